Background: an optimization exercise with open tools, aiming at a short achievable clock period and few clock cycles. Do not read the settings as production practice.
Where RTL was checked, it was by simulation tests only, not by an equivalence proof against the original.
Runs are listed by start time; runs that overlapped did not see each other's results, and the first one shown may already differ from the original design.
Not every run is shown, and edits may drop behaviour that the tests do not exercise.
The RTL of runs 2 to 8, 10 to 19, 22, 23, 25, 26, 28 and 30 was laid out without a check of its function.
Power and IR drop assume default switching activity.

## design/flow/run.sh

```bash
#!/bin/bash
# synth_recipe.tcl (not shown) runs the flow's synth.tcl, then flattens the netlist and writes it again
# the make line also repeats each setting of config.mk as NAME=value (left out here)
make -C /OpenROAD-flow-scripts/flow DESIGN_CONFIG=/design/flow/config.mk WORK_HOME=/design/flow/orfs CLKGATE_MAP_FILE= SYNTH_SCRIPT=/design/flow/synth_recipe.tcl finish
```

## design/flow/config.mk

```make
export PLATFORM = sky130hd
export DESIGN_NAME = cpu4
export DESIGN_NICKNAME = cpu4
export VERILOG_FILES = /design/flow/design.v
export SDC_FILE = /design/flow/constraint.sdc
export NUM_CORES = 4
export LEC_CHECK = 0
export CAP_MARGIN = 20
export CORE_MARGIN = 2
export CORE_UTILIZATION = 40
export SLEW_MARGIN = 20
```

## design/flow/constraint.sdc

```tcl
create_clock -name core_clock -period 8.0 [get_ports {clk}]
set_input_delay 1.6000 -clock core_clock [delete_from_list [all_inputs] [get_ports {clk}]]
set_output_delay 1.6000 -clock core_clock [all_outputs]
set_load 0.01 [all_outputs]
```

## design/flow/design.v

```verilog
module ALU(input [15:0] in_A,
		   input [15:0] in_B,
		   input add_sub,
		   output reg [15:0] adder_out);
	always@(*)
	begin
		if(add_sub == 0)  
		begin
			adder_out <= in_A + in_B;
		end
		else
		begin
			adder_out <= in_A - in_B;
		end
	end
endmodule
module HALT(input halt,
            output reg LE);
always @ ( * )
begin            
    if ( halt ) 
        LE=0;
    else 
        LE=1;
end
endmodule
module IR(input [15:0] mem_data,
          input clk,
          input rst,
		  input IRin,  
		  input hazard,
		  input branch,
		  output reg [3:0] opcode,
          output reg [3:0] dest_reg,
          output reg [3:0] src_reg1,
          output reg [3:0] src_reg2);
	always@(posedge clk)
    begin
        if(rst)
            opcode <= 4'b1100;
        else if(IRin)
        begin
            if ( hazard || branch ) begin
                src_reg2 <= mem_data[3:0];
                src_reg1 <= mem_data[7:4];
                dest_reg <= mem_data[11:8];
                opcode <= 4'b1100; end
            else begin
                src_reg2 <= mem_data[3:0];
                src_reg1 <= mem_data[7:4];
                dest_reg <= mem_data[11:8];
                opcode <= mem_data[15:12]; end
        end
    end
endmodule
module Lab6_DECODE(input [3:0] opcode,
			  output reg D,       
			  output reg WrX,
			  output reg MemWr,   
			  output reg MemRd,
			  output reg imm,     
			  output reg bz,      
			  output reg bnz,
			  output reg beq,
			  output reg bneq,
			  output reg bgt,
			  output reg blt,     
			  output reg jmp,     
			  output reg sub,     
			  output reg spc,
			  output reg halt);
always @ ( * )
begin
    D=0;
    WrX=0;
    MemWr=0;
    MemRd=0;
    imm=0;
    sub=0;
    halt=0;
    bz=0;
    bnz=0;
    beq=0;
    bneq=0;
    bgt=0;
    blt=0;
    jmp=0;
    spc=0;
    if ( opcode == 0 ) begin
        D=0;
        WrX=1;
        MemWr=0;
        MemRd=1;
        imm=0;
        sub=0;
        halt=0;
        bz=0;
        bnz=0;
        beq=0;
        bneq=0;
        bgt=0;
        blt=0; end
    if ( opcode == 1 ) begin
        D=0;
        WrX=0;
        MemWr=1;
        MemRd=1;
        imm=0;
        sub=0;
        halt=0;
        bz=0;
        bnz=0;
        beq=0;
        bneq=0;
        bgt=0;
        blt=0; end
    if ( opcode == 2 ) begin
        D=0;
        WrX=1;
        MemWr=0;
        MemRd=0;
        imm=0;
        sub=0;
        halt=0;
        bz=0;
        bnz=0; end
    if ( opcode == 3 ) begin
        D=0;
        WrX=1;
        MemWr=0;
        MemRd=0;
        imm=0;
        sub=1;
        halt=0;
        bz=0;
        bnz=0;
        beq=0;
        bneq=0;
        bgt=0;
        blt=0; end
    if ( opcode == 4 ) begin
        D=0;
        WrX=1;
        MemWr=0;
        MemRd=0;
        imm=1;
        sub=0;
        halt=0;
        bz=0;
        bnz=0;
        beq=0;
        bneq=0;
        bgt=0;
        blt=0; end
    if ( opcode == 5 ) begin
        D=0;
        WrX=1;
        MemWr=0;
        MemRd=0;
        imm=1;
        sub=1;
        halt=0;
        bz=0;
        bnz=0;
        beq=0;
        bneq=0;
        bgt=0;
        blt=0; end
    if ( opcode == 6 ) begin
        D=0;
        WrX=0;
        MemWr=0;
        MemRd=0;
        imm=0;
        sub=0;
        halt=0;
        bz=0;
        bnz=0;
        beq=0;
        bneq=0;
        bgt=0;
        blt=1; end
    if ( opcode == 7 ) begin
        D=0;
        WrX=0;
        MemWr=0;
        MemRd=0;
        imm=0;
        sub=0;
        halt=1;
        bz=0;
        bnz=0;
        beq=0;
        bneq=0;
        bgt=0;
        blt=1; end
    if ( opcode == 8 ) begin
        D=0;
        WrX=0;
        MemWr=0;
        MemRd=0;
        imm=0;
        sub=0;
        halt=0;
        bz=1;
        bnz=0;
        beq=0;
        bneq=0;
        bgt=0;
        blt=0; end
    if ( opcode == 9 ) begin
        D=0;
        WrX=0;
        MemWr=0;
        MemRd=0;
        imm=0;
        sub=0;
        halt=0;
        bz=0;
        bnz=1;
        beq=0;
        bneq=0;
        bgt=0;
        blt=0; end
    if ( opcode == 12 ) begin
        D=0;
        WrX=0;
        MemWr=0;
        MemRd=0;
        imm=0;
        sub=0;
        halt=0;
        bz=0;
        bnz=0;
        beq=0;
        bneq=0;
        bgt=0;
        blt=0; end
    if ( opcode == 13 ) begin
        D=0;
        WrX=0;
        MemWr=0;
        MemRd=0;
        imm=0;
        sub=0;
        halt=0;
        bz=0;
        bnz=0;
        beq=1;
        bneq=0;
        bgt=0;
        blt=0; end
    if ( opcode == 14 ) begin
        D=0;
        WrX=0;
        MemWr=0;
        MemRd=0;
        imm=0;
        sub=0;
        halt=0;
        bz=0;
        bnz=0;
        beq=0;
        bneq=1;
        bgt=0;
        blt=0; end
    if ( opcode == 15 ) begin
        D=0;
        WrX=0;
        MemWr=0;
        MemRd=0;
        imm=0;
        sub=0;
        halt=0;
        bz=0;
        bnz=0;
        beq=0;
        bneq=0;
        bgt=1;
        blt=0; end
end      
endmodule
module Lab6_PC(input clk,
               input rst,
               input hazard,
               input load_new_pc,
               input [7:0] new_pc,
               output reg [7:0] PC_out);
    reg [7:0] counter;
    always@(posedge clk)
    begin
    if ( rst ) begin
        PC_out <= 0;
        counter <= 1; end
    else if ( hazard ) begin
        PC_out <= counter - 2;
        counter <= counter - 1; end
    else if ( load_new_pc) begin
        PC_out <= new_pc;
        counter <= new_pc + 1; end
    else begin
        PC_out <= counter;
        counter <= counter + 1; end
    end
endmodule
module MDR(input [15:0] MD_in,
           input load_en,
           input clk,
           output reg [15:0] MD_out);
    always@(posedge clk)
    begin
        if(load_en)
			MD_out <= MD_in;
    end
endmodule
module RF(input clk,
          input [15:0] DataIn,
          input [3:0] raddr_0,
          input [3:0] raddr_1,
          input [3:0] waddr,
          input WrX,
          output [15:0] out_data_0,
          output [15:0] out_data_1);
   reg [15:0] datastorage [15:0]; 
    always@(posedge clk)
    begin
        if(WrX)  
            datastorage[waddr] <= DataIn;
    end
    assign out_data_0 = datastorage[raddr_0];
    assign out_data_1 = datastorage[raddr_1];
endmodule
module STAGING (input clk,
           input rst,
           input LD_EN,
           input WrX_in,
           output reg Wrx_out,
           input sub_in,
           output reg sub_out,
           input [3:0] op_in,
           output reg [3:0] op_out,
           input MemRd_in,
           output reg MemRd_out,
           input MemWr_in,
           output reg MemWr_out,
           input [3:0] dst_in,  
           output reg [3:0] dst_out,
           input hazard,
           input branch);
always @ (posedge clk)
  begin
    if (rst)
      begin
          op_out <= 4'b1100;
          MemRd_out <= 0;
          MemWr_out <= 0;
          Wrx_out <= 0;
      end
    else if (LD_EN)
      begin
      if ( hazard || branch ) begin
          op_out <= 4'b1100;
          MemRd_out <= 0;
          MemWr_out <= 0;
          Wrx_out <= 0; end
      else begin
          sub_out <= sub_in;
          op_out <= op_in;
          MemRd_out <= MemRd_in;
          MemWr_out <= MemWr_in;
          dst_out <= dst_in;
          Wrx_out <= WrX_in; end
      end
  end
endmodule
module SimpleReg1(input Ain,
                  input load_en,
                  input clk,
                  output reg Aout);
    always@(posedge clk)
    begin
        if(load_en)
			Aout <= Ain;
    end
endmodule
module WBMux(input [15:0] MDR_data,
			 input [15:0] G_data,
			 input load,
			 output reg [15:0] mux_output);
always @ ( * )
begin
    if ( load )
        mux_output <= MDR_data;
    else
        mux_output <= G_data;
end
endmodule
module WB_staging(input WrX_in,
                  input [3:0] dst_in,
                  input LD_EN,
                  input clk,
                  input rst,
                  output reg WrX_out,
                  output reg [3:0] dst_out );
    always@(posedge clk)
    begin
        if(rst)
            WrX_out <= 0;
        else if(LD_EN)
          begin
      			WrX_out <= WrX_in;
            dst_out <= dst_in;
          end
    end
endmodule
module branch_ct(input bz,
                 input bnz,
                 input beq,
                 input bneq,
                 input bgt,
                 input blt,
                 input jmp,
                 input [15:0] rf_0,
                 input [15:0] rf_1,
                 output reg load_new_pc);
always@( * ) 
begin
if ( bz && $signed(rf_0) == 0 )
    load_new_pc=1;
else if ( bnz && $signed(rf_0) != 0 )
    load_new_pc=1;
else if ( beq && $signed(rf_0) == $signed(rf_1) )
    load_new_pc=1;
else if ( bneq && $signed(rf_0) != $signed(rf_1) )
    load_new_pc=1;
else if ( bgt && $signed(rf_0) > $signed(rf_1) )
    load_new_pc=1;
else if ( blt && $signed(rf_0) < $signed(rf_1) )
    load_new_pc=1;
else
    load_new_pc=0;
end
endmodule
module branch_mux(input [1:0] forward_a,
                  input [1:0] forward_b,
                  input [15:0] rf_0,
                  input [15:0] rf_1,
                  input [15:0] adder_data,
                  input [15:0] wbmux_data,
                  output reg [15:0] mux_output_a,
                  output reg [15:0] mux_output_b);
always@( * )
begin
mux_output_a = rf_0;
mux_output_b = rf_1;
if ( forward_a == 1 )
    mux_output_a = adder_data;
if ( forward_a == 2 )
    mux_output_a = wbmux_data;
if (forward_b == 1 )
    mux_output_b = adder_data;
if ( forward_b == 2 )
    mux_output_b = wbmux_data;
end
endmodule
module branch_pc(input [7:0] pc_address,
                 input [3:0] offset,
                 output reg [7:0] adjusted_pc);
always@( * )
begin
    adjusted_pc = (pc_address-1) + { {4{offset[3]}}, offset};
end
endmodule
module forward_ct(input WrX_s,
                  input WrX_s2,
                  input imm,
                  input [3:0] dest_s,
                  input [3:0] src1_reg,
                  input [3:0] src2_reg,
                  input [3:0] dest_s2,
                  output reg [1:0] forward_a,
                  output reg [1:0] forward_b);
always@( * )
begin
forward_a=0;
forward_b=0;              
if ( WrX_s && (dest_s == src1_reg) )
    forward_a=1;
if ( WrX_s && (dest_s == src2_reg) && !imm )
    forward_b=1;
if ( WrX_s2 && (dest_s2 == src1_reg) && !(WrX_s && (dest_s == src1_reg)) )
    forward_a=2;
if ( WrX_s2 && (dest_s2 == src2_reg) && !(WrX_s && (dest_s == src2_reg)) && !imm )
    forward_b=2;
end
endmodule
module fwd_mux(input [15:0] rf_out,
               input [15:0] adder_data,
               input [15:0] wbmux_data,
               input [1:0] fwd,
               output reg [15:0] fwd_mux_out);
always@( * )
begin
fwd_mux_out <= rf_out;
if ( fwd == 1 )
    fwd_mux_out <= adder_data;
if ( fwd == 2 )
    fwd_mux_out <= wbmux_data;
end
endmodule
module hazard_ct(input MemRd_s,
                 input [3:0] dest_s,
                 input [3:0] src1_reg,
                 input [3:0] src2_reg,
                 output reg hazard);
always@( * )
begin
if ( MemRd_s && ((dest_s == src1_reg) || (dest_s == src2_reg)) )
    hazard=1;
else
    hazard=0;
end
endmodule
module immediate_mux(input [15:0] RF,
                    input [3:0] imm,
                    input RF_imm,
                    output [15:0] B);
    assign B = RF_imm ? { {12{imm[3]}}, imm} : RF;              
endmodule
module rf_mux(input beq,
              input bneq,
              input bgt,
              input blt,
              input [3:0] src2_reg,
              input [3:0] dst_reg,
              output reg [3:0] mux_out);
always@( * )
begin
    if ( beq || bneq || bgt || blt )
        mux_out = dst_reg;
    else
        mux_out  = src2_reg;
end
endmodule
module simple_reg(input [15:0] Ain,
                  input load_en,
                  input clk,
                  output reg [15:0] Aout);
    always@(posedge clk)
    begin
        if(load_en)
			Aout <= Ain;
    end
endmodule
module cpu4(input clk,
            input rst,
            output [7:0] imem_addr,
            input [15:0] imem_data,
            output [7:0] dmem_addr,
            output [15:0] dmem_wdata,
            output dmem_we,
            output dmem_re,
            input [15:0] dmem_rdata,
            output rf_we,
            output [3:0] rf_waddr,
            output [15:0] rf_wdata,
            output halted);
	wire const1 = 1'b1;
	wire [7:0] pc;	
	wire [3:0] opcode, dst, src1, offset;
	wire D, WrX, MemWr, MemRd, imm, bz, bnz, beq, bneq, bgt, blt, jmp, sub, spc, halt;
	wire [15:0] rf_0, rf_1;
	wire branch;
	wire WrX_s2;
	wire [3:0] dst_s2;
	wire [15:0] wbdata;
	wire hzd;
	wire [7:0] new_pc;
    Lab6_PC pcm(.clk(clk),
                .rst(rst),
                .hazard(hzd),
                .load_new_pc(branch),
                .new_pc(new_pc),
		        .PC_out(pc));
    branch_pc BPC(.pc_address(pc),
                  .offset(offset),
                  .adjusted_pc(new_pc));
	wire [15:0] instruction = imem_data;
	assign imem_addr = pc;
    wire ir_le;
    HALT h(.halt(halt),
           .LE(ir_le));
	IR ir(.mem_data(instruction),
		  .clk(clk),
		  .rst(rst),
		  .IRin(ir_le),
		  .hazard(hzd),
		  .branch(branch),
		  .opcode(opcode),
          .dest_reg(dst),
          .src_reg1(src1),
          .src_reg2(offset));
	Lab6_DECODE decoder(.opcode(opcode),
						.D(D),       
						.WrX(WrX),
						.MemWr(MemWr),   
						.MemRd(MemRd),
						.imm(imm),     
						.bz(bz),      
						.bnz(bnz),
						.beq(beq),
						.bneq(bneq),
						.bgt(bgt),
						.blt(blt),     
						.jmp(jmp),     
						.sub(sub),     
						.spc(spc),
						.halt(halt));
    wire [3:0] rf_1_in;                     
    rf_mux rfMUX(.beq(beq),
                 .bneq(bneq),
                 .bgt(bgt),
                 .blt(blt),
                 .src2_reg(offset),
                 .dst_reg(dst),
                 .mux_out(rf_1_in));	
	wire WrX_s, MemRd_s;
	wire [1:0] fwd_a, fwd_b;
	wire [3:0] dst_s;				
    forward_ct FWD(.WrX_s(WrX_s),
                   .WrX_s2(WrX_s2),
                   .imm(imm),
                   .dest_s(dst_s),
                   .dest_s2(dst_s2),
                   .src1_reg(src1),
                   .src2_reg(rf_1_in),
                   .forward_a(fwd_a),
                   .forward_b(fwd_b));
    hazard_ct HZD(.MemRd_s(MemRd_s),
                  .dest_s(dst_s),
                  .src1_reg(src1),
                  .src2_reg(rf_1_in),
                  .hazard(hzd));
    wire [15:0] rf_0_branch, rf_1_branch;              
    branch_ct BRANCH(.bz(bz),
                     .bnz(bnz),
                     .beq(beq),
                     .bneq(bneq),
                     .bgt(bgt),
                     .blt(blt),
                     .jmp(jmp),
                     .rf_0(rf_0_branch),
                     .rf_1(rf_1_branch),
                     .load_new_pc(branch));
    wire [15:0] aluResult;                 
    branch_mux BRNCH_MUX(.forward_a(fwd_a),
                         .forward_b(fwd_b),
                         .rf_0(rf_0),
                         .rf_1(rf_1),
                         .adder_data(aluResult),
                         .wbmux_data(wbdata),
                         .mux_output_a(rf_0_branch),
                         .mux_output_b(rf_1_branch));
	RF rf(.clk(clk),
          .DataIn(wbdata),
          .raddr_0(src1),
          .raddr_1(rf_1_in),
          .waddr(dst_s2),
          .WrX(WrX_s2),
          .out_data_0(rf_0),
          .out_data_1(rf_1));
	wire [15:0] B_in;
	immediate_mux im(.RF(rf_1),
                     .imm(offset),
                     .RF_imm(imm),
                     .B(B_in));
    wire [15:0] fwd_a_data, fwd_b_data;                
    fwd_mux fwd_A(.rf_out(rf_0),
                  .adder_data(aluResult),
                  .wbmux_data(wbdata),
                  .fwd(fwd_a),
                  .fwd_mux_out(fwd_a_data));
    fwd_mux fwd_B(.rf_out(B_in),
                  .adder_data(aluResult),
                  .wbmux_data(wbdata),
                  .fwd(fwd_b),
                  .fwd_mux_out(fwd_b_data));
	wire [15:0] A_out;
	simple_reg A(.Ain(fwd_a_data),
                 .load_en(const1),
                 .clk(clk),
                 .Aout(A_out));
	wire [15:0] B_out;	
	simple_reg B(.Ain(fwd_b_data),
                 .load_en(const1),
                 .clk(clk),
                 .Aout(B_out));
	wire sub_s, MemWr_s;
	wire [3:0] opcode_s;
	STAGING stg(.clk(clk),
				.rst(rst),
				.LD_EN(const1),
				.WrX_in(WrX),
				.Wrx_out(WrX_s),
				.sub_in(sub),
				.sub_out(sub_s),
				.op_in(opcode),
				.op_out(opcode_s),
				.MemRd_in(MemRd),
				.MemRd_out(MemRd_s),
				.MemWr_in(MemWr),
				.MemWr_out(MemWr_s),
				.dst_in(dst),
				.dst_out(dst_s),
				.hazard(hzd),
				.branch(branch));
	ALU alu(.in_A(A_out),
		    .in_B(B_out),
		    .add_sub(sub_s),
		    .adder_out(aluResult));
	wire [15:0] G;
	simple_reg Gr(.Ain(aluResult),
                 .load_en(const1),
                 .clk(clk),
                 .Aout(G));
	assign dmem_addr = A_out[7:0];
	assign dmem_wdata = B_out;
	assign dmem_we = MemWr_s;
	assign dmem_re = MemRd_s;
	wire MemRd_s2;					
	SimpleReg1 memrdstage(.Ain(MemRd_s),
						 .load_en(const1),
						 .clk(clk),
						 .Aout(MemRd_s2));
	wire [15:0] memdata;
	MDR mdr(.MD_in(dmem_rdata),
            .load_en(const1),
            .clk(clk),
            .MD_out(memdata));
	WB_staging wbs(.clk(clk),
				   .rst(rst),
				   .LD_EN(const1),
				   .WrX_in(WrX_s),
				   .WrX_out(WrX_s2),
				   .dst_in(dst_s),
				   .dst_out(dst_s2));
	WBMux wbm(.MDR_data(memdata),
			  .G_data(G),
			  .load(MemRd_s2),
			  .mux_output(wbdata));
	assign rf_we = WrX_s2;
	assign rf_waddr = dst_s2;
	assign rf_wdata = wbdata;
	assign halted = halt && !WrX_s && !MemWr_s && !WrX_s2;
endmodule
```

==> results.toml, run 1 <==
[clocking]
htree_levels = 2
holdBufCountCts = 0
cts_tree = "yes"
cts_resized = 0
clock_sinks = 370
cts_root_buf = "clkbuf_16"
post-cts-setup-buffer-count = 0
clockBufferDepth = 3
clk_pin_slew_ps = 60
numCtsBuffers = 42
clkLatencyLatePin_ps = 590

[logic_synthesis]
syn_avg_cell_area_sq_um = 13.28
synthFlopType = "edfxtp_1"
ys_types = 64
yosysWarnings = 19
netlist_instances = 1422
syn_nets = 1507
async_flop_share_pct = 0
synth_seq_area_share_pct = 53.90
synthesis.area_sq_um = 18890
synth_edf_count = 277
ys_ff_latch = 370

[route]
drt-wirelength-per-cell_um = 25.37
drc = 0
first_iter_violations = 1486
routed_wl_um = 54400
drt-pass1-iter-count = 7
ant_nets = 0
viasPerCell = 5.940
vias = 12736

[floorplan]
ioPinCount = 90
die_h_um = 221.3
rows = 79
die-area_sq_um = 48970
core_sq_um = 46560
start_util_pct = 40.57
die_w_um = 221.3

[timing]
min_period_ps = 7073
drv_slew = 0
setup_viol = 0
period_share_pct = 88.42
hold_viol = 0
setup_slack_ps = 926.6
rsz0062_at_grt = "false"
max_freq_mhz = 141.4
finClkSkew_ps = 20.37
fin_tns_setup_ps = 0
slew_headroom_pct = 22.42
tightest_slew_ps = 1159

[grt]
grt_use_met3_pct = 4.276
grt-busiest-layer = "met2"
antenna_found_initial = 0
grt.met1_usage_pct = 30.16
grt.total_usage_pct = 22.09
overflow = 0
gr-usage-met2_pct = 35.75
grt_max_degree = 66
grt_pass1_vias = 12816
grt_first_pass_wirelength_um = 81610

[setup_path]
critPathLaunchType = "register"
worstPathRequired_ps = 8480
cp_max_fo = 18
worstSetupPathType = "register to register"
critical_path_arrival_ps = 7550
cp-end-kind = "register"

[final_layout]
fill_cells = 4132
layout_commonest_cell = "edfxtp_1"
largest_reg_flops = 256
layout_common_cells = "277 x edfxtp_1, 130 x mux4_2, 102 x nand2_1"
diodes = 0
layout.nets = 1591
top_register = "rf.datastorage"
drive_above_1_share_pct = 19.06
area_growth_pct = 16.14

[place]
numPortBuffers = 89
pre_cts_ws_ps = 994.1
dpl.hpwl_um = 36010
gp_congestion = 0.8966

[hold_path]
hp-class = "register to register"

[status]
status = "complete, no violations"

[power]
ir_drop_uv = 234.8
p_total_mw = 6.753
leakagePower_nw = 7.753
power.density_nw_per_um2 = 307.9

[job]
cap_violations = 0
-- final cells by class --
class	count	area (sq um)	share of cell area [%]
inverters	67	251.5	1.146
clock inverters	25	260.3	1.186
repair buffers	131	1231	5.613
flip-flops and latches	370	10180	46.43
clock buffers	50	1091	4.974
well taps	607	759.5	3.462
multi-input cells	894	8158	37.19
-- synth_stat cells, types with 9 or more instances --
cell	number	share of area, %
a21o_1	21	0.83
inv_1	66	1.3
and2_1	21	0.70
mux2_2	21	1.3
dfxtp_1	93	9.9
buf_2	9	0.24
clkbuf_1	59	1.2
and3_1	13	0.43
mux4_2	130	16
ha_1	49	3.2
a22oi_1	19	0.76
xnor2_1	48	2.2
nand2_1	102	2.0
edfxtp_1	277	44
buf_4	11	0.44
a21oi_1	92	2.4
nor4_1	11	0.36
o21ai_0	30	0.79
nor2_1	74	1.5
a31oi_1	22	0.73
mux2i_1	31	1.6
nand3_1	32	0.85
a211oi_1	24	0.95
nor3_1	21	0.56
buf_1	10	0.20
o211ai_1	11	0.44
xor2_1	20	0.93
nand4_1	11	0.36
-- per-stage QoR --
stage,area [sq um],util (%),hold WS (ps),instances
after global placement,20580,44.22,421.3,2069
after floorplan,18890,-,402.1,1422
final,21940,47.12,417.6,2144
after CTS,21940,47.12,425.7,2144
after global routing,21940,47.12,428.0,2144
after detailed placement,20580,44.22,417.7,2069
-- power breakdown --
group          total [mW]  internal, mW  switching [mW]
clock                1.90          1.08           0.818
sequential           2.56          2.41           0.140
combinational        2.30         0.891            1.40
total                6.75          4.39            2.36
-- per-layer routing --
| layer | vias up | wire length, um |
|---|---|---|
| li1 | 5680 | - |
| met1 | 6455 | 22860 |
| met2 | 527 | 26060 |
| met3 | 74 | 4150 |
| met4 | 0 | 1332 |
| met5 | - | 0 |
-- path summary, 6_finish.rpt --
kind | startpoint | endpoint | slack, ps | depth (start not counted)
worst max-delay path | ir.opcode[1]$_SDFFE_PP0N_ | pcm.counter[6]$_SDFF_PP0_ | 930 | 25
worst min-delay path | stg.MemRd_out$_SDFF_PP0_ | memrdstage.Aout$_DFF_P_ | 420 | 0
worst max register to register | ir.opcode[1]$_SDFFE_PP0N_ | pcm.counter[6]$_SDFF_PP0_ | 930 | 25
worst min register to register | stg.MemRd_out$_SDFF_PP0_ | memrdstage.Aout$_DFF_P_ | 420 | 0
-- critical path, cell delays in order, from the launching register on --
cell and delay [ps]:
dfxtp_1 400, a21o_1 190, nand2_1 370, mux2i_4 540
xnor2_1 110, nor4_1 310, buf_4 190, nand3_1 600
mux2_2 520, a21oi_1 180, ha_1 270, a2111oi_0 430
a2111oi_0 140, a21oi_1 190, mux2i_1 370, nor2_1 120
or2_2 300, o21a_1 340, o21ai_1 250, o21ai_0 130
ha_1 270, and3_1 210, nand3_1 90, xor2_1 150
o211ai_1 110, o311a_1 150
-- cells by family after synthesis --
group,Yosys count,synth area share (%)
AOI/OAI and AO/OA,277,9.678
and+or+nand+nor,316,7.923
xor gates and xnor gates,68,3.153
DFF,370,53.90
muxes,182,18.40
adders and majority gates,51,3.458
buffers and inverters,158,3.498
Testbench counts, summed over its fixed seeds: cycles 19,177.
==> inputs of run 2 (changes only) <==
==> design/flow/design.v (replaced) <==
module cpu4(input clk,
            input rst,
            output [7:0] imem_addr,
            input [15:0] imem_data,
            output [7:0] dmem_addr,
            output [15:0] dmem_wdata,
            output dmem_we,
            output dmem_re,
            input [15:0] dmem_rdata,
            output rf_we,
            output [3:0] rf_waddr,
            output [15:0] rf_wdata,
            output halted);
    reg [7:0]  pc;
    reg        halted_r;
    reg        e_valid;       
    reg        e_wr;          
    reg        e_ld;          
    reg        e_st;          
    reg        e_sub;         
    reg        e_br;          
    reg        e_pred;        
    reg [5:0]  e_bt;          
    reg [3:0]  e_dst;
    reg [15:0] e_a, e_b;
    reg [7:0]  e_redir;       
    reg        e_re_r, e_we_r;
    reg        w_we;
    reg [3:0]  w_addr;
    reg [15:0] w_data;
    reg [15:0] rf [0:15];
    wire [15:0] sum  = e_a + e_b;
    wire [15:0] diff = e_a - e_b;
    wire [15:0] alu  = e_sub ? diff : sum;
    wire [15:0] e_res = e_ld ? dmem_rdata : alu;
    wire eq   = (e_a == e_b);
    wire zero = (e_a == 16'd0);
    wire lt   = $signed(e_a) < $signed(e_b);
    wire gt   = $signed(e_a) > $signed(e_b);
    wire taken = (e_bt[0] & zero) | (e_bt[1] & ~zero) | (e_bt[2] & eq) |
                 (e_bt[3] & ~eq) | (e_bt[4] & lt) | (e_bt[5] & gt);
    wire mispredict = e_valid & e_br & (taken ^ e_pred);
    wire e_fwd = e_valid & e_wr;
    wire [3:0] op = imem_data[15:12];
    wire [3:0] rd = imem_data[11:8];
    wire [3:0] ra = imem_data[7:4];
    wire [3:0] rb = imem_data[3:0];
    wire f_ld   = (op == 4'd0);
    wire f_st   = (op == 4'd1);
    wire f_rr   = (op == 4'd2) | (op == 4'd3);
    wire f_ri   = (op == 4'd4) | (op == 4'd5);
    wire f_sub  = (op == 4'd3) | (op == 4'd5);
    wire f_halt = (op == 4'd7);
    wire f_bz   = (op == 4'd8);
    wire f_bnz  = (op == 4'd9);
    wire f_beq  = (op == 4'd13);
    wire f_bneq = (op == 4'd14);
    wire f_blt  = (op == 4'd6);
    wire f_bgt  = (op == 4'd15);
    wire f_cmp  = f_beq | f_bneq | f_blt | f_bgt;    
    wire f_br   = f_bz | f_bnz | f_cmp;
    wire f_wr   = f_ld | f_rr | f_ri;
    wire same = (ra == rd);
    wire back = rb[3];
    wire f_pred = f_bnz | (f_beq & (same | back)) | (f_bneq & ~same) |
                  ((f_blt | f_bgt) & ~same & back);
    wire [15:0] rf_a = rf[ra];
    wire [15:0] rf_b = rf[rb];
    wire [15:0] rf_d = rf[rd];
    wire fa = e_fwd & (e_dst == ra);
    wire fb = e_fwd & (e_dst == rb);
    wire fd = e_fwd & (e_dst == rd);
    wire [15:0] opa = fa ? e_res : rf_a;
    wire [15:0] opb = f_ri ? {{12{rb[3]}}, rb} :
                      f_cmp ? (fd ? e_res : rf_d) :
                      (fb ? e_res : rf_b);
    wire [7:0] pc_inc = pc + 8'd1;
    wire [7:0] pc_tgt = pc + {{4{rb[3]}}, rb};
    wire [7:0] pc_pred = f_pred ? pc_tgt : pc_inc;
    wire [7:0] f_redir = f_pred ? pc_inc : pc_tgt;
    wire f_go = ~mispredict & ~f_halt & ~halted_r;
    always @(posedge clk) begin
        if (rst) begin
            pc <= 8'd0;
            halted_r <= 1'b0;
            e_valid <= 1'b0;
            e_re_r <= 1'b0;
            e_we_r <= 1'b0;
            w_we <= 1'b0;
        end else begin
            if (mispredict)
                pc <= e_redir;
            else if (!f_halt && !halted_r)
                pc <= pc_pred;
            if (f_halt && !mispredict && !e_fwd)
                halted_r <= 1'b1;
            e_valid <= f_go;
            e_re_r <= f_go & f_ld;
            e_we_r <= f_go & f_st;
            w_we <= e_fwd;
        end
        e_wr <= f_wr;
        e_ld <= f_ld;
        e_st <= f_st;
        e_sub <= f_sub;
        e_br <= f_br;
        e_pred <= f_pred;
        e_bt <= {f_bgt, f_blt, f_bneq, f_beq, f_bnz, f_bz};
        e_dst <= rd;
        e_a <= opa;
        e_b <= opb;
        e_redir <= f_redir;
        w_addr <= e_dst;
        w_data <= e_res;
        if (e_fwd)
            rf[e_dst] <= e_res;
    end
    assign imem_addr = pc;
    assign dmem_addr = e_a[7:0];
    assign dmem_wdata = e_b;
    assign dmem_we = e_we_r;
    assign dmem_re = e_re_r;
    assign rf_we = w_we;
    assign rf_waddr = w_addr;
    assign rf_wdata = w_data;
    assign halted = halted_r;
endmodule
--- a/design/flow/config.mk
+++ b/design/flow/config.mk
@@ -5,7 +5,9 @@
 export SDC_FILE = /design/flow/constraint.sdc
 export NUM_CORES = 4
 export LEC_CHECK = 0
+export ABC_CLOCK_PERIOD_IN_PS = 2000
 export CAP_MARGIN = 20
 export CORE_MARGIN = 2
 export CORE_UTILIZATION = 40
+export SETUP_SLACK_MARGIN = 5
 export SLEW_MARGIN = 20
==> run 2 against run 1 <==
Still clean on timing, DRC and antenna. Global-route usage rose by 5.1 points. Combinational power decreased by 16%. Final cell count is 2.3% higher. Clock-buffer cell count is 2 higher. Final area is 15% higher. Synthesized area down 0.58%. Critical endpoint is now rf[13][12]$_DFFE_PP_. Largest cell class is now multi-input combinational cells.
==> results.toml, run 2 <==
[setup_path]
worstPathRequired_ps = 8320
critPathLaunchType = "register"
critical_path_arrival_ps = 4740
cp-end-kind = "register"
cp_max_fo = 9
rrSetupSlack_ps = 3580
worstSetupPathType = "register to register"

[route]
first_iter_violations = 1888
viasPerCell = 6.502
routed_wl_um = 66630
vias = 14258
drt-wirelength-per-cell_um = 30.38
ant_nets = 0
drt-pass1-iter-count = 6
drc = 0

[floorplan]
start_util_pct = 40.42
die_h_um = 220.7
die_w_um = 220.7
ioPinCount = 90
core_sq_um = 46460
rows = 79
die-area_sq_um = 48700

[timing]
finClkSkew_ps = 19.86
hold_viol = 0
period_share_pct = 55.24
max_freq_mhz = 226.3
slew_headroom_pct = 25.07
tightest_slew_ps = 1118
setup_viol = 0
rsz0062_at_grt = "true"
min_period_ps = 4419
fin_tns_setup_ps = 0
drv_slew = 0

[clocking]
clockBufferDepth = 3
clock_sinks = 332
numCtsBuffers = 38
holdBufCountCts = 0
cts_tree = "yes"
clk_pin_slew_ps = 60
cts_root_buf = "clkbuf_16"
clkLatencyLatePin_ps = 570
htree_levels = 2

[final_layout]
layout_common_cells = "256 x edfxtp_1, 220 x mux4_2, 102 x buf_4"
area_growth_pct = 33.82
layout.nets = 1631
fill_cells = 3669
drive_above_1_share_pct = 44.48
final_util_pct = 54.09
largest_reg_flops = 256
layout_commonest_cell = "edfxtp_1"
fin_cells = 2193
largestRegisters = "rf x256, e_b x16, w_data x16"
top_register = "rf"

[logic_synthesis]
synth_top_area_share_pct = 40.94
synthTopCellsByCount = "256 x edfxtp_1, 220 x mux4_2, 81 x nor2_1, 80 x nand2_1, 76 x dfxtp_1"
synthesis.area_sq_um = 18780
synth_top_family_by_area = "multiplexers"
synth_edf_count = 256
synthFlopType = "edfxtp_1"
synth_fa_ha_area_share_pct = 2.918
synth_compound_area_share_pct = 8.002
async_flop_share_pct = 0
synthSimpleGateAreaFrac_pct = 6.796
synth_xor_area_share_pct = 1.446
yosysMostFrequentCell = "edfxtp_1"
yosysWarnings = 1
syn_avg_cell_area_sq_um = 14.23
ys_types = 75
ys_ff_latch = 332
yosys-mux-area-fraction_pct = 28.60
synth_seq_area_share_pct = 49.04
synth_area_leaders = "edfxtp_1 41%, mux4_2 26%, dfxtp_1 8.1%"
synth_top_area_cell = "edfxtp_1"
netlist_instances = 1320
syn_nets = 1396

[grt]
grt.total_usage_pct = 27.20
overflow = 0
antenna_found_initial = 0
grt_first_pass_wirelength_um = 94500
grt_max_degree = 67
grt_pass1_vias = 14120

[status]
status = "complete, no violations"

[power]
ir_drop_uv = 205.8
p_int_mw = 4.304
leakagePower_nw = 8.908
p_seq_share_pct = 36.2
netSwitchingPower_mw = 1.836
power.density_nw_per_um2 = 244.3
clockPowerShare_pct = 32.2
power_frac_comb_pct = 31.6
swShare_pct = 29.91

[place]
gp_congestion = 0.9478
dpl.hpwl_um = 37000
dp_cells = 1948
numPortBuffers = 89

[hold_path]
hp-class = "register to register"

[job]
cap_violations = 0
[run 2: cell types whose count changed in the layout (fill, tap and decap cells not counted), sizes merged, moves of 15 or more]
cell	change
buf	+150
mux4	+90
clkdlybuf4s50	-71
dlygate4sd2	+48
a21oi	-38
o21ai	+34
xnor2	-29
edfxtp	-21
nand2	-19
a211oi	-18
dfxtp	-17
mux2	-17
nand3	-16
a21o	-15
[run 2: worst paths after layout]
path / from / end / depth (start not counted)
worst max-delay path: register / rf[13][12]$_DFFE_PP_ / 23
worst min-delay path: e_redir[4]$_DFF_P_ / pc[4]$_SDFFE_PP0P_ / 2
worst max register to register: register / rf[13][12]$_DFFE_PP_ / 23
worst min register to register: e_redir[4]$_DFF_P_ / pc[4]$_SDFFE_PP0P_ / 2
[run 2: per-stage QoR]
step / worst slack, ps / hold slack (ps) / area (sq um) / power, mW
finish: 3581 / 434.9 / 25130 / 6.140
detailed placement: 2367 / 438.7 / 20500 / 3.485
CTS: 3670 / 438.7 / 24410 / 5.961
global placement: 2491 / 428.4 / 20500 / 3.473
global route: 3511 / 464.1 / 25130 / 6.332
floorplan: 3781 / 329.0 / 19300 / 3.035
[run 2: layer usage]
metal	routed length, um	vias to the layer above	track usage (%)
li1	-	5831	-
met1	24250	7288	35.23
met2	30350	915	42.51
met3	8012	224	6.887
met4	4017	0	13.91
met5	0	-	0
[run 2: power by group through the flow]
stage               logic (mW)  clock network, mW  registers (mW)
floorplan                0.782                  0            2.25
CTS                       1.74               2.00            2.22
global route              2.04               2.06            2.23
detailed placement        1.22                  0            2.27
global placement          1.21                  0            2.27
finish                    1.94               1.98            2.22
[run 2: repair_timing]
action                                 4_1_cts  5_1_grt
cloned                                      27        5
pin swaps                                   46       51
gates resized for setup                    385       78
endpoints found under the hold margin        0        0
setup endpoints to repair                  365      316
setup buffers                              108       34
[run 2: cell type report]
cell class | instances | area (sq um) | area share, %
Antenna cell | 1 | 2.502 | 0.009958
Clock buffer | 52 | 1127 | 4.486
Clock inverter | 18 | 292.8 | 1.165
Inverter | 62 | 296.5 | 1.180
Multi-Input combinational cell | 846 | 10330 | 41.12
Sequential cell | 332 | 9249 | 36.81
Tap cell | 607 | 759.5 | 3.022
Timing Repair Buffer | 270 | 3029 | 12.05
Timing Repair inverter | 5 | 38.79 | 0.1544
[run 2: cells by family after synthesis]
group / count (synthesis)
mux: 261
flops: 332
simple gates: 270
buf+inv: 155
fa+ha+maj: 42
xor+xnor: 31
compound gates: 229
[run 2: critical path: stages (launching register included)]
cell	delay [ps]
dfxtp_4	380
buf_12	140
buf_12	130
buf_16	140
buf_6	120
mux2i_2	140
a221o_1	340
a21oi_4	190
buf_6	130
buf_6	90
buf_6	100
ha_4	140
inv_2	40
fa_2	350
o21ba_4	220
o21ai_4	160
a21oi_2	100
o21ai_2	190
a311oi_2	150
nor3_1	220
o21ai_1	120
xnor2_2	290
o21ai_4	150
buf_12	160
==> inputs of run 3 (changes only) <==
==> design/flow/config.mk (replaced) <==
export PLATFORM = sky130hd
export DESIGN_NAME = cpu4
export DESIGN_NICKNAME = cpu4
export VERILOG_FILES = /design/flow/design.v
export SDC_FILE = /design/flow/constraint.sdc
export NUM_CORES = 4
export LEC_CHECK = 0
export CAP_MARGIN = 20
export CORE_MARGIN = 2
export CORE_UTILIZATION = 40
export SLEW_MARGIN = 20
==> run 3 against run 2 <==
Critical endpoint is now pc[7]$_SDFFE_PP0P_. Total power down 15%. Routed wire length decreased by 13%. Still clean. Clock skew increased by 0.59 ps. Highest routed layer unchanged. Sequential power barely moved. Sequential cell count did not move. Largest power group unchanged. Worst hold slack gained 13 ps. Synthesized area did not move. First-iteration DRC count fell by 8.4%. Largest cell class is now sequential cells.
==> results.toml, run 3 <==
[clocking]
htree_levels = 2
clock_sinks = 332
cts_root_buf = "clkbuf_16"
holdBufCountCts = 0
cts_resized = 0
clk_pin_slew_ps = 60
cts_tree = "yes"
clockBufferDepth = 3
numCtsBuffers = 38
post-cts-setup-buffer-count = 0
clkLatencyLatePin_ps = 570

[route]
drt-pass1-iter-count = 5
vias = 12845
first_iter_violations = 1729
viasPerCell = 6.365
drt-wirelength-per-cell_um = 28.73
ant_nets = 0
drc = 0
routed_wl_um = 57980

[grt]
antenna_found_initial = 0
overflow = 0
grt_max_degree = 69
grt_first_pass_wirelength_um = 84260
grt_pass1_vias = 12460
grt.total_usage_pct = 24.13

[timing]
rsz0062_at_grt = "false"
slew_headroom_pct = 23.48
period_share_pct = 76.59
hold_viol = 0
drv_slew = 0
max_freq_mhz = 163.2
min_period_ps = 6127
finClkSkew_ps = 20.45
fin_tns_setup_ps = 0
setup_viol = 0
tightest_slew_ps = 1148

[setup_path]
cpMaxStageDelayCell = "nor3_2"
cp-end-kind = "register"
worstSetupPathType = "register to register"
cp_max_fo = 27
cp_cell_sequence = "buf_4 -> nor2b_1 -> a22oi_1 -> a32oi_1 -> o21ai_0 -> ha_1 -> a21oi_1 -> o21ai_0 -> a211oi_1 -> o311a_1 -> a21oi_1 -> nor2b_1 -> o41a_1 -> nor3_2 -> mux2_2"
critPathMaxStageDelay_ps = 820
worstPathRequired_ps = 8450
critPathLaunchType = "register"
critical_path_arrival_ps = 6570

[final_layout]
drive_above_1_share_pct = 24.52
layout_common_cells = "256 x edfxtp_1, 220 x mux4_2, 83 x clkdlybuf4s50_1"
area_growth_pct = 15.18
layout_commonest_cell = "edfxtp_1"
diodes = 0
largest_reg_flops = 256
layout.nets = 1457
largestRegisters = "rf x256, e_b x16, w_data x16"
top_register = "rf"
final_util_pct = 46.56

[hold_path]
hp-class = "register to register"

[logic_synthesis]
synth_edf_count = 256
synth_compound_area_share_pct = 8.002
synthTopCellsByCount = "256 x edfxtp_1, 220 x mux4_2, 81 x nor2_1, 80 x nand2_1, 76 x dfxtp_1"
ys_ff_latch = 332
synth_top_area_share_pct = 40.94
syn_nets = 1396
synth_area_leaders = "edfxtp_1 41%, mux4_2 26%, dfxtp_1 8.1%"
synth_top_family_by_area = "multiplexers"
synth_xor_area_share_pct = 1.446
yosysWarnings = 1
synthFlopType = "edfxtp_1"
netlist_instances = 1320
synth_fa_ha_area_share_pct = 2.918
synthesis.area_sq_um = 18780
syn_avg_cell_area_sq_um = 14.23
ys_types = 75
synthSimpleGateAreaFrac_pct = 6.796
async_flop_share_pct = 0
yosys-mux-area-fraction_pct = 28.60
synth_seq_area_share_pct = 49.04
yosysMostFrequentCell = "edfxtp_1"
synth_top_area_cell = "edfxtp_1"

[floorplan]
rows = 79
die_h_um = 220.7
ioPinCount = 90
core_sq_um = 46460
start_util_pct = 40.42
die_w_um = 220.7
die-area_sq_um = 48700

[power]
ir_drop_uv = 164.3
power.density_nw_per_um2 = 241.8
leakagePower_nw = 7.358

[place]
gp_congestion = 0.8991
numPortBuffers = 89
dpl.hpwl_um = 36540

[job]
cap_violations = 0

[status]
status = "complete, no violations"
-- run 3: through the flow --
step	area, sq um	power (mW)	hold slack (ps)	setup slack, ps	cells
detailed placement	20350	3.464	438.7	1981	1948
CTS	21620	5.255	448.7	1912	2018
global placement	20340	3.446	431.0	1995	1948
global route	21630	5.434	461.5	1577	2018
floorplan	18780	2.972	329.0	2917	1320
finish	21630	5.230	448.3	1873	2018
-- run 3: critical path: cells and delay by family, from the launching register on --
family / cells / cell delay (ps)
adders and majority gates: 1 / 610
DFF: 1 / 530
muxes: 1 / 420
AOI/OAI and AO/OA: 9 / 2360
and+or+nand+nor: 3 / 1600
buffers and inverters: 1 / 470
-- run 3: logic make-up after synthesis --
family                     Yosys count
xor gates and xnor gates            31
DFF                                332
buffers and inverters              155
and+or+nand+nor                    270
muxes                              261
adders and majority gates           42
AOI/OAI and AO/OA                  229
-- run 3: final timing paths --
kind,from,end,slack [ps],cells after the start
max reg2reg,register,pc[7]$_SDFFE_PP0P_,1870,15
min reg2reg,e_redir[4]$_DFF_P_,pc[4]$_SDFFE_PP0P_,450,2
max,register,pc[7]$_SDFFE_PP0P_,1870,15
min,e_redir[4]$_DFF_P_,pc[4]$_SDFFE_PP0P_,450,2
-- run 3: cell type report --
type / instances / area [sq um]
multi-input cells: 833 / 9092
repair buffers: 114 / 1054
fillers: 4031 / 24830
clock buffers: 58 / 1140
flip-flops and latches: 332 / 9215
well taps: 607 / 759.5
inverters: 62 / 232.7
clock inverters: 12 / 135.1
-- run 3: metal layers --
| layer | wire length (um) | global-route usage (%) | vias to the layer above |
|---|---|---|---|
| met5 | 0 | 0 | - |
| met4 | 1895 | 9.044 | 0 |
| met3 | 5420 | 4.976 | 121 |
| met2 | 27580 | 38.70 | 692 |
| met1 | 23090 | 32.49 | 6592 |
| li1 | - | - | 5440 |
-- run 3: report_power, final --
| group | leakage, nW | internal (mW) | switching (mW) |
|---|---|---|---|
| clock network | 0.627 | 1.08 | 0.711 |
| logic | 3.79 | 0.480 | 0.730 |
| registers | 2.94 | 2.15 | 0.0786 |
| total | 7.36 | 3.71 | 1.52 |
==> inputs of run 4 (changes only) <==
--- a/design/flow/design.v
+++ b/design/flow/design.v
@@ -11,27 +11,30 @@
             output [3:0] rf_waddr,
             output [15:0] rf_wdata,
             output halted);
-    reg [7:0]  pc;
+    reg [7:0]  pc;            
+    reg [7:0]  pc1;           
     reg        halted_r;
     reg        e_valid;       
     reg        e_wr;          
     reg        e_ld;          
-    reg        e_st;          
-    reg        e_sub;         
     reg        e_br;          
     reg        e_pred;        
     reg [5:0]  e_bt;          
     reg [3:0]  e_dst;
-    reg [15:0] e_a, e_b;
+    reg [15:0] e_a;           
+    reg [15:0] e_b;           
+    reg        e_cin;         
     reg [7:0]  e_redir;       
+    reg [7:0]  e_redir1;      
     reg        e_re_r, e_we_r;
+    reg [7:0]  e_daddr;       
+    reg [15:0] e_wdata;       
     reg        w_we;
     reg [3:0]  w_addr;
     reg [15:0] w_data;
-    reg [15:0] rf [0:15];
-    wire [15:0] sum  = e_a + e_b;
-    wire [15:0] diff = e_a - e_b;
-    wire [15:0] alu  = e_sub ? diff : sum;
+    wire [255:0] rfv;
+    wire [16:0] sum17 = {e_a, 1'b1} + {e_b, e_cin};
+    wire [15:0] alu   = sum17[16:1];
     wire [15:0] e_res = e_ld ? dmem_rdata : alu;
     wire eq   = (e_a == e_b);
     wire zero = (e_a == 16'd0);
@@ -41,6 +44,16 @@
                  (e_bt[3] & ~eq) | (e_bt[4] & lt) | (e_bt[5] & gt);
     wire mispredict = e_valid & e_br & (taken ^ e_pred);
     wire e_fwd = e_valid & e_wr;
+    genvar gi;
+    generate
+        for (gi = 0; gi < 16; gi = gi + 1) begin : R
+            reg [15:0] q;
+            always @(posedge clk)
+                if (e_fwd && e_dst == gi)
+                    q <= e_res;
+            assign rfv[gi*16 +: 16] = q;
+        end
+    endgenerate
     wire [3:0] op = imem_data[15:12];
     wire [3:0] rd = imem_data[11:8];
     wire [3:0] ra = imem_data[7:4];
@@ -64,34 +77,50 @@
     wire back = rb[3];
     wire f_pred = f_bnz | (f_beq & (same | back)) | (f_bneq & ~same) |
                   ((f_blt | f_bgt) & ~same & back);
-    wire [15:0] rf_a = rf[ra];
-    wire [15:0] rf_b = rf[rb];
-    wire [15:0] rf_d = rf[rd];
+    wire [15:0] rf_a = rfv[ra*16 +: 16];
+    wire [15:0] rf_b = rfv[rb*16 +: 16];
+    wire [15:0] rf_d = rfv[rd*16 +: 16];
     wire fa = e_fwd & (e_dst == ra);
     wire fb = e_fwd & (e_dst == rb);
     wire fd = e_fwd & (e_dst == rd);
     wire [15:0] opa = fa ? e_res : rf_a;
+    wire [15:0] opr = fb ? e_res : rf_b;
     wire [15:0] opb = f_ri ? {{12{rb[3]}}, rb} :
-                      f_cmp ? (fd ? e_res : rf_d) :
-                      (fb ? e_res : rf_b);
-    wire [7:0] pc_inc = pc + 8'd1;
-    wire [7:0] pc_tgt = pc + {{4{rb[3]}}, rb};
-    wire [7:0] pc_pred = f_pred ? pc_tgt : pc_inc;
-    wire [7:0] f_redir = f_pred ? pc_inc : pc_tgt;
+                      f_cmp ? (fd ? e_res : rf_d) : opr;
+    wire [127:0] tgv, tgv1;
+    generate
+        for (gi = 0; gi < 16; gi = gi + 1) begin : T
+            wire [7:0] k = gi;
+            wire [7:0] sk = {{4{k[3]}}, k[3:0]};
+            assign tgv[gi*8 +: 8]  = pc1 + sk - 8'd1;
+            assign tgv1[gi*8 +: 8] = pc1 + sk;
+        end
+    endgenerate
+    wire [7:0] pc_tgt  = tgv[rb*8 +: 8];
+    wire [7:0] pc_tgt1 = tgv1[rb*8 +: 8];
+    wire [7:0] pc2 = pc1 + 8'd1;
+    wire [7:0] pc_pred  = f_pred ? pc_tgt  : pc1;
+    wire [7:0] pc_pred1 = f_pred ? pc_tgt1 : pc2;
+    wire [7:0] f_redir  = f_pred ? pc1 : pc_tgt;
+    wire [7:0] f_redir1 = f_pred ? pc2 : pc_tgt1;
     wire f_go = ~mispredict & ~f_halt & ~halted_r;
     always @(posedge clk) begin
         if (rst) begin
             pc <= 8'd0;
+            pc1 <= 8'd1;
             halted_r <= 1'b0;
             e_valid <= 1'b0;
             e_re_r <= 1'b0;
             e_we_r <= 1'b0;
             w_we <= 1'b0;
         end else begin
-            if (mispredict)
+            if (mispredict) begin
                 pc <= e_redir;
-            else if (!f_halt && !halted_r)
+                pc1 <= e_redir1;
+            end else if (!f_halt && !halted_r) begin
                 pc <= pc_pred;
+                pc1 <= pc_pred1;
+            end
             if (f_halt && !mispredict && !e_fwd)
                 halted_r <= 1'b1;
             e_valid <= f_go;
@@ -101,23 +130,25 @@
         end
         e_wr <= f_wr;
         e_ld <= f_ld;
-        e_st <= f_st;
-        e_sub <= f_sub;
         e_br <= f_br;
         e_pred <= f_pred;
         e_bt <= {f_bgt, f_blt, f_bneq, f_beq, f_bnz, f_bz};
         e_dst <= rd;
         e_a <= opa;
-        e_b <= opb;
+        e_b <= f_sub ? ~opb : opb;
+        e_cin <= f_sub;
         e_redir <= f_redir;
+        e_redir1 <= f_redir1;
+        if (f_ld | f_st)
+            e_daddr <= opa[7:0];
+        if (f_st)
+            e_wdata <= opr;
         w_addr <= e_dst;
         w_data <= e_res;
-        if (e_fwd)
-            rf[e_dst] <= e_res;
     end
     assign imem_addr = pc;
-    assign dmem_addr = e_a[7:0];
-    assign dmem_wdata = e_b;
+    assign dmem_addr = e_daddr;
+    assign dmem_wdata = e_wdata;
     assign dmem_we = e_we_r;
     assign dmem_re = e_re_r;
     assign rf_we = w_we;
==> design/flow/flow/run.sh (new file) <==
#!/bin/bash
# Standard ORFS layout; timing repair aims for a tighter setup margin.
set -o pipefail
bash standard.sh finish SETUP_SLACK_MARGIN=5.2 > standard.log 2>&1
==> design/flow/standard.sh (new file) <==
#!/bin/bash
# synth_recipe.tcl (not shown) runs the flow's synth.tcl, then flattens the netlist and writes it again
# the make line also repeats each setting of config.mk as NAME=value (left out here)
make -C /OpenROAD-flow-scripts/flow DESIGN_CONFIG=/design/flow/config.mk WORK_HOME=/design/flow/orfs CLKGATE_MAP_FILE= SYNTH_SCRIPT=/design/flow/synth_recipe.tcl "${@:-finish}"
--- a/design/flow/config.mk
+++ b/design/flow/config.mk
@@ -8,4 +8,5 @@
 export CAP_MARGIN = 20
 export CORE_MARGIN = 2
 export CORE_UTILIZATION = 40
+export SETUP_SLACK_MARGIN = 5
 export SLEW_MARGIN = 20
removed: design/flow/run.sh
==> run 4 against run 3 <==
Still clean. Synthesized cell count grew 47%. Via count is 57% higher. Sequential power grew 17%. Critical path type unchanged. Largest cell class is now multi-input combinational cells.
==> results.toml, run 4 <==
[setup_path]
critical_path_arrival_ps = 3830
cpMaxStageDelayCell = "or3b_2"
timing.critical_path.to = "pc[6]$_SDFFE_PP0P_"
rr_worst_depth = 16
cpLargestDelayFamily = "compound AO/OA/AOI/OAI gates"
cp_max_fo = 9
rrSetupSlack_ps = 4620
worst-path-stages = 16
critPathLaunchType = "register"
r2r-start = "pc1[3]$_SDFFE_PP0P_"
worstSetupPathType = "register to register"
crit_start = "pc1[3]$_SDFFE_PP0P_"
cp-end-kind = "register"
timing.rr.end = "pc[6]$_SDFFE_PP0P_"
cp_cell_sequence = "buf_12 -> clkinvlp_4 -> buf_8 -> buf_12 -> buf_4 -> ha_4 -> nand2_1 -> xnor2_1 -> o21a_1 -> or3b_2 -> xnor2_1 -> o22ai_1 -> o21ai_1 -> a21oi_2 -> a221o_1 -> a21oi_1"
critPathMaxStageDelay_ps = 510
worstPathRequired_ps = 8450
critPathBufInv = 5

[timing]
fin_tns_setup_ps = 0
slew_headroom_pct = 41.66
setup_slack_ps = 4618
hold_viol = 0
setup_viol = 0
drv_slew = 0
min_period_ps = 3382
tightest_slew_ps = 870.3
rsz0062_at_grt = "true"
period_share_pct = 42.27
max_freq_mhz = 295.7
finClkSkew_ps = 87.58

[final_layout]
drive_above_1_share_pct = 43.24
layout_common_cells = "280 x edfxtp_1, 246 x mux4_2, 166 x buf_4"
final_area_sq_um = 32900
area_growth_pct = 34.93
layout.nets = 2319
regArea_sq_um = 10530
top_register = "R.q"
fill_cells = 4691
layout_commonest_cell = "edfxtp_1"
multi_input_area_sq_um = 14630
largest_reg_flops = 256
final_util_pct = 54.50
diodes = 0

[logic_synthesis]
async_flop_share_pct = 0
yosysMostFrequentCell = "edfxtp_1"
yosysWarnings = 1
ys_ff_latch = 384
synth_top_area_share_pct = 34.49
synthesis.area_sq_um = 24380
synth_edf_count = 280
syn_nets = 2028
ys_types = 93
synthFlopType = "edfxtp_1"
synthTopCellsByCount = "280 x edfxtp_1, 246 x mux4_2, 148 x nand2_1, 128 x xnor2_1, 127 x nor2_1"
synth_seq_area_share_pct = 43.03
netlist_instances = 1938
syn_avg_cell_area_sq_um = 12.58
synth_top_area_cell = "edfxtp_1"
synth_area_leaders = "edfxtp_1 34%, mux4_2 23%, dfxtp_1 8.5%"

[route]
viasPerCell = 6.627
drt-wirelength-per-cell_um = 30.91
vias = 20172
drc = 0
first_iter_violations = 2689
routed_wl_um = 94090
drt-pass1-iter-count = 6
ant_nets = 0

[grt]
antenna_found_initial = 3
grt_pass1_vias = 19454
grt_first_pass_wirelength_um = 133400
overflow = 0
grt_max_degree = 47
grt.total_usage_pct = 28.84

[power]
power.density_nw_per_um2 = 248.7
leakagePower_nw = 11.90
ir_drop_uv = 179.6
p_total_mw = 8.182

[hold_path]
hp-class = "register to register"
hold_path_depth = 2
hp-start = "e_redir[6]$_DFF_P_"

[floorplan]
die-area_sq_um = 62940
die_w_um = 250.9
die_h_um = 250.9
core_sq_um = 60360
start_util_pct = 40.39
ioPinCount = 90
rows = 90

[place]
pre_cts_ws_ps = 2249
gp_congestion = 0.9183
dpl_cell_area_sq_um = 26180
numPortBuffers = 89
dpl.hpwl_um = 49560

[job]
cap_violations = 0

[clocking]
htree_levels = 2
clockBufferDepth = 3
clkLatencyLatePin_ps = 620
clk_pin_slew_ps = 60
cts_tree = "yes"
clock_sinks = 384
numCtsBuffers = 42
holdBufCountCts = 0
cts_root_buf = "clkbuf_16"

[status]
status = "complete, no violations"
==> run 4: cell families (layout without fill, tap and decap cells) <==
family	after synthesis	after routing	share of synthesized area (%)
compound gates	314	317	8.914
xor+xnor	180	180	6.466
fa+ha+maj	57	57	2.946
buf+inv	214	529	3.741
flops	384	384	43.03
mux	300	305	25.13
simple gates	489	490	9.776
==> run 4: layout make-up <==
class / instances / share of cell area (%)
Multi-Input combinational cell: 1349 / 44.47
Sequential cell: 384 / 32.01
Timing Repair Buffer: 398 / 15.03
Clock buffer: 45 / 3.290
Tap cell: 782 / 2.974
Clock inverter: 32 / 1.400
Inverter: 53 / 0.7721
Timing Repair inverter: 1 / 0.04944
==> run 4: layer usage <==
metal / share of wire, % / track usage, %
met1: 37 / 39.19
met2: 44 / 43.88
met3: 14 / 8.035
met4: 5.0 / 11.48
met5: 0.030 / 0
==> run 4: report_power, final <==
part           total (mW)  switching (mW)  leakage [nW]  internal, mW
sequential           2.60          0.0858          3.40          2.52
clock                2.17           0.882         0.742          1.29
combinational        3.41            1.91          7.76          1.50
total                8.18            2.88          11.9          5.30
==> run 4: stage by stage <==
stage	hold slack (ps)	cells
2_1_floorplan	329.0	1938
3_3_place_gp	425.0	2704
3_5_place_dp	438.2	2704
4_1_cts	446.2	2991
5_1_grt	461.3	3044
6_report	448.2	3044
==> run 4: how the worst min path moves through the flow <==
| stage | endpoint | slack [ps] |
|---|---|---|
| final | pc[6]$_SDFFE_PP0P_ | 450 |
| after global routing | pc[6]$_SDFFE_PP0P_ | 460 |
| after CTS | pc[6]$_SDFFE_PP0P_ | 450 |
| after detailed placement | pc[6]$_SDFFE_PP0P_ | 440 |
| after global placement | pc1[0]$_SDFFE_PP1P_ | 430 |
| after floorplan | w_addr[0]$_DFF_P_ | 330 |
==> run 4: worst min-delay path: stages (launching register included) <==
cell	delay, ps
dfxtp_1	300
nand2_1	50
a21oi_1	50
==> run 4: what timing repair did <==
action                                 4_1_cts  5_1_grt
cloned                                      48        9
setup buffers                              162       44
pin swaps                                   94       40
endpoints found under the hold margin        0        0
resized for setup                          560      122
setup endpoints to repair                  274      195
==> inputs of run 5 (changes only) <==
==> design/flow/flow/run.sh (replaced) <==
#!/bin/bash
# Standard ORFS layout; timing repair aims for a tighter setup margin.
set -o pipefail
bash standard.sh finish SETUP_SLACK_MARGIN=5.5 > standard.log 2>&1
==> run 5 against run 4 <==
Setup slack better by 66 ps. Final cell count rose by 0.53%. Core utilization increased by 1.1 points. Clock power is 11% lower. Die area stayed put. Non-clock buffer count is 3 higher. Critical path type unchanged.
==> results.toml, run 5 <==
[logic_synthesis]
synth_edf_count = 280
synth_area_leaders = "edfxtp_1 34%, mux4_2 23%, dfxtp_1 8.5%"
netlist_instances = 1938
synth_seq_area_share_pct = 43.03
synth_top_area_cell = "edfxtp_1"
synthesis.area_sq_um = 24380
syn_avg_cell_area_sq_um = 12.58
syn_nets = 2028
async_flop_share_pct = 0
yosysMostFrequentCell = "edfxtp_1"
ys_ff_latch = 384
synthTopCellsByCount = "280 x edfxtp_1, 246 x mux4_2, 148 x nand2_1, 128 x xnor2_1, 127 x nor2_1"
synthFlopType = "edfxtp_1"
yosysWarnings = 1
synth_top_area_share_pct = 34.49
ys_types = 93

[setup_path]
cp-end-kind = "register"
rrSetupSlack_ps = 4680
worstSetupPathType = "register to register"
critical_path_arrival_ps = 3770
critPathLaunchType = "register"
cp_max_fo = 11
worstPathRequired_ps = 8450

[route]
drt-wirelength-per-cell_um = 31.47
vias = 20265
drt-pass1-iter-count = 6
first_iter_violations = 2956
ant_nets = 0
drc = 0
routed_wl_um = 96280
viasPerCell = 6.623

[grt]
overflow = 0
grt_max_degree = 66
antenna_found_initial = 2
grt_pass1_vias = 19689
grt_first_pass_wirelength_um = 135300
grt.total_usage_pct = 29.32

[timing]
rsz0062_at_grt = "true"
hold_viol = 0
period_share_pct = 41.45
hold-worst-slack_ps = 464.8
tightest_slew_ps = 1088
setup_viol = 0
drv_slew = 0
min_period_ps = 3316
slew_headroom_pct = 27.38
max_freq_mhz = 301.5
fin_tns_setup_ps = 0
finClkSkew_ps = 37.45

[clocking]
numCtsBuffers = 43
clockBufferDepth = 3
clk_pin_slew_ps = 60
cts_root_buf = "clkbuf_16"
cts_tree = "yes"
holdBufCountCts = 0
clkLatencyLatePin_ps = 620
htree_levels = 2
clock_sinks = 384

[final_layout]
layout_commonest_cell = "edfxtp_1"
multi_input_area_sq_um = 15120
drive_above_1_share_pct = 48.09
layout.nets = 2332
layout_common_cells = "280 x edfxtp_1, 246 x mux4_2, 158 x buf_4"
area_growth_pct = 37.65
fill_cells = 4630
regArea_sq_um = 10560
largest_reg_flops = 256
top_register = "R.q"

[place]
dpl.hpwl_um = 50140
gp_congestion = 0.9304
numPortBuffers = 89

[floorplan]
die_h_um = 250.9
core_sq_um = 60360
die_w_um = 250.9
rows = 90
ioPinCount = 90
die-area_sq_um = 62940
start_util_pct = 40.39

[power]
power.density_nw_per_um2 = 246.2
ir_drop_uv = 189.8
leakagePower_nw = 12.07

[job]
cap_violations = 0

[status]
status = "complete, no violations"

[hold_path]
hp-class = "register to register"
[run 5: changes by cell type in the layout (fill, tap and decap cells not counted), moves of 10 or more]
cell	delta
buf_2	+17
nand2_1	-10
clkdlybuf4s15_2	-11
dfxtp_2	+24
buf_6	+23
dfxtp_1	-25
clkdlybuf4s15_1	-14
[run 5: logic make-up after synthesis]
group	after synthesis	share of synthesized area, %
simple gates	489	9.776
mux	300	25.13
buf+inv	214	3.741
fa+ha+maj	57	2.946
xor+xnor	180	6.466
compound gates	314	8.914
flops	384	43.03
[run 5: timing repair]
item,in CTS,in global routing
resized for setup,719,190
buffers inserted,157,52
gates cloned,60,11
pin swaps,105,85
setup endpoints to repair,360,300
[run 5: worst max-delay path, cell delays in order, from the launching register on]
cell,delay (ps)
dfxtp_2,350
buf_12,150
inv_8,140
ha_4,220
inv_2,60
or3_4,330
o21a_1,200
or4_4,550
nor2_2,140
nor3_2,60
o211ai_1,300
a32oi_2,250
a221oi_2,300
a211oi_1,100
[run 5: area by class of cell]
type | instances | share of cell area [%]
repair buffers | 401 | 15.36
inverters | 53 | 0.8687
clock buffers | 57 | 3.516
well taps | 782 | 2.916
flip-flops and latches | 384 | 31.48
repair inverters | 5 | 0.2684
clock inverters | 23 | 0.5294
diodes | 1 | 0.007457
multi-input cells | 1354 | 45.06
[run 5: layer usage]
metal | GRT usage [%] | part of all wire (%) | up-vias
met1 | 39.18 | 37 | 10137
met3 | 9.609 | 14 | 308
met2 | 43.66 | 44 | 1631
met4 | 12.99 | 4.9 | 2
met5 | 0 | 0.13 | -
li1 | - | - | 8187
[run 5: worst paths after layout]
kind | start | end | cells after the start
worst min register to register | e_redir[6]$_DFF_P_ | pc[6]$_SDFFE_PP0P_ | 2
worst min-delay path | e_redir[6]$_DFF_P_ | pc[6]$_SDFFE_PP0P_ | 2
worst max-delay path | pc1[2]$_SDFFE_PP0P_ | pc[7]$_SDFFE_PP0P_ | 13
worst max register to register | pc1[2]$_SDFFE_PP0P_ | pc[7]$_SDFFE_PP0P_ | 13
[run 5: stage by stage]
step / instance area [sq um] / setup WS (ps) / instances / power (mW) / utilization [%]
6_report: 33560 / 4684 / 3060 / 8.264 / 55.60
4_1_cts: 32100 / 4773 / 2996 / 7.833 / 53.18
2_1_floorplan: 25290 / 4426 / 1938 / 4.251 / -
3_5_place_dp: 26290 / 2448 / 2699 / 4.986 / 43.55
3_3_place_gp: 26290 / 2472 / 2699 / 4.961 / 43.55
5_1_grt: 33560 / 4608 / 3059 / 8.503 / 55.60
[run 5: power breakdown]
group	leakage (nW)	switching, mW	internal, mW
logic	8.00	2.04	1.67
registers	3.40	0.0941	2.53
clock network	0.668	0.851	1.08
==> inputs of run 6 (changes only) <==
--- a/design/flow/design.v
+++ b/design/flow/design.v
@@ -11,6 +11,7 @@
             output [3:0] rf_waddr,
             output [15:0] rf_wdata,
             output halted);
+    genvar gi;
     reg [7:0]  pc;            
     reg [7:0]  pc1;           
     reg        halted_r;
@@ -21,8 +22,12 @@
     reg        e_pred;        
     reg [5:0]  e_bt;          
     reg [3:0]  e_dst;
-    reg [15:0] e_a;           
-    reg [15:0] e_b;           
+    reg [15:0] e_ra;          
+    reg [15:0] e_rb;          
+    reg [15:0] e_rd;          
+    reg [15:0] e_imm;         
+    reg        e_fa;          
+    reg [5:0]  e_sb;          
     reg        e_cin;         
     reg [7:0]  e_redir;       
     reg [7:0]  e_redir1;      
@@ -32,7 +37,13 @@
     reg        w_we;
     reg [3:0]  w_addr;
     reg [15:0] w_data;
+    reg [15:0] w_fwd;         
     wire [255:0] rfv;
+    wire [15:0] zf;
+    wire [15:0] e_a = e_fa ? w_fwd : e_ra;
+    wire [15:0] e_b = ({16{e_sb[0]}} & e_rb) | ({16{e_sb[1]}} & ~e_rb) |
+                      ({16{e_sb[2]}} & e_rd) | ({16{e_sb[3]}} & e_imm) |
+                      ({16{e_sb[4]}} & w_fwd) | ({16{e_sb[5]}} & ~w_fwd);
     wire [16:0] sum17 = {e_a, 1'b1} + {e_b, e_cin};
     wire [15:0] alu   = sum17[16:1];
     wire [15:0] e_res = e_ld ? dmem_rdata : alu;
@@ -44,14 +55,19 @@
                  (e_bt[3] & ~eq) | (e_bt[4] & lt) | (e_bt[5] & gt);
     wire mispredict = e_valid & e_br & (taken ^ e_pred);
     wire e_fwd = e_valid & e_wr;
-    genvar gi;
+    wire alu_zero = ((e_a ^ e_b) == {e_a[14:0] | e_b[14:0], e_cin});
+    wire e_zero = e_ld ? (dmem_rdata == 16'd0) : alu_zero;
     generate
         for (gi = 0; gi < 16; gi = gi + 1) begin : R
             reg [15:0] q;
+            reg z;
             always @(posedge clk)
-                if (e_fwd && e_dst == gi)
+                if (e_fwd && e_dst == gi) begin
                     q <= e_res;
+                    z <= e_zero;
+                end
             assign rfv[gi*16 +: 16] = q;
+            assign zf[gi] = z;
         end
     endgenerate
     wire [3:0] op = imem_data[15:12];
@@ -73,32 +89,45 @@
     wire f_cmp  = f_beq | f_bneq | f_blt | f_bgt;    
     wire f_br   = f_bz | f_bnz | f_cmp;
     wire f_wr   = f_ld | f_rr | f_ri;
+    wire fa = e_fwd & (e_dst == ra);
+    wire fb = e_fwd & (e_dst == rb);
+    wire fd = e_fwd & (e_dst == rd);
     wire same = (ra == rd);
     wire back = rb[3];
-    wire f_pred = f_bnz | (f_beq & (same | back)) | (f_bneq & ~same) |
-                  ((f_blt | f_bgt) & ~same & back);
+    wire z_ra = fa ? e_zero : zf[ra];
+    wire f_pred = (f_bz & z_ra) | (f_bnz & ~z_ra) | (f_beq & (same | back)) |
+                  (f_bneq & ~same) | ((f_blt | f_bgt) & ~same & back);
     wire [15:0] rf_a = rfv[ra*16 +: 16];
     wire [15:0] rf_b = rfv[rb*16 +: 16];
     wire [15:0] rf_d = rfv[rd*16 +: 16];
-    wire fa = e_fwd & (e_dst == ra);
-    wire fb = e_fwd & (e_dst == rb);
-    wire fd = e_fwd & (e_dst == rd);
-    wire [15:0] opa = fa ? e_res : rf_a;
-    wire [15:0] opr = fb ? e_res : rf_b;
-    wire [15:0] opb = f_ri ? {{12{rb[3]}}, rb} :
-                      f_cmp ? (fd ? e_res : rf_d) : opr;
+    wire [15:0] sx16 = {{12{rb[3]}}, rb};
+    wire b_imm = f_ri;
+    wire b_rd  = f_cmp & ~fd;
+    wire b_w   = (f_cmp & fd) | (~f_ri & ~f_cmp & fb & ~f_sub);
+    wire b_wn  = ~f_ri & ~f_cmp & fb & f_sub;
+    wire b_rb  = ~f_ri & ~f_cmp & ~fb & ~f_sub;
+    wire b_rbn = ~f_ri & ~f_cmp & ~fb & f_sub;
+    wire [3:0] hi   = pc1[7:4];
+    wire [3:0] hi_p = hi + 4'd1;
+    wire [3:0] hi_m = hi - 4'd1;
     wire [127:0] tgv, tgv1;
     generate
         for (gi = 0; gi < 16; gi = gi + 1) begin : T
-            wire [7:0] k = gi;
-            wire [7:0] sk = {{4{k[3]}}, k[3:0]};
-            assign tgv[gi*8 +: 8]  = pc1 + sk - 8'd1;
-            assign tgv1[gi*8 +: 8] = pc1 + sk;
+            localparam integer SK = (gi >= 8) ? gi - 16 : gi;
+            localparam [4:0] C1 = SK - 1;
+            localparam [4:0] C2 = SK;
+            wire [4:0] l1 = {1'b0, pc1[3:0]} + C1;
+            wire [4:0] l2 = {1'b0, pc1[3:0]} + C2;
+            wire [3:0] h1 = l1[4] ? ((SK - 1 < 0) ? hi_m : hi_p) : hi;
+            wire [3:0] h2 = l2[4] ? ((SK < 0) ? hi_m : hi_p) : hi;
+            assign tgv[gi*8 +: 8]  = {h1, l1[3:0]};    
+            assign tgv1[gi*8 +: 8] = {h2, l2[3:0]};    
         end
     endgenerate
+    wire [4:0] l3 = {1'b0, pc1[3:0]} + 5'd1;
+    wire [7:0] pc2 = {l3[4] ? hi_p : hi, l3[3:0]};
     wire [7:0] pc_tgt  = tgv[rb*8 +: 8];
     wire [7:0] pc_tgt1 = tgv1[rb*8 +: 8];
-    wire [7:0] pc2 = pc1 + 8'd1;
     wire [7:0] pc_pred  = f_pred ? pc_tgt  : pc1;
     wire [7:0] pc_pred1 = f_pred ? pc_tgt1 : pc2;
     wire [7:0] f_redir  = f_pred ? pc1 : pc_tgt;
@@ -134,17 +163,23 @@
         e_pred <= f_pred;
         e_bt <= {f_bgt, f_blt, f_bneq, f_beq, f_bnz, f_bz};
         e_dst <= rd;
-        e_a <= opa;
-        e_b <= f_sub ? ~opb : opb;
+        e_ra <= rf_a;
+        e_rb <= rf_b;
+        e_rd <= rf_d;
+        e_imm <= f_sub ? ~sx16 : sx16;
+        e_fa <= fa;
+        e_sb <= {b_wn, b_w, b_imm, b_rd, b_rbn, b_rb};
         e_cin <= f_sub;
         e_redir <= f_redir;
         e_redir1 <= f_redir1;
         if (f_ld | f_st)
-            e_daddr <= opa[7:0];
+            e_daddr <= fa ? e_res[7:0] : rf_a[7:0];
         if (f_st)
-            e_wdata <= opr;
+            e_wdata <= fb ? e_res : rf_b;
         w_addr <= e_dst;
         w_data <= e_res;
+        if (e_fwd)
+            w_fwd <= e_res;
     end
     assign imem_addr = pc;
     assign dmem_addr = e_daddr;
==> run 6 against run 5 <==
Synthesized area fell by 4.3%. Worst hold slack got worse by 35 ps. Still clean. Critical endpoint is now pc[4]$_SDFFE_PP0P_. Largest cell class unchanged. Global-route usage down 2.8 points. Synthesized cell count down 17%. Register-to-register slack got worse by 520 ps. Sequential share of layout area grew 5.9 points.
==> results.toml, run 6 <==
[setup_path]
cpMaxStageDelayCell = "edfxtp_1"
timing.rr.end = "pc[4]$_SDFFE_PP0P_"
rr_worst_depth = 17
critPathMaxStageDelay_ps = 400
cp_cell_sequence = "mux2_4 -> a2111oi_4 -> ha_4 -> buf_6 -> xor2_4 -> nor4_2 -> nand4_1 -> buf_6 -> buf_4 -> a311oi_4 -> a211oi_4 -> buf_12 -> buf_4 -> or2_4 -> xnor2_2 -> o21ai_1 -> a22o_1"
cp_max_fo = 6
timing.critical_path.to = "pc[4]$_SDFFE_PP0P_"
cp-end-kind = "register"
r2r-start = "w_fwd[15]$_DFFE_PP_"
rrSetupSlack_ps = 4170
worstPathRequired_ps = 8500
worstSetupPathType = "register to register"
critical_path_arrival_ps = 4330
critPathLaunchType = "register"
crit_start = "w_fwd[15]$_DFFE_PP_"

[floorplan]
die_h_um = 245.5
start_util_pct = 40.44
rows = 88
core_sq_um = 57700
die-area_sq_um = 60280
die_w_um = 245.5
ioPinCount = 90

[clocking]
cts_root_buf = "clkbuf_16"
cts_tree = "yes"
clkLatencyLatePin_ps = 610
clock_sinks = 443
clockBufferDepth = 3
clk_pin_slew_ps = 60
numCtsBuffers = 50
htree_levels = 2
holdBufCountCts = 0

[timing]
drv_slew = 0
max_freq_mhz = 261.0
hold-worst-slack_ps = 430.0
fin_tns_setup_ps = 0
min_period_ps = 3832
setup_viol = 0
period_share_pct = 47.90
hold_viol = 0
finClkSkew_ps = 38.60
tightest_slew_ps = 924.5
rsz0062_at_grt = "true"
slew_headroom_pct = 38.22

[route]
drt-wirelength-per-cell_um = 30.89
vias = 17231
routed_wl_um = 84630
ant_nets = 0
drc = 0
first_iter_violations = 2029
viasPerCell = 6.289
drt-pass1-iter-count = 5

[grt]
grt.total_usage_pct = 26.56
overflow = 0
grt_first_pass_wirelength_um = 115100
antenna_found_initial = 3
grt_max_degree = 27
grt_pass1_vias = 16654

[final_layout]
fin_cells = 2740
fill_cells = 4356
layout_commonest_cell = "edfxtp_1"
largest_reg_flops = 256
layout.nets = 2025
top_register = "R.q"
area_growth_pct = 38.26
layout_common_cells = "312 x edfxtp_1, 245 x mux4_2, 102 x dfxtp_1, 102 x buf_4, 84 x buf_6"
drive_above_1_share_pct = 48.56

[logic_synthesis]
synth_top_area_share_pct = 40.15
ys_ff_latch = 443
yosysWarnings = 1
syn_avg_cell_area_sq_um = 14.42
netlist_instances = 1618
syn_nets = 1712
synthFlopType = "edfxtp_1"
synthesis.area_sq_um = 23330
synth_edf_count = 312
ys_types = 69
synth_seq_area_share_pct = 51.39
synth_top_area_cell = "edfxtp_1"
yosysMostFrequentCell = "edfxtp_1"
async_flop_share_pct = 0
synthTopCellsByCount = "312 x edfxtp_1, 245 x mux4_2, 131 x dfxtp_1, 98 x nor2_1, 86 x nand2_1"
synth_area_leaders = "edfxtp_1 40%, mux4_2 24%, dfxtp_1 11%"

[power]
leakagePower_nw = 11.64
ir_drop_uv = 204.7
p_total_mw = 7.957
power.density_nw_per_um2 = 246.6

[status]
status = "complete, no violations"

[job]
cap_violations = 0

[hold_path]
hp-start = "e_redir1[3]$_DFF_P_"
hp-class = "register to register"

[place]
dp_cells = 2377
gp_congestion = 0.8759
dpl.hpwl_um = 42610
numPortBuffers = 89
## run 6: cell types whose count changed in the layout (fill, tap and decap cells not counted), moves of 21 or more
cell,before,now
mux2i_1,18,44
xnor2_1,110,44
edfxtp_1,280,312
nor2_1,89,68
nand2_1,123,75
dfxtp_2,44,21
buf_4,158,102
xor2_1,43,14
dfxtp_1,55,102
## run 6: cell families (layout without fill, tap and decap cells)
family                     after synthesis  count (layout)  share of synthesized area (%)
AOI/OAI and AO/OA                      218             223                          5.936
xor gates and xnor gates                73              73                          2.740
adders and majority gates               60              60                          3.250
buffers and inverters                  178             522                          2.912
DFF                                    443             443                          51.39
muxes                                  328             330                          27.34
other                                    0               2                              0
and+or+nand+nor                        318             322                          6.435
## run 6: worst max-delay path: cells and delay by family (launching register included)
family	cells	cell delay, ps
fa+ha+maj	1	270
flops	1	400
simple gates	3	680
mux	1	340
compound gates	5	940
xor+xnor	2	300
buf+inv	5	770
## run 6: report_power, final
group          internal, mW  switching (mW)  total (mW)
clock network          1.33           0.971        2.30
logic                  1.30            1.39        2.69
registers              2.84           0.118        2.96
total                  5.48            2.48        7.96
## run 6: worst min path at each step
stage                                     end  depth (start not counted)
after global routing       pc[4]$_SDFFE_PP0P_                          1
final                     pc1[3]$_SDFFE_PP0P_                          2
after detailed placement  pc1[3]$_SDFFE_PP0P_                          2
after CTS                 pc1[3]$_SDFFE_PP0P_                          2
after global placement    pc1[3]$_SDFFE_PP0P_                          2
after floorplan             w_addr[0]$_DFF_P_                          0
## run 6: final cells by class
class	instances	area [sq um]	share of cell area (%)
Antenna cell	2	5.005	0.01551
Clock buffer	71	1453	4.503
Clock inverter	23	186.4	0.5779
Inverter	59	261.5	0.8105
Multi-Input combinational cell	1008	12400	38.43
Sequential cell	443	12050	37.34
Tap cell	765	957.2	2.967
Timing Repair Buffer	364	4907	15.21
Timing Repair inverter	5	46.29	0.1435
## run 6: routing by layer
| layer | GRT usage [%] | vias to the layer above | routed length (um) |
|---|---|---|---|
| met3 | 5.861 | 273 | 9555 |
| met1 | 35.02 | 8770 | 31380 |
| met5 | 0 | - | 13 |
| met2 | 42.41 | 1129 | 39460 |
| met4 | 11.32 | 2 | 4212 |
| li1 | - | 7057 | - |
## run 6: timing repair
action,in CTS,in global routing
pin swaps,82,92
gates resized for setup,638,173
buffers inserted,128,74
cloned,46,19
setup endpoints to repair,644,538
## run 6: per-stage QoR
step	util [%]	setup slack [ps]	instance area, sq um
final	55.92	4168	32260
after CTS	52.72	4256	30420
after global routing	55.91	4007	32260
after global placement	43.72	2717	25230
after detailed placement	43.72	2688	25230
after floorplan	-	4058	24170
==> inputs of run 7 (changes only) <==
==> design/flow/run.sh (new file) <==
#!/bin/bash
# synth_recipe.tcl (not shown) runs the flow's synth.tcl, then flattens the netlist and writes it again
# the make line also repeats each setting of config.mk as NAME=value (left out here)
make -C /OpenROAD-flow-scripts/flow DESIGN_CONFIG=/design/flow/config.mk WORK_HOME=/design/flow/orfs CLKGATE_MAP_FILE= SYNTH_SCRIPT=/design/flow/synth_recipe.tcl finish
removed: design/flow/flow/run.sh
removed: design/flow/standard.sh
==> run 7 against run 6 <==
Core utilization is 4.2 points lower. Clock power hardly changed. Critical path depth is 2 lower. Worst hold slack improved by 0.84 ps. Via count shrank 6.7%. Total power shrank 3.6%. Synthesized area did not move. Global-route usage decreased by 2.3 points. Die area is the same. Final cell count decreased by 4.2%.
==> results.toml, run 7 <==
[status]
status = "complete, no violations"

[timing]
rsz0062_at_grt = "true"
hold_viol = 0
slew_headroom_pct = 31.83
max_freq_mhz = 260.9
tightest_slew_ps = 1020
finClkSkew_ps = 29.90
setup_viol = 0
period_share_pct = 47.91
min_period_ps = 3833
drv_slew = 0
setup_slack_ps = 4167
fin_tns_setup_ps = 0

[floorplan]
die-area_sq_um = 60280
rows = 88
start_util_pct = 40.44
ioPinCount = 90
die_h_um = 245.5
core_sq_um = 57700
die_w_um = 245.5

[final_layout]
area_growth_pct = 27.92
final_util_pct = 51.73
largest_reg_flops = 256
final_area_sq_um = 29850
layout_commonest_cell = "edfxtp_1"
layout.nets = 1913
top_register = "R.q"
layout_common_cells = "312 x edfxtp_1, 245 x mux4_2, 123 x dfxtp_1"
drive_above_1_share_pct = 37.80

[place]
numPortBuffers = 89
pre_cts_ws_ps = 2744
gp_congestion = 0.8592
dpl.hpwl_um = 42270
dpl_cell_area_sq_um = 25100

[logic_synthesis]
synthFlopType = "edfxtp_1"
syn_nets = 1712
synth_edf_count = 312
synth_area_leaders = "edfxtp_1 40%, mux4_2 24%, dfxtp_1 11%"
yosysMostFrequentCell = "edfxtp_1"
synth_top_area_share_pct = 40.15
ys_ff_latch = 443
yosysWarnings = 1
synthTopCellsByCount = "312 x edfxtp_1, 245 x mux4_2, 131 x dfxtp_1, 98 x nor2_1, 86 x nand2_1"
synth_seq_area_share_pct = 51.39
netlist_instances = 1618
syn_avg_cell_area_sq_um = 14.42
synth_top_area_cell = "edfxtp_1"
synthesis.area_sq_um = 23330
async_flop_share_pct = 0
ys_types = 69

[clocking]
cts_root_buf = "clkbuf_16"
clkLatencyLatePin_ps = 610
htree_levels = 2
cts_tree = "yes"
clockBufferDepth = 3
clk_pin_slew_ps = 60
clock_sinks = 443
numCtsBuffers = 49

[grt]
antenna_found_initial = 3
grt.total_usage_pct = 24.28
overflow = 0
grt_pass1_vias = 15687
grt_first_pass_wirelength_um = 106100
grt_max_degree = 59

[setup_path]
cp_max_fo = 8
r2r-start = "e_fa$_DFF_P_"
critPathLaunchType = "register"
rrSetupSlack_ps = 4170
rr_worst_depth = 15
timing.rr.end = "pc[1]$_SDFFE_PP0P_"
worstPathRequired_ps = 8500
critical_path_arrival_ps = 4330
worstSetupPathType = "register to register"
cp-end-kind = "register"

[hold_path]
hp-class = "register to register"
holdPathEnd = "pc1[5]$_SDFFE_PP0P_"
hp-start = "e_redir1[5]$_DFF_P_"
hold_path_depth = 2

[route]
drt-pass1-iter-count = 5
ant_nets = 0
routed_wl_um = 75160
vias = 16069
first_iter_violations = 1966
viasPerCell = 6.119
drt-wirelength-per-cell_um = 28.62
drc = 0

[power]
ir_drop_uv = 158.5
p_total_mw = 7.668
leakagePower_nw = 10.54
power.density_nw_per_um2 = 256.9

[job]
cap_violations = 0
[run 7: cell counts after synthesis]
Identical to the previous run, type by type.
[run 7: worst max-delay path by stage]
stage / from / slack (ps) / cells past startpoint / to
6_report: e_fa$_DFF_P_ / 4170 / 15 / pc[1]$_SDFFE_PP0P_
5_1_grt: e_fa$_DFF_P_ / 4080 / 16 / pc[1]$_SDFFE_PP0P_
4_1_cts: e_sb[0]$_DFF_P_ / 4250 / 14 / pc[5]$_SDFFE_PP0P_
3_3_place_gp: imem_data[7] / 2770 / 12 / pc1[4]$_SDFFE_PP0P_
2_1_floorplan: imem_data[4] / 4060 / 11 / pc1[4]$_SDFFE_PP0P_
3_5_place_dp: imem_data[7] / 2740 / 12 / pc1[4]$_SDFFE_PP0P_
[run 7: cells by family after synthesis]
group,count (synthesis),synth area share (%)
flip-flops,443,51.39
multiplexers,328,27.34
AND/OR/NAND/NOR,318,6.435
AO/OA/AOI/OAI,218,5.936
buffers and inverters,178,2.912
XOR/XNOR,73,2.740
adder cells (fa/ha/maj),60,3.250
[run 7: layer usage]
layer / vias to the layer above / global-route usage (%) / share of wire, %
li1: 6804 / - / -
met1: 8257 / 32.56 / 39
met2: 842 / 39.73 / 47
met3: 166 / 4.747 / 9.6
met4: 0 / 7.879 / 3.8
met5: - / 0 / 0
[run 7: critical path: stages (launching register included)]
cell and delay, ps:
dfxtp_4 430, mux2i_1 430, inv_1 170, ha_4 290, xnor2_1 180, nor4_2 280
nand4_1 250, buf_4 220, a31o_4 240, a211oi_4 290, buf_12 180, buf_8 130
nor2_1 50, o21ai_1 130, o2111ai_1 150, a311oi_1 280
[run 7: layout make-up]
class	count	area [sq um]
fill	4679	27850
clock inverter	21	201.4
inverter	59	247.7
clock buffer	71	1429
antenna	1	2.502
timing repair inverter	2	18.77
sequential	443	12020
tap	765	957.2
multi-input combinational	1000	11830
timing repair buffer	264	3138
[run 7: power breakdown]
part	internal [mW]	switching, mW	total, mW
logic	1.16	1.28	2.44
registers	2.84	0.101	2.94
clock network	1.34	0.948	2.28
total	5.34	2.33	7.67
[run 7: per-stage QoR]
step	cells	hold slack, ps
6_report	2626	430.8
5_1_grt	2626	458.2
4_1_cts	2587	428.8
3_5_place_dp	2378	420.4
3_3_place_gp	2378	415.0
2_1_floorplan	1618	329.0
[run 7: what timing repair did]
item                       4_1_cts  5_1_grt
gates resized for setup        340       80
cloned                          20        9
pin swaps                       68       42
setup endpoints to repair      556      268
hold buffers                     0        0
setup buffers                   97       29
==> inputs of run 8 (changes only) <==
--- a/design/flow/design.v
+++ b/design/flow/design.v
@@ -29,8 +29,12 @@
     reg        e_fa;          
     reg [5:0]  e_sb;          
     reg        e_cin;         
-    reg [7:0]  e_redir;       
-    reg [7:0]  e_redir1;      
+    reg [7:0]  e_tgt;         
+    reg [7:0]  e_tgt1;        
+    reg [7:0]  e_fall;        
+    reg [7:0]  e_fall1;       
+    reg        e_zok;         
+    reg        e_zpre;        
     reg        e_re_r, e_we_r;
     reg [7:0]  e_daddr;       
     reg [15:0] e_wdata;       
@@ -94,13 +98,17 @@
     wire fd = e_fwd & (e_dst == rd);
     wire same = (ra == rd);
     wire back = rb[3];
-    wire z_ra = fa ? e_zero : zf[ra];
-    wire f_pred = (f_bz & z_ra) | (f_bnz & ~z_ra) | (f_beq & (same | back)) |
+    wire z_ok = ~fa | e_zok;
+    wire z_ra = fa ? e_zpre : zf[ra];
+    wire f_pred = (f_bz & z_ok & z_ra) | (f_bnz & ~(z_ok & z_ra)) |
+                  (f_beq & (same | back)) |
                   (f_bneq & ~same) | ((f_blt | f_bgt) & ~same & back);
     wire [15:0] rf_a = rfv[ra*16 +: 16];
     wire [15:0] rf_b = rfv[rb*16 +: 16];
     wire [15:0] rf_d = rfv[rd*16 +: 16];
     wire [15:0] sx16 = {{12{rb[3]}}, rb};
+    wire [15:0] zk = f_sub ? sx16 : (16'd0 - sx16);
+    wire f_zpre = (rf_a == zk);
     wire b_imm = f_ri;
     wire b_rd  = f_cmp & ~fd;
     wire b_w   = (f_cmp & fd) | (~f_ri & ~f_cmp & fb & ~f_sub);
@@ -130,8 +138,8 @@
     wire [7:0] pc_tgt1 = tgv1[rb*8 +: 8];
     wire [7:0] pc_pred  = f_pred ? pc_tgt  : pc1;
     wire [7:0] pc_pred1 = f_pred ? pc_tgt1 : pc2;
-    wire [7:0] f_redir  = f_pred ? pc1 : pc_tgt;
-    wire [7:0] f_redir1 = f_pred ? pc2 : pc_tgt1;
+    wire [7:0] e_redir  = e_pred ? e_fall : e_tgt;
+    wire [7:0] e_redir1 = e_pred ? e_fall1 : e_tgt1;
     wire f_go = ~mispredict & ~f_halt & ~halted_r;
     always @(posedge clk) begin
         if (rst) begin
@@ -170,8 +178,12 @@
         e_fa <= fa;
         e_sb <= {b_wn, b_w, b_imm, b_rd, b_rbn, b_rb};
         e_cin <= f_sub;
-        e_redir <= f_redir;
-        e_redir1 <= f_redir1;
+        e_tgt <= pc_tgt;
+        e_tgt1 <= pc_tgt1;
+        e_fall <= pc1;
+        e_fall1 <= pc2;
+        e_zok <= f_ri & ~fa;
+        e_zpre <= f_zpre;
         if (f_ld | f_st)
             e_daddr <= fa ? e_res[7:0] : rf_a[7:0];
         if (f_st)
==> run 8 against run 7 <==
Clock-buffer cell count rose by 4. Sequential power rose by 4%. Critical path depth fell by 4. Synthesized cell count rose by 4.1%. Final area rose by 6.8%. Synthesized area rose by 3.9%. Final cell count rose by 5.2%. Non-clock buffer count rose by 59. Worst hold slack improved by 64 ps. Die area rose by 3.8%. Critical endpoint is now pc[6]$_SDFFE_PP0P_. Largest power group unchanged.
==> results.toml, run 8 <==
[status]
status = "complete, no violations"

[floorplan]
core_sq_um = 60130
die_h_um = 250.2
ioPinCount = 90
die-area_sq_um = 62600
start_util_pct = 40.32
rows = 90
die_w_um = 250.2

[final_layout]
fin_cells = 2763
layout_common_cells = "312 x edfxtp_1, 246 x mux4_2, 139 x dfxtp_1"
layout_commonest_cell = "edfxtp_1"
drive_above_1_share_pct = 41.20
fill_cells = 4788
area_growth_pct = 31.46
top_register = "R.q"
final_util_pct = 53.01
largest_reg_flops = 256
layout.nets = 2033

[logic_synthesis]
synthTopCellsByCount = "312 x edfxtp_1, 246 x mux4_2, 149 x dfxtp_1, 82 x clkbuf_1, 70 x nand2_1"
syn_nets = 1780
synth_top_area_share_pct = 38.64
syn_avg_cell_area_sq_um = 14.39
synth_edf_count = 312
netlist_instances = 1685
yosysMostFrequentCell = "edfxtp_1"
synthFlopType = "edfxtp_1"
ys_types = 76
synth_area_leaders = "edfxtp_1 39%, mux4_2 23%, dfxtp_1 12%"
async_flop_share_pct = 0
synthesis.area_sq_um = 24250
synth_seq_area_share_pct = 50.94
ys_ff_latch = 461
synth_top_area_cell = "edfxtp_1"
yosysWarnings = 1

[grt]
grt.total_usage_pct = 24.41
overflow = 0
grt_first_pass_wirelength_um = 112200
grt-busiest-layer = "met2"
grt_use_met3_pct = 5.134
grt.met1_usage_pct = 31.29
antenna_found_initial = 4
grt_pass1_vias = 17096
gr-usage-met2_pct = 40.63
grt_max_degree = 66

[setup_path]
critPathLaunchType = "input port"
cpMaxStageDelayCell = "mux4_2"
worstPathRequired_ps = 8460
critical_path_arrival_ps = 4310
cp_common_cell = "mux4_2"
cp-end-kind = "register"
worstSetupPathType = "input port to register"
critPathMaxStageDelay_ps = 520
cp_cell_sequence = "buf_16 -> mux4_2 -> mux4_2 -> o21a_1 -> or4_4 -> nand3_4 -> buf_4 -> mux2i_1 -> nor2_1 -> o32ai_1 -> a221oi_1"
cp_max_fo = 6

[timing]
slew_headroom_pct = 33.25
rsz0062_at_grt = "true"
min_period_ps = 3846
drv_slew = 0
fin_tns_setup_ps = 0
finClkSkew_ps = 24.37
tightest_slew_ps = 998.9
hold_viol = 0
setup_viol = 0
period_share_pct = 48.08
max_freq_mhz = 260.0

[hold_path]
hp-class = "register to register"

[power]
leakagePower_nw = 11.31
clockPowerShare_pct = 29.7
power_frac_comb_pct = 31.6
swShare_pct = 30.75
p_seq_share_pct = 38.7
p_int_mw = 5.470
netSwitchingPower_mw = 2.429
ir_drop_uv = 152.0
power.density_nw_per_um2 = 247.8

[route]
drt-wirelength-per-cell_um = 28.45
vias = 17024
ant_nets = 0
drc = 0
drt-pass1-iter-count = 5
routed_wl_um = 78600
first_iter_violations = 1850
viasPerCell = 6.161

[clocking]
clockBufferDepth = 3
htree_levels = 2
cts_root_buf = "clkbuf_16"
cts_tree = "yes"
clk_pin_slew_ps = 60
numCtsBuffers = 50
clock_sinks = 461
clkLatencyLatePin_ps = 600

[place]
dpl.hpwl_um = 45290
gp_congestion = 0.8480
numPortBuffers = 89
dp_cells = 2457

[job]
cap_violations = 0
run 8: changes by cell type in the layout (fill, tap and decap cells not counted), sizes merged, moves of 8 or more:
cell	previous run	this run
buf	178	234
nor2	99	66
nand2	89	70
dfxtp	131	149
a211oi	10	24
clkdlybuf4s50	5	16
o21ai	57	46
nor3	23	32
o21a	4	12
run 8: kinds of logic (layout without fill, tap and decap cells):
group,after synthesis,after routing,synth area share [%]
compound gates,246,246,6.827
fa+ha+maj,61,61,3.179
mux,337,337,26.74
other cells,0,3,0
flops,461,461,50.94
buf+inv,188,478,2.978
simple gates,319,322,6.698
xor+xnor,73,73,2.637
run 8: layout make-up:
| cell class | count | area (sq um) | share of cell area (%) |
|---|---|---|---|
| inverters | 63 | 251.5 | 0.7890 |
| repair buffers | 323 | 3897 | 12.23 |
| clock buffers | 75 | 1469 | 4.608 |
| clock inverters | 17 | 183.9 | 0.5770 |
| well taps | 782 | 978.4 | 3.070 |
| multi-input cells | 1039 | 12700 | 39.85 |
| diodes | 3 | 7.507 | 0.02355 |
| flip-flops and latches | 461 | 12380 | 38.85 |
run 8: final timing paths:
check	end	cells past startpoint	from	slack (ps)
min reg2reg	e_fall[2]$_DFF_P_	0	pc1[2]$_SDFFE_PP0P_	490
min	e_fall[2]$_DFF_P_	0	pc1[2]$_SDFFE_PP0P_	490
max	pc[6]$_SDFFE_PP0P_	11	imem_data[4]	4150
max reg2reg	pc[6]$_SDFFE_PP0P_	14	e_sb[0]$_DFF_P_	4350
run 8: layer usage:
layer / part of all wire, % / wire length, um
met5: 0 / 0
met2: 49 / 38150
met3: 8.7 / 6822
met4: 4.4 / 3453
met1: 38 / 30180
run 8: metrics by stage:
step / power, mW / setup WS, ps / cell area [sq um] / hold WS (ps)
2_1_floorplan: 4.159 / 3742 / 25080 / 329.0
3_3_place_gp: 4.721 / 2250 / 26170 / 515.9
3_5_place_dp: 4.754 / 2169 / 26170 / 527.9
4_1_cts: 7.687 / 4223 / 30620 / 535.2
5_1_grt: 8.177 / 4069 / 31870 / 507.0
6_report: 7.899 / 4154 / 31870 / 494.6
run 8: repair_timing:
action / CTS / global route
buffers inserted: 106 / 77
resized for setup: 354 / 112
cloned: 23 / 5
setup endpoints to repair: 521 / 248
hold buffers: 0 / 0
pin swaps: 66 / 54
run 8: worst max-delay path: cells and delay by family:
family | cells | cell delay, ps
AO/OA/AOI/OAI | 3 | 610
buffers and inverters | 2 | 250
multiplexers | 3 | 1180
AND/OR/NAND/NOR | 3 | 670
run 8: power groups by stage:
stage | Combinational [mW] | Clock (mW) | Sequential, mW
after global routing | 2.63 | 2.47 | 3.08
after global placement | 1.62 | 0 | 3.10
final | 2.50 | 2.35 | 3.06
after floorplan | 1.09 | 0 | 3.07
after CTS | 2.26 | 2.38 | 3.06
after detailed placement | 1.64 | 0 | 3.11
==> inputs of run 9 (changes only) <==
==> design/flow/design.v (replaced) <==
module cpu4(input clk,
            input rst,
            output [7:0] imem_addr,
            input [15:0] imem_data,
            output [7:0] dmem_addr,
            output [15:0] dmem_wdata,
            output dmem_we,
            output dmem_re,
            input [15:0] dmem_rdata,
            output rf_we,
            output [3:0] rf_waddr,
            output [15:0] rf_wdata,
            output halted);
    reg [7:0]  pc;            
    reg [7:0]  pc1;           
    reg        halted_r;
    reg        e_valid;       
    reg        e_wr;          
    reg        e_ld;          
    reg        e_br;          
    reg        e_pred;        
    reg [5:0]  e_bt;          
    reg [3:0]  e_dst;
    reg [15:0] e_a;           
    reg [15:0] e_b;           
    reg        e_cin;         
    reg [7:0]  e_redir;       
    reg [7:0]  e_redir1;      
    reg        e_re_r, e_we_r;
    reg [7:0]  e_daddr;       
    reg [15:0] e_wdata;       
    reg        w_we;
    reg [3:0]  w_addr;
    reg [15:0] w_data;
    wire [255:0] rfv;
    wire [16:0] sum17 = {e_a, 1'b1} + {e_b, e_cin};
    wire [15:0] alu   = sum17[16:1];
    wire [15:0] e_res = e_ld ? dmem_rdata : alu;
    wire eq   = (e_a == e_b);
    wire zero = (e_a == 16'd0);
    wire lt   = $signed(e_a) < $signed(e_b);
    wire gt   = $signed(e_a) > $signed(e_b);
    wire taken = (e_bt[0] & zero) | (e_bt[1] & ~zero) | (e_bt[2] & eq) |
                 (e_bt[3] & ~eq) | (e_bt[4] & lt) | (e_bt[5] & gt);
    wire mispredict = e_valid & e_br & (taken ^ e_pred);
    wire e_fwd = e_valid & e_wr;
    genvar gi;
    generate
        for (gi = 0; gi < 16; gi = gi + 1) begin : R
            reg [15:0] q;
            always @(posedge clk)
                if (e_fwd && e_dst == gi)
                    q <= e_res;
            assign rfv[gi*16 +: 16] = q;
        end
    endgenerate
    wire [3:0] op = imem_data[15:12];
    wire [3:0] rd = imem_data[11:8];
    wire [3:0] ra = imem_data[7:4];
    wire [3:0] rb = imem_data[3:0];
    wire f_ld   = (op == 4'd0);
    wire f_st   = (op == 4'd1);
    wire f_rr   = (op == 4'd2) | (op == 4'd3);
    wire f_ri   = (op == 4'd4) | (op == 4'd5);
    wire f_sub  = (op == 4'd3) | (op == 4'd5);
    wire f_halt = (op == 4'd7);
    wire f_bz   = (op == 4'd8);
    wire f_bnz  = (op == 4'd9);
    wire f_beq  = (op == 4'd13);
    wire f_bneq = (op == 4'd14);
    wire f_blt  = (op == 4'd6);
    wire f_bgt  = (op == 4'd15);
    wire f_cmp  = f_beq | f_bneq | f_blt | f_bgt;    
    wire f_br   = f_bz | f_bnz | f_cmp;
    wire f_wr   = f_ld | f_rr | f_ri;
    wire same = (ra == rd);
    wire back = rb[3];
    wire f_pred = f_bnz | (f_beq & (same | back)) | (f_bneq & ~same) |
                  ((f_blt | f_bgt) & ~same & back);
    wire [15:0] rf_a = rfv[ra*16 +: 16];
    wire [15:0] rf_b = rfv[rb*16 +: 16];
    wire [15:0] rf_d = rfv[rd*16 +: 16];
    wire fa = e_fwd & (e_dst == ra);
    wire fb = e_fwd & (e_dst == rb);
    wire fd = e_fwd & (e_dst == rd);
    wire [15:0] opa = fa ? e_res : rf_a;
    wire [15:0] opr = fb ? e_res : rf_b;
    wire [15:0] opb = f_ri ? {{12{rb[3]}}, rb} :
                      f_cmp ? (fd ? e_res : rf_d) : opr;
    wire [7:0] sx = {{4{rb[3]}}, rb};
    wire [7:0] pc_tgt  = pc1 + sx - 8'd1;
    wire [7:0] pc_tgt1 = pc1 + sx;
    wire [7:0] pc2 = pc1 + 8'd1;
    wire [7:0] pc_pred  = f_pred ? pc_tgt  : pc1;
    wire [7:0] pc_pred1 = f_pred ? pc_tgt1 : pc2;
    wire [7:0] f_redir  = f_pred ? pc1 : pc_tgt;
    wire [7:0] f_redir1 = f_pred ? pc2 : pc_tgt1;
    wire f_go = ~mispredict & ~f_halt & ~halted_r;
    always @(posedge clk) begin
        if (rst) begin
            pc <= 8'd0;
            pc1 <= 8'd1;
            halted_r <= 1'b0;
            e_valid <= 1'b0;
            e_re_r <= 1'b0;
            e_we_r <= 1'b0;
            w_we <= 1'b0;
        end else begin
            if (mispredict) begin
                pc <= e_redir;
                pc1 <= e_redir1;
            end else if (!f_halt && !halted_r) begin
                pc <= pc_pred;
                pc1 <= pc_pred1;
            end
            if (f_halt && !mispredict && !e_fwd)
                halted_r <= 1'b1;
            e_valid <= f_go;
            e_re_r <= f_go & f_ld;
            e_we_r <= f_go & f_st;
            w_we <= e_fwd;
        end
        e_wr <= f_wr;
        e_ld <= f_ld;
        e_br <= f_br;
        e_pred <= f_pred;
        e_bt <= {f_bgt, f_blt, f_bneq, f_beq, f_bnz, f_bz};
        e_dst <= rd;
        e_a <= opa;
        e_b <= f_sub ? ~opb : opb;
        e_cin <= f_sub;
        e_redir <= f_redir;
        e_redir1 <= f_redir1;
        if (f_ld | f_st)
            e_daddr <= opa[7:0];
        if (f_st)
            e_wdata <= opr;
        w_addr <= e_dst;
        w_data <= e_res;
    end
    assign imem_addr = pc;
    assign dmem_addr = e_daddr;
    assign dmem_wdata = e_wdata;
    assign dmem_we = e_we_r;
    assign dmem_re = e_re_r;
    assign rf_we = w_we;
    assign rf_waddr = w_addr;
    assign rf_wdata = w_data;
    assign halted = halted_r;
endmodule
==> run 9 against run 8 <==
Final area shrank 18%. Clock power shrank 16%. Core utilization shrank 0.88 points. Sequential power shrank 15%. Fmax grew 17%. Critical endpoint is now pc[7]$_SDFFE_PP0P_.
==> results.toml, run 9 <==
[floorplan]
core_sq_um = 50380
die_w_um = 230.4
die_h_um = 230.4
ioPinCount = 90
rows = 82
start_util_pct = 40.71
die-area_sq_um = 53100

[logic_synthesis]
synthSimpleGateAreaFrac_pct = 6.491
synth_edf_count = 280
syn_avg_cell_area_sq_um = 14.88
yosysMostFrequentCell = "edfxtp_1"
synth_xor_area_share_pct = 2.221
netlist_instances = 1378
yosysWarnings = 1
synthesis.area_sq_um = 20510
syn_nets = 1454
synth_fa_ha_area_share_pct = 2.635
yosys-mux-area-fraction_pct = 28.72
synth_seq_area_share_pct = 51.15
synth_compound_area_share_pct = 5.985
synth_top_family_by_area = "multiplexers"
ys_ff_latch = 384
synth_top_area_share_pct = 41.00
synthFlopType = "edfxtp_1"
synthTopCellsByCount = "280 x edfxtp_1, 237 x mux4_2, 104 x dfxtp_1, 88 x nor2_1, 86 x nand2_1"
ys_types = 65
async_flop_share_pct = 0
synth_area_leaders = "edfxtp_1 41%, mux4_2 26%, dfxtp_1 10%"
synth_top_area_cell = "edfxtp_1"

[setup_path]
critPathLaunchType = "input port"
worstSetupPathType = "input port to register"
cp_cell_sequence = "buf_16 -> ha_4 -> fa_2 -> a211oi_4 -> o21ba_4 -> o221ai_4 -> nor3_2 -> xor2_1 -> mux2i_1 -> o21ai_1 -> mux2i_1 -> nor2_1"
critPathMaxStageDelay_ps = 390
rr_worst_depth = 11
rrSetupSlack_ps = 4780
cp_max_fo = 4
timing.rr.end = "e_we_r$_SDFF_PP0_"
cp_common_cell = "mux2i_1"
worstPathRequired_ps = 8510
cp-end-kind = "register"
critical_path_arrival_ps = 3780
r2r-start = "e_a[6]$_DFF_P_"
cpMaxStageDelayCell = "fa_2"

[hold_path]
hold_path_depth = 2
hp-class = "register to register"
holdPathEnd = "pc[0]$_SDFFE_PP0P_"
hp-start = "e_redir[0]$_DFF_P_"

[route]
routed_wl_um = 66210
drc = 0
ant_nets = 0
vias = 13997
drt-pass1-iter-count = 5
drt-wirelength-per-cell_um = 29.30
first_iter_violations = 1423
viasPerCell = 6.193

[final_layout]
largest_reg_flops = 256
top_register = "R.q"
diodes = 0
drive_above_1_share_pct = 40.68
layout.nets = 1631
layout_commonest_cell = "edfxtp_1"
final_util_pct = 52.13
area_growth_pct = 28.04
layout_common_cells = "280 x edfxtp_1, 237 x mux4_2, 93 x dfxtp_1"

[grt]
grt_use_met3_pct = 4.484
grt_pass1_vias = 13818
grt-busiest-layer = "met2"
grt.total_usage_pct = 24.42
gr-usage-met2_pct = 40.52
grt_max_degree = 33
antenna_found_initial = 0
overflow = 0
grt.met1_usage_pct = 31.51
grt_first_pass_wirelength_um = 94040

[clocking]
clockBufferDepth = 3
cts_tree = "yes"
cts_root_buf = "clkbuf_16"
numCtsBuffers = 42
clock_sinks = 384
clk_pin_slew_ps = 60
htree_levels = 2
clkLatencyLatePin_ps = 590

[power]
ir_drop_uv = 150.0
leakagePower_nw = 9.216
power.density_nw_per_um2 = 240.1
p_total_mw = 6.304

[timing]
tightest_slew_ps = 970.4
fin_tns_setup_ps = 0
slew_headroom_pct = 35.16
hold_viol = 0
rsz0062_at_grt = "true"
min_period_ps = 3274
drv_slew = 0
max_freq_mhz = 305.4
period_share_pct = 40.92
finClkSkew_ps = 24.91
setup_viol = 0

[place]
gp_congestion = 0.8804
numPortBuffers = 89
dpl.hpwl_um = 36390

[job]
cap_violations = 0

[status]
status = "complete, no violations"
-- run 9: worst max-delay path, delay by kind of cell --
kind                     cells  cell delay [ps]
AO/OA/AOI/OAI                4              820
XOR/XNOR                     1              220
adder cells (fa/ha/maj)      2              550
buffers and inverters        1              120
multiplexers                 2              190
AND/OR/NAND/NOR              2              280
-- run 9: cell type report --
cell class	instances	area, sq um
Sequential cell	384	10510
Inverter	46	205.2
Clock inverter	24	255.2
Tap cell	672	840.8
Timing Repair Buffer	227	2851
Multi-Input combinational cell	853	10450
Timing Repair inverter	1	16.27
Clock buffer	53	1134
Fill cell	4103	24120
-- run 9: where the power goes --
part / internal (mW) / switching [mW] / total, mW
combinational: 0.726 / 1.00 / 1.73
sequential: 2.50 / 0.0944 / 2.60
clock: 1.14 / 0.834 / 1.98
total: 4.37 / 1.93 / 6.30
-- run 9: cells by family after synthesis --
| logic type | Yosys count |
|---|---|
| xor+xnor | 52 |
| mux | 289 |
| compound gates | 183 |
| flops | 384 |
| fa+ha+maj | 42 |
| simple gates | 286 |
| buf+inv | 142 |
-- run 9: how the worst max path moves through the flow --
| stage | cells past startpoint | startpoint | slack (ps) | end |
|---|---|---|---|---|
| 4_1_cts | 12 | imem_data[0] | 4720 | pc[7]$_SDFFE_PP0P_ |
| 3_5_place_dp | 8 | imem_data[0] | 3040 | e_b[5]$_DFF_P_ |
| 2_1_floorplan | 9 | imem_data[8] | 4450 | e_b[10]$_DFF_P_ |
| 6_report | 12 | imem_data[0] | 4730 | pc[7]$_SDFFE_PP0P_ |
| 5_1_grt | 12 | imem_data[0] | 4610 | pc[7]$_SDFFE_PP0P_ |
| 3_3_place_gp | 8 | imem_data[0] | 3050 | e_b[5]$_DFF_P_ |
-- run 9: repair_timing --
| item | in CTS | in global routing |
|---|---|---|
| setup buffers | 49 | 23 |
| endpoints found under the setup margin | 249 | 82 |
| pin swaps | 34 | 37 |
| hold buffers | 0 | 0 |
| gates cloned | 25 | 5 |
| resized for setup | 269 | 82 |
-- run 9: routing by layer --
metal | vias up | wire (um)
met5 | - | 0
met4 | 0 | 3203
met3 | 149 | 5585
met2 | 750 | 32090
met1 | 7223 | 25340
li1 | 5875 | -
-- run 9: stage by stage --
| stage | cell area [sq um] | cells | hold slack, ps | worst slack, ps |
|---|---|---|---|---|
| 2_1_floorplan | 21170 | 1378 | 329.0 | 4451 |
| 3_5_place_dp | 22390 | 2081 | 427.6 | 3044 |
| 3_3_place_gp | 22360 | 2080 | 425.6 | 3047 |
| 5_1_grt | 26260 | 2260 | 471.9 | 4614 |
| 4_1_cts | 25690 | 2232 | 436.3 | 4720 |
| 6_report | 26260 | 2260 | 442.8 | 4726 |
Testbench counts for the RTL of run 9, summed over its fixed seeds: cycles 16,154.
==> inputs of run 10 (changes only) <==
--- a/design/flow/design.v
+++ b/design/flow/design.v
@@ -11,8 +11,8 @@
             output [3:0] rf_waddr,
             output [15:0] rf_wdata,
             output halted);
+    genvar gi;
     reg [7:0]  pc;            
-    reg [7:0]  pc1;           
     reg        halted_r;
     reg        e_valid;       
     reg        e_wr;          
@@ -21,18 +21,30 @@
     reg        e_pred;        
     reg [5:0]  e_bt;          
     reg [3:0]  e_dst;
-    reg [15:0] e_a;           
-    reg [15:0] e_b;           
+    reg [15:0] e_ra;          
+    reg [15:0] e_rb;          
+    reg [15:0] e_rd;          
+    reg [15:0] e_imm;         
+    reg        e_fa;          
+    reg [5:0]  e_sb;          
     reg        e_cin;         
-    reg [7:0]  e_redir;       
-    reg [7:0]  e_redir1;      
+    reg [7:0]  e_tgt;         
+    reg [7:0]  e_fall;        
+    reg        e_zok;         
+    reg        e_zpre;        
     reg        e_re_r, e_we_r;
     reg [7:0]  e_daddr;       
     reg [15:0] e_wdata;       
     reg        w_we;
     reg [3:0]  w_addr;
     reg [15:0] w_data;
+    reg [15:0] w_fwd;         
     wire [255:0] rfv;
+    wire [15:0] zf;
+    wire [15:0] e_a = e_fa ? w_fwd : e_ra;
+    wire [15:0] e_b = ({16{e_sb[0]}} & e_rb) | ({16{e_sb[1]}} & ~e_rb) |
+                      ({16{e_sb[2]}} & e_rd) | ({16{e_sb[3]}} & e_imm) |
+                      ({16{e_sb[4]}} & w_fwd) | ({16{e_sb[5]}} & ~w_fwd);
     wire [16:0] sum17 = {e_a, 1'b1} + {e_b, e_cin};
     wire [15:0] alu   = sum17[16:1];
     wire [15:0] e_res = e_ld ? dmem_rdata : alu;
@@ -44,14 +56,19 @@
                  (e_bt[3] & ~eq) | (e_bt[4] & lt) | (e_bt[5] & gt);
     wire mispredict = e_valid & e_br & (taken ^ e_pred);
     wire e_fwd = e_valid & e_wr;
-    genvar gi;
+    wire alu_zero = ((e_a ^ e_b) == {e_a[14:0] | e_b[14:0], e_cin});
+    wire e_zero = e_ld ? (dmem_rdata == 16'd0) : alu_zero;
     generate
         for (gi = 0; gi < 16; gi = gi + 1) begin : R
             reg [15:0] q;
+            reg z;
             always @(posedge clk)
-                if (e_fwd && e_dst == gi)
+                if (e_fwd && e_dst == gi) begin
                     q <= e_res;
+                    z <= e_zero;
+                end
             assign rfv[gi*16 +: 16] = q;
+            assign zf[gi] = z;
         end
     endgenerate
     wire [3:0] op = imem_data[15:12];
@@ -73,33 +90,50 @@
     wire f_cmp  = f_beq | f_bneq | f_blt | f_bgt;    
     wire f_br   = f_bz | f_bnz | f_cmp;
     wire f_wr   = f_ld | f_rr | f_ri;
+    wire fa = e_fwd & (e_dst == ra);
+    wire fb = e_fwd & (e_dst == rb);
+    wire fd = e_fwd & (e_dst == rd);
     wire same = (ra == rd);
     wire back = rb[3];
-    wire f_pred = f_bnz | (f_beq & (same | back)) | (f_bneq & ~same) |
-                  ((f_blt | f_bgt) & ~same & back);
+    wire z_ok = ~fa | e_zok;
+    wire z_ra = fa ? e_zpre : zf[ra];
+    wire f_pred = (f_bz & z_ok & z_ra) | (f_bnz & ~(z_ok & z_ra)) |
+                  (f_beq & (same | back)) |
+                  (f_bneq & ~same) | ((f_blt | f_bgt) & ~same & back);
     wire [15:0] rf_a = rfv[ra*16 +: 16];
     wire [15:0] rf_b = rfv[rb*16 +: 16];
     wire [15:0] rf_d = rfv[rd*16 +: 16];
-    wire fa = e_fwd & (e_dst == ra);
-    wire fb = e_fwd & (e_dst == rb);
-    wire fd = e_fwd & (e_dst == rd);
-    wire [15:0] opa = fa ? e_res : rf_a;
-    wire [15:0] opr = fb ? e_res : rf_b;
-    wire [15:0] opb = f_ri ? {{12{rb[3]}}, rb} :
-                      f_cmp ? (fd ? e_res : rf_d) : opr;
-    wire [7:0] sx = {{4{rb[3]}}, rb};
-    wire [7:0] pc_tgt  = pc1 + sx - 8'd1;
-    wire [7:0] pc_tgt1 = pc1 + sx;
-    wire [7:0] pc2 = pc1 + 8'd1;
-    wire [7:0] pc_pred  = f_pred ? pc_tgt  : pc1;
-    wire [7:0] pc_pred1 = f_pred ? pc_tgt1 : pc2;
-    wire [7:0] f_redir  = f_pred ? pc1 : pc_tgt;
-    wire [7:0] f_redir1 = f_pred ? pc2 : pc_tgt1;
+    wire [15:0] sx16 = {{12{rb[3]}}, rb};
+    wire [15:0] zk = f_sub ? sx16 : (16'd0 - sx16);
+    wire f_zpre = (rf_a == zk);
+    wire b_imm = f_ri;
+    wire b_rd  = f_cmp & ~fd;
+    wire b_w   = (f_cmp & fd) | (~f_ri & ~f_cmp & fb & ~f_sub);
+    wire b_wn  = ~f_ri & ~f_cmp & fb & f_sub;
+    wire b_rb  = ~f_ri & ~f_cmp & ~fb & ~f_sub;
+    wire b_rbn = ~f_ri & ~f_cmp & ~fb & f_sub;
+    wire [3:0] hi   = pc[7:4];
+    wire [3:0] hi_p = hi + 4'd1;
+    wire [3:0] hi_m = hi - 4'd1;
+    wire [127:0] tgv;
+    generate
+        for (gi = 0; gi < 16; gi = gi + 1) begin : T
+            localparam integer SK = (gi >= 8) ? gi - 16 : gi;
+            localparam [4:0] C1 = SK;
+            wire [4:0] l1 = {1'b0, pc[3:0]} + C1;
+            wire [3:0] h1 = l1[4] ? ((SK < 0) ? hi_m : hi_p) : hi;
+            assign tgv[gi*8 +: 8] = {h1, l1[3:0]};    
+        end
+    endgenerate
+    wire [4:0] l3 = {1'b0, pc[3:0]} + 5'd1;
+    wire [7:0] pc1 = {l3[4] ? hi_p : hi, l3[3:0]};
+    wire [7:0] pc_tgt  = tgv[rb*8 +: 8];
+    wire [7:0] pc_pred = f_pred ? pc_tgt : pc1;
+    wire [7:0] e_redir = e_pred ? e_fall : e_tgt;
     wire f_go = ~mispredict & ~f_halt & ~halted_r;
     always @(posedge clk) begin
         if (rst) begin
             pc <= 8'd0;
-            pc1 <= 8'd1;
             halted_r <= 1'b0;
             e_valid <= 1'b0;
             e_re_r <= 1'b0;
@@ -108,10 +142,8 @@
         end else begin
             if (mispredict) begin
                 pc <= e_redir;
-                pc1 <= e_redir1;
             end else if (!f_halt && !halted_r) begin
                 pc <= pc_pred;
-                pc1 <= pc_pred1;
             end
             if (f_halt && !mispredict && !e_fwd)
                 halted_r <= 1'b1;
@@ -126,17 +158,25 @@
         e_pred <= f_pred;
         e_bt <= {f_bgt, f_blt, f_bneq, f_beq, f_bnz, f_bz};
         e_dst <= rd;
-        e_a <= opa;
-        e_b <= f_sub ? ~opb : opb;
+        e_ra <= rf_a;
+        e_rb <= rf_b;
+        e_rd <= rf_d;
+        e_imm <= f_sub ? ~sx16 : sx16;
+        e_fa <= fa;
+        e_sb <= {b_wn, b_w, b_imm, b_rd, b_rbn, b_rb};
         e_cin <= f_sub;
-        e_redir <= f_redir;
-        e_redir1 <= f_redir1;
+        e_tgt <= pc_tgt;
+        e_fall <= pc1;
+        e_zok <= f_ri & ~fa;
+        e_zpre <= f_zpre;
         if (f_ld | f_st)
-            e_daddr <= opa[7:0];
+            e_daddr <= fa ? e_res[7:0] : rf_a[7:0];
         if (f_st)
-            e_wdata <= opr;
+            e_wdata <= fb ? e_res : rf_b;
         w_addr <= e_dst;
         w_data <= e_res;
+        if (e_fwd)
+            w_fwd <= e_res;
     end
     assign imem_addr = pc;
     assign dmem_addr = e_daddr;
==> run 10 against run 9 <==
Sequential share of layout area up 0.37 points. Clock power up 8%. Synthesized area up 11%. Via count up 15%. Critical endpoint is now pc[4]$_SDFFE_PP0P_. Global-route usage up 2.0 points.
==> results.toml, run 10 <==
[timing]
fin_tns_setup_ps = 0
tightest_slew_ps = 1032
min_period_ps = 3657
finClkSkew_ps = 17.62
rsz0062_at_grt = "true"
hold_viol = 0
max_freq_mhz = 273.4
setup_viol = 0
setup_slack_ps = 4343
slew_headroom_pct = 31.00
drv_slew = 0
period_share_pct = 45.71

[grt]
grt_use_met3_pct = 4.699
grt_pass1_vias = 16282
overflow = 0
grt_max_degree = 65
gr-usage-met2_pct = 42.40
grt_first_pass_wirelength_um = 113300
grt.total_usage_pct = 26.39
antenna_found_initial = 5
grt-busiest-layer = "met2"
grt.met1_usage_pct = 35.57

[setup_path]
critical_path_arrival_ps = 4120
critPathLaunchType = "input port"
worstSetupPathType = "input port to register"
cpMaxStageDelayCell = "mux4_2"
worstPathRequired_ps = 8460
critPathMaxStageDelay_ps = 520
cp-end-kind = "register"
cp_cell_sequence = "buf_16 -> mux4_2 -> mux4_2 -> o21a_1 -> or4_4 -> nand3_4 -> mux2i_1 -> nand2_1 -> xnor2_1 -> a21oi_1"
cp_max_fo = 6
cpLargestDelayFamily = "multiplexers"
critPathBufInv = 1
cp_common_cell = "mux4_2"

[final_layout]
top_register = "R.q"
layout_common_cells = "312 x edfxtp_1, 197 x mux4_2, 113 x mux2i_1"
area_growth_pct = 29.56
layout_commonest_cell = "edfxtp_1"
drive_above_1_share_pct = 37.18
largest_reg_flops = 256
layout.nets = 1922
final_area_sq_um = 29510

[clocking]
clock_sinks = 437
numCtsBuffers = 46
clkLatencyLatePin_ps = 590
cts_tree = "yes"
holdBufCountCts = 0
clockBufferDepth = 3
htree_levels = 2
cts_root_buf = "clkbuf_16"
clk_pin_slew_ps = 60

[floorplan]
die_h_um = 242.6
core_sq_um = 56390
start_util_pct = 40.39
die_w_um = 242.6
ioPinCount = 90
rows = 87
die-area_sq_um = 58860

[logic_synthesis]
synthSimpleGateAreaFrac_pct = 5.966
ys_types = 75
synthTopCellsByCount = "312 x edfxtp_1, 197 x mux4_2, 129 x mux2i_1, 125 x dfxtp_1, 76 x nor2_1"
syn_avg_cell_area_sq_um = 14.37
synth_fa_ha_area_share_pct = 3.439
netlist_instances = 1585
async_flop_share_pct = 0
synth_edf_count = 312
yosys-mux-area-fraction_pct = 26.24
yosysMostFrequentCell = "edfxtp_1"
syn_nets = 1681
synth_top_area_cell = "edfxtp_1"
ys_ff_latch = 437
synth_area_leaders = "edfxtp_1 41%, mux4_2 19%, dfxtp_1 11%"
synth_top_family_by_area = "multiplexers"
synthFlopType = "edfxtp_1"
synth_compound_area_share_pct = 6.823
synthesis.area_sq_um = 22770
synth_top_area_share_pct = 41.14
yosysWarnings = 1
synth_seq_area_share_pct = 52.13
synth_xor_area_share_pct = 2.423

[power]
leakagePower_nw = 10.62
ir_drop_uv = 150.0
power.density_nw_per_um2 = 242.4

[route]
drt-pass1-iter-count = 6
drc = 0
vias = 16152
ant_nets = 0
drt-wirelength-per-cell_um = 29.85
routed_wl_um = 78250
viasPerCell = 6.163
first_iter_violations = 1987

[place]
gp_congestion = 0.8861
dpl.hpwl_um = 45520
dpl_cell_area_sq_um = 24850
numPortBuffers = 89
pre_cts_ws_ps = 2854

[job]
cap_violations = 0

[hold_path]
hp-class = "register to register"

[status]
status = "complete, no violations"
## run 10: cell count changes after synthesis, moves of 17 or more
| cell | delta |
|---|---|
| a221oi_1 | +32 |
| a22oi_1 | +17 |
| dfxtp_1 | +21 |
| edfxtp_1 | +32 |
| ha_1 | +21 |
| mux2i_1 | +100 |
| mux4_2 | -40 |
| nand2_1 | -23 |
| nand3_1 | +19 |
## run 10: power breakdown
group / switching, mW / internal (mW) / total (mW)
registers: 0.103 / 2.77 / 2.87
logic: 1.14 / 0.994 / 2.14
clock network: 0.903 / 1.24 / 2.14
## run 10: timing repair
action / CTS / global route
pin swaps: 41 / 29
setup endpoints to repair: 450 / 235
gates resized for setup: 326 / 47
gates cloned: 26 / 2
setup buffers: 120 / 31
## run 10: kinds of logic after synthesis
group / count (synthesis)
muxes: 348
buffers and inverters: 173
DFF: 437
AOI/OAI and AO/OA: 227
xor gates and xnor gates: 63
and+or+nand+nor: 275
adders and majority gates: 62
## run 10: layout make-up
type                            count  area [sq um]
Fill cell                        4687         26880
Tap cell                          756         945.9
Multi-Input combinational cell    985         11500
Sequential cell                   437         11920
Antenna cell                        1         2.502
Timing Repair Buffer              295          3407
Clock buffer                       63          1309
Clock inverter                     23         185.2
Inverter                           61         237.7
## run 10: worst reg2reg max path, cell delays in order (launching register included)
cell	delay, ps
dfxtp_4	360
buf_8	140
mux2i_1	180
nand3_1	190
inv_2	120
ha_4	230
nor4_4	290
nand4_1	220
nand4bb_4	330
mux2i_1	190
nand3_1	130
a311oi_4	380
buf_6	220
mux2i_1	190
o21ai_0	90
a41oi_1	190
## run 10: through the flow
step	power (mW)	utilization, %	instances	hold slack [ps]
after floorplan	3.766	-	1585	329.0
after global placement	4.284	44.05	2354	525.1
after detailed placement	4.299	44.07	2355	525.3
after CTS	7.010	51.40	2587	511.7
after global routing	7.380	52.33	2621	526.8
final	7.152	52.33	2621	519.7
## run 10: final timing paths
path | start | end | slack [ps] | cells past startpoint
worst max register to register | e_sb[0]$_DFF_P_ | pc[6]$_SDFFE_PP0P_ | 4450 | 15
worst max-delay path | imem_data[4] | pc[4]$_SDFFE_PP0P_ | 4340 | 10
worst min-delay path | pc[0]$_SDFFE_PP0P_ | e_fall[0]$_DFF_P_ | 520 | 1
worst min register to register | pc[0]$_SDFFE_PP0P_ | e_fall[0]$_DFF_P_ | 520 | 1
## run 10: per-layer routing
layer	part of all wire (%)	up-vias
li1	-	6800
met1	39	8236
met2	47	926
met3	9.8	188
met4	4.4	2
met5	0.018	-
==> inputs of run 11 (changes only) <==
--- a/design/flow/design.v
+++ b/design/flow/design.v
@@ -45,8 +45,8 @@
     wire [15:0] e_b = ({16{e_sb[0]}} & e_rb) | ({16{e_sb[1]}} & ~e_rb) |
                       ({16{e_sb[2]}} & e_rd) | ({16{e_sb[3]}} & e_imm) |
                       ({16{e_sb[4]}} & w_fwd) | ({16{e_sb[5]}} & ~w_fwd);
-    wire [16:0] sum17 = {e_a, 1'b1} + {e_b, e_cin};
-    wire [15:0] alu   = sum17[16:1];
+    wire [15:0] alu;
+    cpu4_add16 add(.a(e_a), .b(e_b), .cin(e_cin), .s(alu));
     wire [15:0] e_res = e_ld ? dmem_rdata : alu;
     wire eq   = (e_a == e_b);
     wire zero = (e_a == 16'd0);
@@ -96,13 +96,19 @@
     wire same = (ra == rd);
     wire back = rb[3];
     wire z_ok = ~fa | e_zok;
-    wire z_ra = fa ? e_zpre : zf[ra];
-    wire f_pred = (f_bz & z_ok & z_ra) | (f_bnz & ~(z_ok & z_ra)) |
-                  (f_beq & (same | back)) |
-                  (f_bneq & ~same) | ((f_blt | f_bgt) & ~same & back);
-    wire [15:0] rf_a = rfv[ra*16 +: 16];
-    wire [15:0] rf_b = rfv[rb*16 +: 16];
-    wire [15:0] rf_d = rfv[rd*16 +: 16];
+    wire zf_ra;
+    cpu4_mux16 #(.W(1)) zf_rd(.d(zf), .s(ra), .y(zf_ra));
+    wire st_pred = (f_beq & (same | back)) | (f_bneq & ~same) |
+                   ((f_blt | f_bgt) & ~same & back);
+    wire p_z  = f_bz | st_pred;
+    wire p_nz = f_bnz | st_pred;
+    wire f_pred;
+    cpu4_zsel zs(.z_ok(z_ok), .fa(fa), .zpre(e_zpre), .zf(zf_ra),
+                 .p_z(p_z), .p_nz(p_nz), .pred(f_pred));
+    wire [15:0] rf_a, rf_b, rf_d;
+    cpu4_mux16 #(.W(16)) rd_a(.d(rfv), .s(ra), .y(rf_a));
+    cpu4_mux16 #(.W(16)) rd_b(.d(rfv), .s(rb), .y(rf_b));
+    cpu4_mux16 #(.W(16)) rd_d(.d(rfv), .s(rd), .y(rf_d));
     wire [15:0] sx16 = {{12{rb[3]}}, rb};
     wire [15:0] zk = f_sub ? sx16 : (16'd0 - sx16);
     wire f_zpre = (rf_a == zk);
@@ -127,24 +133,24 @@
     endgenerate
     wire [4:0] l3 = {1'b0, pc[3:0]} + 5'd1;
     wire [7:0] pc1 = {l3[4] ? hi_p : hi, l3[3:0]};
-    wire [7:0] pc_tgt  = tgv[rb*8 +: 8];
-    wire [7:0] pc_pred = f_pred ? pc_tgt : pc1;
+    wire [7:0] pc_tgt;
+    cpu4_mux16 #(.W(8)) tg(.d(tgv), .s(rb), .y(pc_tgt));
     wire [7:0] e_redir = e_pred ? e_fall : e_tgt;
+    wire [7:0] pc_d;
+    cpu4_pcmux pm(.rst(rst), .misp(mispredict), .hold(f_halt | halted_r),
+                  .sel(f_pred), .redir(e_redir), .pc(pc), .tgt(pc_tgt),
+                  .pc1(pc1), .d(pc_d));
+    always @(posedge clk)
+        pc <= pc_d;
     wire f_go = ~mispredict & ~f_halt & ~halted_r;
     always @(posedge clk) begin
         if (rst) begin
-            pc <= 8'd0;
             halted_r <= 1'b0;
             e_valid <= 1'b0;
             e_re_r <= 1'b0;
             e_we_r <= 1'b0;
             w_we <= 1'b0;
         end else begin
-            if (mispredict) begin
-                pc <= e_redir;
-            end else if (!f_halt && !halted_r) begin
-                pc <= pc_pred;
-            end
             if (f_halt && !mispredict && !e_fwd)
                 halted_r <= 1'b1;
             e_valid <= f_go;
@@ -188,3 +194,37 @@
     assign rf_wdata = w_data;
     assign halted = halted_r;
 endmodule
+module cpu4_mux16 #(parameter W = 16)
+                  (input [16*W-1:0] d,
+                   input [3:0] s,
+                   output [W-1:0] y);
+    assign y = d[s*W +: W];
+endmodule
+module cpu4_add16(input [15:0] a,
+                  input [15:0] b,
+                  input cin,
+                  output [15:0] s);
+    wire [16:0] t = {a, 1'b1} + {b, cin};
+    assign s = t[16:1];
+endmodule
+module cpu4_zsel(input z_ok,
+                 input fa,
+                 input zpre,
+                 input zf,
+                 input p_z,
+                 input p_nz,
+                 output pred);
+    wire z = z_ok & (fa ? zpre : zf);
+    assign pred = z ? p_z : p_nz;
+endmodule
+module cpu4_pcmux(input rst,
+                  input misp,
+                  input hold,
+                  input sel,
+                  input [7:0] redir,
+                  input [7:0] pc,
+                  input [7:0] tgt,
+                  input [7:0] pc1,
+                  output [7:0] d);
+    assign d = rst ? 8'd0 : misp ? redir : hold ? pc : sel ? tgt : pc1;
+endmodule
--- a/design/flow/config.mk
+++ b/design/flow/config.mk
@@ -10,3 +10,5 @@
 export CORE_UTILIZATION = 40
 export SETUP_SLACK_MARGIN = 5
 export SLEW_MARGIN = 20
+export SYNTH_HIERARCHICAL = 1
+export SYNTH_MINIMUM_KEEP_SIZE = 0
==> run 11 against run 10 <==
Core utilization is 2.7 points lower. Sequential cell count stayed put. Worst hold slack worse by 54 ps. Routed wire length is 4.1% lower. Sequential share of layout area is 0.61 points lower. Fmax is 3.5% lower. Die area is 6.9% higher. Clock-buffer cell count is 8 higher. Setup slack worse by 130 ps. Final cell count is 3.0% higher. Final area is 1.5% higher.
==> results.toml, run 11 <==
[clocking]
clock_sinks = 437
cts_tree = "yes"
numCtsBuffers = 49
clkLatencyLatePin_ps = 610
htree_levels = 2
clk_pin_slew_ps = 60
cts_root_buf = "clkbuf_16"
clockBufferDepth = 3
holdBufCountCts = 0

[logic_synthesis]
async_flop_share_pct = 0
syn_avg_cell_area_sq_um = 14.29
yosysMostFrequentCell = "edfxtp_1"
ys_types = 74
synth_top_area_cell = "edfxtp_1"
yosysWarnings = 7
synthTopCellsByCount = "312 x edfxtp_1, 180 x mux4_2, 125 x dfxtp_1, 115 x a22oi_1, 115 x nand2_1"
synth_edf_count = 312
ys_ff_latch = 437
netlist_instances = 1706
synthesis.area_sq_um = 24380
synth_area_leaders = "edfxtp_1 38%, mux4_2 17%, dfxtp_1 10%"
synthFlopType = "edfxtp_1"
synth_top_area_share_pct = 38.43
syn_nets = 1801
synth_seq_area_share_pct = 48.70

[final_layout]
drive_above_1_share_pct = 35.56
layout_common_cells = "312 x edfxtp_1, 193 x mux4_2, 110 x dfxtp_1"
layout.nets = 1970
largest_reg_flops = 256
final_util_pct = 49.64
top_register = "R.q"
area_growth_pct = 22.90
final_area_sq_um = 29960
fill_cells = 4977
layout_commonest_cell = "edfxtp_1"
regArea_sq_um = 11920
multi_input_area_sq_um = 12510

[grt]
overflow = 0
grt_max_degree = 68
grt.total_usage_pct = 23.49
grt_pass1_vias = 16628
grt_first_pass_wirelength_um = 108500
antenna_found_initial = 3

[route]
drt-pass1-iter-count = 5
viasPerCell = 6.071
dr_wl_met3_um = 5439
drc = 0
wl_met2_um = 37330
top_layer = "met4"
vias = 16385
ant_nets = 0
first_iter_violations = 1763
drt-wirelength-per-cell_um = 27.79
routed_wl_um = 75010
routedLengthMet1_um = 29590

[power]
ir_drop_uv = 132.8
power.density_nw_per_um2 = 240.0
p_total_mw = 7.190
leakagePower_nw = 10.85

[setup_path]
critPathLaunchType = "register"
cpLargestDelayFamily = "simple AND/OR/NAND/NOR gates"
worstPathRequired_ps = 8510
cp_cell_sequence = "and2_4 -> a21oi_1 -> and3_4 -> ha_1 -> nor3b_1 -> o31ai_1 -> a311oi_1 -> or4_1 -> o22ai_4 -> mux2i_4 -> mux2i_4 -> or3_4 -> o221ai_2"
critPathBufInv = 0
cp_common_cell = "mux2i_4"
critical_path_arrival_ps = 4290
worstSetupPathType = "register to register"
cpMaxStageDelayCell = "or4_1"
critPathMaxStageDelay_ps = 580
cp_max_fo = 8
cp-end-kind = "register"

[floorplan]
die_w_um = 250.9
rows = 90
die_h_um = 250.9
ioPinCount = 90
die-area_sq_um = 62940
core_sq_um = 60360
start_util_pct = 40.39

[timing]
fin_tns_setup_ps = 0
finClkSkew_ps = 29.81
setup_viol = 0
period_share_pct = 47.35
slew_headroom_pct = 38.73
hold_viol = 0
max_freq_mhz = 264.0
drv_slew = 0
min_period_ps = 3788
rsz0062_at_grt = "true"
tightest_slew_ps = 914.0

[hold_path]
hp-class = "register to register"

[job]
cap_violations = 0

[place]
numPortBuffers = 89
dpl_cell_area_sq_um = 25940
dpl.hpwl_um = 45480
gp_congestion = 0.8559

[status]
status = "complete, no violations"
run 11: modules after synthesis (local to each module, per instance), a selection:
module,flip-flops and latches,copies in the design,cells,area (sq um)
cpu4_add16,0,1,95,718.2
cpu4_pcmux,0,1,39,337.8
cpu4,437,1,1081,16320
cpu4_zsel,0,1,3,30.03
run 11: power by group:
| group | switching, mW | leakage, nW | internal, mW | total (mW) |
|---|---|---|---|---|
| Clock | 0.949 | 0.809 | 1.34 | 2.29 |
| Combinational | 1.13 | 6.13 | 0.886 | 2.02 |
| Sequential | 0.0957 | 3.91 | 2.79 | 2.88 |
| Total | 2.18 | 10.8 | 5.01 | 7.19 |
run 11: logic make-up after synthesis:
kind of cell / share of synthesized area (%)
XOR/XNOR: 3.988
flip-flops: 48.70
buffers and inverters: 3.993
adder cells (fa/ha/maj): 3.162
AO/OA/AOI/OAI: 6.965
multiplexers: 26.45
AND/OR/NAND/NOR: 6.744
run 11: repair_timing:
action,in CTS,in global routing
gates cloned,12,2
setup buffers,76,27
gates resized for setup,319,74
pin swaps,40,21
endpoints found under the hold margin,0,0
setup endpoints to repair,497,317
run 11: worst paths after layout:
path | from | end | slack, ps | cells after the start
setup / recovery | e_imm[14]$_DFF_P_ | pc[5]$_DFF_P_ | 4210 | 13
hold / removal | e_dst[0]$_DFF_P_ | w_addr[0]$_DFF_P_ | 470 | 0
setup reg to reg | e_imm[14]$_DFF_P_ | pc[5]$_DFF_P_ | 4210 | 13
hold reg to reg | e_dst[0]$_DFF_P_ | w_addr[0]$_DFF_P_ | 470 | 0
run 11: metrics by stage:
step / worst slack, ps / instances / hold slack [ps]
4_1_cts: 4290 / 2667 / 473.8
5_1_grt: 4136 / 2698 / 506.6
3_3_place_gp: 3092 / 2487 / 467.5
3_5_place_dp: 3011 / 2488 / 465.4
6_report: 4212 / 2699 / 465.4
2_1_floorplan: 4321 / 1706 / 329.0
run 11: area by class of cell:
type	instances	area share [%]
sequential	437	39.79
clock buffer	71	4.878
antenna	2	0.01670
multi-input combinational	1075	41.74
tap	782	3.266
inverter	75	1.011
clock inverter	20	0.6473
timing repair buffer	237	8.653
run 11: layer usage:
layer / vias up / track usage [%]
met4: 0 / 8.095
met1: 8383 / 30.53
li1: 7124 / -
met5: - / 0
met3: 163 / 3.852
met2: 715 / 40.04
==> inputs of run 12 (changes only) <==
--- a/design/flow/design.v
+++ b/design/flow/design.v
@@ -26,6 +26,7 @@
     reg [15:0] e_rd;          
     reg [15:0] e_imm;         
     reg        e_fa;          
+    reg [3:0]  e_cs;          
     reg [5:0]  e_sb;          
     reg        e_cin;         
     reg [7:0]  e_tgt;         
@@ -48,12 +49,11 @@
     wire [15:0] alu;
     cpu4_add16 add(.a(e_a), .b(e_b), .cin(e_cin), .s(alu));
     wire [15:0] e_res = e_ld ? dmem_rdata : alu;
-    wire eq   = (e_a == e_b);
-    wire zero = (e_a == 16'd0);
-    wire lt   = $signed(e_a) < $signed(e_b);
-    wire gt   = $signed(e_a) > $signed(e_b);
-    wire taken = (e_bt[0] & zero) | (e_bt[1] & ~zero) | (e_bt[2] & eq) |
-                 (e_bt[3] & ~eq) | (e_bt[4] & lt) | (e_bt[5] & gt);
+    wire t0, t1, t2;
+    cpu4_brcmp c0(.bt(e_bt), .x(e_ra), .y(e_rd), .taken(t0));
+    cpu4_brcmp c1(.bt(e_bt), .x(w_fwd), .y(e_rd), .taken(t1));
+    cpu4_brcmp c2(.bt(e_bt), .x(e_ra), .y(w_fwd), .taken(t2));
+    wire taken = (e_cs[0] & t0) | (e_cs[1] & t1) | (e_cs[2] & t2) | e_cs[3];
     wire mispredict = e_valid & e_br & (taken ^ e_pred);
     wire e_fwd = e_valid & e_wr;
     wire alu_zero = ((e_a ^ e_b) == {e_a[14:0] | e_b[14:0], e_cin});
@@ -169,6 +169,8 @@
         e_rd <= rf_d;
         e_imm <= f_sub ? ~sx16 : sx16;
         e_fa <= fa;
+        e_cs <= {f_cmp & fa & fd & f_beq, f_cmp & ~fa & fd,
+                 fa & ~(f_cmp & fd), ~fa & ~(f_cmp & fd)};
         e_sb <= {b_wn, b_w, b_imm, b_rd, b_rbn, b_rb};
         e_cin <= f_sub;
         e_tgt <= pc_tgt;
@@ -228,3 +230,14 @@
                   output [7:0] d);
     assign d = rst ? 8'd0 : misp ? redir : hold ? pc : sel ? tgt : pc1;
 endmodule
+module cpu4_brcmp(input [5:0] bt,
+                  input [15:0] x,
+                  input [15:0] y,
+                  output taken);
+    wire eq   = (x == y);
+    wire zero = (x == 16'd0);
+    wire lt   = $signed(x) < $signed(y);
+    wire gt   = $signed(x) > $signed(y);
+    assign taken = (bt[0] & zero) | (bt[1] & ~zero) | (bt[2] & eq) |
+                   (bt[3] & ~eq) | (bt[4] & lt) | (bt[5] & gt);
+endmodule
==> run 12 against run 11 <==
Routed wire length is 9.7% higher. Synthesized area is 4.4% higher. Still clean on timing, DRC and antenna. Critical path depth is 1 lower. Clock power is 2% higher. Critical path type unchanged. Critical endpoint is now pc[0]$_DFF_P_. Register-to-register slack better by 200 ps.
==> results.toml, run 12 <==
[status]
status = "complete, no violations"

[logic_synthesis]
yosysWarnings = 7
syn_nets = 1976
synthFlopType = "edfxtp_1"
synth_top_area_cell = "edfxtp_1"
synth_top_area_share_pct = 36.80
yosysMostFrequentCell = "edfxtp_1"
syn_avg_cell_area_sq_um = 13.78
synth_area_leaders = "edfxtp_1 37%, mux4_2 16%, dfxtp_1 10%"
ys_types = 68
ys_ff_latch = 441
synth_edf_count = 312
synthesis.area_sq_um = 25460
synthTopCellsByCount = "312 x edfxtp_1, 180 x mux4_2, 135 x nand2_1, 129 x dfxtp_1, 117 x a22oi_1"
synth_seq_area_share_pct = 46.94
netlist_instances = 1848
async_flop_share_pct = 0

[clocking]
cts_root_buf = "clkbuf_16"
numCtsBuffers = 49
clock_sinks = 441
cts_tree = "yes"
clk_pin_slew_ps = 60
clockBufferDepth = 3
clkLatencyLatePin_ps = 610
holdBufCountCts = 0
htree_levels = 2

[timing]
max_freq_mhz = 278.4
finClkSkew_ps = 17.66
tightest_slew_ps = 1075
setup_viol = 0
hold_viol = 0
min_period_ps = 3592
slew_headroom_pct = 28.35
rsz0062_at_grt = "true"
drv_slew = 0
period_share_pct = 44.90
fin_tns_setup_ps = 0
setup_slack_ps = 4408

[setup_path]
cpMaxStageDelayCell = "dfxtp_1"
critPathBufInv = 0
critPathMaxStageDelay_ps = 520
worstPathRequired_ps = 8520
worstSetupPathType = "register to register"
critical_path_arrival_ps = 4110
cp_cell_sequence = "ha_1 -> nand4_1 -> nor2_1 -> a221o_1 -> o31a_1 -> o211ai_1 -> or3b_4 -> a21oi_2 -> nand3b_1 -> and4b_4 -> or3_4 -> o221ai_2"
critPathLaunchType = "register"
cp-end-kind = "register"
cp_max_fo = 8
cpLargestDelayFamily = "simple AND/OR/NAND/NOR gates"

[route]
viasPerCell = 6.114
first_iter_violations = 1743
routed_wl_um = 82290
vias = 17927
drt-pass1-iter-count = 8
ant_nets = 0
drc = 0
drt-wirelength-per-cell_um = 28.07

[final_layout]
layout.nets = 2172
layout_common_cells = "312 x edfxtp_1, 196 x mux4_2, 123 x nand2_1"
largest_reg_flops = 256
regArea_sq_um = 12020
drive_above_1_share_pct = 33.33
fill_cells = 5373
area_growth_pct = 24.38
multi_input_area_sq_um = 13280
top_register = "R.q"
fin_cells = 2932
layout_commonest_cell = "edfxtp_1"

[power]
leakagePower_nw = 11.84
p_total_mw = 7.733
power.density_nw_per_um2 = 244.2
ir_drop_uv = 147.3

[grt]
grt_first_pass_wirelength_um = 118300
overflow = 0
grt_max_degree = 68
grt_pass1_vias = 18079
grt.total_usage_pct = 24.36
antenna_found_initial = 3

[floorplan]
die_h_um = 256.3
start_util_pct = 40.44
die-area_sq_um = 65680
core_sq_um = 62970
ioPinCount = 90
die_w_um = 256.3
rows = 92

[hold_path]
hp-class = "register to register"

[place]
gp_congestion = 0.8906
dp_cells = 2692
dpl.hpwl_um = 50300
pre_cts_ws_ps = 3291
numPortBuffers = 89

[job]
cap_violations = 0
run 12: layout make-up:
cell class	count	share of cell area (%)
Tap cell	846	3.343
Multi-Input combinational cell	1174	41.93
Sequential cell	441	37.95
Inverter	113	1.430
Antenna cell	1	0.007902
Clock inverter	31	0.9601
Timing Repair Buffer	265	10.14
Clock buffer	61	4.239
run 12: where the power goes:
group / leakage, nW / switching (mW) / internal (mW)
clock network: 0.815 / 0.968 / 1.36
logic: 7.08 / 1.29 / 1.22
registers: 3.94 / 0.104 / 2.79
total: 11.8 / 2.36 / 5.37
run 12: routing by layer:
metal | global-route usage (%) | share of wire, % | wire length (um)
met3 | 4.132 | 7.4 | 6085
met2 | 42.68 | 50 | 41260
met1 | 30.07 | 38 | 31330
met4 | 9.227 | 4.4 | 3607
met5 | 0 | 0 | 0
run 12: final timing paths:
kind,startpoint,to,slack (ps),depth (start not counted)
max reg2reg,e_ra[11]$_DFF_P_,pc[0]$_DFF_P_,4410,12
min,e_dst[1]$_DFF_P_,w_addr[1]$_DFF_P_,480,0
min reg2reg,e_dst[1]$_DFF_P_,w_addr[1]$_DFF_P_,480,0
max,e_ra[11]$_DFF_P_,pc[0]$_DFF_P_,4410,12
run 12: through the flow:
step	hold slack [ps]	utilization [%]	cell area [sq um]
final	484.3	50.29	31670
after global routing	506.9	50.29	31670
after CTS	480.4	49.07	30900
after detailed placement	471.2	42.93	27030
after global placement	475.7	42.93	27030
after floorplan	325.8	-	25660
run 12: modules after synthesis, one instance, submodules excluded, a selection:
module      cell area (sq um)  times used  cells
cpu4                    15940           1   1018
cpu4_pcmux              337.8           1     39
cpu4_zsel               30.03           1      3
cpu4_brcmp              488.0           3     68
cpu4_add16              724.4           1     96
run 12: what timing repair did:
action / 4_1_cts / 5_1_grt
resized for setup: 325 / 83
cloned: 24 / 7
setup buffers: 89 / 27
endpoints found under the setup margin: 559 / 316
pin swaps: 50 / 25
run 12: cell families (layout without fill, tap and decap cells):
family	after synthesis	in the layout	share of synthesized area [%]
AOI/OAI and AO/OA	264	264	7.229
muxes	340	341	25.46
other	0	1	0
and+or+nand+nor	362	364	7.253
adders and majority gates	94	94	4.649
xor gates and xnor gates	111	111	3.872
DFF	441	441	46.94
buffers and inverters	236	470	4.600
==> inputs of run 13 (changes only) <==
--- a/design/flow/design.v
+++ b/design/flow/design.v
@@ -102,9 +102,9 @@
                    ((f_blt | f_bgt) & ~same & back);
     wire p_z  = f_bz | st_pred;
     wire p_nz = f_bnz | st_pred;
-    wire f_pred;
-    cpu4_zsel zs(.z_ok(z_ok), .fa(fa), .zpre(e_zpre), .zf(zf_ra),
-                 .p_z(p_z), .p_nz(p_nz), .pred(f_pred));
+    wire z_ra;
+    cpu4_zget zs(.z_ok(z_ok), .fa(fa), .zpre(e_zpre), .zf(zf_ra), .z(z_ra));
+    wire f_pred = z_ra ? p_z : p_nz;
     wire [15:0] rf_a, rf_b, rf_d;
     cpu4_mux16 #(.W(16)) rd_a(.d(rfv), .s(ra), .y(rf_a));
     cpu4_mux16 #(.W(16)) rd_b(.d(rfv), .s(rb), .y(rf_b));
@@ -137,9 +137,12 @@
     cpu4_mux16 #(.W(8)) tg(.d(tgv), .s(rb), .y(pc_tgt));
     wire [7:0] e_redir = e_pred ? e_fall : e_tgt;
     wire [7:0] pc_d;
-    cpu4_pcmux pm(.rst(rst), .misp(mispredict), .hold(f_halt | halted_r),
-                  .sel(f_pred), .redir(e_redir), .pc(pc), .tgt(pc_tgt),
-                  .pc1(pc1), .d(pc_d));
+    wire pc_k = rst | mispredict | f_halt | halted_r;
+    wire [7:0] pc_kv = rst ? 8'd0 : mispredict ? e_redir : pc;
+    cpu4_pcnext pm(.z(z_ra), .t1(~pc_k & p_z), .f1(~pc_k & ~p_z),
+                   .t0(~pc_k & p_nz), .f0(~pc_k & ~p_nz),
+                   .kterm(pc_kv & {8{pc_k}}), .tgt(pc_tgt), .pc1(pc1),
+                   .d(pc_d));
     always @(posedge clk)
         pc <= pc_d;
     wire f_go = ~mispredict & ~f_halt & ~halted_r;
@@ -209,26 +212,25 @@
     wire [16:0] t = {a, 1'b1} + {b, cin};
     assign s = t[16:1];
 endmodule
-module cpu4_zsel(input z_ok,
+module cpu4_zget(input z_ok,
                  input fa,
                  input zpre,
                  input zf,
-                 input p_z,
-                 input p_nz,
-                 output pred);
-    wire z = z_ok & (fa ? zpre : zf);
-    assign pred = z ? p_z : p_nz;
-endmodule
-module cpu4_pcmux(input rst,
-                  input misp,
-                  input hold,
-                  input sel,
-                  input [7:0] redir,
-                  input [7:0] pc,
-                  input [7:0] tgt,
-                  input [7:0] pc1,
-                  output [7:0] d);
-    assign d = rst ? 8'd0 : misp ? redir : hold ? pc : sel ? tgt : pc1;
+                 output z);
+    assign z = z_ok & (fa ? zpre : zf);
+endmodule
+module cpu4_pcnext(input z,
+                   input t1,
+                   input f1,
+                   input t0,
+                   input f0,
+                   input [7:0] kterm,
+                   input [7:0] tgt,
+                   input [7:0] pc1,
+                   output [7:0] d);
+    wire [7:0] d1 = ({8{t1}} & tgt) | ({8{f1}} & pc1);
+    wire [7:0] d0 = ({8{t0}} & tgt) | ({8{f0}} & pc1);
+    assign d = (z ? d1 : d0) | kterm;
 endmodule
 module cpu4_brcmp(input [5:0] bt,
                   input [15:0] x,
==> run 13 against run 12 <==
Combinational power fell by 13%. Register-to-register slack got worse by 600 ps. Clock skew fell by 0.96 ps. Die area rose by 0.46%. Final cell count rose by 0.68%. Clock power rose by 3%. Still clean. Clock-buffer cell count rose by 2. Total power fell by 3.1%. Core utilization fell by 0.14 points. Routed wire length rose by 2.0%.
==> results.toml, run 13 <==
[final_layout]
regArea_sq_um = 11990
layout.nets = 2195
layout_commonest_cell = "edfxtp_1"
final_util_pct = 50.16
largest_reg_flops = 256
drive_above_1_share_pct = 32.16
fin_cells = 2952
top_register = "R.q"
area_growth_pct = 23.93
multi_input_area_sq_um = 13560
layout_common_cells = "312 x edfxtp_1, 196 x mux4_2, 118 x nand2_1"
fill_cells = 5266

[logic_synthesis]
netlist_instances = 1891
yosysMostFrequentCell = "edfxtp_1"
synthFlopType = "edfxtp_1"
synth_top_area_cell = "edfxtp_1"
syn_nets = 2019
synthesis.area_sq_um = 25580
async_flop_share_pct = 0
synth_seq_area_share_pct = 46.73
syn_avg_cell_area_sq_um = 13.53
synth_edf_count = 312
ys_types = 69
ys_ff_latch = 441
synth_area_leaders = "edfxtp_1 37%, mux4_2 16%, dfxtp_1 10%"
yosysWarnings = 7
synth_top_area_share_pct = 36.63
synthTopCellsByCount = "312 x edfxtp_1, 180 x mux4_2, 131 x nand2_1, 129 x dfxtp_1, 125 x inv_1"

[route]
routed_wl_um = 83960
drc = 0
drt-pass1-iter-count = 5
first_iter_violations = 1646
viasPerCell = 6.128
drt-wirelength-per-cell_um = 28.44
vias = 18091
ant_nets = 0

[clocking]
clk_pin_slew_ps = 60
clkLatencyLatePin_ps = 600
numCtsBuffers = 47
clockBufferDepth = 3
htree_levels = 2
cts_root_buf = "clkbuf_16"
clock_sinks = 441
cts_tree = "yes"

[place]
pre_cts_ws_ps = 2815
numPortBuffers = 89
dpl.hpwl_um = 51710
dp_cells = 2737
gp_congestion = 0.9263

[grt]
grt_use_met3_pct = 3.723
antenna_found_initial = 1
grt_pass1_vias = 18192
overflow = 0
gr-usage-met2_pct = 42.21
grt-busiest-layer = "met2"
grt_max_degree = 41
grt_first_pass_wirelength_um = 120600
grt.total_usage_pct = 24.84
grt.met1_usage_pct = 31.33

[setup_path]
timing.rr.end = "pc[4]$_DFF_P_"
crit_start = "w_fwd[6]$_DFFE_PP_"
critPathMaxStageDelay_ps = 480
timing.critical_path.to = "pc[4]$_DFF_P_"
cpLargestDelayFamily = "simple AND/OR/NAND/NOR gates"
cp_max_fo = 8
critPathLaunchType = "register"
cp_cell_sequence = "buf_4 -> ha_1 -> nand2_2 -> o21ai_1 -> a221o_1 -> nor4_2 -> nor3b_1 -> or3b_4 -> a22oi_2 -> nand3b_1 -> and4b_4 -> nand2b_4 -> buf_12 -> a21oi_4 -> nand2_1 -> a31oi_1 -> o221a_1"
worst-path-stages = 17
worstSetupPathType = "register to register"
r2r-start = "w_fwd[6]$_DFFE_PP_"
critPathBufInv = 2
cpMaxStageDelayCell = "edfxtp_1"
worstPathRequired_ps = 8520
rrSetupSlack_ps = 3800
rr_worst_depth = 17
cp-end-kind = "register"
critical_path_arrival_ps = 4720

[timing]
rsz0062_at_grt = "true"
fin_tns_setup_ps = 0
slew_headroom_pct = 36.66
tightest_slew_ps = 946.6
period_share_pct = 52.44
hold_viol = 0
hold-worst-slack_ps = 502.3
setup_slack_ps = 3805
finClkSkew_ps = 16.70
setup_viol = 0
min_period_ps = 4195
max_freq_mhz = 238.4
drv_slew = 0

[floorplan]
start_util_pct = 40.47
rows = 92
die_w_um = 256.9
ioPinCount = 90
die_h_um = 256.9
core_sq_um = 63200
die-area_sq_um = 65980

[job]
cap_violations = 0

[status]
status = "complete, no violations"

[power]
power.density_nw_per_um2 = 236.4
ir_drop_uv = 167.6
leakagePower_nw = 11.73

[hold_path]
hp-class = "register to register"
[run 13: how the worst min path moves through the flow]
stage                startpoint  cells past startpoint           endpoint
2_1_floorplan  e_dst[2]$_DFF_P_                      0  w_addr[2]$_DFF_P_
3_3_place_gp   e_dst[0]$_DFF_P_                      0  w_addr[0]$_DFF_P_
3_5_place_dp   e_dst[0]$_DFF_P_                      0  w_addr[0]$_DFF_P_
4_1_cts        e_dst[0]$_DFF_P_                      0  w_addr[0]$_DFF_P_
5_1_grt        e_dst[0]$_DFF_P_                      0  w_addr[0]$_DFF_P_
6_report       e_dst[0]$_DFF_P_                      0  w_addr[0]$_DFF_P_
[run 13: cell families (layout without fill, tap and decap cells)]
kind of cell | count (synthesis) | in the layout | share of synthesized area [%]
xor+xnor | 113 | 113 | 3.952
fa+ha+maj | 95 | 95 | 4.667
other cells | 0 | 1 | 0
mux | 329 | 329 | 24.84
flops | 441 | 441 | 46.73
simple gates | 375 | 379 | 7.284
compound gates | 289 | 289 | 7.822
buf+inv | 249 | 459 | 4.706
[run 13: layout make-up]
type	count	share of cell area [%]
Clock buffer	63	4.295
Tap cell	846	3.339
Timing Repair Buffer	246	9.059
Clock inverter	24	1.082
Inverter	126	1.626
Multi-Input combinational cell	1205	42.76
Sequential cell	441	37.83
Antenna cell	1	0.007895
[run 13: Yosys stat by module, one instance, submodules excluded, excerpt]
| module | flops+latches | times used | cell area [sq um] |
|---|---|---|---|
| cpu4_add16 | 0 | 1 | 724.4 |
| cpu4_brcmp | 0 | 3 | 488.0 |
| cpu4 | 441 | 1 | 16010 |
| cpu4_pcnext | 0 | 1 | 399.1 |
| cpu4_zget | 0 | 1 | 16.27 |
[run 13: metrics by stage]
stage          cell area, sq um  power, mW
2_1_floorplan             25860      3.947
3_3_place_gp              27240      4.517
3_5_place_dp              27240      4.537
4_1_cts                   30750      7.304
5_1_grt                   31700      7.757
6_report                  31700      7.493
[run 13: layer usage]
layer	part of all wire [%]	vias to the layer above
li1	-	7778
met1	39	9222
met2	50	862
met3	7.0	229
met4	4.8	0
met5	0	-
[run 13: where the power goes]
| group | internal (mW) | switching (mW) |
|---|---|---|
| clock network | 1.46 | 0.939 |
| logic | 0.998 | 1.19 |
| registers | 2.79 | 0.120 |
| total | 5.25 | 2.25 |
[run 13: worst register-to-register path, stage by stage, from the launching register on]
cell	delay [ps]
edfxtp_1	480
buf_4	190
ha_1	280
nand2_2	110
o21ai_1	90
a221o_1	350
nor4_2	370
nor3b_1	100
or3b_4	380
a22oi_2	240
nand3b_1	150
and4b_4	240
nand2b_4	170
buf_12	150
a21oi_4	280
nand2_1	130
a31oi_1	200
o221a_1	210
[run 13: timing repair]
item | CTS | global route
hold buffers | 0 | 0
gates resized for setup | 321 | 92
pin swaps | 39 | 50
buffers inserted | 58 | 47
cloned | 14 | 8
setup endpoints to repair | 471 | 315
==> inputs of run 14 (changes only) <==
--- a/design/flow/design.v
+++ b/design/flow/design.v
@@ -39,20 +39,20 @@
     reg        w_we;
     reg [3:0]  w_addr;
     reg [15:0] w_data;
-    reg [15:0] w_fwd;         
+    reg        w_zero;        
     wire [255:0] rfv;
     wire [15:0] zf;
-    wire [15:0] e_a = e_fa ? w_fwd : e_ra;
+    wire [15:0] e_a = e_fa ? w_data : e_ra;
     wire [15:0] e_b = ({16{e_sb[0]}} & e_rb) | ({16{e_sb[1]}} & ~e_rb) |
                       ({16{e_sb[2]}} & e_rd) | ({16{e_sb[3]}} & e_imm) |
-                      ({16{e_sb[4]}} & w_fwd) | ({16{e_sb[5]}} & ~w_fwd);
+                      ({16{e_sb[4]}} & w_data) | ({16{e_sb[5]}} & ~w_data);
     wire [15:0] alu;
     cpu4_add16 add(.a(e_a), .b(e_b), .cin(e_cin), .s(alu));
     wire [15:0] e_res = e_ld ? dmem_rdata : alu;
     wire t0, t1, t2;
     cpu4_brcmp c0(.bt(e_bt), .x(e_ra), .y(e_rd), .taken(t0));
-    cpu4_brcmp c1(.bt(e_bt), .x(w_fwd), .y(e_rd), .taken(t1));
-    cpu4_brcmp c2(.bt(e_bt), .x(e_ra), .y(w_fwd), .taken(t2));
+    cpu4_brcmp c1(.bt(e_bt), .x(w_data), .y(e_rd), .taken(t1));
+    cpu4_brcmp c2(.bt(e_bt), .x(e_ra), .y(w_data), .taken(t2));
     wire taken = (e_cs[0] & t0) | (e_cs[1] & t1) | (e_cs[2] & t2) | e_cs[3];
     wire mispredict = e_valid & e_br & (taken ^ e_pred);
     wire e_fwd = e_valid & e_wr;
@@ -62,13 +62,14 @@
         for (gi = 0; gi < 16; gi = gi + 1) begin : R
             reg [15:0] q;
             reg z;
+            wire wr = w_we && w_addr == gi;
             always @(posedge clk)
-                if (e_fwd && e_dst == gi) begin
-                    q <= e_res;
-                    z <= e_zero;
+                if (wr) begin
+                    q <= w_data;
+                    z <= w_zero;
                 end
-            assign rfv[gi*16 +: 16] = q;
-            assign zf[gi] = z;
+            assign rfv[gi*16 +: 16] = wr ? w_data : q;
+            assign zf[gi] = wr ? w_zero : z;
         end
     endgenerate
     wire [3:0] op = imem_data[15:12];
@@ -180,14 +181,11 @@
         e_fall <= pc1;
         e_zok <= f_ri & ~fa;
         e_zpre <= f_zpre;
-        if (f_ld | f_st)
-            e_daddr <= fa ? e_res[7:0] : rf_a[7:0];
-        if (f_st)
-            e_wdata <= fb ? e_res : rf_b;
+        e_daddr <= fa ? e_res[7:0] : rf_a[7:0];
+        e_wdata <= fb ? e_res : rf_b;
         w_addr <= e_dst;
         w_data <= e_res;
-        if (e_fwd)
-            w_fwd <= e_res;
+        w_zero <= e_zero;
     end
     assign imem_addr = pc;
     assign dmem_addr = e_daddr;
@@ -236,10 +234,36 @@
                   input [15:0] x,
                   input [15:0] y,
                   output taken);
-    wire eq   = (x == y);
+    wire [15:0] xu = {~x[15], x[14:0]};
+    wire [15:0] yu = {~y[15], y[14:0]};
+    wire [15:0] g0 = xu & ~yu;
+    wire [15:0] l0 = ~xu & yu;
+    wire [15:0] e0 = ~(xu ^ yu);
+    wire [7:0] g1, l1, e1;
+    wire [3:0] g2, l2, e2;
+    wire [1:0] g3, l3, e3;
+    genvar i;
+    generate
+        for (i = 0; i < 8; i = i + 1) begin : L1
+            assign g1[i] = g0[2*i+1] | (e0[2*i+1] & g0[2*i]);
+            assign l1[i] = l0[2*i+1] | (e0[2*i+1] & l0[2*i]);
+            assign e1[i] = e0[2*i+1] & e0[2*i];
+        end
+        for (i = 0; i < 4; i = i + 1) begin : L2
+            assign g2[i] = g1[2*i+1] | (e1[2*i+1] & g1[2*i]);
+            assign l2[i] = l1[2*i+1] | (e1[2*i+1] & l1[2*i]);
+            assign e2[i] = e1[2*i+1] & e1[2*i];
+        end
+        for (i = 0; i < 2; i = i + 1) begin : L3
+            assign g3[i] = g2[2*i+1] | (e2[2*i+1] & g2[2*i]);
+            assign l3[i] = l2[2*i+1] | (e2[2*i+1] & l2[2*i]);
+            assign e3[i] = e2[2*i+1] & e2[2*i];
+        end
+    endgenerate
+    wire gt = g3[1] | (e3[1] & g3[0]);
+    wire lt = l3[1] | (e3[1] & l3[0]);
+    wire eq = e3[1] & e3[0];
     wire zero = (x == 16'd0);
-    wire lt   = $signed(x) < $signed(y);
-    wire gt   = $signed(x) > $signed(y);
     assign taken = (bt[0] & zero) | (bt[1] & ~zero) | (bt[2] & eq) |
                    (bt[3] & ~eq) | (bt[4] & lt) | (bt[5] & gt);
 endmodule
==> run 14 against run 13 <==
Core utilization up 0.15 points. Synthesized area is 4.1% higher. Via count is 14% higher. Sequential share of layout area decreased by 12 points. First-iteration DRC count up 1.1%. Clock skew is 0.69 ps higher. Clock-buffer cell count stayed put. Critical path type unchanged. Critical endpoint is now pc[1]$_DFF_P_. Largest cell class unchanged.
==> results.toml, run 14 <==
[status]
status = "complete, no violations"

[logic_synthesis]
synthTopCellsByCount = "426 x dfxtp_1, 288 x mux2_2, 180 x mux4_2, 171 x inv_1, 140 x ha_1"
ys_ff_latch = 426
synth_edf_count = 0
netlist_instances = 2318
synthesis.area_sq_um = 26630
yosysWarnings = 7
syn_avg_cell_area_sq_um = 11.49
synth_top_area_cell = "dfxtp_1"
synth_area_leaders = "dfxtp_1 32%, mux4_2 15%, mux2_2 12%"
yosysMostFrequentCell = "dfxtp_1"
syn_nets = 2493
ys_types = 79
synth_top_area_share_pct = 32.02
synth_seq_area_share_pct = 32.02
async_flop_share_pct = 0
synthFlopType = "dfxtp_1"

[power]
p_total_mw = 6.638
swShare_pct = 31.35
clockPowerShare_pct = 34.9
ir_drop_uv = 159.8
p_seq_share_pct = 36.6
netSwitchingPower_mw = 2.081
power_frac_comb_pct = 28.6
p_int_mw = 4.557
leakagePower_nw = 13.73
power.density_nw_per_um2 = 200.3

[place]
dpl.hpwl_um = 52520
pre_cts_ws_ps = 3044
gp_congestion = 0.8393
dpl_cell_area_sq_um = 28120
numPortBuffers = 89

[clocking]
cts_tree = "yes"
clk_pin_slew_ps = 60
numCtsBuffers = 47
cts_root_buf = "clkbuf_16"
htree_levels = 2
clock_sinks = 426
clkLatencyLatePin_ps = 600
clockBufferDepth = 3

[timing]
setup_viol = 0
slew_headroom_pct = 44.55
hold_viol = 0
tightest_slew_ps = 828.7
drv_slew = 0
setup_slack_ps = 4023
rsz0062_at_grt = "true"
max_freq_mhz = 251.4
hold-worst-slack_ps = 414.6
min_period_ps = 3977
finClkSkew_ps = 17.39
fin_tns_setup_ps = 0
period_share_pct = 49.72

[floorplan]
core_sq_um = 65860
start_util_pct = 40.44
die_h_um = 262.0
die_w_um = 262.0
die-area_sq_um = 68660
rows = 94
ioPinCount = 90

[final_layout]
top_register = "R.q"
largest_reg_flops = 256
layout_common_cells = "366 x dfxtp_1, 284 x mux2_2, 191 x mux4_2"
drive_above_1_share_pct = 42.43
fill_cells = 5691
final_area_sq_um = 33140
layout_commonest_cell = "dfxtp_1"
area_growth_pct = 24.42
layout.nets = 2679

[grt]
overflow = 0
grt_first_pass_wirelength_um = 131700
grt_max_degree = 57
grt.total_usage_pct = 25.79
antenna_found_initial = 5
grt_pass1_vias = 20696

[route]
viasPerCell = 6.024
drc = 0
vias = 20543
ant_nets = 0
drt-wirelength-per-cell_um = 26.12
first_iter_violations = 1664
drt-pass1-iter-count = 5
routed_wl_um = 89080

[setup_path]
worstPathRequired_ps = 8480
critPathLaunchType = "register"
cp_max_fo = 5
rrSetupSlack_ps = 4020
worstSetupPathType = "register to register"
cp-end-kind = "register"
critical_path_arrival_ps = 4460

[job]
cap_violations = 0

[hold_path]
hp-class = "register to register"
## run 14: cell types whose count changed after synthesis, sizes merged, moves of 22 or more
cell | previous run | this run
buf | 73 | 102
clkbuf | 47 | 69
dfxtp | 129 | 426
edfxtp | 312 | 0
ha | 93 | 140
inv | 125 | 172
mux2 | 23 | 301
## run 14: cell families (layout without fill, tap and decap cells)
| group | after synthesis | in the layout | synth area share (%) |
|---|---|---|---|
| AND/OR/NAND/NOR | 363 | 366 | 7.310 |
| AO/OA/AOI/OAI | 327 | 327 | 8.409 |
| multiplexers | 602 | 602 | 35.57 |
| buffers and inverters | 347 | 569 | 6.300 |
| other | 0 | 3 | 0 |
| XOR/XNOR | 111 | 111 | 3.702 |
| adder cells (fa/ha/maj) | 142 | 142 | 6.690 |
| flip-flops | 426 | 426 | 32.02 |
## run 14: power groups by stage
stage                     logic, mW  registers, mW  clock network (mW)
final                          1.90           2.43                2.32
after global placement         1.36           2.57                   0
after detailed placement       1.40           2.58                   0
after floorplan                1.10           2.44                   0
after global routing           2.03           2.44                2.43
after CTS                      1.80           2.42                2.34
## run 14: Yosys stat by module (local to each module, per instance), a selection
module | times used | flip-flops and latches | cell area [sq um] | cells inside
cpu4 | 1 | 426 | 16020 | 1342
cpu4_zget | 1 | 0 | 16.27 | 2
cpu4_add16 | 1 | 0 | 718.2 | 95
cpu4_pcnext | 1 | 0 | 399.1 | 61
cpu4_brcmp | 3 | 0 | 835.8 | 110
## run 14: critical path, stage by stage, from the launching register on
cell	delay [ps]
dfxtp_4	380
inv_1	70
ha_4	280
nand4_1	180
nor4_2	330
mux2_2	370
a311oi_2	200
nand4_1	280
a21oi_2	280
nand3b_1	150
and4b_4	250
o31ai_4	220
buf_6	180
a211oi_2	60
a211oi_2	260
or2b_1	250
o221a_1	110
## run 14: final timing paths
path                         start           endpoint  cells past startpoint
setup / recovery   e_rd[3]$_DFF_P_      pc[1]$_DFF_P_                     16
hold / removal    e_dst[0]$_DFF_P_  w_addr[0]$_DFF_P_                      0
setup reg to reg   e_rd[3]$_DFF_P_      pc[1]$_DFF_P_                     16
hold reg to reg   e_dst[0]$_DFF_P_  w_addr[0]$_DFF_P_                      0
## run 14: through the flow
step                      utilization, %  std cells
after CTS                          49.45       3389
final                              50.31       3410
after detailed placement           42.69       3131
after global placement             42.69       3131
after global routing               50.31       3409
after floorplan                        -       2318
## run 14: repair_timing
item                                    in CTS  in global routing
pin swaps                                   48                 48
hold buffers                                 0                  0
buffers inserted                           160                 17
gates resized for setup                    343                108
gates cloned                                10                  1
endpoints found under the setup margin     169                 55
## run 14: final cells by class
class | instances | area, sq um | share of cell area (%)
multi-input cells | 1548 | 17560 | 52.98
flip-flops and latches | 426 | 8713 | 26.29
repair buffers | 308 | 3468 | 10.47
clock buffers | 63 | 1359 | 4.100
well taps | 864 | 1081 | 3.262
inverters | 173 | 663.1 | 2.001
clock inverters | 25 | 290.3 | 0.8760
diodes | 3 | 7.507 | 0.02265
## run 14: routing by layer
layer / global-route usage, % / vias to the layer above / part of all wire (%)
met3: 4.659 / 202 / 7.5
met5: 0 / - / 0.012
met1: 32.51 / 10406 / 40
li1: - / 9037 / -
met2: 43.71 / 896 / 49
met4: 10.40 / 2 / 4.0
==> inputs of run 15 (changes only) <==
--- a/design/flow/design.v
+++ b/design/flow/design.v
@@ -138,11 +138,11 @@
     cpu4_mux16 #(.W(8)) tg(.d(tgv), .s(rb), .y(pc_tgt));
     wire [7:0] e_redir = e_pred ? e_fall : e_tgt;
     wire [7:0] pc_d;
-    wire pc_k = rst | mispredict | f_halt | halted_r;
-    wire [7:0] pc_kv = rst ? 8'd0 : mispredict ? e_redir : pc;
-    cpu4_pcnext pm(.z(z_ra), .t1(~pc_k & p_z), .f1(~pc_k & ~p_z),
-                   .t0(~pc_k & p_nz), .f0(~pc_k & ~p_nz),
-                   .kterm(pc_kv & {8{pc_k}}), .tgt(pc_tgt), .pc1(pc1),
+    wire hold = f_halt | halted_r;
+    cpu4_pcnext pm(.z(z_ra), .t1(~hold & p_z), .f1(~hold & ~p_z),
+                   .t0(~hold & p_nz), .f0(~hold & ~p_nz), .h(hold),
+                   .pc(pc), .tgt(pc_tgt), .pc1(pc1),
+                   .m(mispredict | rst), .redir(rst ? 8'd0 : e_redir),
                    .d(pc_d));
     always @(posedge clk)
         pc <= pc_d;
@@ -222,13 +222,17 @@
                    input f1,
                    input t0,
                    input f0,
-                   input [7:0] kterm,
+                   input h,
+                   input [7:0] pc,
                    input [7:0] tgt,
                    input [7:0] pc1,
+                   input m,
+                   input [7:0] redir,
                    output [7:0] d);
-    wire [7:0] d1 = ({8{t1}} & tgt) | ({8{f1}} & pc1);
-    wire [7:0] d0 = ({8{t0}} & tgt) | ({8{f0}} & pc1);
-    assign d = (z ? d1 : d0) | kterm;
+    wire [7:0] d1 = ({8{t1}} & tgt) | ({8{f1}} & pc1) | ({8{h}} & pc);
+    wire [7:0] d0 = ({8{t0}} & tgt) | ({8{f0}} & pc1) | ({8{h}} & pc);
+    wire [7:0] df = z ? d1 : d0;
+    assign d = m ? redir : df;
 endmodule
 module cpu4_brcmp(input [5:0] bt,
                   input [15:0] x,
==> run 15 against run 14 <==
Largest cell class unchanged. Clock power shrank 5%. Total power increased by 1.4%. Core utilization down 1.6 points. Critical endpoint is now e_zpre$_DFF_P_. Non-clock buffer count decreased by 45. Sequential power hardly changed. Largest power group unchanged. Synthesized area decreased by 1.0%.
==> results.toml, run 15 <==
[final_layout]
fill_cells = 5745
top_register = "R.q"
largest_reg_flops = 256
drive_above_1_share_pct = 40.36
layout_commonest_cell = "dfxtp_1"
layout.nets = 2611
layout_common_cells = "360 x dfxtp_1, 292 x mux2_2, 198 x mux4_2"
regArea_sq_um = 8713
fin_cells = 3337
area_growth_pct = 21.11
multi_input_area_sq_um = 17180

[floorplan]
ioPinCount = 90
die-area_sq_um = 67950
die_h_um = 260.7
core_sq_um = 65510
rows = 94
start_util_pct = 40.23
die_w_um = 260.7

[setup_path]
critical_path_arrival_ps = 3990
timing.rr.end = "e_zpre$_DFF_P_"
rrSetupSlack_ps = 4510
rr_worst_depth = 12
worstPathRequired_ps = 8500
cp_max_fo = 15
worstSetupPathType = "register to register"
critPathLaunchType = "register"
cp-end-kind = "register"
r2r-start = "w_addr[1]$_DFF_P_"

[power]
clockPowerShare_pct = 32.7
netSwitchingPower_mw = 2.144
p_seq_share_pct = 36.1
swShare_pct = 31.86
power_frac_comb_pct = 31.1
power.density_nw_per_um2 = 210.8
ir_drop_uv = 146.0
p_int_mw = 4.585
leakagePower_nw = 13.20

[logic_synthesis]
synth_edf_count = 0
synth_area_leaders = "dfxtp_1 32%, mux4_2 15%, mux2_2 13%"
yosysMostFrequentCell = "dfxtp_1"
synth_top_area_share_pct = 32.36
synth_seq_area_share_pct = 32.36
yosysWarnings = 7
syn_nets = 2476
synthTopCellsByCount = "426 x dfxtp_1, 298 x mux2_2, 180 x mux4_2, 164 x inv_1, 140 x ha_1"
synthesis.area_sq_um = 26350
syn_avg_cell_area_sq_um = 11.45
synth_top_area_cell = "dfxtp_1"
ys_types = 71
async_flop_share_pct = 0
synthFlopType = "dfxtp_1"
netlist_instances = 2301
ys_ff_latch = 426

[route]
drt-wirelength-per-cell_um = 26.63
routed_wl_um = 88860
ant_nets = 0
first_iter_violations = 1752
viasPerCell = 6.057
drc = 0
vias = 20213
drt-pass1-iter-count = 6

[place]
gp_congestion = 0.8642
numPortBuffers = 89
dp_cells = 3122
pre_cts_ws_ps = 3341
dpl.hpwl_um = 55360

[clocking]
htree_levels = 2
clk_pin_slew_ps = 70
numCtsBuffers = 45
cts_root_buf = "clkbuf_16"
clockBufferDepth = 3
cts_tree = "yes"
clock_sinks = 426
clkLatencyLatePin_ps = 590

[timing]
period_share_pct = 43.61
tightest_slew_ps = 851.6
slew_headroom_pct = 42.82
min_period_ps = 3489
setup_viol = 0
max_freq_mhz = 286.6
drv_slew = 0
fin_tns_setup_ps = 0
setup_slack_ps = 4511
hold_viol = 0
rsz0062_at_grt = "true"
finClkSkew_ps = 16.67
hold-worst-slack_ps = 417.9

[hold_path]
hold_path_depth = 0
hp-class = "register to register"
holdPathEnd = "w_addr[0]$_DFF_P_"
hp-start = "e_dst[0]$_DFF_P_"

[grt]
overflow = 0
grt_max_degree = 71
grt.total_usage_pct = 25.91
antenna_found_initial = 6
grt_pass1_vias = 20393
grt_first_pass_wirelength_um = 131700

[status]
status = "complete, no violations"

[job]
cap_violations = 0
## run 15: critical path, stage by stage, from the launching register on
cell,delay (ps)
dfxtp_2,360
nand3b_1,250
nor2_2,290
buf_8,270
mux2_2,410
mux4_2,460
a22oi_1,250
nand2_1,250
nor4_1,260
nand2_1,140
nor3_4,180
mux2i_1,110
nor3_1,150
## run 15: cell type report
class,count,area share (%)
Clock buffer,59,3.983
Multi-Input combinational cell,1535,53.81
Timing Repair Buffer,263,8.742
Tap cell,864,3.387
Inverter,165,1.944
Antenna cell,3,0.02352
Sequential cell,426,27.30
Clock inverter,22,0.8114
## run 15: worst max path at each step
stage                     slack [ps]              to               from  depth (start not counted)
after global placement          3490  e_zpre$_DFF_P_       imem_data[4]                          9
after global routing            4420  e_zpre$_DFF_P_  w_addr[1]$_DFF_P_                         12
after detailed placement        3340  e_zpre$_DFF_P_       imem_data[4]                          9
after CTS                       4530  e_zpre$_DFF_P_       imem_data[4]                         10
final                           4510  e_zpre$_DFF_P_  w_addr[1]$_DFF_P_                         12
after floorplan                 4490  e_zpre$_DFF_P_       imem_data[4]                          9
## run 15: power by group through the flow
stage	Clock [mW]	Combinational (mW)	Sequential, mW
2_1_floorplan	0	1.24	2.44
3_3_place_gp	0	1.55	2.54
3_5_place_dp	0	1.60	2.56
4_1_cts	2.23	2.01	2.43
5_1_grt	2.31	2.24	2.45
6_report	2.20	2.09	2.43
## run 15: what timing repair did
item / 4_1_cts / 5_1_grt
gates resized for setup: 350 / 102
hold buffers: 0 / 0
pin swaps: 49 / 24
cloned: 9 / 0
endpoints found under the setup margin: 168 / 69
setup buffers: 112 / 10
## run 15: Yosys stat by module, one instance, submodules excluded, a selection
module | cells inside | flip-flops and latches | area, sq um | copies in the design
cpu4_add16 | 95 | 0 | 718.2 | 1
cpu4_brcmp | 110 | 0 | 835.8 | 3
cpu4 | 1328 | 426 | 15770 | 1
cpu4_pcnext | 58 | 0 | 379.1 | 1
cpu4_zget | 2 | 0 | 16.27 | 1
## run 15: kinds of logic after synthesis
group	Yosys count	synth area share (%)
AOI/OAI and AO/OA	327	8.370
xor gates and xnor gates	112	3.774
adders and majority gates	141	6.723
buffers and inverters	341	5.968
DFF	426	32.36
muxes	603	35.84
and+or+nand+nor	351	6.965
## run 15: layer usage
| metal | part of all wire [%] | vias to the layer above | GRT usage, % |
|---|---|---|---|
| met2 | 47 | 933 | 42.23 |
| met3 | 8.0 | 217 | 4.856 |
| li1 | - | 8837 | - |
| met5 | 0.015 | - | 0 |
| met1 | 41 | 10224 | 34.00 |
| met4 | 4.1 | 2 | 10.11 |
## run 15: stage by stage
| step | area (sq um) | utilization, % | power [mW] |
|---|---|---|---|
| floorplan | 26480 | - | 3.676 |
| global placement | 27660 | 42.23 | 4.097 |
| detailed placement | 27660 | 42.23 | 4.157 |
| CTS | 31430 | 47.98 | 6.667 |
| global route | 31920 | 48.72 | 6.993 |
| finish | 31920 | 48.72 | 6.729 |
==> inputs of run 16 (changes only) <==
--- a/design/flow/design.v
+++ b/design/flow/design.v
@@ -31,8 +31,9 @@
     reg        e_cin;         
     reg [7:0]  e_tgt;         
     reg [7:0]  e_fall;        
-    reg        e_zok;         
-    reg        e_zpre;        
+    reg        s_pend;        
+    reg        s_miss;        
+    reg [7:0]  s_redir;       
     reg        e_re_r, e_we_r;
     reg [7:0]  e_daddr;       
     reg [15:0] e_wdata;       
@@ -50,14 +51,20 @@
     cpu4_add16 add(.a(e_a), .b(e_b), .cin(e_cin), .s(alu));
     wire [15:0] e_res = e_ld ? dmem_rdata : alu;
     wire t0, t1, t2;
-    cpu4_brcmp c0(.bt(e_bt), .x(e_ra), .y(e_rd), .taken(t0));
-    cpu4_brcmp c1(.bt(e_bt), .x(w_data), .y(e_rd), .taken(t1));
-    cpu4_brcmp c2(.bt(e_bt), .x(e_ra), .y(w_data), .taken(t2));
+    wire s0, s1, s2;
+    cpu4_brcmp c0(.bt(e_bt), .x(e_ra), .y(e_rd), .taken(t0), .slow(s0));
+    cpu4_brcmp c1(.bt(e_bt), .x(w_data), .y(e_rd), .taken(t1), .slow(s1));
+    cpu4_brcmp c2(.bt(e_bt), .x(e_ra), .y(w_data), .taken(t2), .slow(s2));
     wire taken = (e_cs[0] & t0) | (e_cs[1] & t1) | (e_cs[2] & t2) | e_cs[3];
-    wire mispredict = e_valid & e_br & (taken ^ e_pred);
+    wire taken_s = (e_cs[0] & s0) | (e_cs[1] & s1) | (e_cs[2] & s2);
+    wire e_slow = e_bt[4] | e_bt[5];
+    wire mispredict2 = s_pend & s_miss;
+    wire mispredict = (e_valid & e_br & ~e_slow & (taken ^ e_pred)) | mispredict2;
     wire e_fwd = e_valid & e_wr;
     wire alu_zero = ((e_a ^ e_b) == {e_a[14:0] | e_b[14:0], e_cin});
     wire e_zero = e_ld ? (dmem_rdata == 16'd0) : alu_zero;
+    wire e_zfwd;
+    cpu4_zero16 ez(.a(e_a), .b(e_b), .cin(e_cin), .z(e_zfwd));
     generate
         for (gi = 0; gi < 16; gi = gi + 1) begin : R
             reg [15:0] q;
@@ -96,7 +103,7 @@
     wire fd = e_fwd & (e_dst == rd);
     wire same = (ra == rd);
     wire back = rb[3];
-    wire z_ok = ~fa | e_zok;
+    wire z_ok = ~fa | ~e_ld;
     wire zf_ra;
     cpu4_mux16 #(.W(1)) zf_rd(.d(zf), .s(ra), .y(zf_ra));
     wire st_pred = (f_beq & (same | back)) | (f_bneq & ~same) |
@@ -104,15 +111,13 @@
     wire p_z  = f_bz | st_pred;
     wire p_nz = f_bnz | st_pred;
     wire z_ra;
-    cpu4_zget zs(.z_ok(z_ok), .fa(fa), .zpre(e_zpre), .zf(zf_ra), .z(z_ra));
+    cpu4_zget zs(.z_ok(z_ok), .fa(fa), .zpre(e_zfwd), .zf(zf_ra), .z(z_ra));
     wire f_pred = z_ra ? p_z : p_nz;
     wire [15:0] rf_a, rf_b, rf_d;
     cpu4_mux16 #(.W(16)) rd_a(.d(rfv), .s(ra), .y(rf_a));
     cpu4_mux16 #(.W(16)) rd_b(.d(rfv), .s(rb), .y(rf_b));
     cpu4_mux16 #(.W(16)) rd_d(.d(rfv), .s(rd), .y(rf_d));
     wire [15:0] sx16 = {{12{rb[3]}}, rb};
-    wire [15:0] zk = f_sub ? sx16 : (16'd0 - sx16);
-    wire f_zpre = (rf_a == zk);
     wire b_imm = f_ri;
     wire b_rd  = f_cmp & ~fd;
     wire b_w   = (f_cmp & fd) | (~f_ri & ~f_cmp & fb & ~f_sub);
@@ -138,29 +143,32 @@
     cpu4_mux16 #(.W(8)) tg(.d(tgv), .s(rb), .y(pc_tgt));
     wire [7:0] e_redir = e_pred ? e_fall : e_tgt;
     wire [7:0] pc_d;
-    wire hold = f_halt | halted_r;
+    wire st_wait = f_st & e_valid & e_slow;
+    wire hold = f_halt | halted_r | st_wait;
     cpu4_pcnext pm(.z(z_ra), .t1(~hold & p_z), .f1(~hold & ~p_z),
                    .t0(~hold & p_nz), .f0(~hold & ~p_nz), .h(hold),
                    .pc(pc), .tgt(pc_tgt), .pc1(pc1),
-                   .m(mispredict | rst), .redir(rst ? 8'd0 : e_redir),
+                   .m(mispredict | rst), .redir(rst ? 8'd0 : mispredict2 ? s_redir : e_redir),
                    .d(pc_d));
     always @(posedge clk)
         pc <= pc_d;
-    wire f_go = ~mispredict & ~f_halt & ~halted_r;
+    wire f_go = ~mispredict & ~f_halt & ~halted_r & ~st_wait;
     always @(posedge clk) begin
         if (rst) begin
             halted_r <= 1'b0;
+            s_pend <= 1'b0;
             e_valid <= 1'b0;
             e_re_r <= 1'b0;
             e_we_r <= 1'b0;
             w_we <= 1'b0;
         end else begin
-            if (f_halt && !mispredict && !e_fwd)
+            if (f_halt && !mispredict && !e_fwd && !(e_valid && e_slow))
                 halted_r <= 1'b1;
+            s_pend <= e_valid & e_slow & ~mispredict2;
             e_valid <= f_go;
             e_re_r <= f_go & f_ld;
             e_we_r <= f_go & f_st;
-            w_we <= e_fwd;
+            w_we <= e_fwd & ~mispredict2;
         end
         e_wr <= f_wr;
         e_ld <= f_ld;
@@ -179,8 +187,8 @@
         e_cin <= f_sub;
         e_tgt <= pc_tgt;
         e_fall <= pc1;
-        e_zok <= f_ri & ~fa;
-        e_zpre <= f_zpre;
+        s_miss <= taken_s ^ e_pred;
+        s_redir <= e_redir;
         e_daddr <= fa ? e_res[7:0] : rf_a[7:0];
         e_wdata <= fb ? e_res : rf_b;
         w_addr <= e_dst;
@@ -237,37 +245,19 @@
 module cpu4_brcmp(input [5:0] bt,
                   input [15:0] x,
                   input [15:0] y,
-                  output taken);
-    wire [15:0] xu = {~x[15], x[14:0]};
-    wire [15:0] yu = {~y[15], y[14:0]};
-    wire [15:0] g0 = xu & ~yu;
-    wire [15:0] l0 = ~xu & yu;
-    wire [15:0] e0 = ~(xu ^ yu);
-    wire [7:0] g1, l1, e1;
-    wire [3:0] g2, l2, e2;
-    wire [1:0] g3, l3, e3;
-    genvar i;
-    generate
-        for (i = 0; i < 8; i = i + 1) begin : L1
-            assign g1[i] = g0[2*i+1] | (e0[2*i+1] & g0[2*i]);
-            assign l1[i] = l0[2*i+1] | (e0[2*i+1] & l0[2*i]);
-            assign e1[i] = e0[2*i+1] & e0[2*i];
-        end
-        for (i = 0; i < 4; i = i + 1) begin : L2
-            assign g2[i] = g1[2*i+1] | (e1[2*i+1] & g1[2*i]);
-            assign l2[i] = l1[2*i+1] | (e1[2*i+1] & l1[2*i]);
-            assign e2[i] = e1[2*i+1] & e1[2*i];
-        end
-        for (i = 0; i < 2; i = i + 1) begin : L3
-            assign g3[i] = g2[2*i+1] | (e2[2*i+1] & g2[2*i]);
-            assign l3[i] = l2[2*i+1] | (e2[2*i+1] & l2[2*i]);
-            assign e3[i] = e2[2*i+1] & e2[2*i];
-        end
-    endgenerate
-    wire gt = g3[1] | (e3[1] & g3[0]);
-    wire lt = l3[1] | (e3[1] & l3[0]);
-    wire eq = e3[1] & e3[0];
+                  output taken,
+                  output slow);
+    wire eq   = (x == y);
     wire zero = (x == 16'd0);
+    wire lt   = $signed(x) < $signed(y);
+    wire gt   = $signed(x) > $signed(y);
     assign taken = (bt[0] & zero) | (bt[1] & ~zero) | (bt[2] & eq) |
-                   (bt[3] & ~eq) | (bt[4] & lt) | (bt[5] & gt);
-endmodule
+                   (bt[3] & ~eq);
+    assign slow = (bt[4] & lt) | (bt[5] & gt);
+endmodule
+module cpu4_zero16(input [15:0] a,
+                   input [15:0] b,
+                   input cin,
+                   output z);
+    assign z = ((a ^ b) == {a[14:0] | b[14:0], cin});
+endmodule
==> run 16 against run 15 <==
Critical endpoint is now pc[1]$_DFF_P_. Critical path type unchanged. First-iteration DRC count is 1.6% lower. Synthesized cell count is 2.9% lower. Largest cell class unchanged. Via count is 1.7% lower.
==> results.toml, run 16 <==
[logic_synthesis]
ys_ff_latch = 434
synth_seq_area_share_pct = 33.36
synthFlopType = "dfxtp_1"
synth_top_area_cell = "dfxtp_1"
syn_avg_cell_area_sq_um = 11.66
yosysWarnings = 7
synthesis.area_sq_um = 26040
syn_nets = 2375
netlist_instances = 2234
synth_top_area_share_pct = 33.36
synthTopCellsByCount = "434 x dfxtp_1, 327 x mux2_2, 180 x mux4_2, 136 x inv_1, 130 x a22oi_1"
ys_types = 65
yosysMostFrequentCell = "dfxtp_1"
synth_edf_count = 0
synth_area_leaders = "dfxtp_1 33%, mux4_2 16%, mux2_2 14%"
async_flop_share_pct = 0

[final_layout]
top_register = "R.q"
layout_common_cells = "393 x dfxtp_1, 314 x mux2_2, 195 x mux4_2"
diodes = 0
multi_input_area_sq_um = 16590
layout_commonest_cell = "dfxtp_1"
layout.nets = 2500
regArea_sq_um = 8820
area_growth_pct = 19.71
largest_reg_flops = 256
drive_above_1_share_pct = 39.28
fill_cells = 5681

[floorplan]
die_h_um = 259.2
die-area_sq_um = 67160
core_sq_um = 64460
rows = 93
die_w_um = 259.2
start_util_pct = 40.40
ioPinCount = 90

[route]
first_iter_violations = 1724
vias = 19864
top_layer = "met5"
drt-pass1-iter-count = 5
routedLengthMet1_um = 34950
dr_wl_met3_um = 6652
drt-wirelength-per-cell_um = 26.41
routed_wl_um = 85900
viasPerCell = 6.106
wl_met2_um = 40120
drc = 0
ant_nets = 0

[place]
numPortBuffers = 89
pre_cts_ws_ps = 3133
dpl.hpwl_um = 52390
gp_congestion = 0.8832

[power]
netSwitchingPower_mw = 2.113
clockPowerShare_pct = 34.2
swShare_pct = 31.28
power_frac_comb_pct = 28.9
p_int_mw = 4.644
ir_drop_uv = 151.4
leakagePower_nw = 12.78
power.density_nw_per_um2 = 216.7
p_seq_share_pct = 36.9

[timing]
min_period_ps = 3348
tightest_slew_ps = 636.7
setup_viol = 0
period_share_pct = 41.85
hold_viol = 0
rsz0062_at_grt = "true"
slew_headroom_pct = 57.40
setup_slack_ps = 4652
drv_slew = 0
finClkSkew_ps = 21.90
max_freq_mhz = 298.7
fin_tns_setup_ps = 0

[clocking]
numCtsBuffers = 47
htree_levels = 2
clock_sinks = 434
cts_tree = "yes"
clk_pin_slew_ps = 60
cts_root_buf = "clkbuf_16"
clockBufferDepth = 3
clkLatencyLatePin_ps = 600

[setup_path]
critPathLaunchType = "register"
cp_max_fo = 7
worstPathRequired_ps = 8470
cp-end-kind = "register"
worstSetupPathType = "register to register"
critical_path_arrival_ps = 3820

[grt]
grt.total_usage_pct = 24.97
overflow = 0
grt_max_degree = 62
grt_first_pass_wirelength_um = 125800
grt_pass1_vias = 20052
antenna_found_initial = 2

[job]
cap_violations = 0

[status]
status = "complete, no violations"

[hold_path]
hp-class = "register to register"
run 16: changes by cell type in the layout (fill, tap and decap cells not counted), sizes merged, moves of 11 or more:
cell,change
ha,-34
inv,-31
mux2,+26
buf,-22
a21o,-20
dlygate4sd2,+19
a21oi,-17
o21ai,-15
mux2i,-13
nor2,+12
nor3,+11
xor2,+11
run 16: area by class of cell:
| cell class | count | share of cell area (%) |
|---|---|---|
| Multi-Input combinational cell | 1493 | 53.23 |
| Inverter | 136 | 1.690 |
| Clock inverter | 22 | 0.8749 |
| Sequential cell | 434 | 28.29 |
| Clock buffer | 66 | 4.423 |
| Timing Repair Buffer | 247 | 8.063 |
| Tap cell | 855 | 3.432 |
run 16: per-layer routing:
metal  track usage, %  vias to the layer above
li1                 -                     8608
met1            31.80                    10132
met2            40.99                      909
met3            4.833                      213
met4            11.51                        2
met5                0                        -
run 16: metrics by stage:
step	std cells	instance area [sq um]	utilization (%)	power, mW	hold WS, ps
3_5_place_dp	3036	27290	42.34	4.213	416.8
6_report	3253	31170	48.36	6.757	413.6
2_1_floorplan	2234	26160	-	3.744	396.1
3_3_place_gp	3036	27290	42.34	4.151	420.6
4_1_cts	3240	30770	47.73	6.703	412.3
5_1_grt	3253	31170	48.36	7.017	422.7
run 16: worst paths after layout:
path	cells after the start	endpoint	from	slack (ps)
setup reg to reg	15	pc[1]$_DFF_P_	e_sb[3]$_DFF_P_	4650
hold reg to reg	0	w_addr[2]$_DFF_P_	e_dst[2]$_DFF_P_	410
hold / removal	0	w_addr[2]$_DFF_P_	e_dst[2]$_DFF_P_	410
setup / recovery	15	pc[1]$_DFF_P_	e_sb[3]$_DFF_P_	4650
run 16: cell families after synthesis:
group / Yosys count / share of synthesized area (%)
AND/OR/NAND/NOR: 375 / 7.678
AO/OA/AOI/OAI: 270 / 7.125
buffers and inverters: 308 / 5.549
XOR/XNOR: 124 / 4.223
flip-flops: 434 / 33.36
adder cells (fa/ha/maj): 107 / 5.170
multiplexers: 616 / 36.89
run 16: critical path: stages, from the launching register on:
cell and delay [ps]:
dfxtp_4 390, and2_4 260, buf_6 130, a21oi_1 30
and3_4 210, inv_2 80, inv_1 50, ha_1 270
xor2_1 150, nand4_1 160, nor4_4 560, mux2i_1 180
nor2b_2 240, nor2b_4 270, a22o_1 190, a21oi_2 50
run 16: power groups by stage:
| stage | Combinational (mW) | Sequential (mW) | Clock (mW) |
|---|---|---|---|
| global route | 2.09 | 2.51 | 2.41 |
| detailed placement | 1.58 | 2.63 | 0 |
| CTS | 1.89 | 2.48 | 2.33 |
| floorplan | 1.26 | 2.48 | 0 |
| global placement | 1.53 | 2.62 | 0 |
| finish | 1.96 | 2.49 | 2.31 |
run 16: per-module statistics from Yosys (local to each module, per instance), a selection:
module,cells,copies in the design
cpu4,1307,1
cpu4_add16,96,1
cpu4_brcmp,72,3
cpu4_zero16,67,1
cpu4_pcnext,58,1
cpu4_zget,2,1
run 16: what timing repair did:
item	4_1_cts	5_1_grt
buffers inserted	111	10
cloned	5	3
endpoints found under the setup margin	162	38
pin swaps	47	38
hold buffers	0	0
resized for setup	291	65
==> inputs of run 17 (changes only) <==
==> design/flow/design.v (replaced) <==
module cpu4(input clk,
            input rst,
            output [7:0] imem_addr,
            input [15:0] imem_data,
            output [7:0] dmem_addr,
            output [15:0] dmem_wdata,
            output dmem_we,
            output dmem_re,
            input [15:0] dmem_rdata,
            output rf_we,
            output [3:0] rf_waddr,
            output [15:0] rf_wdata,
            output halted);
    reg [7:0]  pc;            
    reg        halted_r;
    reg        e_valid;       
    reg        e_wr;          
    reg        e_ld;          
    reg        e_br;          
    reg        e_pred;        
    reg [5:0]  e_bt;          
    reg [3:0]  e_dst;
    reg [15:0] e_a;           
    reg [15:0] e_b;           
    reg        e_cin;         
    reg [7:0]  e_redir;       
    reg        e_re_r, e_we_r;
    reg [7:0]  e_daddr;       
    reg [15:0] e_wdata;       
    reg        w_we;
    reg [3:0]  w_addr;
    reg [15:0] w_data;
    wire [255:0] rfv;
    wire [16:0] sum17 = {e_a, 1'b1} + {e_b, e_cin};
    wire [15:0] alu   = sum17[16:1];
    wire [15:0] e_res = e_ld ? dmem_rdata : alu;
    wire eq   = (e_a == e_b);
    wire zero = (e_a == 16'd0);
    wire lt   = $signed(e_a) < $signed(e_b);
    wire gt   = $signed(e_a) > $signed(e_b);
    wire taken = (e_bt[0] & zero) | (e_bt[1] & ~zero) | (e_bt[2] & eq) |
                 (e_bt[3] & ~eq) | (e_bt[4] & lt) | (e_bt[5] & gt);
    wire mispredict = e_valid & e_br & (taken ^ e_pred);
    wire e_fwd = e_valid & e_wr;
    genvar gi;
    generate
        for (gi = 0; gi < 16; gi = gi + 1) begin : R
            reg [15:0] q;
            always @(posedge clk)
                if (e_fwd && e_dst == gi)
                    q <= e_res;
            assign rfv[gi*16 +: 16] = q;
        end
    endgenerate
    wire [3:0] op = imem_data[15:12];
    wire [3:0] rd = imem_data[11:8];
    wire [3:0] ra = imem_data[7:4];
    wire [3:0] rb = imem_data[3:0];
    wire f_ld   = (op == 4'd0);
    wire f_st   = (op == 4'd1);
    wire f_rr   = (op == 4'd2) | (op == 4'd3);
    wire f_ri   = (op == 4'd4) | (op == 4'd5);
    wire f_sub  = (op == 4'd3) | (op == 4'd5);
    wire f_halt = (op == 4'd7);
    wire f_bz   = (op == 4'd8);
    wire f_bnz  = (op == 4'd9);
    wire f_beq  = (op == 4'd13);
    wire f_bneq = (op == 4'd14);
    wire f_blt  = (op == 4'd6);
    wire f_bgt  = (op == 4'd15);
    wire f_cmp  = f_beq | f_bneq | f_blt | f_bgt;    
    wire f_br   = f_bz | f_bnz | f_cmp;
    wire f_wr   = f_ld | f_rr | f_ri;
    wire same = (ra == rd);
    wire back = rb[3];
    wire f_pred = f_bnz | (f_beq & (same | back)) | (f_bneq & ~same) |
                  ((f_blt | f_bgt) & ~same & back);
    wire [15:0] rf_a = rfv[ra*16 +: 16];
    wire [15:0] rf_b = rfv[rb*16 +: 16];
    wire [15:0] rf_d = rfv[rd*16 +: 16];
    wire fa = e_fwd & (e_dst == ra);
    wire fb = e_fwd & (e_dst == rb);
    wire fd = e_fwd & (e_dst == rd);
    wire [15:0] opa = fa ? e_res : rf_a;
    wire [15:0] opr = fb ? e_res : rf_b;
    wire [15:0] opb = f_ri ? {{12{rb[3]}}, rb} :
                      f_cmp ? (fd ? e_res : rf_d) : opr;
    wire [3:0] hi   = pc[7:4];
    wire [3:0] hi_p = hi + 4'd1;
    wire [3:0] hi_m = hi - 4'd1;
    wire [127:0] tgv;
    generate
        for (gi = 0; gi < 16; gi = gi + 1) begin : T
            localparam integer SK = (gi >= 8) ? gi - 16 : gi;
            localparam [4:0] C1 = SK;
            wire [4:0] l1 = {1'b0, pc[3:0]} + C1;
            wire [3:0] h1 = l1[4] ? ((SK < 0) ? hi_m : hi_p) : hi;
            assign tgv[gi*8 +: 8] = {h1, l1[3:0]};    
        end
    endgenerate
    wire [4:0] l3 = {1'b0, pc[3:0]} + 5'd1;
    wire [7:0] pc_inc = {l3[4] ? hi_p : hi, l3[3:0]};
    wire [7:0] pc_tgt = tgv[rb*8 +: 8];
    wire [7:0] pc_pred = f_pred ? pc_tgt : pc_inc;
    wire [7:0] f_redir = f_pred ? pc_inc : pc_tgt;
    wire f_go = ~mispredict & ~f_halt & ~halted_r;
    always @(posedge clk) begin
        if (rst) begin
            pc <= 8'd0;
            halted_r <= 1'b0;
            e_valid <= 1'b0;
            e_re_r <= 1'b0;
            e_we_r <= 1'b0;
            w_we <= 1'b0;
        end else begin
            if (mispredict) begin
                pc <= e_redir;
            end else if (!f_halt && !halted_r) begin
                pc <= pc_pred;
            end
            if (f_halt && !mispredict && !e_fwd)
                halted_r <= 1'b1;
            e_valid <= f_go;
            e_re_r <= f_go & f_ld;
            e_we_r <= f_go & f_st;
            w_we <= e_fwd;
        end
        e_wr <= f_wr;
        e_ld <= f_ld;
        e_br <= f_br;
        e_pred <= f_pred;
        e_bt <= {f_bgt, f_blt, f_bneq, f_beq, f_bnz, f_bz};
        e_dst <= rd;
        e_a <= opa;
        e_b <= f_sub ? ~opb : opb;
        e_cin <= f_sub;
        e_redir <= f_redir;
        if (f_ld | f_st)
            e_daddr <= opa[7:0];
        if (f_st)
            e_wdata <= opr;
        w_addr <= e_dst;
        w_data <= e_res;
    end
    assign imem_addr = pc;
    assign dmem_addr = e_daddr;
    assign dmem_wdata = e_wdata;
    assign dmem_we = e_we_r;
    assign dmem_re = e_re_r;
    assign rf_we = w_we;
    assign rf_waddr = w_addr;
    assign rf_wdata = w_data;
    assign halted = halted_r;
endmodule
--- a/design/flow/config.mk
+++ b/design/flow/config.mk
@@ -10,5 +10,3 @@
 export CORE_UTILIZATION = 40
 export SETUP_SLACK_MARGIN = 5
 export SLEW_MARGIN = 20
-export SYNTH_HIERARCHICAL = 1
-export SYNTH_MINIMUM_KEEP_SIZE = 0
==> run 17 against run 16 <==
Die area is 22% lower. Sequential power about the same. Combinational power decreased by 14%. First-iteration DRC count down 2.9%. Critical path type is now input port to register. Still clean on timing, DRC and antenna. Total power decreased by 9.8%. Global-route usage rose by 1.2 points. Synthesized cell count decreased by 38%. Highest routed layer unchanged. Core utilization is 3.6 points higher. Sequential share of layout area up 11 points. Worst hold slack better by 51 ps. Critical path depth shrank 3. Clock skew grew 6.1 ps.
==> results.toml, run 17 <==
[final_layout]
fin_cells = 2276
layout_commonest_cell = "edfxtp_1"
top_register = "R.q"
drive_above_1_share_pct = 40.26
largest_reg_flops = 256
area_growth_pct = 28.39
layout_common_cells = "280 x edfxtp_1, 236 x mux4_2, 85 x buf_4"
layout.nets = 1648

[grt]
grt_first_pass_wirelength_um = 99330
antenna_found_initial = 3
grt.total_usage_pct = 26.16
grt_pass1_vias = 14244
grt_max_degree = 30
overflow = 0

[job]
cap_violations = 0

[clocking]
clockBufferDepth = 3
cts_tree = "yes"
clk_pin_slew_ps = 60
cts_root_buf = "clkbuf_16"
clkLatencyLatePin_ps = 580
htree_levels = 2
numCtsBuffers = 42
clock_sinks = 368

[logic_synthesis]
synth_edf_count = 280
synthesis.area_sq_um = 20290
ys_types = 73
async_flop_share_pct = 0
synth_top_area_cell = "edfxtp_1"
synth_seq_area_share_pct = 50.11
netlist_instances = 1376
yosysWarnings = 1
synth_area_leaders = "edfxtp_1 41%, mux4_2 26%, dfxtp_1 8.7%"
synth_top_area_share_pct = 41.43
synthTopCellsByCount = "280 x edfxtp_1, 236 x mux4_2, 92 x nand2_1, 88 x dfxtp_1, 73 x nor2_1"
syn_avg_cell_area_sq_um = 14.75
yosysMostFrequentCell = "edfxtp_1"
syn_nets = 1456
ys_ff_latch = 368
synthFlopType = "edfxtp_1"

[place]
dpl.hpwl_um = 38050
numPortBuffers = 89
dp_cells = 2073
gp_congestion = 0.9126

[timing]
fin_tns_setup_ps = 0
tightest_slew_ps = 1085
setup_viol = 0
finClkSkew_ps = 28.01
hold_viol = 0
rsz0062_at_grt = "true"
max_freq_mhz = 302.7
drv_slew = 0
period_share_pct = 41.29
slew_headroom_pct = 27.24
min_period_ps = 3303

[power]
p_total_mw = 6.093
swShare_pct = 30.83
p_seq_share_pct = 40.5
p_int_mw = 4.215
ir_drop_uv = 132.1
power_frac_comb_pct = 27.7
clockPowerShare_pct = 31.7
power.density_nw_per_um2 = 233.9
netSwitchingPower_mw = 1.879
leakagePower_nw = 9.254

[setup_path]
worstSetupPathType = "input port to register"
critical_path_arrival_ps = 3750
cp_max_fo = 4
cp-end-kind = "register"
critPathLaunchType = "input port"
cp_cell_sequence = "buf_6 -> buf_12 -> xor2_4 -> or4_4 -> a22o_4 -> a21o_4 -> clkinv_4 -> buf_12 -> mux2i_1 -> a21oi_1 -> mux2i_1 -> nor2_1"
cpMaxStageDelayCell = "or4_4"
critPathMaxStageDelay_ps = 550
worstPathRequired_ps = 8450

[status]
status = "complete, no violations"

[route]
vias = 14471
first_iter_violations = 1674
ant_nets = 0
drt-pass1-iter-count = 5
routed_wl_um = 69670
drc = 0
viasPerCell = 6.358
drt-wirelength-per-cell_um = 30.61

[floorplan]
die_h_um = 229.2
die-area_sq_um = 52550
rows = 82
start_util_pct = 40.45
die_w_um = 229.2
core_sq_um = 50170
ioPinCount = 90

[hold_path]
hp-class = "register to register"
## run 17: cell type report
cell class                 instances  area [sq um]
clock buffer                      51          1106
antenna                            2         5.005
timing repair buffer             244          3075
fill                            4114         24120
sequential                       368         10200
inverter                          44         183.9
multi-input combinational        868         10370
tap                              672         840.8
clock inverter                    27         265.3
## run 17: power groups by stage
stage                     Combinational [mW]  Clock, mW  Sequential [mW]
after floorplan                        0.789          0             2.50
after global placement                  1.29          0             2.51
after detailed placement                1.31          0             2.51
after CTS                               1.56       1.96             2.47
after global routing                    1.79       2.03             2.48
final                                   1.69       1.93             2.47
## run 17: metrics by stage
| step | instance area (sq um) | util [%] | setup slack, ps | hold WS [ps] |
|---|---|---|---|---|
| 2_1_floorplan | 20730 | - | 4393 | 329.0 |
| 3_3_place_gp | 22040 | 43.93 | 3050 | 444.2 |
| 3_5_place_dp | 22070 | 43.98 | 3064 | 454.6 |
| 4_1_cts | 25380 | 50.59 | 4760 | 470.5 |
| 5_1_grt | 26050 | 51.93 | 4654 | 509.9 |
| 6_report | 26060 | 51.93 | 4697 | 464.2 |
## run 17: timing repair
| item | 4_1_cts | 5_1_grt |
|---|---|---|
| pin swaps | 39 | 51 |
| setup endpoints to repair | 243 | 65 |
| setup buffers | 60 | 26 |
| gates resized for setup | 267 | 95 |
| hold buffers | 0 | 0 |
| cloned | 32 | 5 |
## run 17: worst paths after layout
path / startpoint / end / slack (ps) / cells after the start
max: imem_data[10] / pc[3]$_SDFFE_PP0P_ / 4700 / 12
min: e_redir[5]$_DFF_P_ / pc[5]$_SDFFE_PP0P_ / 460 / 2
max reg2reg: e_b[2]$_DFF_P_ / e_b[8]$_DFF_P_ / 4920 / 12
min reg2reg: e_redir[5]$_DFF_P_ / pc[5]$_SDFFE_PP0P_ / 460 / 2
## run 17: kinds of logic after synthesis
family	after synthesis	synth area share, %
DFF	368	50.11
muxes	284	28.74
and+or+nand+nor	283	6.745
AOI/OAI and AO/OA	196	6.425
buffers and inverters	148	2.867
xor gates and xnor gates	51	2.238
adders and majority gates	46	2.873
## run 17: critical path, delay by kind of cell
kind,cells,cell delay (ps)
buf+inv,4,440
xor+xnor,1,150
compound gates,3,620
simple gates,2,590
mux,2,340
## run 17: per-layer routing
| layer | vias to the layer above | part of all wire, % | global-route usage (%) |
|---|---|---|---|
| met3 | 184 | 11 | 7.072 |
| met2 | 910 | 47 | 41.94 |
| li1 | 5963 | - | - |
| met1 | 7412 | 37 | 33.46 |
| met5 | - | 0.016 | 0 |
| met4 | 2 | 4.7 | 11.40 |
==> inputs of run 18 (changes only) <==
==> design/flow/design.v: back to that of run 16 <==
--- a/design/flow/config.mk
+++ b/design/flow/config.mk
@@ -7,6 +7,9 @@
 export LEC_CHECK = 0
 export CAP_MARGIN = 20
 export CORE_MARGIN = 2
-export CORE_UTILIZATION = 40
+export CORE_UTILIZATION = 60
+export GPL_TIMING_DRIVEN = 1
 export SETUP_SLACK_MARGIN = 5
 export SLEW_MARGIN = 20
+export SYNTH_HIERARCHICAL = 1
+export SYNTH_MINIMUM_KEEP_SIZE = 0
==> run 18 against run 17 <==
Still clean on timing, DRC and antenna. Sequential power about the same. Routed wire length up 25%. Synthesized area up 28%. Synthesized cell count up 62%. Setup slack better by 39 ps. Final cell count up 32%. Clock power up 13%. Non-clock buffer count up 24. Fmax up 1.2%. Critical path type is now register to register. Largest cell class unchanged.
==> results.toml, run 18 <==
[setup_path]
cpLargestDelayFamily = "multiplexers"
critPathBufInv = 3
cp_max_fo = 10
critPathLaunchType = "register"
cp_cell_sequence = "nor3b_4 -> buf_4 -> nand2_4 -> buf_6 -> mux2_2 -> mux4_2 -> mux2i_1 -> mux2i_1 -> mux2i_1 -> nor2b_2 -> buf_4 -> nor2_4 -> a22o_1 -> a21oi_2"
worstPathRequired_ps = 8480
worst-path-stages = 14
cp_common_cell = "mux2i_1"
cp-end-kind = "register"
critPathMaxStageDelay_ps = 470
worstSetupPathType = "register to register"
cpMaxStageDelayCell = "mux4_2"
rr_worst_depth = 14
critical_path_arrival_ps = 3740

[logic_synthesis]
synth_top_area_cell = "dfxtp_1"
netlist_instances = 2234
yosysMostFrequentCell = "dfxtp_1"
async_flop_share_pct = 0
synthTopCellsByCount = "434 x dfxtp_1, 327 x mux2_2, 180 x mux4_2, 136 x inv_1, 130 x a22oi_1"
synth_edf_count = 0
ys_ff_latch = 434
yosysWarnings = 7
synthFlopType = "dfxtp_1"
syn_avg_cell_area_sq_um = 11.66
synth_seq_area_share_pct = 33.36
ys_types = 65
synth_top_area_share_pct = 33.36
synth_area_leaders = "dfxtp_1 33%, mux4_2 16%, mux2_2 14%"
synthesis.area_sq_um = 26040
syn_nets = 2375

[floorplan]
die_h_um = 212.3
die_w_um = 212.3
core_sq_um = 42980
rows = 76
start_util_pct = 60.59
die-area_sq_um = 45090
ioPinCount = 90

[route]
vias = 20163
routed_wl_um = 86830
viasPerCell = 6.717
first_iter_violations = 2076
ant_nets = 0
drt-wirelength-per-cell_um = 28.92
drt-pass1-iter-count = 5
drc = 0

[power]
p_int_mw = 4.595
power.density_nw_per_um2 = 214.4
ir_drop_uv = 201.9
leakagePower_nw = 12.88
power_frac_comb_pct = 30.0
netSwitchingPower_mw = 2.098
swShare_pct = 31.35
clockPowerShare_pct = 32.6
p_seq_share_pct = 37.4

[clocking]
clk_pin_slew_ps = 60
clockBufferDepth = 3
htree_levels = 2
clock_sinks = 434
clkLatencyLatePin_ps = 600
cts_root_buf = "clkbuf_16"
cts_tree = "yes"
numCtsBuffers = 47

[final_layout]
fin_cells = 3002
layout_common_cells = "386 x dfxtp_1, 313 x mux2_2, 196 x mux4_2"
largest_reg_flops = 256
layout_commonest_cell = "dfxtp_1"
layout.nets = 2520
area_growth_pct = 19.86
drive_above_1_share_pct = 41.22
top_register = "R.q"

[grt]
grt-busiest-layer = "met2"
grt.total_usage_pct = 38.66
grt_max_degree = 52
overflow = 0
grt_use_met3_pct = 8.996
grt_first_pass_wirelength_um = 127200
grt_pass1_vias = 19732
grt.met1_usage_pct = 47.87
gr-usage-met2_pct = 61.53
antenna_found_initial = 5

[timing]
max_freq_mhz = 306.4
finClkSkew_ps = 21.80
setup_slack_ps = 4736
tightest_slew_ps = 664.1
drv_slew = 0
min_period_ps = 3264
rsz0062_at_grt = "true"
period_share_pct = 40.80
fin_tns_setup_ps = 0
hold-worst-slack_ps = 412.7
slew_headroom_pct = 55.73
setup_viol = 0
hold_viol = 0

[job]
cap_violations = 0

[hold_path]
hp-class = "register to register"
hold_path_depth = 0

[place]
pre_cts_ws_ps = 3426
dpl.hpwl_um = 54550
numPortBuffers = 89
dp_cells = 2781
gp_congestion = 0.9345

[status]
status = "complete, no violations"
[run 18: per-module statistics from Yosys (local to each module, per instance), a selection]
module / cell area (sq um) / flip-flops and latches / cells inside / times used
cpu4: 15880 / 434 / 1307 / 1
cpu4_add16: 724.4 / 0 / 96 / 1
cpu4_brcmp: 529.3 / 0 / 72 / 3
cpu4_zero16: 486.7 / 0 / 67 / 1
cpu4_pcnext: 379.1 / 0 / 58 / 1
cpu4_zget: 16.27 / 0 / 2 / 1
[run 18: power groups by stage]
stage	clock network, mW	registers [mW]	logic, mW
after floorplan	0	2.48	1.26
after global placement	0	2.58	1.59
after detailed placement	0	2.59	1.64
after CTS	2.19	2.50	1.93
after global routing	2.28	2.51	2.15
final	2.18	2.50	2.01
[run 18: area by class of cell]
class                   count  area, sq um
multi-input cells        1492        16660
fillers                  3082        11770
flip-flops and latches    434         8833
repair buffers            268         2922
clock buffers              72         1370
well taps                 585        732.0
inverters                 136        528.0
clock inverters            12        158.9
diodes                      3        7.507
[run 18: kinds of logic after synthesis]
| kind of cell | Yosys count | synth area share (%) |
|---|---|---|
| muxes | 616 | 36.89 |
| DFF | 434 | 33.36 |
| and+or+nand+nor | 375 | 7.678 |
| buffers and inverters | 308 | 5.549 |
| AOI/OAI and AO/OA | 270 | 7.125 |
| xor gates and xnor gates | 124 | 4.223 |
| adders and majority gates | 107 | 5.170 |
[run 18: final timing paths]
kind	startpoint	end	slack [ps]
max	w_we$_SDFF_PP0_	pc[7]$_DFF_P_	4740
min	e_dst[0]$_DFF_P_	w_addr[0]$_DFF_P_	410
max reg2reg	w_we$_SDFF_PP0_	pc[7]$_DFF_P_	4740
min reg2reg	e_dst[0]$_DFF_P_	w_addr[0]$_DFF_P_	410
[run 18: worst register-to-register path: stages (launching register included)]
cell	delay, ps
dfxtp_2	410
nor3b_4	310
buf_4	180
nand2_4	130
buf_6	230
mux2_2	320
mux4_2	470
mux2i_1	140
mux2i_1	120
mux2i_1	190
nor2b_2	90
buf_4	150
nor2_4	180
a22o_1	180
a21oi_2	60
[run 18: routing by layer]
metal	vias to the layer above	share of wire, %
li1	8666	-
met1	10096	38
met2	1086	46
met3	311	9.1
met4	4	6.4
met5	-	0.030
[run 18: metrics by stage]
step	power (mW)	instance area [sq um]	utilization, %
after floorplan	3.744	26160	-
after global placement	4.174	27030	62.88
after detailed placement	4.229	27050	62.95
after CTS	6.620	30660	71.34
after global routing	6.943	31210	72.60
final	6.693	31210	72.62
[run 18: what timing repair did]
action	CTS	global route
hold buffers	0	0
endpoints found under the setup margin	163	43
resized for setup	354	99
pin swaps	41	42
setup buffers	105	20
cloned	8	1
==> inputs of run 19 (changes only) <==
--- a/design/flow/config.mk
+++ b/design/flow/config.mk
@@ -7,7 +7,7 @@
 export LEC_CHECK = 0
 export CAP_MARGIN = 20
 export CORE_MARGIN = 2
-export CORE_UTILIZATION = 60
+export CORE_UTILIZATION = 25
 export GPL_TIMING_DRIVEN = 1
 export SETUP_SLACK_MARGIN = 5
 export SLEW_MARGIN = 20
==> run 19 against run 18 <==
Still clean. Sequential share of layout area is 0.53 points lower. Clock power is 13% higher. Register-to-register slack worse by 150 ps. Total power is 4.2% higher. Final area is 1.7% higher. Fmax is 4.5% lower. Clock skew is 45 ps higher. Routed wire length is 2.3% higher. Clock-buffer cell count is 5 lower. Core utilization is 42 points lower. Via count is 2.4% lower. Sequential cell count stayed put. Largest power group unchanged. Highest routed layer unchanged.
==> results.toml, run 19 <==
[route]
first_iter_violations = 1904
ant_nets = 0
routed_wl_um = 88840
drc = 0
drt-pass1-iter-count = 5
drt-wirelength-per-cell_um = 23.52
vias = 19677
viasPerCell = 5.208

[final_layout]
multi_input_area_sq_um = 16410
layout.nets = 2499
fin_cells = 3778
area_growth_pct = 21.91
layout_commonest_cell = "dfxtp_1"
regArea_sq_um = 8817
largest_reg_flops = 256
layout_common_cells = "389 x dfxtp_1, 325 x mux2_2, 195 x mux4_2"
top_register = "R.q"
fill_cells = 10445
drive_above_1_share_pct = 39.47

[grt]
grt_max_degree = 68
grt.total_usage_pct = 16.06
grt_pass1_vias = 18907
overflow = 0
antenna_found_initial = 10
grt_first_pass_wirelength_um = 128400

[setup_path]
rr_worst_depth = 14
cp_max_fo = 9
worstSetupPathType = "register to register"
worst-path-stages = 14
cpMaxStageDelayCell = "nor4_4"
cpLargestDelayFamily = "simple AND/OR/NAND/NOR gates"
critPathBufInv = 3
critPathMaxStageDelay_ps = 530
worstPathRequired_ps = 8490
cp-end-kind = "register"
critPathLaunchType = "register"
cp_cell_sequence = "buf_4 -> mux2i_1 -> and3_1 -> inv_1 -> inv_1 -> ha_1 -> xor2_1 -> nand4_1 -> nor4_4 -> mux2i_1 -> nor2b_2 -> nor2b_4 -> a32o_1 -> a21oi_2"
critical_path_arrival_ps = 3910

[timing]
fin_tns_setup_ps = 0
min_period_ps = 3417
period_share_pct = 42.71
rsz0062_at_grt = "true"
setup_viol = 0
tightest_slew_ps = 741.9
max_freq_mhz = 292.7
hold_viol = 0
finClkSkew_ps = 66.42
drv_slew = 0
slew_headroom_pct = 50.44

[hold_path]
hold_path_depth = 0
hp-class = "register to register"

[floorplan]
die_h_um = 326.8
die_w_um = 326.8
start_util_pct = 25.20
ioPinCount = 90
core_sq_um = 103300
rows = 118
die-area_sq_um = 106800

[logic_synthesis]
syn_nets = 2375
syn_avg_cell_area_sq_um = 11.66
async_flop_share_pct = 0
synth_top_area_cell = "dfxtp_1"
synth_top_area_share_pct = 33.36
synth_edf_count = 0
yosysWarnings = 7
synthFlopType = "dfxtp_1"
synth_seq_area_share_pct = 33.36
synthTopCellsByCount = "434 x dfxtp_1, 327 x mux2_2, 180 x mux4_2, 136 x inv_1, 130 x a22oi_1"
ys_types = 65
synth_area_leaders = "dfxtp_1 33%, mux4_2 16%, mux2_2 14%"
yosysMostFrequentCell = "dfxtp_1"
netlist_instances = 2234
ys_ff_latch = 434
synthesis.area_sq_um = 26040

[place]
numPortBuffers = 89
gp_congestion = 0.8485
dp_cells = 3575
dpl.hpwl_um = 54910

[clocking]
clk_pin_slew_ps = 60
cts_root_buf = "clkbuf_16"
clock_sinks = 434
holdBufCountCts = 0
htree_levels = 2
numCtsBuffers = 49
clockBufferDepth = 3
clkLatencyLatePin_ps = 640
cts_tree = "yes"

[power]
power.density_nw_per_um2 = 219.6
ir_drop_uv = 178.2
leakagePower_nw = 12.80

[job]
cap_violations = 0

[status]
status = "complete, no violations"
run 19: modules after synthesis, one instance, submodules excluded, a selection:
module	cell area, sq um	flops+latches	copies in the design	cells
cpu4	15880	434	1	1307
cpu4_add16	724.4	0	1	96
cpu4_brcmp	529.3	0	3	72
cpu4_pcnext	379.1	0	1	58
cpu4_zero16	486.7	0	1	67
cpu4_zget	16.27	0	1	2
run 19: kinds of logic after synthesis:
family                     share of synthesized area, %
AOI/OAI and AO/OA                                 7.125
xor gates and xnor gates                          4.223
adders and majority gates                         5.170
buffers and inverters                             5.549
DFF                                               33.36
muxes                                             36.89
and+or+nand+nor                                   7.678
run 19: metal layers:
layer	global-route usage (%)	part of all wire, %
met3	3.771	9.9
met1	22.83	44
met4	4.607	3.0
met5	0	0.083
met2	24.16	43
run 19: through the flow:
stage	hold WS [ps]	util [%]	power [mW]	setup slack, ps	cell area [sq um]
detailed placement	415.1	27.13	4.250	3324	28030
CTS	424.0	30.36	6.927	4591	31380
floorplan	396.1	-	3.744	4858	26160
global placement	416.1	27.13	4.226	3366	28030
global route	430.9	30.72	7.247	4482	31750
finish	420.6	30.72	6.973	4583	31750
run 19: what timing repair did:
action,in CTS,in global routing
gates resized for setup,280,57
endpoints found under the setup margin,144,43
pin swaps,27,22
setup buffers,83,20
gates cloned,9,0
run 19: path summary, 6_finish.rpt:
| kind | start | to | slack [ps] |
|---|---|---|---|
| setup / recovery | e_sb[4]$_DFF_P_ | pc[6]$_DFF_P_ | 4580 |
| hold / removal | e_dst[3]$_DFF_P_ | w_addr[3]$_DFF_P_ | 420 |
| hold reg to reg | e_dst[3]$_DFF_P_ | w_addr[3]$_DFF_P_ | 420 |
| setup reg to reg | e_sb[4]$_DFF_P_ | pc[6]$_DFF_P_ | 4580 |
run 19: power breakdown:
part,internal [mW],switching [mW],total (mW)
logic,0.951,1.07,2.03
clock network,1.48,0.977,2.46
registers,2.36,0.132,2.49
run 19: layout make-up:
class / instances / area share [%]
Tap cell: 1380 / 5.439
Multi-Input combinational cell: 1493 / 51.70
Clock inverter: 23 / 1.178
Inverter: 136 / 1.628
Sequential cell: 434 / 27.77
Clock buffer: 67 / 4.453
Antenna cell: 1 / 0.007882
Timing Repair Buffer: 244 / 7.819
==> inputs of run 20 (changes only) <==
--- a/design/flow/design.v
+++ b/design/flow/design.v
@@ -17,6 +17,7 @@
     reg        e_valid;       
     reg        e_wr;          
     reg        e_ld;          
+    reg        e_ri;          
     reg        e_br;          
     reg        e_pred;        
     reg [5:0]  e_bt;          
@@ -63,8 +64,10 @@
     wire e_fwd = e_valid & e_wr;
     wire alu_zero = ((e_a ^ e_b) == {e_a[14:0] | e_b[14:0], e_cin});
     wire e_zero = e_ld ? (dmem_rdata == 16'd0) : alu_zero;
-    wire e_zfwd;
-    cpu4_zero16 ez(.a(e_a), .b(e_b), .cin(e_cin), .z(e_zfwd));
+    wire za0, za1;
+    cpu4_zero16 ez0(.a(e_ra), .b(e_imm), .cin(e_cin), .z(za0));
+    cpu4_zero16 ez1(.a(w_data), .b(e_imm), .cin(e_cin), .z(za1));
+    wire e_zfwd = e_fa ? za1 : za0;
     generate
         for (gi = 0; gi < 16; gi = gi + 1) begin : R
             reg [15:0] q;
@@ -103,7 +106,7 @@
     wire fd = e_fwd & (e_dst == rd);
     wire same = (ra == rd);
     wire back = rb[3];
-    wire z_ok = ~fa | ~e_ld;
+    wire z_ok = ~fa | e_ri;
     wire zf_ra;
     cpu4_mux16 #(.W(1)) zf_rd(.d(zf), .s(ra), .y(zf_ra));
     wire st_pred = (f_beq & (same | back)) | (f_bneq & ~same) |
@@ -172,6 +175,7 @@
         end
         e_wr <= f_wr;
         e_ld <= f_ld;
+        e_ri <= f_ri;
         e_br <= f_br;
         e_pred <= f_pred;
         e_bt <= {f_bgt, f_blt, f_bneq, f_beq, f_bnz, f_bz};
--- a/design/flow/config.mk
+++ b/design/flow/config.mk
@@ -7,7 +7,7 @@
 export LEC_CHECK = 0
 export CAP_MARGIN = 20
 export CORE_MARGIN = 2
-export CORE_UTILIZATION = 25
+export CORE_UTILIZATION = 70
 export GPL_TIMING_DRIVEN = 1
 export SETUP_SLACK_MARGIN = 5
 export SLEW_MARGIN = 20
==> run 20 against run 19 <==
Sequential share of layout area hardly changed. Clock-buffer cell count is 3 lower. Via count is 9.2% higher. Critical path depth is 2 lower. Sequential power hardly changed. Fmax is 4.8% higher. Register-to-register slack better by 160 ps. Clock power is 8% lower. Combinational power is 9% higher. Non-clock buffer count is 37 higher. Final area is 0.49% higher. Setup slack better by 160 ps. Largest cell class unchanged.
==> results.toml, run 20 <==
[logic_synthesis]
netlist_instances = 2302
ys_types = 67
ys_ff_latch = 434
syn_avg_cell_area_sq_um = 11.54
syn_nets = 2458
synthesis.area_sq_um = 26560
synth_top_area_cell = "dfxtp_1"
synthFlopType = "dfxtp_1"
synth_top_area_share_pct = 32.71
yosysMostFrequentCell = "dfxtp_1"
synth_seq_area_share_pct = 32.71
yosysWarnings = 7
async_flop_share_pct = 0
synth_area_leaders = "dfxtp_1 33%, mux4_2 15%, mux2_2 14%"
synthTopCellsByCount = "434 x dfxtp_1, 325 x mux2_2, 180 x mux4_2, 166 x inv_1, 130 x a22oi_1"
synth_edf_count = 0

[power]
netSwitchingPower_mw = 2.241
ir_drop_uv = 189.5
p_seq_share_pct = 35.9
p_int_mw = 4.751
leakagePower_nw = 13.35
clockPowerShare_pct = 32.4
swShare_pct = 32.05
power.density_nw_per_um2 = 219.1
power_frac_comb_pct = 31.6

[setup_path]
cp-end-kind = "register"
cp_max_fo = 6
worstPathRequired_ps = 8460
critical_path_arrival_ps = 3720
worstSetupPathType = "register to register"
critPathLaunchType = "register"

[clocking]
cts_root_buf = "clkbuf_16"
numCtsBuffers = 45
clk_pin_slew_ps = 60
clockBufferDepth = 3
clkLatencyLatePin_ps = 610
cts_tree = "yes"
clock_sinks = 434
htree_levels = 2
holdBufCountCts = 0

[route]
first_iter_violations = 2524
routed_wl_um = 88840
drc = 0
viasPerCell = 7.152
vias = 21478
drt-pass1-iter-count = 8
ant_nets = 0
drt-wirelength-per-cell_um = 29.59

[final_layout]
final_area_sq_um = 31900
drive_above_1_share_pct = 41.27
largest_reg_flops = 256
fin_cells = 3003
layout_commonest_cell = "dfxtp_1"
top_register = "R.q"
area_growth_pct = 20.12
layout_common_cells = "376 x dfxtp_1, 322 x mux2_2, 191 x mux4_2"
layout.nets = 2614
fill_cells = 1906

[grt]
grt-busiest-layer = "met2"
grt_max_degree = 68
grt_first_pass_wirelength_um = 125900
grt.met1_usage_pct = 55.61
overflow = 0
grt.total_usage_pct = 43.26
grt_use_met3_pct = 11.39
gr-usage-met2_pct = 66.08
antenna_found_initial = 3
grt_pass1_vias = 20652

[floorplan]
start_util_pct = 70.85
die_h_um = 198.8
ioPinCount = 90
die-area_sq_um = 39520
core_sq_um = 37490
rows = 71
die_w_um = 198.8

[timing]
rsz0062_at_grt = "true"
max_freq_mhz = 306.7
hold_viol = 0
slew_headroom_pct = 12.75
min_period_ps = 3261
setup_slack_ps = 4739
finClkSkew_ps = 31.11
tightest_slew_ps = 1309
drv_slew = 0
setup_viol = 0
fin_tns_setup_ps = 0
period_share_pct = 40.76

[job]
cap_violations = 0

[place]
pre_cts_ws_ps = 3253
dp_cells = 2766
dpl.hpwl_um = 50080
numPortBuffers = 89
gp_congestion = 0.9918
dpl_cell_area_sq_um = 27410

[status]
status = "complete, no violations"

[hold_path]
hp-class = "register to register"
## run 20: Yosys stat by module, one instance, submodules excluded, a selection
| module | copies in the design | cells inside | area, sq um | flip-flops and latches |
|---|---|---|---|---|
| cpu4_add16 | 1 | 96 | 724.4 | 0 |
| cpu4 | 1 | 1308 | 15910 | 434 |
| cpu4_zget | 1 | 2 | 16.27 | 0 |
| cpu4_brcmp | 3 | 72 | 529.3 | 0 |
| cpu4_zero16 | 2 | 67 | 486.7 | 0 |
| cpu4_pcnext | 1 | 58 | 379.1 | 0 |
## run 20: layout make-up
cell class	count	area, sq um	area share (%)
diodes	1	2.502	0.007843
clock buffers	64	1319	4.133
clock inverters	16	266.5	0.8353
inverters	166	649.4	2.035
multi-input cells	1530	17210	53.93
flip-flops and latches	434	8861	27.77
well taps	511	639.4	2.004
repair buffers	281	2962	9.283
## run 20: cells by family (layout without fill, tap and decap cells)
kind of cell,Yosys count,after routing,synth area share (%)
AO/OA/AOI/OAI,270,270,6.986
XOR/XNOR,141,141,4.701
adder cells (fa/ha/maj),122,122,5.775
buffers and inverters,338,527,5.893
flip-flops,434,434,32.71
multiplexers,617,617,36.22
other,0,1,0
AND/OR/NAND/NOR,380,380,7.716
## run 20: path summary, 6_finish.rpt
kind | startpoint | cells past startpoint | slack [ps] | to
setup / recovery | e_ra[5]$_DFF_P_ | 12 | 4740 | pc[7]$_DFF_P_
hold / removal | e_dst[3]$_DFF_P_ | 0 | 430 | w_addr[3]$_DFF_P_
setup reg to reg | e_ra[5]$_DFF_P_ | 12 | 4740 | pc[7]$_DFF_P_
hold reg to reg | e_dst[3]$_DFF_P_ | 0 | 430 | w_addr[3]$_DFF_P_
## run 20: worst max-delay path: stages (launching register included)
cell     delay, ps
dfxtp_1        760
ha_1           250
nand4_1        180
nor4_4         350
mux2i_1        230
nand2_1         70
a22o_1         230
o21a_1         200
o31ai_2        200
buf_6          190
buf_4          160
nor2b_1        230
a21oi_1         80
## run 20: layer usage
metal	up-vias	wire length, um	share of wire, %
met5	-	46	0.052
met4	4	6143	6.9
met3	435	11440	13
met2	1566	39500	44
met1	10600	31710	36
li1	8873	-	-
## run 20: power by group through the flow
stage          clock network [mW]  registers (mW)  logic, mW
3_3_place_gp                    0            2.60       1.57
4_1_cts                      2.25            2.49       1.99
5_1_grt                      2.35            2.52       2.33
2_1_floorplan                   0            2.49       1.30
6_report                     2.27            2.51       2.21
3_5_place_dp                    0            2.62       1.64
## run 20: per-stage QoR
| step | power (mW) | hold WS (ps) | util [%] |
|---|---|---|---|
| global route | 7.200 | 439.4 | 85.10 |
| global placement | 4.177 | 416.1 | 73.11 |
| floorplan | 3.792 | 396.1 | - |
| CTS | 6.728 | 420.4 | 82.62 |
| finish | 6.992 | 428.1 | 85.10 |
| detailed placement | 4.258 | 417.7 | 73.11 |
## run 20: repair_timing
action                     in CTS  in global routing
gates cloned                    9                  0
setup endpoints to repair     160                 40
resized for setup             296                168
pin swaps                      28                 35
buffers inserted              115                 32
Testbench counts for the RTL of run 20, summed over its fixed seeds: cycles 15,983.
==> inputs of run 21 (changes only) <==
--- a/design/flow/config.mk
+++ b/design/flow/config.mk
@@ -7,8 +7,7 @@
 export LEC_CHECK = 0
 export CAP_MARGIN = 20
 export CORE_MARGIN = 2
-export CORE_UTILIZATION = 70
-export GPL_TIMING_DRIVEN = 1
+export CORE_UTILIZATION = 40
 export SETUP_SLACK_MARGIN = 5
 export SLEW_MARGIN = 20
 export SYNTH_HIERARCHICAL = 1
==> run 21 against run 20 <==
Sequential share of layout area shrank 0.46 points. Global-route usage shrank 18 points. Routed wire length shrank 1.9%. First-iteration DRC count shrank 27%. Critical path depth grew 1. Synthesized cell count is the same. Setup slack gained 140 ps. Die area grew 73%. Non-clock buffer count grew 3. Worst hold slack is essentially flat. Via count shrank 5.9%. Sequential cell count is the same. Critical path type unchanged. Largest cell class unchanged.
==> results.toml, run 21 <==
[power]
power.density_nw_per_um2 = 215.0
p_seq_share_pct = 35.6
ir_drop_uv = 151.3
leakagePower_nw = 13.45
p_int_mw = 4.769
netSwitchingPower_mw = 2.196
power_frac_comb_pct = 31.2
clockPowerShare_pct = 33.2
swShare_pct = 31.53
p_total_mw = 6.965

[route]
drc = 0
first_iter_violations = 1843
viasPerCell = 6.005
vias = 20220
drt-pass1-iter-count = 5
routed_wl_um = 87180
drt-wirelength-per-cell_um = 25.89
ant_nets = 0

[setup_path]
cp-end-kind = "register"
rr_worst_depth = 13
cp_max_fo = 7
cpLargestDelayFamily = "multiplexers"
r2r-start = "w_addr[1]$_DFF_P_"
critPathLaunchType = "register"
worstPathRequired_ps = 8510
timing.rr.end = "pc[0]$_DFF_P_"
cpMaxStageDelayCell = "mux4_2"
critical_path_arrival_ps = 3630
worstSetupPathType = "register to register"
cp_cell_sequence = "nand3b_1 -> buf_4 -> nor2_2 -> buf_12 -> mux2_2 -> mux4_2 -> mux2i_2 -> mux2i_2 -> mux2i_2 -> nor2b_4 -> nor2b_4 -> a22o_1 -> a21oi_2"
critPathBufInv = 2
cp_common_cell = "mux2i_2"
rrSetupSlack_ps = 4880
critPathMaxStageDelay_ps = 460

[timing]
finClkSkew_ps = 36.93
period_share_pct = 38.98
max_freq_mhz = 320.7
min_period_ps = 3118
slew_headroom_pct = 24.44
hold-worst-slack_ps = 427.9
setup_viol = 0
tightest_slew_ps = 1133
hold_viol = 0
setup_slack_ps = 4882
drv_slew = 0
rsz0062_at_grt = "true"
fin_tns_setup_ps = 0

[final_layout]
top_register = "R.q"
layout.nets = 2619
layout_commonest_cell = "dfxtp_1"
largest_reg_flops = 256
drive_above_1_share_pct = 40.80
final_util_pct = 49.27
final_area_sq_um = 32390
fin_cells = 3367
layout_common_cells = "378 x dfxtp_1, 324 x mux2_2, 190 x mux4_2"
fill_cells = 5670
area_growth_pct = 21.95

[logic_synthesis]
synth_fa_ha_area_share_pct = 5.775
synthFlopType = "dfxtp_1"
yosys-mux-area-fraction_pct = 36.22
synthTopCellsByCount = "434 x dfxtp_1, 325 x mux2_2, 180 x mux4_2, 166 x inv_1, 130 x a22oi_1"
synth_xor_area_share_pct = 4.701
synth_seq_area_share_pct = 32.71
synth_top_family_by_area = "multiplexers"
synth_compound_area_share_pct = 6.986
yosysMostFrequentCell = "dfxtp_1"
synth_area_leaders = "dfxtp_1 33%, mux4_2 15%, mux2_2 14%"
synth_edf_count = 0
async_flop_share_pct = 0
ys_types = 67
synth_top_area_share_pct = 32.71
synthSimpleGateAreaFrac_pct = 7.716
yosysWarnings = 7
synth_top_area_cell = "dfxtp_1"
ys_ff_latch = 434
netlist_instances = 2302
synthesis.area_sq_um = 26560
syn_avg_cell_area_sq_um = 11.54
syn_nets = 2458

[clocking]
clockBufferDepth = 3
clkLatencyLatePin_ps = 600
clk_pin_slew_ps = 60
cts_tree = "yes"
clock_sinks = 434
holdBufCountCts = 0
numCtsBuffers = 47
cts_root_buf = "clkbuf_16"
htree_levels = 2

[place]
dpl.hpwl_um = 54850
dpl_cell_area_sq_um = 27930
numPortBuffers = 89
pre_cts_ws_ps = 3233
dp_cells = 3128
gp_congestion = 0.8900

[floorplan]
start_util_pct = 40.40
die_w_um = 261.7
core_sq_um = 65750
rows = 94
ioPinCount = 90
die-area_sq_um = 68480
die_h_um = 261.7

[grt]
antenna_found_initial = 6
overflow = 0
grt.total_usage_pct = 25.27
grt_pass1_vias = 20463
grt_first_pass_wirelength_um = 129100
grt_max_degree = 51

[job]
cap_violations = 0

[hold_path]
holdPathEnd = "w_addr[3]$_DFF_P_"
hp-class = "register to register"
hp-start = "e_dst[3]$_DFF_P_"
hold_path_depth = 0

[status]
status = "complete, no violations"
run 21: layer usage:
metal	vias up	global-route usage [%]	part of all wire [%]
met5	-	0	0.083
met4	4	12.12	5.1
met3	267	5.893	8.6
met2	970	41.14	47
met1	10085	31.67	40
li1	8894	-	-
run 21: area by class of cell:
cell class	instances	area, sq um	area share, %
flip-flops and latches	434	8846	27.31
clock inverters	22	275.3	0.8498
multi-input cells	1530	17050	52.63
inverters	166	633.1	1.955
well taps	864	1081	3.337
clock buffers	64	1370	4.230
diodes	3	7.507	0.02318
repair buffers	284	3131	9.665
run 21: worst max path at each step:
stage	start	endpoint	depth (start not counted)
final	w_addr[1]$_DFF_P_	pc[0]$_DFF_P_	13
after global routing	w_addr[1]$_DFF_P_	pc[1]$_DFF_P_	13
after CTS	w_data[2]$_DFF_P_	pc[7]$_DFF_P_	14
after detailed placement	imem_data[7]	pc[7]$_DFF_P_	8
after global placement	imem_data[7]	pc[6]$_DFF_P_	8
after floorplan	imem_data[5]	pc[6]$_DFF_P_	11
run 21: cell families (layout without fill, tap and decap cells):
group	count (synthesis)	count (layout)
compound gates	270	270
buf+inv	338	536
simple gates	380	380
other cells	0	3
fa+ha+maj	122	122
flops	434	434
mux	617	617
xor+xnor	141	141
run 21: power by group through the flow:
stage	clock [mW]	sequential, mW	combinational, mW
after CTS	2.34	2.48	2.06
after detailed placement	0	2.58	1.71
after floorplan	0	2.49	1.30
after global placement	0	2.58	1.66
final	2.31	2.48	2.17
after global routing	2.42	2.50	2.33
run 21: per-module statistics from Yosys (local to each module, per instance), excerpt:
| module | area (sq um) | times used | flip-flops and latches | cells inside |
|---|---|---|---|---|
| cpu4_brcmp | 529.3 | 3 | 0 | 72 |
| cpu4_zget | 16.27 | 1 | 0 | 2 |
| cpu4_pcnext | 379.1 | 1 | 0 | 58 |
| cpu4 | 15910 | 1 | 434 | 1308 |
| cpu4_zero16 | 486.7 | 2 | 0 | 67 |
| cpu4_add16 | 724.4 | 1 | 0 | 96 |
run 21: what timing repair did:
item	CTS	global route
resized for setup	343	106
pin swaps	31	12
gates cloned	12	1
setup endpoints to repair	170	49
buffers inserted	122	15
hold endpoints to repair	0	0
==> inputs of run 22 (changes only) <==
--- a/design/flow/design.v
+++ b/design/flow/design.v
@@ -39,6 +39,7 @@
     reg [7:0]  e_daddr;       
     reg [15:0] e_wdata;       
     reg        w_we;
+    reg [15:0] w_oh;          
     reg [3:0]  w_addr;
     reg [15:0] w_data;
     reg        w_zero;        
@@ -72,7 +73,7 @@
         for (gi = 0; gi < 16; gi = gi + 1) begin : R
             reg [15:0] q;
             reg z;
-            wire wr = w_we && w_addr == gi;
+            wire wr = w_oh[gi];
             always @(posedge clk)
                 if (wr) begin
                     q <= w_data;
@@ -155,6 +156,12 @@
                    .d(pc_d));
     always @(posedge clk)
         pc <= pc_d;
+    wire [7:0] e_daddr_d;
+    wire [15:0] e_wdata_d;
+    cpu4_fwd3 #(.W(8)) fwd_ad(.alu(alu[7:0]), .ld(dmem_rdata[7:0]), .rf(rf_a[7:0]),
+                              .sa(fa & ~e_ld), .sl(fa & e_ld), .y(e_daddr_d));
+    cpu4_fwd3 #(.W(16)) fwd_wd(.alu(alu), .ld(dmem_rdata), .rf(rf_b),
+                               .sa(fb & ~e_ld), .sl(fb & e_ld), .y(e_wdata_d));
     wire f_go = ~mispredict & ~f_halt & ~halted_r & ~st_wait;
     always @(posedge clk) begin
         if (rst) begin
@@ -164,6 +171,7 @@
             e_re_r <= 1'b0;
             e_we_r <= 1'b0;
             w_we <= 1'b0;
+            w_oh <= 16'd0;
         end else begin
             if (f_halt && !mispredict && !e_fwd && !(e_valid && e_slow))
                 halted_r <= 1'b1;
@@ -172,6 +180,7 @@
             e_re_r <= f_go & f_ld;
             e_we_r <= f_go & f_st;
             w_we <= e_fwd & ~mispredict2;
+            w_oh <= {16{e_fwd & ~mispredict2}} & (16'd1 << e_dst);
         end
         e_wr <= f_wr;
         e_ld <= f_ld;
@@ -193,8 +202,8 @@
         e_fall <= pc1;
         s_miss <= taken_s ^ e_pred;
         s_redir <= e_redir;
-        e_daddr <= fa ? e_res[7:0] : rf_a[7:0];
-        e_wdata <= fb ? e_res : rf_b;
+        e_daddr <= e_daddr_d;
+        e_wdata <= e_wdata_d;
         w_addr <= e_dst;
         w_data <= e_res;
         w_zero <= e_zero;
@@ -265,3 +274,12 @@
                    output z);
     assign z = ((a ^ b) == {a[14:0] | b[14:0], cin});
 endmodule
+module cpu4_fwd3 #(parameter W = 16)
+                 (input [W-1:0] alu,
+                  input [W-1:0] ld,
+                  input [W-1:0] rf,
+                  input sa,
+                  input sl,
+                  output [W-1:0] y);
+    assign y = ({W{sa}} & alu) | ({W{sl}} & ld) | ({W{~sa & ~sl}} & rf);
+endmodule
==> run 22 against run 21 <==
Still clean. Die area is 2.2% higher. Routed wire length up 4.2%. Clock-buffer cell count increased by 8. Sequential share of layout area up 0.88 points. Highest routed layer unchanged.
==> results.toml, run 22 <==
[logic_synthesis]
synthSimpleGateAreaFrac_pct = 7.499
syn_avg_cell_area_sq_um = 11.49
syn_nets = 2521
synth_area_leaders = "dfxtp_1 33%, mux4_2 15%, mux2_2 13%"
synth_xor_area_share_pct = 4.597
yosysMostFrequentCell = "dfxtp_1"
synthFlopType = "dfxtp_1"
synth_top_area_cell = "dfxtp_1"
netlist_instances = 2365
synth_fa_ha_area_share_pct = 5.647
ys_ff_latch = 450
yosys-mux-area-fraction_pct = 34.42
synth_seq_area_share_pct = 33.16
synthesis.area_sq_um = 27160
ys_types = 74
async_flop_share_pct = 0
synth_compound_area_share_pct = 8.544
synth_top_family_by_area = "multiplexers"
synth_edf_count = 0
synth_top_area_share_pct = 33.16
synthTopCellsByCount = "450 x dfxtp_1, 304 x mux2_2, 180 x mux4_2, 164 x inv_1, 130 x a22oi_1"
yosysWarnings = 7

[job]
cap_violations = 0

[setup_path]
cp_max_fo = 5
critPathBufInv = 10
timing.rr.end = "s_miss$_DFF_P_"
worstPathRequired_ps = 8460
worstSetupPathType = "register to register"
cpLargestDelayFamily = "buffers and inverters"
cp_common_cell = "buf_6"
cp-end-kind = "register"
r2r-start = "w_data[7]$_DFF_P_"
critPathLaunchType = "register"
critical_path_arrival_ps = 3580
cpMaxStageDelayCell = "a222oi_1"
cp_cell_sequence = "buf_8 -> clkinv_4 -> ha_4 -> nand4_1 -> buf_4 -> buf_6 -> buf_6 -> buf_6 -> buf_6 -> buf_6 -> buf_6 -> buf_6 -> nor3_4 -> o31ai_4 -> o2111ai_2 -> nand2_1 -> a222oi_1 -> xnor2_1"
rr_worst_depth = 18
rrSetupSlack_ps = 4880
critPathMaxStageDelay_ps = 380

[route]
routed_wl_um = 90880
viasPerCell = 6.155
vias = 20950
ant_nets = 0
drc = 0
first_iter_violations = 2227
drt-pass1-iter-count = 5
drt-wirelength-per-cell_um = 26.70

[hold_path]
hp-start = "R[3].z$_DFF_P_"
hold_path_depth = 1
holdPathEnd = "R[3].z$_DFF_P_"
hp-class = "register to register"

[floorplan]
die_w_um = 264.6
start_util_pct = 40.45
die-area_sq_um = 70010
die_h_um = 264.6
ioPinCount = 90
core_sq_um = 67160
rows = 95

[final_layout]
area_growth_pct = 19.54
drive_above_1_share_pct = 36.69
largest_reg_flops = 256
top_register = "R.q"
layout.nets = 2652
layout_commonest_cell = "dfxtp_1"
fin_cells = 3404
layout_common_cells = "397 x dfxtp_1, 302 x mux2_2, 185 x mux4_2"

[power]
ir_drop_uv = 152.3
clockPowerShare_pct = 31.3
power.density_nw_per_um2 = 219.5
leakagePower_nw = 13.57
p_seq_share_pct = 36.1
swShare_pct = 31.80
power_frac_comb_pct = 32.6
netSwitchingPower_mw = 2.266
p_int_mw = 4.860

[clocking]
clkLatencyLatePin_ps = 620
clock_sinks = 450
numCtsBuffers = 47
htree_levels = 2
cts_tree = "yes"
cts_root_buf = "clkbuf_16"
clk_pin_slew_ps = 60
clockBufferDepth = 3
holdBufCountCts = 0

[timing]
finClkSkew_ps = 37.47
rsz0062_at_grt = "true"
hold_viol = 0
tightest_slew_ps = 836.5
slew_headroom_pct = 44.23
setup_viol = 0
max_freq_mhz = 320.9
period_share_pct = 38.96
min_period_ps = 3117
drv_slew = 0
fin_tns_setup_ps = 0

[grt]
antenna_found_initial = 9
grt_max_degree = 67
grt_first_pass_wirelength_um = 132700
overflow = 0
grt_pass1_vias = 20423
grt.total_usage_pct = 25.21

[place]
dp_cells = 3182
dpl.hpwl_um = 55460
gp_congestion = 0.9173
numPortBuffers = 89

[status]
status = "complete, no violations"
-- run 22: repair_timing --
item	CTS	global route
cloned	11	2
endpoints found under the setup margin	145	49
gates resized for setup	289	105
hold endpoints to repair	0	0
setup buffers	98	27
pin swaps	31	38
-- run 22: logic make-up after synthesis --
family,count (synthesis)
fa+ha+maj,122
buf+inv,355
mux,593
xor+xnor,141
simple gates,376
flops,450
compound gates,328
-- run 22: power groups by stage --
stage          Sequential, mW  Clock, mW  Combinational, mW
6_report                 2.58       2.23               2.32
4_1_cts                  2.58       2.26               2.16
2_1_floorplan            2.58          0               1.34
3_3_place_gp             2.67          0               1.71
5_1_grt                  2.59       2.34               2.48
3_5_place_dp             2.68          0               1.76
-- run 22: how the worst max path moves through the flow --
stage,startpoint,end,slack [ps],depth (start not counted)
finish,w_data[7]$_DFF_P_,s_miss$_DFF_P_,4880,18
global route,w_data[7]$_DFF_P_,pc[0]$_DFF_P_,4780,14
CTS,w_data[0]$_DFF_P_,pc[0]$_DFF_P_,4920,14
detailed placement,imem_data[7],pc[7]$_DFF_P_,3360,8
global placement,imem_data[7],pc[7]$_DFF_P_,3320,8
floorplan,imem_data[4],pc[6]$_DFF_P_,4860,9
-- run 22: cell type report --
class	count	area, sq um
antenna	2	5.005
clock buffer	72	1410
clock inverter	10	140.1
fill	5820	34690
inverter	164	636.9
multi-input combinational	1560	17090
sequential	450	9155
tap	873	1092
timing repair buffer	273	2947
-- run 22: routing by layer --
metal / up-vias / GRT usage [%] / wire length [um]
met5: - / 0 / 61
met1: 10577 / 33.20 / 36930
met4: 10 / 11.15 / 4222
met3: 247 / 5.499 / 8370
li1: 9055 / - / -
met2: 1061 / 39.82 / 41290
-- run 22: stage by stage --
| step | setup WS, ps | area (sq um) | utilization, % | power (mW) | hold WS (ps) |
|---|---|---|---|---|---|
| after global routing | 4785 | 32470 | 48.35 | 7.415 | 489.3 |
| final | 4883 | 32470 | 48.35 | 7.126 | 471.2 |
| after detailed placement | 3361 | 28430 | 42.34 | 4.444 | 460.5 |
| after floorplan | 4857 | 27180 | - | 3.921 | 325.8 |
| after CTS | 4916 | 31830 | 47.40 | 6.998 | 475.9 |
| after global placement | 3320 | 28430 | 42.34 | 4.376 | 452.0 |
-- run 22: modules after synthesis (local to each module, per instance), a selection --
module,copies in the design,area (sq um),cells inside,flip-flops and latches
cpu4_zget,1,16.27,2,0
cpu4_add16,1,724.4,96,0
cpu4_zero16,2,486.7,67,0
cpu4_pcnext,1,379.1,58,0
cpu4,1,16030,1314,450
cpu4_brcmp,3,529.3,72,0
==> inputs of run 23 (changes only) <==
==> design/flow/flow/run.sh (new file) <==
#!/bin/bash
# Standard ORFS layout; timing repair aims for a tighter setup margin.
set -o pipefail
bash standard.sh finish SETUP_SLACK_MARGIN=5.4 > standard.log 2>&1
==> design/flow/standard.sh (new file) <==
#!/bin/bash
# synth_recipe.tcl (not shown) runs the flow's synth.tcl, then flattens the netlist and writes it again
# the make line also repeats each setting of config.mk as NAME=value (left out here)
make -C /OpenROAD-flow-scripts/flow DESIGN_CONFIG=/design/flow/config.mk WORK_HOME=/design/flow/orfs CLKGATE_MAP_FILE= SYNTH_SCRIPT=/design/flow/synth_recipe.tcl "${@:-finish}"
removed: design/flow/run.sh
==> run 23 against run 22 <==
Still clean on timing, DRC and antenna. Routed wire length rose by 7.7%. Clock-buffer cell count rose by 7. Synthesized area did not move. Register-to-register slack barely moved. Critical endpoint is now imem_addr[6].
==> results.toml, run 23 <==
[logic_synthesis]
yosysWarnings = 7
netlist_instances = 2365
yosysMostFrequentCell = "dfxtp_1"
syn_nets = 2521
synth_area_leaders = "dfxtp_1 33%, mux4_2 15%, mux2_2 13%"
synthFlopType = "dfxtp_1"
synthTopCellsByCount = "450 x dfxtp_1, 304 x mux2_2, 180 x mux4_2, 164 x inv_1, 130 x a22oi_1"
synth_seq_area_share_pct = 33.16
synth_edf_count = 0
synth_top_area_share_pct = 33.16
syn_avg_cell_area_sq_um = 11.49
ys_ff_latch = 450
synth_top_area_cell = "dfxtp_1"
async_flop_share_pct = 0
synthesis.area_sq_um = 27160
ys_types = 74

[route]
drc = 0
viasPerCell = 6.190
drt-wirelength-per-cell_um = 27.90
ant_nets = 0
routed_wl_um = 97860
drt-pass1-iter-count = 5
first_iter_violations = 2480
vias = 21716

[power]
power.density_nw_per_um2 = 214.2
leakagePower_nw = 14.18
ir_drop_uv = 171.6
p_total_mw = 7.406

[setup_path]
critPathBufInv = 2
critical_path_arrival_ps = 1510
critPathMaxStageDelay_ps = 460
critPathLaunchType = "register"
cp_cell_sequence = "buf_12 -> dlygate4sd2_1"
cp_max_fo = 11
r2r-start = "w_data[9]$_DFF_P_"
worstSetupPathType = "register to output pin"
cpMaxStageDelayCell = "dfxtp_1"
rr_worst_depth = 15
timing.rr.end = "pc[6]$_DFF_P_"
cp-end-kind = "output pin"
worstPathRequired_ps = 6400
cpLargestDelayFamily = "buffers and inverters"
rrSetupSlack_ps = 4890

[place]
dpl.hpwl_um = 56950
dpl_cell_area_sq_um = 28390
dp_cells = 3185
numPortBuffers = 89
gp_congestion = 0.9308

[final_layout]
final_area_sq_um = 34570
diodes = 0
drive_above_1_share_pct = 47.32
fill_cells = 5549
fin_cells = 3508
layout.nets = 2753
layout_commonest_cell = "dfxtp_1"
area_growth_pct = 27.28
layout_common_cells = "362 x dfxtp_1, 303 x mux2_2, 225 x mux4_2"
largest_reg_flops = 256
top_register = "R.q"

[timing]
hold_viol = 0
tightest_slew_ps = 680.7
setup_viol = 0
drv_slew = 0
min_period_ps = 3114
fin_tns_setup_ps = 0
slew_headroom_pct = 54.56
finClkSkew_ps = 23.08
period_share_pct = 38.92
rsz0062_at_grt = "true"
max_freq_mhz = 321.2

[grt]
overflow = 0
grt_pass1_vias = 21519
grt_max_degree = 66
grt_first_pass_wirelength_um = 140400
grt.total_usage_pct = 26.85
antenna_found_initial = 1

[job]
cap_violations = 0

[hold_path]
hp-class = "register to register"
holdPathEnd = "R[8].z$_DFF_P_"
hp-start = "R[8].z$_DFF_P_"
hold_path_depth = 1

[floorplan]
core_sq_um = 67160
ioPinCount = 90
start_util_pct = 40.45
rows = 95
die-area_sq_um = 70010
die_h_um = 264.6
die_w_um = 264.6

[status]
status = "complete, no violations"

[clocking]
cts_root_buf = "clkbuf_16"
numCtsBuffers = 49
clockBufferDepth = 3
htree_levels = 2
clk_pin_slew_ps = 60
cts_tree = "yes"
clock_sinks = 450
clkLatencyLatePin_ps = 610
## run 23: area by class of cell
class	count	area (sq um)	share of cell area, %
Clock buffer	79	1521	4.401
Clock inverter	10	120.1	0.3474
Inverter	164	636.9	1.842
Multi-Input combinational cell	1561	17490	50.60
Sequential cell	450	9254	26.77
Tap cell	873	1092	3.159
Timing Repair Buffer	371	4456	12.89
## run 23: through the flow
stage	worst slack, ps	hold slack, ps	utilization, %
4_1_cts	4931	475.7	49.70
6_report	4886	474.7	51.48
2_1_floorplan	4865	325.8	-
3_3_place_gp	3548	452.5	42.28
3_5_place_dp	3440	461.3	42.28
5_1_grt	4828	486.1	51.48
## run 23: how the worst max path moves through the flow
stage | startpoint | depth (start not counted) | to
floorplan | imem_data[4] | 9 | pc[6]$_DFF_P_
CTS | pc[6]$_DFF_P_ | 2 | imem_addr[6]
global placement | imem_data[7] | 8 | pc[6]$_DFF_P_
global route | w_data[9]$_DFF_P_ | 15 | pc[3]$_DFF_P_
finish | pc[6]$_DFF_P_ | 2 | imem_addr[6]
detailed placement | imem_data[7] | 8 | pc[7]$_DFF_P_
## run 23: per-module statistics from Yosys (local to each module, per instance), excerpt
module	flip-flops and latches	cells
cpu4_pcnext	0	58
cpu4_brcmp	0	72
cpu4_zero16	0	67
cpu4_add16	0	96
cpu4	450	1314
cpu4_zget	0	2
## run 23: power breakdown
part | internal, mW | total [mW] | switching [mW]
Clock | 1.34 | 2.31 | 0.974
Sequential | 2.45 | 2.59 | 0.145
Combinational | 1.25 | 2.50 | 1.25
Total | 5.04 | 7.41 | 2.37
## run 23: cells by family after synthesis
kind of cell               after synthesis  share of synthesized area [%]
muxes                                  593                          34.42
DFF                                    450                          33.16
and+or+nand+nor                        376                          7.499
buffers and inverters                  355                          6.131
AOI/OAI and AO/OA                      328                          8.545
xor gates and xnor gates               141                          4.597
adders and majority gates              122                          5.647
## run 23: timing repair
action / CTS / global route
endpoints found under the setup margin: 189 / 132
pin swaps: 60 / 71
buffers inserted: 161 / 41
hold buffers: 0 / 0
gates cloned: 24 / 8
gates resized for setup: 654 / 156
## run 23: layer usage
| metal | vias up | part of all wire (%) | track usage [%] |
|---|---|---|---|
| li1 | 9240 | - | - |
| met1 | 10957 | 40 | 35.17 |
| met2 | 1229 | 45 | 42.94 |
| met3 | 288 | 9.5 | 4.849 |
| met4 | 2 | 5.2 | 12.91 |
| met5 | - | 0.014 | 0 |
## run 23: worst reg2reg max path, stage by stage (launching register included)
cell	delay [ps]
dfxtp_4	360
buf_12	110
inv_1	60
ha_4	260
nand4_1	190
nor4_4	330
buf_4	190
mux2i_1	180
nand2_1	70
a22o_1	240
o21a_1	230
o31ai_4	220
buf_12	170
nor2b_4	60
a32o_1	260
a21oi_2	110
==> inputs of run 24 (changes only) <==
--- a/design/flow/design.v
+++ b/design/flow/design.v
@@ -33,7 +33,9 @@
     reg [7:0]  e_tgt;         
     reg [7:0]  e_fall;        
     reg        s_pend;        
-    reg        s_miss;        
+    reg [2:0]  s_t;           
+    reg [2:0]  s_cs;          
+    reg        s_pred;        
     reg [7:0]  s_redir;       
     reg        e_re_r, e_we_r;
     reg [7:0]  e_daddr;       
@@ -50,7 +52,8 @@
                       ({16{e_sb[2]}} & e_rd) | ({16{e_sb[3]}} & e_imm) |
                       ({16{e_sb[4]}} & w_data) | ({16{e_sb[5]}} & ~w_data);
     wire [15:0] alu;
-    cpu4_add16 add(.a(e_a), .b(e_b), .cin(e_cin), .s(alu));
+    cpu4_alu add(.ra(e_ra), .rb(e_rb), .rd(e_rd), .imm(e_imm), .w(w_data),
+                 .fa(e_fa), .sb(e_sb), .cin(e_cin), .s(alu));
     wire [15:0] e_res = e_ld ? dmem_rdata : alu;
     wire t0, t1, t2;
     wire s0, s1, s2;
@@ -58,8 +61,9 @@
     cpu4_brcmp c1(.bt(e_bt), .x(w_data), .y(e_rd), .taken(t1), .slow(s1));
     cpu4_brcmp c2(.bt(e_bt), .x(e_ra), .y(w_data), .taken(t2), .slow(s2));
     wire taken = (e_cs[0] & t0) | (e_cs[1] & t1) | (e_cs[2] & t2) | e_cs[3];
-    wire taken_s = (e_cs[0] & s0) | (e_cs[1] & s1) | (e_cs[2] & s2);
     wire e_slow = e_bt[4] | e_bt[5];
+    wire s_miss = ((s_cs[0] & s_t[0]) | (s_cs[1] & s_t[1]) |
+                   (s_cs[2] & s_t[2])) ^ s_pred;
     wire mispredict2 = s_pend & s_miss;
     wire mispredict = (e_valid & e_br & ~e_slow & (taken ^ e_pred)) | mispredict2;
     wire e_fwd = e_valid & e_wr;
@@ -149,7 +153,7 @@
     wire [7:0] pc_d;
     wire st_wait = f_st & e_valid & e_slow;
     wire hold = f_halt | halted_r | st_wait;
-    cpu4_pcnext pm(.z(z_ra), .t1(~hold & p_z), .f1(~hold & ~p_z),
+    cpu4_pcnext pm(.z_ok(z_ok), .fa(fa), .zfwd(e_zfwd), .zf(zf_ra), .t1(~hold & p_z), .f1(~hold & ~p_z),
                    .t0(~hold & p_nz), .f0(~hold & ~p_nz), .h(hold),
                    .pc(pc), .tgt(pc_tgt), .pc1(pc1),
                    .m(mispredict | rst), .redir(rst ? 8'd0 : mispredict2 ? s_redir : e_redir),
@@ -200,7 +204,9 @@
         e_cin <= f_sub;
         e_tgt <= pc_tgt;
         e_fall <= pc1;
-        s_miss <= taken_s ^ e_pred;
+        s_t <= {s2, s1, s0};
+        s_cs <= e_cs[2:0];
+        s_pred <= e_pred;
         s_redir <= e_redir;
         e_daddr <= e_daddr_d;
         e_wdata <= e_wdata_d;
@@ -224,13 +230,6 @@
                    output [W-1:0] y);
     assign y = d[s*W +: W];
 endmodule
-module cpu4_add16(input [15:0] a,
-                  input [15:0] b,
-                  input cin,
-                  output [15:0] s);
-    wire [16:0] t = {a, 1'b1} + {b, cin};
-    assign s = t[16:1];
-endmodule
 module cpu4_zget(input z_ok,
                  input fa,
                  input zpre,
@@ -238,7 +237,10 @@
                  output z);
     assign z = z_ok & (fa ? zpre : zf);
 endmodule
-module cpu4_pcnext(input z,
+module cpu4_pcnext(input z_ok,
+                   input fa,
+                   input zfwd,
+                   input zf,
                    input t1,
                    input f1,
                    input t0,
@@ -252,6 +254,7 @@
                    output [7:0] d);
     wire [7:0] d1 = ({8{t1}} & tgt) | ({8{f1}} & pc1) | ({8{h}} & pc);
     wire [7:0] d0 = ({8{t0}} & tgt) | ({8{f0}} & pc1) | ({8{h}} & pc);
+    wire z = z_ok & (fa ? zfwd : zf);
     wire [7:0] df = z ? d1 : d0;
     assign d = m ? redir : df;
 endmodule
@@ -283,3 +286,19 @@
                   output [W-1:0] y);
     assign y = ({W{sa}} & alu) | ({W{sl}} & ld) | ({W{~sa & ~sl}} & rf);
 endmodule
+module cpu4_alu(input [15:0] ra,
+                input [15:0] rb,
+                input [15:0] rd,
+                input [15:0] imm,
+                input [15:0] w,
+                input fa,
+                input [5:0] sb,
+                input cin,
+                output [15:0] s);
+    wire [15:0] a = fa ? w : ra;
+    wire [15:0] b = ({16{sb[0]}} & rb) | ({16{sb[1]}} & ~rb) |
+                    ({16{sb[2]}} & rd) | ({16{sb[3]}} & imm) |
+                    ({16{sb[4]}} & w) | ({16{sb[5]}} & ~w);
+    wire [16:0] t = {a, 1'b1} + {b, cin};
+    assign s = t[16:1];
+endmodule
==> design/flow/run.sh (new file) <==
#!/bin/bash
# synth_recipe.tcl (not shown) runs the flow's synth.tcl, then flattens the netlist and writes it again
# the make line also repeats each setting of config.mk as NAME=value (left out here)
make -C /OpenROAD-flow-scripts/flow DESIGN_CONFIG=/design/flow/config.mk WORK_HOME=/design/flow/orfs CLKGATE_MAP_FILE= SYNTH_SCRIPT=/design/flow/synth_recipe.tcl finish
removed: design/flow/flow/run.sh
removed: design/flow/standard.sh
==> run 24 against run 23 <==
Sequential cell count increased by 6. Still clean on timing, DRC and antenna. First-iteration DRC count decreased by 14%. Setup slack improved by 100 ps. Critical path depth increased by 7. Combinational power decreased by 14%.
==> results.toml, run 24 <==
[status]
status = "complete, no violations"

[route]
routed_wl_um = 93320
drt-wirelength-per-cell_um = 26.75
ant_nets = 0
vias = 21394
first_iter_violations = 2135
viasPerCell = 6.132
drc = 0
drt-pass1-iter-count = 5

[floorplan]
ioPinCount = 90
die_h_um = 268.1
rows = 96
die-area_sq_um = 71860
die_w_um = 268.1
core_sq_um = 68830
start_util_pct = 40.53

[power]
leakagePower_nw = 13.44
power.density_nw_per_um2 = 212.3
ir_drop_uv = 164.7
p_total_mw = 6.927

[final_layout]
layout.nets = 2677
diodes = 0
fin_cells = 3489
fill_cells = 6225
layout_common_cells = "416 x dfxtp_1, 337 x mux2_2, 197 x mux4_2"
area_growth_pct = 16.97
largest_reg_flops = 256
final_area_sq_um = 32620
layout_commonest_cell = "dfxtp_1"
top_register = "R.q"
drive_above_1_share_pct = 35.89

[grt]
grt_max_degree = 61
grt_pass1_vias = 21128
grt.total_usage_pct = 25.23
antenna_found_initial = 8
grt_first_pass_wirelength_um = 134900
overflow = 0

[hold_path]
hp-class = "register to register"

[logic_synthesis]
yosysMostFrequentCell = "dfxtp_1"
synth_top_area_share_pct = 32.73
synthesis.area_sq_um = 27890
ys_ff_latch = 456
netlist_instances = 2424
synth_edf_count = 0
syn_avg_cell_area_sq_um = 11.51
yosysWarnings = 7
syn_nets = 2580
synth_area_leaders = "dfxtp_1 33%, mux4_2 15%, mux2_2 14%"
synth_top_area_cell = "dfxtp_1"
synthFlopType = "dfxtp_1"
async_flop_share_pct = 0
synth_seq_area_share_pct = 32.73
synthTopCellsByCount = "456 x dfxtp_1, 339 x mux2_2, 180 x mux4_2, 148 x inv_1, 137 x a22oi_1"
ys_types = 71

[place]
dpl_cell_area_sq_um = 29250
pre_cts_ws_ps = 3433
dpl.hpwl_um = 57890
gp_congestion = 0.8981
numPortBuffers = 89
dp_cells = 3300

[timing]
max_freq_mhz = 332.1
fin_tns_setup_ps = 0
min_period_ps = 3011
tightest_slew_ps = 714.0
setup_slack_ps = 4989
period_share_pct = 37.64
rsz0062_at_grt = "true"
drv_slew = 0
slew_headroom_pct = 52.40
setup_viol = 0
hold_viol = 0
finClkSkew_ps = 25.50

[clocking]
numCtsBuffers = 48
holdBufCountCts = 0
cts_root_buf = "clkbuf_16"
htree_levels = 2
clk_pin_slew_ps = 60
clkLatencyLatePin_ps = 600
clockBufferDepth = 3
clock_sinks = 456
cts_tree = "yes"

[setup_path]
critical_path_arrival_ps = 3500
critPathLaunchType = "input port"
cp-end-kind = "register"
worstSetupPathType = "input port to register"
worstPathRequired_ps = 8490
cp_max_fo = 8

[job]
cap_violations = 0
## run 24: cell types whose count changed after synthesis, moves of 16 or more
cell / delta
mux2i_1: +17
inv_1: -16
a21oi_1: -20
mux2_2: +35
buf_2: -34
and3_1: -16
nand3_1: +16
clkbuf_1: +24
## run 24: timing repair
| action | 4_1_cts | 5_1_grt |
|---|---|---|
| gates resized for setup | 241 | 106 |
| pin swaps | 11 | 28 |
| cloned | 7 | 5 |
| endpoints found under the setup margin | 154 | 38 |
| setup buffers | 63 | 27 |
## run 24: power breakdown
group	switching, mW	internal (mW)	total, mW
Clock	0.941	1.21	2.15
Combinational	1.14	1.02	2.16
Sequential	0.142	2.47	2.61
## run 24: through the flow
step | util [%] | hold slack (ps)
6_report | 47.40 | 379.4
3_5_place_dp | 42.50 | 354.6
3_3_place_gp | 42.50 | 346.0
2_1_floorplan | - | 329.0
5_1_grt | 47.40 | 381.4
4_1_cts | 46.40 | 363.0
## run 24: worst max-delay path, cell delays in order
cell and delay, ps:
clkbuf_4 180, xnor2_2 210, nand4_1 230, a32oi_2 310
nand2_2 130, nor2_4 310, a22oi_1 120, a21o_2 210
a32oi_1 190
## run 24: cell type report
class	count	area, sq um	share of cell area (%)
well taps	931	1165	3.571
multi-input cells	1632	17650	54.11
inverters	148	565.5	1.734
clock inverters	16	101.3	0.3107
clock buffers	71	1398	4.284
repair buffers	235	2491	7.636
flip-flops and latches	456	9251	28.36
## run 24: final timing paths
| kind | endpoint | slack [ps] | cells past startpoint | startpoint |
|---|---|---|---|---|
| worst min register to register | s_cs[1]$_DFF_P_ | 380 | 0 | e_cs[1]$_DFF_P_ |
| worst max register to register | e_wdata[15]$_DFF_P_ | 5000 | 10 | e_fa$_DFF_P_ |
| worst min-delay path | s_cs[1]$_DFF_P_ | 380 | 0 | e_cs[1]$_DFF_P_ |
| worst max-delay path | pc[7]$_DFF_P_ | 4990 | 9 | imem_data[6] |
## run 24: per-layer routing
layer,part of all wire [%],vias up,GRT usage (%)
li1,-,9285,-
met3,8.5,246,4.866
met5,0.064,-,0
met4,4.9,10,11.51
met1,41,10841,33.12
met2,46,1012,40.29
## run 24: logic make-up after synthesis
family          Yosys count  share of synthesized area, %
buf+inv                 338                         5.549
xor+xnor                139                         4.365
simple gates            377                         7.070
mux                     651                         35.80
fa+ha+maj               122                         5.500
compound gates          341                         8.990
flops                   456                         32.73
## run 24: per-module statistics from Yosys, one instance, submodules excluded, excerpt
module,area (sq um),flops+latches,times used,cells
cpu4_alu,1493,0,1,191
cpu4_brcmp,529.3,0,3,72
cpu4_zero16,486.7,0,2,67
cpu4,15930,456,1,1269
cpu4_pcnext,439.2,0,1,67
cpu4_zget,16.27,0,1,2
Testbench counts for the RTL of run 24, summed over its fixed seeds: cycles 15,983.
==> inputs of run 25 (changes only) <==
--- a/design/flow/design.v
+++ b/design/flow/design.v
@@ -47,10 +47,6 @@
     reg        w_zero;        
     wire [255:0] rfv;
     wire [15:0] zf;
-    wire [15:0] e_a = e_fa ? w_data : e_ra;
-    wire [15:0] e_b = ({16{e_sb[0]}} & e_rb) | ({16{e_sb[1]}} & ~e_rb) |
-                      ({16{e_sb[2]}} & e_rd) | ({16{e_sb[3]}} & e_imm) |
-                      ({16{e_sb[4]}} & w_data) | ({16{e_sb[5]}} & ~w_data);
     wire [15:0] alu;
     cpu4_alu add(.ra(e_ra), .rb(e_rb), .rd(e_rd), .imm(e_imm), .w(w_data),
                  .fa(e_fa), .sb(e_sb), .cin(e_cin), .s(alu));
@@ -67,8 +63,10 @@
     wire mispredict2 = s_pend & s_miss;
     wire mispredict = (e_valid & e_br & ~e_slow & (taken ^ e_pred)) | mispredict2;
     wire e_fwd = e_valid & e_wr;
-    wire alu_zero = ((e_a ^ e_b) == {e_a[14:0] | e_b[14:0], e_cin});
-    wire e_zero = e_ld ? (dmem_rdata == 16'd0) : alu_zero;
+    wire e_zero;
+    cpu4_zalu zalu(.ra(e_ra), .rb(e_rb), .rd(e_rd), .imm(e_imm), .w(w_data),
+                   .fa(e_fa), .sb(e_sb), .cin(e_cin), .ld(e_ld),
+                   .rdata(dmem_rdata), .z(e_zero));
     wire za0, za1;
     cpu4_zero16 ez0(.a(e_ra), .b(e_imm), .cin(e_cin), .z(za0));
     cpu4_zero16 ez1(.a(w_data), .b(e_imm), .cin(e_cin), .z(za1));
@@ -116,11 +114,8 @@
     cpu4_mux16 #(.W(1)) zf_rd(.d(zf), .s(ra), .y(zf_ra));
     wire st_pred = (f_beq & (same | back)) | (f_bneq & ~same) |
                    ((f_blt | f_bgt) & ~same & back);
-    wire p_z  = f_bz | st_pred;
-    wire p_nz = f_bnz | st_pred;
-    wire z_ra;
-    cpu4_zget zs(.z_ok(z_ok), .fa(fa), .zpre(e_zfwd), .zf(zf_ra), .z(z_ra));
-    wire f_pred = z_ra ? p_z : p_nz;
+    wire z_ra = z_ok & (fa ? e_zfwd : zf_ra);
+    wire f_pred = (f_bz & z_ra) | (f_bnz & ~z_ra) | st_pred;
     wire [15:0] rf_a, rf_b, rf_d;
     cpu4_mux16 #(.W(16)) rd_a(.d(rfv), .s(ra), .y(rf_a));
     cpu4_mux16 #(.W(16)) rd_b(.d(rfv), .s(rb), .y(rf_b));
@@ -153,8 +148,8 @@
     wire [7:0] pc_d;
     wire st_wait = f_st & e_valid & e_slow;
     wire hold = f_halt | halted_r | st_wait;
-    cpu4_pcnext pm(.z_ok(z_ok), .fa(fa), .zfwd(e_zfwd), .zf(zf_ra), .t1(~hold & p_z), .f1(~hold & ~p_z),
-                   .t0(~hold & p_nz), .f0(~hold & ~p_nz), .h(hold),
+    cpu4_pcnext pm(.op(op), .ra(ra), .rd(rd), .back(back), .h(hold),
+                   .z_ok(z_ok), .fa(fa), .zfwd(e_zfwd), .zf(zf_ra),
                    .pc(pc), .tgt(pc_tgt), .pc1(pc1),
                    .m(mispredict | rst), .redir(rst ? 8'd0 : mispredict2 ? s_redir : e_redir),
                    .d(pc_d));
@@ -162,10 +157,15 @@
         pc <= pc_d;
     wire [7:0] e_daddr_d;
     wire [15:0] e_wdata_d;
-    cpu4_fwd3 #(.W(8)) fwd_ad(.alu(alu[7:0]), .ld(dmem_rdata[7:0]), .rf(rf_a[7:0]),
-                              .sa(fa & ~e_ld), .sl(fa & e_ld), .y(e_daddr_d));
-    cpu4_fwd3 #(.W(16)) fwd_wd(.alu(alu), .ld(dmem_rdata), .rf(rf_b),
-                               .sa(fb & ~e_ld), .sl(fb & e_ld), .y(e_wdata_d));
+    cpu4_alufwd #(.W(8)) fwd_ad(.ra(e_ra[7:0]), .rb(e_rb[7:0]), .rd(e_rd[7:0]),
+                                .imm(e_imm[7:0]), .w(w_data[7:0]), .fa(e_fa),
+                                .sb(e_sb), .cin(e_cin), .ld(dmem_rdata[7:0]),
+                                .rf(rf_a[7:0]), .sa(fa & ~e_ld), .sl(fa & e_ld),
+                                .y(e_daddr_d));
+    cpu4_alufwd #(.W(16)) fwd_wd(.ra(e_ra), .rb(e_rb), .rd(e_rd), .imm(e_imm),
+                                 .w(w_data), .fa(e_fa), .sb(e_sb), .cin(e_cin),
+                                 .ld(dmem_rdata), .rf(rf_b), .sa(fb & ~e_ld),
+                                 .sl(fb & e_ld), .y(e_wdata_d));
     wire f_go = ~mispredict & ~f_halt & ~halted_r & ~st_wait;
     always @(posedge clk) begin
         if (rst) begin
@@ -230,32 +230,27 @@
                    output [W-1:0] y);
     assign y = d[s*W +: W];
 endmodule
-module cpu4_zget(input z_ok,
-                 input fa,
-                 input zpre,
-                 input zf,
-                 output z);
-    assign z = z_ok & (fa ? zpre : zf);
-endmodule
-module cpu4_pcnext(input z_ok,
+module cpu4_pcnext(input [3:0] op,
+                   input [3:0] ra,
+                   input [3:0] rd,
+                   input back,
+                   input h,
+                   input z_ok,
                    input fa,
                    input zfwd,
                    input zf,
-                   input t1,
-                   input f1,
-                   input t0,
-                   input f0,
-                   input h,
                    input [7:0] pc,
                    input [7:0] tgt,
                    input [7:0] pc1,
                    input m,
                    input [7:0] redir,
                    output [7:0] d);
-    wire [7:0] d1 = ({8{t1}} & tgt) | ({8{f1}} & pc1) | ({8{h}} & pc);
-    wire [7:0] d0 = ({8{t0}} & tgt) | ({8{f0}} & pc1) | ({8{h}} & pc);
+    wire same = (ra == rd);
+    wire st_pred = ((op == 4'd13) & (same | back)) | ((op == 4'd14) & ~same) |
+                   (((op == 4'd6) | (op == 4'd15)) & ~same & back);
     wire z = z_ok & (fa ? zfwd : zf);
-    wire [7:0] df = z ? d1 : d0;
+    wire pred = ((op == 4'd8) & z) | ((op == 4'd9) & ~z) | st_pred;
+    wire [7:0] df = h ? pc : pred ? tgt : pc1;
     assign d = m ? redir : df;
 endmodule
 module cpu4_brcmp(input [5:0] bt,
@@ -277,14 +272,44 @@
                    output z);
     assign z = ((a ^ b) == {a[14:0] | b[14:0], cin});
 endmodule
-module cpu4_fwd3 #(parameter W = 16)
-                 (input [W-1:0] alu,
-                  input [W-1:0] ld,
-                  input [W-1:0] rf,
-                  input sa,
-                  input sl,
-                  output [W-1:0] y);
-    assign y = ({W{sa}} & alu) | ({W{sl}} & ld) | ({W{~sa & ~sl}} & rf);
+module cpu4_alufwd #(parameter W = 16)
+                   (input [W-1:0] ra,
+                    input [W-1:0] rb,
+                    input [W-1:0] rd,
+                    input [W-1:0] imm,
+                    input [W-1:0] w,
+                    input fa,
+                    input [5:0] sb,
+                    input cin,
+                    input [W-1:0] ld,
+                    input [W-1:0] rf,
+                    input sa,
+                    input sl,
+                    output [W-1:0] y);
+    wire [W-1:0] a = fa ? w : ra;
+    wire [W-1:0] b = ({W{sb[0]}} & rb) | ({W{sb[1]}} & ~rb) |
+                     ({W{sb[2]}} & rd) | ({W{sb[3]}} & imm) |
+                     ({W{sb[4]}} & w) | ({W{sb[5]}} & ~w);
+    wire [W:0] t = {a, 1'b1} + {b, cin};
+    assign y = ({W{sa}} & t[W:1]) | ({W{sl}} & ld) | ({W{~sa & ~sl}} & rf);
+endmodule
+module cpu4_zalu(input [15:0] ra,
+                 input [15:0] rb,
+                 input [15:0] rd,
+                 input [15:0] imm,
+                 input [15:0] w,
+                 input fa,
+                 input [5:0] sb,
+                 input cin,
+                 input ld,
+                 input [15:0] rdata,
+                 output z);
+    wire [15:0] a = fa ? w : ra;
+    wire [15:0] b = ({16{sb[0]}} & rb) | ({16{sb[1]}} & ~rb) |
+                    ({16{sb[2]}} & rd) | ({16{sb[3]}} & imm) |
+                    ({16{sb[4]}} & w) | ({16{sb[5]}} & ~w);
+    wire az = ((a ^ b) == {a[14:0] | b[14:0], cin});
+    assign z = ld ? (rdata == 16'd0) : az;
 endmodule
 module cpu4_alu(input [15:0] ra,
                 input [15:0] rb,
==> run 25 against run 24 <==
Routed wire length up 15%. Core utilization is 1.5 points higher. Highest routed layer unchanged. Synthesized area up 7.5%. Setup slack worse by 150 ps. Combinational power is 41% higher. Critical path type unchanged. Total power increased by 17%. Critical path depth is the same. Clock skew about the same. First-iteration DRC count grew 18%. Sequential cell count unchanged.
==> results.toml, run 25 <==
[clocking]
holdBufCountCts = 0
htree_levels = 2
clkLatencyLatePin_ps = 610
cts_tree = "yes"
clock_sinks = 456
cts_root_buf = "clkbuf_16"
numCtsBuffers = 50
clockBufferDepth = 3
clk_pin_slew_ps = 60

[timing]
max_freq_mhz = 316.0
setup_viol = 0
rsz0062_at_grt = "true"
min_period_ps = 3164
hold_viol = 0
tightest_slew_ps = 708.2
finClkSkew_ps = 25.33
hold-worst-slack_ps = 361.4
period_share_pct = 39.55
fin_tns_setup_ps = 0
drv_slew = 0
slew_headroom_pct = 52.73

[final_layout]
final_util_pct = 48.90
final_area_sq_um = 36340
area_growth_pct = 21.24
multi_input_area_sq_um = 19950
regArea_sq_um = 9315
diodes = 0
layout_common_cells = "391 x dfxtp_1, 332 x mux2_2, 187 x mux4_2"
layout_commonest_cell = "dfxtp_1"
fill_cells = 6545
drive_above_1_share_pct = 34.79
top_register = "R.q"
largest_reg_flops = 256
layout.nets = 3036

[floorplan]
die_w_um = 277.7
rows = 100
start_util_pct = 40.33
ioPinCount = 90
die-area_sq_um = 77140
die_h_um = 277.7
core_sq_um = 74320

[logic_synthesis]
yosysWarnings = 7
syn_avg_cell_area_sq_um = 11.02
synth_edf_count = 0
ys_ff_latch = 456
synthFlopType = "dfxtp_1"
syn_nets = 2900
synth_seq_area_share_pct = 30.46
yosysMostFrequentCell = "dfxtp_1"
async_flop_share_pct = 0
synth_top_area_cell = "dfxtp_1"
synthTopCellsByCount = "456 x dfxtp_1, 334 x mux2_2, 180 x mux4_2, 174 x a22oi_1, 146 x inv_1"
ys_types = 90
netlist_instances = 2719
synth_area_leaders = "dfxtp_1 30%, mux4_2 14%, mux2_2 13%"
synthesis.area_sq_um = 29970
synth_top_area_share_pct = 30.46

[grt]
grt_use_met3_pct = 5.786
antenna_found_initial = 4
grt_max_degree = 66
grt.total_usage_pct = 26.48
overflow = 0
grt_pass1_vias = 23910
grt_first_pass_wirelength_um = 154300
grt-busiest-layer = "met2"
gr-usage-met2_pct = 42.43
grt.met1_usage_pct = 34.29

[power]
leakagePower_nw = 14.67
p_seq_share_pct = 33.2
netSwitchingPower_mw = 2.754
clockPowerShare_pct = 29.0
power.density_nw_per_um2 = 222.1
p_int_mw = 5.318
swShare_pct = 34.12
ir_drop_uv = 162.2
power_frac_comb_pct = 37.8

[hold_path]
hp-class = "register to register"

[place]
dpl_cell_area_sq_um = 31530
numPortBuffers = 89
gp_congestion = 0.9194
dpl.hpwl_um = 63690

[route]
drt-pass1-iter-count = 5
routed_wl_um = 107000
ant_nets = 0
first_iter_violations = 2518
drt-wirelength-per-cell_um = 27.72
viasPerCell = 6.299
drc = 0
vias = 24321

[status]
status = "complete, no violations"

[setup_path]
critical_path_arrival_ps = 3680
cp-end-kind = "register"
worstSetupPathType = "input port to register"
cp_max_fo = 8
critPathLaunchType = "input port"
worstPathRequired_ps = 8520

[job]
cap_violations = 0
[run 25: logic make-up after synthesis]
kind of cell,share of synthesized area [%]
multiplexers,35.31
AND/OR/NAND/NOR,8.148
flip-flops,30.46
AO/OA/AOI/OAI,9.860
buffers and inverters,5.243
XOR/XNOR,4.734
adder cells (fa/ha/maj),6.245
[run 25: layer usage]
layer | routed length, um | vias to the layer above
li1 | - | 10562
met1 | 42550 | 12167
met2 | 48990 | 1283
met3 | 10320 | 307
met4 | 5167 | 2
met5 | 13 | -
[run 25: final timing paths]
path	cells past startpoint	end	start	slack, ps
setup / recovery	9	pc[7]$_DFF_P_	imem_data[4]	4840
hold / removal	0	s_cs[0]$_DFF_P_	e_cs[0]$_DFF_P_	360
setup reg to reg	11	pc[7]$_DFF_P_	e_ra[4]$_DFF_P_	4850
hold reg to reg	0	s_cs[0]$_DFF_P_	e_cs[0]$_DFF_P_	360
[run 25: power groups by stage]
stage / registers [mW] / logic (mW) / clock network (mW)
3_5_place_dp: 2.70 / 2.45 / 0
2_1_floorplan: 2.71 / 1.71 / 0
4_1_cts: 2.67 / 2.85 / 2.38
5_1_grt: 2.69 / 3.24 / 2.47
6_report: 2.68 / 3.05 / 2.34
3_3_place_gp: 2.69 / 2.37 / 0
[run 25: final cells by class]
class,count,area share [%]
well taps,969,3.336
clock inverters,20,0.6886
clock buffers,69,3.860
repair buffers,286,10.03
flip-flops and latches,456,25.63
inverters,147,1.556
repair inverters,1,0.01377
multi-input cells,1913,54.89
[run 25: critical path: stages]
cell,delay [ps]
buf_16,100
mux4_2,490
mux2i_1,190
mux2i_2,150
mux2_4,340
a211oi_4,290
a31o_4,230
o31ai_2,100
a31oi_1,180
[run 25: modules after synthesis, one instance, submodules excluded, a selection]
module,flip-flops and latches,copies in the design
cpu4,456,1
cpu4_brcmp,0,3
cpu4_alu,0,1
cpu4_zero16,0,2
cpu4_pcnext,0,1
cpu4_zalu,0,1
[run 25: timing repair]
action,4_1_cts,5_1_grt
buffers inserted,76,31
endpoints found under the setup margin,145,61
resized for setup,299,150
pin swaps,17,35
endpoints found under the hold margin,0,0
gates cloned,23,7
[run 25: metrics by stage]
stage | setup slack, ps | total power [mW] | instances
4_1_cts | 4866 | 7.896 | 3823
3_5_place_dp | 3482 | 5.144 | 3635
6_report | 4836 | 8.071 | 3861
3_3_place_gp | 3564 | 5.057 | 3635
2_1_floorplan | 4601 | 4.418 | 2719
5_1_grt | 4785 | 8.402 | 3861
==> inputs of run 26 (changes only) <==
--- a/design/flow/design.v
+++ b/design/flow/design.v
@@ -47,26 +47,31 @@
     reg        w_zero;        
     wire [255:0] rfv;
     wire [15:0] zf;
+    wire [15:0] e_a = e_fa ? w_data : e_ra;
+    wire [15:0] e_b = ({16{e_sb[0]}} & e_rb) | ({16{e_sb[1]}} & ~e_rb) |
+                      ({16{e_sb[2]}} & e_rd) | ({16{e_sb[3]}} & e_imm) |
+                      ({16{e_sb[4]}} & w_data) | ({16{e_sb[5]}} & ~w_data);
     wire [15:0] alu;
     cpu4_alu add(.ra(e_ra), .rb(e_rb), .rd(e_rd), .imm(e_imm), .w(w_data),
                  .fa(e_fa), .sb(e_sb), .cin(e_cin), .s(alu));
     wire [15:0] e_res = e_ld ? dmem_rdata : alu;
     wire t0, t1, t2;
     wire s0, s1, s2;
-    cpu4_brcmp c0(.bt(e_bt), .x(e_ra), .y(e_rd), .taken(t0), .slow(s0));
-    cpu4_brcmp c1(.bt(e_bt), .x(w_data), .y(e_rd), .taken(t1), .slow(s1));
-    cpu4_brcmp c2(.bt(e_bt), .x(e_ra), .y(w_data), .taken(t2), .slow(s2));
-    wire taken = (e_cs[0] & t0) | (e_cs[1] & t1) | (e_cs[2] & t2) | e_cs[3];
+    wire f0, f1, f2;
+    cpu4_brcmp c0(.bt(e_bt), .x(e_ra), .y(e_rd), .taken(t0), .fast(f0), .slow(s0));
+    cpu4_brcmp c1(.bt(e_bt), .x(w_data), .y(e_rd), .taken(t1), .fast(f1), .slow(s1));
+    cpu4_brcmp c2(.bt(e_bt), .x(e_ra), .y(w_data), .taken(t2), .fast(f2), .slow(s2));
+    wire taken = (e_cs[0] & t0) | (e_cs[1] & t1) | (e_cs[2] & t2) |
+                 (e_cs[3] & e_bt[2]);
+    wire e_fast = (e_cs[0] & f0) | (e_cs[1] & f1) | (e_cs[2] & f2) | e_cs[3];
     wire e_slow = e_bt[4] | e_bt[5];
     wire s_miss = ((s_cs[0] & s_t[0]) | (s_cs[1] & s_t[1]) |
                    (s_cs[2] & s_t[2])) ^ s_pred;
     wire mispredict2 = s_pend & s_miss;
-    wire mispredict = (e_valid & e_br & ~e_slow & (taken ^ e_pred)) | mispredict2;
+    wire mispredict = (e_valid & e_br & e_fast & (taken ^ e_pred)) | mispredict2;
     wire e_fwd = e_valid & e_wr;
-    wire e_zero;
-    cpu4_zalu zalu(.ra(e_ra), .rb(e_rb), .rd(e_rd), .imm(e_imm), .w(w_data),
-                   .fa(e_fa), .sb(e_sb), .cin(e_cin), .ld(e_ld),
-                   .rdata(dmem_rdata), .z(e_zero));
+    wire alu_zero = ((e_a ^ e_b) == {e_a[14:0] | e_b[14:0], e_cin});
+    wire e_zero = e_ld ? (dmem_rdata == 16'd0) : alu_zero;
     wire za0, za1;
     cpu4_zero16 ez0(.a(e_ra), .b(e_imm), .cin(e_cin), .z(za0));
     cpu4_zero16 ez1(.a(w_data), .b(e_imm), .cin(e_cin), .z(za1));
@@ -114,8 +119,11 @@
     cpu4_mux16 #(.W(1)) zf_rd(.d(zf), .s(ra), .y(zf_ra));
     wire st_pred = (f_beq & (same | back)) | (f_bneq & ~same) |
                    ((f_blt | f_bgt) & ~same & back);
-    wire z_ra = z_ok & (fa ? e_zfwd : zf_ra);
-    wire f_pred = (f_bz & z_ra) | (f_bnz & ~z_ra) | st_pred;
+    wire p_z  = f_bz | st_pred;
+    wire p_nz = f_bnz | st_pred;
+    wire z_ra;
+    cpu4_zget zs(.z_ok(z_ok), .fa(fa), .zpre(e_zfwd), .zf(zf_ra), .z(z_ra));
+    wire f_pred = z_ra ? p_z : p_nz;
     wire [15:0] rf_a, rf_b, rf_d;
     cpu4_mux16 #(.W(16)) rd_a(.d(rfv), .s(ra), .y(rf_a));
     cpu4_mux16 #(.W(16)) rd_b(.d(rfv), .s(rb), .y(rf_b));
@@ -148,8 +156,8 @@
     wire [7:0] pc_d;
     wire st_wait = f_st & e_valid & e_slow;
     wire hold = f_halt | halted_r | st_wait;
-    cpu4_pcnext pm(.op(op), .ra(ra), .rd(rd), .back(back), .h(hold),
-                   .z_ok(z_ok), .fa(fa), .zfwd(e_zfwd), .zf(zf_ra),
+    cpu4_pcnext pm(.z_ok(z_ok), .fa(fa), .zfwd(e_zfwd), .zf(zf_ra), .t1(~hold & p_z), .f1(~hold & ~p_z),
+                   .t0(~hold & p_nz), .f0(~hold & ~p_nz), .h(hold),
                    .pc(pc), .tgt(pc_tgt), .pc1(pc1),
                    .m(mispredict | rst), .redir(rst ? 8'd0 : mispredict2 ? s_redir : e_redir),
                    .d(pc_d));
@@ -157,15 +165,10 @@
         pc <= pc_d;
     wire [7:0] e_daddr_d;
     wire [15:0] e_wdata_d;
-    cpu4_alufwd #(.W(8)) fwd_ad(.ra(e_ra[7:0]), .rb(e_rb[7:0]), .rd(e_rd[7:0]),
-                                .imm(e_imm[7:0]), .w(w_data[7:0]), .fa(e_fa),
-                                .sb(e_sb), .cin(e_cin), .ld(dmem_rdata[7:0]),
-                                .rf(rf_a[7:0]), .sa(fa & ~e_ld), .sl(fa & e_ld),
-                                .y(e_daddr_d));
-    cpu4_alufwd #(.W(16)) fwd_wd(.ra(e_ra), .rb(e_rb), .rd(e_rd), .imm(e_imm),
-                                 .w(w_data), .fa(e_fa), .sb(e_sb), .cin(e_cin),
-                                 .ld(dmem_rdata), .rf(rf_b), .sa(fb & ~e_ld),
-                                 .sl(fb & e_ld), .y(e_wdata_d));
+    cpu4_fwd3 #(.W(8)) fwd_ad(.alu(alu[7:0]), .ld(dmem_rdata[7:0]), .rf(rf_a[7:0]),
+                              .sa(fa & ~e_ld), .sl(fa & e_ld), .y(e_daddr_d));
+    cpu4_fwd3 #(.W(16)) fwd_wd(.alu(alu), .ld(dmem_rdata), .rf(rf_b),
+                               .sa(fb & ~e_ld), .sl(fb & e_ld), .y(e_wdata_d));
     wire f_go = ~mispredict & ~f_halt & ~halted_r & ~st_wait;
     always @(posedge clk) begin
         if (rst) begin
@@ -179,7 +182,7 @@
         end else begin
             if (f_halt && !mispredict && !e_fwd && !(e_valid && e_slow))
                 halted_r <= 1'b1;
-            s_pend <= e_valid & e_slow & ~mispredict2;
+            s_pend <= e_valid & e_slow & ~e_fast & ~mispredict2;
             e_valid <= f_go;
             e_re_r <= f_go & f_ld;
             e_we_r <= f_go & f_st;
@@ -198,7 +201,7 @@
         e_rd <= rf_d;
         e_imm <= f_sub ? ~sx16 : sx16;
         e_fa <= fa;
-        e_cs <= {f_cmp & fa & fd & f_beq, f_cmp & ~fa & fd,
+        e_cs <= {f_cmp & fa & fd, f_cmp & ~fa & fd,
                  fa & ~(f_cmp & fd), ~fa & ~(f_cmp & fd)};
         e_sb <= {b_wn, b_w, b_imm, b_rd, b_rbn, b_rb};
         e_cin <= f_sub;
@@ -230,40 +233,48 @@
                    output [W-1:0] y);
     assign y = d[s*W +: W];
 endmodule
-module cpu4_pcnext(input [3:0] op,
-                   input [3:0] ra,
-                   input [3:0] rd,
-                   input back,
-                   input h,
-                   input z_ok,
+module cpu4_zget(input z_ok,
+                 input fa,
+                 input zpre,
+                 input zf,
+                 output z);
+    assign z = z_ok & (fa ? zpre : zf);
+endmodule
+module cpu4_pcnext(input z_ok,
                    input fa,
                    input zfwd,
                    input zf,
+                   input t1,
+                   input f1,
+                   input t0,
+                   input f0,
+                   input h,
                    input [7:0] pc,
                    input [7:0] tgt,
                    input [7:0] pc1,
                    input m,
                    input [7:0] redir,
                    output [7:0] d);
-    wire same = (ra == rd);
-    wire st_pred = ((op == 4'd13) & (same | back)) | ((op == 4'd14) & ~same) |
-                   (((op == 4'd6) | (op == 4'd15)) & ~same & back);
+    wire [7:0] d1 = ({8{t1}} & tgt) | ({8{f1}} & pc1) | ({8{h}} & pc);
+    wire [7:0] d0 = ({8{t0}} & tgt) | ({8{f0}} & pc1) | ({8{h}} & pc);
     wire z = z_ok & (fa ? zfwd : zf);
-    wire pred = ((op == 4'd8) & z) | ((op == 4'd9) & ~z) | st_pred;
-    wire [7:0] df = h ? pc : pred ? tgt : pc1;
+    wire [7:0] df = z ? d1 : d0;
     assign d = m ? redir : df;
 endmodule
 module cpu4_brcmp(input [5:0] bt,
                   input [15:0] x,
                   input [15:0] y,
                   output taken,
+                  output fast,
                   output slow);
     wire eq   = (x == y);
     wire zero = (x == 16'd0);
+    wire sd   = x[15] ^ y[15];
     wire lt   = $signed(x) < $signed(y);
     wire gt   = $signed(x) > $signed(y);
     assign taken = (bt[0] & zero) | (bt[1] & ~zero) | (bt[2] & eq) |
-                   (bt[3] & ~eq);
+                   (bt[3] & ~eq) | (bt[4] & sd & x[15]) | (bt[5] & sd & y[15]);
+    assign fast = ~(bt[4] | bt[5]) | sd | eq;
     assign slow = (bt[4] & lt) | (bt[5] & gt);
 endmodule
 module cpu4_zero16(input [15:0] a,
@@ -272,44 +283,14 @@
                    output z);
     assign z = ((a ^ b) == {a[14:0] | b[14:0], cin});
 endmodule
-module cpu4_alufwd #(parameter W = 16)
-                   (input [W-1:0] ra,
-                    input [W-1:0] rb,
-                    input [W-1:0] rd,
-                    input [W-1:0] imm,
-                    input [W-1:0] w,
-                    input fa,
-                    input [5:0] sb,
-                    input cin,
-                    input [W-1:0] ld,
-                    input [W-1:0] rf,
-                    input sa,
-                    input sl,
-                    output [W-1:0] y);
-    wire [W-1:0] a = fa ? w : ra;
-    wire [W-1:0] b = ({W{sb[0]}} & rb) | ({W{sb[1]}} & ~rb) |
-                     ({W{sb[2]}} & rd) | ({W{sb[3]}} & imm) |
-                     ({W{sb[4]}} & w) | ({W{sb[5]}} & ~w);
-    wire [W:0] t = {a, 1'b1} + {b, cin};
-    assign y = ({W{sa}} & t[W:1]) | ({W{sl}} & ld) | ({W{~sa & ~sl}} & rf);
-endmodule
-module cpu4_zalu(input [15:0] ra,
-                 input [15:0] rb,
-                 input [15:0] rd,
-                 input [15:0] imm,
-                 input [15:0] w,
-                 input fa,
-                 input [5:0] sb,
-                 input cin,
-                 input ld,
-                 input [15:0] rdata,
-                 output z);
-    wire [15:0] a = fa ? w : ra;
-    wire [15:0] b = ({16{sb[0]}} & rb) | ({16{sb[1]}} & ~rb) |
-                    ({16{sb[2]}} & rd) | ({16{sb[3]}} & imm) |
-                    ({16{sb[4]}} & w) | ({16{sb[5]}} & ~w);
-    wire az = ((a ^ b) == {a[14:0] | b[14:0], cin});
-    assign z = ld ? (rdata == 16'd0) : az;
+module cpu4_fwd3 #(parameter W = 16)
+                 (input [W-1:0] alu,
+                  input [W-1:0] ld,
+                  input [W-1:0] rf,
+                  input sa,
+                  input sl,
+                  output [W-1:0] y);
+    assign y = ({W{sa}} & alu) | ({W{sl}} & ld) | ({W{~sa & ~sl}} & rf);
 endmodule
 module cpu4_alu(input [15:0] ra,
                 input [15:0] rb,
==> run 26 against run 25 <==
Sequential cell count did not move. Synthesized area fell by 6.9%. Setup slack got worse by 28 ps. Critical path depth rose by 4. Clock power fell by 4%. Via count fell by 12%. Fmax fell by 0.89%. Clock skew rose by 11 ps. Clock-buffer cell count fell by 3. Largest power group is now registers.
==> results.toml, run 26 <==
[logic_synthesis]
yosysMostFrequentCell = "dfxtp_1"
synth_fa_ha_area_share_pct = 5.531
synth_compound_area_share_pct = 9.265
synth_xor_area_share_pct = 4.455
synthFlopType = "dfxtp_1"
ys_types = 75
yosysWarnings = 7
synth_seq_area_share_pct = 32.70
syn_avg_cell_area_sq_um = 11.58
synthesis.area_sq_um = 27910
synthSimpleGateAreaFrac_pct = 6.602
ys_ff_latch = 456
syn_nets = 2567
synth_top_area_cell = "dfxtp_1"
synth_top_area_share_pct = 32.70
synth_area_leaders = "dfxtp_1 33%, mux4_2 15%, mux2_2 14%"
synth_edf_count = 0
synthTopCellsByCount = "456 x dfxtp_1, 339 x mux2_2, 180 x mux4_2, 150 x inv_1, 140 x a22oi_1"
yosys-mux-area-fraction_pct = 35.88
netlist_instances = 2411
async_flop_share_pct = 0
synth_top_family_by_area = "multiplexers"

[timing]
tightest_slew_ps = 917.5
fin_tns_setup_ps = 0
slew_headroom_pct = 38.83
hold_viol = 0
rsz0062_at_grt = "true"
period_share_pct = 39.91
setup_viol = 0
min_period_ps = 3193
max_freq_mhz = 313.2
finClkSkew_ps = 35.88
drv_slew = 0

[clocking]
clock_sinks = 456
cts_root_buf = "clkbuf_16"
htree_levels = 2
clk_pin_slew_ps = 60
numCtsBuffers = 48
clockBufferDepth = 3
clkLatencyLatePin_ps = 620
cts_tree = "yes"

[place]
gp_congestion = 0.9380
dpl.hpwl_um = 59370
numPortBuffers = 89

[power]
power.density_nw_per_um2 = 214.5
leakagePower_nw = 13.36
ir_drop_uv = 155.4
p_total_mw = 6.988

[route]
vias = 21285
drt-pass1-iter-count = 5
viasPerCell = 6.150
routed_wl_um = 94270
ant_nets = 0
drt-wirelength-per-cell_um = 27.24
first_iter_violations = 2066
drc = 0

[grt]
grt.total_usage_pct = 25.90
antenna_found_initial = 4
overflow = 0
grt_first_pass_wirelength_um = 138900
grt_max_degree = 65
grt_pass1_vias = 21239

[setup_path]
cp_cell_sequence = "inv_1 -> ha_4 -> nand4_4 -> nor3_4 -> nand2_2 -> mux2i_1 -> o211ai_1 -> a22o_1 -> o21ai_1 -> nor4bb_4 -> or2_4 -> a21oi_1 -> a32oi_1"
cpMaxStageDelayCell = "dfxtp_4"
worstPathRequired_ps = 8500
cp_max_fo = 8
critical_path_arrival_ps = 3690
rr_worst_depth = 13
worstSetupPathType = "register to register"
critPathLaunchType = "register"
rrSetupSlack_ps = 4810
cp-end-kind = "register"
critPathMaxStageDelay_ps = 410

[floorplan]
start_util_pct = 40.56
rows = 96
die_h_um = 268.2
ioPinCount = 90
die-area_sq_um = 71920
core_sq_um = 68830
die_w_um = 268.2

[final_layout]
top_register = "R.q"
layout_common_cells = "398 x dfxtp_1, 341 x mux2_2, 197 x mux4_2"
drive_above_1_share_pct = 36.80
diodes = 0
largest_reg_flops = 256
layout_commonest_cell = "dfxtp_1"
area_growth_pct = 16.73
fill_cells = 6136
layout.nets = 2652

[hold_path]
hold_path_depth = 0
hp-class = "register to register"

[job]
cap_violations = 0

[status]
status = "complete, no violations"
==> run 26: routing by layer <==
layer | track usage [%] | up-vias | part of all wire [%]
met5 | 0 | - | 0.032
met4 | 11.66 | 6 | 4.3
met3 | 5.223 | 203 | 8.4
met2 | 40.05 | 1018 | 45
met1 | 34.97 | 10812 | 42
li1 | - | 9246 | -
==> run 26: modules after synthesis, one instance, submodules excluded, excerpt <==
module	flops+latches	times used
cpu4	456	1
cpu4_alu	0	1
cpu4_brcmp	0	3
cpu4_pcnext	0	1
cpu4_zero16	0	2
cpu4_zget	0	1
==> run 26: where the power goes <==
group | total (mW) | switching [mW] | leakage, nW | internal [mW]
logic | 2.11 | 1.12 | 8.85 | 0.992
clock network | 2.25 | 0.972 | 0.764 | 1.28
registers | 2.63 | 0.157 | 3.74 | 2.47
==> run 26: worst max-delay path: cells and delay by family (launching register included) <==
kind / cells / cell delay, ps
simple gates: 5 / 1240
compound gates: 5 / 800
flops: 1 / 410
fa+ha+maj: 1 / 360
mux: 1 / 180
buf+inv: 1 / 80
==> run 26: path summary, 6_finish.rpt <==
check | to | from
min reg2reg | s_cs[2]$_DFF_P_ | e_cs[2]$_DFF_P_
max reg2reg | pc[4]$_DFF_P_ | e_rd[15]$_DFF_P_
max | pc[4]$_DFF_P_ | e_rd[15]$_DFF_P_
min | s_cs[2]$_DFF_P_ | e_cs[2]$_DFF_P_
==> run 26: layout make-up <==
cell class / instances / area [sq um] / area share, %
sequential: 456 / 9281 / 28.48
clock buffer: 66 / 1350 / 4.143
clock inverter: 18 / 210.2 / 0.6451
multi-input combinational: 1616 / 17700 / 54.33
inverter: 150 / 580.6 / 1.782
timing repair buffer: 224 / 2295 / 7.042
tap: 931 / 1165 / 3.575
==> run 26: per-stage QoR <==
| step | util [%] | instances | instance area [sq um] | setup slack, ps | hold slack (ps) |
|---|---|---|---|---|---|
| final | 47.34 | 3461 | 32590 | 4807 | 378.2 |
| after global routing | 47.34 | 3461 | 32590 | 4760 | 390.2 |
| after CTS | 46.89 | 3450 | 32270 | 4772 | 384.3 |
| after detailed placement | 42.56 | 3285 | 29290 | 3435 | 375.7 |
| after global placement | 42.56 | 3285 | 29290 | 3486 | 372.3 |
| after floorplan | - | 2411 | 27960 | 4890 | 329.0 |
==> run 26: kinds of logic (layout without fill, tap and decap cells) <==
| kind of cell | after synthesis | in the layout |
|---|---|---|
| compound gates | 349 | 349 |
| xor+xnor | 142 | 142 |
| fa+ha+maj | 123 | 123 |
| buf+inv | 340 | 458 |
| flops | 456 | 456 |
| mux | 654 | 654 |
| simple gates | 347 | 348 |
==> run 26: repair_timing <==
| item | in CTS | in global routing |
|---|---|---|
| resized for setup | 276 | 54 |
| gates cloned | 6 | 1 |
| setup endpoints to repair | 152 | 42 |
| hold buffers | 0 | 0 |
| pin swaps | 26 | 25 |
| buffers inserted | 75 | 10 |
==> inputs of run 27 (changes only) <==
==> design/flow/design.v: back to that of run 24 <==
==> design/flow/flow/run.sh (new file) <==
#!/bin/bash
# Standard ORFS layout, with the port buffers made from buf_4 cells.
set -o pipefail
bash standard.sh finish "BUFFER_PORTS_ARGS=-buffer_cell sky130_fd_sc_hd__buf_4" > standard.log 2>&1
==> design/flow/standard.sh (new file) <==
#!/bin/bash
# synth_recipe.tcl (not shown) runs the flow's synth.tcl, then flattens the netlist and writes it again
# the make line also repeats each setting of config.mk as NAME=value (left out here)
make -C /OpenROAD-flow-scripts/flow DESIGN_CONFIG=/design/flow/config.mk WORK_HOME=/design/flow/orfs CLKGATE_MAP_FILE= SYNTH_SCRIPT=/design/flow/synth_recipe.tcl "${@:-finish}"
removed: design/flow/run.sh
==> run 27 against run 26 <==
Clock power hardly changed. Sequential power barely moved. Still clean on timing, DRC and antenna. Clock skew down 14 ps. Register-to-register slack improved by 200 ps. Clock-buffer cell count up 5. Fmax rose by 3.7%. Critical endpoint is now w_zero$_DFF_P_. Setup slack better by 110 ps.
==> results.toml, run 27 <==
[logic_synthesis]
synthTopCellsByCount = "456 x dfxtp_1, 339 x mux2_2, 180 x mux4_2, 148 x inv_1, 137 x a22oi_1"
yosysWarnings = 7
netlist_instances = 2424
syn_avg_cell_area_sq_um = 11.51
syn_nets = 2580
synth_seq_area_share_pct = 32.73
synthesis.area_sq_um = 27890
synth_top_area_share_pct = 32.73
synthFlopType = "dfxtp_1"
yosysMostFrequentCell = "dfxtp_1"
synth_top_area_cell = "dfxtp_1"
async_flop_share_pct = 0
synth_area_leaders = "dfxtp_1 33%, mux4_2 15%, mux2_2 14%"
synth_edf_count = 0
ys_types = 71
ys_ff_latch = 456

[grt]
grt.total_usage_pct = 24.50
grt_pass1_vias = 20557
antenna_found_initial = 2
grt_first_pass_wirelength_um = 131800
grt_max_degree = 65
overflow = 0

[clocking]
holdBufCountCts = 0
cts_tree = "yes"
clockBufferDepth = 3
clk_pin_slew_ps = 60
htree_levels = 2
numCtsBuffers = 48
clock_sinks = 456
cts_root_buf = "clkbuf_16"
clkLatencyLatePin_ps = 600

[final_layout]
final_area_sq_um = 32410
layout.nets = 2667
layout_commonest_cell = "dfxtp_1"
largest_reg_flops = 256
drive_above_1_share_pct = 38.23
top_register = "R.q"
layout_common_cells = "425 x dfxtp_1, 337 x mux2_2, 197 x mux4_2"
area_growth_pct = 16.19

[setup_path]
cp_max_fo = 3
timing.rr.end = "e_wdata[15]$_DFF_P_"
worstPathRequired_ps = 8430
rr_worst_depth = 10
cp_cell_sequence = "buf_4 -> nor4b_1 -> nand4_1 -> o41ai_2"
cp-end-kind = "register"
worstSetupPathType = "input port to register"
critPathMaxStageDelay_ps = 750
r2r-start = "e_fa$_DFF_P_"
critical_path_arrival_ps = 3510
rrSetupSlack_ps = 5010
critPathLaunchType = "input port"
cpMaxStageDelayCell = "nor4b_1"

[power]
power.density_nw_per_um2 = 215.9
leakagePower_nw = 13.29
ir_drop_uv = 153.3

[timing]
finClkSkew_ps = 21.57
fin_tns_setup_ps = 0
period_share_pct = 38.49
setup_viol = 0
rsz0062_at_grt = "true"
slew_headroom_pct = 17.07
tightest_slew_ps = 1244
max_freq_mhz = 324.7
min_period_ps = 3080
hold_viol = 0
drv_slew = 0

[floorplan]
die_w_um = 268.1
ioPinCount = 90
core_sq_um = 68830
rows = 96
die_h_um = 268.1
die-area_sq_um = 71860
start_util_pct = 40.53

[route]
routed_wl_um = 90880
viasPerCell = 6.067
drc = 0
ant_nets = 0
drt-wirelength-per-cell_um = 26.14
vias = 21096
drt-pass1-iter-count = 6
first_iter_violations = 1915

[status]
status = "complete, no violations"

[place]
dpl_cell_area_sq_um = 29080
dpl.hpwl_um = 58250
gp_congestion = 0.9093
numPortBuffers = 89

[hold_path]
hold_path_depth = 0
hp-class = "register to register"
holdPathEnd = "s_cs[1]$_DFF_P_"
hp-start = "e_cs[1]$_DFF_P_"

[job]
cap_violations = 0
==> run 27: cell types whose count changed in the layout (fill, tap and decap cells not counted), sizes merged, moves of 6 or more <==
cell / before / now
xnor2: 88 / 81
a21o: 41 / 35
nand3b: 0 / 6
o211ai: 12 / 3
buf: 136 / 218
clkinv: 13 / 7
clkbuf: 68 / 76
clkdlybuf4s50: 17 / 0
o21ai: 15 / 21
nand2: 102 / 115
clkdlybuf4s15: 12 / 0
dlygate4sd2: 52 / 0
nor2: 60 / 74
==> run 27: metal layers <==
metal,global-route usage [%],vias up,wire length [um]
met2,38.07,977,41240
met3,4.435,180,7733
met1,33.55,10654,38280
met4,10.33,4,3605
li1,-,9281,-
met5,0,-,23
==> run 27: critical path: cells and delay by family <==
kind            cells  cell delay, ps
simple gates        2            1180
buf+inv             1             120
compound gates      1             600
==> run 27: through the flow <==
stage | power (mW) | instances | setup WS, ps | hold slack (ps) | utilization [%]
finish | 6.997 | 3477 | 4920 | 364.8 | 47.09
global route | 7.281 | 3476 | 4933 | 376.5 | 47.08
CTS | 6.879 | 3422 | 5000 | 356.7 | 45.84
detailed placement | 4.494 | 3305 | 3329 | 345.8 | 42.25
global placement | 4.424 | 3305 | 3491 | 346.0 | 42.25
floorplan | 3.962 | 2424 | 4896 | 329.0 | -
==> run 27: cell type report <==
cell class,instances,area [sq um]
fill,6185,36420
sequential,456,9228
tap,931,1165
timing repair buffer,226,2236
inverter,148,563.0
clock inverter,13,161.4
clock buffer,71,1419
multi-input combinational,1631,17630
antenna,1,2.502
==> run 27: power breakdown <==
group	total, mW	switching (mW)	leakage, nW	internal [mW]
registers	2.64	0.171	3.73	2.47
logic	2.08	1.09	8.78	0.986
clock network	2.28	0.956	0.780	1.32
total	7.00	2.22	13.3	4.78
==> run 27: worst max-delay path by stage <==
stage                                from  slack [ps]                  end
after detailed placement     imem_data[5]        3330        pc[1]$_DFF_P_
final                      dmem_rdata[14]        4920       w_zero$_DFF_P_
after global routing      e_sb[4]$_DFF_P_        4930  e_wdata[15]$_DFF_P_
after floorplan              imem_data[4]        4900        pc[5]$_DFF_P_
after CTS                    imem_data[4]        5000        pc[2]$_DFF_P_
after global placement       imem_data[5]        3490       e_pred$_DFF_P_
==> run 27: cells by family (layout without fill, tap and decap cells) <==
logic type               count (synthesis)  in the layout  synth area share, %
other                                    0              1                    0
XOR/XNOR                               139            139                4.365
buffers and inverters                  338            458                5.549
AND/OR/NAND/NOR                        377            377                7.070
AO/OA/AOI/OAI                          341            341                8.990
flip-flops                             456            456                32.73
multiplexers                           651            652                35.80
adder cells (fa/ha/maj)                122            122                5.500
==> run 27: modules after synthesis, one instance, submodules excluded, excerpt <==
module       copies in the design  cell area, sq um  flops+latches  cells inside
cpu4_zget                       1             16.27              0             2
cpu4_brcmp                      3             529.3              0            72
cpu4_zero16                     2             486.7              0            67
cpu4_alu                        1              1493              0           191
cpu4_pcnext                     1             439.2              0            67
cpu4                            1             15930            456          1269
==> run 27: repair_timing <==
item | CTS | global route
cloned | 4 | 6
pin swaps | 16 | 28
endpoints found under the setup margin | 114 | 43
gates resized for setup | 141 | 84
buffers inserted | 29 | 48
Testbench counts for the RTL of run 27, summed over its fixed seeds: cycles 15,983.
==> inputs of run 28 (changes only) <==
--- a/design/flow/design.v
+++ b/design/flow/design.v
@@ -57,15 +57,19 @@
     wire [15:0] e_res = e_ld ? dmem_rdata : alu;
     wire t0, t1, t2;
     wire s0, s1, s2;
-    cpu4_brcmp c0(.bt(e_bt), .x(e_ra), .y(e_rd), .taken(t0), .slow(s0));
-    cpu4_brcmp c1(.bt(e_bt), .x(w_data), .y(e_rd), .taken(t1), .slow(s1));
-    cpu4_brcmp c2(.bt(e_bt), .x(e_ra), .y(w_data), .taken(t2), .slow(s2));
-    wire taken = (e_cs[0] & t0) | (e_cs[1] & t1) | (e_cs[2] & t2) | e_cs[3];
+    wire f0, f1, f2;
+    cpu4_brcmp c0(.bt(e_bt), .x(e_ra), .y(e_rd), .taken(t0), .fast(f0), .slow(s0));
+    cpu4_brcmp c1(.bt(e_bt), .x(w_data), .y(e_rd), .taken(t1), .fast(f1), .slow(s1));
+    cpu4_brcmp c2(.bt(e_bt), .x(e_ra), .y(w_data), .taken(t2), .fast(f2), .slow(s2));
+    wire taken = (e_cs[0] & t0) | (e_cs[1] & t1) | (e_cs[2] & t2) |
+                 (e_cs[3] & e_bt[2]);
+    wire e_fast = (e_cs[0] & f0) | (e_cs[1] & f1) | (e_cs[2] & f2) | e_cs[3];
     wire e_slow = e_bt[4] | e_bt[5];
     wire s_miss = ((s_cs[0] & s_t[0]) | (s_cs[1] & s_t[1]) |
                    (s_cs[2] & s_t[2])) ^ s_pred;
     wire mispredict2 = s_pend & s_miss;
-    wire mispredict = (e_valid & e_br & ~e_slow & (taken ^ e_pred)) | mispredict2;
+    wire mispredict = (e_valid & e_br & (~e_slow | e_fast) & (taken ^ e_pred)) |
+                      mispredict2;
     wire e_fwd = e_valid & e_wr;
     wire alu_zero = ((e_a ^ e_b) == {e_a[14:0] | e_b[14:0], e_cin});
     wire e_zero = e_ld ? (dmem_rdata == 16'd0) : alu_zero;
@@ -179,7 +183,7 @@
         end else begin
             if (f_halt && !mispredict && !e_fwd && !(e_valid && e_slow))
                 halted_r <= 1'b1;
-            s_pend <= e_valid & e_slow & ~mispredict2;
+            s_pend <= e_valid & e_slow & ~e_fast & ~mispredict2;
             e_valid <= f_go;
             e_re_r <= f_go & f_ld;
             e_we_r <= f_go & f_st;
@@ -198,7 +202,7 @@
         e_rd <= rf_d;
         e_imm <= f_sub ? ~sx16 : sx16;
         e_fa <= fa;
-        e_cs <= {f_cmp & fa & fd & f_beq, f_cmp & ~fa & fd,
+        e_cs <= {f_cmp & fa & fd, f_cmp & ~fa & fd,
                  fa & ~(f_cmp & fd), ~fa & ~(f_cmp & fd)};
         e_sb <= {b_wn, b_w, b_imm, b_rd, b_rbn, b_rb};
         e_cin <= f_sub;
@@ -262,13 +266,16 @@
                   input [15:0] x,
                   input [15:0] y,
                   output taken,
+                  output fast,
                   output slow);
     wire eq   = (x == y);
     wire zero = (x == 16'd0);
+    wire sd   = x[15] ^ y[15];
     wire lt   = $signed(x) < $signed(y);
     wire gt   = $signed(x) > $signed(y);
     assign taken = (bt[0] & zero) | (bt[1] & ~zero) | (bt[2] & eq) |
-                   (bt[3] & ~eq);
+                   (bt[3] & ~eq) | (bt[4] & sd & x[15]) | (bt[5] & sd & y[15]);
+    assign fast = sd | eq;
     assign slow = (bt[4] & lt) | (bt[5] & gt);
 endmodule
 module cpu4_zero16(input [15:0] a,
==> design/flow/flow/run.sh (replaced) <==
#!/bin/bash
# Standard ORFS layout, with the port buffers made from buf_4 cells and
# timing repair aiming for a tighter setup margin.
set -o pipefail
bash standard.sh finish "BUFFER_PORTS_ARGS=-buffer_cell sky130_fd_sc_hd__buf_4" SETUP_SLACK_MARGIN=5.3 > standard.log 2>&1
==> run 28 against run 27 <==
Worst hold slack better by 5.5 ps. Clock power is 3% lower. Non-clock buffer count is 106 higher. Critical path type is now register to register. Largest cell class unchanged. Largest power group unchanged.
==> results.toml, run 28 <==
[final_layout]
largest_reg_flops = 256
diodes = 0
layout.nets = 2775
drive_above_1_share_pct = 46.97
area_growth_pct = 23.13
layout_commonest_cell = "dfxtp_1"
top_register = "R.q"
final_area_sq_um = 34550
layout_common_cells = "368 x dfxtp_1, 335 x mux2_2, 224 x mux4_2"

[route]
ant_nets = 0
viasPerCell = 6.219
drc = 0
vias = 22358
routed_wl_um = 101300
drt-wirelength-per-cell_um = 28.18
drt-pass1-iter-count = 6
first_iter_violations = 2746

[logic_synthesis]
synth_area_leaders = "dfxtp_1 33%, mux4_2 14%, mux2_2 14%"
syn_avg_cell_area_sq_um = 11.57
synth_edf_count = 0
netlist_instances = 2426
synth_seq_area_share_pct = 32.53
syn_nets = 2582
ys_types = 78
synthFlopType = "dfxtp_1"
synthesis.area_sq_um = 28060
yosysMostFrequentCell = "dfxtp_1"
ys_ff_latch = 456
synth_top_area_share_pct = 32.53
synthTopCellsByCount = "456 x dfxtp_1, 339 x mux2_2, 180 x mux4_2, 147 x inv_1, 139 x a22oi_1"
yosysWarnings = 7
synth_top_area_cell = "dfxtp_1"
async_flop_share_pct = 0

[power]
leakagePower_nw = 13.99
p_seq_share_pct = 36.1
power_frac_comb_pct = 33.3
p_total_mw = 7.263
power.density_nw_per_um2 = 210.2
clockPowerShare_pct = 30.6
ir_drop_uv = 150.9
swShare_pct = 33.01
netSwitchingPower_mw = 2.397
p_int_mw = 4.866

[hold_path]
holdPathEnd = "s_cs[2]$_DFF_P_"
hp-class = "register to register"
hold_path_depth = 0
hp-start = "e_cs[2]$_DFF_P_"

[setup_path]
critical_path_arrival_ps = 3670
worstSetupPathType = "register to register"
worstPathRequired_ps = 8510
critPathLaunchType = "register"
rrSetupSlack_ps = 4840
cp-end-kind = "register"
rr_worst_depth = 14
r2r-start = "e_rd[5]$_DFF_P_"
cp_max_fo = 7
timing.rr.end = "pc[4]$_DFF_P_"

[floorplan]
ioPinCount = 90
rows = 97
die_w_um = 268.9
die-area_sq_um = 72290
core_sq_um = 69790
start_util_pct = 40.21
die_h_um = 268.9

[grt]
grt_pass1_vias = 22095
grt.total_usage_pct = 27.43
antenna_found_initial = 2
overflow = 0
grt_first_pass_wirelength_um = 146000
grt_max_degree = 46

[clocking]
clockBufferDepth = 3
cts_root_buf = "clkbuf_16"
cts_tree = "yes"
htree_levels = 2
clkLatencyLatePin_ps = 610
numCtsBuffers = 49
clk_pin_slew_ps = 60
clock_sinks = 456

[place]
dpl.hpwl_um = 58600
numPortBuffers = 89
gp_congestion = 0.9077
dpl_cell_area_sq_um = 29220

[timing]
setup_viol = 0
slew_headroom_pct = 44.19
finClkSkew_ps = 29.46
rsz0062_at_grt = "true"
period_share_pct = 39.48
hold_viol = 0
max_freq_mhz = 316.6
min_period_ps = 3158
drv_slew = 0
tightest_slew_ps = 835.4
fin_tns_setup_ps = 0

[job]
cap_violations = 0

[status]
status = "complete, no violations"
## run 28: cells by family (layout without fill, tap and decap cells)
logic type | after synthesis | after routing | share of synthesized area (%)
compound gates | 358 | 358 | 9.551
xor+xnor | 139 | 139 | 4.339
fa+ha+maj | 122 | 122 | 5.467
buf+inv | 339 | 567 | 5.649
flops | 456 | 456 | 32.53
mux | 651 | 651 | 35.58
simple gates | 361 | 362 | 6.880
## run 28: power by group through the flow
stage / sequential, mW / clock, mW / combinational [mW]
after global placement: 2.77 / 0 / 1.67
after detailed placement: 2.78 / 0 / 1.73
after floorplan: 2.63 / 0 / 1.37
after global routing: 2.64 / 2.34 / 2.57
final: 2.62 / 2.22 / 2.42
after CTS: 2.62 / 2.24 / 2.26
## run 28: metrics by stage
step | util (%) | worst slack (ps) | std cells | hold WS (ps)
detailed placement | 41.87 | 3545 | 3300 | 364.7
floorplan | - | 4895 | 2426 | 325.8
global route | 49.51 | 4644 | 3595 | 384.0
finish | 49.51 | 4842 | 3595 | 370.4
CTS | 48.17 | 4959 | 3549 | 370.6
global placement | 41.87 | 3559 | 3300 | 364.7
## run 28: what timing repair did
item,in CTS,in global routing
setup buffers,145,44
hold endpoints to repair,0,0
setup endpoints to repair,151,81
cloned,17,2
pin swaps,56,61
resized for setup,326,111
hold buffers,0,0
## run 28: how the worst max path moves through the flow
stage                                  from                  end  slack [ps]  cells after the start
after floorplan                imem_data[4]        pc[5]$_DFF_P_        4900                      7
after global placement         imem_data[0]   e_wdata[9]$_DFF_P_        3560                      6
after detailed placement       imem_data[0]  e_wdata[14]$_DFF_P_        3550                      6
after CTS                 w_data[7]$_DFF_P_        pc[0]$_DFF_P_        4960                     12
after global routing        e_rd[5]$_DFF_P_        pc[4]$_DFF_P_        4640                     14
final                       e_rd[5]$_DFF_P_        pc[4]$_DFF_P_        4840                     14
## run 28: area by class of cell
| class | count | area [sq um] |
|---|---|---|
| sequential | 456 | 9392 |
| clock inverter | 24 | 158.9 |
| fill | 6087 | 35230 |
| clock buffer | 63 | 1379 |
| multi-input combinational | 1632 | 18330 |
| timing repair buffer | 332 | 3543 |
| tap | 940 | 1176 |
| inverter | 148 | 570.5 |
## run 28: critical path: stages, from the launching register on
cell and delay, ps:
dfxtp_1 410, inv_1 60, ha_1 300, nand4_1 180
buf_4 190, buf_4 110, or3_1 350, o21ai_0 320
a21o_1 200, nor3b_1 80, nor3b_4 300, buf_4 170
or2_4 160, a21oi_2 40, a32oi_1 190
## run 28: layer usage
layer / wire length, um / share of wire (%) / up-vias / GRT usage, %
met5: 29 / 0.029 / - / 0
met4: 5437 / 5.4 / 4 / 13.63
li1: - / - / 9532 / -
met1: 40710 / 40 / 11222 / 36.41
met2: 45000 / 44 / 1312 / 42.02
met3: 10150 / 10 / 288 / 6.237
## run 28: modules after synthesis, one instance, submodules excluded, excerpt
module / times used / cells inside
cpu4_zget: 1 / 2
cpu4_pcnext: 1 / 67
cpu4_alu: 1 / 191
cpu4_zero16: 2 / 67
cpu4: 1 / 1268
cpu4_brcmp: 3 / 73
==> inputs of run 29 (changes only) <==
==> design/flow/design.v: back to that of run 24 <==
==> run 29 against run 28 <==
Worst hold slack got worse by 7.5 ps. Setup slack gained 200 ps. Final cell count decreased by 0.81%. Clock-buffer cell count is 4 higher. Sequential share of layout area barely moved. Final area fell by 0.42%. Combinational power about the same. Global-route usage down 0.70 points. Critical endpoint is now pc[3]$_DFF_P_.
==> results.toml, run 29 <==
[status]
status = "complete, no violations"

[final_layout]
layout_commonest_cell = "dfxtp_1"
top_register = "R.q"
regArea_sq_um = 9348
final_area_sq_um = 34410
fill_cells = 5937
largest_reg_flops = 256
multi_input_area_sq_um = 18110
drive_above_1_share_pct = 45.16
diodes = 0
area_growth_pct = 23.36
layout.nets = 2757
layout_common_cells = "381 x dfxtp_1, 334 x mux2_2, 224 x mux4_2"

[logic_synthesis]
synth_top_area_share_pct = 32.73
synthFlopType = "dfxtp_1"
synthesis.area_sq_um = 27890
netlist_instances = 2424
async_flop_share_pct = 0
synthTopCellsByCount = "456 x dfxtp_1, 339 x mux2_2, 180 x mux4_2, 148 x inv_1, 137 x a22oi_1"
synth_area_leaders = "dfxtp_1 33%, mux4_2 15%, mux2_2 14%"
syn_avg_cell_area_sq_um = 11.51
ys_ff_latch = 456
yosys-mux-area-fraction_pct = 35.80
synth_xor_area_share_pct = 4.365
ys_types = 71
yosysWarnings = 7
synth_top_area_cell = "dfxtp_1"
synth_seq_area_share_pct = 32.73
synth_edf_count = 0
synth_top_family_by_area = "multiplexers"
syn_nets = 2580
synth_fa_ha_area_share_pct = 5.500
yosysMostFrequentCell = "dfxtp_1"
synthSimpleGateAreaFrac_pct = 7.070
synth_compound_area_share_pct = 8.990

[setup_path]
critical_path_arrival_ps = 3440
critPathMaxStageDelay_ps = 330
cpMaxStageDelayCell = "a32oi_4"
worstSetupPathType = "input port to register"
critPathLaunchType = "input port"
cp-end-kind = "register"
r2r-start = "e_rd[10]$_DFF_P_"
critPathBufInv = 1
cp_cell_sequence = "buf_4 -> xnor2_2 -> nand4_1 -> a32oi_4 -> nand2_2 -> nor2_4 -> a22oi_1 -> a21o_2 -> a32oi_1"
rrSetupSlack_ps = 5050
timing.rr.end = "pc[3]$_DFF_P_"
worst-path-stages = 9
worstPathRequired_ps = 8480
cp_max_fo = 8
cpLargestDelayFamily = "compound AO/OA/AOI/OAI gates"
rr_worst_depth = 13

[clocking]
clockBufferDepth = 3
numCtsBuffers = 48
holdBufCountCts = 0
cts_root_buf = "clkbuf_16"
cts_tree = "yes"
htree_levels = 2
clk_pin_slew_ps = 60
clkLatencyLatePin_ps = 610
clock_sinks = 456

[floorplan]
die_h_um = 268.1
die-area_sq_um = 71860
start_util_pct = 40.53
rows = 96
die_w_um = 268.1
core_sq_um = 68830
ioPinCount = 90

[timing]
max_freq_mhz = 338.0
tightest_slew_ps = 670.2
setup_viol = 0
hold-worst-slack_ps = 362.9
slew_headroom_pct = 55.23
rsz0062_at_grt = "true"
fin_tns_setup_ps = 0
hold_viol = 0
period_share_pct = 36.98
drv_slew = 0
min_period_ps = 2958
finClkSkew_ps = 36.80

[place]
dpl_cell_area_sq_um = 29020
numPortBuffers = 89
dpl.hpwl_um = 58600
gp_congestion = 0.8764

[hold_path]
hold_path_depth = 0
hp-class = "register to register"
holdPathEnd = "s_cs[2]$_DFF_P_"
hp-start = "e_cs[2]$_DFF_P_"

[route]
drt-pass1-iter-count = 6
routed_wl_um = 98530
ant_nets = 0
drt-wirelength-per-cell_um = 27.63
drc = 0
first_iter_violations = 2470
vias = 22240
viasPerCell = 6.237

[job]
cap_violations = 0

[grt]
grt.total_usage_pct = 26.73
grt_max_degree = 65
grt_pass1_vias = 22249
overflow = 0
antenna_found_initial = 0
grt_first_pass_wirelength_um = 142800

[power]
ir_drop_uv = 177.1
leakagePower_nw = 13.99
power.density_nw_per_um2 = 213.5
[run 29: cell types whose count changed after synthesis, moves of 4 or more]
| cell | delta |
|---|---|
| xnor2_1 | -7 |
| buf_2 | -20 |
| nand3_1 | +8 |
| nand2_1 | +9 |
| nor2_1 | +16 |
| nor4_1 | -6 |
| nor4_2 | -4 |
| a21o_1 | -10 |
| o21ai_0 | -7 |
| o211ai_1 | -6 |
| clkbuf_1 | +19 |
| xor2_1 | +7 |
| a21oi_1 | +7 |
[run 29: timing repair]
action | in CTS | in global routing
gates resized for setup | 355 | 96
pin swaps | 54 | 51
buffers inserted | 126 | 27
gates cloned | 22 | 4
setup endpoints to repair | 157 | 85
[run 29: per-stage QoR]
step | power (mW) | util, % | worst slack, ps | instances
floorplan | 3.982 | - | 4896 | 2424
global placement | 4.440 | 42.16 | 3675 | 3303
detailed placement | 4.511 | 42.16 | 3653 | 3303
CTS | 7.240 | 48.87 | 5088 | 3535
global route | 7.617 | 49.99 | 4935 | 3566
finish | 7.348 | 49.99 | 5042 | 3566
[run 29: where the power goes]
part           internal, mW  switching [mW]  total (mW)
Combinational          1.20            1.23        2.43
Sequential             2.47           0.163        2.63
Clock                  1.32           0.970        2.29
[run 29: modules after synthesis, one instance, submodules excluded, excerpt]
| module | area (sq um) | times used | cells | flops+latches |
|---|---|---|---|---|
| cpu4_alu | 1493 | 1 | 191 | 0 |
| cpu4_zget | 16.27 | 1 | 2 | 0 |
| cpu4_pcnext | 439.2 | 1 | 67 | 0 |
| cpu4_brcmp | 529.3 | 3 | 72 | 0 |
| cpu4 | 15930 | 1 | 1269 | 456 |
| cpu4_zero16 | 486.7 | 2 | 67 | 0 |
[run 29: metal layers]
layer | vias to the layer above | share of wire, % | track usage, %
li1 | 9448 | - | -
met1 | 11231 | 40 | 35.15
met2 | 1271 | 44 | 40.92
met3 | 290 | 10 | 6.607
met4 | 0 | 5.5 | 13.41
met5 | - | 0 | 0
[run 29: worst max-delay path by stage]
stage / start / to / slack [ps]
after floorplan: imem_data[4] / pc[5]$_DFF_P_ / 4900
after global placement: imem_data[0] / e_wdata[4]$_DFF_P_ / 3670
after detailed placement: imem_data[0] / e_wdata[12]$_DFF_P_ / 3650
after CTS: imem_data[4] / pc[3]$_DFF_P_ / 5090
after global routing: w_data[11]$_DFF_P_ / pc[3]$_DFF_P_ / 4940
final: imem_data[7] / pc[3]$_DFF_P_ / 5040
[run 29: final cells by class]
class                           instances  share of cell area (%)
Inverter                              148                   1.651
Clock inverter                         17                  0.6291
Tap cell                              931                   3.385
Clock buffer                           67                   3.960
Timing Repair Buffer                  316                   10.58
Multi-Input combinational cell       1631                   52.63
Sequential cell                       456                   27.17
[run 29: cells by family after synthesis]
group / Yosys count
mux: 651
buf+inv: 338
simple gates: 377
compound gates: 341
fa+ha+maj: 122
flops: 456
xor+xnor: 139
Testbench counts for the RTL of run 29, summed over its fixed seeds: cycles 15,983.
==> inputs of run 30 (changes only) <==
--- a/design/flow/design.v
+++ b/design/flow/design.v
@@ -109,13 +109,11 @@
     wire fa = e_fwd & (e_dst == ra);
     wire fb = e_fwd & (e_dst == rb);
     wire fd = e_fwd & (e_dst == rd);
-    wire same = (ra == rd);
     wire back = rb[3];
     wire z_ok = ~fa | e_ri;
     wire zf_ra;
     cpu4_mux16 #(.W(1)) zf_rd(.d(zf), .s(ra), .y(zf_ra));
-    wire st_pred = (f_beq & (same | back)) | (f_bneq & ~same) |
-                   ((f_blt | f_bgt) & ~same & back);
+    wire st_pred = ((f_beq | f_blt | f_bgt) & back) | f_bneq;
     wire p_z  = f_bz | st_pred;
     wire p_nz = f_bnz | st_pred;
     wire z_ra;
==> run 30 against run 29 <==
Highest routed layer is now met5. Final area down 0.82%. Die area fell by 0.15%. Non-clock buffer count up 7. Largest power group unchanged.
==> results.toml, run 30 <==
[status]
status = "complete, no violations"

[timing]
finClkSkew_ps = 27.09
min_period_ps = 2984
tightest_slew_ps = 785.0
hold-worst-slack_ps = 371.1
period_share_pct = 37.31
setup_viol = 0
max_freq_mhz = 335.1
fin_tns_setup_ps = 0
hold_viol = 0
rsz0062_at_grt = "true"
drv_slew = 0
slew_headroom_pct = 47.66

[logic_synthesis]
synthTopCellsByCount = "456 x dfxtp_1, 339 x mux2_2, 180 x mux4_2, 146 x inv_1, 137 x a22oi_1"
synth_compound_area_share_pct = 9.080
synthesis.area_sq_um = 27850
yosysWarnings = 7
yosysMostFrequentCell = "dfxtp_1"
syn_nets = 2570
synth_xor_area_share_pct = 4.246
synth_seq_area_share_pct = 32.78
ys_ff_latch = 456
synth_area_leaders = "dfxtp_1 33%, mux4_2 15%, mux2_2 14%"
synth_top_area_share_pct = 32.78
synth_edf_count = 0
synth_top_area_cell = "dfxtp_1"
syn_avg_cell_area_sq_um = 11.54
synth_fa_ha_area_share_pct = 5.508
yosys-mux-area-fraction_pct = 35.89
ys_types = 75
synthSimpleGateAreaFrac_pct = 6.946
synthFlopType = "dfxtp_1"
synth_top_family_by_area = "multiplexers"
netlist_instances = 2414
async_flop_share_pct = 0

[route]
drt-wirelength-per-cell_um = 26.66
first_iter_violations = 2350
viasPerCell = 6.131
drt-pass1-iter-count = 6
ant_nets = 0
routed_wl_um = 95180
drc = 0
vias = 21889

[power]
power.density_nw_per_um2 = 225.3
leakagePower_nw = 13.93
p_total_mw = 7.690
ir_drop_uv = 178.6

[grt]
grt_pass1_vias = 21540
grt_max_degree = 66
antenna_found_initial = 1
grt_first_pass_wirelength_um = 138400
grt.total_usage_pct = 25.66
grt.met1_usage_pct = 35.13
grt_use_met3_pct = 4.930
overflow = 0
gr-usage-met2_pct = 40.09
grt-busiest-layer = "met2"

[floorplan]
rows = 96
start_util_pct = 40.53
core_sq_um = 68710
ioPinCount = 90
die-area_sq_um = 71750
die_h_um = 267.9
die_w_um = 267.9

[setup_path]
cp-end-kind = "register"
rrSetupSlack_ps = 5020
crit_start = "e_sb[0]$_DFF_P_"
r2r-start = "e_sb[0]$_DFF_P_"
worstSetupPathType = "register to register"
critical_path_arrival_ps = 3470
critPathLaunchType = "register"
worstPathRequired_ps = 8490
cp_max_fo = 16

[clocking]
holdBufCountCts = 0
cts_root_buf = "clkbuf_16"
numCtsBuffers = 49
clock_sinks = 456
clk_pin_slew_ps = 60
clkLatencyLatePin_ps = 610
clockBufferDepth = 3
htree_levels = 2
cts_tree = "yes"

[final_layout]
fill_cells = 6034
layout_commonest_cell = "dfxtp_1"
layout.nets = 2756
largest_reg_flops = 256
drive_above_1_share_pct = 45.15
area_growth_pct = 22.54
layout_common_cells = "376 x dfxtp_1, 335 x mux2_2, 224 x mux4_2"
top_register = "R.q"

[hold_path]
hp-class = "register to register"
hp-start = "e_cs[0]$_DFF_P_"

[job]
cap_violations = 0

[place]
dpl.hpwl_um = 57760
gp_congestion = 0.8946
numPortBuffers = 89
run 30: cell types whose count changed after synthesis, sizes merged, moves of 2 or more:
cell and change:
inv -2, nand2 -3, buf +2, a21oi -2, xnor2 -5, or3 +2, nand3 -2, nor2b +3
nor4 -2, clkbuf -3, nand2b -3, nor2 +2
run 30: where the power goes:
| group | internal (mW) | switching [mW] |
|---|---|---|
| Clock | 1.37 | 0.989 |
| Combinational | 1.32 | 1.32 |
| Sequential | 2.51 | 0.182 |
run 30: timing repair:
action / in CTS / in global routing
resized for setup: 325 / 114
buffers inserted: 128 / 37
pin swaps: 51 / 47
setup endpoints to repair: 153 / 89
cloned: 13 / 6
run 30: path summary, 6_finish.rpt:
path	end	cells past startpoint
setup / recovery	e_wdata[15]$_DFF_P_	12
hold / removal	s_cs[0]$_DFF_P_	0
setup reg to reg	e_wdata[15]$_DFF_P_	12
hold reg to reg	s_cs[0]$_DFF_P_	0
run 30: cell type report:
class | count | area (sq um) | area share [%]
multi-input cells | 1624 | 17880 | 52.38
flip-flops and latches | 456 | 9346 | 27.39
repair buffers | 323 | 3522 | 10.32
clock buffers | 66 | 1371 | 4.018
well taps | 931 | 1165 | 3.414
inverters | 146 | 560.5 | 1.643
clock inverters | 23 | 281.5 | 0.8250
diodes | 1 | 2.502 | 0.007333
run 30: cells by family after synthesis:
group | Yosys count
AOI/OAI and AO/OA | 343
xor gates and xnor gates | 135
adders and majority gates | 122
buffers and inverters | 335
DFF | 456
muxes | 652
and+or+nand+nor | 371
run 30: metal layers:
metal  up-vias  part of all wire (%)
li1       9430                     -
met1     11040                    42
met2      1200                    44
met3       217                   9.2
met4         2                   4.3
met5         -                 0.017
run 30: critical path, cell delays in order, from the launching register on:
cell	delay (ps)
dfxtp_4	380
buf_12	160
mux2i_1	220
nand3_1	160
ha_4	250
o211ai_2	200
a21oi_4	60
o311a_4	360
a311o_1	360
a21oi_4	220
xnor2_2	110
a22o_1	230
a21o_1	150
run 30: stage by stage:
stage	cell area (sq um)	util [%]	std cells	worst slack, ps
5_1_grt	34120	49.66	3569	5001
3_5_place_dp	28980	42.17	3296	3654
3_3_place_gp	28980	42.17	3296	3695
4_1_cts	33180	48.29	3526	5105
2_1_floorplan	28020	-	2414	4896
6_report	34130	49.67	3570	5016
run 30: per-module statistics from Yosys, one instance, submodules excluded, a selection:
module / cells / copies in the design
cpu4: 1259 / 1
cpu4_alu: 191 / 1
cpu4_brcmp: 72 / 3
cpu4_pcnext: 67 / 1
cpu4_zero16: 67 / 2
cpu4_zget: 2 / 1
==> inputs of run 31 (changes only) <==
--- a/design/flow/design.v
+++ b/design/flow/design.v
@@ -109,11 +109,13 @@
     wire fa = e_fwd & (e_dst == ra);
     wire fb = e_fwd & (e_dst == rb);
     wire fd = e_fwd & (e_dst == rd);
+    wire same = (ra == rd);
     wire back = rb[3];
     wire z_ok = ~fa | e_ri;
     wire zf_ra;
     cpu4_mux16 #(.W(1)) zf_rd(.d(zf), .s(ra), .y(zf_ra));
-    wire st_pred = ((f_beq | f_blt | f_bgt) & back) | f_bneq;
+    wire st_pred = (f_beq & (same | back)) | (f_bneq & ~same) |
+                   ((f_blt | f_bgt) & ~same & back);
     wire p_z  = f_bz | st_pred;
     wire p_nz = f_bnz | st_pred;
     wire z_ra;
--- a/design/flow/config.mk
+++ b/design/flow/config.mk
@@ -8,6 +8,7 @@
 export CAP_MARGIN = 20
 export CORE_MARGIN = 2
 export CORE_UTILIZATION = 40
+export GPL_TIMING_DRIVEN = 1
 export SETUP_SLACK_MARGIN = 5
 export SLEW_MARGIN = 20
 export SYNTH_HIERARCHICAL = 1
==> run 31 against run 30 <==
Clock skew increased by 9.7 ps. Sequential share of layout area decreased by 0.22 points. Critical endpoint is now pc[3]$_DFF_P_. Largest power group unchanged. Register-to-register slack improved by 30 ps. Non-clock buffer count decreased by 7. Total power decreased by 4.4%. Sequential cell count unchanged. Fmax increased by 0.89%.
==> results.toml, run 31 <==
[logic_synthesis]
synth_compound_area_share_pct = 8.990
synth_edf_count = 0
synthSimpleGateAreaFrac_pct = 7.070
syn_nets = 2580
yosys-mux-area-fraction_pct = 35.80
yosysMostFrequentCell = "dfxtp_1"
async_flop_share_pct = 0
synth_fa_ha_area_share_pct = 5.500
synth_top_area_cell = "dfxtp_1"
synth_area_leaders = "dfxtp_1 33%, mux4_2 15%, mux2_2 14%"
synth_top_family_by_area = "multiplexers"
synthFlopType = "dfxtp_1"
synth_seq_area_share_pct = 32.73
syn_avg_cell_area_sq_um = 11.51
synthTopCellsByCount = "456 x dfxtp_1, 339 x mux2_2, 180 x mux4_2, 148 x inv_1, 137 x a22oi_1"
ys_types = 71
synth_xor_area_share_pct = 4.365
synthesis.area_sq_um = 27890
ys_ff_latch = 456
yosysWarnings = 7
synth_top_area_share_pct = 32.73
netlist_instances = 2424

[grt]
grt.total_usage_pct = 26.73
grt_max_degree = 65
overflow = 0
grt_pass1_vias = 22249
grt_first_pass_wirelength_um = 142800
antenna_found_initial = 0

[floorplan]
ioPinCount = 90
die_h_um = 268.1
die_w_um = 268.1
core_sq_um = 68830
start_util_pct = 40.53
die-area_sq_um = 71860
rows = 96

[clocking]
htree_levels = 2
clkLatencyLatePin_ps = 610
cts_root_buf = "clkbuf_16"
clock_sinks = 456
clockBufferDepth = 3
clk_pin_slew_ps = 60
holdBufCountCts = 0
numCtsBuffers = 48
cts_tree = "yes"

[hold_path]
hp-class = "register to register"

[setup_path]
worstSetupPathType = "input port to register"
critPathMaxStageDelay_ps = 330
cp_max_fo = 8
cpMaxStageDelayCell = "a32oi_4"
critical_path_arrival_ps = 3440
cp-end-kind = "register"
cp_cell_sequence = "buf_4 -> xnor2_2 -> nand4_1 -> a32oi_4 -> nand2_2 -> nor2_4 -> a22oi_1 -> a21o_2 -> a32oi_1"
critPathLaunchType = "input port"
worstPathRequired_ps = 8480
rrSetupSlack_ps = 5050

[final_layout]
diodes = 0
area_growth_pct = 23.36
layout_commonest_cell = "dfxtp_1"
fill_cells = 5937
regArea_sq_um = 9348
layout.nets = 2757
multi_input_area_sq_um = 18110
layout_common_cells = "381 x dfxtp_1, 334 x mux2_2, 224 x mux4_2"
top_register = "R.q"
drive_above_1_share_pct = 45.16
largest_reg_flops = 256

[place]
dpl.hpwl_um = 58600
pre_cts_ws_ps = 3653
numPortBuffers = 89
gp_congestion = 0.8764

[job]
cap_violations = 0

[timing]
fin_tns_setup_ps = 0
setup_viol = 0
rsz0062_at_grt = "true"
period_share_pct = 36.98
finClkSkew_ps = 36.80
hold_viol = 0
setup_slack_ps = 5042
min_period_ps = 2958
drv_slew = 0
slew_headroom_pct = 55.23
tightest_slew_ps = 670.2
max_freq_mhz = 338.0

[power]
power_frac_comb_pct = 33.1
power.density_nw_per_um2 = 213.5
p_int_mw = 4.987
p_seq_share_pct = 35.8
swShare_pct = 32.13
clockPowerShare_pct = 31.1
netSwitchingPower_mw = 2.360
leakagePower_nw = 13.99
ir_drop_uv = 177.1

[route]
vias = 22240
first_iter_violations = 2470
viasPerCell = 6.237
drc = 0
ant_nets = 0
drt-wirelength-per-cell_um = 27.63
routed_wl_um = 98530
drt-pass1-iter-count = 6

[status]
status = "complete, no violations"
[run 31: per-layer routing]
metal / global-route usage, % / vias up / part of all wire, %
li1: - / 9448 / -
met3: 6.607 / 290 / 10
met4: 13.41 / 0 / 5.5
met2: 40.92 / 1271 / 44
met1: 35.15 / 11231 / 40
met5: 0 / - / 0
[run 31: logic make-up (layout without fill, tap and decap cells)]
kind of cell,Yosys count,count (layout)
flops,456,456
buf+inv,338,548
simple gates,377,377
compound gates,341,341
xor+xnor,139,139
mux,651,652
fa+ha+maj,122,122
[run 31: worst paths after layout]
| check | startpoint | cells after the start | to |
|---|---|---|---|
| worst max-delay path | imem_data[7] | 9 | pc[3]$_DFF_P_ |
| worst min-delay path | e_cs[2]$_DFF_P_ | 0 | s_cs[2]$_DFF_P_ |
| worst max register to register | e_rd[10]$_DFF_P_ | 13 | pc[3]$_DFF_P_ |
| worst min register to register | e_cs[2]$_DFF_P_ | 0 | s_cs[2]$_DFF_P_ |
[run 31: cell type report]
class | count | share of cell area, %
inverter | 148 | 1.651
clock buffer | 67 | 3.960
tap | 931 | 3.385
timing repair buffer | 316 | 10.58
clock inverter | 17 | 0.6291
sequential | 456 | 27.17
multi-input combinational | 1631 | 52.63
[run 31: stage by stage]
stage	instances	hold slack, ps	power, mW	instance area (sq um)	util (%)
2_1_floorplan	2424	329.0	3.982	28070	-
3_3_place_gp	3303	340.7	4.440	29020	42.16
3_5_place_dp	3303	339.2	4.511	29020	42.16
4_1_cts	3535	361.3	7.240	33630	48.87
5_1_grt	3566	379.0	7.617	34410	49.99
6_report	3566	362.9	7.348	34410	49.99
[run 31: power by group through the flow]
stage / Clock (mW) / Combinational, mW / Sequential (mW)
5_1_grt: 2.39 / 2.58 / 2.65
2_1_floorplan: 0 / 1.35 / 2.63
6_report: 2.29 / 2.43 / 2.63
4_1_cts: 2.31 / 2.31 / 2.63
3_5_place_dp: 0 / 1.79 / 2.72
3_3_place_gp: 0 / 1.73 / 2.71
[run 31: worst max-delay path, delay by kind of cell]
kind	cells	cell delay (ps)
buf+inv	1	180
simple gates	3	560
compound gates	4	870
xor+xnor	1	220
[run 31: Yosys stat by module, one instance, submodules excluded, excerpt]
module | area, sq um | times used | cells inside
cpu4 | 15930 | 1 | 1269
cpu4_alu | 1493 | 1 | 191
cpu4_brcmp | 529.3 | 3 | 72
cpu4_pcnext | 439.2 | 1 | 67
cpu4_zero16 | 486.7 | 2 | 67
cpu4_zget | 16.27 | 1 | 2
[run 31: what timing repair did]
| action | in CTS | in global routing |
|---|---|---|
| setup endpoints to repair | 157 | 85 |
| resized for setup | 355 | 96 |
| cloned | 22 | 4 |
| pin swaps | 54 | 51 |
| buffers inserted | 126 | 27 |
Testbench counts for the RTL of run 31, summed over its fixed seeds: cycles 15,983.
==> inputs of run 32 (changes only) <==
--- a/design/flow/design.v
+++ b/design/flow/design.v
@@ -153,10 +153,10 @@
     wire [7:0] pc_d;
     wire st_wait = f_st & e_valid & e_slow;
     wire hold = f_halt | halted_r | st_wait;
-    cpu4_pcnext pm(.z_ok(z_ok), .fa(fa), .zfwd(e_zfwd), .zf(zf_ra), .t1(~hold & p_z), .f1(~hold & ~p_z),
-                   .t0(~hold & p_nz), .f0(~hold & ~p_nz), .h(hold),
-                   .pc(pc), .tgt(pc_tgt), .pc1(pc1),
-                   .m(mispredict | rst), .redir(rst ? 8'd0 : mispredict2 ? s_redir : e_redir),
+    cpu4_pcnext pm(.z_ok(z_ok), .fa(fa), .zfwd(e_zfwd), .zf(zf_ra),
+                   .p1(p_z), .p0(p_nz), .tgt(pc_tgt), .pc1(pc1),
+                   .m(mispredict | rst | hold),
+                   .redir(rst ? 8'd0 : mispredict ? (mispredict2 ? s_redir : e_redir) : pc),
                    .d(pc_d));
     always @(posedge clk)
         pc <= pc_d;
@@ -241,19 +241,15 @@
                    input fa,
                    input zfwd,
                    input zf,
-                   input t1,
-                   input f1,
-                   input t0,
-                   input f0,
-                   input h,
-                   input [7:0] pc,
+                   input p1,
+                   input p0,
                    input [7:0] tgt,
                    input [7:0] pc1,
                    input m,
                    input [7:0] redir,
                    output [7:0] d);
-    wire [7:0] d1 = ({8{t1}} & tgt) | ({8{f1}} & pc1) | ({8{h}} & pc);
-    wire [7:0] d0 = ({8{t0}} & tgt) | ({8{f0}} & pc1) | ({8{h}} & pc);
+    wire [7:0] d1 = p1 ? tgt : pc1;
+    wire [7:0] d0 = p0 ? tgt : pc1;
     wire z = z_ok & (fa ? zfwd : zf);
     wire [7:0] df = z ? d1 : d0;
     assign d = m ? redir : df;
--- a/design/flow/config.mk
+++ b/design/flow/config.mk
@@ -8,7 +8,6 @@
 export CAP_MARGIN = 20
 export CORE_MARGIN = 2
 export CORE_UTILIZATION = 40
-export GPL_TIMING_DRIVEN = 1
 export SETUP_SLACK_MARGIN = 5
 export SLEW_MARGIN = 20
 export SYNTH_HIERARCHICAL = 1
==> run 32 against run 31 <==
Worst hold slack better by 19 ps. Synthesized area is 0.48% higher. Setup slack worse by 32 ps. Clock power is 4% higher. Sequential power is 2% higher. Sequential share of layout area hardly changed. Register-to-register slack hardly changed. Still clean on timing, DRC and antenna. Global-route usage is 0.38 points higher.
==> results.toml, run 32 <==
[timing]
min_period_ps = 2990
finClkSkew_ps = 59.94
tightest_slew_ps = 955.0
max_freq_mhz = 334.5
fin_tns_setup_ps = 0
setup_viol = 0
hold-worst-slack_ps = 382.3
slew_headroom_pct = 34.51
hold_viol = 0
drv_slew = 0
setup_slack_ps = 5010
period_share_pct = 37.37
rsz0062_at_grt = "true"

[route]
drt-pass1-iter-count = 7
first_iter_violations = 2272
dr_wl_met3_um = 8802
routedLengthMet1_um = 39190
ant_nets = 0
viasPerCell = 6.159
routed_wl_um = 99420
drc = 0
vias = 22148
top_layer = "met4"
wl_met2_um = 46590
drt-wirelength-per-cell_um = 27.65

[final_layout]
multi_input_area_sq_um = 18100
area_growth_pct = 22.84
largest_reg_flops = 256
layout_commonest_cell = "dfxtp_1"
final_util_pct = 49.42
layout.nets = 2769
drive_above_1_share_pct = 45.73
top_register = "R.q"
regArea_sq_um = 9361
fill_cells = 6125
layout_common_cells = "368 x dfxtp_1, 335 x mux2_2, 224 x mux4_2"

[power]
ir_drop_uv = 218.8
power.density_nw_per_um2 = 217.9
leakagePower_nw = 13.91
p_total_mw = 7.502

[hold_path]
hold_path_depth = 0
hp-class = "register to register"

[floorplan]
rows = 97
start_util_pct = 40.23
ioPinCount = 90
die-area_sq_um = 72200
core_sq_um = 69660
die_h_um = 268.7
die_w_um = 268.7

[logic_synthesis]
synth_edf_count = 0
synthFlopType = "dfxtp_1"
ys_types = 76
synth_seq_area_share_pct = 32.57
yosysMostFrequentCell = "dfxtp_1"
synthTopCellsByCount = "456 x dfxtp_1, 337 x mux2_2, 180 x mux4_2, 138 x inv_1, 131 x nand2_1"
yosysWarnings = 7
synth_top_area_cell = "dfxtp_1"
synth_area_leaders = "dfxtp_1 33%, mux4_2 14%, mux2_2 14%"
synthesis.area_sq_um = 28030
synth_top_area_share_pct = 32.57
syn_nets = 2594
netlist_instances = 2438
syn_avg_cell_area_sq_um = 11.50
ys_ff_latch = 456
async_flop_share_pct = 0

[clocking]
numCtsBuffers = 50
htree_levels = 2
clock_sinks = 456
clockBufferDepth = 3
clkLatencyLatePin_ps = 640
cts_root_buf = "clkbuf_16"
cts_tree = "yes"
clk_pin_slew_ps = 60

[setup_path]
critPathLaunchType = "input port"
rr_worst_depth = 14
worstSetupPathType = "input port to register"
critical_path_arrival_ps = 3470
cp-end-kind = "register"
cp_max_fo = 8
worstPathRequired_ps = 8480

[grt]
grt_max_degree = 41
grt_pass1_vias = 21843
overflow = 0
grt_first_pass_wirelength_um = 144300
antenna_found_initial = 1
grt.total_usage_pct = 27.12

[job]
cap_violations = 0

[place]
gp_congestion = 0.8996
pre_cts_ws_ps = 3296
numPortBuffers = 89
dpl.hpwl_um = 59250

[status]
status = "complete, no violations"
run 32: cell count changes in the layout (fill, tap and decap cells not counted), sizes merged, moves of 8 or more:
cell	delta
nand2	+16
nor2b	+8
inv	-8
a32oi	-9
o2111ai	+8
a21o	-8
a221oi	+8
a22o	-8
or3	+10
o31ai	+8
nor3	+8
a22oi	-8
nor2	-15
run 32: layout make-up:
cell class | count | share of cell area, %
timing repair buffer | 312 | 10.34
sequential | 456 | 27.19
antenna | 1 | 0.007269
clock inverter | 25 | 0.8431
tap | 940 | 3.416
clock buffer | 69 | 4.132
inverter | 138 | 1.505
multi-input combinational | 1655 | 52.57
run 32: path summary, 6_finish.rpt:
| check | start | endpoint | slack, ps |
|---|---|---|---|
| setup reg to reg | w_data[3]$_DFF_P_ | pc[5]$_DFF_P_ | 5040 |
| hold reg to reg | e_cs[2]$_DFF_P_ | s_cs[2]$_DFF_P_ | 380 |
| setup / recovery | imem_data[4] | pc[5]$_DFF_P_ | 5010 |
| hold / removal | e_cs[2]$_DFF_P_ | s_cs[2]$_DFF_P_ | 380 |
run 32: critical path: stages:
cell and delay (ps):
buf_16 110, mux4_2 540, mux2i_2 220, mux2i_4 160, mux2_2 410, a221oi_2 330, o31ai_4 90
run 32: per-stage QoR:
stage	instances	instance area, sq um
after floorplan	2438	28340
after global placement	3320	29240
after detailed placement	3320	29240
after CTS	3558	33600
after global routing	3595	34430
final	3596	34430
run 32: cell families (layout without fill, tap and decap cells):
logic type                 after synthesis  after routing  share of synthesized area, %
and+or+nand+nor                        411            411                         7.755
muxes                                  653            654                         35.73
adders and majority gates              122            122                         5.473
AOI/OAI and AO/OA                      329            329                         8.670
buffers and inverters                  328            544                         5.451
DFF                                    456            456                         32.57
other                                    0              1                             0
xor gates and xnor gates               139            139                         4.344
run 32: power by group:
part	switching (mW)	internal (mW)
Combinational	1.25	1.19
Clock	1.01	1.38
Sequential	0.185	2.48
run 32: repair_timing:
action / CTS / global route
gates cloned: 20 / 3
pin swaps: 35 / 51
resized for setup: 280 / 121
setup buffers: 124 / 34
setup endpoints to repair: 162 / 78
hold buffers: 0 / 0
run 32: Yosys stat by module, one instance, submodules excluded, a selection:
module	times used	flops+latches	cell area, sq um
cpu4_zero16	2	0	486.7
cpu4	1	456	16080
cpu4_alu	1	0	1493
cpu4_zget	1	0	16.27
cpu4_pcnext	1	0	424.2
cpu4_brcmp	3	0	529.3
run 32: layer usage:
layer | track usage, % | vias to the layer above
met1 | 34.89 | 11199
met4 | 12.57 | 0
met5 | 0 | -
met3 | 4.804 | 245
li1 | - | 9527
met2 | 44.38 | 1177
Testbench counts for the RTL of run 32, summed over its fixed seeds: cycles 15,983.

[separate check: timing with driven ports]
The flow's constraints put no driver on any port. The routed layouts listed below were extracted and timed again, unchanged, in two steps. Step 1 (the two cells are an assumption about what drives the block):
set clk [get_ports {clk}]
set_driving_cell -lib_cell sky130_fd_sc_hd__clkbuf_16 $clk
set_driving_cell -lib_cell sky130_fd_sc_hd__buf_2 [delete_from_list [all_inputs] $clk]
Step 2, shift: input delay + t, output delay - t, t = (earliest + latest rising clock arrival at the registers) / 2. This alone moves slack from input paths to output paths. Three values: no drivers, after step 1, after step 2; two values: the first two.
| run | t, ns | setup slack, ns | clock arrival spread, ns | worst data-port slew with drivers (ns) | pins driven straight from the clock port |
|---|---|---|---|---|---|
| run 1 | 0.634 | 0.927 / 0.927 / 0.927 | 0.022 / 0.022 | 0.04 | 1 |
| run 2 | 0.621 | 3.581 / 3.581 / 3.581 | 0.020 / 0.020 | 0.30 | 1 |
| run 3 | 0.614 | 1.873 / 1.873 / 1.873 | 0.021 / 0.020 | 0.05 | 1 |
| run 4 | 0.634 | 4.618 / 4.319 / 3.685 | 0.088 / 0.088 | 0.44 | 1 |
| run 5 | 0.661 | 4.684 / 4.420 / 3.759 | 0.043 / 0.043 | 0.45 | 1 |
| run 6 | 0.659 | 4.168 / 4.168 / 3.509 | 0.040 / 0.039 | 0.61 | 1 |
| run 7 | 0.653 | 4.167 / 4.167 / 3.523 | 0.032 / 0.031 | 0.28 | 1 |
| run 8 | 0.651 | 4.154 / 3.981 / 3.330 | 0.025 / 0.025 | 0.32 | 1 |
| run 9 | 0.635 | 4.726 / 4.612 / 3.977 | 0.025 / 0.025 | 0.32 | 1 |
| run 10 | 0.636 | 4.343 / 4.189 / 3.553 | 0.018 / 0.018 | 0.22 | 1 |
| run 11 | 0.651 | 4.212 / 4.212 / 4.018 | 0.032 / 0.032 | 0.23 | 1 |
| run 12 | 0.661 | 4.408 / 4.408 / 3.892 | 0.018 / 0.018 | 0.25 | 1 |
| run 13 | 0.651 | 3.805 / 3.805 / 3.800 | 0.019 / 0.018 | 0.25 | 1 |
| run 14 | 0.662 | 4.023 / 4.023 / 3.688 | 0.020 / 0.020 | 0.19 | 1 |
| run 15 | 0.638 | 4.511 / 4.511 / 3.884 | 0.019 / 0.018 | 0.08 | 1 |
| run 16 | 0.647 | 4.652 / 4.652 / 4.115 | 0.024 / 0.025 | 0.18 | 1 |
| run 17 | 0.622 | 4.697 / 4.446 / 3.824 | 0.028 / 0.028 | 0.54 | 1 |
| run 18 | 0.654 | 4.736 / 4.736 / 4.214 | 0.023 / 0.022 | 0.20 | 1 |
| run 19 | 0.653 | 4.583 / 4.556 / 3.903 | 0.066 / 0.066 | 0.18 | 1 |
| run 20 | 0.643 | 4.739 / 4.739 / 4.129 | 0.035 / 0.035 | 0.26 | 1 |
| run 21 | 0.649 | 4.882 / 4.806 / 4.157 | 0.037 / 0.037 | 0.25 | 1 |
| run 22 | 0.662 | 4.883 / 4.874 / 4.212 | 0.039 / 0.040 | 0.24 | 1 |
| run 23 | 0.663 | 4.886 / 4.824 / 4.280 | 0.025 / 0.025 | 0.45 | 1 |
| run 24 | 0.652 | 4.989 / 4.884 / 4.232 | 0.026 / 0.026 | 0.20 | 1 |
| run 25 | 0.670 | 4.836 / 4.694 / 4.024 | 0.027 / 0.026 | 0.26 | 1 |
| run 26 | 0.656 | 4.807 / 4.807 / 4.226 | 0.036 / 0.036 | 0.25 | 1 |
| run 27 | 0.649 | 4.920 / 4.811 / 4.162 | 0.022 / 0.022 | 0.30 | 1 |
| run 28 | 0.653 | 4.842 / 4.798 / 4.145 | 0.031 / 0.030 | 0.26 | 1 |
| run 29 | 0.655 | 5.042 / 4.890 / 4.235 | 0.038 / 0.039 | 0.36 | 1 |
| run 30 | 0.661 | 5.016 / 4.988 / 4.327 | 0.027 / 0.027 | 0.42 | 1 |
| run 31 | 0.655 | 5.042 / 4.890 / 4.235 | 0.038 / 0.039 | 0.36 | 1 |
| run 32 | 0.672 | 5.010 / 4.833 / 4.161 | 0.060 / 0.060 | 0.29 | 1 |
After both steps setup and hold are still met in every run listed. The setup slack of run 4, which loses most, moves by -0.299 ns with the drivers and by -0.933 ns with both steps.
